This design comes from an exercise in tuning for small area on the open sky130 flow, not from production work.
Where RTL was checked, it was by simulation tests only, not by an equivalence proof against the original.
The runs stand in the order in which they began. Some may have run side by side, so a run need not build on the results above it, and the first need not be the original design.
The series may have gaps, and a smaller design here may also do less where the tests do not look.
Function not checked in runs 1, 3, 4, 12, 14 to 18 and 21: the RTL went through the layout flow alone.
No activity file was given, so power comes from the tool's default toggle rates.

==> design/flow/config.mk <==
export PLATFORM = sky130hd
export DESIGN_NAME = fir16_top
export DESIGN_NICKNAME = fir16_top
export VERILOG_FILES = /design/flow/design.v
export SDC_FILE = /design/flow/constraint.sdc
export NUM_CORES = 4
export LEC_CHECK = 0
export CAP_MARGIN = 20
export CORE_MARGIN = 2
export CORE_UTILIZATION = 40
export SLEW_MARGIN = 20
==> design/flow/run.sh <==
#!/bin/bash
# synth_recipe.tcl (not shown) runs the flow's synth.tcl, then flattens the netlist and writes it again
# the make line also repeats each setting of config.mk as NAME=value (left out here)
make -C /OpenROAD-flow-scripts/flow DESIGN_CONFIG=/design/flow/config.mk WORK_HOME=/design/flow/orfs CLKGATE_MAP_FILE= SYNTH_SCRIPT=/design/flow/synth_recipe.tcl finish
==> design/flow/constraint.sdc <==
create_clock -name core_clock -period 8.0 [get_ports {clk}]
set_input_delay 1.6000 -clock core_clock [delete_from_list [all_inputs] [get_ports {clk}]]
set_output_delay 1.6000 -clock core_clock [all_outputs]
set_load 0.01 [all_outputs]
==> design/flow/design.v <==
module fir16_shift_reg (clk, reset, sample_in, samples_flat);
  input clk;                       
  input reset;                     
  input signed [15:0] sample_in;   
  output [255:0] samples_flat;     
  reg signed [15:0] tap0, tap1, tap2, tap3, tap4, tap5, tap6, tap7;
  reg signed [15:0] tap8, tap9, tap10, tap11, tap12, tap13, tap14, tap15;
  always @(posedge clk or posedge reset) begin
    if (reset) begin
      tap0  <= 0; tap1  <= 0; tap2  <= 0; tap3  <= 0;
      tap4  <= 0; tap5  <= 0; tap6  <= 0; tap7  <= 0;
      tap8  <= 0; tap9  <= 0; tap10 <= 0; tap11 <= 0;
      tap12 <= 0; tap13 <= 0; tap14 <= 0; tap15 <= 0;
    end else begin
      tap15 <= tap14;
      tap14 <= tap13;
      tap13 <= tap12;
      tap12 <= tap11;
      tap11 <= tap10;
      tap10 <= tap9 ;
      tap9  <= tap8 ;
      tap8  <= tap7 ;
      tap7  <= tap6 ;
      tap6  <= tap5 ;
      tap5  <= tap4 ;
      tap4  <= tap3 ;
      tap3  <= tap2 ;
      tap2  <= tap1 ;
      tap1  <= tap0 ;
      tap0  <= sample_in;      
    end
  end
  assign samples_flat[  15:  0] = tap0;
  assign samples_flat[  31: 16] = tap1;
  assign samples_flat[  47: 32] = tap2;
  assign samples_flat[  63: 48] = tap3;
  assign samples_flat[  79: 64] = tap4;
  assign samples_flat[  95: 80] = tap5;
  assign samples_flat[ 111: 96] = tap6;
  assign samples_flat[ 127:112] = tap7;
  assign samples_flat[ 143:128] = tap8;
  assign samples_flat[ 159:144] = tap9;
  assign samples_flat[ 175:160] = tap10;
  assign samples_flat[ 191:176] = tap11;
  assign samples_flat[ 207:192] = tap12;
  assign samples_flat[ 223:208] = tap13;
  assign samples_flat[ 239:224] = tap14;
  assign samples_flat[ 255:240] = tap15;
endmodule
module fir16_coeff_rom (
    coeff0,  coeff1,  coeff2,  coeff3,
    coeff4,  coeff5,  coeff6,  coeff7,
    coeff8,  coeff9,  coeff10, coeff11,
    coeff12, coeff13, coeff14, coeff15
);
    output signed [15:0] coeff0;
    output signed [15:0] coeff1;
    output signed [15:0] coeff2;
    output signed [15:0] coeff3;
    output signed [15:0] coeff4;
    output signed [15:0] coeff5;
    output signed [15:0] coeff6;
    output signed [15:0] coeff7;
    output signed [15:0] coeff8;
    output signed [15:0] coeff9;
    output signed [15:0] coeff10;
    output signed [15:0] coeff11;
    output signed [15:0] coeff12;
    output signed [15:0] coeff13;
    output signed [15:0] coeff14;
    output signed [15:0] coeff15;
    assign coeff0  = -16'sd84;
    assign coeff1  = -16'sd53;
    assign coeff2  =  16'sd120;
    assign coeff3  =  16'sd240;
    assign coeff4  =  16'sd350;
    assign coeff5  =  16'sd420;
    assign coeff6  =  16'sd450;
    assign coeff7  =  16'sd460;
    assign coeff8  =  16'sd460;
    assign coeff9  =  16'sd450;
    assign coeff10 =  16'sd420;
    assign coeff11 =  16'sd350;
    assign coeff12 =  16'sd240;
    assign coeff13 =  16'sd120;
    assign coeff14 = -16'sd53;
    assign coeff15 = -16'sd84;
endmodule
module fir16_mac_core (
    clk, reset,
    samples_flat,
    coeff0, coeff1, coeff2, coeff3, coeff4, coeff5, coeff6, coeff7,
    coeff8, coeff9, coeff10, coeff11, coeff12, coeff13, coeff14, coeff15,
    y_out
);
    input clk;
    input reset;
    input [255:0] samples_flat;
    input signed [15:0] coeff0,  coeff1,  coeff2,  coeff3;
    input signed [15:0] coeff4,  coeff5,  coeff6,  coeff7;
    input signed [15:0] coeff8,  coeff9,  coeff10, coeff11;
    input signed [15:0] coeff12, coeff13, coeff14, coeff15;
    output reg signed [35:0] y_out;
    wire signed [15:0] sample0,  sample1,  sample2,  sample3;
    wire signed [15:0] sample4,  sample5,  sample6,  sample7;
    wire signed [15:0] sample8,  sample9,  sample10, sample11;
    wire signed [15:0] sample12, sample13, sample14, sample15;
    assign sample0  = samples_flat[  15:  0];
    assign sample1  = samples_flat[  31: 16];
    assign sample2  = samples_flat[  47: 32];
    assign sample3  = samples_flat[  63: 48];
    assign sample4  = samples_flat[  79: 64];
    assign sample5  = samples_flat[  95: 80];
    assign sample6  = samples_flat[ 111: 96];
    assign sample7  = samples_flat[ 127:112];
    assign sample8  = samples_flat[ 143:128];
    assign sample9  = samples_flat[ 159:144];
    assign sample10 = samples_flat[ 175:160];
    assign sample11 = samples_flat[ 191:176];
    assign sample12 = samples_flat[ 207:192];
    assign sample13 = samples_flat[ 223:208];
    assign sample14 = samples_flat[ 239:224];
    assign sample15 = samples_flat[ 255:240];
    reg signed [31:0] prod0,  prod1,  prod2,  prod3;
    reg signed [31:0] prod4,  prod5,  prod6,  prod7;
    reg signed [31:0] prod8,  prod9,  prod10, prod11;
    reg signed [31:0] prod12, prod13, prod14, prod15;
    wire signed [35:0] p0_ext,  p1_ext,  p2_ext,  p3_ext;
    wire signed [35:0] p4_ext,  p5_ext,  p6_ext,  p7_ext;
    wire signed [35:0] p8_ext,  p9_ext,  p10_ext, p11_ext;
    wire signed [35:0] p12_ext, p13_ext, p14_ext, p15_ext;
    assign p0_ext  = { {4{prod0[31]}},  prod0 };
    assign p1_ext  = { {4{prod1[31]}},  prod1 };
    assign p2_ext  = { {4{prod2[31]}},  prod2 };
    assign p3_ext  = { {4{prod3[31]}},  prod3 };
    assign p4_ext  = { {4{prod4[31]}},  prod4 };
    assign p5_ext  = { {4{prod5[31]}},  prod5 };
    assign p6_ext  = { {4{prod6[31]}},  prod6 };
    assign p7_ext  = { {4{prod7[31]}},  prod7 };
    assign p8_ext  = { {4{prod8[31]}},  prod8 };
    assign p9_ext  = { {4{prod9[31]}},  prod9 };
    assign p10_ext = { {4{prod10[31]}}, prod10 };
    assign p11_ext = { {4{prod11[31]}}, prod11 };
    assign p12_ext = { {4{prod12[31]}}, prod12 };
    assign p13_ext = { {4{prod13[31]}}, prod13 };
    assign p14_ext = { {4{prod14[31]}}, prod14 };
    assign p15_ext = { {4{prod15[31]}}, prod15 };
    wire signed [35:0] s0, s1, s2, s3, s4, s5, s6, s7;
    wire signed [35:0] t0, t1, t2, t3;
    wire signed [35:0] u0, u1;
    wire signed [35:0] final_sum;
    assign s0 = p0_ext  + p1_ext;
    assign s1 = p2_ext  + p3_ext;
    assign s2 = p4_ext  + p5_ext;
    assign s3 = p6_ext  + p7_ext;
    assign s4 = p8_ext  + p9_ext;
    assign s5 = p10_ext + p11_ext;
    assign s6 = p12_ext + p13_ext;
    assign s7 = p14_ext + p15_ext;
    assign t0 = s0 + s1;
    assign t1 = s2 + s3;
    assign t2 = s4 + s5;
    assign t3 = s6 + s7;
    assign u0 = t0 + t1;
    assign u1 = t2 + t3;
    assign final_sum = u0 + u1;
    always @(posedge clk or posedge reset) begin
        if (reset) begin
            prod0  <= 0;  prod1  <= 0;  prod2  <= 0;  prod3  <= 0;
            prod4  <= 0;  prod5  <= 0;  prod6  <= 0;  prod7  <= 0;
            prod8  <= 0;  prod9  <= 0;  prod10 <= 0;  prod11 <= 0;
            prod12 <= 0;  prod13 <= 0;  prod14 <= 0;  prod15 <= 0;
            y_out <= 0;
        end else begin
            prod0  <= sample0  * coeff0;
            prod1  <= sample1  * coeff1;
            prod2  <= sample2  * coeff2;
            prod3  <= sample3  * coeff3;
            prod4  <= sample4  * coeff4;
            prod5  <= sample5  * coeff5;
            prod6  <= sample6  * coeff6;
            prod7  <= sample7  * coeff7;
            prod8  <= sample8  * coeff8;
            prod9  <= sample9  * coeff9;
            prod10 <= sample10 * coeff10;
            prod11 <= sample11 * coeff11;
            prod12 <= sample12 * coeff12;
            prod13 <= sample13 * coeff13;
            prod14 <= sample14 * coeff14;
            prod15 <= sample15 * coeff15;
            y_out <= final_sum;
        end
    end
endmodule
module fir16_top (clk, reset, sample_in, y_out);
    input clk;
    input reset;
    input  signed [15:0] sample_in;
    output signed [35:0] y_out;
    wire [255:0] samples_flat;
    wire signed [15:0] coeff0,  coeff1,  coeff2,  coeff3;
    wire signed [15:0] coeff4,  coeff5,  coeff6,  coeff7;
    wire signed [15:0] coeff8,  coeff9,  coeff10, coeff11;
    wire signed [15:0] coeff12, coeff13, coeff14, coeff15;
    fir16_shift_reg shift_reg_inst (
        .clk          (clk),
        .reset        (reset),
        .sample_in    (sample_in),
        .samples_flat (samples_flat)
    );
    fir16_coeff_rom coeff_rom_inst (
        .coeff0  (coeff0),
        .coeff1  (coeff1),
        .coeff2  (coeff2),
        .coeff3  (coeff3),
        .coeff4  (coeff4),
        .coeff5  (coeff5),
        .coeff6  (coeff6),
        .coeff7  (coeff7),
        .coeff8  (coeff8),
        .coeff9  (coeff9),
        .coeff10 (coeff10),
        .coeff11 (coeff11),
        .coeff12 (coeff12),
        .coeff13 (coeff13),
        .coeff14 (coeff14),
        .coeff15 (coeff15)
    );
    fir16_mac_core mac_inst (
        .clk          (clk),
        .reset        (reset),
        .samples_flat (samples_flat),
        .coeff0       (coeff0),
        .coeff1       (coeff1),
        .coeff2       (coeff2),
        .coeff3       (coeff3),
        .coeff4       (coeff4),
        .coeff5       (coeff5),
        .coeff6       (coeff6),
        .coeff7       (coeff7),
        .coeff8       (coeff8),
        .coeff9       (coeff9),
        .coeff10      (coeff10),
        .coeff11      (coeff11),
        .coeff12      (coeff12),
        .coeff13      (coeff13),
        .coeff14      (coeff14),
        .coeff15      (coeff15),
        .y_out        (y_out)
    );
endmodule
==> results.txt, run 1 <==
status=complete, no violations; Primary FF master, synth=dfrtp_1; Synth Area in XOR/XNOR=0.0675; DRT antenna net count=0; die width=404 µm; DRC=0; largest net degree at the start of global routing=157; initial antenna violation count=3; synth top area cells=dfrtp_1 25%, fa_1 22%, ha_1 21%; Root Buffer=clkbuf_16; setup TNS=0 ps; Max-slew headroom=0.305; chip height=404 µm; final hold viol count=0; fin util=0.442; Global Route Usage Sum=0.195; vias in the first global route=44,446; Required @ worst endpoint=8610 ps; Num CTS Buffers=78; Post-Synth Simple-Gate Area=0.0629; post-synthesis mux area share=0.00368; Max clock buf depth=3; clock latency (worst-skew pair)=690 ps; Peak Freq=0.136 GHz; via/cell ratio=5.02; share of the synthesized area in the top cell type=0.248; Final Wtd Congestion=0.908; synthesized area=64,000 µm²; I/O pin total=54; unrepaired setup endpoints after global routing=no; critical path class=reg -> reg; Layout Cells excl Fill=8,458; Compound-Gate Fraction of Synth Area=0.106; Vias=42,463; HP Class=reg -> reg; synthesis-to-layout area growth=9.44%; Starting Density=0.403; Rows=146; Seq/Total Area, Yosys=0.248; DIE AREA=163,000 µm²; Port-buffer cells=53; CTS tree=yes; final setup fails=0; drt wl/cell=17.9 µm; setup bufs post-CTS=0; unique cell type count in the Yosys netlist=76; Clock transition at path regs=60 ps; Final nets=8,122; Synth Area in Adders=0.430; Max FO, Critical Path=5; slew at the pin closest to its max-slew limit=1040 ps; Final period util=0.922; clk sinks=635; FF+latch count, synth=635; 1st-pass router iterations=5; Max Clock Skew=31.3 ps; fin. max-slew vios=0; Critical Path End Type=register; Post-synth ARST share=1.00; CTS H-tree depth=3; largest family of logic cells by synthesized area=adder cells; Core Region=159,000 µm²; DR iter-0 viols=2,458; layout cells sized above 1=0.0348; placed instance count=8,315; arrival time worst endpoint=7990 ps; post-layout minimum cycle time=7370 ps; Worst Setup Start Kind=register; post-DP HPWL=127 mm; Post-synth EDFFs=0; Routed WL=152 mm; Synth Area per Inst=10.3 µm²; Yosys warnings=2; gr ovfl total=0; Synth Instances=6,189; Max-Cap Viols=0; first-pass GRT wire length=249 mm; area leader, netlist=dfrtp_1; Mapped Nets=7,988
[stage by stage]
step	cell area (µm²)	setup WS [ps]	hold WS, ps
CTS	70000	593	428
detailed placement	67200	612	410
global placement	67200	588	399
floorplan	64000	-2270	380
global route	70000	123	455
finish	70000	626	432
[cell usage in the layout, fill, tap and decap left out, types with 12 or more instances in the layout]
master,synthesis,routed
a31o_2,16,16
clkdlybuf4s50_1,0,53
o21ai_0,158,158
clkinv_2,0,12
a31oi_1,30,30
xnor2_1,336,336
ha_1,1084,1084
or3_1,28,28
mux2_2,12,12
o211ai_1,24,24
nor2b_1,47,47
o21a_1,62,62
xor2_1,157,157
or2_2,26,26
nor3_1,92,92
inv_1,1379,1378
clkbuf_16,0,80
and2_1,12,12
o21bai_1,44,44
a21o_1,153,153
a211o_1,15,15
and3_1,40,40
a21oi_1,330,330
dfrtp_1,635,635
nand2b_1,50,50
nand2_1,183,183
a211oi_1,36,36
fa_1,697,697
bufinv_16,0,14
nor2_1,229,229
nand3_1,76,76
nand4_1,23,23
[critical path: stages (launching register included)]
cell and delay [ps]:
dfrtp_1 430, ha_1 270, fa_1 410, a21o_1 170
a21oi_1 310, o21ai_1 170, a311o_1 390, and2_1 200
o21ai_0 200, nand2b_1 90, a21oi_1 190, xor2_1 310
fa_1 490, inv_1 130, fa_1 410, fa_1 490
inv_1 50, fa_1 470, inv_1 40, ha_1 340
a21oi_1 220, nand2_1 70, a21oi_1 300, o21a_1 240
a211oi_1 110, o31ai_1 470, nor2b_1 220, xnor2_1 130
[cell usage after synthesis (28+ instances only)]
| library cell | n |
|---|---|
| inv_1 | 1379 |
| fa_1 | 697 |
| nor3_1 | 92 |
| o21ai_0 | 158 |
| xnor2_1 | 336 |
| a31oi_1 | 30 |
| a21oi_1 | 330 |
| nand3_1 | 76 |
| xor2_1 | 157 |
| a21o_1 | 153 |
| nand2_1 | 183 |
| o21a_1 | 62 |
| nor2_1 | 229 |
| nand2b_1 | 50 |
| and3_1 | 40 |
| ha_1 | 1084 |
| o21bai_1 | 44 |
| or3_1 | 28 |
| dfrtp_1 | 635 |
| a211oi_1 | 36 |
| nor2b_1 | 47 |
[metal layers]
layer / global-route usage / vias to the layer above / wire, µm
met1: 0.284 / 21173 / 73200
met4: 0.0462 / 0 / 3310
met2: 0.310 / 686 / 69100
li1: - / 20444 / -
met5: 0 / - / 0
met3: 0.0222 / 160 / 6220
[area by class of cell]
class / count / area (µm²)
fillers: 15022 / 88600
clock inverters: 45 / 649
multi-input cells: 4162 / 42900
inverters: 1379 / 5180
well taps: 2072 / 2590
diodes: 1 / 2.50
repair buffers: 67 / 673
clock buffers: 97 / 2160
flip-flops and latches: 635 / 15900
[registers in the layout, indices dropped and copies added, names as in the netlist, 22 cells and up]
signal	count
mac_inst.prod1	23
mac_inst.prod8	23
mac_inst.prod14	23
mac_inst.y_out	36
mac_inst.prod11	24
mac_inst.prod4	24
mac_inst.prod15	22
mac_inst.prod7	23
[repair_timing]
| item | 4_1_cts | 5_1_grt |
|---|---|---|
| setup endpoints to repair | 0 | 1 |
| resized for setup | 0 | 1 |
| hold buffers | 0 | 0 |
[path summary, 6_finish.rpt]
kind | startpoint | to | slack [ps] | cells after the start
hold reg to reg | shift_reg_inst.tap13[0] | shift_reg_inst.tap14[0] | 430 | 0
setup reg to reg | shift_reg_inst.tap10[1] | mac_inst.y_out[29] | 630 | 27
min in group asynchronous | reset | mac_inst.y_out[1] | 1450 | 2
setup / recovery | shift_reg_inst.tap10[1] | mac_inst.y_out[29] | 630 | 27
hold / removal | shift_reg_inst.tap13[0] | shift_reg_inst.tap14[0] | 430 | 0
max in group asynchronous | reset | mac_inst.prod7[6] | 4780 | 4
[kinds of logic after synthesis]
family,after synthesis
muxes,22
buffers and inverters,1392
xor gates and xnor gates,493
DFF,635
and+or+nand+nor,835
AOI/OAI and AO/OA,1031
adders and majority gates,1781
Power of run 1 is left out: the tool's default activity adds up to more than one toggle a clock period on the data nets, which glitch-free logic cannot reach.
==> run 2, diff against run 1 <==
==> design/flow/design.v (replaced) <==
module fir16_top (clk, reset, sample_in, y_out);
    input clk;
    input reset;
    input  signed [15:0] sample_in;
    output signed [35:0] y_out;
    reg [16*17-1:0] taps;
    reg signed [28:0] y;
    wire signed [15:0] t1 = taps[16*1 +: 16];
    wire signed [15:0] t2 = taps[16*2 +: 16];
    wire signed [15:0] t3 = taps[16*3 +: 16];
    wire signed [15:0] t4 = taps[16*4 +: 16];
    wire signed [15:0] t5 = taps[16*5 +: 16];
    wire signed [15:0] t6 = taps[16*6 +: 16];
    wire signed [15:0] t7 = taps[16*7 +: 16];
    wire signed [15:0] t8 = taps[16*8 +: 16];
    wire signed [15:0] t9 = taps[16*9 +: 16];
    wire signed [15:0] t10 = taps[16*10 +: 16];
    wire signed [15:0] t11 = taps[16*11 +: 16];
    wire signed [15:0] t12 = taps[16*12 +: 16];
    wire signed [15:0] t13 = taps[16*13 +: 16];
    wire signed [15:0] t14 = taps[16*14 +: 16];
    wire signed [15:0] t15 = taps[16*15 +: 16];
    wire signed [15:0] t16 = taps[16*16 +: 16];
    wire signed [16:0] a0 = t1 + t16;
    wire signed [16:0] a1 = t2 + t15;
    wire signed [16:0] a2 = t3 + t14;
    wire signed [16:0] a3 = t4 + t13;
    wire signed [16:0] a4 = t5 + t12;
    wire signed [16:0] a5 = t6 + t11;
    wire signed [16:0] a6 = t7 + t10;
    wire signed [16:0] a7 = t8 + t9;
    wire signed [28:0] sum = -84*a0 - 53*a1 + 120*a2 + 240*a3 + 350*a4
                            + 420*a5 + 450*a6 + 460*a7;
    always @(posedge clk) begin
        if (reset) begin
            taps <= 0;
            y <= 0;
        end else begin
            taps <= {taps[16*16-1:0], sample_in};
            y <= sum;
        end
    end
    assign y_out = {{7{y[28]}}, y};
endmodule
==> results.txt, run 2 <==
drt wl/cell=16.2 µm (was 17.9 µm); DIE AREA=96,500 µm² (was 163,000 µm²); Area after DPL=47,500 µm² (was 67,200 µm²); Num CTS Buffers=41 (was 78); Hold Slack=437 ps (was 432 ps); fin. max-slew vios=0 (unchanged); Port-buffer cells=53 (unchanged); worst setup margin=-2340 ps (was 626 ps); Max-Cap Viols=0 (unchanged); Rows=112 (was 146); Final period util=1.29 (was 0.922); commonest non-fill, non-tap cell in the layout=buf_4 (was inv_1); Global Route Usage Sum=0.217 (was 0.195); DRT antenna net count=0 (unchanged); Post-synth ARST share=0 (was 1.00); HP Class=reg -> reg (unchanged); Final nets=6,216 (was 8,122); CTS Hold Bufs=0 (unchanged); PwrDens=273 nW/µm²; CP max stage cell=fa_1 (unchanged); arrival time worst endpoint=10,770 ps (was 7990 ps); cell mode on critical path=fa_1 (unchanged); die width=311 µm (was 404 µm); DR iter-0 viols=1,114 (was 2,458); most common cell in the netlist=inv_1 (unchanged); Critical Path Max Stage Delay=570 ps (was 490 ps); Pleak=26.7 nW; Synth Area per Inst=9.31 µm² (was 10.3 µm²); chip height=311 µm (was 404 µm); launch point of the worst reg-to-reg path=taps[192] (was shift_reg_inst.tap10[1]); first-pass GRT wire length=167 mm (was 249 mm); synthesized area=37,600 µm² (was 64,000 µm²); most frequent cells after synthesis=888 x inv_1, 616 x ha_1, 454 x fa_1, 301 x dfxtp_1, 294 x nor2b_1 (was 1,379 x inv_1, 1,084 x ha_1, 697 x fa_1, 635 x dfrtp_1, 336 x xnor2_1); Final Wtd Congestion=0.911 (was 0.908); Final Power=0.0137 W; Core Region=93,200 µm² (was 159,000 µm²); Post-synth EDFFs=0 (unchanged); CTS H-tree depth=2 (was 3); CTS tree=yes (unchanged); Primary FF master, synth=dfxtp_1 (was dfrtp_1); Max-slew headroom=0.0601 (was 0.305); vias in the first global route=31,889 (was 44,446); Root Buffer=clkbuf_16 (unchanged); Seq/Total Area, Yosys=0.160 (was 0.248); Clock transition at path regs=60 ps (about the same); fin util=0.538 (was 0.442); share of the synthesized area in the top cell type=0.242 (was 0.248); unique cell type count in the Yosys netlist=97 (was 76); Reg2Reg Setup Slack=-2340 ps (was 630 ps); post-DP HPWL=89.1 mm (was 127 mm); max reg flops=272 (was 36); final setup fails=22 (was 0); Top reg by flops=taps (was mac_inst.y_out); I/O pin total=54 (unchanged); Worst Setup Start Kind=register (unchanged); area leader, netlist=fa_1 (was dfrtp_1); biggest regs=taps (272), y (29) (was mac_inst.y_out (36), mac_inst.prod11 (24), mac_inst.prod4 (24)); Routed WL=104 mm (was 152 mm); clk sinks=301 (was 635); Max Clock Skew=38.9 ps (was 31.3 ps); Max clock buf depth=3 (unchanged); SO Faults=setup timing; final hold viol count=0 (unchanged); 1st-pass router iterations=7 (was 5); critical path class=reg -> reg (unchanged); critical path startpoint=taps[192] (was shift_reg_inst.tap10[1]); Yosys warnings=1 (was 2); Synth Instances=4,041 (was 6,189); layout cells sized above 1=0.272 (was 0.0348); Vias=30,270 (was 42,463); post-layout minimum cycle time=10,340 ps (was 7370 ps); Max FO, Critical Path=4 (was 5); most frequent cells in the layout=1,022 x buf_4, 849 x inv_1, 574 x ha_1, 435 x fa_1, 296 x dfxtp_1 (was 1,378 x inv_1, 1,084 x ha_1, 697 x fa_1, 635 x dfrtp_1, 336 x xnor2_1); Required @ worst endpoint=8430 ps (was 8610 ps); VDD IR-drop max=639 µV; clock latency (worst-skew pair)=600 ps (was 690 ps); via/cell ratio=4.72 (was 5.02); synth top area cells=fa_1 24%, ha_1 20%, dfxtp_1 16% (was dfrtp_1 25%, fa_1 22%, ha_1 21%); slew at the pin closest to its max-slew limit=1410 ps (was 1040 ps); DRC=0 (unchanged); synthesis-to-layout area growth=33.2% (was 9.44%); initial antenna violation count=1 (was 3); Critical Path End Type=register (unchanged); unrepaired setup endpoints after global routing=yes (was no); gr ovfl total=0 (unchanged); Starting Density=0.404 (was 0.403); FF+latch count, synth=301 (was 635); Mapped Nets=5,129 (was 7,988); worst hold start=taps[14] (was shift_reg_inst.tap13[0]); setup TNS=-37,510 ps (was 0 ps); ANT cells=0 (was 1); Peak Freq=0.0967 GHz (was 0.136 GHz); largest net degree at the start of global routing=186 (was 157); post-route cell area=50,100 µm² (was 70,000 µm²); status=failed layout checks (was complete, no violations)
==> run 2: cell types whose count changed after synthesis, moves of 69 or more <==
cell     delta
a21o_1     -91
a21oi_1   -171
dfrtp_1   -635
dfxtp_1   +301
fa_1      -243
ha_1      -468
inv_1     -491
nand2_1    -69
nor2b_1   +247
xnor2_1   -150
==> run 2: per-stage QoR <==
stage | setup slack [ps] | cells
finish | -2340 | 6413
global route | -2630 | 6413
CTS | -2300 | 6397
detailed placement | -2480 | 6308
global placement | -2450 | 6308
floorplan | -1700 | 4041
==> run 2: final timing paths <==
check,endpoint,cells past startpoint
worst max register to register,y[28],40
worst max-delay path,y[28],40
worst min register to register,taps[30],1
worst min-delay path,taps[30],1
==> run 2: layer usage <==
metal	part of all wire	GRT usage
met5	0.00013	0
met4	0.027	0.0580
met3	0.029	0.0202
met2	0.48	0.377
met1	0.46	0.289
==> run 2: critical path: cells and delay by family, from the launching register on <==
family	cells	cell delay (ps)
adders and majority gates	14	5890
and+or+nand+nor	4	820
xor gates and xnor gates	3	500
DFF	1	340
AOI/OAI and AO/OA	11	1890
buffers and inverters	8	690
==> run 2: timing repair <==
item | 4_1_cts | 5_1_grt
endpoints found under the setup margin | 23 | 23
gates resized for setup | 103 | 125
buffers inserted | 15 | 20
pin swaps | 101 | 119
==> run 2: logic make-up (layout without fill, tap and decap cells) <==
logic type / count (synthesis) / count (layout) / synth area share
flip-flops: 301 / 301 / 0.160
AO/OA/AOI/OAI: 582 / 582 / 0.106
AND/OR/NAND/NOR: 834 / 834 / 0.117
XOR/XNOR: 294 / 294 / 0.0698
buffers and inverters: 941 / 2059 / 0.0950
multiplexers: 19 / 19 / 0.00539
adder cells (fa/ha/maj): 1070 / 1070 / 0.447
==> run 2: cell type report <==
class                           instances  area (µm²)
Sequential cell                       301        6030
Clock buffer                           50        1110
Tap cell                             1254        1570
Timing Repair Buffer                 1095        8470
Fill cell                            8500       43100
Inverter                              890        3350
Clock inverter                         24         249
Multi-Input combinational cell       2799       29300
==> run 2: power breakdown <==
part           total, W  internal [W]  switching [W]
clock           0.00188       0.00110       0.000784
combinational    0.0101       0.00535        0.00477
sequential      0.00166       0.00161      0.0000540
==> run 3, diff against run 2 <==
==> design/flow/design.v (replaced) <==
module fir16_top (clk, reset, sample_in, y_out);
    input clk;
    input reset;
    input  signed [15:0] sample_in;
    output signed [35:0] y_out;
    reg [15:0] tap0;
    reg [15:0] tap1;
    reg [15:0] tap2;
    reg [15:0] tap3;
    reg [15:0] tap4;
    reg [15:0] tap5;
    reg [15:0] tap6;
    reg [15:0] tap7;
    reg [15:0] tap8;
    reg [15:0] tap9;
    reg [15:0] tap10;
    reg [15:0] tap11;
    reg [15:0] tap12;
    reg [15:0] tap13;
    reg [15:0] tap14;
    reg [15:0] tap15;
    reg [15:0] tap16;
    always @(posedge clk) begin
        if (reset) begin
            tap0 <= 16'h0000;
            tap1 <= 16'h0000;
            tap2 <= 16'h0000;
            tap3 <= 16'h0000;
            tap4 <= 16'h0000;
            tap5 <= 16'h0000;
            tap6 <= 16'h0000;
            tap7 <= 16'h0000;
            tap8 <= 16'h0000;
            tap9 <= 16'h0000;
            tap10 <= 16'h0000;
            tap11 <= 16'h0000;
            tap12 <= 16'h0000;
            tap13 <= 16'h0000;
            tap14 <= 16'h0000;
            tap15 <= 16'h0000;
            tap16 <= 16'h0000;
        end else begin
            tap0 <= sample_in;
            tap1 <= tap0;
            tap2 <= tap1;
            tap3 <= tap2;
            tap4 <= tap3;
            tap5 <= tap4;
            tap6 <= tap5;
            tap7 <= tap6;
            tap8 <= tap7;
            tap9 <= tap8;
            tap10 <= tap9;
            tap11 <= tap10;
            tap12 <= tap11;
            tap13 <= tap12;
            tap14 <= tap13;
            tap15 <= tap14;
            tap16 <= tap15;
        end
    end
    wire n1, n2, n3, n4, n5, n6, n7, n8, n9, n10, n11, n12, n13, n14, n15, n16;
    wire n17, n18, n19, n20, n21, n22, n23, n24, n25, n26, n27, n28, n29, n30, n31, n32;
    wire n33, n34, n35, n36, n37, n38, n39, n40, n41, n42, n43, n44, n45, n46, n47, n48;
    wire n49, n50, n51, n52, n53, n54, n55, n56, n57, n58, n59, n60, n61, n62, n63, n64;
    wire n65, n66, n67, n68, n69, n70, n71, n72, n73, n74, n75, n76, n77, n78, n79, n80;
    wire n81, n82, n83, n84, n85, n86, n87, n88, n89, n90, n91, n92, n93, n94, n95, n96;
    wire n97, n98, n99, n100, n101, n102, n103, n104, n105, n106, n107, n108, n109, n110, n111, n112;
    wire n113, n114, n115, n116, n117, n118, n119, n120, n121, n122, n123, n124, n125, n126, n127, n128;
    wire n129, n130, n131, n132, n133, n134, n135, n136, n137, n138, n139, n140, n141, n142, n143, n144;
    wire n145, n146, n147, n148, n149, n150, n151, n152, n153, n154, n155, n156, n157, n158, n159, n160;
    wire n161, n162, n163, n164, n165, n166, n167, n168, n169, n170, n171, n172, n173, n174, n175, n176;
    wire n177, n178, n179, n180, n181, n182, n183, n184, n185, n186, n187, n188, n189, n190, n191, n192;
    wire n193, n194, n195, n196, n197, n198, n199, n200, n201, n202, n203, n204, n205, n206, n207, n208;
    wire n209, n210, n211, n212, n213, n214, n215, n216, n217, n218, n219, n220, n221, n222, n223, n224;
    wire n225, n226, n227, n228, n229, n230, n231, n232, n233, n234, n235, n236, n237, n238, n239, n240;
    wire n241, n242, n243, n244, n245, n246, n247, n248, n249, n250, n251, n252, n253, n254, n255, n256;
    wire n257, n258, n259, n260, n261, n262, n263, n264, n265, n266, n267, n268, n269, n270, n271, n272;
    wire n273, n274, n275, n276, n277, n278, n279, n280, n281, n282, n283, n284, n285, n286, n287, n288;
    wire n289, n290, n291, n292, n293, n294, n295, n296, n297, n298, n299, n300, n301, n302, n303, n304;
    wire n305, n306, n307, n308, n309, n310, n311, n312, n313, n314, n315, n316, n317, n318, n319, n320;
    wire n321, n322, n323, n324, n325, n326, n327, n328, n329, n330, n331, n332, n333, n334, n335, n336;
    wire n337, n338, n339, n340, n341, n342, n343, n344, n345, n346, n347, n348, n349, n350, n351, n352;
    wire n353, n354, n355, n356, n357, n358, n359, n360, n361, n362, n363, n364, n365, n366, n367, n368;
    wire n369, n370, n371, n372, n373, n374, n375, n376, n377, n378, n379, n380, n381, n382, n383, n384;
    wire n385, n386, n387, n388, n389, n390, n391, n392, n393, n394, n395, n396, n397, n398, n399, n400;
    wire n401, n402, n403, n404, n405, n406, n407, n408, n409, n410, n411, n412, n413, n414, n415, n416;
    wire n417, n418, n419, n420, n421, n422, n423, n424, n425, n426, n427, n428, n429, n430, n431, n432;
    wire n433, n434, n435, n436, n437, n438, n439, n440, n441, n442, n443, n444, n445, n446, n447, n448;
    wire n449, n450, n451, n452, n453, n454, n455, n456, n457, n458, n459, n460, n461, n462, n463, n464;
    wire n465, n466, n467, n468, n469, n470, n471, n472, n473, n474, n475, n476, n477, n478, n479, n480;
    wire n481, n482, n483, n484, n485, n486, n487, n488, n489, n490, n491, n492, n493, n494, n495, n496;
    wire n497, n498, n499, n500, n501, n502, n503, n504, n505, n506, n507, n508, n509, n510, n511, n512;
    wire n513, n514, n515, n516, n517, n518, n519, n520, n521, n522, n523, n524, n525, n526, n527, n528;
    wire n529, n530, n531, n532, n533, n534, n535, n536, n537, n538, n539, n540, n541, n542, n543, n544;
    wire n545, n546, n547, n548, n549, n550, n551, n552, n553, n554, n555, n556, n557, n558, n559, n560;
    wire n561, n562, n563, n564, n565, n566, n567, n568, n569, n570, n571, n572, n573, n574, n575, n576;
    wire n577, n578, n579, n580, n581, n582, n583, n584, n585, n586, n587, n588, n589, n590, n591, n592;
    wire n593, n594, n595, n596, n597, n598, n599, n600, n601, n602, n603, n604, n605, n606, n607, n608;
    wire n609, n610, n611, n612, n613, n614, n615, n616, n617, n618, n619, n620, n621, n622, n623, n624;
    wire n625, n626, n627, n628, n629, n630, n631, n632, n633, n634, n635, n636, n637, n638, n639, n640;
    wire n641, n642, n643, n644, n645, n646, n647, n648, n649, n650, n651, n652, n653, n654, n655, n656;
    wire n657, n658, n659, n660, n661, n662, n663, n664, n665, n666, n667, n668, n669, n670, n671, n672;
    wire n673, n674, n675, n676, n677, n678, n679, n680, n681, n682, n683, n684, n685, n686, n687, n688;
    wire n689, n690, n691, n692, n693, n694, n695, n696, n697, n698, n699, n700, n701, n702, n703, n704;
    wire n705, n706, n707, n708, n709, n710, n711, n712, n713, n714, n715, n716, n717, n718, n719, n720;
    wire n721, n722, n723, n724, n725, n726, n727, n728, n729, n730, n731, n732, n733, n734, n735, n736;
    wire n737, n738, n739, n740, n741, n742, n743, n744, n745, n746, n747, n748, n749, n750, n751, n752;
    wire n753, n754, n755, n756, n757, n758, n759, n760, n761, n762, n763, n764, n765, n766, n767, n768;
    wire n769, n770, n771, n772, n773, n774, n775, n776, n777, n778, n779, n780, n781, n782, n783, n784;
    wire n785, n786, n787, n788, n789, n790, n791, n792, n793, n794, n795, n796, n797, n798, n799, n800;
    wire n801, n802, n803, n804, n805, n806, n807, n808, n809, n810, n811, n812, n813, n814, n815, n816;
    wire n817, n818, n819, n820, n821, n822, n823, n824, n825, n826, n827, n828, n829, n830, n831, n832;
    wire n833, n834, n835, n836, n837, n838, n839, n840, n841, n842, n843, n844, n845, n846, n847, n848;
    wire n849, n850, n851, n852, n853, n854, n855, n856, n857, n858, n859, n860, n861, n862, n863, n864;
    wire n865, n866, n867, n868, n869, n870, n871, n872, n873, n874, n875, n876, n877, n878, n879, n880;
    wire n881, n882, n883, n884, n885, n886, n887, n888, n889, n890, n891, n892, n893, n894, n895, n896;
    wire n897, n898, n899, n900, n901, n902, n903, n904, n905, n906, n907, n908, n909, n910, n911, n912;
    wire n913, n914, n915, n916, n917, n918, n919, n920, n921, n922, n923, n924, n925, n926, n927, n928;
    wire n929, n930, n931, n932, n933, n934, n935, n936, n937, n938, n939, n940, n941, n942, n943, n944;
    wire n945, n946, n947, n948, n949, n950, n951, n952, n953, n954, n955, n956, n957, n958, n959, n960;
    wire n961, n962, n963, n964, n965, n966, n967, n968, n969, n970, n971, n972, n973, n974, n975, n976;
    wire n977, n978, n979, n980, n981, n982, n983, n984, n985, n986, n987, n988, n989, n990, n991, n992;
    wire n993, n994, n995, n996, n997, n998, n999, n1000, n1001, n1002, n1003, n1004, n1005, n1006, n1007, n1008;
    wire n1009, n1010, n1011, n1012, n1013, n1014, n1015, n1016, n1017, n1018, n1019, n1020, n1021, n1022, n1023, n1024;
    wire n1025, n1026, n1027, n1028, n1029, n1030, n1031, n1032, n1033, n1034, n1035, n1036, n1037, n1038, n1039, n1040;
    wire n1041, n1042, n1043, n1044, n1045, n1046, n1047, n1048, n1049, n1050, n1051, n1052, n1053, n1054, n1055, n1056;
    wire n1057, n1058, n1059, n1060, n1061, n1062, n1063, n1064, n1065, n1066, n1067, n1068, n1069, n1070, n1071, n1072;
    wire n1073, n1074, n1075, n1076, n1077, n1078, n1079, n1080, n1081, n1082, n1083, n1084, n1085, n1086, n1087, n1088;
    wire n1089, n1090, n1091, n1092, n1093, n1094, n1095, n1096, n1097, n1098, n1099, n1100, n1101, n1102, n1103, n1104;
    wire n1105, n1106, n1107, n1108, n1109, n1110, n1111, n1112, n1113, n1114, n1115, n1116, n1117, n1118, n1119, n1120;
    wire n1121, n1122, n1123, n1124, n1125, n1126, n1127, n1128, n1129, n1130, n1131, n1132, n1133, n1134, n1135, n1136;
    wire n1137, n1138, n1139, n1140, n1141, n1142, n1143, n1144, n1145, n1146, n1147, n1148, n1149, n1150, n1151, n1152;
    wire n1153, n1154, n1155, n1156, n1157, n1158, n1159, n1160, n1161, n1162, n1163, n1164, n1165, n1166, n1167, n1168;
    wire n1169, n1170, n1171, n1172, n1173, n1174, n1175, n1176, n1177, n1178, n1179, n1180, n1181, n1182, n1183, n1184;
    wire n1185, n1186, n1187, n1188, n1189, n1190, n1191, n1192, n1193, n1194, n1195, n1196, n1197, n1198, n1199, n1200;
    wire n1201, n1202, n1203, n1204, n1205, n1206, n1207, n1208, n1209, n1210, n1211, n1212, n1213, n1214, n1215, n1216;
    wire n1217, n1218, n1219, n1220, n1221, n1222, n1223, n1224, n1225, n1226, n1227, n1228, n1229, n1230, n1231, n1232;
    wire n1233, n1234, n1235, n1236, n1237, n1238, n1239, n1240, n1241, n1242, n1243;
    reg r_n33;
    reg r_n259;
    reg r_n269;
    reg r_n281;
    reg r_n299;
    reg r_n321;
    reg r_n351;
    reg r_n389;
    reg r_n433;
    reg r_n481;
    reg r_n535;
    reg r_n591;
    reg r_n651;
    reg r_n652;
    reg r_n713;
    reg r_n771;
    reg r_n772;
    reg r_n833;
    reg r_n834;
    reg r_n891;
    reg r_n949;
    reg r_n950;
    reg r_n1003;
    reg r_n1004;
    reg r_n1049;
    reg r_n1093;
    reg r_n1094;
    reg r_n1127;
    reg r_n1128;
    reg r_n1155;
    reg r_n1156;
    reg r_n1177;
    reg r_n1193;
    reg r_n1194;
    reg r_n1205;
    reg r_n1206;
    reg r_n1209;
    reg r_n1208;
    reg r_n1210;
    reg r_n1211;
    assign n1 = tap1[0] ^ tap16[0];
    assign n2 = tap1[0] & tap16[0];
    assign n3 = tap1[1] ^ tap16[1] ^ n2;
    assign n4 = (tap1[1] & tap16[1]) | (tap1[1] & n2) | (tap16[1] & n2);
    assign n5 = tap1[2] ^ tap16[2] ^ n4;
    assign n6 = (tap1[2] & tap16[2]) | (tap1[2] & n4) | (tap16[2] & n4);
    assign n7 = tap1[3] ^ tap16[3] ^ n6;
    assign n8 = (tap1[3] & tap16[3]) | (tap1[3] & n6) | (tap16[3] & n6);
    assign n9 = tap1[4] ^ tap16[4] ^ n8;
    assign n10 = (tap1[4] & tap16[4]) | (tap1[4] & n8) | (tap16[4] & n8);
    assign n11 = tap1[5] ^ tap16[5] ^ n10;
    assign n12 = (tap1[5] & tap16[5]) | (tap1[5] & n10) | (tap16[5] & n10);
    assign n13 = tap1[6] ^ tap16[6];
    assign n14 = tap1[6] & tap16[6];
    assign n15 = tap1[7] ^ tap16[7] ^ n14;
    assign n16 = (tap1[7] & tap16[7]) | (tap1[7] & n14) | (tap16[7] & n14);
    assign n17 = tap1[8] ^ tap16[8] ^ n16;
    assign n18 = (tap1[8] & tap16[8]) | (tap1[8] & n16) | (tap16[8] & n16);
    assign n19 = tap1[9] ^ tap16[9] ^ n18;
    assign n20 = (tap1[9] & tap16[9]) | (tap1[9] & n18) | (tap16[9] & n18);
    assign n21 = tap1[10] ^ tap16[10] ^ n20;
    assign n22 = (tap1[10] & tap16[10]) | (tap1[10] & n20) | (tap16[10] & n20);
    assign n23 = tap1[11] ^ tap16[11];
    assign n24 = tap1[11] & tap16[11];
    assign n25 = tap1[12] ^ tap16[12] ^ n24;
    assign n26 = (tap1[12] & tap16[12]) | (tap1[12] & n24) | (tap16[12] & n24);
    assign n27 = tap1[13] ^ tap16[13] ^ n26;
    assign n28 = (tap1[13] & tap16[13]) | (tap1[13] & n26) | (tap16[13] & n26);
    assign n29 = tap1[14] ^ tap16[14] ^ n28;
    assign n30 = (tap1[14] & tap16[14]) | (tap1[14] & n28) | (tap16[14] & n28);
    assign n31 = tap1[15] ^ tap16[15] ^ ~n30;
    assign n32 = (tap1[15] & tap16[15]) | (tap1[15] & ~n30) | (tap16[15] & ~n30);
    assign n33 = tap2[0] ^ tap15[0];
    assign n34 = tap2[0] & tap15[0];
    assign n35 = tap2[1] ^ tap15[1] ^ n34;
    assign n36 = (tap2[1] & tap15[1]) | (tap2[1] & n34) | (tap15[1] & n34);
    assign n37 = tap2[2] ^ tap15[2] ^ n36;
    assign n38 = (tap2[2] & tap15[2]) | (tap2[2] & n36) | (tap15[2] & n36);
    assign n39 = tap2[3] ^ tap15[3] ^ n38;
    assign n40 = (tap2[3] & tap15[3]) | (tap2[3] & n38) | (tap15[3] & n38);
    assign n41 = tap2[4] ^ tap15[4] ^ n40;
    assign n42 = (tap2[4] & tap15[4]) | (tap2[4] & n40) | (tap15[4] & n40);
    assign n43 = tap2[5] ^ tap15[5] ^ n42;
    assign n44 = (tap2[5] & tap15[5]) | (tap2[5] & n42) | (tap15[5] & n42);
    assign n45 = tap2[6] ^ tap15[6];
    assign n46 = tap2[6] & tap15[6];
    assign n47 = tap2[7] ^ tap15[7] ^ n46;
    assign n48 = (tap2[7] & tap15[7]) | (tap2[7] & n46) | (tap15[7] & n46);
    assign n49 = tap2[8] ^ tap15[8] ^ n48;
    assign n50 = (tap2[8] & tap15[8]) | (tap2[8] & n48) | (tap15[8] & n48);
    assign n51 = tap2[9] ^ tap15[9] ^ n50;
    assign n52 = (tap2[9] & tap15[9]) | (tap2[9] & n50) | (tap15[9] & n50);
    assign n53 = tap2[10] ^ tap15[10] ^ n52;
    assign n54 = (tap2[10] & tap15[10]) | (tap2[10] & n52) | (tap15[10] & n52);
    assign n55 = tap2[11] ^ tap15[11];
    assign n56 = tap2[11] & tap15[11];
    assign n57 = tap2[12] ^ tap15[12] ^ n56;
    assign n58 = (tap2[12] & tap15[12]) | (tap2[12] & n56) | (tap15[12] & n56);
    assign n59 = tap2[13] ^ tap15[13] ^ n58;
    assign n60 = (tap2[13] & tap15[13]) | (tap2[13] & n58) | (tap15[13] & n58);
    assign n61 = tap2[14] ^ tap15[14] ^ n60;
    assign n62 = (tap2[14] & tap15[14]) | (tap2[14] & n60) | (tap15[14] & n60);
    assign n63 = tap2[15] ^ tap15[15] ^ ~n62;
    assign n64 = (tap2[15] & tap15[15]) | (tap2[15] & ~n62) | (tap15[15] & ~n62);
    assign n65 = tap3[0] ^ tap14[0];
    assign n66 = tap3[0] & tap14[0];
    assign n67 = tap3[1] ^ tap14[1] ^ n66;
    assign n68 = (tap3[1] & tap14[1]) | (tap3[1] & n66) | (tap14[1] & n66);
    assign n69 = tap3[2] ^ tap14[2] ^ n68;
    assign n70 = (tap3[2] & tap14[2]) | (tap3[2] & n68) | (tap14[2] & n68);
    assign n71 = tap3[3] ^ tap14[3] ^ n70;
    assign n72 = (tap3[3] & tap14[3]) | (tap3[3] & n70) | (tap14[3] & n70);
    assign n73 = tap3[4] ^ tap14[4] ^ n72;
    assign n74 = (tap3[4] & tap14[4]) | (tap3[4] & n72) | (tap14[4] & n72);
    assign n75 = tap3[5] ^ tap14[5] ^ n74;
    assign n76 = (tap3[5] & tap14[5]) | (tap3[5] & n74) | (tap14[5] & n74);
    assign n77 = tap3[6] ^ tap14[6];
    assign n78 = tap3[6] & tap14[6];
    assign n79 = tap3[7] ^ tap14[7] ^ n78;
    assign n80 = (tap3[7] & tap14[7]) | (tap3[7] & n78) | (tap14[7] & n78);
    assign n81 = tap3[8] ^ tap14[8] ^ n80;
    assign n82 = (tap3[8] & tap14[8]) | (tap3[8] & n80) | (tap14[8] & n80);
    assign n83 = tap3[9] ^ tap14[9] ^ n82;
    assign n84 = (tap3[9] & tap14[9]) | (tap3[9] & n82) | (tap14[9] & n82);
    assign n85 = tap3[10] ^ tap14[10] ^ n84;
    assign n86 = (tap3[10] & tap14[10]) | (tap3[10] & n84) | (tap14[10] & n84);
    assign n87 = tap3[11] ^ tap14[11];
    assign n88 = tap3[11] & tap14[11];
    assign n89 = tap3[12] ^ tap14[12] ^ n88;
    assign n90 = (tap3[12] & tap14[12]) | (tap3[12] & n88) | (tap14[12] & n88);
    assign n91 = tap3[13] ^ tap14[13] ^ n90;
    assign n92 = (tap3[13] & tap14[13]) | (tap3[13] & n90) | (tap14[13] & n90);
    assign n93 = tap3[14] ^ tap14[14] ^ n92;
    assign n94 = (tap3[14] & tap14[14]) | (tap3[14] & n92) | (tap14[14] & n92);
    assign n95 = tap3[15] ^ tap14[15] ^ ~n94;
    assign n96 = (tap3[15] & tap14[15]) | (tap3[15] & ~n94) | (tap14[15] & ~n94);
    assign n97 = tap4[0] ^ tap13[0];
    assign n98 = tap4[0] & tap13[0];
    assign n99 = tap4[1] ^ tap13[1] ^ n98;
    assign n100 = (tap4[1] & tap13[1]) | (tap4[1] & n98) | (tap13[1] & n98);
    assign n101 = tap4[2] ^ tap13[2] ^ n100;
    assign n102 = (tap4[2] & tap13[2]) | (tap4[2] & n100) | (tap13[2] & n100);
    assign n103 = tap4[3] ^ tap13[3] ^ n102;
    assign n104 = (tap4[3] & tap13[3]) | (tap4[3] & n102) | (tap13[3] & n102);
    assign n105 = tap4[4] ^ tap13[4] ^ n104;
    assign n106 = (tap4[4] & tap13[4]) | (tap4[4] & n104) | (tap13[4] & n104);
    assign n107 = tap4[5] ^ tap13[5] ^ n106;
    assign n108 = (tap4[5] & tap13[5]) | (tap4[5] & n106) | (tap13[5] & n106);
    assign n109 = tap4[6] ^ tap13[6];
    assign n110 = tap4[6] & tap13[6];
    assign n111 = tap4[7] ^ tap13[7] ^ n110;
    assign n112 = (tap4[7] & tap13[7]) | (tap4[7] & n110) | (tap13[7] & n110);
    assign n113 = tap4[8] ^ tap13[8] ^ n112;
    assign n114 = (tap4[8] & tap13[8]) | (tap4[8] & n112) | (tap13[8] & n112);
    assign n115 = tap4[9] ^ tap13[9] ^ n114;
    assign n116 = (tap4[9] & tap13[9]) | (tap4[9] & n114) | (tap13[9] & n114);
    assign n117 = tap4[10] ^ tap13[10] ^ n116;
    assign n118 = (tap4[10] & tap13[10]) | (tap4[10] & n116) | (tap13[10] & n116);
    assign n119 = tap4[11] ^ tap13[11];
    assign n120 = tap4[11] & tap13[11];
    assign n121 = tap4[12] ^ tap13[12] ^ n120;
    assign n122 = (tap4[12] & tap13[12]) | (tap4[12] & n120) | (tap13[12] & n120);
    assign n123 = tap4[13] ^ tap13[13] ^ n122;
    assign n124 = (tap4[13] & tap13[13]) | (tap4[13] & n122) | (tap13[13] & n122);
    assign n125 = tap4[14] ^ tap13[14] ^ n124;
    assign n126 = (tap4[14] & tap13[14]) | (tap4[14] & n124) | (tap13[14] & n124);
    assign n127 = tap4[15] ^ tap13[15] ^ ~n126;
    assign n128 = (tap4[15] & tap13[15]) | (tap4[15] & ~n126) | (tap13[15] & ~n126);
    assign n129 = tap5[0] ^ tap12[0];
    assign n130 = tap5[0] & tap12[0];
    assign n131 = tap5[1] ^ tap12[1] ^ n130;
    assign n132 = (tap5[1] & tap12[1]) | (tap5[1] & n130) | (tap12[1] & n130);
    assign n133 = tap5[2] ^ tap12[2] ^ n132;
    assign n134 = (tap5[2] & tap12[2]) | (tap5[2] & n132) | (tap12[2] & n132);
    assign n135 = tap5[3] ^ tap12[3] ^ n134;
    assign n136 = (tap5[3] & tap12[3]) | (tap5[3] & n134) | (tap12[3] & n134);
    assign n137 = tap5[4] ^ tap12[4] ^ n136;
    assign n138 = (tap5[4] & tap12[4]) | (tap5[4] & n136) | (tap12[4] & n136);
    assign n139 = tap5[5] ^ tap12[5] ^ n138;
    assign n140 = (tap5[5] & tap12[5]) | (tap5[5] & n138) | (tap12[5] & n138);
    assign n141 = tap5[6] ^ tap12[6];
    assign n142 = tap5[6] & tap12[6];
    assign n143 = tap5[7] ^ tap12[7] ^ n142;
    assign n144 = (tap5[7] & tap12[7]) | (tap5[7] & n142) | (tap12[7] & n142);
    assign n145 = tap5[8] ^ tap12[8] ^ n144;
    assign n146 = (tap5[8] & tap12[8]) | (tap5[8] & n144) | (tap12[8] & n144);
    assign n147 = tap5[9] ^ tap12[9] ^ n146;
    assign n148 = (tap5[9] & tap12[9]) | (tap5[9] & n146) | (tap12[9] & n146);
    assign n149 = tap5[10] ^ tap12[10] ^ n148;
    assign n150 = (tap5[10] & tap12[10]) | (tap5[10] & n148) | (tap12[10] & n148);
    assign n151 = tap5[11] ^ tap12[11];
    assign n152 = tap5[11] & tap12[11];
    assign n153 = tap5[12] ^ tap12[12] ^ n152;
    assign n154 = (tap5[12] & tap12[12]) | (tap5[12] & n152) | (tap12[12] & n152);
    assign n155 = tap5[13] ^ tap12[13] ^ n154;
    assign n156 = (tap5[13] & tap12[13]) | (tap5[13] & n154) | (tap12[13] & n154);
    assign n157 = tap5[14] ^ tap12[14] ^ n156;
    assign n158 = (tap5[14] & tap12[14]) | (tap5[14] & n156) | (tap12[14] & n156);
    assign n159 = tap5[15] ^ tap12[15] ^ ~n158;
    assign n160 = (tap5[15] & tap12[15]) | (tap5[15] & ~n158) | (tap12[15] & ~n158);
    assign n161 = tap6[0] ^ tap11[0];
    assign n162 = tap6[0] & tap11[0];
    assign n163 = tap6[1] ^ tap11[1] ^ n162;
    assign n164 = (tap6[1] & tap11[1]) | (tap6[1] & n162) | (tap11[1] & n162);
    assign n165 = tap6[2] ^ tap11[2] ^ n164;
    assign n166 = (tap6[2] & tap11[2]) | (tap6[2] & n164) | (tap11[2] & n164);
    assign n167 = tap6[3] ^ tap11[3] ^ n166;
    assign n168 = (tap6[3] & tap11[3]) | (tap6[3] & n166) | (tap11[3] & n166);
    assign n169 = tap6[4] ^ tap11[4] ^ n168;
    assign n170 = (tap6[4] & tap11[4]) | (tap6[4] & n168) | (tap11[4] & n168);
    assign n171 = tap6[5] ^ tap11[5] ^ n170;
    assign n172 = (tap6[5] & tap11[5]) | (tap6[5] & n170) | (tap11[5] & n170);
    assign n173 = tap6[6] ^ tap11[6];
    assign n174 = tap6[6] & tap11[6];
    assign n175 = tap6[7] ^ tap11[7] ^ n174;
    assign n176 = (tap6[7] & tap11[7]) | (tap6[7] & n174) | (tap11[7] & n174);
    assign n177 = tap6[8] ^ tap11[8] ^ n176;
    assign n178 = (tap6[8] & tap11[8]) | (tap6[8] & n176) | (tap11[8] & n176);
    assign n179 = tap6[9] ^ tap11[9] ^ n178;
    assign n180 = (tap6[9] & tap11[9]) | (tap6[9] & n178) | (tap11[9] & n178);
    assign n181 = tap6[10] ^ tap11[10] ^ n180;
    assign n182 = (tap6[10] & tap11[10]) | (tap6[10] & n180) | (tap11[10] & n180);
    assign n183 = tap6[11] ^ tap11[11];
    assign n184 = tap6[11] & tap11[11];
    assign n185 = tap6[12] ^ tap11[12] ^ n184;
    assign n186 = (tap6[12] & tap11[12]) | (tap6[12] & n184) | (tap11[12] & n184);
    assign n187 = tap6[13] ^ tap11[13] ^ n186;
    assign n188 = (tap6[13] & tap11[13]) | (tap6[13] & n186) | (tap11[13] & n186);
    assign n189 = tap6[14] ^ tap11[14] ^ n188;
    assign n190 = (tap6[14] & tap11[14]) | (tap6[14] & n188) | (tap11[14] & n188);
    assign n191 = tap6[15] ^ tap11[15] ^ ~n190;
    assign n192 = (tap6[15] & tap11[15]) | (tap6[15] & ~n190) | (tap11[15] & ~n190);
    assign n193 = tap7[0] ^ tap10[0];
    assign n194 = tap7[0] & tap10[0];
    assign n195 = tap7[1] ^ tap10[1] ^ n194;
    assign n196 = (tap7[1] & tap10[1]) | (tap7[1] & n194) | (tap10[1] & n194);
    assign n197 = tap7[2] ^ tap10[2] ^ n196;
    assign n198 = (tap7[2] & tap10[2]) | (tap7[2] & n196) | (tap10[2] & n196);
    assign n199 = tap7[3] ^ tap10[3] ^ n198;
    assign n200 = (tap7[3] & tap10[3]) | (tap7[3] & n198) | (tap10[3] & n198);
    assign n201 = tap7[4] ^ tap10[4] ^ n200;
    assign n202 = (tap7[4] & tap10[4]) | (tap7[4] & n200) | (tap10[4] & n200);
    assign n203 = tap7[5] ^ tap10[5] ^ n202;
    assign n204 = (tap7[5] & tap10[5]) | (tap7[5] & n202) | (tap10[5] & n202);
    assign n205 = tap7[6] ^ tap10[6];
    assign n206 = tap7[6] & tap10[6];
    assign n207 = tap7[7] ^ tap10[7] ^ n206;
    assign n208 = (tap7[7] & tap10[7]) | (tap7[7] & n206) | (tap10[7] & n206);
    assign n209 = tap7[8] ^ tap10[8] ^ n208;
    assign n210 = (tap7[8] & tap10[8]) | (tap7[8] & n208) | (tap10[8] & n208);
    assign n211 = tap7[9] ^ tap10[9] ^ n210;
    assign n212 = (tap7[9] & tap10[9]) | (tap7[9] & n210) | (tap10[9] & n210);
    assign n213 = tap7[10] ^ tap10[10] ^ n212;
    assign n214 = (tap7[10] & tap10[10]) | (tap7[10] & n212) | (tap10[10] & n212);
    assign n215 = tap7[11] ^ tap10[11];
    assign n216 = tap7[11] & tap10[11];
    assign n217 = tap7[12] ^ tap10[12] ^ n216;
    assign n218 = (tap7[12] & tap10[12]) | (tap7[12] & n216) | (tap10[12] & n216);
    assign n219 = tap7[13] ^ tap10[13] ^ n218;
    assign n220 = (tap7[13] & tap10[13]) | (tap7[13] & n218) | (tap10[13] & n218);
    assign n221 = tap7[14] ^ tap10[14] ^ n220;
    assign n222 = (tap7[14] & tap10[14]) | (tap7[14] & n220) | (tap10[14] & n220);
    assign n223 = tap7[15] ^ tap10[15] ^ ~n222;
    assign n224 = (tap7[15] & tap10[15]) | (tap7[15] & ~n222) | (tap10[15] & ~n222);
    assign n225 = tap8[0] ^ tap9[0];
    assign n226 = tap8[0] & tap9[0];
    assign n227 = tap8[1] ^ tap9[1] ^ n226;
    assign n228 = (tap8[1] & tap9[1]) | (tap8[1] & n226) | (tap9[1] & n226);
    assign n229 = tap8[2] ^ tap9[2] ^ n228;
    assign n230 = (tap8[2] & tap9[2]) | (tap8[2] & n228) | (tap9[2] & n228);
    assign n231 = tap8[3] ^ tap9[3] ^ n230;
    assign n232 = (tap8[3] & tap9[3]) | (tap8[3] & n230) | (tap9[3] & n230);
    assign n233 = tap8[4] ^ tap9[4] ^ n232;
    assign n234 = (tap8[4] & tap9[4]) | (tap8[4] & n232) | (tap9[4] & n232);
    assign n235 = tap8[5] ^ tap9[5] ^ n234;
    assign n236 = (tap8[5] & tap9[5]) | (tap8[5] & n234) | (tap9[5] & n234);
    assign n237 = tap8[6] ^ tap9[6];
    assign n238 = tap8[6] & tap9[6];
    assign n239 = tap8[7] ^ tap9[7] ^ n238;
    assign n240 = (tap8[7] & tap9[7]) | (tap8[7] & n238) | (tap9[7] & n238);
    assign n241 = tap8[8] ^ tap9[8] ^ n240;
    assign n242 = (tap8[8] & tap9[8]) | (tap8[8] & n240) | (tap9[8] & n240);
    assign n243 = tap8[9] ^ tap9[9] ^ n242;
    assign n244 = (tap8[9] & tap9[9]) | (tap8[9] & n242) | (tap9[9] & n242);
    assign n245 = tap8[10] ^ tap9[10] ^ n244;
    assign n246 = (tap8[10] & tap9[10]) | (tap8[10] & n244) | (tap9[10] & n244);
    assign n247 = tap8[11] ^ tap9[11];
    assign n248 = tap8[11] & tap9[11];
    assign n249 = tap8[12] ^ tap9[12] ^ n248;
    assign n250 = (tap8[12] & tap9[12]) | (tap8[12] & n248) | (tap9[12] & n248);
    assign n251 = tap8[13] ^ tap9[13] ^ n250;
    assign n252 = (tap8[13] & tap9[13]) | (tap8[13] & n250) | (tap9[13] & n250);
    assign n253 = tap8[14] ^ tap9[14] ^ n252;
    assign n254 = (tap8[14] & tap9[14]) | (tap8[14] & n252) | (tap9[14] & n252);
    assign n255 = tap8[15] ^ tap9[15] ^ ~n254;
    assign n256 = (tap8[15] & tap9[15]) | (tap8[15] & ~n254) | (tap9[15] & ~n254);
    assign n257 = ~(~n129 ^ n193);
    assign n258 = ~n129 | n193;
    assign n259 = n33 ^ ~n257 ^ n35;
    assign n260 = (n33 & ~n257) | (n33 & n35) | (~n257 & n35);
    assign n261 = ~(~n1 ^ ~n33);
    assign n262 = ~n1 | ~n33;
    assign n263 = n161 ^ n258 ^ n261;
    assign n264 = (n161 & n258) | (n161 & n261) | (n258 & n261);
    assign n265 = n225 ^ n131 ^ ~n195;
    assign n266 = (n225 & n131) | (n225 & ~n195) | (n131 & ~n195);
    assign n267 = n37 ^ n260 ^ ~n263;
    assign n268 = (n37 & n260) | (n37 & ~n263) | (n260 & ~n263);
    assign n269 = ~n265 ^ ~n267;
    assign n270 = ~n265 & ~n267;
    assign n271 = n65 ^ n3 ^ n35;
    assign n272 = (n65 & n3) | (n65 & n35) | (n3 & n35);
    assign n273 = n262 ^ n163 ^ ~n227;
    assign n274 = (n262 & n163) | (n262 & ~n227) | (n163 & ~n227);
    assign n275 = n264 ^ ~n133 ^ n197;
    assign n276 = (n264 & ~n133) | (n264 & n197) | (~n133 & n197);
    assign n277 = n266 ^ n271 ^ ~n273;
    assign n278 = (n266 & n271) | (n266 & ~n273) | (n271 & ~n273);
    assign n279 = n39 ^ n268 ^ ~n275;
    assign n280 = (n39 & n268) | (n39 & ~n275) | (n268 & ~n275);
    assign n281 = n277 ^ ~n270 ^ n279;
    assign n282 = (n277 & ~n270) | (n277 & n279) | (~n270 & n279);
    assign n283 = ~(~n1 ^ n33);
    assign n284 = ~n1 | n33;
    assign n285 = ~n97 ^ n225 ^ n283;
    assign n286 = (~n97 & n225) | (~n97 & n283) | (n225 & n283);
    assign n287 = n67 ^ n5 ^ n37;
    assign n288 = (n67 & n5) | (n67 & n37) | (n5 & n37);
    assign n289 = n285 ^ n165 ^ n274;
    assign n290 = (n285 & n165) | (n285 & n274) | (n165 & n274);
    assign n291 = n229 ^ n272 ^ n135;
    assign n292 = (n229 & n272) | (n229 & n135) | (n272 & n135);
    assign n293 = n199 ^ n276 ^ n289;
    assign n294 = (n199 & n276) | (n199 & n289) | (n276 & n289);
    assign n295 = n287 ^ n278 ^ n41;
    assign n296 = (n287 & n278) | (n287 & n41) | (n278 & n41);
    assign n297 = n291 ^ n280 ^ ~n293;
    assign n298 = (n291 & n280) | (n291 & ~n293) | (n280 & ~n293);
    assign n299 = n295 ^ n282 ^ n297;
    assign n300 = (n295 & n282) | (n295 & n297) | (n282 & n297);
    assign n301 = ~n129 ^ n161 ^ n284;
    assign n302 = (~n129 & n161) | (~n129 & n284) | (n161 & n284);
    assign n303 = n3 ^ ~n35 ^ n99;
    assign n304 = (n3 & ~n35) | (n3 & n99) | (~n35 & n99);
    assign n305 = n227 ^ n286 ^ n301;
    assign n306 = (n227 & n286) | (n227 & n301) | (n286 & n301);
    assign n307 = n69 ^ n303 ^ n7;
    assign n308 = (n69 & n303) | (n69 & n7) | (n303 & n7);
    assign n309 = n39 ^ n231 ^ n288;
    assign n310 = (n39 & n231) | (n39 & n288) | (n231 & n288);
    assign n311 = n167 ^ n290 ^ n305;
    assign n312 = (n167 & n290) | (n167 & n305) | (n290 & n305);
    assign n313 = n137 ^ n292 ^ n307;
    assign n314 = (n137 & n292) | (n137 & n307) | (n292 & n307);
    assign n315 = n201 ^ n294 ^ n311;
    assign n316 = (n201 & n294) | (n201 & n311) | (n294 & n311);
    assign n317 = n309 ^ n43 ^ n296;
    assign n318 = (n309 & n43) | (n309 & n296) | (n43 & n296);
    assign n319 = n313 ^ n298 ^ ~n315;
    assign n320 = (n313 & n298) | (n313 & ~n315) | (n298 & ~n315);
    assign n321 = n317 ^ n300 ^ n319;
    assign n322 = (n317 & n300) | (n317 & n319) | (n300 & n319);
    assign n323 = n1 ^ n45 ^ n33;
    assign n324 = (n1 & n45) | (n1 & n33) | (n45 & n33);
    assign n325 = n193 ^ n225 ^ n131;
    assign n326 = (n193 & n225) | (n193 & n131) | (n225 & n131);
    assign n327 = n163 ^ n302 ^ n37;
    assign n328 = (n163 & n302) | (n163 & n37) | (n302 & n37);
    assign n329 = n323 ^ n5 ^ n101;
    assign n330 = (n323 & n5) | (n323 & n101) | (n5 & n101);
    assign n331 = ~n229 ^ n304 ^ n325;
    assign n332 = (~n229 & n304) | (~n229 & n325) | (n304 & n325);
    assign n333 = n71 ^ n329 ^ n331;
    assign n334 = (n71 & n329) | (n71 & n331) | (n329 & n331);
    assign n335 = n306 ^ n327 ^ n169;
    assign n336 = (n306 & n327) | (n306 & n169) | (n327 & n169);
    assign n337 = n9 ^ n41 ^ n233;
    assign n338 = (n9 & n41) | (n9 & n233) | (n41 & n233);
    assign n339 = n308 ^ n310 ^ n44;
    assign n340 = (n308 & n310) | (n308 & n44) | (n310 & n44);
    assign n341 = n312 ^ n203 ^ n335;
    assign n342 = (n312 & n203) | (n312 & n335) | (n203 & n335);
    assign n343 = n139 ^ n333 ^ n314;
    assign n344 = (n139 & n333) | (n139 & n314) | (n333 & n314);
    assign n345 = n337 ^ n339 ^ n318;
    assign n346 = (n337 & n339) | (n337 & n318) | (n339 & n318);
    assign n347 = n316 ^ n341 ^ ~n343;
    assign n348 = (n316 & n341) | (n316 & ~n343) | (n341 & ~n343);
    assign n349 = n320 ^ n345 ^ n322;
    assign n350 = (n320 & n345) | (n320 & n322) | (n345 & n322);
    assign n351 = n347 ^ ~n349;
    assign n352 = n347 & ~n349;
    assign n353 = ~(n65 ^ ~n141);
    assign n354 = n65 | ~n141;
    assign n355 = n129 ^ n161 ^ ~n205;
    assign n356 = (n129 & n161) | (n129 & ~n205) | (n161 & ~n205);
    assign n357 = n3 ^ n47 ^ n35;
    assign n358 = (n3 & n47) | (n3 & n35) | (n47 & n35);
    assign n359 = n195 ^ n227 ^ n324;
    assign n360 = (n195 & n227) | (n195 & n324) | (n227 & n324);
    assign n361 = n355 ^ n133 ^ n326;
    assign n362 = (n355 & n133) | (n355 & n326) | (n133 & n326);
    assign n363 = n353 ^ n165 ^ ~n357;
    assign n364 = (n353 & n165) | (n353 & ~n357) | (n165 & ~n357);
    assign n365 = n359 ^ n7 ^ n103;
    assign n366 = (n359 & n7) | (n359 & n103) | (n7 & n103);
    assign n367 = n39 ^ n231 ^ n328;
    assign n368 = (n39 & n231) | (n39 & n328) | (n231 & n328);
    assign n369 = n330 ^ n332 ^ n361;
    assign n370 = (n330 & n332) | (n330 & n361) | (n332 & n361);
    assign n371 = n73 ^ n365 ^ n334;
    assign n372 = (n73 & n365) | (n73 & n334) | (n365 & n334);
    assign n373 = n363 ^ n367 ^ n204;
    assign n374 = (n363 & n367) | (n363 & n204) | (n367 & n204);
    assign n375 = n140 ^ n369 ^ n11;
    assign n376 = (n140 & n369) | (n140 & n11) | (n369 & n11);
    assign n377 = n43 ^ n235 ^ n338;
    assign n378 = (n43 & n235) | (n43 & n338) | (n235 & n338);
    assign n379 = n171 ^ n336 ^ n373;
    assign n380 = (n171 & n336) | (n171 & n373) | (n336 & n373);
    assign n381 = n340 ^ n371 ^ n344;
    assign n382 = (n340 & n371) | (n340 & n344) | (n371 & n344);
    assign n383 = ~n342 ^ n375 ^ n377;
    assign n384 = (~n342 & n375) | (~n342 & n377) | (n375 & n377);
    assign n385 = n346 ^ n381 ^ n383;
    assign n386 = (n346 & n381) | (n346 & n383) | (n381 & n383);
    assign n387 = n379 ^ n348 ^ ~n385;
    assign n388 = (n379 & n348) | (n379 & ~n385) | (n348 & ~n385);
    assign n389 = ~n350 ^ n352 ^ n387;
    assign n390 = (~n350 & n352) | (~n350 & n387) | (n352 & n387);
    assign n391 = n13 ^ n45 ^ n237;
    assign n392 = (n13 & n45) | (n13 & n237) | (n45 & n237);
    assign n393 = n97 ^ n173 ^ n354;
    assign n394 = (n97 & n173) | (n97 & n354) | (n173 & n354);
    assign n395 = n143 ^ n131 ^ n163;
    assign n396 = (n143 & n131) | (n143 & n163) | (n131 & n163);
    assign n397 = n67 ^ n207 ^ ~n356;
    assign n398 = (n67 & n207) | (n67 & ~n356) | (n207 & ~n356);
    assign n399 = n391 ^ n5 ^ n49;
    assign n400 = (n391 & n5) | (n391 & n49) | (n5 & n49);
    assign n401 = n37 ^ n197 ^ n229;
    assign n402 = (n37 & n197) | (n37 & n229) | (n197 & n229);
    assign n403 = n358 ^ n360 ^ n395;
    assign n404 = (n358 & n360) | (n358 & n395) | (n360 & n395);
    assign n405 = n393 ^ n397 ^ n167;
    assign n406 = (n393 & n397) | (n393 & n167) | (n397 & n167);
    assign n407 = n135 ^ n362 ^ n399;
    assign n408 = (n135 & n362) | (n135 & n399) | (n362 & n399);
    assign n409 = n401 ^ n403 ^ n9;
    assign n410 = (n401 & n403) | (n401 & n9) | (n403 & n9);
    assign n411 = n364 ^ n41 ^ n233;
    assign n412 = (n364 & n41) | (n364 & n233) | (n41 & n233);
    assign n413 = n105 ^ n366 ^ n370;
    assign n414 = (n105 & n366) | (n105 & n370) | (n366 & n370);
    assign n415 = n368 ^ n405 ^ n172;
    assign n416 = (n368 & n405) | (n368 & n172) | (n405 & n172);
    assign n417 = n12 ^ n44 ^ n236;
    assign n418 = (n12 & n44) | (n12 & n236) | (n44 & n236);
    assign n419 = n407 ^ n75 ^ n409;
    assign n420 = (n407 & n75) | (n407 & n409) | (n75 & n409);
    assign n421 = n411 ^ n374 ^ n415;
    assign n422 = (n411 & n374) | (n411 & n415) | (n374 & n415);
    assign n423 = n372 ^ n413 ^ n376;
    assign n424 = (n372 & n413) | (n372 & n376) | (n413 & n376);
    assign n425 = n378 ^ n417 ^ n419;
    assign n426 = (n378 & n417) | (n378 & n419) | (n417 & n419);
    assign n427 = n382 ^ n423 ^ n384;
    assign n428 = (n382 & n423) | (n382 & n384) | (n423 & n384);
    assign n429 = n380 ^ n421 ^ ~n425;
    assign n430 = (n380 & n421) | (n380 & ~n425) | (n421 & ~n425);
    assign n431 = n427 ^ n386 ^ ~n429;
    assign n432 = (n427 & n386) | (n427 & ~n429) | (n386 & ~n429);
    assign n433 = n388 ^ ~n431 ^ n390;
    assign n434 = (n388 & ~n431) | (n388 & n390) | (~n431 & n390);
    assign n435 = n129 ^ n161 ^ n193;
    assign n436 = (n129 & n161) | (n129 & n193) | (n161 & n193);
    assign n437 = n77 ^ n15 ^ n47;
    assign n438 = (n77 & n15) | (n77 & n47) | (n15 & n47);
    assign n439 = n225 ^ n99 ^ n175;
    assign n440 = (n225 & n99) | (n225 & n175) | (n99 & n175);
    assign n441 = n239 ^ n392 ^ ~n435;
    assign n442 = (n239 & n392) | (n239 & ~n435) | (n392 & ~n435);
    assign n443 = n394 ^ n69 ^ n209;
    assign n444 = (n394 & n69) | (n394 & n209) | (n69 & n209);
    assign n445 = n145 ^ n133 ^ n165;
    assign n446 = (n145 & n133) | (n145 & n165) | (n133 & n165);
    assign n447 = n396 ^ n437 ^ n441;
    assign n448 = (n396 & n437) | (n396 & n441) | (n437 & n441);
    assign n449 = n7 ^ n51 ^ n39;
    assign n450 = (n7 & n51) | (n7 & n39) | (n51 & n39);
    assign n451 = n199 ^ n231 ^ n400;
    assign n452 = (n199 & n231) | (n199 & n400) | (n231 & n400);
    assign n453 = n398 ^ n439 ^ n443;
    assign n454 = (n398 & n439) | (n398 & n443) | (n439 & n443);
    assign n455 = n402 ^ n404 ^ n445;
    assign n456 = (n402 & n404) | (n402 & n445) | (n404 & n445);
    assign n457 = ~n137 ^ n169 ^ n406;
    assign n458 = (~n137 & n169) | (~n137 & n406) | (n169 & n406);
    assign n459 = n447 ^ n408 ^ n449;
    assign n460 = (n447 & n408) | (n447 & n449) | (n408 & n449);
    assign n461 = n451 ^ n76 ^ n11;
    assign n462 = (n451 & n76) | (n451 & n11) | (n76 & n11);
    assign n463 = n453 ^ n43 ^ n235;
    assign n464 = (n453 & n43) | (n453 & n235) | (n43 & n235);
    assign n465 = n107 ^ n410 ^ n455;
    assign n466 = (n107 & n410) | (n107 & n455) | (n410 & n455);
    assign n467 = n412 ^ n457 ^ n416;
    assign n468 = (n412 & n457) | (n412 & n416) | (n457 & n416);
    assign n469 = n414 ^ n418 ^ n459;
    assign n470 = (n414 & n418) | (n414 & n459) | (n418 & n459);
    assign n471 = n461 ^ n420 ^ n465;
    assign n472 = (n461 & n420) | (n461 & n465) | (n420 & n465);
    assign n473 = n463 ^ n422 ^ n467;
    assign n474 = (n463 & n422) | (n463 & n467) | (n422 & n467);
    assign n475 = n424 ^ n469 ^ n426;
    assign n476 = (n424 & n469) | (n424 & n426) | (n469 & n426);
    assign n477 = n471 ^ n428 ^ n475;
    assign n478 = (n471 & n428) | (n471 & n475) | (n428 & n475);
    assign n479 = n473 ^ n430 ^ ~n432;
    assign n480 = (n473 & n430) | (n473 & ~n432) | (n430 & ~n432);
    assign n481 = ~n477 ^ n479 ^ n434;
    assign n482 = (~n477 & n479) | (~n477 & n434) | (n479 & n434);
    assign n483 = ~(~n13 ^ n45);
    assign n484 = ~n13 | n45;
    assign n485 = ~n109 ^ n237 ^ n483;
    assign n486 = (~n109 & n237) | (~n109 & n483) | (n237 & n483);
    assign n487 = n131 ^ n163 ^ n195;
    assign n488 = (n131 & n163) | (n131 & n195) | (n163 & n195);
    assign n489 = ~n79 ^ n227 ^ n436;
    assign n490 = (~n79 & n227) | (~n79 & n436) | (n227 & n436);
    assign n491 = n485 ^ n101 ^ n177;
    assign n492 = (n485 & n101) | (n485 & n177) | (n101 & n177);
    assign n493 = n17 ^ n49 ^ n241;
    assign n494 = (n17 & n49) | (n17 & n241) | (n49 & n241);
    assign n495 = n440 ^ n487 ^ n489;
    assign n496 = (n440 & n487) | (n440 & n489) | (n487 & n489);
    assign n497 = n438 ^ n442 ^ n147;
    assign n498 = (n438 & n442) | (n438 & n147) | (n442 & n147);
    assign n499 = n71 ^ n211 ^ n444;
    assign n500 = (n71 & n211) | (n71 & n444) | (n211 & n444);
    assign n501 = n135 ^ n167 ^ n446;
    assign n502 = (n135 & n167) | (n135 & n446) | (n167 & n446);
    assign n503 = n493 ^ n448 ^ n9;
    assign n504 = (n493 & n448) | (n493 & n9) | (n448 & n9);
    assign n505 = n53 ^ n41 ^ n201;
    assign n506 = (n53 & n41) | (n53 & n201) | (n41 & n201);
    assign n507 = n233 ^ n450 ^ n452;
    assign n508 = (n233 & n450) | (n233 & n452) | (n450 & n452);
    assign n509 = n491 ^ n495 ^ n454;
    assign n510 = (n491 & n495) | (n491 & n454) | (n495 & n454);
    assign n511 = n497 ^ n501 ^ n456;
    assign n512 = (n497 & n501) | (n497 & n456) | (n501 & n456);
    assign n513 = n499 ^ n44 ^ n236;
    assign n514 = (n499 & n44) | (n499 & n236) | (n44 & n236);
    assign n515 = n12 ^ n108 ^ n139;
    assign n516 = (n12 & n108) | (n12 & n139) | (n108 & n139);
    assign n517 = n503 ^ n505 ^ n507;
    assign n518 = (n503 & n505) | (n503 & n507) | (n505 & n507);
    assign n519 = n171 ^ n458 ^ n509;
    assign n520 = (n171 & n458) | (n171 & n509) | (n458 & n509);
    assign n521 = n460 ^ n462 ^ n511;
    assign n522 = (n460 & n462) | (n460 & n511) | (n462 & n511);
    assign n523 = n464 ^ ~n466 ^ n513;
    assign n524 = (n464 & ~n466) | (n464 & n513) | (~n466 & n513);
    assign n525 = n515 ^ n517 ^ n470;
    assign n526 = (n515 & n517) | (n515 & n470) | (n517 & n470);
    assign n527 = n468 ^ n519 ^ n523;
    assign n528 = (n468 & n519) | (n468 & n523) | (n519 & n523);
    assign n529 = n472 ^ n521 ^ n525;
    assign n530 = (n472 & n521) | (n472 & n525) | (n521 & n525);
    assign n531 = n474 ^ ~n476 ^ n527;
    assign n532 = (n474 & ~n476) | (n474 & n527) | (~n476 & n527);
    assign n533 = n529 ^ n478 ^ ~n531;
    assign n534 = (n529 & n478) | (n529 & ~n531) | (n478 & ~n531);
    assign n535 = n480 ^ ~n533 ^ n482;
    assign n536 = (n480 & ~n533) | (n480 & n482) | (~n533 & n482);
    assign n537 = n55 ^ n141 ^ ~n173;
    assign n538 = (n55 & n141) | (n55 & ~n173) | (n141 & ~n173);
    assign n539 = n484 ^ n47 ^ n239;
    assign n540 = (n484 & n47) | (n484 & n239) | (n47 & n239);
    assign n541 = n15 ^ n111 ^ n537;
    assign n542 = (n15 & n111) | (n15 & n537) | (n111 & n537);
    assign n543 = n486 ^ n133 ^ n165;
    assign n544 = (n486 & n133) | (n486 & n165) | (n133 & n165);
    assign n545 = n197 ^ n229 ^ n488;
    assign n546 = (n197 & n229) | (n197 & n488) | (n229 & n488);
    assign n547 = ~n81 ^ n490 ^ n539;
    assign n548 = (~n81 & n490) | (~n81 & n539) | (n490 & n539);
    assign n549 = n541 ^ n19 ^ n51;
    assign n550 = (n541 & n19) | (n541 & n51) | (n19 & n51);
    assign n551 = n103 ^ n179 ^ n492;
    assign n552 = (n103 & n179) | (n103 & n492) | (n179 & n492);
    assign n553 = n543 ^ n545 ^ n496;
    assign n554 = (n543 & n545) | (n543 & n496) | (n545 & n496);
    assign n555 = n243 ^ n494 ^ n54;
    assign n556 = (n243 & n494) | (n243 & n54) | (n494 & n54);
    assign n557 = n547 ^ n73 ^ n213;
    assign n558 = (n547 & n73) | (n547 & n213) | (n73 & n213);
    assign n559 = n149 ^ n137 ^ n169;
    assign n560 = (n149 & n137) | (n149 & n169) | (n137 & n169);
    assign n561 = n498 ^ n502 ^ n549;
    assign n562 = (n498 & n502) | (n498 & n549) | (n502 & n549);
    assign n563 = n500 ^ n551 ^ n172;
    assign n564 = (n500 & n551) | (n500 & n172) | (n551 & n172);
    assign n565 = n140 ^ n11 ^ n43;
    assign n566 = (n140 & n11) | (n140 & n43) | (n11 & n43);
    assign n567 = n203 ^ n235 ^ n504;
    assign n568 = (n203 & n235) | (n203 & n504) | (n235 & n504);
    assign n569 = n555 ^ n506 ^ n508;
    assign n570 = (n555 & n506) | (n555 & n508) | (n506 & n508);
    assign n571 = n553 ^ n510 ^ n557;
    assign n572 = (n553 & n510) | (n553 & n557) | (n510 & n557);
    assign n573 = n559 ^ n512 ^ n561;
    assign n574 = (n559 & n512) | (n559 & n561) | (n512 & n561);
    assign n575 = n514 ^ ~n516 ^ n563;
    assign n576 = (n514 & ~n516) | (n514 & n563) | (~n516 & n563);
    assign n577 = n565 ^ n567 ^ n518;
    assign n578 = (n565 & n567) | (n565 & n518) | (n567 & n518);
    assign n579 = n569 ^ n522 ^ n573;
    assign n580 = (n569 & n522) | (n569 & n573) | (n522 & n573);
    assign n581 = n520 ^ n571 ^ n524;
    assign n582 = (n520 & n571) | (n520 & n524) | (n571 & n524);
    assign n583 = ~n575 ^ n577 ^ n526;
    assign n584 = (~n575 & n577) | (~n575 & n526) | (n577 & n526);
    assign n585 = n581 ^ n528 ^ ~n579;
    assign n586 = (n581 & n528) | (n581 & ~n579) | (n528 & ~n579);
    assign n587 = n583 ^ n530 ^ ~n532;
    assign n588 = (n583 & n530) | (n583 & ~n532) | (n530 & ~n532);
    assign n589 = ~n585 ^ n534 ^ n587;
    assign n590 = (~n585 & n534) | (~n585 & n587) | (n534 & n587);
    assign n591 = ~n589 ^ n536;
    assign n592 = ~n589 & n536;
    assign n593 = ~(~n13 ^ ~n45);
    assign n594 = ~n13 | ~n45;
    assign n595 = n151 ^ n205 ^ n237;
    assign n596 = (n151 & n205) | (n151 & n237) | (n205 & n237);
    assign n597 = n215 ^ n593 ^ n175;
    assign n598 = (n215 & n593) | (n215 & n175) | (n593 & n175);
    assign n599 = n57 ^ n143 ^ n538;
    assign n600 = (n57 & n143) | (n57 & n538) | (n143 & n538);
    assign n601 = n595 ^ n17 ^ n113;
    assign n602 = (n595 & n17) | (n595 & n113) | (n17 & n113);
    assign n603 = n49 ^ n241 ^ n540;
    assign n604 = (n49 & n241) | (n49 & n540) | (n241 & n540);
    assign n605 = ~n597 ^ n542 ^ n599;
    assign n606 = (~n597 & n542) | (~n597 & n599) | (n542 & n599);
    assign n607 = n135 ^ n167 ^ n199;
    assign n608 = (n135 & n167) | (n135 & n199) | (n167 & n199);
    assign n609 = n231 ^ n544 ^ n546;
    assign n610 = (n231 & n544) | (n231 & n546) | (n544 & n546);
    assign n611 = n83 ^ n601 ^ n150;
    assign n612 = (n83 & n601) | (n83 & n150) | (n601 & n150);
    assign n613 = n548 ^ n603 ^ n214;
    assign n614 = (n548 & n603) | (n548 & n214) | (n603 & n214);
    assign n615 = n605 ^ n21 ^ n53;
    assign n616 = (n605 & n21) | (n605 & n53) | (n21 & n53);
    assign n617 = n105 ^ n181 ^ n552;
    assign n618 = (n105 & n181) | (n105 & n552) | (n181 & n552);
    assign n619 = n607 ^ n554 ^ n609;
    assign n620 = (n607 & n554) | (n607 & n609) | (n554 & n609);
    assign n621 = n245 ^ n550 ^ n12;
    assign n622 = (n245 & n550) | (n245 & n12) | (n550 & n12);
    assign n623 = n44 ^ n204 ^ n236;
    assign n624 = (n44 & n204) | (n44 & n236) | (n204 & n236);
    assign n625 = n556 ^ n139 ^ n171;
    assign n626 = (n556 & n139) | (n556 & n171) | (n139 & n171);
    assign n627 = n75 ^ n613 ^ n558;
    assign n628 = (n75 & n613) | (n75 & n558) | (n613 & n558);
    assign n629 = n611 ^ n560 ^ n562;
    assign n630 = (n611 & n560) | (n611 & n562) | (n560 & n562);
    assign n631 = ~n615 ^ n617 ^ n564;
    assign n632 = (~n615 & n617) | (~n615 & n564) | (n617 & n564);
    assign n633 = n621 ^ n566 ^ n568;
    assign n634 = (n621 & n566) | (n621 & n568) | (n566 & n568);
    assign n635 = n623 ^ n570 ^ n625;
    assign n636 = (n623 & n570) | (n623 & n625) | (n570 & n625);
    assign n637 = n619 ^ n627 ^ n572;
    assign n638 = (n619 & n627) | (n619 & n572) | (n627 & n572);
    assign n639 = n629 ^ n574 ^ ~n631;
    assign n640 = (n629 & n574) | (n629 & ~n631) | (n574 & ~n631);
    assign n641 = n633 ^ n578 ^ n635;
    assign n642 = (n633 & n578) | (n633 & n635) | (n578 & n635);
    assign n643 = n576 ^ n637 ^ n582;
    assign n644 = (n576 & n637) | (n576 & n582) | (n637 & n582);
    assign n645 = n580 ^ n639 ^ n641;
    assign n646 = (n580 & n639) | (n580 & n641) | (n639 & n641);
    assign n647 = ~n584 ^ n643 ^ n586;
    assign n648 = (~n584 & n643) | (~n584 & n586) | (n643 & n586);
    assign n649 = n645 ^ n588 ^ ~n647;
    assign n650 = (n645 & n588) | (n645 & ~n647) | (n588 & ~n647);
    assign n651 = n590 ^ n649 ^ ~n592;
    assign n652 = (n590 & n649) | (n590 & ~n592) | (n649 & ~n592);
    assign n653 = ~(~n23 ^ ~n55);
    assign n654 = ~n23 | ~n55;
    assign n655 = n141 ^ n173 ^ n247;
    assign n656 = (n141 & n173) | (n141 & n247) | (n173 & n247);
    assign n657 = n77 ^ n183 ^ n594;
    assign n658 = (n77 & n183) | (n77 & n594) | (n183 & n594);
    assign n659 = n15 ^ n47 ^ n153;
    assign n660 = (n15 & n47) | (n15 & n153) | (n47 & n153);
    assign n661 = n207 ^ n239 ^ n596;
    assign n662 = (n207 & n239) | (n207 & n596) | (n239 & n596);
    assign n663 = n653 ^ n217 ^ ~n655;
    assign n664 = (n653 & n217) | (n653 & ~n655) | (n217 & ~n655);
    assign n665 = n657 ^ n177 ^ n598;
    assign n666 = (n657 & n177) | (n657 & n598) | (n177 & n598);
    assign n667 = n59 ^ n145 ^ n600;
    assign n668 = (n59 & n145) | (n59 & n600) | (n145 & n600);
    assign n669 = n659 ^ n661 ^ n19;
    assign n670 = (n659 & n661) | (n659 & n19) | (n661 & n19);
    assign n671 = n663 ^ n51 ^ n243;
    assign n672 = (n663 & n51) | (n663 & n243) | (n51 & n243);
    assign n673 = n115 ^ n602 ^ n667;
    assign n674 = (n115 & n602) | (n115 & n667) | (n602 & n667);
    assign n675 = n604 ^ n665 ^ n182;
    assign n676 = (n604 & n665) | (n604 & n182) | (n665 & n182);
    assign n677 = n606 ^ n22 ^ n54;
    assign n678 = (n606 & n22) | (n606 & n54) | (n22 & n54);
    assign n679 = n137 ^ n169 ^ n201;
    assign n680 = (n137 & n169) | (n137 & n201) | (n169 & n201);
    assign n681 = n246 ^ n85 ^ n669;
    assign n682 = (n246 & n85) | (n246 & n669) | (n85 & n669);
    assign n683 = n233 ^ n608 ^ n610;
    assign n684 = (n233 & n608) | (n233 & n610) | (n608 & n610);
    assign n685 = n671 ^ n76 ^ n614;
    assign n686 = (n671 & n76) | (n671 & n614) | (n76 & n614);
    assign n687 = n140 ^ n172 ^ n612;
    assign n688 = (n140 & n172) | (n140 & n612) | (n172 & n612);
    assign n689 = n107 ^ n675 ^ n618;
    assign n690 = (n107 & n675) | (n107 & n618) | (n675 & n618);
    assign n691 = n673 ^ n616 ^ n677;
    assign n692 = (n673 & n616) | (n673 & n677) | (n616 & n677);
    assign n693 = n679 ^ n683 ^ n620;
    assign n694 = (n679 & n683) | (n679 & n620) | (n683 & n620);
    assign n695 = n681 ^ n622 ^ n624;
    assign n696 = (n681 & n622) | (n681 & n624) | (n622 & n624);
    assign n697 = n626 ^ n687 ^ n630;
    assign n698 = (n626 & n687) | (n626 & n630) | (n687 & n630);
    assign n699 = n628 ^ n685 ^ n689;
    assign n700 = (n628 & n685) | (n628 & n689) | (n685 & n689);
    assign n701 = n691 ^ n695 ^ n634;
    assign n702 = (n691 & n695) | (n691 & n634) | (n695 & n634);
    assign n703 = n632 ^ n693 ^ n638;
    assign n704 = (n632 & n693) | (n632 & n638) | (n693 & n638);
    assign n705 = n636 ^ n697 ^ n640;
    assign n706 = (n636 & n697) | (n636 & n640) | (n697 & n640);
    assign n707 = ~n699 ^ n701 ^ n642;
    assign n708 = (~n699 & n701) | (~n699 & n642) | (n701 & n642);
    assign n709 = n703 ^ ~n705 ^ n644;
    assign n710 = (n703 & ~n705) | (n703 & n644) | (~n705 & n644);
    assign n711 = n646 ^ n707 ^ ~n709;
    assign n712 = (n646 & n707) | (n646 & ~n709) | (n707 & ~n709);
    assign n713 = ~n648 ^ n711 ^ n650;
    assign n714 = (~n648 & n711) | (~n648 & n650) | (n711 & n650);
    assign n715 = ~n87 ^ n109 ^ n654;
    assign n716 = (~n87 & n109) | (~n87 & n654) | (n109 & n654);
    assign n717 = n25 ^ n57 ^ n143;
    assign n718 = (n25 & n57) | (n25 & n143) | (n57 & n143);
    assign n719 = n175 ^ n249 ^ n656;
    assign n720 = (n175 & n249) | (n175 & n656) | (n249 & n656);
    assign n721 = n79 ^ n185 ^ n658;
    assign n722 = (n79 & n185) | (n79 & n658) | (n185 & n658);
    assign n723 = n17 ^ n49 ^ n155;
    assign n724 = (n17 & n49) | (n17 & n155) | (n49 & n155);
    assign n725 = n209 ^ n241 ^ n660;
    assign n726 = (n209 & n241) | (n209 & n660) | (n241 & n660);
    assign n727 = n715 ^ n219 ^ n664;
    assign n728 = (n715 & n219) | (n715 & n664) | (n219 & n664);
    assign n729 = n662 ^ n717 ^ n719;
    assign n730 = (n662 & n717) | (n662 & n719) | (n717 & n719);
    assign n731 = n721 ^ n179 ^ n666;
    assign n732 = (n721 & n179) | (n721 & n666) | (n179 & n666);
    assign n733 = n61 ^ n147 ^ n668;
    assign n734 = (n61 & n147) | (n61 & n668) | (n147 & n668);
    assign n735 = n723 ^ n725 ^ n86;
    assign n736 = (n723 & n725) | (n723 & n86) | (n725 & n86);
    assign n737 = n727 ^ n53 ^ n245;
    assign n738 = (n727 & n53) | (n727 & n245) | (n53 & n245);
    assign n739 = n21 ^ n117 ^ n670;
    assign n740 = (n21 & n117) | (n21 & n670) | (n117 & n670);
    assign n741 = n729 ^ n674 ^ n733;
    assign n742 = (n729 & n674) | (n729 & n733) | (n674 & n733);
    assign n743 = n672 ^ n731 ^ n108;
    assign n744 = (n672 & n731) | (n672 & n108) | (n731 & n108);
    assign n745 = n676 ^ n139 ^ n171;
    assign n746 = (n676 & n139) | (n676 & n171) | (n139 & n171);
    assign n747 = n203 ^ n235 ^ n680;
    assign n748 = (n203 & n235) | (n203 & n680) | (n235 & n680);
    assign n749 = n678 ^ n735 ^ n682;
    assign n750 = (n678 & n735) | (n678 & n682) | (n735 & n682);
    assign n751 = n684 ^ n737 ^ n686;
    assign n752 = (n684 & n737) | (n684 & n686) | (n737 & n686);
    assign n753 = n739 ^ n688 ^ n741;
    assign n754 = (n739 & n688) | (n739 & n741) | (n688 & n741);
    assign n755 = n743 ^ n690 ^ n745;
    assign n756 = (n743 & n690) | (n743 & n745) | (n690 & n745);
    assign n757 = n692 ^ n749 ^ n696;
    assign n758 = (n692 & n749) | (n692 & n696) | (n749 & n696);
    assign n759 = n747 ^ n694 ^ n751;
    assign n760 = (n747 & n694) | (n747 & n751) | (n694 & n751);
    assign n761 = n753 ^ n698 ^ ~n700;
    assign n762 = (n753 & n698) | (n753 & ~n700) | (n698 & ~n700);
    assign n763 = n755 ^ n759 ^ n704;
    assign n764 = (n755 & n759) | (n755 & n704) | (n759 & n704);
    assign n765 = n757 ^ n702 ^ n761;
    assign n766 = (n757 & n702) | (n757 & n761) | (n702 & n761);
    assign n767 = n706 ^ n708 ^ n765;
    assign n768 = (n706 & n708) | (n706 & n765) | (n708 & n765);
    assign n769 = n763 ^ n710 ^ ~n767;
    assign n770 = (n763 & n710) | (n763 & ~n767) | (n710 & ~n767);
    assign n771 = n712 ^ ~n769 ^ n714;
    assign n772 = (n712 & ~n769) | (n712 & n714) | (~n769 & n714);
    assign n773 = ~(~n23 ^ n55);
    assign n774 = ~n23 | n55;
    assign n775 = n141 ^ n173 ^ n205;
    assign n776 = (n141 & n173) | (n141 & n205) | (n173 & n205);
    assign n777 = ~n119 ^ n247 ^ n237;
    assign n778 = (~n119 & n247) | (~n119 & n237) | (n247 & n237);
    assign n779 = n773 ^ n111 ^ n775;
    assign n780 = (n773 & n111) | (n773 & n775) | (n111 & n775);
    assign n781 = n89 ^ n27 ^ n59;
    assign n782 = (n89 & n27) | (n89 & n59) | (n27 & n59);
    assign n783 = n777 ^ n716 ^ n81;
    assign n784 = (n777 & n716) | (n777 & n81) | (n716 & n81);
    assign n785 = n145 ^ n177 ^ n251;
    assign n786 = (n145 & n177) | (n145 & n251) | (n177 & n251);
    assign n787 = ~n187 ^ n718 ^ n720;
    assign n788 = (~n187 & n718) | (~n187 & n720) | (n718 & n720);
    assign n789 = n722 ^ n779 ^ n221;
    assign n790 = (n722 & n779) | (n722 & n221) | (n779 & n221);
    assign n791 = n19 ^ n51 ^ n157;
    assign n792 = (n19 & n51) | (n19 & n157) | (n51 & n157);
    assign n793 = n211 ^ n243 ^ n724;
    assign n794 = (n211 & n243) | (n211 & n724) | (n243 & n724);
    assign n795 = n726 ^ n781 ^ n785;
    assign n796 = (n726 & n781) | (n726 & n785) | (n781 & n785);
    assign n797 = n783 ^ n728 ^ n54;
    assign n798 = (n783 & n728) | (n783 & n54) | (n728 & n54);
    assign n799 = n787 ^ n730 ^ n22;
    assign n800 = (n787 & n730) | (n787 & n22) | (n730 & n22);
    assign n801 = n246 ^ n63 ^ n181;
    assign n802 = (n246 & n63) | (n246 & n181) | (n63 & n181);
    assign n803 = n118 ^ n149 ^ n734;
    assign n804 = (n118 & n149) | (n118 & n734) | (n149 & n734);
    assign n805 = n732 ^ n789 ^ n140;
    assign n806 = (n732 & n789) | (n732 & n140) | (n789 & n140);
    assign n807 = n791 ^ n793 ^ n736;
    assign n808 = (n791 & n793) | (n791 & n736) | (n793 & n736);
    assign n809 = n172 ^ n204 ^ n236;
    assign n810 = (n172 & n204) | (n172 & n236) | (n204 & n236);
    assign n811 = n795 ^ n740 ^ n799;
    assign n812 = (n795 & n740) | (n795 & n799) | (n740 & n799);
    assign n813 = n797 ^ n738 ^ n801;
    assign n814 = (n797 & n738) | (n797 & n801) | (n738 & n801);
    assign n815 = n803 ^ n742 ^ n807;
    assign n816 = (n803 & n742) | (n803 & n807) | (n742 & n807);
    assign n817 = n744 ^ n805 ^ n746;
    assign n818 = (n744 & n805) | (n744 & n746) | (n805 & n746);
    assign n819 = n748 ^ n809 ^ ~n750;
    assign n820 = (n748 & n809) | (n748 & ~n750) | (n809 & ~n750);
    assign n821 = ~n811 ^ n813 ^ n752;
    assign n822 = (~n811 & n813) | (~n811 & n752) | (n813 & n752);
    assign n823 = n756 ^ n817 ^ n819;
    assign n824 = (n756 & n817) | (n756 & n819) | (n817 & n819);
    assign n825 = n754 ^ n815 ^ n758;
    assign n826 = (n754 & n815) | (n754 & n758) | (n815 & n758);
    assign n827 = n760 ^ n821 ^ n823;
    assign n828 = (n760 & n821) | (n760 & n823) | (n821 & n823);
    assign n829 = n762 ^ n825 ^ n766;
    assign n830 = (n762 & n825) | (n762 & n766) | (n825 & n766);
    assign n831 = n764 ^ n827 ^ ~n768;
    assign n832 = (n764 & n827) | (n764 & ~n768) | (n827 & ~n768);
    assign n833 = ~n829 ^ n770 ^ n831;
    assign n834 = (~n829 & n770) | (~n829 & n831) | (n770 & n831);
    assign n835 = ~(~n151 ^ n183);
    assign n836 = ~n151 | n183;
    assign n837 = n774 ^ n835 ^ n57;
    assign n838 = (n774 & n835) | (n774 & n57) | (n835 & n57);
    assign n839 = n143 ^ n175 ^ n207;
    assign n840 = (n143 & n175) | (n143 & n207) | (n175 & n207);
    assign n841 = n249 ^ n239 ^ n776;
    assign n842 = (n249 & n239) | (n249 & n776) | (n239 & n776);
    assign n843 = n25 ^ n121 ^ ~n778;
    assign n844 = (n25 & n121) | (n25 & ~n778) | (n121 & ~n778);
    assign n845 = n113 ^ n837 ^ n780;
    assign n846 = (n113 & n837) | (n113 & n780) | (n837 & n780);
    assign n847 = ~n91 ^ n839 ^ n841;
    assign n848 = (~n91 & n839) | (~n91 & n841) | (n839 & n841);
    assign n849 = n843 ^ n29 ^ n61;
    assign n850 = (n843 & n29) | (n843 & n61) | (n29 & n61);
    assign n851 = n83 ^ n189 ^ n784;
    assign n852 = (n83 & n189) | (n83 & n784) | (n189 & n784);
    assign n853 = n147 ^ n179 ^ n253;
    assign n854 = (n147 & n179) | (n147 & n253) | (n179 & n253);
    assign n855 = n782 ^ n786 ^ n788;
    assign n856 = (n782 & n786) | (n782 & n788) | (n786 & n788);
    assign n857 = n64 ^ n182 ^ n845;
    assign n858 = (n64 & n182) | (n64 & n845) | (n182 & n845);
    assign n859 = n150 ^ n21 ^ n53;
    assign n860 = (n150 & n21) | (n150 & n53) | (n21 & n53);
    assign n861 = n223 ^ n213 ^ n245;
    assign n862 = (n223 & n213) | (n223 & n245) | (n213 & n245);
    assign n863 = n159 ^ n790 ^ n847;
    assign n864 = (n159 & n790) | (n159 & n847) | (n790 & n847);
    assign n865 = n792 ^ n794 ^ n849;
    assign n866 = (n792 & n794) | (n792 & n849) | (n794 & n849);
    assign n867 = n853 ^ n796 ^ n855;
    assign n868 = (n853 & n796) | (n853 & n855) | (n796 & n855);
    assign n869 = n851 ^ n798 ^ n802;
    assign n870 = (n851 & n798) | (n851 & n802) | (n798 & n802);
    assign n871 = n800 ^ n804 ^ n859;
    assign n872 = (n800 & n804) | (n800 & n859) | (n804 & n859);
    assign n873 = n857 ^ n863 ^ n806;
    assign n874 = (n857 & n863) | (n857 & n806) | (n863 & n806);
    assign n875 = n861 ^ n808 ^ n865;
    assign n876 = (n861 & n808) | (n861 & n865) | (n808 & n865);
    assign n877 = n810 ^ n869 ^ n814;
    assign n878 = (n810 & n869) | (n810 & n814) | (n869 & n814);
    assign n879 = n867 ^ n812 ^ n871;
    assign n880 = (n867 & n812) | (n867 & n871) | (n812 & n871);
    assign n881 = n873 ^ n818 ^ n820;
    assign n882 = (n873 & n818) | (n873 & n820) | (n818 & n820);
    assign n883 = n816 ^ n875 ^ n879;
    assign n884 = (n816 & n875) | (n816 & n879) | (n875 & n879);
    assign n885 = n822 ^ n877 ^ n881;
    assign n886 = (n822 & n877) | (n822 & n881) | (n877 & n881);
    assign n887 = ~n824 ^ n826 ^ n883;
    assign n888 = (~n824 & n826) | (~n824 & n883) | (n826 & n883);
    assign n889 = n885 ^ n828 ^ ~n887;
    assign n890 = (n885 & n828) | (n885 & ~n887) | (n828 & ~n887);
    assign n891 = ~n830 ^ n889 ^ n832;
    assign n892 = (~n830 & n889) | (~n830 & n832) | (n889 & n832);
    assign n893 = ~(~n23 ^ ~n55);
    assign n894 = ~n23 | ~n55;
    assign n895 = n215 ^ n247 ^ ~n836;
    assign n896 = (n215 & n247) | (n215 & ~n836) | (n247 & ~n836);
    assign n897 = n893 ^ ~n153 ^ n185;
    assign n898 = (n893 & ~n153) | (n893 & n185) | (~n153 & n185);
    assign n899 = n895 ^ n27 ^ n123;
    assign n900 = (n895 & n27) | (n895 & n123) | (n27 & n123);
    assign n901 = n59 ^ n145 ^ n177;
    assign n902 = (n59 & n145) | (n59 & n177) | (n145 & n177);
    assign n903 = n209 ^ n251 ^ n241;
    assign n904 = (n209 & n251) | (n209 & n241) | (n251 & n241);
    assign n905 = n838 ^ n840 ^ n842;
    assign n906 = (n838 & n840) | (n838 & n842) | (n840 & n842);
    assign n907 = n844 ^ ~n897 ^ n93;
    assign n908 = (n844 & ~n897) | (n844 & n93) | (~n897 & n93);
    assign n909 = n115 ^ n846 ^ n901;
    assign n910 = (n115 & n846) | (n115 & n901) | (n846 & n901);
    assign n911 = n903 ^ n905 ^ n848;
    assign n912 = (n903 & n905) | (n903 & n848) | (n905 & n848);
    assign n913 = n899 ^ n22 ^ n54;
    assign n914 = (n899 & n22) | (n899 & n54) | (n22 & n54);
    assign n915 = n224 ^ n214 ^ n246;
    assign n916 = (n224 & n214) | (n224 & n246) | (n214 & n246);
    assign n917 = n160 ^ n31 ^ n63;
    assign n918 = (n160 & n31) | (n160 & n63) | (n31 & n63);
    assign n919 = n149 ^ n191 ^ n181;
    assign n920 = (n149 & n191) | (n149 & n181) | (n191 & n181);
    assign n921 = n85 ^ n255 ^ n852;
    assign n922 = (n85 & n255) | (n85 & n852) | (n255 & n852);
    assign n923 = n850 ^ n854 ^ n907;
    assign n924 = (n850 & n854) | (n850 & n907) | (n854 & n907);
    assign n925 = n856 ^ n860 ^ n862;
    assign n926 = (n856 & n860) | (n856 & n862) | (n860 & n862);
    assign n927 = n858 ^ n909 ^ n864;
    assign n928 = (n858 & n909) | (n858 & n864) | (n909 & n864);
    assign n929 = n913 ^ n915 ^ n866;
    assign n930 = (n913 & n915) | (n913 & n866) | (n915 & n866);
    assign n931 = n911 ^ n917 ^ n921;
    assign n932 = (n911 & n917) | (n911 & n921) | (n917 & n921);
    assign n933 = n919 ^ n923 ^ n868;
    assign n934 = (n919 & n923) | (n919 & n868) | (n923 & n868);
    assign n935 = n870 ^ n927 ^ n874;
    assign n936 = (n870 & n927) | (n870 & n874) | (n927 & n874);
    assign n937 = n872 ^ n925 ^ n929;
    assign n938 = (n872 & n925) | (n872 & n929) | (n925 & n929);
    assign n939 = n876 ^ ~n931 ^ n933;
    assign n940 = (n876 & ~n931) | (n876 & n933) | (~n931 & n933);
    assign n941 = n878 ^ ~n880 ^ n935;
    assign n942 = (n878 & ~n880) | (n878 & n935) | (~n880 & n935);
    assign n943 = n937 ^ ~n882 ^ n939;
    assign n944 = (n937 & ~n882) | (n937 & n939) | (~n882 & n939);
    assign n945 = ~n884 ^ n941 ^ n886;
    assign n946 = (~n884 & n941) | (~n884 & n886) | (n941 & n886);
    assign n947 = n943 ^ n888 ^ ~n945;
    assign n948 = (n943 & n888) | (n943 & ~n945) | (n888 & ~n945);
    assign n949 = n890 ^ ~n947 ^ n892;
    assign n950 = (n890 & ~n947) | (n890 & n892) | (~n947 & n892);
    assign n951 = ~(n87 ^ ~n151);
    assign n952 = n87 | ~n151;
    assign n953 = ~n183 ^ n894 ^ n951;
    assign n954 = (~n183 & n894) | (~n183 & n951) | (n894 & n951);
    assign n955 = n25 ^ n57 ^ n217;
    assign n956 = (n25 & n57) | (n25 & n217) | (n57 & n217);
    assign n957 = n249 ^ n896 ^ n155;
    assign n958 = (n249 & n896) | (n249 & n155) | (n896 & n155);
    assign n959 = n187 ^ n953 ^ n898;
    assign n960 = (n187 & n953) | (n187 & n898) | (n953 & n898);
    assign n961 = n955 ^ n29 ^ n125;
    assign n962 = (n955 & n29) | (n955 & n125) | (n29 & n125);
    assign n963 = n61 ^ n147 ^ n179;
    assign n964 = (n61 & n147) | (n61 & n179) | (n147 & n179);
    assign n965 = n211 ^ n253 ^ n243;
    assign n966 = (n211 & n253) | (n211 & n243) | (n253 & n243);
    assign n967 = n902 ^ n904 ^ n906;
    assign n968 = (n902 & n904) | (n902 & n906) | (n904 & n906);
    assign n969 = n900 ^ n957 ^ n150;
    assign n970 = (n900 & n957) | (n900 & n150) | (n957 & n150);
    assign n971 = n959 ^ n32 ^ n64;
    assign n972 = (n959 & n32) | (n959 & n64) | (n32 & n64);
    assign n973 = n86 ^ n256 ^ n95;
    assign n974 = (n86 & n256) | (n86 & n95) | (n256 & n95);
    assign n975 = n192 ^ n182 ^ n908;
    assign n976 = (n192 & n182) | (n192 & n908) | (n182 & n908);
    assign n977 = n117 ^ n963 ^ n965;
    assign n978 = (n117 & n963) | (n117 & n965) | (n963 & n965);
    assign n979 = n910 ^ n967 ^ n912;
    assign n980 = (n910 & n967) | (n910 & n912) | (n967 & n912);
    assign n981 = n961 ^ n914 ^ n916;
    assign n982 = (n961 & n914) | (n961 & n916) | (n914 & n916);
    assign n983 = n918 ^ n922 ^ n971;
    assign n984 = (n918 & n922) | (n918 & n971) | (n922 & n971);
    assign n985 = n969 ^ n920 ^ n975;
    assign n986 = (n969 & n920) | (n969 & n975) | (n920 & n975);
    assign n987 = n973 ^ n977 ^ n928;
    assign n988 = (n973 & n977) | (n973 & n928) | (n977 & n928);
    assign n989 = n924 ^ n926 ^ n981;
    assign n990 = (n924 & n926) | (n924 & n981) | (n926 & n981);
    assign n991 = n979 ^ n932 ^ n983;
    assign n992 = (n979 & n932) | (n979 & n983) | (n932 & n983);
    assign n993 = n930 ^ n985 ^ n934;
    assign n994 = (n930 & n985) | (n930 & n934) | (n985 & n934);
    assign n995 = n987 ^ n936 ^ n991;
    assign n996 = (n987 & n936) | (n987 & n991) | (n936 & n991);
    assign n997 = n989 ^ n938 ^ n940;
    assign n998 = (n989 & n938) | (n989 & n940) | (n938 & n940);
    assign n999 = n993 ^ n997 ^ n944;
    assign n1000 = (n993 & n997) | (n993 & n944) | (n997 & n944);
    assign n1001 = n942 ^ n995 ^ n946;
    assign n1002 = (n942 & n995) | (n942 & n946) | (n995 & n946);
    assign n1003 = n999 ^ n948 ^ ~n1001;
    assign n1004 = (n999 & n948) | (n999 & ~n1001) | (n948 & ~n1001);
    assign n1005 = ~(n119 ^ n952);
    assign n1006 = n119 | n952;
    assign n1007 = ~n89 ^ n153 ^ n185;
    assign n1008 = (~n89 & n153) | (~n89 & n185) | (n153 & n185);
    assign n1009 = n27 ^ n59 ^ n219;
    assign n1010 = (n27 & n59) | (n27 & n219) | (n59 & n219);
    assign n1011 = n1005 ^ n954 ^ ~n251;
    assign n1012 = (n1005 & n954) | (n1005 & ~n251) | (n954 & ~n251);
    assign n1013 = n956 ^ n1007 ^ n157;
    assign n1014 = (n956 & n1007) | (n956 & n157) | (n1007 & n157);
    assign n1015 = n189 ^ n960 ^ n1011;
    assign n1016 = (n189 & n960) | (n189 & n1011) | (n960 & n1011);
    assign n1017 = n958 ^ n1009 ^ n63;
    assign n1018 = (n958 & n1009) | (n958 & n63) | (n1009 & n63);
    assign n1019 = n96 ^ n118 ^ n31;
    assign n1020 = (n96 & n118) | (n96 & n31) | (n118 & n31);
    assign n1021 = n127 ^ n149 ^ n181;
    assign n1022 = (n127 & n149) | (n127 & n181) | (n149 & n181);
    assign n1023 = n213 ^ n245 ^ n964;
    assign n1024 = (n213 & n245) | (n213 & n964) | (n245 & n964);
    assign n1025 = n255 ^ n962 ^ n1013;
    assign n1026 = (n255 & n962) | (n255 & n1013) | (n962 & n1013);
    assign n1027 = n966 ^ n968 ^ n1015;
    assign n1028 = (n966 & n968) | (n966 & n1015) | (n968 & n1015);
    assign n1029 = n970 ^ n976 ^ n1017;
    assign n1030 = (n970 & n976) | (n970 & n1017) | (n976 & n1017);
    assign n1031 = n972 ^ n974 ^ n1019;
    assign n1032 = (n972 & n974) | (n972 & n1019) | (n974 & n1019);
    assign n1033 = n1021 ^ n1023 ^ n978;
    assign n1034 = (n1021 & n1023) | (n1021 & n978) | (n1023 & n978);
    assign n1035 = n1025 ^ n982 ^ n986;
    assign n1036 = (n1025 & n982) | (n1025 & n986) | (n982 & n986);
    assign n1037 = n980 ^ n1027 ^ n984;
    assign n1038 = (n980 & n1027) | (n980 & n984) | (n1027 & n984);
    assign n1039 = n1031 ^ n1033 ^ n988;
    assign n1040 = (n1031 & n1033) | (n1031 & n988) | (n1033 & n988);
    assign n1041 = n1029 ^ n990 ^ n1035;
    assign n1042 = (n1029 & n990) | (n1029 & n1035) | (n990 & n1035);
    assign n1043 = n1037 ^ n992 ^ ~n994;
    assign n1044 = (n1037 & n992) | (n1037 & ~n994) | (n992 & ~n994);
    assign n1045 = n1039 ^ n996 ^ n1043;
    assign n1046 = (n1039 & n996) | (n1039 & n1043) | (n996 & n1043);
    assign n1047 = n1041 ^ n998 ^ n1000;
    assign n1048 = (n1041 & n998) | (n1041 & n1000) | (n998 & n1000);
    assign n1049 = n1045 ^ n1002 ^ ~n1047;
    assign n1050 = (n1045 & n1002) | (n1045 & ~n1047) | (n1002 & ~n1047);
    assign n1051 = n151 ^ n183 ^ n215;
    assign n1052 = (n151 & n183) | (n151 & n215) | (n183 & n215);
    assign n1053 = n247 ^ n121 ^ n1006;
    assign n1054 = (n247 & n121) | (n247 & n1006) | (n121 & n1006);
    assign n1055 = n155 ^ n187 ^ n1008;
    assign n1056 = (n155 & n187) | (n155 & n1008) | (n187 & n1008);
    assign n1057 = n1051 ^ n91 ^ n1053;
    assign n1058 = (n1051 & n91) | (n1051 & n1053) | (n91 & n1053);
    assign n1059 = n29 ^ n61 ^ n221;
    assign n1060 = (n29 & n61) | (n29 & n221) | (n61 & n221);
    assign n1061 = n253 ^ n1010 ^ n1055;
    assign n1062 = (n253 & n1010) | (n253 & n1055) | (n1010 & n1055);
    assign n1063 = n1012 ^ n32 ^ n128;
    assign n1064 = (n1012 & n32) | (n1012 & n128) | (n32 & n128);
    assign n1065 = n150 ^ n182 ^ n214;
    assign n1066 = (n150 & n182) | (n150 & n214) | (n182 & n214);
    assign n1067 = n64 ^ n256 ^ n191;
    assign n1068 = (n64 & n256) | (n64 & n191) | (n256 & n191);
    assign n1069 = n246 ^ n1057 ^ n159;
    assign n1070 = (n246 & n1057) | (n246 & n159) | (n1057 & n159);
    assign n1071 = n1014 ^ n1059 ^ n1061;
    assign n1072 = (n1014 & n1059) | (n1014 & n1061) | (n1059 & n1061);
    assign n1073 = n1016 ^ n1020 ^ n1022;
    assign n1074 = (n1016 & n1020) | (n1016 & n1022) | (n1020 & n1022);
    assign n1075 = n1024 ^ n1063 ^ n1065;
    assign n1076 = (n1024 & n1063) | (n1024 & n1065) | (n1063 & n1065);
    assign n1077 = n1018 ^ n1067 ^ n1026;
    assign n1078 = (n1018 & n1067) | (n1018 & n1026) | (n1067 & n1026);
    assign n1079 = n1069 ^ n1028 ^ n1032;
    assign n1080 = (n1069 & n1028) | (n1069 & n1032) | (n1028 & n1032);
    assign n1081 = n1073 ^ n1034 ^ n1075;
    assign n1082 = (n1073 & n1034) | (n1073 & n1075) | (n1034 & n1075);
    assign n1083 = n1071 ^ n1030 ^ n1077;
    assign n1084 = (n1071 & n1030) | (n1071 & n1077) | (n1030 & n1077);
    assign n1085 = ~n1036 ^ n1038 ^ n1079;
    assign n1086 = (~n1036 & n1038) | (~n1036 & n1079) | (n1038 & n1079);
    assign n1087 = ~n1083 ^ n1040 ^ n1081;
    assign n1088 = (~n1083 & n1040) | (~n1083 & n1081) | (n1040 & n1081);
    assign n1089 = ~n1042 ^ n1085 ^ n1044;
    assign n1090 = (~n1042 & n1085) | (~n1042 & n1044) | (n1085 & n1044);
    assign n1091 = n1087 ^ n1046 ^ n1089;
    assign n1092 = (n1087 & n1046) | (n1087 & n1089) | (n1046 & n1089);
    assign n1093 = ~n1048 ^ n1091 ^ n1050;
    assign n1094 = (~n1048 & n1091) | (~n1048 & n1050) | (n1091 & n1050);
    assign n1095 = n153 ^ n185 ^ n217;
    assign n1096 = (n153 & n185) | (n153 & n217) | (n185 & n217);
    assign n1097 = n249 ^ n1052 ^ n123;
    assign n1098 = (n249 & n1052) | (n249 & n123) | (n1052 & n123);
    assign n1099 = n1054 ^ n1095 ^ n93;
    assign n1100 = (n1054 & n1095) | (n1054 & n93) | (n1095 & n93);
    assign n1101 = n157 ^ n189 ^ n1056;
    assign n1102 = (n157 & n189) | (n157 & n1056) | (n189 & n1056);
    assign n1103 = n1097 ^ n1058 ^ n160;
    assign n1104 = (n1097 & n1058) | (n1097 & n160) | (n1058 & n160);
    assign n1105 = n31 ^ n63 ^ n223;
    assign n1106 = (n31 & n63) | (n31 & n223) | (n63 & n223);
    assign n1107 = n192 ^ n1060 ^ n1062;
    assign n1108 = (n192 & n1060) | (n192 & n1062) | (n1060 & n1062);
    assign n1109 = n255 ^ n1099 ^ n1064;
    assign n1110 = (n255 & n1099) | (n255 & n1064) | (n1099 & n1064);
    assign n1111 = n1066 ^ n1070 ^ n1103;
    assign n1112 = (n1066 & n1070) | (n1066 & n1103) | (n1070 & n1103);
    assign n1113 = n1101 ^ n1068 ^ n1072;
    assign n1114 = (n1101 & n1068) | (n1101 & n1072) | (n1068 & n1072);
    assign n1115 = n1105 ^ n1074 ^ n1109;
    assign n1116 = (n1105 & n1074) | (n1105 & n1109) | (n1074 & n1109);
    assign n1117 = n1107 ^ ~n1076 ^ n1078;
    assign n1118 = (n1107 & ~n1076) | (n1107 & n1078) | (~n1076 & n1078);
    assign n1119 = n1111 ^ ~n1113 ^ n1080;
    assign n1120 = (n1111 & ~n1113) | (n1111 & n1080) | (~n1113 & n1080);
    assign n1121 = n1115 ^ ~n1084 ^ n1082;
    assign n1122 = (n1115 & ~n1084) | (n1115 & n1082) | (~n1084 & n1082);
    assign n1123 = ~n1117 ^ n1086 ^ n1119;
    assign n1124 = (~n1117 & n1086) | (~n1117 & n1119) | (n1086 & n1119);
    assign n1125 = n1121 ^ n1088 ^ n1090;
    assign n1126 = (n1121 & n1088) | (n1121 & n1090) | (n1088 & n1090);
    assign n1127 = n1123 ^ n1125 ^ n1092;
    assign n1128 = (n1123 & n1125) | (n1123 & n1092) | (n1125 & n1092);
    assign n1129 = ~(n155 ^ n187);
    assign n1130 = n155 | n187;
    assign n1131 = n219 ^ n251 ^ n1096;
    assign n1132 = (n219 & n251) | (n219 & n1096) | (n251 & n1096);
    assign n1133 = n1129 ^ n125 ^ n1098;
    assign n1134 = (n1129 & n125) | (n1129 & n1098) | (n125 & n1098);
    assign n1135 = n1131 ^ n32 ^ n64;
    assign n1136 = (n1131 & n32) | (n1131 & n64) | (n32 & n64);
    assign n1137 = n224 ^ n256 ^ n159;
    assign n1138 = (n224 & n256) | (n224 & n159) | (n256 & n159);
    assign n1139 = ~n95 ^ n191 ^ n1100;
    assign n1140 = (~n95 & n191) | (~n95 & n1100) | (n191 & n1100);
    assign n1141 = n1133 ^ n1104 ^ n1106;
    assign n1142 = (n1133 & n1104) | (n1133 & n1106) | (n1104 & n1106);
    assign n1143 = n1135 ^ n1137 ^ n1139;
    assign n1144 = (n1135 & n1137) | (n1135 & n1139) | (n1137 & n1139);
    assign n1145 = n1102 ^ n1108 ^ ~n1110;
    assign n1146 = (n1102 & n1108) | (n1102 & ~n1110) | (n1108 & ~n1110);
    assign n1147 = n1112 ^ n1141 ^ n1143;
    assign n1148 = (n1112 & n1141) | (n1112 & n1143) | (n1141 & n1143);
    assign n1149 = n1114 ^ n1145 ^ n1118;
    assign n1150 = (n1114 & n1145) | (n1114 & n1118) | (n1145 & n1118);
    assign n1151 = n1116 ^ n1147 ^ n1120;
    assign n1152 = (n1116 & n1147) | (n1116 & n1120) | (n1147 & n1120);
    assign n1153 = n1122 ^ n1151 ^ n1124;
    assign n1154 = (n1122 & n1151) | (n1122 & n1124) | (n1151 & n1124);
    assign n1155 = ~n1149 ^ n1126 ^ n1153;
    assign n1156 = (~n1149 & n1126) | (~n1149 & n1153) | (n1126 & n1153);
    assign n1157 = ~(n1130 ^ n157);
    assign n1158 = n1130 | n157;
    assign n1159 = n189 ^ n221 ^ n253;
    assign n1160 = (n189 & n221) | (n189 & n253) | (n221 & n253);
    assign n1161 = n1132 ^ n160 ^ n192;
    assign n1162 = (n1132 & n160) | (n1132 & n192) | (n160 & n192);
    assign n1163 = n96 ^ ~n1157 ^ n127;
    assign n1164 = (n96 & ~n1157) | (n96 & n127) | (~n1157 & n127);
    assign n1165 = n1134 ^ n1159 ^ n1136;
    assign n1166 = (n1134 & n1159) | (n1134 & n1136) | (n1159 & n1136);
    assign n1167 = n1138 ^ n1140 ^ n1161;
    assign n1168 = (n1138 & n1140) | (n1138 & n1161) | (n1140 & n1161);
    assign n1169 = n1142 ^ n1165 ^ n1144;
    assign n1170 = (n1142 & n1165) | (n1142 & n1144) | (n1165 & n1144);
    assign n1171 = n1163 ^ ~n1167 ^ n1146;
    assign n1172 = (n1163 & ~n1167) | (n1163 & n1146) | (~n1167 & n1146);
    assign n1173 = n1148 ^ n1169 ^ ~n1171;
    assign n1174 = (n1148 & n1169) | (n1148 & ~n1171) | (n1169 & ~n1171);
    assign n1175 = ~n1150 ^ n1152 ^ n1173;
    assign n1176 = (~n1150 & n1152) | (~n1150 & n1173) | (n1152 & n1173);
    assign n1177 = n1154 ^ n1175;
    assign n1178 = n1154 & n1175;
    assign n1179 = ~(~n128 ^ n1158);
    assign n1180 = ~n128 | n1158;
    assign n1181 = n159 ^ n191 ^ n223;
    assign n1182 = (n159 & n191) | (n159 & n223) | (n191 & n223);
    assign n1183 = ~n255 ^ n1160 ^ n1179;
    assign n1184 = (~n255 & n1160) | (~n255 & n1179) | (n1160 & n1179);
    assign n1185 = n1162 ^ n1183 ^ n1166;
    assign n1186 = (n1162 & n1183) | (n1162 & n1166) | (n1183 & n1166);
    assign n1187 = n1164 ^ n1181 ^ ~n1168;
    assign n1188 = (n1164 & n1181) | (n1164 & ~n1168) | (n1181 & ~n1168);
    assign n1189 = n1185 ^ n1170 ^ ~n1187;
    assign n1190 = (n1185 & n1170) | (n1185 & ~n1187) | (n1170 & ~n1187);
    assign n1191 = ~n1172 ^ n1189 ^ n1174;
    assign n1192 = (~n1172 & n1189) | (~n1172 & n1174) | (n1189 & n1174);
    assign n1193 = n1176 ^ n1191 ^ n1178;
    assign n1194 = (n1176 & n1191) | (n1176 & n1178) | (n1191 & n1178);
    assign n1195 = ~(~n160 ^ ~n192);
    assign n1196 = ~n160 | ~n192;
    assign n1197 = n224 ^ n256 ^ ~n1195;
    assign n1198 = (n224 & n256) | (n224 & ~n1195) | (n256 & ~n1195);
    assign n1199 = n1180 ^ ~n1182 ^ n1184;
    assign n1200 = (n1180 & ~n1182) | (n1180 & n1184) | (~n1182 & n1184);
    assign n1201 = ~n1197 ^ n1199 ^ n1186;
    assign n1202 = (~n1197 & n1199) | (~n1197 & n1186) | (n1199 & n1186);
    assign n1203 = ~n1188 ^ n1201 ^ n1190;
    assign n1204 = (~n1188 & n1201) | (~n1188 & n1190) | (n1201 & n1190);
    assign n1205 = n1203 ^ n1192;
    assign n1206 = n1203 & n1192;
    assign n1207 = n1196 ^ ~n1198 ^ n1200;
    assign n1208 = (n1196 & ~n1198) | (n1196 & n1200) | (~n1198 & n1200);
    assign n1209 = n1207 ^ n1202 ^ n1204;
    assign n1210 = (n1207 & n1202) | (n1207 & n1204) | (n1202 & n1204);
    assign n1211 = 1'b1;
    assign n1212 = ~r_n652 ^ ~r_n713;
    assign n1213 = ~r_n652 & ~r_n713;
    assign n1214 = ~r_n771 ^ n1213;
    assign n1215 = ~r_n771 & n1213;
    assign n1216 = ~r_n772 ^ r_n833 ^ n1215;
    assign n1217 = (~r_n772 & r_n833) | (~r_n772 & n1215) | (r_n833 & n1215);
    assign n1218 = r_n834 ^ r_n891 ^ n1217;
    assign n1219 = (r_n834 & r_n891) | (r_n834 & n1217) | (r_n891 & n1217);
    assign n1220 = r_n949 ^ n1219;
    assign n1221 = r_n949 & n1219;
    assign n1222 = r_n950 ^ ~r_n1003 ^ n1221;
    assign n1223 = (r_n950 & ~r_n1003) | (r_n950 & n1221) | (~r_n1003 & n1221);
    assign n1224 = ~r_n1004 ^ r_n1049 ^ n1223;
    assign n1225 = (~r_n1004 & r_n1049) | (~r_n1004 & n1223) | (r_n1049 & n1223);
    assign n1226 = r_n1093 ^ n1225;
    assign n1227 = r_n1093 & n1225;
    assign n1228 = r_n1094 ^ r_n1127 ^ n1227;
    assign n1229 = (r_n1094 & r_n1127) | (r_n1094 & n1227) | (r_n1127 & n1227);
    assign n1230 = r_n1128 ^ r_n1155 ^ n1229;
    assign n1231 = (r_n1128 & r_n1155) | (r_n1128 & n1229) | (r_n1155 & n1229);
    assign n1232 = r_n1156 ^ r_n1177 ^ n1231;
    assign n1233 = (r_n1156 & r_n1177) | (r_n1156 & n1231) | (r_n1177 & n1231);
    assign n1234 = r_n1193 ^ n1233;
    assign n1235 = r_n1193 & n1233;
    assign n1236 = r_n1194 ^ r_n1205 ^ n1235;
    assign n1237 = (r_n1194 & r_n1205) | (r_n1194 & n1235) | (r_n1205 & n1235);
    assign n1238 = r_n1206 ^ r_n1209 ^ n1237;
    assign n1239 = (r_n1206 & r_n1209) | (r_n1206 & n1237) | (r_n1209 & n1237);
    assign n1240 = r_n1208 ^ r_n1210 ^ n1239;
    assign n1241 = (r_n1208 & r_n1210) | (r_n1208 & n1239) | (r_n1210 & n1239);
    assign n1242 = r_n1211 ^ n1241;
    assign n1243 = r_n1211 & n1241;
    wire [28:0] y = {n1242, n1240, n1238, n1236, n1234, n1232, n1230, n1228, n1226, n1224, n1222, n1220, n1218, n1216, n1214, n1212, ~r_n651, r_n591, r_n535, r_n481, r_n433, r_n389, r_n351, ~r_n321, ~r_n299, ~r_n281, r_n269, ~r_n259, r_n33};
    always @(posedge clk) begin
        if (reset) begin
            r_n33 <= 1'b0;
            r_n259 <= 1'b1;
            r_n269 <= 1'b0;
            r_n281 <= 1'b1;
            r_n299 <= 1'b1;
            r_n321 <= 1'b1;
            r_n351 <= 1'b0;
            r_n389 <= 1'b0;
            r_n433 <= 1'b0;
            r_n481 <= 1'b0;
            r_n535 <= 1'b0;
            r_n591 <= 1'b0;
            r_n651 <= 1'b1;
            r_n652 <= 1'b1;
            r_n713 <= 1'b1;
            r_n771 <= 1'b1;
            r_n772 <= 1'b1;
            r_n833 <= 1'b0;
            r_n834 <= 1'b0;
            r_n891 <= 1'b0;
            r_n949 <= 1'b0;
            r_n950 <= 1'b0;
            r_n1003 <= 1'b1;
            r_n1004 <= 1'b1;
            r_n1049 <= 1'b0;
            r_n1093 <= 1'b0;
            r_n1094 <= 1'b0;
            r_n1127 <= 1'b0;
            r_n1128 <= 1'b0;
            r_n1155 <= 1'b0;
            r_n1156 <= 1'b0;
            r_n1177 <= 1'b0;
            r_n1193 <= 1'b0;
            r_n1194 <= 1'b0;
            r_n1205 <= 1'b0;
            r_n1206 <= 1'b0;
            r_n1209 <= 1'b0;
            r_n1208 <= 1'b0;
            r_n1210 <= 1'b0;
            r_n1211 <= 1'b0;
        end else begin
            r_n33 <= n33;
            r_n259 <= n259;
            r_n269 <= n269;
            r_n281 <= n281;
            r_n299 <= n299;
            r_n321 <= n321;
            r_n351 <= n351;
            r_n389 <= n389;
            r_n433 <= n433;
            r_n481 <= n481;
            r_n535 <= n535;
            r_n591 <= n591;
            r_n651 <= n651;
            r_n652 <= n652;
            r_n713 <= n713;
            r_n771 <= n771;
            r_n772 <= n772;
            r_n833 <= n833;
            r_n834 <= n834;
            r_n891 <= n891;
            r_n949 <= n949;
            r_n950 <= n950;
            r_n1003 <= n1003;
            r_n1004 <= n1004;
            r_n1049 <= n1049;
            r_n1093 <= n1093;
            r_n1094 <= n1094;
            r_n1127 <= n1127;
            r_n1128 <= n1128;
            r_n1155 <= n1155;
            r_n1156 <= n1156;
            r_n1177 <= n1177;
            r_n1193 <= n1193;
            r_n1194 <= n1194;
            r_n1205 <= n1205;
            r_n1206 <= n1206;
            r_n1209 <= n1209;
            r_n1208 <= n1208;
            r_n1210 <= n1210;
            r_n1211 <= n1211;
        end
    end
    assign y_out = {{7{y[28]}}, y};
endmodule
==> results.txt, run 3 <==
slew at the pin closest to its max-slew limit=976 ps (was 1410 ps); commonest non-fill, non-tap cell in the layout=inv_1 (was buf_4); synthesized area=23,200 µm² (was 37,600 µm²); Required @ worst endpoint=6400 ps (was 8430 ps); Max clock buf depth=3 (unchanged); Peak Freq=0.132 GHz (was 0.0967 GHz); Num CTS Buffers=37 (was 41); Worst Setup Start Kind=register (unchanged); gr ovfl total=0 (unchanged); final setup fails=0 (was 22); synthesis-to-layout area growth=10.1% (was 33.2%); initial antenna violation count=0 (was 1); cell family with most CP delay=adder cells (unchanged); CTS tree=yes (unchanged); DIE AREA=59,900 µm² (was 96,500 µm²); chip height=245 µm (was 311 µm); 1st-pass router iterations=4 (was 7); Root Buffer=clkbuf_16 (unchanged); share of the synthesized area in the top cell type=0.490 (was 0.242); CTS Hold Bufs=0 (unchanged); clk sinks=312 (was 301); HP Class=reg -> reg (unchanged); Final nets=2,750 (was 6,216); Port-buffer cells=53 (unchanged); die width=245 µm (was 311 µm); Post-synth EDFFs=0 (unchanged); Max-Cap Viols=0 (unchanged); CTS H-tree depth=2 (unchanged); most frequent cells after synthesis=766 x inv_1, 568 x fa_1, 312 x dfxtp_1, 153 x nor2b_1, 148 x nor2_1 (was 888 x inv_1, 616 x ha_1, 454 x fa_1, 301 x dfxtp_1, 294 x nor2b_1); Clock transition at path regs=60 ps (about the same); P_int=0.00332 W (was 0.00806 W); Critical Path End Type=primary output (was register); Final Power=0.00470 W (was 0.0137 W); critical path, cell by cell=inv_1 > ha_1 > ha_1 > inv_1 > fa_1 > inv_1 > fa_1 > ha_1 > inv_1 > fa_1 > fa_1 > inv_1 > ha_1 > fa_1 > fa_1 > fa_1 > ha_1 > fa_1 > fa_1 > inv_1 > fa_2 > inv_1 > clkdlybuf4s50_1; Core Region=57,500 µm² (was 93,200 µm²); Crit path buffers/inverters=8 (unchanged); Critical Path Max Stage Delay=530 ps (was 570 ps); CP max stage cell=clkdlybuf4s50_1 (was fa_1); most common cell in the netlist=inv_1 (unchanged); DRC=0 (unchanged); setup TNS=0 ps (was -37,510 ps); synth top area cells=fa_1 49%, dfxtp_1 27%, inv_1 12% (was fa_1 24%, ha_1 20%, dfxtp_1 16%); arrival time worst endpoint=5950 ps (was 10,770 ps); PwrDens=184 nW/µm² (was 273 nW/µm²); via/cell ratio=4.23 (was 4.72); share of total power in the clock network=0.361 (was 0.138); first-pass GRT wire length=82.1 mm (was 167 mm); unrepaired setup endpoints after global routing=no (was yes); FF+latch count, synth=312 (was 301); placed instance count=2,837 (was 6,308); ANT cells=0 (unchanged); cell mode on critical path=fa_1 (unchanged); Routed WL=50.5 mm (was 104 mm); Max FO, Critical Path=1 (was 4); Final Wtd Congestion=0.889 (was 0.911); sw frac=0.293 (was 0.410); Reg power frac=0.356 (was 0.122); P_sw=0.00138 W (was 0.00560 W); status=complete, no violations (was failed layout checks); I/O pin total=54 (unchanged); clock latency (worst-skew pair)=560 ps (was 600 ps); Starting Density=0.404 (about the same); post-DP HPWL=43.9 mm (was 89.1 mm); final hold viol count=0 (unchanged); Pleak=11.6 nW (was 26.7 nW); Synth Instances=2,082 (was 4,041); fin. max-slew vios=0 (unchanged); vias in the first global route=14,774 (was 31,889); layout cells sized above 1=0.0323 (was 0.272); critical path class=reg -> out (was reg -> reg); DRT antenna net count=0 (unchanged); drt wl/cell=17.4 µm (was 16.2 µm); Vias=12,274 (was 30,270); Max-slew headroom=0.349 (was 0.0601); Primary FF master, synth=dfxtp_1 (unchanged); Comb pwr share=0.283 (was 0.741); Final period util=0.944 (was 1.29); Rows=88 (was 112); DR iter-0 viols=445 (was 1,114); Layout Cells excl Fill=2,903 (was 6,413); largest net degree at the start of global routing=120 (was 186); area leader, netlist=fa_1 (unchanged); Post-synth ARST share=0 (unchanged); Global Route Usage Sum=0.186 (was 0.217); post-layout minimum cycle time=7550 ps (was 10,340 ps); Mapped Nets=2,721 (was 5,129); VDD IR-drop max=175 µV (was 639 µV); Seq/Total Area, Yosys=0.269 (was 0.160); unique cell type count in the Yosys netlist=16 (was 97); Yosys warnings=1 (unchanged); Max Clock Skew=34.0 ps (was 38.9 ps); most frequent cells in the layout=766 x inv_1, 567 x fa_1, 312 x dfxtp_1, 153 x nor2b_1, 148 x nor2_1 (was 1,022 x buf_4, 849 x inv_1, 574 x ha_1, 435 x fa_1, 296 x dfxtp_1); Synth Area per Inst=11.1 µm² (was 9.31 µm²)
-- run 3: final timing paths --
check / start / endpoint / slack [ps] / depth (start not counted)
min: tap0[7] / tap1[7] / 440 / 1
max: r_n652 / y_out[27] / 450 / 23
max reg2reg: tap2[0] / r_n651 / 580 / 28
min reg2reg: tap0[7] / tap1[7] / 440 / 1
-- run 3: routing by layer --
metal | wire (µm) | GRT usage | share of wire
met3 | 1970 | 0.0320 | 0.039
met4 | 1930 | 0.0678 | 0.038
met1 | 19400 | 0.215 | 0.38
met2 | 27200 | 0.344 | 0.54
met5 | 0 | 0 | 0
-- run 3: cell families after synthesis --
| kind of cell | share of synthesized area |
|---|---|
| XOR/XNOR | 0.00151 |
| buffers and inverters | 0.142 |
| flip-flops | 0.269 |
| AO/OA/AOI/OAI | 0.000324 |
| AND/OR/NAND/NOR | 0.0677 |
| adder cells (fa/ha/maj) | 0.519 |
-- run 3: stage by stage --
step / util / hold slack (ps) / setup slack, ps / cell area, µm²
5_1_grt: 0.445 / 451 / 68.7 / 25600
3_5_place_dp: 0.423 / 428 / 570 / 24300
4_1_cts: 0.444 / 443 / 92.2 / 25500
3_3_place_gp: 0.423 / 422 / 616 / 24300
6_report: 0.445 / 439 / 448 / 25600
2_1_floorplan: - / 414 / 954 / 23200
-- run 3: repair_timing --
item,4_1_cts,5_1_grt
buffers inserted,0,0
setup endpoints to repair,8,8
pin swaps,0,0
cloned,0,0
gates resized for setup,1,9
-- run 3: worst reg2reg max path: cells and delay by family (launching register included) --
family	cells	cell delay (ps)
AND/OR/NAND/NOR	1	280
adder cells (fa/ha/maj)	16	6010
flip-flops	1	320
buffers and inverters	11	710
-- run 3: cell type report --
cell class	count	area, µm²
fill	5510	31900
multi-input combinational	939	13700
sequential	312	6250
inverter	766	2880
clock buffer	55	1110
tap	765	957
timing repair buffer	55	571
clock inverter	11	130
-- run 3: power by group through the flow --
stage          clock, W  combinational, W  sequential [W]
2_1_floorplan         0           0.00102         0.00170
3_3_place_gp          0           0.00136         0.00171
3_5_place_dp          0           0.00136         0.00171
4_1_cts         0.00175           0.00139         0.00167
5_1_grt         0.00181           0.00157         0.00168
6_report        0.00170           0.00133         0.00167
## Run 4: large edit since run 3, in outline
design/flow/design.v: 1510 -> 1456 lines; modules unchanged: 0
  fir16_top: edited, 1510 -> 1456 lines, shown in part
==> module fir16_top, changes in run 4, first 70 of 2169 lines <==
@@ -135,6 +135,3 @@
     wire n1169, n1170, n1171, n1172, n1173, n1174, n1175, n1176, n1177, n1178, n1179, n1180, n1181, n1182, n1183, n1184;
-    wire n1185, n1186, n1187, n1188, n1189, n1190, n1191, n1192, n1193, n1194, n1195, n1196, n1197, n1198, n1199, n1200;
-    wire n1201, n1202, n1203, n1204, n1205, n1206, n1207, n1208, n1209, n1210, n1211, n1212, n1213, n1214, n1215, n1216;
-    wire n1217, n1218, n1219, n1220, n1221, n1222, n1223, n1224, n1225, n1226, n1227, n1228, n1229, n1230, n1231, n1232;
-    wire n1233, n1234, n1235, n1236, n1237, n1238, n1239, n1240, n1241, n1242, n1243;
+    wire n1185, n1186, n1187, n1188, n1189, n1190, n1191, n1192, n1193, n1194, n1195;
     reg r_n33;
@@ -146,35 +143,34 @@
     reg r_n351;
-    reg r_n389;
-    reg r_n433;
-    reg r_n481;
-    reg r_n535;
-    reg r_n591;
-    reg r_n651;
-    reg r_n652;
-    reg r_n713;
-    reg r_n771;
-    reg r_n772;
-    reg r_n833;
-    reg r_n834;
-    reg r_n891;
-    reg r_n949;
-    reg r_n950;
-    reg r_n1003;
-    reg r_n1004;
-    reg r_n1049;
-    reg r_n1093;
-    reg r_n1094;
-    reg r_n1127;
-    reg r_n1128;
-    reg r_n1155;
-    reg r_n1156;
-    reg r_n1177;
-    reg r_n1193;
-    reg r_n1194;
-    reg r_n1205;
-    reg r_n1206;
-    reg r_n1209;
-    reg r_n1208;
-    reg r_n1210;
-    reg r_n1211;
+    reg r_n387;
+    reg r_n429;
+    reg r_n479;
+    reg r_n533;
+    reg r_n587;
+    reg r_n643;
+    reg r_n699;
+    reg r_n757;
+    reg r_n758;
+    reg r_n815;
+    reg r_n816;
+    reg r_n869;
+    reg r_n870;
+    reg r_n923;
+    reg r_n924;
+    reg r_n971;
+    reg r_n1013;
+    reg r_n1014;
+    reg r_n1051;
+    reg r_n1052;
+    reg r_n1083;
+    reg r_n1084;
+    reg r_n1111;
+    reg r_n1133;
+    reg r_n1134;
+    reg r_n1149;
+    reg r_n1161;
==> results.txt, run 4 <==
layout cells sized above 1=0.0669 (was 0.0323); synthesized area=22,900 µm² (was 23,200 µm²); DRT antenna net count=0 (unchanged); Post-synth ARST share=0 (unchanged); unique cell type count in the Yosys netlist=12 (was 16); Reg power frac=0.342 (was 0.356); dpl ws=-94.2 ps (was 570 ps); DR iter-0 viols=502 (was 445); share of the synthesized area in the top cell type=0.482 (was 0.490); most common cell in the netlist=inv_1 (unchanged); Pleak=11.2 nW (was 11.6 nW); Synth Instances=2,025 (was 2,082); Max-Cap Viols=0 (unchanged); P_int=0.00339 W (was 0.00332 W); Layout Cells excl Fill=2,877 (was 2,903); Routed WL=49.2 mm (was 50.5 mm); most frequent cells in the layout=743 x inv_1, 522 x fa_1, 309 x dfxtp_1, 292 x nor2b_1, 52 x clkdlybuf4s50_1 (was 766 x inv_1, 567 x fa_1, 312 x dfxtp_1, 153 x nor2b_1, 148 x nor2_1); placed instance count=2,806 (was 2,837); post-DP HPWL=42.2 mm (was 43.9 mm); synth top area cells=fa_1 48%, dfxtp_1 27%, inv_1 12% (was fa_1 49%, dfxtp_1 27%, inv_1 12%); fin. max-slew vios=0 (unchanged); Final nets=2,707 (was 2,750); critical path, cell by cell=ha_1 > inv_1 > fa_1 > fa_2 > buf_4 > fa_1 > fa_2 > fa_1 > fa_2 > fa_1 > fa_1 > fa_1 > fa_1 > inv_1 > fa_1 > fa_2 > fa_2 > fa_1 > inv_1 > fa_1 > inv_1 > ha_1 > nor2b_1 (was inv_1 > ha_1 > ha_1 > inv_1 > fa_1 > inv_1 > fa_1 > ha_1 > inv_1 > fa_1 > fa_1 > inv_1 > ha_1 > fa_1 > fa_1 > fa_1 > ha_1 > fa_1 > fa_1 > inv_1 > fa_2 > inv_1 > clkdlybuf4s50_1); Root Buffer=clkbuf_16 (unchanged); share of total power in the clock network=0.358 (was 0.361); worst setup margin=242 ps (was 448 ps); Mapped Nets=2,640 (was 2,721); Final Wtd Congestion=0.925 (was 0.889); Port-buffer cells=53 (unchanged); clk sinks=311 (was 312); drt wl/cell=17.1 µm (was 17.4 µm); Max-slew headroom=0.429 (was 0.349); commonest non-fill, non-tap cell in the layout=inv_1 (unchanged); DRC=0 (unchanged); Core Region=56,600 µm² (was 57,500 µm²); gr ovfl total=0 (unchanged); initial antenna violation count=0 (unchanged); Critical Path Max Stage Delay=580 ps (was 530 ps); Synth Area per Inst=11.3 µm² (was 11.1 µm²); FF+latch count, synth=311 (was 312); synthesis-to-layout area growth=11.9% (was 10.1%); die width=244 µm (was 245 µm); slew at the pin closest to its max-slew limit=856 ps (was 976 ps); Final period util=0.970 (was 0.944); via/cell ratio=4.20 (was 4.23); Global Route Usage Sum=0.177 (was 0.186); critical path class=reg -> reg (was reg -> out); Comb pwr share=0.300 (was 0.283); post-layout minimum cycle time=7760 ps (was 7550 ps); VDD IR-drop max=147 µV (was 175 µV); Peak Freq=0.129 GHz (was 0.132 GHz); Vias=12,081 (was 12,274); Max Clock Skew=13.6 ps (was 34.0 ps); Max FO, Critical Path=3 (was 1); most frequent cells after synthesis=745 x inv_1, 552 x fa_1, 311 x dfxtp_1, 292 x nor2b_1, 45 x ha_1 (was 766 x inv_1, 568 x fa_1, 312 x dfxtp_1, 153 x nor2b_1, 148 x nor2_1); Starting Density=0.405 (was 0.404); Critical Path End Type=register (was primary output); final setup fails=0 (unchanged); clock latency (worst-skew pair)=570 ps (was 560 ps); Rows=87 (was 88); cell mode on critical path=fa_1 (unchanged); Required @ worst endpoint=8410 ps (was 6400 ps); Clock transition at path regs=60 ps (about the same); Primary FF master, synth=dfxtp_1 (unchanged); I/O pin total=54 (unchanged); HP Class=reg -> reg (unchanged); Worst Setup Start Kind=register (unchanged); ANT cells=0 (unchanged); chip height=244 µm (was 245 µm); CTS tree=yes (unchanged); Crit path buffers/inverters=5 (was 8); CP max stage cell=fa_2 (was clkdlybuf4s50_1); Post-synth EDFFs=0 (unchanged); Seq/Total Area, Yosys=0.271 (was 0.269); area leader, netlist=fa_1 (unchanged); vias in the first global route=14,087 (was 14,774); Yosys warnings=1 (unchanged); 1st-pass router iterations=5 (was 4); largest net degree at the start of global routing=170 (was 120); Max clock buf depth=3 (unchanged); status=complete, no violations (unchanged); final hold viol count=0 (unchanged); first-pass GRT wire length=79.2 mm (was 82.1 mm); arrival time worst endpoint=8170 ps (was 5950 ps); P_sw=0.00148 W (was 0.00138 W); cell family with most CP delay=adder cells (unchanged); Num CTS Buffers=37 (unchanged); PwrDens=189 nW/µm² (was 184 nW/µm²); DIE AREA=59,300 µm² (was 59,900 µm²); sw frac=0.304 (was 0.293); CTS H-tree depth=2 (unchanged)
-- run 4: changes by cell type in the layout (fill, tap and decap cells not counted), sizes merged, moves of 9 or more --
cell,before,now
nor2b,153,292
nand2b,0,9
clkinv,3,12
buf,3,37
fa,568,552
inv,768,746
nor2,148,2
-- run 4: final timing paths --
path | start | to | slack (ps) | cells past startpoint
setup / recovery | tap2[0] | r_n757 | 240 | 23
hold / removal | tap0[14] | tap1[14] | 430 | 1
setup reg to reg | tap2[0] | r_n757 | 240 | 23
hold reg to reg | tap0[14] | tap1[14] | 430 | 1
-- run 4: cells by family (layout without fill, tap and decap cells) --
logic type | after synthesis | count (layout) | share of synthesized area
simple gates | 310 | 310 | 0.0843
buf+inv | 806 | 902 | 0.138
xor+xnor | 1 | 1 | 0.000382
fa+ha+maj | 597 | 597 | 0.506
flops | 311 | 311 | 0.271
-- run 4: per-layer routing --
metal,vias up,global-route usage,part of all wire,wire [µm]
li1,5500,-,-,-
met5,-,0,0,0
met2,238,0.281,0.45,22300
met1,6273,0.253,0.48,23400
met3,70,0.0322,0.048,2360
met4,0,0.0434,0.021,1050
-- run 4: layout make-up --
type                    count  area [µm²]
well taps                 756         946
fillers                  5346       30900
clock inverters            21         249
multi-input cells         908       13600
inverters                 745        2800
repair buffers             89         818
flip-flops and latches    311        6230
clock buffers              47        1010
-- run 4: power by group through the flow --
stage	registers, W	clock network (W)	logic (W)
floorplan	0.00169	0	0.00107
global placement	0.00170	0	0.00149
detailed placement	0.00170	0	0.00152
CTS	0.00167	0.00180	0.00152
global route	0.00167	0.00186	0.00175
finish	0.00166	0.00174	0.00146
-- run 4: through the flow --
step | hold WS, ps | util | setup TNS (ps) | area [µm²] | total power [W]
2_1_floorplan | 414 | - | 0 | 22900 | 0.00276
3_3_place_gp | 423 | 0.430 | 0 | 24300 | 0.00319
3_5_place_dp | 424 | 0.430 | -94.2 | 24300 | 0.00322
4_1_cts | 436 | 0.452 | 0 | 25600 | 0.00499
5_1_grt | 453 | 0.454 | -6.05 | 25700 | 0.00529
6_report | 429 | 0.454 | 0 | 25700 | 0.00487
-- run 4: timing repair --
action,4_1_cts,5_1_grt
endpoints found under the setup margin,1,3
buffers inserted,0,3
pin swaps,0,13
resized for setup,4,31
hold buffers,0,0
-- run 4: worst register-to-register path, delay by kind of cell, from the launching register on --
kind / cells / cell delay [ps]
flip-flops: 1 / 330
buffers and inverters: 5 / 400
adder cells (fa/ha/maj): 17 / 6750
AND/OR/NAND/NOR: 1 / 130
==> run 5: too many edits to list; what changed since run 4 <==
design/flow/design.v: 1456 -> 917 lines; modules unchanged: 0
  fir16_top: edited, 1456 -> 905 lines, shown in part
  fir16_fa: new, 6 lines
  fir16_ha: new, 6 lines
==> module fir16_top, changes in run 5, first 51 of 2041 lines <==
@@ -135,3 +135,6 @@
     wire n1169, n1170, n1171, n1172, n1173, n1174, n1175, n1176, n1177, n1178, n1179, n1180, n1181, n1182, n1183, n1184;
-    wire n1185, n1186, n1187, n1188, n1189, n1190, n1191, n1192, n1193, n1194, n1195;
+    wire n1185, n1186, n1187, n1188, n1189, n1190, n1191, n1192, n1193, n1194, n1195, n1196, n1197, n1198, n1199, n1200;
+    wire n1201, n1202, n1203, n1204, n1205, n1206, n1207, n1208, n1209, n1210, n1211, n1212, n1213, n1214, n1215, n1216;
+    wire n1217, n1218, n1219, n1220, n1221, n1222, n1223, n1224, n1225, n1226, n1227, n1228, n1229, n1230, n1231, n1232;
+    wire n1233, n1234, n1235, n1236, n1237, n1238, n1239, n1240, n1241, n1242, n1243;
     reg r_n33;
@@ -143,1230 +146,674 @@
     reg r_n351;
-    reg r_n387;
-    reg r_n429;
-    reg r_n479;
-    reg r_n533;
-    reg r_n587;
-    reg r_n643;
-    reg r_n699;
-    reg r_n757;
-    reg r_n758;
-    reg r_n815;
-    reg r_n816;
-    reg r_n869;
-    reg r_n870;
-    reg r_n923;
-    reg r_n924;
-    reg r_n971;
-    reg r_n1013;
-    reg r_n1014;
-    reg r_n1051;
-    reg r_n1052;
-    reg r_n1083;
-    reg r_n1084;
-    reg r_n1111;
-    reg r_n1133;
-    reg r_n1134;
-    reg r_n1149;
-    reg r_n1161;
-    reg r_n1162;
-    reg r_n1165;
-    reg r_n1164;
-    reg r_n1166;
-    reg r_n1167;
-    assign n1 = tap1[0] ^ tap16[0];
-    assign n2 = tap1[0] & tap16[0];
-    assign n3 = tap1[1] ^ tap16[1] ^ n2;
-    assign n4 = (tap1[1] & tap16[1]) | (tap1[1] & n2) | (tap16[1] & n2);
-    assign n5 = tap1[2] ^ tap16[2] ^ n4;
-    assign n6 = (tap1[2] & tap16[2]) | (tap1[2] & n4) | (tap16[2] & n4);
-    assign n7 = tap1[3] ^ tap16[3] ^ n6;
-    assign n8 = (tap1[3] & tap16[3]) | (tap1[3] & n6) | (tap16[3] & n6);
-    assign n9 = tap1[4] ^ tap16[4] ^ n8;
==> module fir16_fa as of run 5 <==
module fir16_fa (a, b, c, s, co);
    input a, b, c;
    output s, co;
    assign s = a ^ b ^ c;
    assign co = (a & b) | (a & c) | (b & c);
endmodule
==> module fir16_ha as of run 5 <==
module fir16_ha (a, b, s, co);
    input a, b;
    output s, co;
    assign s = a ^ b;
    assign co = a & b;
endmodule
--- a/design/flow/config.mk
+++ b/design/flow/config.mk
@@ -11 +11,3 @@
 export SLEW_MARGIN = 20
+export SYNTH_HIERARCHICAL = 1
+export SYNTH_MINIMUM_KEEP_SIZE = 0
==> results.txt, run 5 <==
Vias=10,015 (was 12,081); Final Power=0.00458 W (was 0.00487 W); dpl ws=113 ps (was -94.2 ps); Hold Slack=437 ps (was 429 ps); Post-synth EDFFs=0 (unchanged); most common cell in the netlist=fa_1 (was inv_1); Max-Cap Viols=0 (unchanged); Primary FF master, synth=dfxtp_1 (unchanged); unrepaired setup endpoints after global routing=no; clock latency (worst-skew pair)=550 ps (was 570 ps); post-DP HPWL=39.2 mm (was 42.2 mm); Max FO, Critical Path=1 (was 3); VDD IR-drop max=175 µV (was 147 µV); synth top area cells=fa_1 54%, dfxtp_1 29%, nor2b_1 8.9% (was fa_1 48%, dfxtp_1 27%, inv_1 12%); Final period util=0.965 (was 0.970); I/O pin total=54 (unchanged); Rows=84 (was 87); chip height=234 µm (was 244 µm); Synth Area per Inst=14.5 µm² (was 11.3 µm²); Core Region=52,400 µm² (was 56,600 µm²); slew at the pin closest to its max-slew limit=988 ps (was 856 ps); area leader, netlist=fa_1 (unchanged); DIE AREA=54,900 µm² (was 59,300 µm²); Fillers=4,685 (was 5,346); cell mode on critical path=fa_1 (unchanged); commonest non-fill, non-tap cell in the layout=fa_1 (was inv_1); Root Buffer=clkbuf_16 (unchanged); worst setup margin=279 ps (was 242 ps); vias in the first global route=12,189 (was 14,087); initial antenna violation count=0 (unchanged); clk sinks=312 (was 311); Port-buffer cells=53 (unchanged); share of the synthesized area in the top cell type=0.538 (was 0.482); Max-slew headroom=0.341 (was 0.429); largest net degree at the start of global routing=169 (was 170); Worst Setup Start Kind=register (unchanged); Mapped Nets=2,099 (was 2,640); fin. max-slew vios=0 (unchanged); 1st-pass router iterations=4 (was 5); layout cells sized above 1=0.0562 (was 0.0669); via/cell ratio=4.55 (was 4.20); Routed WL=45.8 mm (was 49.2 mm); Peak Freq=0.130 GHz (was 0.129 GHz); Starting Density=0.404 (was 0.405); Max Clock Skew=17.8 ps (was 13.6 ps); final hold viol count=0 (unchanged); status=complete, no violations (unchanged); first-pass GRT wire length=71.3 mm (was 79.2 mm); drt wl/cell=20.8 µm (was 17.1 µm); gr ovfl total=0 (unchanged); cell family with most CP delay=adder cells (unchanged); Final Wtd Congestion=0.901 (was 0.925); Num CTS Buffers=36 (was 37); Post-synth ARST share=0 (unchanged); ANT cells=0 (unchanged); PwrDens=196 nW/µm² (was 189 nW/µm²); Crit path buffers/inverters=2 (was 5); post-layout minimum cycle time=7720 ps (was 7760 ps); setup TNS=0 ps (unchanged); Max clock buf depth=3 (unchanged); critical path, cell by cell=inv_1 > ha_1 > ha_1 > fa_1 > fa_1 > ha_1 > fa_2 > fa_1 > ha_2 > fa_2 > fa_1 > fa_1 > ha_1 > fa_1 > fa_1 > fa_2 > dlygate4sd2_1 (was ha_1 > inv_1 > fa_1 > fa_2 > buf_4 > fa_1 > fa_2 > fa_1 > fa_2 > fa_1 > fa_1 > fa_1 > fa_1 > inv_1 > fa_1 > fa_2 > fa_2 > fa_1 > inv_1 > fa_1 > inv_1 > ha_1 > nor2b_1); Synth Instances=1,461 (was 2,025); Pleak=10.7 nW (was 11.2 nW); Seq/Total Area, Yosys=0.295 (was 0.271); Required @ worst endpoint=6400 ps (was 8410 ps); Yosys warnings=7 (was 1); synthesized area=21,200 µm² (was 22,900 µm²); most frequent cells in the layout=567 x fa_1, 312 x dfxtp_1, 300 x nor2b_1, 153 x inv_1, 48 x ha_1 (was 743 x inv_1, 522 x fa_1, 309 x dfxtp_1, 292 x nor2b_1, 52 x clkdlybuf4s50_1); unique cell type count in the Yosys netlist=9 (was 12); FF+latch count, synth=312 (was 311); arrival time worst endpoint=6120 ps (was 8170 ps); CTS tree=yes (unchanged); CTS Hold Bufs=0 (unchanged); synthesis-to-layout area growth=10.3% (was 11.9%); DRC=0 (unchanged); Final nets=2,128 (was 2,707); most frequent cells after synthesis=570 x fa_1, 312 x dfxtp_1, 300 x nor2b_1, 153 x inv_1, 50 x ha_1 (was 745 x inv_1, 552 x fa_1, 311 x dfxtp_1, 292 x nor2b_1, 45 x ha_1); critical path class=reg -> out (was reg -> reg); register area=6250 µm² (was 6230 µm²); CTS H-tree depth=2 (unchanged); CP max stage cell=fa_2 (unchanged); Critical Path Max Stage Delay=550 ps (was 580 ps); area of the multi-input gates=14,000 µm² (was 13,600 µm²); DR iter-0 viols=408 (was 502); Critical Path End Type=primary output (was register); Global Route Usage Sum=0.182 (was 0.177); Clock transition at path regs=70 ps (was 60 ps); final setup fails=0 (unchanged); HP Class=reg -> reg (unchanged); die width=234 µm (was 244 µm); DRT antenna net count=0 (unchanged)
-- run 5: cell count changes in the layout (fill, tap and decap cells not counted), moves of 4 or more --
cell | previous run | this run
buf_4 | 35 | 3
ha_1 | 44 | 48
clkbuf_2 | 0 | 8
nand2b_1 | 9 | 0
clkdlybuf4s50_1 | 52 | 43
inv_1 | 743 | 153
clkinv_4 | 2 | 7
or2_2 | 7 | 11
fa_2 | 30 | 3
nor2b_1 | 292 | 300
clkinv_2 | 8 | 2
fa_1 | 522 | 567
-- run 5: final timing paths --
kind	startpoint	to	slack, ps	cells past startpoint
worst max-delay path	r_n652	y_out[27]	280	17
worst min-delay path	tap0[12]	tap1[12]	440	1
worst max register to register	tap1[0]	r_n651	560	19
worst min register to register	tap0[12]	tap1[12]	440	1
-- run 5: metal layers --
layer,vias to the layer above,global-route usage,share of wire
li1,4335,-,-
met5,-,0,0
met4,0,0.0732,0.039
met3,83,0.0299,0.034
met1,5418,0.217,0.39
met2,179,0.326,0.54
-- run 5: per-module statistics from Yosys (local to each module, per instance) --
module     copies in the design  cells inside  flops+latches  cell area, µm²
fir16_fa                    570             1              0            20.0
fir16_top                     1           856            312            9350
fir16_ha                     35             1              0            12.5
-- run 5: through the flow --
stage / instances / instance area [µm²] / utilization
finish: 2201 / 23400 / 0.446
global route: 2201 / 23400 / 0.446
CTS: 2201 / 23400 / 0.446
detailed placement: 2140 / 22200 / 0.424
global placement: 2140 / 22200 / 0.424
floorplan: 1461 / 21200 / -
-- run 5: layout make-up --
cell class	instances	share of cell area
clock inverters	13	0.00567
well taps	688	0.0368
inverters	153	0.0246
multi-input cells	931	0.599
clock buffers	48	0.0448
repair buffers	56	0.0221
flip-flops and latches	312	0.267
-- run 5: kinds of logic (layout without fill, tap and decap cells) --
kind of cell  after synthesis  count (layout)  synth area share
simple gates              311             311            0.0918
buf+inv                   218             270            0.0459
fa+ha+maj                 620             620             0.568
flops                     312             312             0.295
-- run 5: worst register-to-register path, stage by stage (launching register included) --
cell and delay [ps]:
dfxtp_1 310, ha_1 200, fa_1 410, fa_1 450, fa_1 690, fa_1 490
fa_1 400, fa_1 390, fa_1 460, fa_1 510, inv_1 50, fa_1 450
fa_1 390, fa_1 400, fa_1 390, fa_1 400, ha_1 200, inv_1 60
fa_1 400, or2_2 270
-- run 5: power by group --
part	internal, W	leakage (nW)	switching (W)
Sequential	0.00164	2.53	0.0000350
Clock	0.000959	0.574	0.000684
Combinational	0.000651	7.61	0.000609
Total	0.00325	10.7	0.00133
-- run 5: what timing repair did --
action                     in CTS  in global routing
pin swaps                       0                  0
setup buffers                   0                  0
gates cloned                    0                  0
setup endpoints to repair       9                  9
gates resized for setup        15                 16
==> run 6, diff against run 5 <==
--- a/design/flow/config.mk
+++ b/design/flow/config.mk
@@ -10,2 +10,3 @@
 export CORE_UTILIZATION = 40
+export CTS_BUF_LIST = sky130_fd_sc_hd__clkbuf_4
 export SLEW_MARGIN = 20
==> results.txt, run 6 <==
final hold viol count=0 (unchanged); DRC=0 (unchanged); CTS Hold Bufs=0 (unchanged); gr busiest metal=met2 (unchanged); clk sinks=312 (unchanged); fin. max-slew vios=0 (unchanged); Yosys warnings=7 (unchanged); Max clock buf depth=3 (unchanged); critical path startpoint=r_n652 (unchanged); Num CTS Buffers=85 (was 36); drt wl/cell=20.1 µm (was 20.8 µm); critical path, cell by cell=inv_1 > ha_1 > ha_1 > fa_2 > fa_2 > ha_2 > fa_2 > fa_2 > ha_2 > fa_2 > fa_2 > fa_2 > ha_2 > fa_2 > fa_2 > fa_2 > ha_4 > clkdlybuf4s15_2 (was inv_1 > ha_1 > ha_1 > fa_1 > fa_1 > ha_1 > fa_2 > fa_1 > ha_2 > fa_2 > fa_1 > fa_1 > ha_1 > fa_1 > fa_1 > fa_2 > dlygate4sd2_1); CTS tree=yes (unchanged); final setup fails=0 (unchanged); DR iter-0 viols=397 (was 408); Max Clock Skew=46.8 ps (was 17.8 ps); Root Buffer=clkbuf_4 (was clkbuf_16); Primary FF master, synth=dfxtp_1 (unchanged); area leader, netlist=fa_1 (unchanged); status=complete, no violations (unchanged); most common cell in the netlist=fa_1 (unchanged); Critical Path Max Stage Delay=380 ps (was 550 ps); Seq/Total Area, Yosys=0.295 (unchanged); Synth Instances=1,461 (unchanged); Final Power=0.00434 W (was 0.00458 W); chip height=234 µm (unchanged); first-pass GRT wire length=71.9 mm (was 71.3 mm); setup bufs post-CTS=0 (unchanged); DRT antenna net count=0 (unchanged); DIE AREA=54,900 µm² (unchanged); met1 usage=0.213 (was 0.217); commonest non-fill, non-tap cell in the layout=fa_1 (unchanged); Post-synth ARST share=0 (unchanged); Required @ worst endpoint=6400 ps (about the same); Starting Density=0.404 (unchanged); Max-slew headroom=0.335 (was 0.341); HP Class=reg -> reg (unchanged); Critical Path End Type=primary output (unchanged); post-route cell area=23,300 µm² (was 23,400 µm²); 1st-pass router iterations=6 (was 4); vias in the first global route=12,523 (was 12,189); synthesis-to-layout area growth=9.87% (was 10.3%); arrival time worst endpoint=6110 ps (was 6120 ps); Clock transition at path regs=60 ps (was 70 ps); clock latency (worst-skew pair)=810 ps (was 550 ps); PwrDens=186 nW/µm² (was 196 nW/µm²); M2 GR Usage=0.327 (was 0.326); Global Route Usage Sum=0.184 (was 0.182); synthesized area=21,200 µm² (unchanged); cell mode on critical path=fa_2 (was fa_1); launch point of the worst reg-to-reg path=tap8[0] (was tap1[0]); Worst Setup Start Kind=register (unchanged); FF+latch count, synth=312 (unchanged); Peak Freq=0.130 GHz (about the same); Vias=10,296 (was 10,015); VDD IR-drop max=128 µV (was 175 µV); via/cell ratio=4.51 (was 4.55); largest net degree at the start of global routing=169 (unchanged); Reg2Reg Setup Slack=580 ps (was 560 ps); Core Region=52,400 µm² (unchanged); Final Wtd Congestion=0.901 (unchanged); CP max stage cell=fa_2 (unchanged); most frequent cells in the layout=560 x fa_1, 312 x dfxtp_1, 300 x nor2b_1, 153 x inv_1, 120 x clkbuf_4 (was 567 x fa_1, 312 x dfxtp_1, 300 x nor2b_1, 153 x inv_1, 48 x ha_1); Max FO, Critical Path=8 (was 1); post-layout minimum cycle time=7710 ps (was 7720 ps); Rows=84 (unchanged); Max-Cap Viols=0 (unchanged); slew at the pin closest to its max-slew limit=997 ps (was 988 ps); Final period util=0.964 (was 0.965); Post-synth EDFFs=0 (unchanged); Final nets=2,177 (was 2,128); Area after DPL=22,200 µm² (unchanged); crit path to=y_out[35] (was y_out[27]); most frequent cells after synthesis=570 x fa_1, 312 x dfxtp_1, 300 x nor2b_1, 153 x inv_1, 50 x ha_1 (unchanged); die width=234 µm (unchanged); Mapped Nets=2,099 (unchanged); unique cell type count in the Yosys netlist=9 (unchanged); initial antenna violation count=2 (was 0); synth top area cells=fa_1 54%, dfxtp_1 29%, nor2b_1 8.9% (unchanged); layout cells sized above 1=0.105 (was 0.0562); RR Endpoint=r_n651 (unchanged); Routed WL=46.0 mm (was 45.8 mm); gr ovfl total=0 (unchanged); post-DP HPWL=39.2 mm (unchanged); Port-buffer cells=53 (unchanged); share of the synthesized area in the top cell type=0.538 (unchanged); I/O pin total=54 (unchanged); critical path class=reg -> out (unchanged); CTS H-tree depth=3 (was 2); Synth Area per Inst=14.5 µm² (unchanged); Pleak=10.7 nW (about the same); Register-to-Register Path Depth=19 (unchanged); met3 Use GR=0.0451 (was 0.0299)
run 6: cell counts after synthesis:
No cell type changed its count.
run 6: Yosys stat by module (local to each module, per instance):
module / flops+latches / cells / times used / cell area [µm²]
fir16_ha: 0 / 1 / 35 / 12.5
fir16_fa: 0 / 1 / 570 / 20.0
fir16_top: 312 / 856 / 1 / 9350
run 6: how the worst min path moves through the flow:
| stage | startpoint | to | slack (ps) | cells after the start |
|---|---|---|---|---|
| global placement | tap0[14] | tap1[14] | 430 | 1 |
| detailed placement | tap0[7] | tap1[7] | 430 | 1 |
| floorplan | tap0[0] | tap1[0] | 410 | 1 |
| finish | tap0[13] | tap1[13] | 420 | 1 |
| global route | tap0[11] | tap1[11] | 440 | 1 |
| CTS | tap0[13] | tap1[13] | 430 | 1 |
run 6: final cells by class:
type                            count  area (µm²)
Timing Repair Buffer               56         554
Sequential cell                   312        6250
Antenna cell                        3        7.51
Inverter                          153         574
Tap cell                          688         861
Clock buffer                      120         901
Clock inverter                     22         121
Fill cell                        4728       29200
Multi-Input combinational cell    931       14000
run 6: repair_timing:
action                                  CTS  global route
endpoints found under the setup margin   10             9
gates resized for setup                  37             5
pin swaps                                 3             2
run 6: logic make-up after synthesis:
logic type    synth area share
fa+ha+maj                0.568
buf+inv                 0.0459
flops                    0.295
simple gates            0.0918
run 6: power by group:
| group | switching [W] | internal (W) | leakage [nW] | total (W) |
|---|---|---|---|---|
| clock network | 0.000673 | 0.000719 | 0.618 | 0.00139 |
| logic | 0.000608 | 0.000656 | 7.60 | 0.00126 |
| registers | 0.0000365 | 0.00164 | 2.53 | 0.00168 |
| total | 0.00132 | 0.00302 | 10.7 | 0.00434 |
run 6: routing by layer:
| metal | wire (µm) | part of all wire |
|---|---|---|
| met1 | 17200 | 0.37 |
| met2 | 25100 | 0.54 |
| met3 | 2220 | 0.048 |
| met4 | 1600 | 0.035 |
| met5 | 0 | 0 |
run 6: worst max-delay path, delay by kind of cell, from the launching register on:
kind	cells	cell delay (ps)
buffers and inverters	2	270
adder cells (fa/ha/maj)	16	4750
flip-flops	1	310
run 6: through the flow:
| stage | util | cells | setup WS [ps] | hold slack, ps | TNS (ps) |
|---|---|---|---|---|---|
| final | 0.444 | 2285 | 290 | 420 | 0 |
| after global placement | 0.424 | 2140 | 179 | 426 | 0 |
| after floorplan | - | 1461 | 912 | 414 | 0 |
| after CTS | 0.444 | 2282 | 10.7 | 428 | 0 |
| after detailed placement | 0.424 | 2140 | 113 | 427 | 0 |
| after global routing | 0.444 | 2285 | -23.2 | 445 | -122 |
==> run 7, diff against run 6 <==
--- a/design/flow/config.mk
+++ b/design/flow/config.mk
@@ -10,3 +10,3 @@
 export CORE_UTILIZATION = 40
-export CTS_BUF_LIST = sky130_fd_sc_hd__clkbuf_4
+export CTS_BUF_LIST = sky130_fd_sc_hd__clkbuf_8
 export SLEW_MARGIN = 20
==> results.txt, run 7 <==
largest net degree at the start of global routing=169 (unchanged); Core Region=52,400 µm² (unchanged); Num CTS Buffers=52 (was 85); setup bufs post-CTS=0 (unchanged); Critical Path End Type=primary output (unchanged); Port-buffer cells=53 (unchanged); Crit path buffers/inverters=2 (unchanged); final setup fails=0 (unchanged); VDD IR-drop max=142 µV (was 128 µV); Routed WL=45.9 mm (was 46.0 mm); post-route cell area=23,500 µm² (was 23,300 µm²); Worst Setup Start Kind=register (unchanged); cell mode on critical path=fa_2 (unchanged); final hold viol count=0 (unchanged); via/cell ratio=4.52 (was 4.51); most frequent cells after synthesis=570 x fa_1, 312 x dfxtp_1, 300 x nor2b_1, 153 x inv_1, 50 x ha_1 (unchanged); slew at the pin closest to its max-slew limit=992 ps (was 997 ps); Yosys warnings=7 (unchanged); Critical Path Max Stage Delay=390 ps (was 380 ps); CTS tree=yes (unchanged); CP max stage cell=fa_1 (was fa_2); Synth Area per Inst=14.5 µm² (unchanged); Final Wtd Congestion=0.901 (unchanged); fin. max-slew vios=0 (unchanged); DR iter-0 viols=368 (was 397); chip height=234 µm (unchanged); unrepaired setup endpoints after global routing=no; arrival time worst endpoint=6110 ps (about the same); synthesis-to-layout area growth=10.7% (was 9.87%); Mapped Nets=2,099 (unchanged); Synth Instances=1,461 (unchanged); Rows=84 (unchanged); commonest non-fill, non-tap cell in the layout=fa_1 (unchanged); status=complete, no violations (unchanged); HP Class=reg -> reg (unchanged); share of the synthesized area in the top cell type=0.538 (unchanged); Max FO, Critical Path=8 (unchanged); drt wl/cell=20.5 µm (was 20.1 µm); Fillers=4,673 (was 4,728); DIE AREA=54,900 µm² (unchanged); Peak Freq=0.130 GHz (about the same); post-DP HPWL=39.2 mm (unchanged); layout cells sized above 1=0.0762 (was 0.105); cell family with most CP delay=adder cells (unchanged); post-layout minimum cycle time=7710 ps (about the same); first-pass GRT wire length=71.3 mm (was 71.9 mm); Area after DPL=22,200 µm² (unchanged); unique cell type count in the Yosys netlist=9 (unchanged); Root Buffer=clkbuf_8 (was clkbuf_4); Seq/Total Area, Yosys=0.295 (unchanged); clock latency (worst-skew pair)=640 ps (was 810 ps); critical path class=reg -> out (unchanged); clk sinks=312 (unchanged); Final nets=2,144 (was 2,177); critical path, cell by cell=inv_1 > ha_1 > ha_1 > fa_2 > fa_1 > ha_2 > fa_2 > fa_1 > ha_2 > fa_2 > fa_1 > fa_1 > ha_1 > fa_2 > fa_2 > fa_2 > ha_4 > clkdlybuf4s15_2 (was inv_1 > ha_1 > ha_1 > fa_2 > fa_2 > ha_2 > fa_2 > fa_2 > ha_2 > fa_2 > fa_2 > fa_2 > ha_2 > fa_2 > fa_2 > fa_2 > ha_4 > clkdlybuf4s15_2); FF+latch count, synth=312 (unchanged); Required @ worst endpoint=6400 ps (about the same); Pleak=10.8 nW (was 10.7 nW); Post-synth ARST share=0 (unchanged); Vias=10,116 (was 10,296); gr ovfl total=0 (unchanged); most common cell in the netlist=fa_1 (unchanged); initial antenna violation count=1 (was 2); die width=234 µm (unchanged); Final period util=0.964 (about the same); Global Route Usage Sum=0.181 (was 0.184); 1st-pass router iterations=4 (was 6); most frequent cells in the layout=564 x fa_1, 312 x dfxtp_1, 300 x nor2b_1, 164 x inv_1, 69 x clkbuf_8 (was 560 x fa_1, 312 x dfxtp_1, 300 x nor2b_1, 153 x inv_1, 120 x clkbuf_4); Max-slew headroom=0.338 (was 0.335); I/O pin total=54 (unchanged); synthesized area=21,200 µm² (unchanged); CTS H-tree depth=2 (was 3); Max clock buf depth=3 (unchanged); synth top area cells=fa_1 54%, dfxtp_1 29%, nor2b_1 8.9% (unchanged); Clock transition at path regs=60 ps (about the same); Max Clock Skew=24.1 ps (was 46.8 ps); Post-synth EDFFs=0 (unchanged); DRC=0 (unchanged); Starting Density=0.404 (unchanged); Max-Cap Viols=0 (unchanged); setup TNS=0 ps (unchanged); Primary FF master, synth=dfxtp_1 (unchanged); vias in the first global route=12,243 (was 12,523); area leader, netlist=fa_1 (unchanged); PwrDens=194 nW/µm² (was 186 nW/µm²); DRT antenna net count=0 (unchanged)
## run 7: cell type report
cell class,instances,area (µm²),share of cell area
Multi-Input combinational cell,931,14000,0.597
Sequential cell,312,6250,0.266
Clock buffer,69,950,0.0405
Tap cell,688,861,0.0367
Inverter,153,574,0.0245
Timing Repair Buffer,56,567,0.0241
Clock inverter,28,262,0.0111
Antenna cell,1,2.50,0.000107
## run 7: worst register-to-register path, stage by stage, from the launching register on
cell and delay [ps]:
dfxtp_1 320, ha_1 210, fa_1 410, fa_1 430
fa_1 690, fa_1 490, fa_1 410, fa_1 390
fa_1 460, fa_1 510, inv_1 50, fa_1 450
fa_1 390, fa_1 400, fa_1 390, fa_1 400
ha_1 200, inv_1 60, fa_1 400, or2_2 270
## run 7: logic make-up after synthesis
family | synth area share
simple gates | 0.0918
buf+inv | 0.0459
fa+ha+maj | 0.568
flops | 0.295
## run 7: layer usage
| metal | up-vias | GRT usage | routed length (µm) |
|---|---|---|---|
| met5 | - | 0 | 0 |
| met4 | 0 | 0.0686 | 1520 |
| met1 | 5456 | 0.215 | 17500 |
| li1 | 4366 | - | - |
| met2 | 211 | 0.328 | 25000 |
| met3 | 83 | 0.0323 | 1820 |
## run 7: Yosys stat by module (local to each module, per instance)
module | cells inside | times used | area [µm²] | flops+latches
fir16_top | 856 | 1 | 9350 | 312
fir16_fa | 1 | 570 | 20.0 | 0
fir16_ha | 1 | 35 | 12.5 | 0
## run 7: what timing repair did
action                     in CTS  in global routing
gates resized for setup        32                  3
pin swaps                       0                  1
gates cloned                    0                  0
hold buffers                    0                  0
setup endpoints to repair       9                  9
## run 7: path summary, 6_finish.rpt
kind	start	endpoint	slack, ps	cells past startpoint
worst max-delay path	r_n652	y_out[35]	290	18
worst min-delay path	tap0[9]	tap1[9]	440	1
worst max register to register	tap1[0]	r_n651	570	19
worst min register to register	tap0[9]	tap1[9]	440	1
## run 7: metrics by stage
stage / utilization / hold WS, ps / cells / power (W) / setup slack [ps]
4_1_cts: 0.447 / 442 / 2237 / 0.00467 / 53.6
6_report: 0.448 / 436 / 2238 / 0.00456 / 288
3_5_place_dp: 0.424 / 427 / 2140 / 0.00301 / 113
2_1_floorplan: - / 414 / 1461 / 0.00266 / 912
3_3_place_gp: 0.424 / 426 / 2140 / 0.00302 / 179
5_1_grt: 0.448 / 454 / 2238 / 0.00491 / 16.7
## run 7: power breakdown
group / leakage (nW) / switching (W) / internal, W
sequential: 2.53 / 0.0000354 / 0.00164
combinational: 7.61 / 0.000612 / 0.000657
clock: 0.669 / 0.000680 / 0.000936
total: 10.8 / 0.00133 / 0.00323
==> run 8, diff against run 7 <==
--- a/design/flow/config.mk
+++ b/design/flow/config.mk
@@ -10,3 +10,5 @@
 export CORE_UTILIZATION = 40
-export CTS_BUF_LIST = sky130_fd_sc_hd__clkbuf_8
+export CTS_BUF_LIST = sky130_fd_sc_hd__clkbuf_4 sky130_fd_sc_hd__clkbuf_8
+export CTS_CLUSTER_DIAMETER = 60
+export CTS_CLUSTER_SIZE = 12
 export SLEW_MARGIN = 20
==> results.txt, run 8 <==
Layout Cells excl Fill=2,197 (was 2,238); setup bufs post-CTS=0 (unchanged); Pleak=10.5 nW (was 10.8 nW); Post-synth ARST share=0 (unchanged); CTS H-tree depth=2 (unchanged); final hold viol count=0 (unchanged); Final period util=0.964 (about the same); Hold Slack=424 ps (was 436 ps); Vias=9,982 (was 10,116); Global Route Usage Sum=0.179 (was 0.181); Primary FF master, synth=dfxtp_1 (unchanged); VDD IR-drop max=127 µV (was 142 µV); critical path startpoint=r_n652 (unchanged); clk sinks=312 (unchanged); Routed WL=45.4 mm (was 45.9 mm); placed instance count=2,140 (unchanged); RR Endpoint=r_n651 (unchanged); FF+latch count, synth=312 (unchanged); synthesis-to-layout area growth=8.27% (was 10.7%); share of the synthesized area in the top cell type=0.538 (unchanged); largest net degree at the start of global routing=169 (unchanged); 1st-pass router iterations=4 (unchanged); Required @ worst endpoint=6400 ps (about the same); Core Region=52,400 µm² (unchanged); Yosys warnings=7 (unchanged); CTS Hold Bufs=0 (unchanged); Fillers=4,728 (was 4,673); Register-to-Register Path Depth=19 (unchanged); Reg2Reg Setup Slack=580 ps (was 570 ps); area leader, netlist=fa_1 (unchanged); Area after DPL=22,200 µm² (unchanged); PwrDens=179 nW/µm² (was 194 nW/µm²); chip height=234 µm (unchanged); unrepaired setup endpoints after global routing=no (unchanged); Critical Path End Type=primary output (unchanged); most common cell in the netlist=fa_1 (unchanged); Num CTS Buffers=37 (was 52); drt wl/cell=20.7 µm (was 20.5 µm); Final Wtd Congestion=0.901 (unchanged); worst hold endpoint=tap1[15] (was tap1[9]); post-route cell area=23,000 µm² (was 23,500 µm²); layout cells sized above 1=0.0570 (was 0.0762); synthesized area=21,200 µm² (unchanged); first-pass GRT wire length=70.6 mm (was 71.3 mm); CTS tree=yes (unchanged); synth top area cells=fa_1 54%, dfxtp_1 29%, nor2b_1 8.9% (unchanged); most frequent cells in the layout=565 x fa_1, 312 x dfxtp_1, 300 x nor2b_1, 153 x inv_1, 48 x ha_1 (was 564 x fa_1, 312 x dfxtp_1, 300 x nor2b_1, 164 x inv_1, 69 x clkbuf_8); Peak Freq=0.130 GHz (about the same); Max Clock Skew=32.5 ps (was 24.1 ps); Worst Setup Start Kind=register (unchanged); hold-critical path depth=1 (unchanged); status=complete, no violations (unchanged); Synth Instances=1,461 (unchanged); critical path, cell by cell=inv_1 > ha_1 > ha_1 > fa_2 > fa_1 > ha_2 > fa_2 > fa_1 > ha_1 > fa_2 > fa_1 > fa_1 > ha_1 > fa_1 > fa_2 > fa_2 > ha_4 > clkdlybuf4s15_2 (was inv_1 > ha_1 > ha_1 > fa_2 > fa_1 > ha_2 > fa_2 > fa_1 > ha_2 > fa_2 > fa_1 > fa_1 > ha_1 > fa_2 > fa_2 > fa_2 > ha_4 > clkdlybuf4s15_2); Final nets=2,129 (was 2,144); gr ovfl total=0 (unchanged); Mapped Nets=2,099 (unchanged); Root Buffer=clkbuf_8 (unchanged); DR iter-0 viols=416 (was 368); Rows=84 (unchanged); launch point of the worst reg-to-reg path=tap1[0] (unchanged); post-layout minimum cycle time=7710 ps (about the same); fin. max-slew vios=0 (unchanged); DRC=0 (unchanged); Max-Cap Viols=0 (unchanged); Clock transition at path regs=80 ps (was 60 ps); I/O pin total=54 (unchanged); CP max stage cell=fa_1 (unchanged); Synth Area per Inst=14.5 µm² (unchanged); via/cell ratio=4.54 (was 4.52); Max FO, Critical Path=8 (unchanged); initial antenna violation count=1 (unchanged); HP Class=reg -> reg (unchanged); vias in the first global route=12,077 (was 12,243); CTS resizes=16 (was 32); Starting Density=0.404 (unchanged); DIE AREA=54,900 µm² (unchanged); critical path class=reg -> out (unchanged); post-DP HPWL=39.2 mm (unchanged); arrival time worst endpoint=6110 ps (about the same); unique cell type count in the Yosys netlist=9 (unchanged); fin util=0.438 (was 0.448); Post-synth EDFFs=0 (unchanged); slew at the pin closest to its max-slew limit=998 ps (was 992 ps); DRT antenna net count=0 (unchanged); final setup fails=0 (unchanged); commonest non-fill, non-tap cell in the layout=fa_1 (unchanged); Max-slew headroom=0.335 (was 0.338); die width=234 µm (unchanged); Port-buffer cells=53 (unchanged); most frequent cells after synthesis=570 x fa_1, 312 x dfxtp_1, 300 x nor2b_1, 153 x inv_1, 50 x ha_1 (unchanged); Critical Path Max Stage Delay=390 ps (about the same); Seq/Total Area, Yosys=0.295 (unchanged); worst hold start=tap0[15] (was tap0[9]); Max clock buf depth=3 (unchanged); clock latency (worst-skew pair)=580 ps (was 640 ps)
-- run 8: worst max-delay path: cells and delay by family, from the launching register on --
family | cells | cell delay [ps]
adders and majority gates | 16 | 4980
buffers and inverters | 2 | 260
DFF | 1 | 310
-- run 8: how the worst max path moves through the flow --
stage	to	slack [ps]	depth (start not counted)
6_report	y_out[30]	290	18
5_1_grt	y_out[30]	10	18
4_1_cts	y_out[35]	-10	18
3_5_place_dp	y_out[35]	110	18
3_3_place_gp	y_out[35]	180	18
2_1_floorplan	y_out[28]	910	18
-- run 8: power breakdown --
group	internal [W]	leakage (nW)	switching [W]
sequential	0.00164	2.53	0.0000350
combinational	0.000652	7.61	0.000610
clock	0.000569	0.383	0.000598
total	0.00286	10.5	0.00124
-- run 8: per-layer routing --
layer	share of wire	vias to the layer above	GRT usage	routed length (µm)
met5	0	-	0	0
met4	0.031	0	0.0585	1430
met3	0.036	72	0.0294	1650
met2	0.55	173	0.327	24900
met1	0.38	5421	0.215	17400
li1	-	4316	-	-
-- run 8: area by class of cell --
class / count / area [µm²] / area share
diodes: 1 / 2.50 / 0.000109
flip-flops and latches: 312 / 6250 / 0.272
well taps: 688 / 861 / 0.0375
clock buffers: 45 / 601 / 0.0262
clock inverters: 11 / 138 / 0.00600
inverters: 153 / 574 / 0.0250
multi-input cells: 931 / 14000 / 0.610
repair buffers: 56 / 523 / 0.0228
-- run 8: logic make-up (layout without fill, tap and decap cells) --
kind of cell,Yosys count,in the layout,share of synthesized area
adders and majority gates,620,620,0.568
other,0,1,0
buffers and inverters,218,265,0.0459
and+or+nand+nor,311,311,0.0918
DFF,312,312,0.295
-- run 8: per-stage QoR --
stage	setup slack, ps	TNS (ps)	total power [W]
2_1_floorplan	912	0	0.00266
3_3_place_gp	179	0	0.00302
3_5_place_dp	113	0	0.00301
4_1_cts	-12.0	-51.2	0.00421
5_1_grt	13.1	0	0.00444
6_report	286	0	0.00410
-- run 8: per-module statistics from Yosys, one instance, submodules excluded --
| module | times used | flip-flops and latches | cells inside |
|---|---|---|---|
| fir16_fa | 570 | 0 | 1 |
| fir16_ha | 35 | 0 | 1 |
| fir16_top | 1 | 312 | 856 |
==> run 9, diff against run 8 <==
--- a/design/flow/config.mk
+++ b/design/flow/config.mk
@@ -10,5 +10,5 @@
 export CORE_UTILIZATION = 40
-export CTS_BUF_LIST = sky130_fd_sc_hd__clkbuf_4 sky130_fd_sc_hd__clkbuf_8
+export CTS_BUF_LIST = sky130_fd_sc_hd__clkbuf_8 sky130_fd_sc_hd__clkbuf_16
 export CTS_CLUSTER_DIAMETER = 60
-export CTS_CLUSTER_SIZE = 12
+export CTS_CLUSTER_SIZE = 18
 export SLEW_MARGIN = 20
==> results.txt, run 9 <==
setup TNS=0 ps (unchanged); Area after DPL=22,200 µm² (unchanged); Worst Setup Start Kind=register (unchanged); Fillers=4,671 (was 4,728); PwrDens=191 nW/µm² (was 179 nW/µm²); launch point of the worst reg-to-reg path=tap1[0] (unchanged); Final nets=2,121 (was 2,129); chip height=234 µm (unchanged); commonest non-fill, non-tap cell in the layout=fa_1 (unchanged); DRT antenna net count=0 (unchanged); Seq/Total Area, Yosys=0.295 (unchanged); gr ovfl total=0 (unchanged); setup bufs post-CTS=0 (unchanged); Max FO, Critical Path=8 (unchanged); critical path, cell by cell=inv_1 > ha_1 > ha_1 > fa_2 > fa_1 > ha_1 > fa_2 > fa_1 > ha_1 > fa_2 > fa_2 > fa_1 > ha_1 > fa_1 > fa_2 > fa_2 > ha_4 > clkdlybuf4s15_2 (was inv_1 > ha_1 > ha_1 > fa_2 > fa_1 > ha_2 > fa_2 > fa_1 > ha_1 > fa_2 > fa_1 > fa_1 > ha_1 > fa_1 > fa_2 > fa_2 > ha_4 > clkdlybuf4s15_2); most frequent cells after synthesis=570 x fa_1, 312 x dfxtp_1, 300 x nor2b_1, 153 x inv_1, 50 x ha_1 (unchanged); CTS tree=yes (unchanged); final setup fails=0 (unchanged); die width=234 µm (unchanged); Mapped Nets=2,099 (unchanged); Critical Path Max Stage Delay=390 ps (about the same); critical path startpoint=r_n652 (unchanged); cell family with most CP delay=adder cells (unchanged); CTS resizes=17 (was 16); placed instance count=2,140 (unchanged); Crit path buffers/inverters=2 (unchanged); post-DP HPWL=39.2 mm (unchanged); fin. max-slew vios=0 (unchanged); Core Region=52,400 µm² (unchanged); largest net degree at the start of global routing=169 (unchanged); clock latency (worst-skew pair)=600 ps (was 580 ps); vias in the first global route=12,027 (was 12,077); Primary FF master, synth=dfxtp_1 (unchanged); Synth Instances=1,461 (unchanged); ANT cells=0 (was 1); DIE AREA=54,900 µm² (unchanged); Root Buffer=clkbuf_16 (was clkbuf_8); unique cell type count in the Yosys netlist=9 (unchanged); CP max stage cell=fa_1 (unchanged); synthesized area=21,200 µm² (unchanged); most frequent cells in the layout=564 x fa_1, 312 x dfxtp_1, 300 x nor2b_1, 156 x inv_1, 49 x ha_1 (was 565 x fa_1, 312 x dfxtp_1, 300 x nor2b_1, 153 x inv_1, 48 x ha_1); Global Route Usage Sum=0.178 (was 0.179); Required @ worst endpoint=6400 ps (about the same); Final Wtd Congestion=0.901 (unchanged); highest metal used=met4 (unchanged); Synth Area per Inst=14.5 µm² (unchanged); synth top area cells=fa_1 54%, dfxtp_1 29%, nor2b_1 8.9% (unchanged); slew at the pin closest to its max-slew limit=994 ps (was 998 ps); Final period util=0.966 (was 0.964); FF+latch count, synth=312 (unchanged); Max clock buf depth=3 (unchanged); M1 WL=17.4 mm (about the same); critical path class=reg -> out (unchanged); DR iter-0 viols=459 (was 416); drt wl/cell=20.7 µm (about the same); Max-slew headroom=0.337 (was 0.335); final hold viol count=0 (unchanged); RR Endpoint=r_n651 (unchanged); Reg2Reg Setup Slack=570 ps (was 580 ps); via/cell ratio=4.58 (was 4.54); first-pass GRT wire length=70.6 mm (about the same); Rows=84 (unchanged); Max-Cap Viols=0 (unchanged); layout cells sized above 1=0.0519 (was 0.0570); Starting Density=0.404 (unchanged); CTS Hold Bufs=0 (unchanged); register area=6250 µm² (unchanged); Post-synth EDFFs=0 (unchanged); status=complete, no violations (unchanged); VDD IR-drop max=151 µV (was 127 µV); post-layout minimum cycle time=7730 ps (was 7710 ps); unrepaired setup endpoints after global routing=no (unchanged); Pleak=10.6 nW (was 10.5 nW); Peak Freq=0.129 GHz (was 0.130 GHz); Clock transition at path regs=70 ps (was 80 ps); Levels on crit path=18 (unchanged); Num CTS Buffers=29 (was 37); CTS H-tree depth=1 (was 2); met3 wire len=1.60 mm (was 1.65 mm); most common cell in the netlist=fa_1 (unchanged); arrival time worst endpoint=6130 ps (was 6110 ps); clk sinks=312 (unchanged); share of the synthesized area in the top cell type=0.538 (unchanged); Layout Cells excl Fill=2,191 (was 2,197); Port-buffer cells=53 (unchanged); cell mode on critical path=fa_2; met2 WL post-DR=24.6 mm (was 24.9 mm); HP Class=reg -> reg (unchanged); I/O pin total=54 (unchanged); 1st-pass router iterations=5 (was 4); crit path to=y_out[30] (unchanged); Post-synth ARST share=0 (unchanged); DRC=0 (unchanged); area of the multi-input gates=14,000 µm² (unchanged); Routed WL=45.4 mm (about the same); Vias=10,031 (was 9,982); area leader, netlist=fa_1 (unchanged); synthesis-to-layout area growth=9.67% (was 8.27%); Register-to-Register Path Depth=19 (unchanged); initial antenna violation count=0 (was 1); Yosys warnings=7 (unchanged); post-route cell area=23,200 µm² (was 23,000 µm²); Max Clock Skew=26.2 ps (was 32.5 ps); Critical Path End Type=primary output (unchanged); Hold Slack=425 ps (was 424 ps)
-- run 9: cell counts after synthesis --
No cell type changed its count.
-- run 9: per-module statistics from Yosys, one instance, submodules excluded --
module	cell area, µm²	times used	cells	flip-flops and latches
fir16_fa	20.0	570	1	0
fir16_ha	12.5	35	1	0
fir16_top	9350	1	856	312
-- run 9: how the worst min path moves through the flow --
stage                         from  endpoint  cells past startpoint
after detailed placement   tap0[7]   tap1[7]                      1
after global placement    tap0[14]  tap1[14]                      1
final                      tap0[7]   tap1[7]                      1
after CTS                  tap0[7]   tap1[7]                      1
after global routing       tap0[7]   tap1[7]                      1
after floorplan            tap0[0]   tap1[0]                      1
-- run 9: routing by layer --
layer / vias to the layer above / track usage
li1: 4310 / -
met1: 5451 / 0.215
met2: 182 / 0.323
met3: 88 / 0.0277
met4: 0 / 0.0633
met5: - / 0
-- run 9: cells by family (layout without fill, tap and decap cells) --
family                   Yosys count  after routing  synth area share
adder cells (fa/ha/maj)          620            620             0.568
buffers and inverters            218            260            0.0459
flip-flops                       312            312             0.295
AND/OR/NAND/NOR                  311            311            0.0918
-- run 9: layout make-up --
type / count / share of cell area
clock buffers: 30 / 0.0318
clock inverters: 21 / 0.0128
inverters: 153 / 0.0247
multi-input cells: 931 / 0.603
flip-flops and latches: 312 / 0.269
well taps: 688 / 0.0370
repair buffers: 56 / 0.0225
-- run 9: power breakdown --
part           internal, W  leakage (nW)  switching [W]  total (W)
clock             0.000802         0.499       0.000695    0.00150
combinational     0.000652          7.61       0.000609    0.00126
sequential         0.00164          2.53      0.0000351    0.00167
total              0.00309          10.6        0.00134    0.00443
-- run 9: stage by stage --
step | setup WS (ps) | power, W | utilization
detailed placement | 113 | 0.00301 | 0.424
finish | 275 | 0.00443 | 0.443
global placement | 179 | 0.00302 | 0.424
floorplan | 912 | 0.00266 | -
global route | 1.31 | 0.00476 | 0.443
CTS | 21.0 | 0.00453 | 0.444
-- run 9: worst reg2reg max path: stages (launching register included) --
cell and delay, ps:
dfxtp_1 320, ha_1 210, fa_1 410, fa_1 440
fa_1 680, fa_1 490, fa_1 400, fa_1 390
fa_1 460, fa_1 510, inv_1 50, fa_1 450
fa_1 390, fa_1 400, fa_1 390, fa_1 400
ha_1 200, inv_1 60, fa_1 400, or2_2 270
==> run 10, diff against run 9 <==
--- a/design/flow/config.mk
+++ b/design/flow/config.mk
@@ -10,5 +10,5 @@
 export CORE_UTILIZATION = 40
-export CTS_BUF_LIST = sky130_fd_sc_hd__clkbuf_8 sky130_fd_sc_hd__clkbuf_16
-export CTS_CLUSTER_DIAMETER = 60
-export CTS_CLUSTER_SIZE = 18
+export CTS_BUF_LIST = sky130_fd_sc_hd__clkbuf_8
+export CTS_CLUSTER_DIAMETER = 50
+export CTS_CLUSTER_SIZE = 20
 export SLEW_MARGIN = 20
==> results.txt, run 10 <==
status=complete, no violations (unchanged); Reg2Reg Setup Slack=580 ps (was 570 ps); CP max stage cell=fa_1 (unchanged); Hold Slack=433 ps (was 425 ps); launch point of the worst reg-to-reg path=tap1[0] (unchanged); RR Endpoint=r_n651 (unchanged); Critical Path Max Stage Delay=390 ps (about the same); Synth Instances=1,461 (unchanged); Global Route Usage Sum=0.179 (was 0.178); DRC=0 (unchanged); clock latency (worst-skew pair)=600 ps (about the same); Rows=84 (unchanged); Max-Cap Viols=0 (unchanged); Clock transition at path regs=110 ps (was 70 ps); Yosys warnings=7 (unchanged); fin util=0.442 (was 0.443); area leader, netlist=fa_1 (unchanged); CTS Hold Bufs=0 (unchanged); Max-slew headroom=0.331 (was 0.337); largest net degree at the start of global routing=169 (unchanged); via/cell ratio=4.52 (was 4.58); Required @ worst endpoint=6400 ps (about the same); Starting Density=0.404 (unchanged); Max FO, Critical Path=8 (unchanged); initial antenna violation count=1 (was 0); Final nets=2,128 (was 2,121); PwrDens=184 nW/µm² (was 191 nW/µm²); Num CTS Buffers=36 (was 29); fin. max-slew vios=0 (unchanged); FF+latch count, synth=312 (unchanged); Post-synth ARST share=0 (unchanged); Port-buffer cells=53 (unchanged); Synth Area per Inst=14.5 µm² (unchanged); Core Region=52,400 µm² (unchanged); Critical Path End Type=primary output (unchanged); final setup fails=0 (unchanged); synthesized area=21,200 µm² (unchanged); slew at the pin closest to its max-slew limit=1000 ps (was 994 ps); gr ovfl total=0 (unchanged); DIE AREA=54,900 µm² (unchanged); worst setup margin=285 ps (was 275 ps); die width=234 µm (unchanged); Mapped Nets=2,099 (unchanged); DR iter-0 viols=431 (was 459); first-pass GRT wire length=70.5 mm (was 70.6 mm); share of the synthesized area in the top cell type=0.538 (unchanged); layout cells sized above 1=0.0633 (was 0.0519); unrepaired setup endpoints after global routing=no (unchanged); worst hold endpoint=tap1[7] (unchanged); cell mode on critical path=fa_2 (unchanged); critical path class=reg -> out (unchanged); Fillers=4,698 (was 4,671); I/O pin total=54 (unchanged); Routed WL=45.3 mm (was 45.4 mm); most frequent cells in the layout=564 x fa_1, 312 x dfxtp_1, 300 x nor2b_1, 153 x inv_1, 48 x ha_1 (was 564 x fa_1, 312 x dfxtp_1, 300 x nor2b_1, 156 x inv_1, 49 x ha_1); CTS tree=yes (unchanged); drt wl/cell=20.5 µm (was 20.7 µm); HP Class=reg -> reg (unchanged); Final Power=0.00427 W (was 0.00443 W); worst hold start=tap0[7] (unchanged); post-layout minimum cycle time=7720 ps (was 7730 ps); clk sinks=312 (unchanged); chip height=234 µm (unchanged); synthesis-to-layout area growth=9.27% (was 9.67%); commonest non-fill, non-tap cell in the layout=fa_1 (unchanged); Worst Setup Start Kind=register (unchanged); post-DP HPWL=39.2 mm (unchanged); synth top area cells=fa_1 54%, dfxtp_1 29%, nor2b_1 8.9% (unchanged); 1st-pass router iterations=4 (was 5); Primary FF master, synth=dfxtp_1 (unchanged); Pleak=10.6 nW (about the same); most frequent cells after synthesis=570 x fa_1, 312 x dfxtp_1, 300 x nor2b_1, 153 x inv_1, 50 x ha_1 (unchanged); dpl ws=113 ps (unchanged); Final Wtd Congestion=0.901 (unchanged); setup TNS=0 ps (unchanged); critical path, cell by cell=inv_1 > ha_1 > ha_1 > fa_2 > fa_1 > ha_2 > fa_2 > fa_1 > ha_1 > fa_2 > fa_1 > fa_1 > ha_1 > fa_2 > fa_2 > fa_2 > ha_4 > clkdlybuf4s15_2 (was inv_1 > ha_1 > ha_1 > fa_2 > fa_1 > ha_1 > fa_2 > fa_1 > ha_1 > fa_2 > fa_2 > fa_1 > ha_1 > fa_1 > fa_2 > fa_2 > ha_4 > clkdlybuf4s15_2); CTS H-tree depth=2 (was 1); Post-synth EDFFs=0 (unchanged); Vias=9,982 (was 10,031); Seq/Total Area, Yosys=0.295 (unchanged); hold-critical path depth=1 (unchanged); unique cell type count in the Yosys netlist=9 (unchanged); Max clock buf depth=3 (unchanged); DRT antenna net count=0 (unchanged); arrival time worst endpoint=6120 ps (was 6130 ps); Register-to-Register Path Depth=19 (unchanged); Max Clock Skew=43.2 ps (was 26.2 ps); Final period util=0.964 (was 0.966); most common cell in the netlist=fa_1 (unchanged); vias in the first global route=12,101 (was 12,027); VDD IR-drop max=165 µV (was 151 µV); Peak Freq=0.130 GHz (was 0.129 GHz); final hold viol count=0 (unchanged); Root Buffer=clkbuf_8 (was clkbuf_16)
## run 10: routing by layer
metal  up-vias  GRT usage  wire [µm]
li1       4323          -          -
met1      5393      0.214      17300
met2       189      0.325      24700
met3        77     0.0298       1700
met4         0     0.0625       1570
met5         -          0          0
## run 10: worst max-delay path, delay by kind of cell (launching register included)
kind                       cells  cell delay, ps
adders and majority gates     16            4910
DFF                            1             330
buffers and inverters          2             270
## run 10: kinds of logic after synthesis
kind of cell	Yosys count	share of synthesized area
simple gates	311	0.0918
fa+ha+maj	620	0.568
buf+inv	218	0.0459
flops	312	0.295
## run 10: what timing repair did
| item | 4_1_cts | 5_1_grt |
|---|---|---|
| endpoints found under the setup margin | 9 | 10 |
| gates resized for setup | 30 | 4 |
| pin swaps | 0 | 1 |
| setup buffers | 0 | 0 |
## run 10: layout make-up
| class | count | area [µm²] | share of cell area |
|---|---|---|---|
| Antenna cell | 1 | 2.50 | 0.000108 |
| Clock buffer | 37 | 509 | 0.0220 |
| Clock inverter | 28 | 393 | 0.0170 |
| Inverter | 153 | 574 | 0.0248 |
| Multi-Input combinational cell | 931 | 14000 | 0.605 |
| Sequential cell | 312 | 6250 | 0.270 |
| Tap cell | 688 | 861 | 0.0372 |
| Timing Repair Buffer | 56 | 567 | 0.0245 |
## run 10: report_power, final
group | leakage [nW] | internal, W | switching [W] | total [W]
sequential | 2.53 | 0.00164 | 0.0000354 | 0.00167
clock | 0.440 | 0.000583 | 0.000748 | 0.00133
combinational | 7.61 | 0.000654 | 0.000607 | 0.00126
## run 10: worst max-delay path by stage
stage / start / to / slack (ps) / depth (start not counted)
after global placement: r_n652 / y_out[35] / 180 / 18
after floorplan: r_n652 / y_out[28] / 910 / 18
after global routing: r_n652 / y_out[32] / 5 / 18
final: r_n652 / y_out[35] / 280 / 18
after detailed placement: r_n652 / y_out[35] / 110 / 18
after CTS: r_n652 / y_out[35] / 2 / 18
## run 10: through the flow
step,cell area (µm²),cells
2_1_floorplan,21200,1461
3_3_place_gp,22200,2140
3_5_place_dp,22200,2140
4_1_cts,23200,2205
5_1_grt,23200,2206
6_report,23200,2206
## run 10: Yosys stat by module, one instance, submodules excluded
module | cells inside | copies in the design
fir16_top | 856 | 1
fir16_fa | 1 | 570
fir16_ha | 1 | 35
==> run 11, diff against run 10 <==
--- a/design/flow/config.mk
+++ b/design/flow/config.mk
@@ -11,4 +11,4 @@
 export CTS_BUF_LIST = sky130_fd_sc_hd__clkbuf_8
-export CTS_CLUSTER_DIAMETER = 50
-export CTS_CLUSTER_SIZE = 20
+export CTS_CLUSTER_DIAMETER = 80
+export CTS_CLUSTER_SIZE = 16
 export SLEW_MARGIN = 20
==> results.txt, run 11 <==
Max-slew headroom=0.347 (was 0.331); synthesized area=21,200 µm² (unchanged); P_sw=0.00121 W (was 0.00139 W); most frequent cells after synthesis=570 x fa_1, 312 x dfxtp_1, 300 x nor2b_1, 153 x inv_1, 50 x ha_1 (unchanged); Worst Setup Start Kind=register (unchanged); P_int=0.00263 W (was 0.00288 W); Required @ worst endpoint=6400 ps (about the same); area leader, netlist=fa_1 (unchanged); synth top area cells=fa_1 54%, dfxtp_1 29%, nor2b_1 8.9% (unchanged); DR iter-0 viols=428 (was 431); clock latency (worst-skew pair)=620 ps (was 600 ps); final hold viol count=0 (unchanged); Critical Path End Type=primary output (unchanged); DRC=0 (unchanged); Crit path buffers/inverters=2 (unchanged); CP max stage cell=fa_1 (unchanged); DIE AREA=54,900 µm² (unchanged); I/O pin total=54 (unchanged); initial antenna violation count=1 (unchanged); Max Clock Skew=18.0 ps (was 43.2 ps); via/cell ratio=4.56 (was 4.52); DRT antenna net count=0 (unchanged); Synth Area per Inst=14.5 µm² (unchanged); cell mode on critical path=fa_2 (unchanged); layout cells sized above 1=0.0457 (was 0.0633); CTS H-tree depth=1 (was 2); Comb pwr share=0.329 (was 0.296); unrepaired setup endpoints after global routing=no (unchanged); share of total power in the clock network=0.235 (was 0.312); Reg power frac=0.436 (was 0.392); final setup fails=0 (unchanged); Root Buffer=clkbuf_8 (unchanged); most frequent cells in the layout=563 x fa_1, 312 x dfxtp_1, 300 x nor2b_1, 153 x inv_1, 48 x ha_1 (was 564 x fa_1, 312 x dfxtp_1, 300 x nor2b_1, 153 x inv_1, 48 x ha_1); Synth Instances=1,461 (unchanged); vias in the first global route=11,969 (was 12,101); unique cell type count in the Yosys netlist=9 (unchanged); 1st-pass router iterations=4 (unchanged); commonest non-fill, non-tap cell in the layout=fa_1 (unchanged); Primary FF master, synth=dfxtp_1 (unchanged); Final period util=0.960 (was 0.964); post-DP HPWL=39.2 mm (unchanged); sw frac=0.314 (was 0.326); Core Region=52,400 µm² (unchanged); Seq/Total Area, Yosys=0.295 (unchanged); status=complete, no violations (unchanged); arrival time worst endpoint=6080 ps (was 6120 ps); gr ovfl total=0 (unchanged); Post-synth EDFFs=0 (unchanged); dpl ws=113 ps (unchanged); first-pass GRT wire length=70.3 mm (was 70.5 mm); Vias=9,937 (was 9,982); fin util=0.433 (was 0.442); Critical Path Max Stage Delay=380 ps (was 390 ps); Final nets=2,118 (was 2,128); fin. max-slew vios=0 (unchanged); slew at the pin closest to its max-slew limit=980 ps (was 1000 ps); Post-synth ARST share=0 (unchanged); Final Power=0.00384 W (was 0.00427 W); Peak Freq=0.130 GHz (about the same); Max FO, Critical Path=8 (unchanged); Area after DPL=22,200 µm² (unchanged); post-layout minimum cycle time=7680 ps (was 7720 ps); PwrDens=169 nW/µm² (was 184 nW/µm²); clk sinks=312 (unchanged); most common cell in the netlist=fa_1 (unchanged); Rows=84 (unchanged); VDD IR-drop max=128 µV (was 165 µV); cell family with most CP delay=adder cells (unchanged); Num CTS Buffers=26 (was 36); CTS tree=yes (unchanged); Final Wtd Congestion=0.901 (unchanged); largest net degree at the start of global routing=169 (unchanged); area of the multi-input gates=14,000 µm² (about the same); drt wl/cell=20.8 µm (was 20.5 µm); Routed WL=45.3 mm (about the same); Max-Cap Viols=0 (unchanged); Starting Density=0.404 (unchanged); post-route cell area=22,700 µm² (was 23,200 µm²); worst setup margin=317 ps (was 285 ps); Fillers=4,735 (was 4,698); HP Class=reg -> reg (unchanged); synthesis-to-layout area growth=7.23% (was 9.27%); Pleak=10.4 nW (was 10.6 nW); Clock transition at path regs=100 ps (was 110 ps); FF+latch count, synth=312 (unchanged); Yosys warnings=7 (unchanged); setup bufs post-CTS=0 (unchanged); setup TNS=0 ps (unchanged); share of the synthesized area in the top cell type=0.538 (unchanged); chip height=234 µm (unchanged); Mapped Nets=2,099 (unchanged); Global Route Usage Sum=0.178 (was 0.179); critical path, cell by cell=inv_1 > ha_1 > ha_1 > fa_2 > fa_1 > ha_2 > fa_2 > fa_1 > ha_1 > fa_2 > fa_2 > fa_1 > ha_1 > fa_2 > fa_2 > fa_2 > ha_4 > clkdlybuf4s15_2 (was inv_1 > ha_1 > ha_1 > fa_2 > fa_1 > ha_2 > fa_2 > fa_1 > ha_1 > fa_2 > fa_1 > fa_1 > ha_1 > fa_2 > fa_2 > fa_2 > ha_4 > clkdlybuf4s15_2); critical path class=reg -> out (unchanged); die width=234 µm (unchanged); Max clock buf depth=3 (unchanged); Port-buffer cells=53 (unchanged); register area=6250 µm² (unchanged)
-- run 11: cells by family after synthesis --
logic type | Yosys count | share of synthesized area
flops | 312 | 0.295
simple gates | 311 | 0.0918
fa+ha+maj | 620 | 0.568
buf+inv | 218 | 0.0459
-- run 11: final timing paths --
kind,start,end,slack [ps],depth (start not counted)
worst min register to register,tap0[7],tap1[7],440,1
worst min-delay path,tap0[7],tap1[7],440,1
worst max register to register,tap1[0],r_n651,560,19
worst max-delay path,r_n652,y_out[35],320,18
-- run 11: stage by stage --
stage / cells / hold slack [ps]
6_report: 2177 / 435
5_1_grt: 2177 / 452
4_1_cts: 2176 / 432
3_5_place_dp: 2140 / 427
3_3_place_gp: 2140 / 426
2_1_floorplan: 1461 / 414
-- run 11: worst register-to-register path, cell delays in order (launching register included) --
cell and delay (ps):
dfxtp_1 330, ha_1 200, fa_1 410, fa_1 440, fa_1 680, fa_1 490
fa_1 410, fa_1 390, fa_1 460, fa_1 510, inv_1 50, fa_1 450
fa_1 390, fa_1 400, fa_1 390, fa_1 400, ha_1 200, inv_1 70
fa_1 410, or2_2 270
-- run 11: modules after synthesis, one instance, submodules excluded --
| module | cells | flip-flops and latches | cell area (µm²) |
|---|---|---|---|
| fir16_fa | 1 | 0 | 20.0 |
| fir16_top | 856 | 312 | 9350 |
| fir16_ha | 1 | 0 | 12.5 |
-- run 11: repair_timing --
item,in CTS,in global routing
pin swaps,0,1
hold buffers,0,0
endpoints found under the setup margin,9,10
gates resized for setup,31,4
-- run 11: metal layers --
| layer | part of all wire | up-vias | GRT usage |
|---|---|---|---|
| li1 | - | 4283 | - |
| met1 | 0.38 | 5400 | 0.215 |
| met2 | 0.55 | 180 | 0.325 |
| met3 | 0.038 | 74 | 0.0265 |
| met4 | 0.036 | 0 | 0.0568 |
| met5 | 0 | - | 0 |
-- run 11: power groups by stage --
stage          Sequential [W]  Combinational, W  Clock [W]
2_1_floorplan         0.00170          0.000956          0
3_3_place_gp          0.00171           0.00131          0
3_5_place_dp          0.00171           0.00130          0
4_1_cts               0.00168           0.00131   0.000943
5_1_grt               0.00169           0.00148   0.000994
6_report              0.00167           0.00126   0.000903
-- run 11: area by class of cell --
type | instances | area share
sequential | 312 | 0.275
clock inverter | 7 | 0.00303
timing repair buffer | 56 | 0.0249
tap | 688 | 0.0379
inverter | 153 | 0.0253
clock buffer | 29 | 0.0176
antenna | 1 | 0.000110
multi-input combinational | 931 | 0.616
==> run 12: too many edits to list; what changed since run 11 <==
design/flow/design.v: 917 -> 833 lines; modules unchanged: 2
  fir16_top: edited, 905 -> 821 lines, shown in part
==> module fir16_top as of run 12, first 63 of 821 lines <==
module fir16_top (clk, reset, sample_in, y_out);
    input clk;
    input reset;
    input  signed [15:0] sample_in;
    output signed [35:0] y_out;
    reg [15:0] tap0;
    reg [15:0] tap1;
    reg [15:0] tap2;
    reg [15:0] tap3;
    reg [15:0] tap4;
    reg [15:0] tap5;
    reg [15:0] tap6;
    reg [15:0] tap7;
    reg [15:0] tap8;
    reg [15:0] tap9;
    reg [15:0] tap10;
    reg [15:0] tap11;
    reg [15:0] tap12;
    reg [15:0] tap13;
    reg [15:0] tap14;
    reg [15:0] tap15;
    reg [15:0] tap16;
    always @(posedge clk) begin
        if (reset) begin
            tap0 <= 16'h0000;
            tap1 <= 16'h0000;
            tap2 <= 16'h0000;
            tap3 <= 16'h0000;
            tap4 <= 16'h0000;
            tap5 <= 16'h0000;
            tap6 <= 16'h0000;
            tap7 <= 16'h0000;
            tap8 <= 16'h0000;
            tap9 <= 16'h0000;
            tap10 <= 16'h0000;
            tap11 <= 16'h0000;
            tap12 <= 16'h0000;
            tap13 <= 16'h0000;
            tap14 <= 16'h0000;
            tap15 <= 16'h0000;
            tap16 <= 16'h0000;
        end else begin
            tap0 <= sample_in;
            tap1 <= tap0;
            tap2 <= tap1;
            tap3 <= tap2;
            tap4 <= tap3;
            tap5 <= tap4;
            tap6 <= tap5;
            tap7 <= tap6;
            tap8 <= tap7;
            tap9 <= tap8;
            tap10 <= tap9;
            tap11 <= tap10;
            tap12 <= tap11;
            tap13 <= tap12;
            tap14 <= tap13;
            tap15 <= tap14;
            tap16 <= tap15;
        end
    end
    wire n1, n2, n3, n4, n5, n6, n7, n8, n9, n10, n11, n12, n13, n14, n15, n16;
    wire n17, n18, n19, n20, n21, n22, n23, n24, n25, n26, n27, n28, n29, n30, n31, n32;
--- a/design/flow/config.mk
+++ b/design/flow/config.mk
@@ -7,2 +7,3 @@
 export LEC_CHECK = 0
+export ABC_AREA = 1
 export CAP_MARGIN = 20
@@ -10,5 +11,5 @@
 export CORE_UTILIZATION = 40
-export CTS_BUF_LIST = sky130_fd_sc_hd__clkbuf_8
-export CTS_CLUSTER_DIAMETER = 80
-export CTS_CLUSTER_SIZE = 16
+export CTS_BUF_LIST = sky130_fd_sc_hd__clkbuf_4 sky130_fd_sc_hd__clkbuf_8
+export CTS_CLUSTER_DIAMETER = 60
+export CTS_CLUSTER_SIZE = 12
 export SLEW_MARGIN = 20
==> results.txt, run 12 <==
Global Route Usage Sum=0.162 (was 0.178); first-pass GRT wire length=63.7 mm (was 70.3 mm); arrival time worst endpoint=6020 ps (was 6080 ps); CP max stage cell=clkdlybuf4s50_1 (was fa_1); Comb pwr share=0.293 (was 0.329); share of the synthesized area in the top cell type=0.491 (was 0.538); DR iter-0 viols=461 (was 428); CTS tree=yes (unchanged); share of total power in the clock network=0.293 (was 0.235); Synth Area per Inst=12.0 µm² (was 14.5 µm²); Synth Instances=1,677 (was 1,461); critical path startpoint=r_n690 (was r_n652); Required @ worst endpoint=6400 ps (about the same); commonest non-fill, non-tap cell in the layout=fa_1 (unchanged); slew at the pin closest to its max-slew limit=1000 ps (was 980 ps); P_sw=0.00125 W (was 0.00121 W); most frequent cells in the layout=490 x fa_1, 447 x inv_1, 313 x dfxtp_1, 290 x nor2_1, 49 x ha_1 (was 563 x fa_1, 312 x dfxtp_1, 300 x nor2b_1, 153 x inv_1, 48 x ha_1); Root Buffer=clkbuf_8 (unchanged); 1st-pass router iterations=5 (was 4); chip height=228 µm (was 234 µm); Mapped Nets=2,237 (was 2,099); I/O pin total=54 (unchanged); Levels on crit path=20 (was 18); Vias=10,083 (was 9,937); CTS H-tree depth=2 (was 1); Num CTS Buffers=37 (was 26); final hold viol count=0 (unchanged); vias in the first global route=11,714 (was 11,969); Port-buffer cells=53 (unchanged); layout cells sized above 1=0.0348 (was 0.0457); cell family with most CP delay=adder cells (unchanged); synth top area cells=fa_1 49%, dfxtp_1 31%, inv_1 8.4% (was fa_1 54%, dfxtp_1 29%, nor2b_1 8.9%); Max Clock Skew=45.2 ps (was 18.0 ps); DIE AREA=52,000 µm² (was 54,900 µm²); HP Class=reg -> reg (unchanged); ANT cells=0 (was 1); status=complete, no violations (unchanged); Final Power=0.00406 W (was 0.00384 W); cell mode on critical path=fa_1 (was fa_2); most frequent cells after synthesis=493 x fa_1, 447 x inv_1, 313 x dfxtp_1, 290 x nor2_1, 49 x ha_1 (was 570 x fa_1, 312 x dfxtp_1, 300 x nor2b_1, 153 x inv_1, 50 x ha_1); setup TNS=0 ps (unchanged); DRT antenna net count=0 (unchanged); worst hold start=tap5[8] (was tap0[7]); Clock transition at path regs=80 ps (was 100 ps); synthesis-to-layout area growth=8.25% (was 7.23%); Post-synth EDFFs=0 (unchanged); PwrDens=187 nW/µm² (was 169 nW/µm²); Register-to-Register Path Depth=17 (was 19); Worst Setup Start Kind=register (unchanged); critical path class=reg -> out (unchanged); Core Region=49,900 µm² (was 52,400 µm²); unique cell type count in the Yosys netlist=10 (was 9); final setup fails=0 (unchanged); clock latency (worst-skew pair)=600 ps (was 620 ps); Reg power frac=0.413 (was 0.436); hold-critical path depth=2 (was 1); Final nets=2,271 (was 2,118); Final Wtd Congestion=0.880 (was 0.901); post-layout minimum cycle time=7620 ps (was 7680 ps); Primary FF master, synth=dfxtp_1 (unchanged); fin. max-slew vios=0 (unchanged); Seq/Total Area, Yosys=0.312 (was 0.295); Critical Path Max Stage Delay=520 ps (was 380 ps); via/cell ratio=4.20 (was 4.56); Fillers=4,735 (unchanged); Max-Cap Viols=0 (unchanged); Max-slew headroom=0.333 (was 0.347); P_int=0.00281 W (was 0.00263 W); Max FO, Critical Path=1 (was 8); Routed WL=39.7 mm (was 45.3 mm); gr ovfl total=0 (unchanged); DRC=0 (unchanged); clk sinks=313 (was 312); setup bufs post-CTS=0 (unchanged); Post-synth ARST share=0 (unchanged); FF+latch count, synth=313 (was 312); most common cell in the netlist=fa_1 (unchanged); sw frac=0.307 (was 0.314); Max clock buf depth=3 (unchanged); VDD IR-drop max=118 µV (was 128 µV); Rows=82 (was 84); unrepaired setup endpoints after global routing=no (unchanged); Crit path buffers/inverters=6 (was 2); Critical Path End Type=primary output (unchanged); initial antenna violation count=0 (was 1); drt wl/cell=16.5 µm (was 20.8 µm); synthesized area=20,100 µm² (was 21,200 µm²); Yosys warnings=7 (unchanged); Final period util=0.953 (was 0.960); Peak Freq=0.131 GHz (was 0.130 GHz); launch point of the worst reg-to-reg path=tap2[0] (was tap1[0]); Pleak=10.1 nW (was 10.4 nW); Reg2Reg Setup Slack=540 ps (was 560 ps); area leader, netlist=fa_1 (unchanged); largest net degree at the start of global routing=203 (was 169); critical path, cell by cell=inv_1 > ha_1 > fa_1 > fa_2 > fa_2 > fa_1 > fa_1 > ha_1 > fa_2 > fa_1 > ha_1 > fa_1 > inv_1 > fa_1 > inv_1 > ha_1 > inv_1 > fa_1 > inv_1 > clkdlybuf4s50_1 (was inv_1 > ha_1 > ha_1 > fa_2 > fa_1 > ha_2 > fa_2 > fa_1 > ha_1 > fa_2 > fa_2 > fa_1 > ha_1 > fa_2 > fa_2 > fa_2 > ha_4 > clkdlybuf4s15_2); post-DP HPWL=34.2 mm (was 39.2 mm); CTS Hold Bufs=0 (unchanged); Starting Density=0.403 (was 0.404); die width=228 µm (was 234 µm)
[run 12: area by class of cell]
cell class	instances	area, µm²	share of cell area
well taps	672	841	0.0387
clock buffers	40	538	0.0247
inverters	448	1680	0.0773
clock inverters	14	201	0.00926
repair buffers	54	548	0.0252
flip-flops and latches	313	6270	0.288
multi-input cells	857	11700	0.537
[run 12: logic make-up after synthesis]
| logic type | Yosys count | synth area share |
|---|---|---|
| fa+ha+maj | 542 | 0.522 |
| buf+inv | 507 | 0.107 |
| simple gates | 315 | 0.0589 |
| flops | 313 | 0.312 |
[run 12: routing by layer]
layer,GRT usage,vias to the layer above,wire [µm]
met3,0.0299,58,1480
li1,-,4678,-
met4,0.0415,0,899
met5,0,-,0
met1,0.225,5225,18400
met2,0.264,122,18900
[run 12: through the flow]
stage                     hold WS [ps]  worst slack [ps]  std cells   util  instance area, µm²
after floorplan                    388               956       1677      -               20100
after global placement             389               538       2344  0.421               21000
after detailed placement           394               490       2344  0.421               21000
after CTS                          383              52.1       2398  0.436               21700
after global routing               401              35.9       2398  0.436               21700
final                              395               377       2398  0.436               21700
[run 12: worst min-delay path: cells and delay by family, from the launching register on]
family | cells | cell delay, ps
flip-flops | 1 | 320
buffers and inverters | 1 | 50
AND/OR/NAND/NOR | 1 | 30
[run 12: final timing paths]
kind | endpoint
worst max register to register | r_n729
worst min register to register | tap6[8]
worst max-delay path | y_out[26]
worst min-delay path | tap6[8]
[run 12: per-module statistics from Yosys (local to each module, per instance)]
| module | times used | flip-flops and latches |
|---|---|---|
| fir16_top | 1 | 313 |
| fir16_fa | 493 | 0 |
| fir16_ha | 33 | 0 |
[run 12: repair_timing]
item                       CTS  global route
gates cloned                 0             0
gates resized for setup     11             1
pin swaps                    0             0
setup endpoints to repair    9             1
[run 12: power groups by stage]
| stage | registers (W) | clock network [W] | logic, W |
|---|---|---|---|
| finish | 0.00168 | 0.00119 | 0.00119 |
| global placement | 0.00171 | 0 | 0.00122 |
| floorplan | 0.00171 | 0 | 0.000921 |
| CTS | 0.00168 | 0.00126 | 0.00124 |
| global route | 0.00169 | 0.00132 | 0.00142 |
| detailed placement | 0.00172 | 0 | 0.00124 |
==> run 13, diff against run 12 <==
--- a/design/flow/design.v
+++ b/design/flow/design.v
@@ -23,19 +23,21 @@
     always @(posedge clk) begin
+        tap1 <= tap0;
+        tap3 <= tap2;
+        tap5 <= tap4;
+        tap7 <= tap6;
+        tap9 <= tap8;
+        tap11 <= tap10;
+        tap13 <= tap12;
+        tap15 <= tap14;
+    end
+    always @(posedge clk) begin
         if (reset) begin
             tap0 <= 16'h0000;
-            tap1 <= 16'h0000;
             tap2 <= 16'h0000;
-            tap3 <= 16'h0000;
             tap4 <= 16'h0000;
-            tap5 <= 16'h0000;
             tap6 <= 16'h0000;
-            tap7 <= 16'h0000;
             tap8 <= 16'h0000;
-            tap9 <= 16'h0000;
             tap10 <= 16'h0000;
-            tap11 <= 16'h0000;
             tap12 <= 16'h0000;
-            tap13 <= 16'h0000;
             tap14 <= 16'h0000;
-            tap15 <= 16'h0000;
             tap16 <= 16'h0000;
@@ -43,17 +45,9 @@
             tap0 <= sample_in;
-            tap1 <= tap0;
             tap2 <= tap1;
-            tap3 <= tap2;
             tap4 <= tap3;
-            tap5 <= tap4;
             tap6 <= tap5;
-            tap7 <= tap6;
             tap8 <= tap7;
-            tap9 <= tap8;
             tap10 <= tap9;
-            tap11 <= tap10;
             tap12 <= tap11;
-            tap13 <= tap12;
             tap14 <= tap13;
-            tap15 <= tap14;
             tap16 <= tap15;
--- a/design/flow/config.mk
+++ b/design/flow/config.mk
@@ -7,3 +7,2 @@
 export LEC_CHECK = 0
-export ABC_AREA = 1
 export CAP_MARGIN = 20
@@ -11,5 +10,5 @@
 export CORE_UTILIZATION = 40
-export CTS_BUF_LIST = sky130_fd_sc_hd__clkbuf_4 sky130_fd_sc_hd__clkbuf_8
-export CTS_CLUSTER_DIAMETER = 60
-export CTS_CLUSTER_SIZE = 12
+export CTS_BUF_LIST = sky130_fd_sc_hd__clkbuf_8
+export CTS_CLUSTER_DIAMETER = 80
+export CTS_CLUSTER_SIZE = 16
 export SLEW_MARGIN = 20
==> results.txt, run 13 <==
Max clock buf depth=3 (unchanged); DR iter-0 viols=299 (was 461); arrival time worst endpoint=6080 ps (was 6020 ps); Max Clock Skew=68.1 ps (was 45.2 ps); Max-Cap Viols=0 (unchanged); area leader, netlist=fa_1 (unchanged); Yosys warnings=7 (unchanged); status=complete, no violations (unchanged); Starting Density=0.405 (was 0.403); vias in the first global route=10,157 (was 11,714); first-pass GRT wire length=56.3 mm (was 63.7 mm); fin util=0.436 (about the same); Vias=8,459 (was 10,083); drt wl/cell=18.5 µm (was 16.5 µm); I/O pin total=54 (unchanged); ANT cells=0 (unchanged); area of the multi-input gates=11,600 µm² (was 11,700 µm²); M2 GR Usage=0.258 (was 0.264); Core Region=46,500 µm² (was 49,900 µm²); Critical Path End Type=primary output (unchanged); Final nets=1,855 (was 2,271); Max FO, Critical Path=1 (unchanged); Worst Setup Start Kind=register (unchanged); gr ovfl total=0 (unchanged); post-layout minimum cycle time=7680 ps (was 7620 ps); synthesis-to-layout area growth=7.75% (was 8.25%); CTS Hold Bufs=0 (unchanged); Routed WL=35.2 mm (was 39.7 mm); Reg2Reg Setup Slack=500 ps (was 540 ps); most common cell in the netlist=fa_1 (unchanged); die width=221 µm (was 228 µm); via/cell ratio=4.43 (was 4.20); DIE AREA=48,800 µm² (was 52,000 µm²); FF+latch count, synth=313 (unchanged); clk sinks=313 (unchanged); synthesized area=18,800 µm² (was 20,100 µm²); post-DP HPWL=30.8 mm (was 34.2 mm); Seq/Total Area, Yosys=0.333 (was 0.312); Hold Slack=305 ps (was 395 ps); Clock transition at path regs=100 ps (was 80 ps); largest net degree at the start of global routing=114 (was 203); initial antenna violation count=0 (unchanged); Peak Freq=0.130 GHz (was 0.131 GHz); Post-synth ARST share=0 (unchanged); Num CTS Buffers=25 (was 37); CTS tree=yes (unchanged); Mapped Nets=1,818 (was 2,237); Fillers=4,300 (was 4,735); HP Class=reg -> reg (unchanged); share of the synthesized area in the top cell type=0.525 (was 0.491); DRC=0 (unchanged); Final Power=0.00550 W (was 0.00406 W); met1 usage=0.208 (was 0.225); final hold viol count=0 (unchanged); register area=6270 µm² (unchanged); Root Buffer=clkbuf_8 (unchanged); PwrDens=272 nW/µm² (was 187 nW/µm²); slew at the pin closest to its max-slew limit=897 ps (was 1000 ps); commonest non-fill, non-tap cell in the layout=fa_1 (unchanged); Max-slew headroom=0.402 (was 0.333); Synth Area per Inst=14.9 µm² (was 12.0 µm²); Final Wtd Congestion=0.871 (was 0.880); Final period util=0.960 (was 0.953); most frequent cells after synthesis=493 x fa_1, 313 x dfxtp_1, 173 x inv_1, 142 x nor2b_1, 49 x ha_1 (was 493 x fa_1, 447 x inv_1, 313 x dfxtp_1, 290 x nor2_1, 49 x ha_1); Layout Cells excl Fill=1,909 (was 2,398); Required @ worst endpoint=6400 ps (about the same); layout cells sized above 1=0.0307 (was 0.0348); setup TNS=0 ps (unchanged); placed instance count=1,874 (was 2,344); unrepaired setup endpoints after global routing=no (unchanged); synth top area cells=fa_1 52%, dfxtp_1 33%, nor2b_1 4.7% (was fa_1 49%, dfxtp_1 31%, inv_1 8.4%); Rows=79 (was 82); 1st-pass router iterations=4 (was 5); critical path class=reg -> out (unchanged); Pleak=9.33 nW (was 10.1 nW); met3 Use GR=0.0226 (was 0.0299); Synth Instances=1,258 (was 1,677); unique cell type count in the Yosys netlist=12 (was 10); DRT antenna net count=0 (unchanged); VDD IR-drop max=225 µV (was 118 µV); Global Route Usage Sum=0.153 (was 0.162); clock latency (worst-skew pair)=630 ps (was 600 ps); chip height=221 µm (was 228 µm); final setup fails=0 (unchanged); Port-buffer cells=53 (unchanged); fin. max-slew vios=0 (unchanged); gr busiest metal=met2 (unchanged); CTS H-tree depth=1 (was 2); Post-synth EDFFs=0 (unchanged); Primary FF master, synth=dfxtp_1 (unchanged); most frequent cells in the layout=492 x fa_1, 313 x dfxtp_1, 175 x inv_1, 142 x nor2b_1, 49 x ha_1 (was 490 x fa_1, 447 x inv_1, 313 x dfxtp_1, 290 x nor2_1, 49 x ha_1)
## run 13: cell types whose count changed after synthesis, moves of 12 or more
cell      delta
buf_2       +13
nor2b_1    +142
inv_1      -274
nand2b_1    +22
nor2_1     -272
buf_4       -17
buf_6       -12
nand2_1     -25
## run 13: layout make-up
| type | count | share of cell area |
|---|---|---|
| multi-input cells | 727 | 0.574 |
| clock inverters | 7 | 0.00327 |
| clock buffers | 27 | 0.0183 |
| repair buffers | 55 | 0.0260 |
| flip-flops and latches | 313 | 0.309 |
| well taps | 607 | 0.0375 |
| inverters | 173 | 0.0321 |
## run 13: timing repair
action,CTS,global route
resized for setup,12,7
setup buffers,0,1
pin swaps,1,0
setup endpoints to repair,9,9
## run 13: cells by family (layout without fill, tap and decap cells)
group / after synthesis / in the layout / synth area share
DFF: 313 / 313 / 0.333
adders and majority gates: 542 / 542 / 0.557
xor gates and xnor gates: 1 / 1 / 0.000466
buffers and inverters: 218 / 262 / 0.0498
and+or+nand+nor: 184 / 184 / 0.0590
## run 13: worst max-delay path: stages, from the launching register on
cell           delay, ps
dfxtp_1              320
inv_1                 40
ha_1                 200
fa_1                 380
fa_1                 390
fa_1                 390
fa_1                 390
fa_1                 380
ha_1                 200
fa_1                 380
fa_1                 370
ha_1                 220
fa_1                 370
inv_1                 80
fa_1                 160
inv_1                 40
ha_1                 180
inv_1                 60
fa_1                 170
fa_2                 430
inv_1                 60
dlygate4sd2_1        260
## run 13: power by group
group          switching, W  total [W]  internal [W]
clock              0.000523   0.000839      0.000316
sequential        0.0000435    0.00174       0.00169
combinational       0.00151    0.00293       0.00142
## run 13: final timing paths
check                           startpoint   endpoint  depth (start not counted)
worst max-delay path                r_n690  y_out[27]                         21
worst min-delay path               tap4[8]    tap5[8]                          0
worst max register to register    tap11[0]     r_n729                         18
worst min register to register     tap4[8]    tap5[8]                          0
## run 13: per-module statistics from Yosys, one instance, submodules excluded
| module | cells | area, µm² |
|---|---|---|
| fir16_fa | 1 | 20.0 |
| fir16_top | 732 | 8520 |
| fir16_ha | 1 | 12.5 |
## run 13: metal layers
metal  share of wire  wire [µm]  vias to the layer above
met5               0          0                        -
met4           0.024        840                        0
met3           0.031       1080                       46
met2            0.51      18100                      114
met1            0.43      15200                     4599
li1                -          -                     3700
## run 13: through the flow
step	worst slack, ps	instance area [µm²]
after detailed placement	367	19800
after global routing	16.6	20300
after CTS	82.4	20300
final	316	20300
after floorplan	956	18800
after global placement	505	19800
## Run 14: large edit since run 13, in outline
design/flow/design.v: 827 -> 859 lines; modules unchanged: 2
  fir16_top: edited, 815 -> 847 lines, shown in part
==> module fir16_top, changes in run 14, first 69 of 1250 lines <==
@@ -122,44 +122,47 @@
     wire n1057, n1058, n1059, n1060, n1061, n1062, n1063, n1064, n1065, n1066, n1067, n1068, n1069, n1070, n1071, n1072;
-    wire n1073, n1074, n1075, n1076, n1077, n1078, n1079, n1080, n1081, n1082, n1083, n1084, n1085, n1086, n1087;
+    wire n1073, n1074, n1075, n1076, n1077, n1078, n1079, n1080, n1081, n1082, n1083, n1084, n1085, n1086, n1087, n1088;
+    wire n1089, n1090, n1091, n1092, n1093, n1094, n1095, n1096, n1097, n1098, n1099, n1100, n1101, n1102, n1103, n1104;
+    wire n1105, n1106, n1107, n1108, n1109, n1110, n1111, n1112, n1113, n1114, n1115, n1116, n1117, n1118, n1119, n1120;
+    wire n1121, n1122, n1123, n1124, n1125, n1126, n1127, n1128, n1129, n1130, n1131, n1132, n1133;
     reg r_n33;
-    reg r_n397;
-    reg r_n405;
-    reg r_n415;
-    reg r_n429;
-    reg r_n447;
-    reg r_n471;
-    reg r_n499;
-    reg r_n529;
-    reg r_n565;
-    reg r_n605;
-    reg r_n645;
-    reg r_n689;
-    reg r_n690;
-    reg r_n729;
-    reg r_n730;
-    reg r_n769;
-    reg r_n770;
-    reg r_n811;
-    reg r_n812;
-    reg r_n851;
-    reg r_n889;
-    reg r_n891;
-    reg r_n892;
-    reg r_n927;
-    reg r_n957;
-    reg r_n958;
-    reg r_n983;
-    reg r_n984;
-    reg r_n1003;
-    reg r_n1019;
-    reg r_n1020;
-    reg r_n1031;
-    reg r_n1032;
-    reg r_n1041;
-    reg r_n1049;
-    reg r_n1050;
-    reg r_n1053;
-    reg r_n1052;
-    reg r_n1054;
-    reg r_n1055;
+    reg r_n403;
+    reg r_n411;
+    reg r_n423;
+    reg r_n437;
+    reg r_n455;
+    reg r_n479;
+    reg r_n511;
+    reg r_n545;
+    reg r_n583;
+    reg r_n623;
+    reg r_n665;
+    reg r_n711;
+    reg r_n712;
+    reg r_n755;
+    reg r_n801;
+    reg r_n802;
+    reg r_n843;
+    reg r_n844;
+    reg r_n885;
+    reg r_n886;
+    reg r_n923;
==> results.txt, run 14 <==
post-DP HPWL=33.2 mm (was 30.8 mm); first-pass GRT wire length=59.9 mm (was 56.3 mm); VDD IR-drop max=233 µV (was 225 µV); most frequent cells after synthesis=492 x fa_1, 313 x dfxtp_1, 179 x inv_1, 142 x nor2b_1, 73 x ha_1 (was 493 x fa_1, 313 x dfxtp_1, 173 x inv_1, 142 x nor2b_1, 49 x ha_1); Root Buffer=clkbuf_8 (unchanged); I/O pin total=54 (unchanged); Core Region=47,400 µm² (was 46,500 µm²); Routed WL=37.3 mm (was 35.2 mm); Max Clock Skew=25.4 ps (was 68.1 ps); unique cell type count in the Yosys netlist=12 (unchanged); Starting Density=0.402 (was 0.405); P_sw=0.00193 W (was 0.00208 W); Final Wtd Congestion=0.908 (was 0.871); Max-slew headroom=0.321 (was 0.402); Max FO, Critical Path=1 (unchanged); Vias=8,691 (was 8,459); clock latency (worst-skew pair)=600 ps (was 630 ps); vias in the first global route=10,611 (was 10,157); synthesis-to-layout area growth=7.83% (was 7.75%); commonest non-fill, non-tap cell in the layout=fa_1 (unchanged); status=complete, no violations (unchanged); Global Route Usage Sum=0.162 (was 0.153); critical path, cell by cell=inv_1 > ha_1 > ha_1 > fa_1 > fa_2 > fa_1 > ha_1 > fa_1 > fa_2 > fa_2 > fa_1 > fa_2 > fa_1 > ha_1 > inv_1 > fa_2 > inv_1 > clkdlybuf4s50_1 (was inv_1 > ha_1 > fa_1 > fa_1 > fa_1 > fa_1 > fa_1 > ha_1 > fa_1 > fa_1 > ha_1 > fa_1 > inv_1 > fa_1 > inv_1 > ha_1 > inv_1 > fa_1 > fa_2 > inv_1 > dlygate4sd2_1); Worst Setup Start Kind=register (unchanged); sw frac=0.369 (was 0.378); DRT antenna net count=0 (unchanged); most common cell in the netlist=fa_1 (unchanged); Max clock buf depth=3 (unchanged); chip height=222 µm (was 221 µm); DR iter-0 viols=344 (was 299); arrival time worst endpoint=6090 ps (was 6080 ps); post-layout minimum cycle time=7690 ps (was 7680 ps); clk sinks=313 (unchanged); HP Class=reg -> reg (unchanged); share of total power in the clock network=0.157 (was 0.152); FF+latch count, synth=313 (unchanged); CP max stage cell=clkdlybuf4s50_1 (was fa_2); CTS Hold Bufs=0 (unchanged); synth top area cells=fa_1 52%, dfxtp_1 33%, ha_1 4.8% (was fa_1 52%, dfxtp_1 33%, nor2b_1 4.7%); final hold viol count=0 (unchanged); area leader, netlist=fa_1 (unchanged); most frequent cells in the layout=486 x fa_1, 313 x dfxtp_1, 180 x inv_1, 142 x nor2b_1, 73 x ha_1 (was 492 x fa_1, 313 x dfxtp_1, 175 x inv_1, 142 x nor2b_1, 49 x ha_1); DRC=0 (unchanged); Comb pwr share=0.511 (was 0.532); die width=222 µm (was 221 µm); Clock transition at path regs=100 ps (about the same); area of the multi-input gates=11,900 µm² (was 11,600 µm²); Reg power frac=0.332 (was 0.316); initial antenna violation count=0 (unchanged); via/cell ratio=4.47 (was 4.43); share of the synthesized area in the top cell type=0.516 (was 0.525); Rows=80 (was 79); setup TNS=0 ps (unchanged); Critical Path Max Stage Delay=530 ps (was 430 ps); Post-synth ARST share=0 (unchanged); drt wl/cell=19.2 µm (was 18.5 µm); final setup fails=0 (unchanged); 1st-pass router iterations=4 (unchanged); unrepaired setup endpoints after global routing=no (unchanged); Required @ worst endpoint=6400 ps (about the same); Yosys warnings=7 (unchanged); PwrDens=254 nW/µm² (was 272 nW/µm²); Post-synth EDFFs=0 (unchanged); ANT cells=0 (unchanged); Seq/Total Area, Yosys=0.328 (was 0.333); Fillers=4,394 (was 4,300); DIE AREA=49,500 µm² (was 48,800 µm²); Critical Path End Type=primary output (unchanged); post-route cell area=20,600 µm² (was 20,300 µm²); critical path class=reg -> out (unchanged); P_int=0.00330 W (was 0.00343 W); fin. max-slew vios=0 (unchanged); Synth Instances=1,285 (was 1,258); Synth Area per Inst=14.9 µm² (about the same); layout cells sized above 1=0.0331 (was 0.0307); synthesized area=19,100 µm² (was 18,800 µm²); Mapped Nets=1,868 (was 1,818); Num CTS Buffers=25 (unchanged); Pleak=9.65 nW (was 9.33 nW); Final period util=0.962 (was 0.960); slew at the pin closest to its max-slew limit=1020 ps (was 897 ps); Max-Cap Viols=0 (unchanged); Primary FF master, synth=dfxtp_1 (unchanged); register area=6270 µm² (unchanged); CTS H-tree depth=1 (unchanged); CTS tree=yes (unchanged); gr ovfl total=0 (unchanged); Port-buffer cells=53 (unchanged); Final nets=1,908 (was 1,855); Area after DPL=20,100 µm² (was 19,800 µm²); Peak Freq=0.130 GHz (about the same); largest net degree at the start of global routing=96 (was 114)
run 14: cells by family after synthesis:
logic type / after synthesis / synth area share
adder cells (fa/ha/maj): 565 / 0.564
flip-flops: 313 / 0.328
buffers and inverters: 222 / 0.0494
AND/OR/NAND/NOR: 184 / 0.0578
XOR/XNOR: 1 / 0.000459
run 14: critical path, delay by kind of cell (launching register included):
kind	cells	cell delay, ps
DFF	1	320
adders and majority gates	14	4490
buffers and inverters	4	700
run 14: final timing paths:
check / from / cells after the start / end / slack [ps]
hold / removal: tap0[12] / 0 / tap1[12] / 330
hold reg to reg: tap0[12] / 0 / tap1[12] / 330
setup reg to reg: tap2[0] / 23 / r_n711 / 730
setup / recovery: r_n712 / 18 / y_out[26] / 310
run 14: per-stage QoR:
stage | hold WS, ps | util | total power [W] | setup slack [ps] | instances
final | 333 | 0.434 | 0.00524 | 307 | 1945
after global routing | 347 | 0.434 | 0.00591 | 28.2 | 1945
after CTS | 336 | 0.434 | 0.00542 | 58.1 | 1945
after detailed placement | 312 | 0.424 | 0.00458 | 235 | 1911
after global placement | 311 | 0.424 | 0.00454 | 375 | 1911
after floorplan | 310 | - | 0.00392 | 1020 | 1285
run 14: final cells by class:
| type | instances | share of cell area |
|---|---|---|
| clock inverters | 6 | 0.00316 |
| well taps | 615 | 0.0374 |
| repair buffers | 56 | 0.0261 |
| flip-flops and latches | 313 | 0.305 |
| inverters | 179 | 0.0327 |
| multi-input cells | 750 | 0.579 |
| clock buffers | 26 | 0.0174 |
run 14: Yosys stat by module (local to each module, per instance):
module	cells inside	flops+latches	copies in the design	cell area, µm²
fir16_fa	1	0	492	20.0
fir16_ha	1	0	51	12.5
fir16_top	742	313	1	8600
run 14: layer usage:
layer	wire length, µm	GRT usage	vias up
li1	-	-	3803
met1	14200	0.195	4731
met2	21100	0.310	115
met3	1180	0.0192	42
met4	811	0.0364	0
met5	0	0	-
run 14: power by group through the flow:
stage	registers [W]	logic [W]	clock network, W
2_1_floorplan	0.00177	0.00216	0
6_report	0.00174	0.00268	0.000821
3_5_place_dp	0.00177	0.00280	0
4_1_cts	0.00174	0.00282	0.000866
3_3_place_gp	0.00177	0.00277	0
5_1_grt	0.00175	0.00324	0.000924
run 14: timing repair:
item | CTS | global route
resized for setup | 16 | 4
setup buffers | 2 | 0
pin swaps | 2 | 1
endpoints found under the hold margin | 0 | 0
setup endpoints to repair | 9 | 10
--- run 15: outline of the changes from run 14 ---
design/flow/design.v: 859 -> 807 lines; modules unchanged: 2
  fir16_top: edited, 847 -> 795 lines, shown in part
==> module fir16_top, changes in run 15, first 58 of 1078 lines <==
@@ -120,8 +120,3 @@
     wire n1025, n1026, n1027, n1028, n1029, n1030, n1031, n1032, n1033, n1034, n1035, n1036, n1037, n1038, n1039, n1040;
-    wire n1041, n1042, n1043, n1044, n1045, n1046, n1047, n1048, n1049, n1050, n1051, n1052, n1053, n1054, n1055, n1056;
-    wire n1057, n1058, n1059, n1060, n1061, n1062, n1063, n1064, n1065, n1066, n1067, n1068, n1069, n1070, n1071, n1072;
-    wire n1073, n1074, n1075, n1076, n1077, n1078, n1079, n1080, n1081, n1082, n1083, n1084, n1085, n1086, n1087, n1088;
-    wire n1089, n1090, n1091, n1092, n1093, n1094, n1095, n1096, n1097, n1098, n1099, n1100, n1101, n1102, n1103, n1104;
-    wire n1105, n1106, n1107, n1108, n1109, n1110, n1111, n1112, n1113, n1114, n1115, n1116, n1117, n1118, n1119, n1120;
-    wire n1121, n1122, n1123, n1124, n1125, n1126, n1127, n1128, n1129, n1130, n1131, n1132, n1133;
+    wire n1041, n1042, n1043, n1044, n1045, n1046, n1047, n1048, n1049, n1050, n1051, n1052, n1053;
     reg r_n33;
@@ -132,37 +127,35 @@
     reg r_n455;
-    reg r_n479;
-    reg r_n511;
-    reg r_n545;
-    reg r_n583;
-    reg r_n623;
-    reg r_n665;
-    reg r_n711;
-    reg r_n712;
-    reg r_n755;
-    reg r_n801;
-    reg r_n802;
-    reg r_n843;
-    reg r_n844;
-    reg r_n885;
-    reg r_n886;
-    reg r_n923;
-    reg r_n959;
-    reg r_n960;
-    reg r_n993;
-    reg r_n994;
+    reg r_n475;
+    reg r_n499;
+    reg r_n527;
+    reg r_n559;
+    reg r_n595;
+    reg r_n631;
+    reg r_n669;
+    reg r_n709;
+    reg r_n710;
+    reg r_n749;
+    reg r_n750;
+    reg r_n787;
+    reg r_n788;
+    reg r_n823;
+    reg r_n824;
+    reg r_n859;
+    reg r_n891;
+    reg r_n921;
+    reg r_n922;
+    reg r_n945;
+    reg r_n946;
+    reg r_n967;
+    reg r_n985;
+    reg r_n986;
+    reg r_n999;
+    reg r_n1000;
==> results.txt, run 15 <==
P_sw=0.00213 W (was 0.00193 W); Max clock buf depth=3 (unchanged); final hold viol count=0 (unchanged); fin. max-slew vios=0 (unchanged); dpl ws=163 ps (was 235 ps); DRT antenna net count=0 (unchanged); most common cell in the netlist=fa_1 (unchanged); Critical Path End Type=register (was primary output); status=complete, no violations (unchanged); Max FO, Critical Path=3 (was 1); slew at the pin closest to its max-slew limit=878 ps (was 1020 ps); share of total power in the clock network=0.170 (was 0.157); worst setup margin=230 ps (was 307 ps); gr ovfl total=0 (unchanged); post-DP HPWL=30.7 mm (was 33.2 mm); cell mode on critical path=fa_1; unique cell type count in the Yosys netlist=11 (was 12); HP Class=reg -> reg (unchanged); largest net degree at the start of global routing=103 (was 96); Final Power=0.00558 W (was 0.00524 W); unrepaired setup endpoints after global routing=no (unchanged); Yosys warnings=7 (unchanged); Final Wtd Congestion=0.927 (was 0.908); final setup fails=0 (unchanged); CP max stage cell=fa_1 (was clkdlybuf4s50_1); Worst Setup Start Kind=register (unchanged); critical path class=reg -> reg (was reg -> out); chip height=218 µm (was 222 µm); Seq/Total Area, Yosys=0.339 (was 0.328); Max-slew headroom=0.415 (was 0.321); Critical Path Max Stage Delay=760 ps (was 530 ps); Post-synth EDFFs=0 (unchanged); CTS H-tree depth=1 (unchanged); area leader, netlist=fa_1 (unchanged); P_int=0.00345 W (was 0.00330 W); sw frac=0.381 (was 0.369); first-pass GRT wire length=57.1 mm (was 59.9 mm); VDD IR-drop max=314 µV (was 233 µV); Final period util=0.971 (was 0.962); die width=218 µm (was 222 µm); Synth Instances=1,236 (was 1,285); via/cell ratio=4.42 (was 4.47); post-layout minimum cycle time=7770 ps (was 7690 ps); Clock transition at path regs=100 ps (about the same); PwrDens=279 nW/µm² (was 254 nW/µm²); Pleak=9.23 nW (was 9.65 nW); DR iter-0 viols=404 (was 344); Vias=8,389 (was 8,691); Max Clock Skew=29.6 ps (was 25.4 ps); Port-buffer cells=53 (unchanged); 1st-pass router iterations=4 (unchanged); Reg power frac=0.309 (was 0.332); DIE AREA=47,600 µm² (was 49,500 µm²); drt wl/cell=18.9 µm (was 19.2 µm); commonest non-fill, non-tap cell in the layout=fa_1 (unchanged); Final nets=1,831 (was 1,908); clock latency (worst-skew pair)=630 ps (was 600 ps); Post-synth ARST share=0 (unchanged); Global Route Usage Sum=0.161 (was 0.162); initial antenna violation count=0 (unchanged); DRC=0 (unchanged); Required @ worst endpoint=8560 ps (was 6400 ps); most frequent cells in the layout=457 x fa_1, 311 x dfxtp_1, 176 x inv_1, 144 x nor2b_1, 57 x ha_1 (was 486 x fa_1, 313 x dfxtp_1, 180 x inv_1, 142 x nor2b_1, 73 x ha_1); Mapped Nets=1,779 (was 1,868); Synth Area per Inst=14.8 µm² (was 14.9 µm²); arrival time worst endpoint=8330 ps (was 6090 ps); critical path, cell by cell=ha_1 > fa_1 > fa_1 > fa_1 > fa_1 > fa_1 > fa_1 > fa_1 > fa_1 > fa_1 > fa_1 > fa_1 > fa_1 > fa_1 > inv_1 > fa_1 > inv_1 > fa_1 > nand2b_1 (was inv_1 > ha_1 > ha_1 > fa_1 > fa_2 > fa_1 > ha_1 > fa_1 > fa_2 > fa_2 > fa_1 > fa_2 > fa_1 > ha_1 > inv_1 > fa_2 > inv_1 > clkdlybuf4s50_1); clk sinks=311 (was 313); Routed WL=35.9 mm (was 37.3 mm); Num CTS Buffers=28 (was 25); Root Buffer=clkbuf_8 (unchanged); layout cells sized above 1=0.0470 (was 0.0331); synthesized area=18,300 µm² (was 19,100 µm²); vias in the first global route=9,975 (was 10,611); share of the synthesized area in the top cell type=0.511 (was 0.516); Rows=78 (was 80); I/O pin total=54 (unchanged); Core Region=45,300 µm² (was 47,400 µm²); Max-Cap Viols=0 (unchanged); Peak Freq=0.129 GHz (was 0.130 GHz); CTS tree=yes (unchanged); Comb pwr share=0.521 (was 0.511); FF+latch count, synth=311 (was 313); Starting Density=0.405 (was 0.402); synthesis-to-layout area growth=9.01% (was 7.83%); most frequent cells after synthesis=468 x fa_1, 311 x dfxtp_1, 176 x inv_1, 144 x nor2b_1, 57 x ha_1 (was 492 x fa_1, 313 x dfxtp_1, 179 x inv_1, 142 x nor2b_1, 73 x ha_1); fin util=0.442 (was 0.434); Primary FF master, synth=dfxtp_1 (unchanged); synth top area cells=fa_1 51%, dfxtp_1 34%, nor2b_1 4.9% (was fa_1 52%, dfxtp_1 33%, ha_1 4.8%); setup TNS=0 ps (unchanged)
run 15: logic make-up after synthesis:
| logic type | count (synthesis) | share of synthesized area |
|---|---|---|
| XOR/XNOR | 1 | 0.000478 |
| flip-flops | 311 | 0.339 |
| buffers and inverters | 217 | 0.0500 |
| AND/OR/NAND/NOR | 182 | 0.0603 |
| adder cells (fa/ha/maj) | 525 | 0.550 |
run 15: layout make-up:
class / instances / area (µm²)
Fill cell: 4113 / 25300
Multi-Input combinational cell: 708 / 11200
Sequential cell: 311 / 6230
Tap cell: 600 / 751
Inverter: 176 / 661
Timing Repair Buffer: 63 / 607
Clock buffer: 30 / 413
Clock inverter: 9 / 109
Antenna cell: 1 / 2.50
run 15: modules after synthesis (local to each module, per instance):
module     cells inside  cell area [µm²]  copies in the design
fir16_ha              1             12.5                    36
fir16_top           732             8520                     1
fir16_fa              1             20.0                   468
run 15: critical path, delay by kind of cell, from the launching register on:
family	cells	cell delay, ps
adder cells (fa/ha/maj)	16	7180
buffers and inverters	2	130
flip-flops	1	320
AND/OR/NAND/NOR	1	70
run 15: final timing paths:
path / end / cells past startpoint / slack, ps / start
min reg2reg: tap1[10] / 0 / 330 / tap0[10]
min: tap1[10] / 0 / 330 / tap0[10]
max: r_n921 / 19 / 230 / tap6[8]
max reg2reg: r_n921 / 19 / 230 / tap6[8]
run 15: power by group through the flow:
stage,Combinational [W],Clock (W),Sequential (W)
global route,0.00353,0.00105,0.00174
CTS,0.00303,0.000991,0.00173
finish,0.00291,0.000949,0.00173
floorplan,0.00231,0,0.00175
global placement,0.00299,0,0.00176
detailed placement,0.00302,0,0.00176
run 15: timing repair:
item                       CTS  global route
buffers inserted             0             1
hold buffers                 0             0
setup endpoints to repair    0             2
gates resized for setup      0            11
run 15: metrics by stage:
| stage | cells | area, µm² | hold WS [ps] |
|---|---|---|---|
| finish | 1898 | 20000 | 335 |
| global route | 1897 | 20000 | 341 |
| CTS | 1896 | 20000 | 335 |
| detailed placement | 1857 | 19400 | 312 |
| global placement | 1857 | 19400 | 312 |
| floorplan | 1236 | 18300 | 310 |
run 15: routing by layer:
metal	vias up	track usage	share of wire
met5	-	0	0
met4	0	0.0293	0.012
met3	27	0.0335	0.054
met2	161	0.258	0.48
met1	4522	0.230	0.46
li1	3679	-	-
==> run 16, diff against run 15 <==
--- a/design/flow/config.mk
+++ b/design/flow/config.mk
@@ -9,3 +9,3 @@
 export CORE_MARGIN = 2
-export CORE_UTILIZATION = 40
+export CORE_UTILIZATION = 55
 export CTS_BUF_LIST = sky130_fd_sc_hd__clkbuf_8
==> results.txt, run 16 <==
via/cell ratio=4.78 (was 4.42); Pleak=9.17 nW (was 9.23 nW); most common cell in the netlist=fa_1 (unchanged); post-route cell area=19,700 µm² (was 20,000 µm²); drt wl/cell=20.4 µm (was 18.9 µm); Post-synth EDFFs=0 (unchanged); cell family with most CP delay=adder cells (unchanged); Synth Area in XOR/XNOR=0.000478 (unchanged); VDD IR-drop max=274 µV (was 314 µV); met3 Use GR=0.0431 (was 0.0335); Worst Setup Start Kind=register (unchanged); first-pass GRT wire length=55.7 mm (was 57.1 mm); 1st-pass router iterations=6 (was 4); post-layout minimum cycle time=7810 ps (was 7770 ps); Peak Freq=0.128 GHz (was 0.129 GHz); PwrDens=279 nW/µm² (about the same); post-DP HPWL=30.6 mm (was 30.7 mm); fin util=0.601 (was 0.442); clock latency (worst-skew pair)=590 ps (was 630 ps); CTS tree=yes (unchanged); DR iter-0 viols=469 (was 404); Required @ worst endpoint=8540 ps (was 8560 ps); initial antenna violation count=0 (unchanged); DIE AREA=34,800 µm² (was 47,600 µm²); gr busiest metal=met1 (was met2); Routed WL=35.4 mm (was 35.9 mm); Max Clock Skew=15.3 ps (was 29.6 ps); Max FO, Critical Path=2 (was 3); largest family of logic cells by synthesized area=adder cells (unchanged); chip height=187 µm (was 218 µm); DRT antenna net count=0 (unchanged); Root Buffer=clkbuf_8 (unchanged); Mapped Nets=1,779 (unchanged); commonest non-fill, non-tap cell in the layout=fa_1 (unchanged); unique cell type count in the Yosys netlist=11 (unchanged); Final nets=1,828 (was 1,831); die width=187 µm (was 218 µm); cell mode on critical path=fa_1 (unchanged); CTS Hold Bufs=0 (unchanged); Num CTS Buffers=24 (was 28); Compound-Gate Fraction of Synth Area=0 (unchanged); CP max stage cell=fa_1 (unchanged); Starting Density=0.561 (was 0.405); Global Route Usage Sum=0.215 (was 0.161); Rows=66 (was 78); area leader, netlist=fa_1 (unchanged); setup TNS=0 ps (unchanged); critical path class=reg -> reg (unchanged); Synth Area in Adders=0.550 (unchanged); final hold viol count=0 (unchanged); Synth Area per Inst=14.8 µm² (unchanged); synthesized area=18,300 µm² (unchanged); Synth Instances=1,236 (unchanged); Core Region=32,700 µm² (was 45,300 µm²); status=complete, no violations (unchanged); Max clock buf depth=3 (unchanged); FF+latch count, synth=311 (unchanged); Layout Cells excl Fill=1,731 (was 1,898); Critical Path End Type=register (unchanged); Max-Cap Viols=0 (unchanged); HP Class=reg -> reg (unchanged); layout cells sized above 1=0.0396 (was 0.0470); most frequent cells in the layout=459 x fa_1, 311 x dfxtp_1, 176 x inv_1, 144 x nor2b_1, 57 x ha_1 (was 457 x fa_1, 311 x dfxtp_1, 176 x inv_1, 144 x nor2b_1, 57 x ha_1); Port-buffer cells=53 (unchanged); Area after DPL=19,200 µm² (was 19,400 µm²); Primary FF master, synth=dfxtp_1 (unchanged); placed instance count=1,699 (was 1,857); post-synthesis mux area share=0 (unchanged); slew at the pin closest to its max-slew limit=871 ps (was 878 ps); Post-synth ARST share=0 (unchanged); vias in the first global route=9,595 (was 9,975); final setup fails=0 (unchanged); Clock transition at path regs=90 ps (was 100 ps); Post-Synth Simple-Gate Area=0.0603 (unchanged); share of the synthesized area in the top cell type=0.511 (unchanged); Vias=8,269 (was 8,389); Critical Path Max Stage Delay=520 ps (was 760 ps); clk sinks=311 (unchanged); synthesis-to-layout area growth=7.22% (was 9.01%); critical path, cell by cell=ha_1 > fa_1 > fa_2 > fa_1 > fa_1 > fa_1 > fa_1 > fa_1 > fa_1 > fa_1 > fa_2 > fa_1 > fa_1 > fa_1 > fa_1 > fa_1 > fa_1 > inv_1 > fa_1 > nand2b_1 (was ha_1 > fa_1 > fa_1 > fa_1 > fa_1 > fa_1 > fa_1 > fa_1 > fa_1 > fa_1 > fa_1 > fa_1 > fa_1 > fa_1 > inv_1 > fa_1 > inv_1 > fa_1 > nand2b_1); Seq/Total Area, Yosys=0.339 (unchanged); unrepaired setup endpoints after global routing=no (unchanged); largest net degree at the start of global routing=120 (was 103); Final period util=0.976 (was 0.971); M2 GR Usage=0.292 (was 0.258); DRC=0 (unchanged); arrival time worst endpoint=8350 ps (was 8330 ps); most frequent cells after synthesis=468 x fa_1, 311 x dfxtp_1, 176 x inv_1, 144 x nor2b_1, 57 x ha_1 (unchanged); met1 usage=0.365 (was 0.230); Final Wtd Congestion=0.900 (was 0.927); Max-slew headroom=0.419 (was 0.415); Crit path buffers/inverters=1 (was 2); fin. max-slew vios=0 (unchanged); CTS H-tree depth=1 (unchanged); synth top area cells=fa_1 51%, dfxtp_1 34%, nor2b_1 4.9% (unchanged); Yosys warnings=7 (unchanged); gr ovfl total=0 (unchanged); I/O pin total=54 (unchanged); ANT cells=0 (was 1)
-- run 16: Yosys stat by module (local to each module, per instance) --
module     area [µm²]  flops+latches  cells inside
fir16_ha         12.5              0             1
fir16_fa         20.0              0             1
fir16_top        8520            311           732
-- run 16: layer usage --
layer | routed length, µm | part of all wire
met1 | 19000 | 0.54
met2 | 13900 | 0.39
met3 | 2130 | 0.060
met4 | 396 | 0.011
met5 | 0 | 0
-- run 16: repair_timing --
item / CTS / global route
gates resized for setup: 0 / 9
setup buffers: 0 / 2
endpoints found under the setup margin: 0 / 2
-- run 16: worst paths after layout --
kind	endpoint	depth (start not counted)	slack, ps	startpoint
max	r_n921	20	190	tap2[0]
min	tap1[13]	0	330	tap0[13]
max reg2reg	r_n921	20	190	tap2[0]
min reg2reg	tap1[13]	0	330	tap0[13]
-- run 16: layout make-up --
type	count	area, µm²
clock buffers	25	344
multi-input cells	708	11200
flip-flops and latches	311	6230
clock inverters	5	47.5
inverters	176	661
well taps	442	553
repair buffers	64	614
fillers	2616	13000
-- run 16: power breakdown --
part           total [W]  internal (W)  switching [W]  leakage [nW]
sequential       0.00172       0.00168      0.0000406          2.53
combinational    0.00298       0.00144        0.00154          6.43
clock           0.000787      0.000290       0.000497         0.203
-- run 16: cell families after synthesis --
kind of cell,after synthesis
adders and majority gates,525
DFF,311
buffers and inverters,217
and+or+nand+nor,182
xor gates and xnor gates,1
-- run 16: per-stage QoR --
stage	worst slack, ps	hold slack, ps	total power (W)
2_1_floorplan	510	310	0.00406
3_3_place_gp	79.3	310	0.00481
3_5_place_dp	106	312	0.00480
4_1_cts	42.7	333	0.00561
5_1_grt	7.68	336	0.00611
6_report	188	330	0.00549
==> run 17, diff against run 16 <==
--- a/design/flow/config.mk
+++ b/design/flow/config.mk
@@ -9,3 +9,3 @@
 export CORE_MARGIN = 2
-export CORE_UTILIZATION = 55
+export CORE_UTILIZATION = 70
 export CTS_BUF_LIST = sky130_fd_sc_hd__clkbuf_8
==> results.txt, run 17 <==
Critical Path End Type=register (unchanged); Post-synth ARST share=0 (unchanged); final setup fails=0 (unchanged); cell mode on critical path=fa_1 (unchanged); post-DP HPWL=29.6 mm (was 30.6 mm); Mapped Nets=1,779 (unchanged); critical path, cell by cell=ha_1 > fa_1 > fa_1 > fa_1 > fa_1 > fa_1 > fa_1 > fa_1 > fa_1 > fa_1 > inv_1 > fa_1 > fa_1 > fa_1 > fa_1 > fa_1 > fa_1 > inv_1 > fa_1 > nand2b_1 (was ha_1 > fa_1 > fa_2 > fa_1 > fa_1 > fa_1 > fa_1 > fa_1 > fa_1 > fa_1 > fa_2 > fa_1 > fa_1 > fa_1 > fa_1 > fa_1 > fa_1 > inv_1 > fa_1 > nand2b_1); CTS Hold Bufs=0 (unchanged); initial antenna violation count=0 (unchanged); critical path class=reg -> reg (unchanged); setup TNS=0 ps (unchanged); synthesized area=18,300 µm² (unchanged); most frequent cells in the layout=462 x fa_1, 311 x dfxtp_1, 176 x inv_1, 144 x nor2b_1, 57 x ha_1 (was 459 x fa_1, 311 x dfxtp_1, 176 x inv_1, 144 x nor2b_1, 57 x ha_1); Post-synth EDFFs=0 (unchanged); gr ovfl total=0 (unchanged); Core Region=25,900 µm² (was 32,700 µm²); DIE AREA=27,500 µm² (was 34,800 µm²); Max clock buf depth=3 (unchanged); PwrDens=282 nW/µm² (was 279 nW/µm²); most frequent cells after synthesis=468 x fa_1, 311 x dfxtp_1, 176 x inv_1, 144 x nor2b_1, 57 x ha_1 (unchanged); vias in the first global route=9,855 (was 9,595); die width=166 µm (was 187 µm); register area=6230 µm² (unchanged); clock latency (worst-skew pair)=580 ps (was 590 ps); worst hold start=tap0[8] (was tap0[13]); arrival time worst endpoint=8310 ps (was 8350 ps); launch point of the worst reg-to-reg path=tap5[0] (was tap2[0]); DR iter-0 viols=427 (was 469); first-pass GRT wire length=54.7 mm (was 55.7 mm); Max Clock Skew=25.2 ps (was 15.3 ps); Root Buffer=clkbuf_8 (unchanged); most common cell in the netlist=fa_1 (unchanged); RR Endpoint=r_n921 (unchanged); Required @ worst endpoint=8520 ps (was 8540 ps); Max FO, Critical Path=3 (was 2); CP max stage cell=fa_1 (unchanged); unrepaired setup endpoints after global routing=no (unchanged); chip height=166 µm (was 187 µm); 1st-pass router iterations=4 (was 6); Primary FF master, synth=dfxtp_1 (unchanged); commonest non-fill, non-tap cell in the layout=fa_1 (unchanged); slew at the pin closest to its max-slew limit=829 ps (was 871 ps); Final Wtd Congestion=0.924 (was 0.900); hold-critical path depth=0 (unchanged); synth top area cells=fa_1 51%, dfxtp_1 34%, nor2b_1 4.9% (unchanged); Fillers=1,649 (was 2,616); Port-buffer cells=53 (unchanged); Max-slew headroom=0.448 (was 0.419); FF+latch count, synth=311 (unchanged); Clock transition at path regs=90 ps (about the same); CTS tree=yes (unchanged); worst hold endpoint=tap1[8] (was tap1[13]); Worst Setup Start Kind=register (unchanged); final hold viol count=0 (unchanged); DRT antenna net count=0 (unchanged); Synth Instances=1,236 (unchanged); CTS H-tree depth=1 (unchanged); Seq/Total Area, Yosys=0.339 (unchanged); Peak Freq=0.128 GHz (about the same); synthesis-to-layout area growth=6.30% (was 7.22%); Pleak=9.15 nW (was 9.17 nW); largest net degree at the start of global routing=102 (was 120); Area after DPL=19,100 µm² (was 19,200 µm²); area leader, netlist=fa_1 (unchanged); fin. max-slew vios=0 (unchanged); Vias=8,440 (was 8,269); Num CTS Buffers=25 (was 24); Yosys warnings=7 (unchanged); clk sinks=311 (unchanged); Register-to-Register Path Depth=20 (unchanged); post-route cell area=19,500 µm² (was 19,700 µm²); I/O pin total=54 (unchanged); via/cell ratio=5.20 (was 4.78); status=complete, no violations (unchanged); VDD IR-drop max=549 µV (was 274 µV); ANT cells=0 (unchanged); Synth Area per Inst=14.8 µm² (unchanged); share of the synthesized area in the top cell type=0.511 (unchanged); Max-Cap Viols=0 (unchanged); Routed WL=34.0 mm (was 35.4 mm); area of the multi-input gates=11,200 µm² (about the same); HP Class=reg -> reg (unchanged); Final nets=1,823 (was 1,828); Global Route Usage Sum=0.268 (was 0.215); Starting Density=0.708 (was 0.561); Final period util=0.974 (was 0.976); Reg2Reg Setup Slack=210 ps (was 190 ps); layout cells sized above 1=0.0357 (was 0.0396); post-layout minimum cycle time=7790 ps (was 7810 ps); Critical Path Max Stage Delay=580 ps (was 520 ps); drt wl/cell=21.0 µm (was 20.4 µm); Rows=59 (was 66); unique cell type count in the Yosys netlist=11 (unchanged); DRC=0 (unchanged)
run 17: cell type report:
cell class / instances / area share
Inverter: 176 / 0.0339
Timing Repair Buffer: 58 / 0.0292
Tap cell: 335 / 0.0215
Multi-Input combinational cell: 708 / 0.575
Clock buffer: 25 / 0.0176
Clock inverter: 9 / 0.00334
Sequential cell: 311 / 0.319
run 17: power breakdown:
| group | internal (W) | switching [W] | total, W | leakage, nW |
|---|---|---|---|---|
| sequential | 0.00168 | 0.0000427 | 0.00173 | 2.53 |
| combinational | 0.00142 | 0.00154 | 0.00296 | 6.41 |
| clock | 0.000296 | 0.000516 | 0.000812 | 0.203 |
| total | 0.00340 | 0.00210 | 0.00550 | 9.15 |
run 17: timing repair:
item / CTS / global route
setup endpoints to repair: 0 / 3
setup buffers: 0 / 0
gates resized for setup: 0 / 6
run 17: layer usage:
metal,GRT usage,part of all wire,vias up
met5,0,0,-
met3,0.0353,0.044,45
li1,-,-,3659
met4,0.0537,0.018,0
met2,0.464,0.53,186
met1,0.375,0.41,4550
run 17: worst max-delay path: cells and delay by family (launching register included):
kind / cells / cell delay [ps]
and+or+nand+nor: 1 / 70
buffers and inverters: 2 / 140
DFF: 1 / 320
adders and majority gates: 17 / 7220
run 17: cell families (layout without fill, tap and decap cells):
kind of cell,Yosys count,count (layout),share of synthesized area
adder cells (fa/ha/maj),525,525,0.550
flip-flops,311,311,0.339
buffers and inverters,217,268,0.0500
AND/OR/NAND/NOR,182,182,0.0603
XOR/XNOR,1,1,0.000478
run 17: worst max path at each step:
stage                     startpoint      to
after floorplan              tap2[0]  r_n921
after global placement       tap5[0]  r_n921
after detailed placement     tap2[0]  r_n921
after CTS                    tap2[0]  r_n921
after global routing        tap10[0]  r_n709
final                        tap5[0]  r_n921
run 17: modules after synthesis, one instance, submodules excluded:
| module | flip-flops and latches | copies in the design |
|---|---|---|
| fir16_top | 311 | 1 |
| fir16_fa | 0 | 468 |
| fir16_ha | 0 | 36 |
run 17: per-stage QoR:
stage          setup slack [ps]  hold WS (ps)  power, W  cells   util
2_1_floorplan               510           310   0.00406   1236      -
3_3_place_gp                223           311   0.00474   1588  0.736
3_5_place_dp                110           312   0.00482   1588  0.736
4_1_cts                    64.7           333   0.00563   1622  0.752
5_1_grt                    23.8           340   0.00615   1622  0.752
6_report                    208           329   0.00550   1622  0.752
==> run 18, diff against run 17 <==
==> design/flow/flow/run.sh (new file) <==
#!/bin/bash
# Standard layout; only the port buffers are the smallest buffer cell.
set -euo pipefail
bash standard.sh 'BUFFER_PORTS_ARGS=-buffer_cell sky130_fd_sc_hd__buf_1' finish > standard_flow.log 2>&1
==> design/flow/standard.sh (new file) <==
#!/bin/bash
# synth_recipe.tcl (not shown) runs the flow's synth.tcl, then flattens the netlist and writes it again
# the make line also repeats each setting of config.mk as NAME=value (left out here)
make -C /OpenROAD-flow-scripts/flow DESIGN_CONFIG=/design/flow/config.mk WORK_HOME=/design/flow/orfs CLKGATE_MAP_FILE= SYNTH_SCRIPT=/design/flow/synth_recipe.tcl "${@:-finish}"
--- a/design/flow/config.mk
+++ b/design/flow/config.mk
@@ -9,3 +9,3 @@
 export CORE_MARGIN = 2
-export CORE_UTILIZATION = 70
+export CORE_UTILIZATION = 40
 export CTS_BUF_LIST = sky130_fd_sc_hd__clkbuf_8
removed: design/flow/run.sh
==> results.txt, run 18 <==
chip height=218 µm (was 166 µm); area of the multi-input gates=11,200 µm² (about the same); Starting Density=0.405 (was 0.708); Hold Slack=333 ps (was 329 ps); Fillers=4,125 (was 1,649); DR iter-0 viols=439 (was 427); final hold viol count=0 (unchanged); synthesis-to-layout area growth=7.12% (was 6.30%); Mapped Nets=1,779 (unchanged); final setup fails=0 (unchanged); Synth Area per Inst=14.8 µm² (unchanged); first-pass GRT wire length=56.0 mm (was 54.7 mm); largest net degree at the start of global routing=103 (was 102); P_int=0.00333 W (was 0.00340 W); Peak Freq=0.129 GHz (was 0.128 GHz); critical path, cell by cell=ha_1 > fa_1 > fa_1 > fa_1 > fa_1 > fa_1 > fa_1 > fa_1 > fa_1 > fa_1 > fa_1 > fa_1 > fa_1 > fa_1 > inv_1 > fa_1 > inv_1 > fa_1 > nand2b_1 (was ha_1 > fa_1 > fa_1 > fa_1 > fa_1 > fa_1 > fa_1 > fa_1 > fa_1 > fa_1 > inv_1 > fa_1 > fa_1 > fa_1 > fa_1 > fa_1 > fa_1 > inv_1 > fa_1 > nand2b_1); unique cell type count in the Yosys netlist=11 (unchanged); Rows=78 (was 59); status=complete, no violations (unchanged); area leader, netlist=fa_1 (unchanged); clk sinks=311 (unchanged); P_sw=0.00212 W (was 0.00210 W); DRC=0 (unchanged); VDD IR-drop max=298 µV (was 549 µV); unrepaired setup endpoints after global routing=no (unchanged); Critical Path End Type=register (unchanged); DRT antenna net count=0 (unchanged); Max-slew headroom=0.386 (was 0.448); DIE AREA=47,600 µm² (was 27,500 µm²); Max-Cap Viols=0 (unchanged); Pleak=9.08 nW (was 9.15 nW); post-DP HPWL=30.4 mm (was 29.6 mm); Final Wtd Congestion=0.948 (was 0.924); Max Clock Skew=45.2 ps (was 25.2 ps); met1 usage=0.227 (was 0.375); post-layout minimum cycle time=7760 ps (was 7790 ps); I/O pin total=54 (unchanged); via/cell ratio=4.38 (was 5.20); share of the synthesized area in the top cell type=0.511 (unchanged); Reg power frac=0.317 (was 0.314); commonest non-fill, non-tap cell in the layout=fa_1 (unchanged); share of total power in the clock network=0.169 (was 0.148); Port-buffer cells=53 (unchanged); M2 GR Usage=0.251 (was 0.464); Num CTS Buffers=28 (was 25); layout cells sized above 1=0.0455 (was 0.0357); Max FO, Critical Path=3 (unchanged); PwrDens=277 nW/µm² (was 282 nW/µm²); CTS tree=yes (unchanged); Core Region=45,300 µm² (was 25,900 µm²); slew at the pin closest to its max-slew limit=921 ps (was 829 ps); most common cell in the netlist=fa_1 (unchanged); Clock transition at path regs=100 ps (was 90 ps); CTS H-tree depth=1 (unchanged); CTS Hold Bufs=0 (unchanged); Worst Setup Start Kind=register (unchanged); clock latency (worst-skew pair)=640 ps (was 580 ps); Max clock buf depth=3 (unchanged); cell family with most CP delay=adder cells (unchanged); setup TNS=0 ps (unchanged); most frequent cells in the layout=459 x fa_1, 311 x dfxtp_1, 177 x inv_1, 144 x nor2b_1, 57 x ha_1 (was 462 x fa_1, 311 x dfxtp_1, 176 x inv_1, 144 x nor2b_1, 57 x ha_1); Global Route Usage Sum=0.158 (was 0.268); Post-synth EDFFs=0 (unchanged); Final nets=1,830 (was 1,823); Primary FF master, synth=dfxtp_1 (unchanged); initial antenna violation count=0 (unchanged); HP Class=reg -> reg (unchanged); gr busiest metal=met2 (unchanged); Final period util=0.970 (was 0.974); Critical Path Max Stage Delay=730 ps (was 580 ps); critical path class=reg -> reg (unchanged); most frequent cells after synthesis=468 x fa_1, 311 x dfxtp_1, 176 x inv_1, 144 x nor2b_1, 57 x ha_1 (unchanged); 1st-pass router iterations=4 (unchanged); met3 Use GR=0.0266 (was 0.0353); register area=6230 µm² (unchanged); drt wl/cell=18.6 µm (was 21.0 µm); die width=218 µm (was 166 µm); gr ovfl total=0 (unchanged); sw frac=0.389 (was 0.381); Seq/Total Area, Yosys=0.339 (unchanged); CP max stage cell=fa_1 (unchanged); Post-synth ARST share=0 (unchanged); Yosys warnings=7 (unchanged); FF+latch count, synth=311 (unchanged); synthesized area=18,300 µm² (unchanged); Comb pwr share=0.514 (was 0.538); Required @ worst endpoint=8570 ps (was 8520 ps); Synth Instances=1,236 (unchanged); synth top area cells=fa_1 51%, dfxtp_1 34%, nor2b_1 4.9% (unchanged); cell mode on critical path=fa_1 (unchanged); arrival time worst endpoint=8330 ps (was 8310 ps); Routed WL=35.4 mm (was 34.0 mm); vias in the first global route=9,966 (was 9,855); fin. max-slew vios=0 (unchanged); Root Buffer=clkbuf_8 (unchanged); Crit path buffers/inverters=2 (unchanged); Vias=8,310 (was 8,440)
## run 18: per-module statistics from Yosys (local to each module, per instance)
module,cells,times used,flops+latches
fir16_top,732,1,311
fir16_fa,1,468,0
fir16_ha,1,36,0
## run 18: final cells by class
type,instances,area share
tap,600,0.0382
clock buffer,28,0.0196
multi-input combinational,708,0.571
antenna,1,0.000127
sequential,311,0.317
clock inverter,13,0.00650
timing repair buffer,62,0.0139
inverter,176,0.0336
## run 18: path summary, 6_finish.rpt
path | startpoint | endpoint | slack [ps] | depth (start not counted)
hold reg to reg | tap0[9] | tap1[9] | 330 | 0
hold / removal | tap0[9] | tap1[9] | 330 | 0
setup / recovery | tap8[8] | r_n921 | 240 | 19
setup reg to reg | tap8[8] | r_n921 | 240 | 19
## run 18: through the flow
step | worst slack, ps | total power (W) | utilization | area [µm²] | std cells
floorplan | 510 | 0.00406 | - | 18300 | 1236
CTS | 90.7 | 0.00561 | 0.433 | 19600 | 1898
global placement | 224 | 0.00461 | 0.422 | 19100 | 1857
detailed placement | 122 | 0.00466 | 0.422 | 19100 | 1857
finish | 240 | 0.00545 | 0.434 | 19600 | 1899
global route | 7.92 | 0.00617 | 0.434 | 19600 | 1898
## run 18: cells by family (layout without fill, tap and decap cells)
family,Yosys count,in the layout,share of synthesized area
DFF,311,311,0.339
and+or+nand+nor,182,182,0.0603
adders and majority gates,525,525,0.550
xor gates and xnor gates,1,1,0.000478
buffers and inverters,217,279,0.0500
other,0,1,0
## run 18: timing repair
| item | CTS | global route |
|---|---|---|
| gates resized for setup | 0 | 9 |
| buffers inserted | 0 | 0 |
| endpoints found under the setup margin | 0 | 2 |
## run 18: power by group through the flow
stage          clock (W)  combinational (W)  sequential (W)
6_report        0.000921            0.00280         0.00173
5_1_grt          0.00103            0.00340         0.00174
4_1_cts         0.000965            0.00291         0.00173
3_5_place_dp           0            0.00289         0.00177
3_3_place_gp           0            0.00285         0.00176
2_1_floorplan          0            0.00231         0.00175
## run 18: per-layer routing
layer  up-vias  wire length, µm
met4         0              800
met3        44             1450
met5         -                0
met2       130            16500
met1      4453            16600
li1       3683                -
==> run 19, diff against run 18 <==
--- a/design/flow/design.v
+++ b/design/flow/design.v
@@ -374,6 +374,6 @@
     assign n414 = ~n65 | n225;
-    fir16_fa un415 (.a(n413), .b(~n35), .c(n406), .s(n415), .co(n416));
-    fir16_fa un417 (.a(n197), .b(n408), .c(n369), .s(n417), .co(n418));
-    fir16_fa un419 (.a(n133), .b(~n415), .c(n410), .s(n419), .co(n420));
-    fir16_fa un421 (.a(n417), .b(~n259), .c(n412), .s(n421), .co(n422));
+    fir16_fa un415 (.a(n413), .b(n406), .c(n197), .s(n415), .co(n416));
+    fir16_fa un417 (.a(n408), .b(n369), .c(n415), .s(n417), .co(n418));
+    fir16_fa un419 (.a(n35), .b(n133), .c(n410), .s(n419), .co(n420));
+    fir16_fa un421 (.a(~n259), .b(n417), .c(n412), .s(n421), .co(n422));
     fir16_ha un423 (.a(~n419), .b(n421), .s(n423), .co(n424));
@@ -381,28 +381,28 @@
     assign n426 = ~n33 | n414;
-    fir16_fa un427 (.a(n227), .b(n425), .c(~n295), .s(n427), .co(n428));
-    fir16_fa un429 (.a(n416), .b(n199), .c(n427), .s(n429), .co(n430));
-    fir16_fa un431 (.a(n257), .b(n135), .c(~n371), .s(n431), .co(n432));
-    fir16_fa un433 (.a(n418), .b(n429), .c(~n431), .s(n433), .co(n434));
-    fir16_fa un435 (.a(n420), .b(n261), .c(~n422), .s(n435), .co(n436));
-    fir16_fa un437 (.a(n433), .b(n424), .c(~n435), .s(n437), .co(n438));
+    fir16_fa un427 (.a(n227), .b(n425), .c(n199), .s(n427), .co(n428));
+    fir16_fa un429 (.a(n295), .b(n257), .c(n135), .s(n429), .co(n430));
+    fir16_fa un431 (.a(n416), .b(n371), .c(n418), .s(n431), .co(n432));
+    fir16_fa un433 (.a(n429), .b(n420), .c(n261), .s(n433), .co(n434));
+    fir16_fa un435 (.a(n427), .b(n431), .c(n422), .s(n435), .co(n436));
+    fir16_fa un437 (.a(~n433), .b(n424), .c(n435), .s(n437), .co(n438));
     assign n439 = ~(~n129 ^ ~n33);
     assign n440 = ~n129 | ~n33;
-    fir16_fa un441 (.a(n161), .b(~n439), .c(n35), .s(n441), .co(n442));
-    fir16_fa un443 (.a(n426), .b(n229), .c(~n441), .s(n443), .co(n444));
-    fir16_fa un445 (.a(n428), .b(~n297), .c(n443), .s(n445), .co(n446));
-    fir16_fa un447 (.a(n201), .b(n430), .c(n373), .s(n447), .co(n448));
-    fir16_fa un449 (.a(n137), .b(n259), .c(n432), .s(n449), .co(n450));
-    fir16_fa un451 (.a(n445), .b(n434), .c(n447), .s(n451), .co(n452));
-    fir16_fa un453 (.a(n449), .b(n263), .c(n436), .s(n453), .co(n454));
-    fir16_fa un455 (.a(n451), .b(n438), .c(~n453), .s(n455), .co(n456));
+    fir16_fa un441 (.a(n439), .b(n426), .c(n229), .s(n441), .co(n442));
+    fir16_fa un443 (.a(n161), .b(n35), .c(n297), .s(n443), .co(n444));
+    fir16_fa un445 (.a(n441), .b(n201), .c(n428), .s(n445), .co(n446));
+    fir16_fa un447 (.a(n137), .b(n430), .c(n259), .s(n447), .co(n448));
+    fir16_fa un449 (.a(n373), .b(n432), .c(n445), .s(n449), .co(n450));
+    fir16_fa un451 (.a(n443), .b(n447), .c(n263), .s(n451), .co(n452));
+    fir16_fa un453 (.a(~n434), .b(n449), .c(n436), .s(n453), .co(n454));
+    fir16_fa un455 (.a(~n451), .b(n438), .c(n453), .s(n455), .co(n456));
     fir16_fa un457 (.a(n367), .b(n35), .c(n163), .s(n457), .co(n458));
-    fir16_fa un459 (.a(~n440), .b(n331), .c(n442), .s(n459), .co(n460));
-    fir16_fa un461 (.a(n457), .b(n257), .c(~n231), .s(n461), .co(n462));
-    fir16_fa un463 (.a(n459), .b(n461), .c(n299), .s(n463), .co(n464));
-    fir16_fa un465 (.a(n444), .b(n446), .c(n203), .s(n465), .co(n466));
-    fir16_fa un467 (.a(n139), .b(n261), .c(n450), .s(n467), .co(n468));
-    fir16_fa un469 (.a(n375), .b(n448), .c(~n463), .s(n469), .co(n470));
-    fir16_fa un471 (.a(n465), .b(n452), .c(n469), .s(n471), .co(n472));
-    fir16_fa un473 (.a(n467), .b(n265), .c(n454), .s(n473), .co(n474));
-    fir16_fa un475 (.a(n471), .b(~n473), .c(n456), .s(n475), .co(n476));
+    fir16_fa un459 (.a(n331), .b(n457), .c(n257), .s(n459), .co(n460));
+    fir16_fa un461 (.a(n440), .b(n231), .c(n442), .s(n461), .co(n462));
+    fir16_fa un463 (.a(n459), .b(n444), .c(n299), .s(n463), .co(n464));
+    fir16_fa un465 (.a(n461), .b(n203), .c(n446), .s(n465), .co(n466));
+    fir16_fa un467 (.a(n139), .b(n448), .c(n261), .s(n467), .co(n468));
+    fir16_fa un469 (.a(n375), .b(n450), .c(n465), .s(n469), .co(n470));
+    fir16_fa un471 (.a(n463), .b(n467), .c(n265), .s(n471), .co(n472));
+    fir16_fa un473 (.a(~n452), .b(n454), .c(n469), .s(n473), .co(n474));
+    fir16_fa un475 (.a(~n471), .b(n456), .c(n473), .s(n475), .co(n476));
     assign n477 = ~(n65 ^ n129);
@@ -410,12 +410,12 @@
     fir16_fa un479 (.a(n37), .b(n165), .c(n458), .s(n479), .co(n480));
-    fir16_fa un481 (.a(n369), .b(n460), .c(n333), .s(n481), .co(n482));
-    fir16_fa un483 (.a(n479), .b(n462), .c(n259), .s(n483), .co(n484));
-    fir16_fa un485 (.a(n477), .b(n233), .c(~n481), .s(n485), .co(n486));
-    fir16_fa un487 (.a(n301), .b(n464), .c(n483), .s(n487), .co(n488));
-    fir16_fa un489 (.a(n485), .b(n205), .c(n466), .s(n489), .co(n490));
-    fir16_fa un491 (.a(n141), .b(n263), .c(n468), .s(n491), .co(n492));
-    fir16_fa un493 (.a(n377), .b(n470), .c(~n487), .s(n493), .co(n494));
-    fir16_fa un495 (.a(n489), .b(n472), .c(n493), .s(n495), .co(n496));
-    fir16_fa un497 (.a(n491), .b(n267), .c(n474), .s(n497), .co(n498));
-    fir16_fa un499 (.a(n495), .b(~n497), .c(n476), .s(n499), .co(n500));
+    fir16_fa un481 (.a(n369), .b(n333), .c(n479), .s(n481), .co(n482));
+    fir16_fa un483 (.a(n477), .b(n233), .c(n462), .s(n483), .co(n484));
+    fir16_fa un485 (.a(n460), .b(n259), .c(n481), .s(n485), .co(n486));
+    fir16_fa un487 (.a(n301), .b(n464), .c(n141), .s(n487), .co(n488));
+    fir16_fa un489 (.a(n483), .b(n205), .c(n466), .s(n489), .co(n490));
+    fir16_fa un491 (.a(n485), .b(n263), .c(n468), .s(n491), .co(n492));
+    fir16_fa un493 (.a(n377), .b(n489), .c(n470), .s(n493), .co(n494));
+    fir16_fa un495 (.a(n487), .b(n491), .c(n267), .s(n495), .co(n496));
+    fir16_fa un497 (.a(~n472), .b(n493), .c(n474), .s(n497), .co(n498));
+    fir16_fa un499 (.a(~n495), .b(n497), .c(n476), .s(n499), .co(n500));
     assign n501 = ~(n129 ^ n478);
@@ -424,200 +424,198 @@
     fir16_fa un505 (.a(n39), .b(n167), .c(n480), .s(n505), .co(n506));
-    fir16_fa un507 (.a(n371), .b(n482), .c(n335), .s(n507), .co(n508));
-    fir16_fa un509 (.a(n503), .b(~n505), .c(n235), .s(n509), .co(n510));
-    fir16_fa un511 (.a(n484), .b(n261), .c(n507), .s(n511), .co(n512));
-    fir16_fa un513 (.a(n303), .b(n48), .c(n488), .s(n513), .co(n514));
-    fir16_fa un515 (.a(n486), .b(n509), .c(n207), .s(n515), .co(n516));
-    fir16_fa un517 (.a(n143), .b(n511), .c(n265), .s(n517), .co(n518));
-    fir16_fa un519 (.a(n490), .b(n379), .c(n494), .s(n519), .co(n520));
-    fir16_fa un521 (.a(n492), .b(n513), .c(~n515), .s(n521), .co(n522));
-    fir16_fa un523 (.a(n517), .b(n269), .c(n521), .s(n523), .co(n524));
-    fir16_fa un525 (.a(n519), .b(n496), .c(~n498), .s(n525), .co(n526));
+    fir16_fa un507 (.a(n371), .b(n335), .c(n482), .s(n507), .co(n508));
+    fir16_fa un509 (.a(n503), .b(n235), .c(n484), .s(n509), .co(n510));
+    fir16_fa un511 (.a(n505), .b(n261), .c(n486), .s(n511), .co(n512));
+    fir16_fa un513 (.a(n507), .b(n303), .c(n48), .s(n513), .co(n514));
+    fir16_fa un515 (.a(n143), .b(n488), .c(n511), .s(n515), .co(n516));
+    fir16_fa un517 (.a(n509), .b(n207), .c(n490), .s(n517), .co(n518));
+    fir16_fa un519 (.a(n265), .b(n492), .c(n513), .s(n519), .co(n520));
+    fir16_fa un521 (.a(n379), .b(n517), .c(n494), .s(n521), .co(n522));
+    fir16_fa un523 (.a(n515), .b(n519), .c(n269), .s(n523), .co(n524));
+    fir16_fa un525 (.a(~n496), .b(n521), .c(n498), .s(n525), .co(n526));
     fir16_fa un527 (.a(~n523), .b(n525), .c(n500), .s(n527), .co(n528));
-    fir16_fa un529 (.a(~n145), .b(n209), .c(n367), .s(n529), .co(n530));
-    fir16_fa un531 (.a(n502), .b(n331), .c(n133), .s(n531), .co(n532));
-    fir16_fa un533 (.a(n529), .b(n504), .c(n297), .s(n533), .co(n534));
-    fir16_fa un535 (.a(n41), .b(n169), .c(n506), .s(n535), .co(n536));
-    fir16_fa un537 (.a(n531), .b(~n373), .c(n533), .s(n537), .co(n538));
-    fir16_fa un539 (.a(n337), .b(n508), .c(n535), .s(n539), .co(n540));
-    fir16_fa un541 (.a(n237), .b(n510), .c(n537), .s(n541), .co(n542));
+    fir16_fa un529 (.a(n209), .b(n367), .c(n502), .s(n529), .co(n530));
+    fir16_fa un531 (.a(n331), .b(n133), .c(n529), .s(n531), .co(n532));
+    fir16_fa un533 (.a(n504), .b(n297), .c(n531), .s(n533), .co(n534));
+    fir16_fa un535 (.a(n145), .b(n41), .c(n169), .s(n535), .co(n536));
+    fir16_fa un537 (.a(n506), .b(n373), .c(n337), .s(n537), .co(n538));
+    fir16_fa un539 (.a(~n533), .b(n535), .c(n508), .s(n539), .co(n540));
+    fir16_fa un541 (.a(n237), .b(n510), .c(n208), .s(n541), .co(n542));
     fir16_fa un543 (.a(n263), .b(n144), .c(n512), .s(n543), .co(n544));
-    fir16_fa un545 (.a(n539), .b(n305), .c(n514), .s(n545), .co(n546));
-    fir16_fa un547 (.a(n208), .b(n541), .c(n516), .s(n547), .co(n548));
-    fir16_fa un549 (.a(n543), .b(n267), .c(n518), .s(n549), .co(n550));
-    fir16_fa un551 (.a(n381), .b(n520), .c(n547), .s(n551), .co(n552));
-    fir16_fa un553 (.a(n545), .b(n522), .c(n549), .s(n553), .co(n554));
-    fir16_fa un555 (.a(n271), .b(~n551), .c(n524), .s(n555), .co(n556));
-    fir16_fa un557 (.a(~n526), .b(n553), .c(n555), .s(n557), .co(n558));
-    fir16_ha un559 (.a(n528), .b(~n557), .s(n559), .co(n560));
-    fir16_fa un561 (.a(~n147), .b(n211), .c(n530), .s(n561), .co(n562));
-    fir16_fa un563 (.a(n369), .b(n135), .c(n561), .s(n563), .co(n564));
-    fir16_fa un565 (.a(~n273), .b(n532), .c(n333), .s(n565), .co(n566));
-    fir16_fa un567 (.a(n534), .b(n299), .c(n563), .s(n567), .co(n568));
-    fir16_fa un569 (.a(n43), .b(n171), .c(n536), .s(n569), .co(n570));
-    fir16_fa un571 (.a(n565), .b(n538), .c(n567), .s(n571), .co(n572));
-    fir16_fa un573 (.a(n375), .b(n339), .c(n569), .s(n573), .co(n574));
+    fir16_fa un545 (.a(n537), .b(n539), .c(n305), .s(n545), .co(n546));
+    fir16_fa un547 (.a(n514), .b(n516), .c(n543), .s(n547), .co(n548));
+    fir16_fa un549 (.a(n541), .b(n518), .c(n381), .s(n549), .co(n550));
+    fir16_fa un551 (.a(n267), .b(n545), .c(n520), .s(n551), .co(n552));
+    fir16_fa un553 (.a(~n547), .b(n522), .c(n549), .s(n553), .co(n554));
+    fir16_fa un555 (.a(n551), .b(n271), .c(n524), .s(n555), .co(n556));
+    fir16_fa un557 (.a(n526), .b(n553), .c(~n555), .s(n557), .co(n558));
+    fir16_ha un559 (.a(n528), .b(n557), .s(n559), .co(n560));
+    fir16_fa un561 (.a(n211), .b(n530), .c(n369), .s(n561), .co(n562));
+    fir16_fa un563 (.a(n135), .b(n333), .c(n532), .s(n563), .co(n564));
+    fir16_fa un565 (.a(n561), .b(n299), .c(n534), .s(n565), .co(n566));
+    fir16_fa un567 (.a(n147), .b(n273), .c(n43), .s(n567), .co(n568));
+    fir16_fa un569 (.a(n171), .b(n536), .c(n375), .s(n569), .co(n570));
+    fir16_fa un571 (.a(n567), .b(n339), .c(n538), .s(n571), .co(n572));
+    fir16_fa un573 (.a(n563), .b(n565), .c(n176), .s(n573), .co(n574));
     fir16_fa un575 (.a(n540), .b(n16), .c(n48), .s(n575), .co(n576));
-    fir16_fa un577 (.a(n176), .b(n240), .c(n239), .s(n577), .co(n578));
-    fir16_fa un579 (.a(n542), .b(n571), .c(~n265), .s(n579), .co(n580));
-    fir16_fa un581 (.a(n544), .b(n573), .c(n575), .s(n581), .co(n582));
-    fir16_fa un583 (.a(n577), .b(n579), .c(n548), .s(n583), .co(n584));
-    fir16_fa un585 (.a(n307), .b(n546), .c(n269), .s(n585), .co(n586));
-    fir16_fa un587 (.a(~n383), .b(n581), .c(n550), .s(n587), .co(n588));
-    fir16_fa un589 (.a(~n272), .b(n552), .c(n583), .s(n589), .co(n590));
-    fir16_fa un591 (.a(n585), .b(n554), .c(n587), .s(n591), .co(n592));
-    fir16_fa un593 (.a(n556), .b(~n589), .c(n591), .s(n593), .co(n594));
-    fir16_fa un595 (.a(n558), .b(n593), .c(~n560), .s(n595), .co(n596));
+    fir16_fa un577 (.a(n240), .b(~n569), .c(n239), .s(n577), .co(n578));
+    fir16_fa un579 (.a(n265), .b(n544), .c(n571), .s(n579), .co(n580));
+    fir16_fa un581 (.a(n542), .b(n573), .c(n577), .s(n581), .co(n582));
+    fir16_fa un583 (.a(n575), .b(n307), .c(n546), .s(n583), .co(n584));
+    fir16_fa un585 (.a(n548), .b(n579), .c(n269), .s(n585), .co(n586));
+    fir16_fa un587 (.a(n383), .b(n550), .c(n581), .s(n587), .co(n588));
+    fir16_fa un589 (.a(n583), .b(n552), .c(n272), .s(n589), .co(n590));
+    fir16_fa un591 (.a(n554), .b(~n585), .c(n587), .s(n591), .co(n592));
+    fir16_fa un593 (.a(n589), .b(n556), .c(~n591), .s(n593), .co(n594));
+    fir16_fa un595 (.a(n558), .b(~n593), .c(n560), .s(n595), .co(n596));
     assign n597 = ~(n241 ^ ~n149);
     assign n598 = n241 | ~n149;
-    fir16_fa un599 (.a(n213), .b(n562), .c(n597), .s(n599), .co(n600));
-    fir16_fa un601 (.a(n371), .b(n137), .c(n564), .s(n601), .co(n602));
-    fir16_fa un603 (.a(n599), .b(n566), .c(n335), .s(n603), .co(n604));
-    fir16_fa un605 (.a(n301), .b(n601), .c(n568), .s(n605), .co(n606));
-    fir16_fa un607 (.a(n275), .b(n45), .c(n173), .s(n607), .co(n608));
-    fir16_fa un609 (.a(n570), .b(n377), .c(n80), .s(n609), .co(n610));
-    fir16_fa un611 (.a(n603), .b(n240), .c(n572), .s(n611), .co(n612));
-    fir16_fa un613 (.a(n341), .b(n607), .c(n574), .s(n613), .co(n614));
-    fir16_fa un615 (.a(n605), .b(n578), .c(n611), .s(n615), .co(n616));
-    fir16_fa un617 (.a(n576), .b(n609), .c(n267), .s(n617), .co(n618));
-    fir16_fa un619 (.a(n613), .b(n582), .c(n309), .s(n619), .co(n620));
-    fir16_fa un621 (.a(n580), .b(n615), .c(n584), .s(n621), .co(n622));
+    fir16_fa un599 (.a(n213), .b(n597), .c(n371), .s(n599), .co(n600));
+    fir16_fa un601 (.a(n562), .b(n137), .c(n335), .s(n601), .co(n602));
+    fir16_fa un603 (.a(n564), .b(n599), .c(n301), .s(n603), .co(n604));
+    fir16_fa un605 (.a(n275), .b(n45), .c(n173), .s(n605), .co(n606));
+    fir16_fa un607 (.a(n601), .b(n566), .c(~n568), .s(n607), .co(n608));
+    fir16_fa un609 (.a(n377), .b(n570), .c(n80), .s(n609), .co(n610));
+    fir16_fa un611 (.a(n240), .b(n603), .c(n607), .s(n611), .co(n612));
+    fir16_fa un613 (.a(n341), .b(n605), .c(n572), .s(n613), .co(n614));
+    fir16_fa un615 (.a(n574), .b(~n576), .c(n578), .s(n615), .co(n616));
+    fir16_fa un617 (.a(n609), .b(n267), .c(n613), .s(n617), .co(n618));
+    fir16_fa un619 (.a(n611), .b(n582), .c(n615), .s(n619), .co(n620));
+    fir16_fa un621 (.a(n580), .b(n309), .c(n584), .s(n621), .co(n622));
     fir16_fa un623 (.a(n617), .b(n271), .c(n586), .s(n623), .co(n624));
-    fir16_fa un625 (.a(~n385), .b(n588), .c(n619), .s(n625), .co(n626));
-    fir16_fa un627 (.a(n623), .b(n592), .c(n625), .s(n627), .co(n628));
-    fir16_fa un629 (.a(n621), .b(n590), .c(~n594), .s(n629), .co(n630));
-    fir16_fa un631 (.a(n627), .b(~n629), .c(n596), .s(n631), .co(n632));
+    fir16_fa un625 (.a(n385), .b(n588), .c(n619), .s(n625), .co(n626));
+    fir16_fa un627 (.a(n621), .b(n590), .c(n623), .s(n627), .co(n628));
+    fir16_fa un629 (.a(n592), .b(n625), .c(~n627), .s(n629), .co(n630));
+    fir16_fa un631 (.a(~n594), .b(n629), .c(n596), .s(n631), .co(n632));
     fir16_fa un633 (.a(n243), .b(n598), .c(n387), .s(n633), .co(n634));
-    fir16_fa un635 (.a(n273), .b(n151), .c(~n215), .s(n635), .co(n636));
-    fir16_fa un637 (.a(n600), .b(n633), .c(n373), .s(n637), .co(n638));
-    fir16_fa un639 (.a(n139), .b(n602), .c(n337), .s(n639), .co(n640));
-    fir16_fa un641 (.a(n635), .b(n277), .c(~n604), .s(n641), .co(n642));
-    fir16_fa un643 (.a(n637), .b(n303), .c(n606), .s(n643), .co(n644));
-    fir16_fa un645 (.a(n16), .b(n48), .c(n112), .s(n645), .co(n646));
-    fir16_fa un647 (.a(n47), .b(n175), .c(n641), .s(n647), .co(n648));
-    fir16_fa un649 (.a(n608), .b(n379), .c(n610), .s(n649), .co(n650));
-    fir16_fa un651 (.a(n639), .b(n612), .c(n643), .s(n651), .co(n652));
-    fir16_fa un653 (.a(n645), .b(n343), .c(n647), .s(n653), .co(n654));
-    fir16_fa un655 (.a(n614), .b(n649), .c(n269), .s(n655), .co(n656));
-    fir16_fa un657 (.a(n616), .b(~n618), .c(n651), .s(n657), .co(n658));
-    fir16_fa un659 (.a(n653), .b(n272), .c(n311), .s(n659), .co(n660));
-    fir16_fa un661 (.a(n386), .b(n657), .c(n622), .s(n661), .co(n662));
-    fir16_fa un663 (.a(n620), .b(n655), .c(n624), .s(n663), .co(n664));
+    fir16_fa un635 (.a(n215), .b(n633), .c(n373), .s(n635), .co(n636));
+    fir16_fa un637 (.a(n273), .b(n151), .c(n277), .s(n637), .co(n638));
+    fir16_fa un639 (.a(n600), .b(n139), .c(n337), .s(n639), .co(n640));
+    fir16_fa un641 (.a(n602), .b(n635), .c(n303), .s(n641), .co(n642));
+    fir16_fa un643 (.a(n16), .b(n48), .c(n112), .s(n643), .co(n644));
+    fir16_fa un645 (.a(n637), .b(n47), .c(n175), .s(n645), .co(n646));
+    fir16_fa un647 (.a(n604), .b(n639), .c(n608), .s(n647), .co(n648));
+    fir16_fa un649 (.a(n606), .b(n379), .c(n610), .s(n649), .co(n650));
+    fir16_fa un651 (.a(n641), .b(n647), .c(n612), .s(n651), .co(n652));
+    fir16_fa un653 (.a(n643), .b(n343), .c(n645), .s(n653), .co(n654));
+    fir16_fa un655 (.a(n614), .b(n649), .c(~n616), .s(n655), .co(n656));
+    fir16_fa un657 (.a(n269), .b(n653), .c(n618), .s(n657), .co(n658));
+    fir16_fa un659 (.a(n651), .b(n386), .c(n620), .s(n659), .co(n660));
+    fir16_fa un661 (.a(n272), .b(n311), .c(n655), .s(n661), .co(n662));
+    fir16_fa un663 (.a(n622), .b(n657), .c(n624), .s(n663), .co(n664));
     fir16_fa un665 (.a(n659), .b(n626), .c(~n661), .s(n665), .co(n666));
-    fir16_fa un667 (.a(n663), .b(n628), .c(n665), .s(n667), .co(n668));
-    fir16_fa un669 (.a(~n630), .b(n667), .c(n632), .s(n669), .co(n670));
+    fir16_fa un667 (.a(n628), .b(n663), .c(~n665), .s(n667), .co(n668));
+    fir16_fa un669 (.a(n630), .b(~n667), .c(n632), .s(n669), .co(n670));
     assign n671 = ~(~n49 ^ ~n177);
     assign n672 = ~n49 | ~n177;
-    fir16_fa un673 (.a(n671), .b(n245), .c(~n313), .s(n673), .co(n674));
-    fir16_fa un675 (.a(n634), .b(n217), .c(n673), .s(n675), .co(n676));
-    fir16_fa un677 (.a(n153), .b(n636), .c(n275), .s(n677), .co(n678));
-    fir16_fa un679 (.a(n389), .b(n375), .c(n638), .s(n679), .co(n680));
-    fir16_fa un681 (.a(n675), .b(~n677), .c(n141), .s(n681), .co(n682));
-    fir16_fa un683 (.a(n279), .b(n642), .c(n144), .s(n683), .co(n684));
-    fir16_fa un685 (.a(n339), .b(n640), .c(n679), .s(n685), .co(n686));
-    fir16_fa un687 (.a(n48), .b(n176), .c(~n681), .s(n687), .co(n688));
-    fir16_fa un689 (.a(n646), .b(n648), .c(n683), .s(n689), .co(n690));
-    fir16_fa un691 (.a(n305), .b(n644), .c(n685), .s(n691), .co(n692));
-    fir16_fa un693 (.a(n381), .b(n687), .c(n650), .s(n693), .co(n694));
-    fir16_fa un695 (.a(n345), .b(n654), .c(n689), .s(n695), .co(n696));
-    fir16_fa un697 (.a(n693), .b(n312), .c(n271), .s(n697), .co(n698));
-    fir16_fa un699 (.a(n652), .b(n691), .c(n658), .s(n699), .co(n700));
-    fir16_fa un701 (.a(n656), .b(n695), .c(n660), .s(n701), .co(n702));
-    fir16_fa un703 (.a(~n697), .b(n699), .c(n662), .s(n703), .co(n704));
-    fir16_fa un705 (.a(n664), .b(n701), .c(n666), .s(n705), .co(n706));
+    fir16_fa un673 (.a(n671), .b(n245), .c(n634), .s(n673), .co(n674));
+    fir16_fa un675 (.a(n313), .b(n153), .c(n275), .s(n675), .co(n676));
+    fir16_fa un677 (.a(n217), .b(n389), .c(n673), .s(n677), .co(n678));
+    fir16_fa un679 (.a(n375), .b(n636), .c(~n675), .s(n679), .co(n680));
+    fir16_fa un681 (.a(n141), .b(n339), .c(n640), .s(n681), .co(n682));
+    fir16_fa un683 (.a(n279), .b(n638), .c(n144), .s(n683), .co(n684));
+    fir16_fa un685 (.a(~n677), .b(n48), .c(n176), .s(n685), .co(n686));
+    fir16_fa un687 (.a(n679), .b(n305), .c(n642), .s(n687), .co(n688));
+    fir16_fa un689 (.a(n644), .b(n683), .c(n646), .s(n689), .co(n690));
+    fir16_fa un691 (.a(n681), .b(n648), .c(~n685), .s(n691), .co(n692));
+    fir16_fa un693 (.a(n381), .b(n650), .c(~n687), .s(n693), .co(n694));
+    fir16_fa un695 (.a(n345), .b(n689), .c(n654), .s(n695), .co(n696));
+    fir16_fa un697 (.a(n656), .b(n312), .c(n693), .s(n697), .co(n698));
+    fir16_fa un699 (.a(n652), .b(n691), .c(~n271), .s(n699), .co(n700));
+    fir16_fa un701 (.a(n695), .b(n658), .c(n662), .s(n701), .co(n702));
+    fir16_fa un703 (.a(n660), .b(~n697), .c(n699), .s(n703), .co(n704));
+    fir16_fa un705 (.a(n664), .b(n701), .c(~n666), .s(n705), .co(n706));
     fir16_fa un707 (.a(~n703), .b(n668), .c(n705), .s(n707), .co(n708));
-    assign n709 = n707 ^ n670;
-    assign n710 = ~(n707 | n670);
+    fir16_ha un709 (.a(~n707), .b(n670), .s(n709), .co(n710));
     assign n711 = ~(n672 ^ ~n51);
     assign n712 = n672 | ~n51;
-    fir16_fa un713 (.a(n179), .b(~n711), .c(n273), .s(n713), .co(n714));
-    fir16_fa un715 (.a(n247), .b(n674), .c(~n713), .s(n715), .co(n716));
-    fir16_fa un717 (.a(n315), .b(n155), .c(n678), .s(n717), .co(n718));
-    fir16_fa un719 (.a(n219), .b(n676), .c(n715), .s(n719), .co(n720));
-    fir16_fa un721 (.a(n391), .b(n377), .c(n680), .s(n721), .co(n722));
-    fir16_fa un723 (.a(n277), .b(n717), .c(n16), .s(n723), .co(n724));
-    fir16_fa un725 (.a(n208), .b(n176), .c(n240), .s(n725), .co(n726));
-    fir16_fa un727 (.a(n719), .b(n143), .c(n682), .s(n727), .co(n728));
-    fir16_fa un729 (.a(n341), .b(n686), .c(n721), .s(n729), .co(n730));
-    fir16_fa un731 (.a(n281), .b(n684), .c(n723), .s(n731), .co(n732));
-    fir16_fa un733 (.a(n725), .b(n688), .c(~n307), .s(n733), .co(n734));
-    fir16_fa un735 (.a(n690), .b(n731), .c(n383), .s(n735), .co(n736));
-    fir16_fa un737 (.a(n727), .b(n692), .c(n729), .s(n737), .co(n738));
-    fir16_fa un739 (.a(n694), .b(n733), .c(n272), .s(n739), .co(n740));
-    fir16_fa un741 (.a(n347), .b(n696), .c(n735), .s(n741), .co(n742));
-    fir16_fa un743 (.a(~n737), .b(n698), .c(n739), .s(n743), .co(n744));
-    fir16_fa un745 (.a(~n700), .b(n741), .c(n702), .s(n745), .co(n746));
-    fir16_fa un747 (.a(n743), .b(~n704), .c(n745), .s(n747), .co(n748));
-    fir16_fa un749 (.a(n706), .b(n747), .c(n708), .s(n749), .co(n750));
-    fir16_fa un751 (.a(n145), .b(n712), .c(~n53), .s(n751), .co(n752));
-    fir16_fa un753 (.a(n181), .b(n349), .c(~n751), .s(n753), .co(n754));
-    fir16_fa un755 (.a(n714), .b(n275), .c(n753), .s(n755), .co(n756));
-    fir16_fa un757 (.a(n249), .b(n716), .c(~n317), .s(n757), .co(n758));
-    fir16_fa un759 (.a(n755), .b(n157), .c(n718), .s(n759), .co(n760));
-    fir16_fa un761 (.a(n221), .b(n720), .c(n393), .s(n761), .co(n762));
-    fir16_fa un763 (.a(n80), .b(n144), .c(n757), .s(n763), .co(n764));
-    fir16_fa un765 (.a(n279), .b(n759), .c(n724), .s(n765), .co(n766));
-    fir16_fa un767 (.a(n379), .b(n722), .c(n761), .s(n767), .co(n768));
-    fir16_fa un769 (.a(n728), .b(n763), .c(n343), .s(n769), .co(n770));
-    fir16_fa un771 (.a(n726), .b(n283), .c(n765), .s(n771), .co(n772));
-    fir16_fa un773 (.a(n730), .b(n767), .c(n309), .s(n773), .co(n774));
-    fir16_fa un775 (.a(n732), .b(n734), .c(~n769), .s(n775), .co(n776));
-    fir16_fa un777 (.a(n348), .b(n771), .c(n385), .s(n777), .co(n778));
-    fir16_fa un779 (.a(n738), .b(~n736), .c(n773), .s(n779), .co(n780));
-    fir16_fa un781 (.a(n775), .b(n740), .c(n777), .s(n781), .co(n782));
-    fir16_fa un783 (.a(n742), .b(~n779), .c(n744), .s(n783), .co(n784));
-    fir16_fa un785 (.a(n781), .b(n746), .c(n783), .s(n785), .co(n786));
-    assign n787 = n748 ^ n785;
-    assign n788 = ~(n748 | n785);
+    fir16_fa un713 (.a(n179), .b(n273), .c(n315), .s(n713), .co(n714));
+    fir16_fa un715 (.a(n711), .b(n247), .c(n674), .s(n715), .co(n716));
+    fir16_fa un717 (.a(n155), .b(n676), .c(n277), .s(n717), .co(n718));
+    fir16_fa un719 (.a(n219), .b(n391), .c(~n713), .s(n719), .co(n720));
+    fir16_fa un721 (.a(n678), .b(n715), .c(n377), .s(n721), .co(n722));
+    fir16_fa un723 (.a(n16), .b(n208), .c(n176), .s(n723), .co(n724));
+    fir16_fa un725 (.a(n680), .b(n143), .c(n719), .s(n725), .co(n726));
+    fir16_fa un727 (.a(n240), .b(n717), .c(n281), .s(n727), .co(n728));
+    fir16_fa un729 (.a(n341), .b(n682), .c(n721), .s(n729), .co(n730));
+    fir16_fa un731 (.a(n684), .b(n686), .c(n723), .s(n731), .co(n732));
+    fir16_fa un733 (.a(n307), .b(n725), .c(n688), .s(n733), .co(n734));
+    fir16_fa un735 (.a(n727), .b(n690), .c(n383), .s(n735), .co(n736));
+    fir16_fa un737 (.a(n729), .b(n692), .c(~n731), .s(n737), .co(n738));
+    fir16_fa un739 (.a(n694), .b(n272), .c(n347), .s(n739), .co(n740));
+    fir16_fa un741 (.a(~n733), .b(n696), .c(n735), .s(n741), .co(n742));
+    fir16_fa un743 (.a(n737), .b(~n698), .c(n700), .s(n743), .co(n744));
+    fir16_fa un745 (.a(n739), .b(n741), .c(n702), .s(n745), .co(n746));
+    fir16_fa un747 (.a(n704), .b(n743), .c(~n745), .s(n747), .co(n748));
+    fir16_fa un749 (.a(n706), .b(~n747), .c(n708), .s(n749), .co(n750));
+    fir16_fa un751 (.a(n53), .b(n181), .c(n349), .s(n751), .co(n752));
+    fir16_fa un753 (.a(n145), .b(n712), .c(n249), .s(n753), .co(n754));
+    fir16_fa un755 (.a(n751), .b(n275), .c(n714), .s(n755), .co(n756));
+    fir16_fa un757 (.a(n753), .b(n716), .c(n221), .s(n757), .co(n758));
+    fir16_fa un759 (.a(n317), .b(n157), .c(n279), .s(n759), .co(n760));
+    fir16_fa un761 (.a(n393), .b(n720), .c(n80), .s(n761), .co(n762));
+    fir16_fa un763 (.a(n718), .b(n755), .c(~n144), .s(n763), .co(n764));
+    fir16_fa un765 (.a(n757), .b(n379), .c(n722), .s(n765), .co(n766));
+    fir16_fa un767 (.a(n759), .b(n724), .c(n763), .s(n767), .co(n768));
+    fir16_fa un769 (.a(n726), .b(n761), .c(n343), .s(n769), .co(n770));
+    fir16_fa un771 (.a(n283), .b(n728), .c(n732), .s(n771), .co(n772));
+    fir16_fa un773 (.a(n730), .b(n765), .c(n309), .s(n773), .co(n774));
+    fir16_fa un775 (.a(~n767), .b(n734), .c(n769), .s(n775), .co(n776));
+    fir16_fa un777 (.a(n348), .b(n385), .c(n736), .s(n777), .co(n778));
+    fir16_fa un779 (.a(n738), .b(~n771), .c(n773), .s(n779), .co(n780));
+    fir16_fa un781 (.a(n740), .b(n742), .c(n777), .s(n781), .co(n782));
+    fir16_fa un783 (.a(n775), .b(n779), .c(n744), .s(n783), .co(n784));
+    fir16_fa un785 (.a(n781), .b(n746), .c(~n783), .s(n785), .co(n786));
+    fir16_ha un787 (.a(n748), .b(~n785), .s(n787), .co(n788));
     fir16_fa un789 (.a(n387), .b(n55), .c(n183), .s(n789), .co(n790));
-    fir16_fa un791 (.a(n351), .b(n754), .c(n789), .s(n791), .co(n792));
-    fir16_fa un793 (.a(n147), .b(n752), .c(n251), .s(n793), .co(n794));
-    fir16_fa un795 (.a(n277), .b(n756), .c(n791), .s(n795), .co(n796));
-    fir16_fa un797 (.a(n793), .b(n758), .c(n112), .s(n797), .co(n798));
-    fir16_fa un799 (.a(n319), .b(n223), .c(n795), .s(n799), .co(n800));
-    fir16_fa un801 (.a(n144), .b(n159), .c(n395), .s(n801), .co(n802));
-    fir16_fa un803 (.a(n762), .b(n764), .c(n797), .s(n803), .co(n804));
-    fir16_fa un805 (.a(n760), .b(n281), .c(n799), .s(n805), .co(n806));
-    fir16_fa un807 (.a(n381), .b(n801), .c(n768), .s(n807), .co(n808));
+    fir16_fa un791 (.a(n752), .b(n351), .c(n789), .s(n791), .co(n792));
+    fir16_fa un793 (.a(n147), .b(n251), .c(n754), .s(n793), .co(n794));
+    fir16_fa un795 (.a(n277), .b(n791), .c(n756), .s(n795), .co(n796));
+    fir16_fa un797 (.a(n793), .b(n112), .c(n144), .s(n797), .co(n798));
+    fir16_fa un799 (.a(n319), .b(~n159), .c(n223), .s(n799), .co(n800));
+    fir16_fa un801 (.a(n281), .b(n760), .c(n795), .s(n801), .co(n802));
+    fir16_fa un803 (.a(n758), .b(n395), .c(n762), .s(n803), .co(n804));
+    fir16_fa un805 (.a(n797), .b(n381), .c(n766), .s(n805), .co(n806));
+    fir16_fa un807 (.a(n764), .b(n799), .c(n801), .s(n807), .co(n808));
     fir16_fa un809 (.a(n803), .b(n345), .c(n770), .s(n809), .co(n810));
-    fir16_fa un811 (.a(n766), .b(n287), .c(n805), .s(n811), .co(n812));
-    fir16_fa un813 (.a(n807), .b(n311), .c(n774), .s(n813), .co(n814));
-    fir16_fa un815 (.a(n772), .b(n386), .c(n776), .s(n815), .co(n816));
+    fir16_fa un811 (.a(n287), .b(n768), .c(n386), .s(n811), .co(n812));
+    fir16_fa un813 (.a(n805), .b(n311), .c(n774), .s(n813), .co(n814));
+    fir16_fa un815 (.a(n772), .b(n807), .c(~n776), .s(n815), .co(n816));
     fir16_fa un817 (.a(n809), .b(n780), .c(n813), .s(n817), .co(n818));
     fir16_fa un819 (.a(n811), .b(n778), .c(n815), .s(n819), .co(n820));
-    fir16_fa un821 (.a(n782), .b(n819), .c(n784), .s(n821), .co(n822));
-    fir16_fa un823 (.a(~n817), .b(n786), .c(n821), .s(n823), .co(n824));
+    fir16_fa un821 (.a(n782), .b(~n817), .c(n819), .s(n821), .co(n822));
+    fir16_fa un823 (.a(~n784), .b(n821), .c(n786), .s(n823), .co(n824));
     fir16_fa un825 (.a(n57), .b(n185), .c(n790), .s(n825), .co(n826));
-    fir16_fa un827 (.a(n149), .b(n313), .c(~n389), .s(n827), .co(n828));
-    fir16_fa un829 (.a(n353), .b(n792), .c(n825), .s(n829), .co(n830));
-    fir16_fa un831 (.a(n827), .b(n253), .c(n794), .s(n831), .co(n832));
-    fir16_fa un833 (.a(n208), .b(n176), .c(n240), .s(n833), .co(n834));
-    fir16_fa un835 (.a(n279), .b(n224), .c(n796), .s(n835), .co(n836));
-    fir16_fa un837 (.a(n160), .b(n831), .c(n798), .s(n837), .co(n838));
-    fir16_fa un839 (.a(n829), .b(n321), .c(n800), .s(n839), .co(n840));
-    fir16_fa un841 (.a(n835), .b(n283), .c(n397), .s(n841), .co(n842));
-    fir16_fa un843 (.a(n833), .b(n802), .c(n837), .s(n843), .co(n844));
-    fir16_fa un845 (.a(n839), .b(n806), .c(n291), .s(n845), .co(n846));
-    fir16_fa un847 (.a(n804), .b(n383), .c(n808), .s(n847), .co(n848));
-    fir16_fa un849 (.a(n312), .b(n843), .c(n347), .s(n849), .co(n850));
-    fir16_fa un851 (.a(n841), .b(n812), .c(n845), .s(n851), .co(n852));
-    fir16_fa un853 (.a(n810), .b(n847), .c(n814), .s(n853), .co(n854));
-    fir16_fa un855 (.a(n816), .b(~n849), .c(n851), .s(n855), .co(n856));
-    fir16_fa un857 (.a(n853), .b(n818), .c(~n820), .s(n857), .co(n858));
-    fir16_fa un859 (.a(n855), .b(~n857), .c(n822), .s(n859), .co(n860));
+    fir16_fa un827 (.a(n389), .b(n353), .c(n792), .s(n827), .co(n828));
+    fir16_fa un829 (.a(n149), .b(n313), .c(n253), .s(n829), .co(n830));
+    fir16_fa un831 (.a(n794), .b(n208), .c(n176), .s(n831), .co(n832));
+    fir16_fa un833 (.a(n825), .b(n279), .c(n224), .s(n833), .co(n834));
+    fir16_fa un835 (.a(n240), .b(n160), .c(n829), .s(n835), .co(n836));
+    fir16_fa un837 (.a(n827), .b(n796), .c(n321), .s(n837), .co(n838));
+    fir16_fa un839 (.a(n833), .b(n800), .c(n283), .s(n839), .co(n840));
+    fir16_fa un841 (.a(n798), .b(n831), .c(n835), .s(n841), .co(n842));
+    fir16_fa un843 (.a(n397), .b(n802), .c(n837), .s(n843), .co(n844));
+    fir16_fa un845 (.a(n804), .b(n383), .c(n806), .s(n845), .co(n846));
+    fir16_fa un847 (.a(n291), .b(n839), .c(n808), .s(n847), .co(n848));
+    fir16_fa un849 (.a(n841), .b(n312), .c(n347), .s(n849), .co(n850));
+    fir16_fa un851 (.a(n843), .b(n812), .c(n847), .s(n851), .co(n852));
+    fir16_fa un853 (.a(n810), .b(n845), .c(n814), .s(n853), .co(n854));
+    fir16_fa un855 (.a(n849), .b(n853), .c(n818), .s(n855), .co(n856));
+    fir16_fa un857 (.a(n816), .b(n851), .c(n820), .s(n857), .co(n858));
+    fir16_fa un859 (.a(n822), .b(~n855), .c(n857), .s(n859), .co(n860));
     fir16_fa un861 (.a(n349), .b(n151), .c(n315), .s(n861), .co(n862));
     fir16_fa un863 (.a(n59), .b(n187), .c(n826), .s(n863), .co(n864));
-    fir16_fa un865 (.a(~n391), .b(n828), .c(n861), .s(n865), .co(n866));
-    fir16_fa un867 (.a(n355), .b(n863), .c(n830), .s(n867), .co(n868));
-    fir16_fa un869 (.a(~n255), .b(n865), .c(n832), .s(n869), .co(n870));
-    fir16_fa un871 (.a(n281), .b(n836), .c(n867), .s(n871), .co(n872));
-    fir16_fa un873 (.a(n834), .b(n869), .c(n838), .s(n873), .co(n874));
-    fir16_fa un875 (.a(n323), .b(n287), .c(n840), .s(n875), .co(n876));
-    fir16_fa un877 (.a(n871), .b(n399), .c(n842), .s(n877), .co(n878));
-    fir16_fa un879 (.a(n844), .b(n873), .c(n348), .s(n879), .co(n880));
-    fir16_fa un881 (.a(n875), .b(n846), .c(n293), .s(n881), .co(n882));
-    fir16_fa un883 (.a(n385), .b(~n877), .c(n848), .s(n883), .co(n884));
-    fir16_fa un885 (.a(n850), .b(n879), .c(~n852), .s(n885), .co(n886));
-    fir16_fa un887 (.a(~n881), .b(n883), .c(n854), .s(n887), .co(n888));
-    fir16_fa un889 (.a(n885), .b(n887), .c(n858), .s(n889), .co(n890));
-    fir16_fa un891 (.a(n856), .b(~n889), .c(n860), .s(n891), .co(n892));
+    fir16_fa un865 (.a(n391), .b(n355), .c(n863), .s(n865), .co(n866));
+    fir16_fa un867 (.a(~n861), .b(n828), .c(n255), .s(n867), .co(n868));
+    fir16_fa un869 (.a(n281), .b(n834), .c(n865), .s(n869), .co(n870));
+    fir16_fa un871 (.a(n830), .b(n832), .c(n836), .s(n871), .co(n872));
+    fir16_fa un873 (.a(n867), .b(n323), .c(n838), .s(n873), .co(n874));
+    fir16_fa un875 (.a(n287), .b(n869), .c(n399), .s(n875), .co(n876));
+    fir16_fa un877 (.a(~n840), .b(n842), .c(n871), .s(n877), .co(n878));
+    fir16_fa un879 (.a(n844), .b(n873), .c(~n348), .s(n879), .co(n880));
+    fir16_fa un881 (.a(n875), .b(n293), .c(n848), .s(n881), .co(n882));
+    fir16_fa un883 (.a(n385), .b(n846), .c(n877), .s(n883), .co(n884));
+    fir16_fa un885 (.a(n879), .b(n852), .c(n881), .s(n885), .co(n886));
+    fir16_fa un887 (.a(n850), .b(n883), .c(n854), .s(n887), .co(n888));
+    fir16_fa un889 (.a(~n885), .b(n887), .c(n856), .s(n889), .co(n890));
+    fir16_fa un891 (.a(n858), .b(~n889), .c(n860), .s(n891), .co(n892));
     fir16_fa un893 (.a(n387), .b(n153), .c(n351), .s(n893), .co(n894));
@@ -625,14 +623,14 @@
     fir16_fa un897 (.a(n61), .b(n189), .c(n864), .s(n897), .co(n898));
-    fir16_fa un899 (.a(n393), .b(~n866), .c(n256), .s(n899), .co(n900));
-    fir16_fa un901 (.a(n357), .b(n897), .c(n868), .s(n901), .co(n902));
-    fir16_fa un903 (.a(n895), .b(~n899), .c(n870), .s(n903), .co(n904));
-    fir16_fa un905 (.a(n283), .b(n901), .c(n872), .s(n905), .co(n906));
-    fir16_fa un907 (.a(n327), .b(n400), .c(n291), .s(n907), .co(n908));
-    fir16_fa un909 (.a(n903), .b(n874), .c(n386), .s(n909), .co(n910));
-    fir16_fa un911 (.a(n876), .b(n905), .c(n294), .s(n911), .co(n912));
-    fir16_fa un913 (.a(n878), .b(n907), .c(~n880), .s(n913), .co(n914));
-    fir16_fa un915 (.a(~n909), .b(n882), .c(n911), .s(n915), .co(n916));
-    fir16_fa un917 (.a(n884), .b(~n913), .c(n886), .s(n917), .co(n918));
-    fir16_fa un919 (.a(~n915), .b(n888), .c(n917), .s(n919), .co(n920));
-    fir16_fa un921 (.a(n890), .b(n919), .c(~n892), .s(n921), .co(n922));
+    fir16_fa un899 (.a(n393), .b(n256), .c(~n895), .s(n899), .co(n900));
+    fir16_fa un901 (.a(n357), .b(n897), .c(n866), .s(n901), .co(n902));
+    fir16_fa un903 (.a(n868), .b(n899), .c(n283), .s(n903), .co(n904));
+    fir16_fa un905 (.a(n901), .b(n870), .c(n327), .s(n905), .co(n906));
+    fir16_fa un907 (.a(n400), .b(n874), .c(n291), .s(n907), .co(n908));
+    fir16_fa un909 (.a(n903), .b(n876), .c(n905), .s(n909), .co(n910));
+    fir16_fa un911 (.a(n872), .b(n386), .c(n878), .s(n911), .co(n912));
+    fir16_fa un913 (.a(n294), .b(n907), .c(n880), .s(n913), .co(n914));
+    fir16_fa un915 (.a(n909), .b(n882), .c(~n911), .s(n915), .co(n916));
+    fir16_fa un917 (.a(n913), .b(n886), .c(n915), .s(n917), .co(n918));
+    fir16_fa un919 (.a(n884), .b(n888), .c(n890), .s(n919), .co(n920));
+    fir16_fa un921 (.a(n917), .b(~n919), .c(n892), .s(n921), .co(n922));
     fir16_fa un923 (.a(n389), .b(n155), .c(n894), .s(n923), .co(n924));
@@ -643,8 +641,8 @@
     fir16_fa un933 (.a(n902), .b(n287), .c(n929), .s(n933), .co(n934));
-    fir16_fa un935 (.a(n906), .b(n329), .c(n933), .s(n935), .co(n936));
-    fir16_fa un937 (.a(n904), .b(n931), .c(~n908), .s(n937), .co(n938));
-    fir16_fa un939 (.a(n293), .b(n912), .c(n935), .s(n939), .co(n940));
-    fir16_fa un941 (.a(n910), .b(n937), .c(~n914), .s(n941), .co(n942));
-    fir16_fa un943 (.a(n916), .b(n939), .c(~n941), .s(n943), .co(n944));
-    fir16_fa un945 (.a(n918), .b(~n943), .c(n920), .s(n945), .co(n946));
+    fir16_fa un935 (.a(n904), .b(n906), .c(n329), .s(n935), .co(n936));
+    fir16_fa un937 (.a(n933), .b(n908), .c(n293), .s(n937), .co(n938));
+    fir16_fa un939 (.a(~n931), .b(n910), .c(n935), .s(n939), .co(n940));
+    fir16_fa un941 (.a(~n912), .b(n914), .c(n937), .s(n941), .co(n942));
+    fir16_fa un943 (.a(n939), .b(n916), .c(n941), .s(n943), .co(n944));
+    fir16_fa un945 (.a(n918), .b(n943), .c(~n920), .s(n945), .co(n946));
     assign n947 = ~(n391 ^ n157);
@@ -658,5 +656,5 @@
     fir16_fa un961 (.a(n934), .b(n294), .c(n957), .s(n961), .co(n962));
-    fir16_fa un963 (.a(~n936), .b(n959), .c(n938), .s(n963), .co(n964));
-    fir16_fa un965 (.a(n961), .b(n940), .c(~n963), .s(n965), .co(n966));
-    fir16_fa un967 (.a(~n942), .b(n965), .c(n944), .s(n967), .co(n968));
+    fir16_fa un963 (.a(n936), .b(~n959), .c(n938), .s(n963), .co(n964));
+    fir16_fa un965 (.a(n961), .b(n940), .c(n963), .s(n965), .co(n966));
+    fir16_fa un967 (.a(n942), .b(n965), .c(n944), .s(n967), .co(n968));
     assign n969 = ~(n393 ^ n948);
@@ -666,7 +664,7 @@
     fir16_fa un975 (.a(n971), .b(n954), .c(n399), .s(n975), .co(n976));
-    fir16_fa un977 (.a(n956), .b(n973), .c(~n365), .s(n977), .co(n978));
+    fir16_fa un977 (.a(n973), .b(n956), .c(~n365), .s(n977), .co(n978));
     fir16_fa un979 (.a(~n975), .b(n293), .c(n958), .s(n979), .co(n980));
     fir16_fa un981 (.a(n960), .b(n977), .c(~n962), .s(n981), .co(n982));
-    fir16_fa un983 (.a(~n979), .b(n964), .c(n981), .s(n983), .co(n984));
-    fir16_fa un985 (.a(n966), .b(~n983), .c(n968), .s(n985), .co(n986));
+    fir16_fa un983 (.a(n979), .b(n964), .c(~n981), .s(n983), .co(n984));
+    fir16_fa un985 (.a(n966), .b(n983), .c(n968), .s(n985), .co(n986));
     fir16_fa un987 (.a(~n160), .b(n970), .c(n395), .s(n987), .co(n988));
@@ -677,3 +675,3 @@
     fir16_fa un997 (.a(n993), .b(~n980), .c(n995), .s(n997), .co(n998));
-    fir16_fa un999 (.a(n982), .b(n997), .c(n984), .s(n999), .co(n1000));
+    fir16_fa un999 (.a(n982), .b(n997), .c(~n984), .s(n999), .co(n1000));
     assign n1001 = ~(~n397 ^ n988);
@@ -697,6 +695,6 @@
     fir16_ha un1032 (.a(r_n891), .b(n1031), .s(n1032), .co(n1033));
-    fir16_ha un1034 (.a(~r_n921), .b(n1033), .s(n1034), .co(n1035));
-    fir16_fa un1036 (.a(r_n922), .b(r_n945), .c(~n1035), .s(n1036), .co(n1037));
-    fir16_fa un1038 (.a(r_n946), .b(~r_n967), .c(n1037), .s(n1038), .co(n1039));
-    fir16_ha un1040 (.a(r_n985), .b(~n1039), .s(n1040), .co(n1041));
+    fir16_ha un1034 (.a(r_n921), .b(n1033), .s(n1034), .co(n1035));
+    fir16_fa un1036 (.a(r_n922), .b(r_n945), .c(n1035), .s(n1036), .co(n1037));
+    fir16_fa un1038 (.a(r_n946), .b(r_n967), .c(n1037), .s(n1038), .co(n1039));
+    fir16_ha un1040 (.a(r_n985), .b(n1039), .s(n1040), .co(n1041));
     fir16_fa un1042 (.a(r_n986), .b(~r_n999), .c(n1041), .s(n1042), .co(n1043));
@@ -709,3 +707,3 @@
     assign n1053 = ~(r_n1023 | n1051);
-    wire [28:0] y = {n1052, ~n1050, ~n1048, n1046, ~n1044, n1042, n1040, ~n1038, ~n1036, n1034, n1032, n1030, n1028, n1026, n1024, ~r_n709, r_n669, r_n631, r_n595, ~r_n559, ~r_n527, ~r_n499, ~r_n475, ~r_n455, ~r_n437, ~r_n423, ~r_n411, r_n403, ~r_n33};
+    wire [28:0] y = {n1052, ~n1050, ~n1048, n1046, ~n1044, n1042, n1040, n1038, n1036, n1034, n1032, n1030, n1028, n1026, n1024, ~r_n709, ~r_n669, ~r_n631, ~r_n595, ~r_n559, ~r_n527, ~r_n499, ~r_n475, ~r_n455, ~r_n437, ~r_n423, ~r_n411, r_n403, ~r_n33};
     always @(posedge clk) begin
@@ -722,5 +720,5 @@
             r_n559 <= 1'b1;
-            r_n595 <= 1'b0;
-            r_n631 <= 1'b0;
-            r_n669 <= 1'b0;
+            r_n595 <= 1'b1;
+            r_n631 <= 1'b1;
+            r_n669 <= 1'b1;
             r_n709 <= 1'b1;
@@ -735,6 +733,6 @@
             r_n891 <= 1'b0;
-            r_n921 <= 1'b1;
-            r_n922 <= 1'b1;
-            r_n945 <= 1'b1;
-            r_n946 <= 1'b1;
+            r_n921 <= 1'b0;
+            r_n922 <= 1'b0;
+            r_n945 <= 1'b0;
+            r_n946 <= 1'b0;
             r_n967 <= 1'b0;
--- a/design/flow/config.mk
+++ b/design/flow/config.mk
@@ -9,3 +9,3 @@
 export CORE_MARGIN = 2
-export CORE_UTILIZATION = 40
+export CORE_UTILIZATION = 70
 export CTS_BUF_LIST = sky130_fd_sc_hd__clkbuf_8
==> results.txt, run 19 <==
status=complete, no violations (unchanged); Primary FF master, synth=dfxtp_1 (unchanged); clock latency (worst-skew pair)=570 ps (was 640 ps); DR iter-0 viols=411 (was 439); hold-critical path depth=0 (unchanged); I/O pin total=54 (unchanged); Root Buffer=clkbuf_8 (unchanged); CTS H-tree depth=1 (unchanged); setup TNS=0 ps (unchanged); drt wl/cell=21.7 µm (was 18.6 µm); gr ovfl total=0 (unchanged); fin util=0.740 (was 0.434); Final period util=0.977 (was 0.970); RR Endpoint=r_n921 (unchanged); largest net degree at the start of global routing=85 (was 103); Max-Cap Viols=0 (unchanged); Post-synth EDFFs=0 (unchanged); slew at the pin closest to its max-slew limit=857 ps (was 921 ps); post-layout minimum cycle time=7820 ps (was 7760 ps); Max Clock Skew=16.6 ps (was 45.2 ps); Fillers=1,711 (was 4,125); HP Class=reg -> reg (unchanged); Routed WL=34.8 mm (was 35.4 mm); worst setup margin=181 ps (was 240 ps); share of the synthesized area in the top cell type=0.514 (was 0.511); CTS Hold Bufs=0 (unchanged); worst hold endpoint=tap1[7] (was tap1[9]); fin. max-slew vios=0 (unchanged); DRT antenna net count=0 (unchanged); ANT cells=0 (was 1); Clock transition at path regs=100 ps (about the same); Max clock buf depth=3 (unchanged); most frequent cells in the layout=454 x fa_1, 311 x dfxtp_1, 154 x inv_1, 144 x nor2b_1, 57 x ha_1 (was 459 x fa_1, 311 x dfxtp_1, 177 x inv_1, 144 x nor2b_1, 57 x ha_1); arrival time worst endpoint=8250 ps (was 8330 ps); VDD IR-drop max=339 µV (was 298 µV); die width=165 µm (was 218 µm); Required @ worst endpoint=8430 ps (was 8570 ps); Num CTS Buffers=23 (was 28); most common cell in the netlist=fa_1 (unchanged); launch point of the worst reg-to-reg path=tap3[0] (was tap8[8]); via/cell ratio=5.24 (was 4.38); 1st-pass router iterations=4 (unchanged); Port-buffer cells=53 (unchanged); initial antenna violation count=0 (unchanged); Final Wtd Congestion=0.935 (was 0.948); area leader, netlist=fa_1 (unchanged); unique cell type count in the Yosys netlist=11 (unchanged); Synth Instances=1,211 (was 1,236); worst hold start=tap0[7] (was tap0[9]); Yosys warnings=7 (unchanged); Synth Area per Inst=15.1 µm² (was 14.8 µm²); Peak Freq=0.128 GHz (was 0.129 GHz); synthesized area=18,200 µm² (was 18,300 µm²); unrepaired setup endpoints after global routing=yes (was no); Mapped Nets=1,754 (was 1,779); synthesis-to-layout area growth=4.84% (was 7.12%); layout cells sized above 1=0.0457 (was 0.0455); Seq/Total Area, Yosys=0.341 (was 0.339); Max FO, Critical Path=2 (was 3); DIE AREA=27,400 µm² (was 47,600 µm²); post-DP HPWL=30.4 mm (about the same); register area=6230 µm² (unchanged); Rows=59 (was 78); Pleak=9.02 nW (was 9.08 nW); Vias=8,398 (was 8,310); chip height=165 µm (was 218 µm); clk sinks=311 (unchanged); first-pass GRT wire length=53.9 mm (was 56.0 mm); Register-to-Register Path Depth=19 (unchanged); Reg2Reg Setup Slack=180 ps (was 240 ps); Global Route Usage Sum=0.276 (was 0.158); commonest non-fill, non-tap cell in the layout=fa_1 (unchanged); Worst Setup Start Kind=register (unchanged); Max-slew headroom=0.429 (was 0.386); FF+latch count, synth=311 (unchanged); Final nets=1,810 (was 1,830); critical path class=reg -> reg (unchanged); Critical Path End Type=register (unchanged); final setup fails=0 (unchanged); final hold viol count=0 (unchanged); synth top area cells=fa_1 51%, dfxtp_1 34%, nor2b_1 4.9% (unchanged); Hold Slack=331 ps (was 333 ps); area of the multi-input gates=11,200 µm² (about the same); dpl ws=46.2 ps (was 122 ps); PwrDens=258 nW/µm² (was 277 nW/µm²); Starting Density=0.706 (was 0.405); DRC=0 (unchanged); CTS tree=yes (unchanged); most frequent cells after synthesis=468 x fa_1, 311 x dfxtp_1, 152 x inv_1, 144 x nor2b_1, 57 x ha_1 (was 468 x fa_1, 311 x dfxtp_1, 176 x inv_1, 144 x nor2b_1, 57 x ha_1); vias in the first global route=9,647 (was 9,966); Post-synth ARST share=0 (unchanged); Core Region=25,800 µm² (was 45,300 µm²)
==> run 19: cell count changes in the layout (fill, tap and decap cells not counted), sizes merged <==
cell      previous run  this run
buf                 62        70
clkbuf              28        24
clkinv               4         0
clkinvlp             2         1
diode                1         0
inv                183       155
nand2b              25        24
nor2                13        14
==> run 19: kinds of logic after synthesis <==
family                     Yosys count  share of synthesized area
DFF                                311                      0.341
buffers and inverters              192                     0.0449
and+or+nand+nor                    182                     0.0605
adders and majority gates          525                      0.553
xor gates and xnor gates             1                   0.000480
==> run 19: Yosys stat by module (local to each module, per instance) <==
module,copies in the design,cells inside,flops+latches
fir16_fa,468,1,0
fir16_ha,38,1,0
fir16_top,1,705,311
==> run 19: worst max-delay path, cell delays in order (launching register included) <==
cell and delay [ps]:
dfxtp_1 320, ha_1 200, fa_1 400, fa_1 410, fa_1 470, fa_1 420, fa_1 400, fa_1 410
fa_1 400, fa_1 590, fa_1 510, fa_1 410, inv_1 90, fa_1 430, fa_1 470, fa_1 420
fa_1 450, fa_1 390, fa_1 490, nor2_1 40
==> run 19: worst max path at each step <==
stage,start,endpoint,slack (ps)
4_1_cts,tap5[0],r_n921,40
5_1_grt,tap3[0],r_n921,-40
6_report,tap3[0],r_n921,180
3_5_place_dp,tap5[0],r_n921,50
2_1_floorplan,tap6[0],r_n921,480
3_3_place_gp,tap5[0],r_n921,100
==> run 19: cell type report <==
cell class                      instances  share of cell area
Sequential cell                       311               0.326
Timing Repair Buffer                   71              0.0177
Clock inverter                          4             0.00124
Tap cell                              335              0.0219
Multi-Input combinational cell        708               0.587
Clock buffer                           23              0.0166
Inverter                              152              0.0298
==> run 19: power by group <==
group	switching (W)	leakage, nW	internal, W
clock	0.000469	0.181	0.000263
sequential	0.0000435	2.53	0.00168
combinational	0.00134	6.31	0.00114
==> run 19: timing repair <==
action                                  in CTS  in global routing
gates resized for setup                      0                 14
endpoints found under the setup margin       0                  3
setup buffers                                0                  2
==> run 19: stage by stage <==
step,instance area (µm²),instances,total power [W]
2_1_floorplan,18200,1211,0.00372
3_3_place_gp,18700,1575,0.00421
3_5_place_dp,18700,1575,0.00430
4_1_cts,19100,1602,0.00502
5_1_grt,19100,1604,0.00549
6_report,19100,1604,0.00493
==> run 19: metal layers <==
layer  wire length (µm)  vias to the layer above  part of all wire  track usage
met5                  0                        -                 0            0
met4                429                        0             0.012       0.0423
met3               2950                       32             0.085       0.0817
met2              14500                      246              0.42        0.381
met1              17000                     4494              0.49        0.452
li1                   -                     3626                 -            -
==> run 20, diff against run 19 <==
--- a/design/flow/design.v
+++ b/design/flow/design.v
@@ -32,3 +32,3 @@
     end
-    always @(posedge clk) begin
+    always @(posedge clk or posedge reset) begin
         if (reset) begin
==> results.txt, run 20 <==
Post-synth EDFFs=0 (unchanged); critical path startpoint=tap14[0] (was tap3[0]); Primary FF master, synth=dfxtp_1 (unchanged); ANT cells=0 (unchanged); hold-critical path depth=0 (unchanged); die width=164 µm (was 165 µm); Global Route Usage Sum=0.283 (was 0.276); worst setup margin=209 ps (was 181 ps); worst hold start=tap0[3] (was tap0[7]); Vias=7,791 (was 8,398); Final nets=1,670 (was 1,810); CTS H-tree depth=1 (unchanged); critical path class=reg -> reg (unchanged); vias in the first global route=9,384 (was 9,647); most frequent cells after synthesis=468 x fa_1, 167 x dfxtp_1, 153 x inv_1, 144 x dfrtp_1, 57 x ha_1 (was 468 x fa_1, 311 x dfxtp_1, 152 x inv_1, 144 x nor2b_1, 57 x ha_1); Critical Path Max Stage Delay=640 ps (was 590 ps); Seq/Total Area, Yosys=0.386 (was 0.341); chip height=164 µm (was 165 µm); Clock transition at path regs=100 ps (about the same); post-DP HPWL=30.3 mm (was 30.4 mm); fin. max-slew vios=0 (unchanged); CP max stage cell=fa_2 (was fa_1); via/cell ratio=5.29 (was 5.24); layout cells sized above 1=0.0752 (was 0.0457); Max Clock Skew=35.9 ps (was 16.6 ps); Max clock buf depth=3 (unchanged); final setup fails=0 (unchanged); Final Wtd Congestion=0.907 (was 0.935); I/O pin total=54 (unchanged); synth top area cells=fa_1 52%, dfrtp_1 20%, dfxtp_1 19% (was fa_1 51%, dfxtp_1 34%, nor2b_1 4.9%); Critical Path End Type=register (unchanged); FF+latch count, synth=311 (unchanged); HP Class=reg -> reg (unchanged); DR iter-0 viols=429 (was 411); slew at the pin closest to its max-slew limit=960 ps (was 857 ps); Reg2Reg Setup Slack=210 ps (was 180 ps); DRC=0 (unchanged); Yosys warnings=7 (unchanged); dpl ws=-26.0 ps (was 46.2 ps); Routed WL=34.5 mm (was 34.8 mm); post-layout minimum cycle time=7790 ps (was 7820 ps); status=complete, no violations (unchanged); drt wl/cell=23.4 µm (was 21.7 µm); DRT antenna net count=0 (unchanged); Num CTS Buffers=24 (was 23); largest net degree at the start of global routing=77 (was 85); Peak Freq=0.128 GHz (about the same); Mapped Nets=1,595 (was 1,754); synthesized area=18,000 µm² (was 18,200 µm²); commonest non-fill, non-tap cell in the layout=fa_1 (unchanged); Synth Area per Inst=17.1 µm² (was 15.1 µm²); DIE AREA=27,000 µm² (was 27,400 µm²); gr ovfl total=0 (unchanged); area of the multi-input gates=10,400 µm² (was 11,200 µm²); Final period util=0.974 (was 0.977); synthesis-to-layout area growth=6.15% (was 4.84%); Root Buffer=clkbuf_8 (unchanged); Starting Density=0.715 (was 0.706); worst hold endpoint=tap1[3] (was tap1[7]); CTS Hold Bufs=0 (unchanged); final hold viol count=0 (unchanged); Worst Setup Start Kind=register (unchanged); Rows=58 (was 59); Max FO, Critical Path=2 (unchanged); most frequent cells in the layout=432 x fa_1, 167 x dfxtp_1, 166 x inv_1, 144 x dfrtp_1, 57 x ha_1 (was 454 x fa_1, 311 x dfxtp_1, 154 x inv_1, 144 x nor2b_1, 57 x ha_1); Register-to-Register Path Depth=19 (unchanged); launch point of the worst reg-to-reg path=tap14[0] (was tap3[0]); first-pass GRT wire length=53.7 mm (was 53.9 mm); register area=6950 µm² (was 6230 µm²); cell mode on critical path=fa_1 (unchanged); Max-Cap Viols=0 (unchanged); share of the synthesized area in the top cell type=0.521 (was 0.514); Port-buffer cells=53 (unchanged); Synth Instances=1,052 (was 1,211); clk sinks=311 (unchanged); CTS tree=yes (unchanged); RR Endpoint=r_n921 (unchanged); Post-synth ARST share=0.463 (was 0); Fillers=1,507 (was 1,711); Max-slew headroom=0.360 (was 0.429); most common cell in the netlist=fa_1 (unchanged); clock latency (worst-skew pair)=580 ps (was 570 ps); 1st-pass router iterations=4 (unchanged); area leader, netlist=fa_1 (unchanged); arrival time worst endpoint=8240 ps (was 8250 ps); Required @ worst endpoint=8450 ps (was 8430 ps); critical path, cell by cell=ha_1 > fa_1 > fa_1 > fa_1 > fa_1 > fa_1 > fa_1 > fa_1 > fa_1 > fa_1 > fa_2 > fa_1 > fa_1 > inv_1 > fa_2 > fa_1 > fa_1 > fa_1 > nor2_1 (was ha_1 > fa_1 > fa_1 > fa_1 > fa_1 > fa_1 > fa_1 > fa_1 > fa_1 > fa_1 > fa_1 > inv_1 > fa_1 > fa_1 > fa_1 > fa_1 > fa_1 > fa_1 > nor2_1); Core Region=25,200 µm² (was 25,800 µm²); unique cell type count in the Yosys netlist=11 (unchanged); initial antenna violation count=0 (unchanged)
[run 20: per-layer routing]
layer | routed length (µm) | vias to the layer above | share of wire | global-route usage
li1 | - | 3227 | - | -
met5 | 0 | - | 0 | 0
met1 | 13800 | 4312 | 0.40 | 0.391
met4 | 1170 | 0 | 0.034 | 0.0841
met2 | 18200 | 187 | 0.53 | 0.486
met3 | 1320 | 65 | 0.038 | 0.0346
[run 20: critical path: cells and delay by family, from the launching register on]
kind	cells	cell delay [ps]
fa+ha+maj	17	7160
flops	1	390
buf+inv	1	60
simple gates	1	40
[run 20: how the worst max path moves through the flow]
stage | end | slack (ps)
global route | r_n921 | -3
detailed placement | r_n921 | -30
CTS | r_n921 | 30
finish | r_n921 | 210
global placement | r_n921 | 80
floorplan | r_n921 | 410
[run 20: timing repair]
action / CTS / global route
pin swaps: 0 / 6
buffers inserted: 0 / 7
resized for setup: 4 / 33
endpoints found under the setup margin: 1 / 3
[run 20: cell type report]
type,count,share of cell area
clock buffer,25,0.0180
clock inverter,18,0.00465
inverter,153,0.0303
multi-input combinational,564,0.544
sequential,311,0.364
tap,330,0.0216
timing repair buffer,73,0.0183
[run 20: per-module statistics from Yosys (local to each module, per instance)]
module     copies in the design  cell area [µm²]  flip-flops and latches
fir16_top                     1             8150                     311
fir16_ha                     38             12.5                       0
fir16_fa                    468             20.0                       0
[run 20: through the flow]
stage                     TNS (ps)  area (µm²)  instances  hold slack (ps)   util
after floorplan                  0       18000       1052              324      -
after global placement           0       18500       1424              325  0.736
after detailed placement     -26.0       18500       1424              327  0.736
after CTS                        0       19000       1467              346  0.753
after global routing         -2.89       19100       1474              354  0.759
final                            0       19100       1474              332  0.759
[run 20: kinds of logic (layout without fill, tap and decap cells)]
logic type	count (synthesis)	after routing	synth area share
DFF	311	311	0.386
buffers and inverters	177	269	0.0421
adders and majority gates	525	525	0.560
xor gates and xnor gates	1	1	0.000487
and+or+nand+nor	38	38	0.0113
Power of run 20 is left out: the tool's default activity adds up to more than one toggle a clock period on the data nets, which glitch-free logic cannot reach.
--- run 21: outline of the changes from run 20 ---
design/flow/design.v: 805 -> 855 lines; modules unchanged: 2
  fir16_top: edited, 793 -> 843 lines, shown in part
==> module fir16_top, changes in run 21, first 58 of 1073 lines <==
@@ -120,3 +120,8 @@
     wire n1025, n1026, n1027, n1028, n1029, n1030, n1031, n1032, n1033, n1034, n1035, n1036, n1037, n1038, n1039, n1040;
-    wire n1041, n1042, n1043, n1044, n1045, n1046, n1047, n1048, n1049, n1050, n1051, n1052, n1053;
+    wire n1041, n1042, n1043, n1044, n1045, n1046, n1047, n1048, n1049, n1050, n1051, n1052, n1053, n1054, n1055, n1056;
+    wire n1057, n1058, n1059, n1060, n1061, n1062, n1063, n1064, n1065, n1066, n1067, n1068, n1069, n1070, n1071, n1072;
+    wire n1073, n1074, n1075, n1076, n1077, n1078, n1079, n1080, n1081, n1082, n1083, n1084, n1085, n1086, n1087, n1088;
+    wire n1089, n1090, n1091, n1092, n1093, n1094, n1095, n1096, n1097, n1098, n1099, n1100, n1101, n1102, n1103, n1104;
+    wire n1105, n1106, n1107, n1108, n1109, n1110, n1111, n1112, n1113, n1114, n1115, n1116, n1117, n1118, n1119, n1120;
+    wire n1121, n1122, n1123, n1124, n1125, n1126, n1127, n1128, n1129, n1130, n1131, n1132, n1133;
     reg r_n33;
@@ -127,35 +132,36 @@
     reg r_n455;
-    reg r_n475;
-    reg r_n499;
-    reg r_n527;
-    reg r_n559;
-    reg r_n595;
-    reg r_n631;
-    reg r_n669;
-    reg r_n709;
-    reg r_n710;
+    reg r_n479;
+    reg r_n509;
+    reg r_n543;
+    reg r_n579;
+    reg r_n619;
+    reg r_n661;
+    reg r_n705;
+    reg r_n706;
     reg r_n749;
-    reg r_n750;
-    reg r_n787;
-    reg r_n788;
-    reg r_n823;
-    reg r_n824;
-    reg r_n859;
-    reg r_n891;
-    reg r_n921;
-    reg r_n922;
-    reg r_n945;
-    reg r_n946;
-    reg r_n967;
-    reg r_n985;
-    reg r_n986;
-    reg r_n999;
-    reg r_n1000;
-    reg r_n1009;
+    reg r_n793;
+    reg r_n794;
+    reg r_n835;
+    reg r_n836;
+    reg r_n877;
+    reg r_n917;
+    reg r_n918;
+    reg r_n953;
+    reg r_n989;
+    reg r_n990;
     reg r_n1017;
==> results.txt, run 21 <==
Starting Density=0.717 (was 0.715); Required @ worst endpoint=6400 ps (was 8450 ps); 1st-pass router iterations=5 (was 4); CTS resizes=0 (was 4); Final Wtd Congestion=0.961 (was 0.907); most frequent cells after synthesis=492 x fa_1, 168 x dfxtp_1, 159 x inv_1, 144 x dfrtp_1, 73 x ha_1 (was 468 x fa_1, 167 x dfxtp_1, 153 x inv_1, 144 x dfrtp_1, 57 x ha_1); synthesis-to-layout area growth=4.62% (was 6.15%); Num CTS Buffers=23 (was 24); post-DP HPWL=33.0 mm (was 30.3 mm); Post-synth EDFFs=0 (unchanged); CP max stage cell=fa_1 (was fa_2); arrival time worst endpoint=5970 ps (was 8240 ps); post-route cell area=19,600 µm² (was 19,100 µm²); final setup fails=0 (unchanged); DIE AREA=28,100 µm² (was 27,000 µm²); clk sinks=312 (was 311); final hold viol count=0 (unchanged); Core Region=26,100 µm² (was 25,200 µm²); synth top area cells=fa_1 53%, dfrtp_1 19%, dfxtp_1 18% (was fa_1 52%, dfrtp_1 20%, dfxtp_1 19%); via/cell ratio=5.47 (was 5.29); Mapped Nets=1,685 (was 1,595); Critical Path Max Stage Delay=390 ps (was 640 ps); post-layout minimum cycle time=7570 ps (was 7790 ps); FF+latch count, synth=312 (was 311); CTS tree=yes (unchanged); Final period util=0.946 (was 0.974); I/O pin total=54 (unchanged); Global Route Usage Sum=0.292 (was 0.283); initial antenna violation count=0 (unchanged); DRC=0 (unchanged); status=complete, no violations (unchanged); area leader, netlist=fa_1 (unchanged); cell mode on critical path=fa_1 (unchanged); slew at the pin closest to its max-slew limit=719 ps (was 960 ps); Seq/Total Area, Yosys=0.372 (was 0.386); Peak Freq=0.132 GHz (was 0.128 GHz); DR iter-0 viols=625 (was 429); Critical Path End Type=primary output (was register); Fillers=1,589 (was 1,507); Max clock buf depth=3 (unchanged); Max FO, Critical Path=8 (was 2); synthesized area=18,700 µm² (was 18,000 µm²); Rows=59 (was 58); Area after DPL=19,200 µm² (was 18,500 µm²); drt wl/cell=25.0 µm (was 23.4 µm); critical path class=reg -> out (was reg -> reg); layout cells sized above 1=0.0247 (was 0.0752); Max Clock Skew=22.5 ps (was 35.9 ps); setup TNS=0 ps (unchanged); HP Class=reg -> reg (unchanged); chip height=168 µm (was 164 µm); Primary FF master, synth=dfxtp_1 (unchanged); fin. max-slew vios=0 (unchanged); Worst Setup Start Kind=register (unchanged); Yosys warnings=7 (unchanged); CTS H-tree depth=1 (unchanged); gr ovfl total=0 (unchanged); most common cell in the netlist=fa_1 (unchanged); die width=168 µm (was 164 µm); commonest non-fill, non-tap cell in the layout=fa_1 (unchanged); Synth Instances=1,102 (was 1,052); Routed WL=37.7 mm (was 34.5 mm); most frequent cells in the layout=492 x fa_1, 174 x inv_1, 168 x dfxtp_1, 144 x dfrtp_1, 73 x ha_1 (was 432 x fa_1, 167 x dfxtp_1, 166 x inv_1, 144 x dfrtp_1, 57 x ha_1); register area=6970 µm² (was 6950 µm²); Post-synth ARST share=0.462 (was 0.463); Port-buffer cells=53 (unchanged); share of the synthesized area in the top cell type=0.526 (was 0.521); Vias=8,251 (was 7,791); largest net degree at the start of global routing=81 (was 77); Root Buffer=clkbuf_8 (unchanged); ANT cells=0 (unchanged); Max-slew headroom=0.520 (was 0.360); DRT antenna net count=0 (unchanged); Final nets=1,739 (was 1,670); setup bufs post-CTS=0 (unchanged); area of the multi-input gates=11,000 µm² (was 10,400 µm²); unique cell type count in the Yosys netlist=10 (was 11); clock latency (worst-skew pair)=590 ps (was 580 ps); Max-Cap Viols=0 (unchanged); CTS Hold Bufs=0 (unchanged); first-pass GRT wire length=58.1 mm (was 53.7 mm); Clock transition at path regs=90 ps (was 100 ps); unrepaired setup endpoints after global routing=no; vias in the first global route=9,769 (was 9,384); Synth Area per Inst=17.0 µm² (was 17.1 µm²); critical path, cell by cell=inv_1 > ha_1 > ha_1 > fa_1 > fa_1 > ha_1 > fa_1 > ha_1 > fa_1 > fa_1 > ha_1 > fa_1 > fa_1 > fa_1 > inv_1 > fa_1 > fa_1 > xor2_1 > buf_1 (was ha_1 > fa_1 > fa_1 > fa_1 > fa_1 > fa_1 > fa_1 > fa_1 > fa_1 > fa_1 > fa_2 > fa_1 > fa_1 > inv_1 > fa_2 > fa_1 > fa_1 > fa_1 > nor2_1)
run 21: layout make-up:
class                           instances  share of cell area
Clock buffer                           24              0.0169
Sequential cell                       312               0.356
Clock inverter                         18             0.00396
Tap cell                              335              0.0214
Multi-Input combinational cell        605               0.560
Inverter                              159              0.0307
Timing Repair Buffer                   55              0.0111
run 21: logic make-up after synthesis:
kind of cell	synth area share
fa+ha+maj	0.575
simple gates	0.0110
buf+inv	0.0418
xor+xnor	0.000468
flops	0.372
run 21: final timing paths:
path                          start   endpoint  slack (ps)  depth (start not counted)
hold reg to reg            tap0[15]   tap1[15]         350                          0
setup / recovery             r_n706  y_out[31]         430                         19
setup reg to reg            tap2[5]     r_n989         430                         18
max in group asynchronous     reset   tap12[0]        5480                          4
min in group asynchronous     reset   tap12[2]        1320                          3
hold / removal             tap0[15]   tap1[15]         350                          0
run 21: Yosys stat by module (local to each module, per instance):
module,cells inside,area [µm²],times used
fir16_ha,1,12.5,52
fir16_fa,1,20.0,492
fir16_top,558,8230,1
run 21: worst max-delay path, delay by kind of cell (launching register included):
kind | cells | cell delay [ps]
buffers and inverters | 3 | 320
xor gates and xnor gates | 1 | 380
DFF | 1 | 320
adders and majority gates | 15 | 4370
run 21: per-stage QoR:
stage,setup WS [ps],utilization,hold slack (ps),instances
after floorplan,902,-,324,1102
after global placement,575,0.734,324,1466
after detailed placement,495,0.734,327,1466
after CTS,338,0.750,348,1508
after global routing,111,0.750,355,1508
final,428,0.750,345,1508
run 21: routing by layer:
metal | GRT usage | vias up | wire length [µm]
met1 | 0.463 | 4559 | 17100
met5 | 0 | - | 0
met2 | 0.417 | 319 | 16400
li1 | - | 3335 | -
met4 | 0.0529 | 0 | 553
met3 | 0.0948 | 38 | 3600
Power of run 21 is left out for the same reason.
==> run 22, diff against run 21 <==
==> design/flow/design.v: back to that of run 20 <==
--- a/design/flow/config.mk
+++ b/design/flow/config.mk
@@ -11,4 +11,4 @@
 export CTS_BUF_LIST = sky130_fd_sc_hd__clkbuf_8
-export CTS_CLUSTER_DIAMETER = 80
-export CTS_CLUSTER_SIZE = 16
+export CTS_CLUSTER_DIAMETER = 70
+export CTS_CLUSTER_SIZE = 18
 export SLEW_MARGIN = 20
==> results.txt, run 22 <==
critical path class=reg -> reg (was reg -> out); fin. max-slew vios=0 (unchanged); Max FO, Critical Path=2 (was 8); share of the synthesized area in the top cell type=0.521 (was 0.526); arrival time worst endpoint=8230 ps (was 5970 ps); Max clock buf depth=3 (unchanged); Post-synth ARST share=0.463 (was 0.462); worst setup margin=187 ps (was 428 ps); Root Buffer=clkbuf_8 (unchanged); slew at the pin closest to its max-slew limit=957 ps (was 719 ps); Area after DPL=18,500 µm² (was 19,200 µm²); critical path, cell by cell=ha_1 > fa_1 > fa_1 > fa_1 > fa_1 > fa_1 > fa_1 > fa_1 > fa_1 > fa_1 > fa_2 > fa_1 > fa_1 > inv_1 > fa_2 > fa_1 > fa_1 > fa_1 > nor2_1 (was inv_1 > ha_1 > ha_1 > fa_1 > fa_1 > ha_1 > fa_1 > ha_1 > fa_1 > fa_1 > ha_1 > fa_1 > fa_1 > fa_1 > inv_1 > fa_1 > fa_1 > xor2_1 > buf_1); Core Region=25,200 µm² (was 26,100 µm²); first-pass GRT wire length=53.4 mm (was 58.1 mm); CTS tree=yes (unchanged); met3 Use GR=0.0323 (was 0.0948); I/O pin total=54 (unchanged); Num CTS Buffers=23 (unchanged); Starting Density=0.715 (was 0.717); Primary FF master, synth=dfxtp_1 (unchanged); synthesized area=18,000 µm² (was 18,700 µm²); Post-synth EDFFs=0 (unchanged); CP max stage cell=fa_2 (was fa_1); Routed WL=34.2 mm (was 37.7 mm); dpl ws=-26.0 ps (was 495 ps); Rows=58 (was 59); final setup fails=0 (unchanged); Final nets=1,669 (was 1,739); cell mode on critical path=fa_1 (unchanged); vias in the first global route=9,327 (was 9,769); most common cell in the netlist=fa_1 (unchanged); clk sinks=311 (was 312); Critical Path End Type=register (was primary output); HP Class=reg -> reg (unchanged); commonest non-fill, non-tap cell in the layout=fa_1 (unchanged); Port-buffer cells=53 (unchanged); Critical Path Max Stage Delay=630 ps (was 390 ps); post-DP HPWL=30.3 mm (was 33.0 mm); post-layout minimum cycle time=7810 ps (was 7570 ps); clock latency (worst-skew pair)=570 ps (was 590 ps); most frequent cells in the layout=433 x fa_1, 167 x dfxtp_1, 165 x inv_1, 144 x dfrtp_1, 57 x ha_1 (was 492 x fa_1, 174 x inv_1, 168 x dfxtp_1, 144 x dfrtp_1, 73 x ha_1); Required @ worst endpoint=8420 ps (was 6400 ps); Vias=7,793 (was 8,251); layout cells sized above 1=0.0736 (was 0.0247); CTS H-tree depth=1 (unchanged); cell family with most CP delay=adder cells (unchanged); ANT cells=0 (unchanged); synth top area cells=fa_1 52%, dfrtp_1 20%, dfxtp_1 19% (was fa_1 53%, dfrtp_1 19%, dfxtp_1 18%); Mapped Nets=1,595 (was 1,685); Clock transition at path regs=110 ps (was 90 ps); FF+latch count, synth=311 (was 312); DRT antenna net count=0 (unchanged); drt wl/cell=23.3 µm (was 25.0 µm); final hold viol count=0 (unchanged); Worst Setup Start Kind=register (unchanged); Yosys warnings=7 (unchanged); Synth Instances=1,052 (was 1,102); Max-Cap Viols=0 (unchanged); area leader, netlist=fa_1 (unchanged); largest net degree at the start of global routing=77 (was 81); Final Wtd Congestion=0.907 (was 0.961); Reg2Reg Setup Slack=190 ps (was 430 ps); DR iter-0 viols=448 (was 625); Max-slew headroom=0.362 (was 0.520); Crit path buffers/inverters=1 (was 3); die width=164 µm (was 168 µm); status=complete, no violations (unchanged); synthesis-to-layout area growth=6.06% (was 4.62%); M2 GR Usage=0.479 (was 0.417); met1 usage=0.390 (was 0.463); gr ovfl total=0 (unchanged); Peak Freq=0.128 GHz (was 0.132 GHz); CTS Hold Bufs=0 (unchanged); Final period util=0.977 (was 0.946); post-route cell area=19,100 µm² (was 19,600 µm²); unique cell type count in the Yosys netlist=11 (was 10); gr busiest metal=met2 (was met1); initial antenna violation count=0 (unchanged); via/cell ratio=5.29 (was 5.47); 1st-pass router iterations=4 (was 5); Seq/Total Area, Yosys=0.386 (was 0.372); Global Route Usage Sum=0.281 (was 0.292); most frequent cells after synthesis=468 x fa_1, 167 x dfxtp_1, 153 x inv_1, 144 x dfrtp_1, 57 x ha_1 (was 492 x fa_1, 168 x dfxtp_1, 159 x inv_1, 144 x dfrtp_1, 73 x ha_1); DIE AREA=27,000 µm² (was 28,100 µm²); chip height=164 µm (was 168 µm); DRC=0 (unchanged); Max Clock Skew=30.4 ps (was 22.5 ps); Synth Area per Inst=17.1 µm² (was 17.0 µm²)
run 22: changes by cell type in the layout (fill, tap and decap cells not counted), moves of 2 or more:
| cell | before | now |
|---|---|---|
| buf_4 | 1 | 20 |
| fa_1 | 492 | 433 |
| inv_12 | 0 | 2 |
| inv_6 | 1 | 3 |
| ha_1 | 73 | 57 |
| fa_2 | 0 | 35 |
| inv_1 | 174 | 165 |
run 22: cell families after synthesis:
family,share of synthesized area
xor gates and xnor gates,0.000487
adders and majority gates,0.560
buffers and inverters,0.0421
DFF,0.386
and+or+nand+nor,0.0113
run 22: area by class of cell:
class                      count  area, µm²
multi-input combinational    564      10400
sequential                   311       6950
fill                        1508       6090
inverter                     153        579
tap                          330        413
timing repair buffer          73        349
clock buffer                  23        317
clock inverter                18        103
run 22: metrics by stage:
| stage | instances | TNS (ps) | hold WS (ps) | utilization |
|---|---|---|---|---|
| 2_1_floorplan | 1052 | 0 | 324 | - |
| 3_3_place_gp | 1424 | 0 | 325 | 0.736 |
| 3_5_place_dp | 1424 | -26.0 | 327 | 0.736 |
| 4_1_cts | 1465 | 0 | 346 | 0.753 |
| 5_1_grt | 1472 | -19.4 | 359 | 0.758 |
| 6_report | 1472 | 0 | 339 | 0.758 |
run 22: path summary, 6_finish.rpt:
| path | from | to | cells after the start |
|---|---|---|---|
| worst max-delay path | tap14[0] | r_n921 | 19 |
| min in group asynchronous | reset | tap14[1] | 3 |
| worst max register to register | tap14[0] | r_n921 | 19 |
| worst min-delay path | tap0[3] | tap1[3] | 0 |
| worst min register to register | tap0[3] | tap1[3] | 0 |
| max in group asynchronous | reset | tap2[15] | 4 |
run 22: routing by layer:
metal	vias up	share of wire
met1	4308	0.40
met2	203	0.53
li1	3218	-
met5	-	0
met3	64	0.039
met4	0	0.035
run 22: per-module statistics from Yosys, one instance, submodules excluded:
module / cells / cell area (µm²) / flip-flops and latches
fir16_top: 546 / 8150 / 311
fir16_ha: 1 / 12.5 / 0
fir16_fa: 1 / 20.0 / 0
run 22: worst reg2reg max path, stage by stage, from the launching register on:
cell and delay (ps):
dfrtp_1 390, ha_1 190, fa_1 390, fa_1 490, fa_1 440, fa_1 400, fa_1 390, fa_1 390
fa_1 380, fa_1 400, fa_1 420, fa_2 630, fa_1 460, fa_1 500, inv_1 60, fa_2 360
fa_1 440, fa_1 390, fa_1 490, nor2_1 40
run 22: repair_timing:
item                       in CTS  in global routing
pin swaps                       0                  6
setup endpoints to repair       1                  3
setup buffers                   0                  7
gates resized for setup         4                 32
Power of run 22 is left out for the same reason.
==> run 23, diff against run 22 <==
--- a/design/flow/design.v
+++ b/design/flow/design.v
@@ -134,28 +134,26 @@
     reg r_n669;
-    reg r_n709;
-    reg r_n710;
-    reg r_n749;
-    reg r_n750;
-    reg r_n787;
-    reg r_n788;
-    reg r_n823;
-    reg r_n824;
-    reg r_n859;
-    reg r_n891;
-    reg r_n921;
-    reg r_n922;
-    reg r_n945;
-    reg r_n946;
-    reg r_n967;
-    reg r_n985;
-    reg r_n986;
-    reg r_n999;
-    reg r_n1000;
-    reg r_n1009;
-    reg r_n1017;
+    reg r_n670;
+    reg r_n707;
+    reg r_n747;
+    reg r_n785;
+    reg r_n786;
+    reg r_n821;
+    reg r_n822;
+    reg r_n857;
+    reg r_n889;
+    reg r_n919;
+    reg r_n920;
+    reg r_n943;
+    reg r_n944;
+    reg r_n965;
+    reg r_n983;
+    reg r_n984;
+    reg r_n997;
+    reg r_n1007;
+    reg r_n1015;
+    reg r_n1016;
+    reg r_n1019;
     reg r_n1018;
-    reg r_n1021;
     reg r_n1020;
-    reg r_n1022;
-    reg r_n1023;
+    reg r_n1021;
     fir16_ha un1 (.a(tap1[0]), .b(tap16[0]), .s(n1), .co(n2));
@@ -527,183 +525,182 @@
     fir16_fa un707 (.a(~n703), .b(n668), .c(n705), .s(n707), .co(n708));
-    fir16_ha un709 (.a(~n707), .b(n670), .s(n709), .co(n710));
-    assign n711 = ~(n672 ^ ~n51);
-    assign n712 = n672 | ~n51;
-    fir16_fa un713 (.a(n179), .b(n273), .c(n315), .s(n713), .co(n714));
-    fir16_fa un715 (.a(n711), .b(n247), .c(n674), .s(n715), .co(n716));
-    fir16_fa un717 (.a(n155), .b(n676), .c(n277), .s(n717), .co(n718));
-    fir16_fa un719 (.a(n219), .b(n391), .c(~n713), .s(n719), .co(n720));
-    fir16_fa un721 (.a(n678), .b(n715), .c(n377), .s(n721), .co(n722));
-    fir16_fa un723 (.a(n16), .b(n208), .c(n176), .s(n723), .co(n724));
-    fir16_fa un725 (.a(n680), .b(n143), .c(n719), .s(n725), .co(n726));
-    fir16_fa un727 (.a(n240), .b(n717), .c(n281), .s(n727), .co(n728));
-    fir16_fa un729 (.a(n341), .b(n682), .c(n721), .s(n729), .co(n730));
-    fir16_fa un731 (.a(n684), .b(n686), .c(n723), .s(n731), .co(n732));
-    fir16_fa un733 (.a(n307), .b(n725), .c(n688), .s(n733), .co(n734));
-    fir16_fa un735 (.a(n727), .b(n690), .c(n383), .s(n735), .co(n736));
-    fir16_fa un737 (.a(n729), .b(n692), .c(~n731), .s(n737), .co(n738));
-    fir16_fa un739 (.a(n694), .b(n272), .c(n347), .s(n739), .co(n740));
-    fir16_fa un741 (.a(~n733), .b(n696), .c(n735), .s(n741), .co(n742));
-    fir16_fa un743 (.a(n737), .b(~n698), .c(n700), .s(n743), .co(n744));
-    fir16_fa un745 (.a(n739), .b(n741), .c(n702), .s(n745), .co(n746));
-    fir16_fa un747 (.a(n704), .b(n743), .c(~n745), .s(n747), .co(n748));
-    fir16_fa un749 (.a(n706), .b(~n747), .c(n708), .s(n749), .co(n750));
-    fir16_fa un751 (.a(n53), .b(n181), .c(n349), .s(n751), .co(n752));
-    fir16_fa un753 (.a(n145), .b(n712), .c(n249), .s(n753), .co(n754));
-    fir16_fa un755 (.a(n751), .b(n275), .c(n714), .s(n755), .co(n756));
-    fir16_fa un757 (.a(n753), .b(n716), .c(n221), .s(n757), .co(n758));
-    fir16_fa un759 (.a(n317), .b(n157), .c(n279), .s(n759), .co(n760));
-    fir16_fa un761 (.a(n393), .b(n720), .c(n80), .s(n761), .co(n762));
-    fir16_fa un763 (.a(n718), .b(n755), .c(~n144), .s(n763), .co(n764));
-    fir16_fa un765 (.a(n757), .b(n379), .c(n722), .s(n765), .co(n766));
-    fir16_fa un767 (.a(n759), .b(n724), .c(n763), .s(n767), .co(n768));
-    fir16_fa un769 (.a(n726), .b(n761), .c(n343), .s(n769), .co(n770));
-    fir16_fa un771 (.a(n283), .b(n728), .c(n732), .s(n771), .co(n772));
-    fir16_fa un773 (.a(n730), .b(n765), .c(n309), .s(n773), .co(n774));
-    fir16_fa un775 (.a(~n767), .b(n734), .c(n769), .s(n775), .co(n776));
-    fir16_fa un777 (.a(n348), .b(n385), .c(n736), .s(n777), .co(n778));
-    fir16_fa un779 (.a(n738), .b(~n771), .c(n773), .s(n779), .co(n780));
-    fir16_fa un781 (.a(n740), .b(n742), .c(n777), .s(n781), .co(n782));
-    fir16_fa un783 (.a(n775), .b(n779), .c(n744), .s(n783), .co(n784));
-    fir16_fa un785 (.a(n781), .b(n746), .c(~n783), .s(n785), .co(n786));
-    fir16_ha un787 (.a(n748), .b(~n785), .s(n787), .co(n788));
-    fir16_fa un789 (.a(n387), .b(n55), .c(n183), .s(n789), .co(n790));
-    fir16_fa un791 (.a(n752), .b(n351), .c(n789), .s(n791), .co(n792));
-    fir16_fa un793 (.a(n147), .b(n251), .c(n754), .s(n793), .co(n794));
-    fir16_fa un795 (.a(n277), .b(n791), .c(n756), .s(n795), .co(n796));
-    fir16_fa un797 (.a(n793), .b(n112), .c(n144), .s(n797), .co(n798));
-    fir16_fa un799 (.a(n319), .b(~n159), .c(n223), .s(n799), .co(n800));
-    fir16_fa un801 (.a(n281), .b(n760), .c(n795), .s(n801), .co(n802));
-    fir16_fa un803 (.a(n758), .b(n395), .c(n762), .s(n803), .co(n804));
-    fir16_fa un805 (.a(n797), .b(n381), .c(n766), .s(n805), .co(n806));
-    fir16_fa un807 (.a(n764), .b(n799), .c(n801), .s(n807), .co(n808));
-    fir16_fa un809 (.a(n803), .b(n345), .c(n770), .s(n809), .co(n810));
-    fir16_fa un811 (.a(n287), .b(n768), .c(n386), .s(n811), .co(n812));
-    fir16_fa un813 (.a(n805), .b(n311), .c(n774), .s(n813), .co(n814));
-    fir16_fa un815 (.a(n772), .b(n807), .c(~n776), .s(n815), .co(n816));
-    fir16_fa un817 (.a(n809), .b(n780), .c(n813), .s(n817), .co(n818));
-    fir16_fa un819 (.a(n811), .b(n778), .c(n815), .s(n819), .co(n820));
-    fir16_fa un821 (.a(n782), .b(~n817), .c(n819), .s(n821), .co(n822));
-    fir16_fa un823 (.a(~n784), .b(n821), .c(n786), .s(n823), .co(n824));
-    fir16_fa un825 (.a(n57), .b(n185), .c(n790), .s(n825), .co(n826));
-    fir16_fa un827 (.a(n389), .b(n353), .c(n792), .s(n827), .co(n828));
-    fir16_fa un829 (.a(n149), .b(n313), .c(n253), .s(n829), .co(n830));
-    fir16_fa un831 (.a(n794), .b(n208), .c(n176), .s(n831), .co(n832));
-    fir16_fa un833 (.a(n825), .b(n279), .c(n224), .s(n833), .co(n834));
-    fir16_fa un835 (.a(n240), .b(n160), .c(n829), .s(n835), .co(n836));
-    fir16_fa un837 (.a(n827), .b(n796), .c(n321), .s(n837), .co(n838));
-    fir16_fa un839 (.a(n833), .b(n800), .c(n283), .s(n839), .co(n840));
-    fir16_fa un841 (.a(n798), .b(n831), .c(n835), .s(n841), .co(n842));
-    fir16_fa un843 (.a(n397), .b(n802), .c(n837), .s(n843), .co(n844));
-    fir16_fa un845 (.a(n804), .b(n383), .c(n806), .s(n845), .co(n846));
-    fir16_fa un847 (.a(n291), .b(n839), .c(n808), .s(n847), .co(n848));
-    fir16_fa un849 (.a(n841), .b(n312), .c(n347), .s(n849), .co(n850));
-    fir16_fa un851 (.a(n843), .b(n812), .c(n847), .s(n851), .co(n852));
-    fir16_fa un853 (.a(n810), .b(n845), .c(n814), .s(n853), .co(n854));
-    fir16_fa un855 (.a(n849), .b(n853), .c(n818), .s(n855), .co(n856));
-    fir16_fa un857 (.a(n816), .b(n851), .c(n820), .s(n857), .co(n858));
-    fir16_fa un859 (.a(n822), .b(~n855), .c(n857), .s(n859), .co(n860));
-    fir16_fa un861 (.a(n349), .b(n151), .c(n315), .s(n861), .co(n862));
-    fir16_fa un863 (.a(n59), .b(n187), .c(n826), .s(n863), .co(n864));
-    fir16_fa un865 (.a(n391), .b(n355), .c(n863), .s(n865), .co(n866));
-    fir16_fa un867 (.a(~n861), .b(n828), .c(n255), .s(n867), .co(n868));
-    fir16_fa un869 (.a(n281), .b(n834), .c(n865), .s(n869), .co(n870));
-    fir16_fa un871 (.a(n830), .b(n832), .c(n836), .s(n871), .co(n872));
-    fir16_fa un873 (.a(n867), .b(n323), .c(n838), .s(n873), .co(n874));
-    fir16_fa un875 (.a(n287), .b(n869), .c(n399), .s(n875), .co(n876));
-    fir16_fa un877 (.a(~n840), .b(n842), .c(n871), .s(n877), .co(n878));
-    fir16_fa un879 (.a(n844), .b(n873), .c(~n348), .s(n879), .co(n880));
-    fir16_fa un881 (.a(n875), .b(n293), .c(n848), .s(n881), .co(n882));
-    fir16_fa un883 (.a(n385), .b(n846), .c(n877), .s(n883), .co(n884));
-    fir16_fa un885 (.a(n879), .b(n852), .c(n881), .s(n885), .co(n886));
-    fir16_fa un887 (.a(n850), .b(n883), .c(n854), .s(n887), .co(n888));
-    fir16_fa un889 (.a(~n885), .b(n887), .c(n856), .s(n889), .co(n890));
-    fir16_fa un891 (.a(n858), .b(~n889), .c(n860), .s(n891), .co(n892));
-    fir16_fa un893 (.a(n387), .b(n153), .c(n351), .s(n893), .co(n894));
-    fir16_fa un895 (.a(n862), .b(n317), .c(n893), .s(n895), .co(n896));
-    fir16_fa un897 (.a(n61), .b(n189), .c(n864), .s(n897), .co(n898));
-    fir16_fa un899 (.a(n393), .b(n256), .c(~n895), .s(n899), .co(n900));
-    fir16_fa un901 (.a(n357), .b(n897), .c(n866), .s(n901), .co(n902));
-    fir16_fa un903 (.a(n868), .b(n899), .c(n283), .s(n903), .co(n904));
-    fir16_fa un905 (.a(n901), .b(n870), .c(n327), .s(n905), .co(n906));
-    fir16_fa un907 (.a(n400), .b(n874), .c(n291), .s(n907), .co(n908));
-    fir16_fa un909 (.a(n903), .b(n876), .c(n905), .s(n909), .co(n910));
-    fir16_fa un911 (.a(n872), .b(n386), .c(n878), .s(n911), .co(n912));
-    fir16_fa un913 (.a(n294), .b(n907), .c(n880), .s(n913), .co(n914));
-    fir16_fa un915 (.a(n909), .b(n882), .c(~n911), .s(n915), .co(n916));
-    fir16_fa un917 (.a(n913), .b(n886), .c(n915), .s(n917), .co(n918));
-    fir16_fa un919 (.a(n884), .b(n888), .c(n890), .s(n919), .co(n920));
-    fir16_fa un921 (.a(n917), .b(~n919), .c(n892), .s(n921), .co(n922));
-    fir16_fa un923 (.a(n389), .b(n155), .c(n894), .s(n923), .co(n924));
-    fir16_fa un925 (.a(n353), .b(n319), .c(n923), .s(n925), .co(n926));
-    fir16_fa un927 (.a(n896), .b(n63), .c(n191), .s(n927), .co(n928));
-    fir16_fa un929 (.a(n898), .b(n395), .c(n900), .s(n929), .co(n930));
-    fir16_fa un931 (.a(n925), .b(~n359), .c(n927), .s(n931), .co(n932));
-    fir16_fa un933 (.a(n902), .b(n287), .c(n929), .s(n933), .co(n934));
-    fir16_fa un935 (.a(n904), .b(n906), .c(n329), .s(n935), .co(n936));
-    fir16_fa un937 (.a(n933), .b(n908), .c(n293), .s(n937), .co(n938));
-    fir16_fa un939 (.a(~n931), .b(n910), .c(n935), .s(n939), .co(n940));
-    fir16_fa un941 (.a(~n912), .b(n914), .c(n937), .s(n941), .co(n942));
-    fir16_fa un943 (.a(n939), .b(n916), .c(n941), .s(n943), .co(n944));
-    fir16_fa un945 (.a(n918), .b(n943), .c(~n920), .s(n945), .co(n946));
-    assign n947 = ~(n391 ^ n157);
-    assign n948 = n391 | n157;
-    fir16_fa un949 (.a(n924), .b(n355), .c(n64), .s(n949), .co(n950));
-    fir16_fa un951 (.a(n192), .b(n947), .c(n321), .s(n951), .co(n952));
-    fir16_fa un953 (.a(n926), .b(n949), .c(n928), .s(n953), .co(n954));
-    fir16_fa un955 (.a(n397), .b(n951), .c(~n930), .s(n955), .co(n956));
-    fir16_fa un957 (.a(n363), .b(n291), .c(n330), .s(n957), .co(n958));
-    fir16_fa un959 (.a(n953), .b(n932), .c(n955), .s(n959), .co(n960));
-    fir16_fa un961 (.a(n934), .b(n294), .c(n957), .s(n961), .co(n962));
-    fir16_fa un963 (.a(n936), .b(~n959), .c(n938), .s(n963), .co(n964));
-    fir16_fa un965 (.a(n961), .b(n940), .c(n963), .s(n965), .co(n966));
-    fir16_fa un967 (.a(n942), .b(n965), .c(n944), .s(n967), .co(n968));
-    assign n969 = ~(n393 ^ n948);
-    assign n970 = n393 | n948;
-    fir16_fa un971 (.a(n969), .b(n357), .c(n950), .s(n971), .co(n972));
-    fir16_fa un973 (.a(~n159), .b(n323), .c(n952), .s(n973), .co(n974));
-    fir16_fa un975 (.a(n971), .b(n954), .c(n399), .s(n975), .co(n976));
-    fir16_fa un977 (.a(n973), .b(n956), .c(~n365), .s(n977), .co(n978));
-    fir16_fa un979 (.a(~n975), .b(n293), .c(n958), .s(n979), .co(n980));
-    fir16_fa un981 (.a(n960), .b(n977), .c(~n962), .s(n981), .co(n982));
-    fir16_fa un983 (.a(n979), .b(n964), .c(~n981), .s(n983), .co(n984));
-    fir16_fa un985 (.a(n966), .b(n983), .c(n968), .s(n985), .co(n986));
-    fir16_fa un987 (.a(~n160), .b(n970), .c(n395), .s(n987), .co(n988));
-    fir16_fa un989 (.a(n359), .b(n972), .c(n987), .s(n989), .co(n990));
-    fir16_fa un991 (.a(n327), .b(n400), .c(n974), .s(n991), .co(n992));
-    fir16_fa un993 (.a(~n366), .b(n989), .c(n976), .s(n993), .co(n994));
-    fir16_fa un995 (.a(~n294), .b(n991), .c(n978), .s(n995), .co(n996));
-    fir16_fa un997 (.a(n993), .b(~n980), .c(n995), .s(n997), .co(n998));
-    fir16_fa un999 (.a(n982), .b(n997), .c(~n984), .s(n999), .co(n1000));
-    assign n1001 = ~(~n397 ^ n988);
-    assign n1002 = ~n397 | n988;
-    fir16_fa un1003 (.a(n363), .b(n1001), .c(n990), .s(n1003), .co(n1004));
-    fir16_fa un1005 (.a(n329), .b(n992), .c(n1003), .s(n1005), .co(n1006));
-    fir16_fa un1007 (.a(n994), .b(n996), .c(n1005), .s(n1007), .co(n1008));
-    fir16_ha un1009 (.a(n998), .b(n1007), .s(n1009), .co(n1010));
-    assign n1011 = ~(n1002 ^ ~n399);
-    assign n1012 = n1002 | ~n399;
-    fir16_fa un1013 (.a(n330), .b(n365), .c(n1011), .s(n1013), .co(n1014));
-    fir16_fa un1015 (.a(n1004), .b(n1013), .c(n1006), .s(n1015), .co(n1016));
-    fir16_fa un1017 (.a(n1008), .b(n1015), .c(n1010), .s(n1017), .co(n1018));
-    fir16_fa un1019 (.a(~n400), .b(n366), .c(n1012), .s(n1019), .co(n1020));
-    fir16_fa un1021 (.a(n1014), .b(n1019), .c(n1016), .s(n1021), .co(n1022));
-    assign n1023 = 1'b1;
-    fir16_ha un1024 (.a(~r_n710), .b(r_n749), .s(n1024), .co(n1025));
-    fir16_fa un1026 (.a(r_n750), .b(~r_n787), .c(n1025), .s(n1026), .co(n1027));
-    fir16_fa un1028 (.a(~r_n788), .b(r_n823), .c(n1027), .s(n1028), .co(n1029));
-    fir16_fa un1030 (.a(r_n824), .b(r_n859), .c(n1029), .s(n1030), .co(n1031));
-    fir16_ha un1032 (.a(r_n891), .b(n1031), .s(n1032), .co(n1033));
-    fir16_ha un1034 (.a(r_n921), .b(n1033), .s(n1034), .co(n1035));
-    fir16_fa un1036 (.a(r_n922), .b(r_n945), .c(n1035), .s(n1036), .co(n1037));
-    fir16_fa un1038 (.a(r_n946), .b(r_n967), .c(n1037), .s(n1038), .co(n1039));
-    fir16_ha un1040 (.a(r_n985), .b(n1039), .s(n1040), .co(n1041));
-    fir16_fa un1042 (.a(r_n986), .b(~r_n999), .c(n1041), .s(n1042), .co(n1043));
-    fir16_fa un1044 (.a(r_n1000), .b(r_n1009), .c(~n1043), .s(n1044), .co(n1045));
-    assign n1046 = r_n1017 ^ n1045;
-    assign n1047 = ~(r_n1017 | n1045);
-    fir16_fa un1048 (.a(r_n1018), .b(r_n1021), .c(~n1047), .s(n1048), .co(n1049));
-    fir16_fa un1050 (.a(r_n1020), .b(r_n1022), .c(n1049), .s(n1050), .co(n1051));
-    assign n1052 = r_n1023 ^ n1051;
-    assign n1053 = ~(r_n1023 | n1051);
-    wire [28:0] y = {n1052, ~n1050, ~n1048, n1046, ~n1044, n1042, n1040, n1038, n1036, n1034, n1032, n1030, n1028, n1026, n1024, ~r_n709, ~r_n669, ~r_n631, ~r_n595, ~r_n559, ~r_n527, ~r_n499, ~r_n475, ~r_n455, ~r_n437, ~r_n423, ~r_n411, r_n403, ~r_n33};
+    assign n709 = ~(n672 ^ ~n51);
+    assign n710 = n672 | ~n51;
+    fir16_fa un711 (.a(n179), .b(n273), .c(n315), .s(n711), .co(n712));
+    fir16_fa un713 (.a(n709), .b(n247), .c(n674), .s(n713), .co(n714));
+    fir16_fa un715 (.a(n155), .b(n676), .c(n277), .s(n715), .co(n716));
+    fir16_fa un717 (.a(n219), .b(n391), .c(~n711), .s(n717), .co(n718));
+    fir16_fa un719 (.a(n678), .b(n713), .c(n377), .s(n719), .co(n720));
+    fir16_fa un721 (.a(n16), .b(n208), .c(n176), .s(n721), .co(n722));
+    fir16_fa un723 (.a(n680), .b(n143), .c(n717), .s(n723), .co(n724));
+    fir16_fa un725 (.a(n240), .b(n715), .c(n281), .s(n725), .co(n726));
+    fir16_fa un727 (.a(n341), .b(n682), .c(n719), .s(n727), .co(n728));
+    fir16_fa un729 (.a(n684), .b(n686), .c(n721), .s(n729), .co(n730));
+    fir16_fa un731 (.a(n307), .b(n723), .c(n688), .s(n731), .co(n732));
+    fir16_fa un733 (.a(n725), .b(n690), .c(n383), .s(n733), .co(n734));
+    fir16_fa un735 (.a(n727), .b(n692), .c(~n729), .s(n735), .co(n736));
+    fir16_fa un737 (.a(n694), .b(n272), .c(n347), .s(n737), .co(n738));
+    fir16_fa un739 (.a(~n731), .b(n696), .c(n733), .s(n739), .co(n740));
+    fir16_fa un741 (.a(n735), .b(~n698), .c(n700), .s(n741), .co(n742));
+    fir16_fa un743 (.a(n737), .b(n739), .c(n702), .s(n743), .co(n744));
+    fir16_fa un745 (.a(n704), .b(n741), .c(~n743), .s(n745), .co(n746));
+    fir16_fa un747 (.a(n706), .b(~n745), .c(n708), .s(n747), .co(n748));
+    fir16_fa un749 (.a(n53), .b(n181), .c(n349), .s(n749), .co(n750));
+    fir16_fa un751 (.a(n145), .b(n710), .c(n249), .s(n751), .co(n752));
+    fir16_fa un753 (.a(n749), .b(n275), .c(n712), .s(n753), .co(n754));
+    fir16_fa un755 (.a(n751), .b(n714), .c(n221), .s(n755), .co(n756));
+    fir16_fa un757 (.a(n317), .b(n157), .c(n279), .s(n757), .co(n758));
+    fir16_fa un759 (.a(n393), .b(n718), .c(n80), .s(n759), .co(n760));
+    fir16_fa un761 (.a(n716), .b(n753), .c(~n144), .s(n761), .co(n762));
+    fir16_fa un763 (.a(n755), .b(n379), .c(n720), .s(n763), .co(n764));
+    fir16_fa un765 (.a(n757), .b(n722), .c(n761), .s(n765), .co(n766));
+    fir16_fa un767 (.a(n724), .b(n759), .c(n343), .s(n767), .co(n768));
+    fir16_fa un769 (.a(n283), .b(n726), .c(n730), .s(n769), .co(n770));
+    fir16_fa un771 (.a(n728), .b(n763), .c(n309), .s(n771), .co(n772));
+    fir16_fa un773 (.a(~n765), .b(n732), .c(n767), .s(n773), .co(n774));
+    fir16_fa un775 (.a(n348), .b(n385), .c(n734), .s(n775), .co(n776));
+    fir16_fa un777 (.a(n736), .b(~n769), .c(n771), .s(n777), .co(n778));
+    fir16_fa un779 (.a(n738), .b(n740), .c(n775), .s(n779), .co(n780));
+    fir16_fa un781 (.a(n773), .b(n777), .c(n742), .s(n781), .co(n782));
+    fir16_fa un783 (.a(n779), .b(n744), .c(~n781), .s(n783), .co(n784));
+    fir16_fa un785 (.a(~n746), .b(n783), .c(n748), .s(n785), .co(n786));
+    fir16_fa un787 (.a(n387), .b(n55), .c(n183), .s(n787), .co(n788));
+    fir16_fa un789 (.a(n750), .b(n351), .c(n787), .s(n789), .co(n790));
+    fir16_fa un791 (.a(n147), .b(n251), .c(n752), .s(n791), .co(n792));
+    fir16_fa un793 (.a(n277), .b(n789), .c(n754), .s(n793), .co(n794));
+    fir16_fa un795 (.a(n791), .b(n112), .c(n144), .s(n795), .co(n796));
+    fir16_fa un797 (.a(n319), .b(~n159), .c(n223), .s(n797), .co(n798));
+    fir16_fa un799 (.a(n281), .b(n758), .c(n793), .s(n799), .co(n800));
+    fir16_fa un801 (.a(n756), .b(n395), .c(n760), .s(n801), .co(n802));
+    fir16_fa un803 (.a(n795), .b(n381), .c(n764), .s(n803), .co(n804));
+    fir16_fa un805 (.a(n762), .b(n797), .c(n799), .s(n805), .co(n806));
+    fir16_fa un807 (.a(n801), .b(n345), .c(n768), .s(n807), .co(n808));
+    fir16_fa un809 (.a(n287), .b(n766), .c(n386), .s(n809), .co(n810));
+    fir16_fa un811 (.a(n803), .b(n311), .c(n772), .s(n811), .co(n812));
+    fir16_fa un813 (.a(n770), .b(n805), .c(~n774), .s(n813), .co(n814));
+    fir16_fa un815 (.a(n807), .b(n778), .c(n811), .s(n815), .co(n816));
+    fir16_fa un817 (.a(n809), .b(n776), .c(n813), .s(n817), .co(n818));
+    fir16_fa un819 (.a(n780), .b(~n815), .c(n817), .s(n819), .co(n820));
+    fir16_fa un821 (.a(~n782), .b(n819), .c(n784), .s(n821), .co(n822));
+    fir16_fa un823 (.a(n57), .b(n185), .c(n788), .s(n823), .co(n824));
+    fir16_fa un825 (.a(n389), .b(n353), .c(n790), .s(n825), .co(n826));
+    fir16_fa un827 (.a(n149), .b(n313), .c(n253), .s(n827), .co(n828));
+    fir16_fa un829 (.a(n792), .b(n208), .c(n176), .s(n829), .co(n830));
+    fir16_fa un831 (.a(n823), .b(n279), .c(n224), .s(n831), .co(n832));
+    fir16_fa un833 (.a(n240), .b(n160), .c(n827), .s(n833), .co(n834));
+    fir16_fa un835 (.a(n825), .b(n794), .c(n321), .s(n835), .co(n836));
+    fir16_fa un837 (.a(n831), .b(n798), .c(n283), .s(n837), .co(n838));
+    fir16_fa un839 (.a(n796), .b(n829), .c(n833), .s(n839), .co(n840));
+    fir16_fa un841 (.a(n397), .b(n800), .c(n835), .s(n841), .co(n842));
+    fir16_fa un843 (.a(n802), .b(n383), .c(n804), .s(n843), .co(n844));
+    fir16_fa un845 (.a(n291), .b(n837), .c(n806), .s(n845), .co(n846));
+    fir16_fa un847 (.a(n839), .b(n312), .c(n347), .s(n847), .co(n848));
+    fir16_fa un849 (.a(n841), .b(n810), .c(n845), .s(n849), .co(n850));
+    fir16_fa un851 (.a(n808), .b(n843), .c(n812), .s(n851), .co(n852));
+    fir16_fa un853 (.a(n847), .b(n851), .c(n816), .s(n853), .co(n854));
+    fir16_fa un855 (.a(n814), .b(n849), .c(n818), .s(n855), .co(n856));
+    fir16_fa un857 (.a(n820), .b(~n853), .c(n855), .s(n857), .co(n858));
+    fir16_fa un859 (.a(n349), .b(n151), .c(n315), .s(n859), .co(n860));
+    fir16_fa un861 (.a(n59), .b(n187), .c(n824), .s(n861), .co(n862));
+    fir16_fa un863 (.a(n391), .b(n355), .c(n861), .s(n863), .co(n864));
+    fir16_fa un865 (.a(~n859), .b(n826), .c(n255), .s(n865), .co(n866));
+    fir16_fa un867 (.a(n281), .b(n832), .c(n863), .s(n867), .co(n868));
+    fir16_fa un869 (.a(n828), .b(n830), .c(n834), .s(n869), .co(n870));
+    fir16_fa un871 (.a(n865), .b(n323), .c(n836), .s(n871), .co(n872));
+    fir16_fa un873 (.a(n287), .b(n867), .c(n399), .s(n873), .co(n874));
+    fir16_fa un875 (.a(~n838), .b(n840), .c(n869), .s(n875), .co(n876));
+    fir16_fa un877 (.a(n842), .b(n871), .c(~n348), .s(n877), .co(n878));
+    fir16_fa un879 (.a(n873), .b(n293), .c(n846), .s(n879), .co(n880));
+    fir16_fa un881 (.a(n385), .b(n844), .c(n875), .s(n881), .co(n882));
+    fir16_fa un883 (.a(n877), .b(n850), .c(n879), .s(n883), .co(n884));
+    fir16_fa un885 (.a(n848), .b(n881), .c(n852), .s(n885), .co(n886));
+    fir16_fa un887 (.a(~n883), .b(n885), .c(n854), .s(n887), .co(n888));
+    fir16_fa un889 (.a(n856), .b(~n887), .c(n858), .s(n889), .co(n890));
+    fir16_fa un891 (.a(n387), .b(n153), .c(n351), .s(n891), .co(n892));
+    fir16_fa un893 (.a(n860), .b(n317), .c(n891), .s(n893), .co(n894));
+    fir16_fa un895 (.a(n61), .b(n189), .c(n862), .s(n895), .co(n896));
+    fir16_fa un897 (.a(n393), .b(n256), .c(~n893), .s(n897), .co(n898));
+    fir16_fa un899 (.a(n357), .b(n895), .c(n864), .s(n899), .co(n900));
+    fir16_fa un901 (.a(n866), .b(n897), .c(n283), .s(n901), .co(n902));
+    fir16_fa un903 (.a(n899), .b(n868), .c(n327), .s(n903), .co(n904));
+    fir16_fa un905 (.a(n400), .b(n872), .c(n291), .s(n905), .co(n906));
+    fir16_fa un907 (.a(n901), .b(n874), .c(n903), .s(n907), .co(n908));
+    fir16_fa un909 (.a(n870), .b(n386), .c(n876), .s(n909), .co(n910));
+    fir16_fa un911 (.a(n294), .b(n905), .c(n878), .s(n911), .co(n912));
+    fir16_fa un913 (.a(n907), .b(n880), .c(~n909), .s(n913), .co(n914));
+    fir16_fa un915 (.a(n911), .b(n884), .c(n913), .s(n915), .co(n916));
+    fir16_fa un917 (.a(n882), .b(n886), .c(n888), .s(n917), .co(n918));
+    fir16_fa un919 (.a(n915), .b(~n917), .c(n890), .s(n919), .co(n920));
+    fir16_fa un921 (.a(n389), .b(n155), .c(n892), .s(n921), .co(n922));
+    fir16_fa un923 (.a(n353), .b(n319), .c(n921), .s(n923), .co(n924));
+    fir16_fa un925 (.a(n894), .b(n63), .c(n191), .s(n925), .co(n926));
+    fir16_fa un927 (.a(n896), .b(n395), .c(n898), .s(n927), .co(n928));
+    fir16_fa un929 (.a(n923), .b(~n359), .c(n925), .s(n929), .co(n930));
+    fir16_fa un931 (.a(n900), .b(n287), .c(n927), .s(n931), .co(n932));
+    fir16_fa un933 (.a(n902), .b(n904), .c(n329), .s(n933), .co(n934));
+    fir16_fa un935 (.a(n931), .b(n906), .c(n293), .s(n935), .co(n936));
+    fir16_fa un937 (.a(~n929), .b(n908), .c(n933), .s(n937), .co(n938));
+    fir16_fa un939 (.a(~n910), .b(n912), .c(n935), .s(n939), .co(n940));
+    fir16_fa un941 (.a(n937), .b(n914), .c(n939), .s(n941), .co(n942));
+    fir16_fa un943 (.a(n916), .b(n941), .c(~n918), .s(n943), .co(n944));
+    assign n945 = ~(n391 ^ n157);
+    assign n946 = n391 | n157;
+    fir16_fa un947 (.a(n922), .b(n355), .c(n64), .s(n947), .co(n948));
+    fir16_fa un949 (.a(n192), .b(n945), .c(n321), .s(n949), .co(n950));
+    fir16_fa un951 (.a(n924), .b(n947), .c(n926), .s(n951), .co(n952));
+    fir16_fa un953 (.a(n397), .b(n949), .c(~n928), .s(n953), .co(n954));
+    fir16_fa un955 (.a(n363), .b(n291), .c(n330), .s(n955), .co(n956));
+    fir16_fa un957 (.a(n951), .b(n930), .c(n953), .s(n957), .co(n958));
+    fir16_fa un959 (.a(n932), .b(n294), .c(n955), .s(n959), .co(n960));
+    fir16_fa un961 (.a(n934), .b(~n957), .c(n936), .s(n961), .co(n962));
+    fir16_fa un963 (.a(n959), .b(n938), .c(n961), .s(n963), .co(n964));
+    fir16_fa un965 (.a(n940), .b(n963), .c(n942), .s(n965), .co(n966));
+    assign n967 = ~(n393 ^ n946);
+    assign n968 = n393 | n946;
+    fir16_fa un969 (.a(n967), .b(n357), .c(n948), .s(n969), .co(n970));
+    fir16_fa un971 (.a(~n159), .b(n323), .c(n950), .s(n971), .co(n972));
+    fir16_fa un973 (.a(n969), .b(n952), .c(n399), .s(n973), .co(n974));
+    fir16_fa un975 (.a(n971), .b(n954), .c(~n365), .s(n975), .co(n976));
+    fir16_fa un977 (.a(~n973), .b(n293), .c(n956), .s(n977), .co(n978));
+    fir16_fa un979 (.a(n958), .b(n975), .c(~n960), .s(n979), .co(n980));
+    fir16_fa un981 (.a(n977), .b(n962), .c(~n979), .s(n981), .co(n982));
+    fir16_fa un983 (.a(n964), .b(n981), .c(n966), .s(n983), .co(n984));
+    fir16_fa un985 (.a(~n160), .b(n968), .c(n395), .s(n985), .co(n986));
+    fir16_fa un987 (.a(n359), .b(n970), .c(n985), .s(n987), .co(n988));
+    fir16_fa un989 (.a(n327), .b(n400), .c(n972), .s(n989), .co(n990));
+    fir16_fa un991 (.a(~n366), .b(n987), .c(n974), .s(n991), .co(n992));
+    fir16_fa un993 (.a(~n294), .b(n989), .c(n976), .s(n993), .co(n994));
+    fir16_fa un995 (.a(n991), .b(~n978), .c(n993), .s(n995), .co(n996));
+    fir16_fa un997 (.a(n980), .b(n995), .c(~n982), .s(n997), .co(n998));
+    assign n999 = ~(~n397 ^ n986);
+    assign n1000 = ~n397 | n986;
+    fir16_fa un1001 (.a(n363), .b(n999), .c(n988), .s(n1001), .co(n1002));
+    fir16_fa un1003 (.a(n329), .b(n990), .c(n1001), .s(n1003), .co(n1004));
+    fir16_fa un1005 (.a(n992), .b(n994), .c(n1003), .s(n1005), .co(n1006));
+    fir16_fa un1007 (.a(n996), .b(n1005), .c(n998), .s(n1007), .co(n1008));
+    assign n1009 = ~(n1000 ^ ~n399);
+    assign n1010 = n1000 | ~n399;
+    fir16_fa un1011 (.a(n330), .b(n365), .c(n1009), .s(n1011), .co(n1012));
+    fir16_fa un1013 (.a(n1002), .b(n1011), .c(n1004), .s(n1013), .co(n1014));
+    fir16_fa un1015 (.a(n1006), .b(n1013), .c(n1008), .s(n1015), .co(n1016));
+    fir16_fa un1017 (.a(~n400), .b(n366), .c(n1010), .s(n1017), .co(n1018));
+    fir16_fa un1019 (.a(n1012), .b(n1017), .c(n1014), .s(n1019), .co(n1020));
+    assign n1021 = 1'b1;
+    fir16_ha un1022 (.a(~r_n670), .b(r_n707), .s(n1022), .co(n1023));
+    fir16_ha un1024 (.a(r_n747), .b(n1023), .s(n1024), .co(n1025));
+    fir16_ha un1026 (.a(r_n785), .b(n1025), .s(n1026), .co(n1027));
+    fir16_fa un1028 (.a(r_n786), .b(r_n821), .c(n1027), .s(n1028), .co(n1029));
+    fir16_fa un1030 (.a(r_n822), .b(r_n857), .c(n1029), .s(n1030), .co(n1031));
+    fir16_ha un1032 (.a(r_n889), .b(n1031), .s(n1032), .co(n1033));
+    fir16_ha un1034 (.a(r_n919), .b(n1033), .s(n1034), .co(n1035));
+    fir16_fa un1036 (.a(r_n920), .b(r_n943), .c(n1035), .s(n1036), .co(n1037));
+    fir16_fa un1038 (.a(r_n944), .b(r_n965), .c(n1037), .s(n1038), .co(n1039));
+    fir16_ha un1040 (.a(r_n983), .b(n1039), .s(n1040), .co(n1041));
+    fir16_fa un1042 (.a(r_n984), .b(~r_n997), .c(n1041), .s(n1042), .co(n1043));
+    fir16_ha un1044 (.a(~r_n1007), .b(n1043), .s(n1044), .co(n1045));
+    fir16_ha un1046 (.a(~r_n1015), .b(n1045), .s(n1046), .co(n1047));
+    fir16_fa un1048 (.a(r_n1016), .b(r_n1019), .c(~n1047), .s(n1048), .co(n1049));
+    fir16_fa un1050 (.a(r_n1018), .b(r_n1020), .c(n1049), .s(n1050), .co(n1051));
+    assign n1052 = r_n1021 ^ n1051;
+    assign n1053 = ~(r_n1021 | n1051);
+    wire [28:0] y = {n1052, ~n1050, ~n1048, n1046, n1044, n1042, n1040, n1038, n1036, n1034, n1032, n1030, n1028, n1026, n1024, n1022, ~r_n669, ~r_n631, ~r_n595, ~r_n559, ~r_n527, ~r_n499, ~r_n475, ~r_n455, ~r_n437, ~r_n423, ~r_n411, r_n403, ~r_n33};
     always @(posedge clk) begin
@@ -723,28 +720,26 @@
             r_n669 <= 1'b1;
-            r_n709 <= 1'b1;
-            r_n710 <= 1'b1;
-            r_n749 <= 1'b0;
-            r_n750 <= 1'b0;
-            r_n787 <= 1'b1;
-            r_n788 <= 1'b1;
-            r_n823 <= 1'b0;
-            r_n824 <= 1'b0;
-            r_n859 <= 1'b0;
-            r_n891 <= 1'b0;
-            r_n921 <= 1'b0;
-            r_n922 <= 1'b0;
-            r_n945 <= 1'b0;
-            r_n946 <= 1'b0;
-            r_n967 <= 1'b0;
-            r_n985 <= 1'b0;
-            r_n986 <= 1'b0;
-            r_n999 <= 1'b1;
-            r_n1000 <= 1'b1;
-            r_n1009 <= 1'b1;
-            r_n1017 <= 1'b1;
+            r_n670 <= 1'b1;
+            r_n707 <= 1'b0;
+            r_n747 <= 1'b0;
+            r_n785 <= 1'b0;
+            r_n786 <= 1'b0;
+            r_n821 <= 1'b0;
+            r_n822 <= 1'b0;
+            r_n857 <= 1'b0;
+            r_n889 <= 1'b0;
+            r_n919 <= 1'b0;
+            r_n920 <= 1'b0;
+            r_n943 <= 1'b0;
+            r_n944 <= 1'b0;
+            r_n965 <= 1'b0;
+            r_n983 <= 1'b0;
+            r_n984 <= 1'b0;
+            r_n997 <= 1'b1;
+            r_n1007 <= 1'b1;
+            r_n1015 <= 1'b1;
+            r_n1016 <= 1'b1;
+            r_n1019 <= 1'b1;
             r_n1018 <= 1'b1;
-            r_n1021 <= 1'b1;
             r_n1020 <= 1'b1;
-            r_n1022 <= 1'b1;
-            r_n1023 <= 1'b1;
+            r_n1021 <= 1'b1;
         end else begin
@@ -763,28 +758,26 @@
             r_n669 <= ~n669;
-            r_n709 <= ~n709;
-            r_n710 <= ~n710;
-            r_n749 <= ~n749;
-            r_n750 <= ~n750;
-            r_n787 <= ~n787;
-            r_n788 <= ~n788;
-            r_n823 <= ~n823;
-            r_n824 <= ~n824;
-            r_n859 <= ~n859;
-            r_n891 <= ~n891;
-            r_n921 <= ~n921;
-            r_n922 <= ~n922;
-            r_n945 <= ~n945;
-            r_n946 <= ~n946;
-            r_n967 <= ~n967;
-            r_n985 <= ~n985;
-            r_n986 <= ~n986;
-            r_n999 <= ~n999;
-            r_n1000 <= ~n1000;
-            r_n1009 <= ~n1009;
-            r_n1017 <= ~n1017;
+            r_n670 <= ~n670;
+            r_n707 <= ~n707;
+            r_n747 <= ~n747;
+            r_n785 <= ~n785;
+            r_n786 <= ~n786;
+            r_n821 <= ~n821;
+            r_n822 <= ~n822;
+            r_n857 <= ~n857;
+            r_n889 <= ~n889;
+            r_n919 <= ~n919;
+            r_n920 <= ~n920;
+            r_n943 <= ~n943;
+            r_n944 <= ~n944;
+            r_n965 <= ~n965;
+            r_n983 <= ~n983;
+            r_n984 <= ~n984;
+            r_n997 <= ~n997;
+            r_n1007 <= ~n1007;
+            r_n1015 <= ~n1015;
+            r_n1016 <= ~n1016;
+            r_n1019 <= ~n1019;
             r_n1018 <= ~n1018;
-            r_n1021 <= ~n1021;
             r_n1020 <= ~n1020;
-            r_n1022 <= ~n1022;
-            r_n1023 <= ~n1023;
+            r_n1021 <= ~n1021;
         end
==> results.txt, run 23 <==
largest net degree at the start of global routing=77 (unchanged); most frequent cells in the layout=423 x fa_1, 165 x dfxtp_1, 158 x inv_1, 144 x dfrtp_1, 57 x ha_1 (was 433 x fa_1, 167 x dfxtp_1, 165 x inv_1, 144 x dfrtp_1, 57 x ha_1); DRT antenna net count=0 (unchanged); Critical Path End Type=register (unchanged); synthesis-to-layout area growth=6.23% (was 6.06%); first-pass GRT wire length=53.8 mm (was 53.4 mm); Starting Density=0.714 (was 0.715); vias in the first global route=9,527 (was 9,327); gr ovfl total=0 (unchanged); hold-critical path depth=0 (unchanged); layout cells sized above 1=0.0995 (was 0.0736); status=complete, no violations (unchanged); post-layout minimum cycle time=7810 ps (about the same); critical path startpoint=tap14[0] (unchanged); Max-Cap Viols=0 (unchanged); Final period util=0.977 (about the same); Rows=58 (unchanged); Post-synth ARST share=0.466 (was 0.463); CTS Hold Bufs=0 (unchanged); final setup fails=0 (unchanged); Primary FF master, synth=dfxtp_1 (unchanged); initial antenna violation count=0 (unchanged); Final nets=1,664 (was 1,669); slew at the pin closest to its max-slew limit=870 ps (was 957 ps); Global Route Usage Sum=0.282 (was 0.281); CTS H-tree depth=1 (unchanged); Port-buffer cells=53 (unchanged); Routed WL=33.9 mm (was 34.2 mm); Num CTS Buffers=21 (was 23); commonest non-fill, non-tap cell in the layout=fa_1 (unchanged); Max-slew headroom=0.420 (was 0.362); RR Endpoint=r_n785 (was r_n921); Max Clock Skew=21.3 ps (was 30.4 ps); Max clock buf depth=3 (unchanged); 1st-pass router iterations=4 (unchanged); placed instance count=1,422 (was 1,424); Max FO, Critical Path=2 (unchanged); critical path class=reg -> reg (unchanged); post-DP HPWL=30.2 mm (was 30.3 mm); ANT cells=0 (unchanged); Core Region=25,300 µm² (was 25,200 µm²); final hold viol count=0 (unchanged); Synth Instances=1,044 (was 1,052); DR iter-0 viols=396 (was 448); drt wl/cell=23.1 µm (was 23.3 µm); Peak Freq=0.128 GHz (about the same); share of the synthesized area in the top cell type=0.519 (was 0.521); most frequent cells after synthesis=468 x fa_1, 165 x dfxtp_1, 147 x inv_1, 144 x dfrtp_1, 57 x ha_1 (was 468 x fa_1, 167 x dfxtp_1, 153 x inv_1, 144 x dfrtp_1, 57 x ha_1); unique cell type count in the Yosys netlist=11 (unchanged); Vias=7,695 (was 7,793); HP Class=reg -> reg (unchanged); I/O pin total=54 (unchanged); Layout Cells excl Fill=1,466 (was 1,472); Post-synth EDFFs=0 (unchanged); Root Buffer=clkbuf_8 (unchanged); most common cell in the netlist=fa_1 (unchanged); dpl ws=-129 ps (was -26.0 ps); synthesized area=18,000 µm² (about the same); fin util=0.759 (was 0.758); Worst Setup Start Kind=register (unchanged); arrival time worst endpoint=8230 ps (about the same); Final Wtd Congestion=0.934 (was 0.907); clk sinks=309 (was 311); area leader, netlist=fa_1 (unchanged); Seq/Total Area, Yosys=0.383 (was 0.386); crit path to=r_n785 (was r_n921); DIE AREA=27,100 µm² (was 27,000 µm²); via/cell ratio=5.25 (was 5.29); FF+latch count, synth=309 (was 311); Required @ worst endpoint=8420 ps (about the same); clock latency (worst-skew pair)=570 ps (about the same); CTS tree=yes (unchanged); Reg2Reg Setup Slack=190 ps (about the same); launch point of the worst reg-to-reg path=tap14[0] (unchanged); Yosys warnings=7 (unchanged); fin. max-slew vios=0 (unchanged); DRC=0 (unchanged); Synth Area per Inst=17.3 µm² (was 17.1 µm²); worst setup margin=188 ps (was 187 ps); Register-to-Register Path Depth=20 (was 19); Mapped Nets=1,587 (was 1,595); synth top area cells=fa_1 52%, dfrtp_1 20%, dfxtp_1 18% (was fa_1 52%, dfrtp_1 20%, dfxtp_1 19%); die width=165 µm (was 164 µm); Clock transition at path regs=110 ps (about the same); chip height=165 µm (was 164 µm)
==> run 23: cells by family after synthesis <==
| logic type | after synthesis | share of synthesized area |
|---|---|---|
| xor gates and xnor gates | 1 | 0.000486 |
| adders and majority gates | 525 | 0.559 |
| buffers and inverters | 173 | 0.0422 |
| DFF | 309 | 0.383 |
| and+or+nand+nor | 36 | 0.0157 |
==> run 23: metal layers <==
| metal | track usage | vias up | part of all wire |
|---|---|---|---|
| met2 | 0.475 | 178 | 0.52 |
| met1 | 0.391 | 4248 | 0.40 |
| met4 | 0.0917 | 0 | 0.037 |
| li1 | - | 3206 | - |
| met3 | 0.0387 | 63 | 0.040 |
| met5 | 0 | - | 0 |
==> run 23: area by class of cell <==
class                   instances  area, µm²
multi-input cells             562      10500
well taps                     330        413
flip-flops and latches        309       6910
clock buffers                  21        289
clock inverters                17        100
inverters                     147        557
fillers                      1542       6090
repair buffers                 80        415
==> run 23: timing repair <==
item | CTS | global route
setup buffers | 1 | 5
setup endpoints to repair | 4 | 5
resized for setup | 17 | 29
pin swaps | 4 | 7
==> run 23: worst max-delay path, stage by stage, from the launching register on <==
cell and delay (ps):
dfrtp_1 390, ha_1 190, fa_1 400, fa_2 370
fa_1 380, fa_1 400, fa_1 400, fa_1 390
fa_1 530, fa_1 440, fa_1 520, fa_1 450
fa_1 410, fa_1 400, fa_1 490, inv_1 50
fa_1 480, inv_1 50, fa_1 400, fa_1 490
nor2_1 40
==> run 23: how the worst min path moves through the flow <==
stage / start / endpoint / slack (ps)
after floorplan: tap0[0] / tap1[0] / 320
after global placement: tap0[0] / tap1[0] / 320
after detailed placement: tap0[4] / tap1[4] / 330
after CTS: tap0[4] / tap1[4] / 350
after global routing: tap0[4] / tap1[4] / 350
final: tap0[1] / tap1[1] / 350
==> run 23: metrics by stage <==
stage	area (µm²)	TNS, ps	hold slack (ps)
after floorplan	18000	0	324
after global placement	18600	-148	324
after global routing	19200	-27.8	353
after detailed placement	18600	-295	329
final	19200	0	350
after CTS	19000	0	350
==> run 23: modules after synthesis (local to each module, per instance) <==
module	flip-flops and latches	cells
fir16_fa	0	1
fir16_ha	0	1
fir16_top	309	537
Power of run 23 is left out for the same reason.
==> run 24, diff against run 23 <==
--- a/design/flow/design.v
+++ b/design/flow/design.v
@@ -24,9 +24,12 @@
         tap1 <= tap0;
-        tap3 <= tap2;
+        tap2 <= tap1;
+        tap4 <= tap3;
         tap5 <= tap4;
         tap7 <= tap6;
-        tap9 <= tap8;
+        tap8 <= tap7;
+        tap10 <= tap9;
         tap11 <= tap10;
         tap13 <= tap12;
-        tap15 <= tap14;
+        tap14 <= tap13;
+        tap16 <= tap15;
     end
@@ -35,20 +38,14 @@
             tap0 <= 16'h0000;
-            tap2 <= 16'h0000;
-            tap4 <= 16'h0000;
+            tap3 <= 16'h0000;
             tap6 <= 16'h0000;
-            tap8 <= 16'h0000;
-            tap10 <= 16'h0000;
+            tap9 <= 16'h0000;
             tap12 <= 16'h0000;
-            tap14 <= 16'h0000;
-            tap16 <= 16'h0000;
+            tap15 <= 16'h0000;
         end else begin
             tap0 <= sample_in;
-            tap2 <= tap1;
-            tap4 <= tap3;
+            tap3 <= tap2;
             tap6 <= tap5;
-            tap8 <= tap7;
-            tap10 <= tap9;
+            tap9 <= tap8;
             tap12 <= tap11;
-            tap14 <= tap13;
-            tap16 <= tap15;
+            tap15 <= tap14;
         end
@@ -704,17 +701,17 @@
     assign n1053 = ~(r_n1021 | n1051);
-    wire [28:0] y = {n1052, ~n1050, ~n1048, n1046, n1044, n1042, n1040, n1038, n1036, n1034, n1032, n1030, n1028, n1026, n1024, n1022, ~r_n669, ~r_n631, ~r_n595, ~r_n559, ~r_n527, ~r_n499, ~r_n475, ~r_n455, ~r_n437, ~r_n423, ~r_n411, r_n403, ~r_n33};
+    wire [28:0] y = {n1052, ~n1050, ~n1048, n1046, n1044, n1042, n1040, n1038, n1036, n1034, n1032, n1030, n1028, n1026, n1024, n1022, ~r_n669, r_n631, r_n595, r_n559, r_n527, r_n499, r_n475, r_n455, r_n437, r_n423, r_n411, r_n403, r_n33};
     always @(posedge clk) begin
         if (reset) begin
-            r_n33 <= 1'b1;
+            r_n33 <= 1'b0;
             r_n403 <= 1'b0;
-            r_n411 <= 1'b1;
-            r_n423 <= 1'b1;
-            r_n437 <= 1'b1;
-            r_n455 <= 1'b1;
-            r_n475 <= 1'b1;
-            r_n499 <= 1'b1;
-            r_n527 <= 1'b1;
-            r_n559 <= 1'b1;
-            r_n595 <= 1'b1;
-            r_n631 <= 1'b1;
+            r_n411 <= 1'b0;
+            r_n423 <= 1'b0;
+            r_n437 <= 1'b0;
+            r_n455 <= 1'b0;
+            r_n475 <= 1'b0;
+            r_n499 <= 1'b0;
+            r_n527 <= 1'b0;
+            r_n559 <= 1'b0;
+            r_n595 <= 1'b0;
+            r_n631 <= 1'b0;
             r_n669 <= 1'b1;
@@ -745,14 +742,14 @@
         end else begin
-            r_n33 <= ~n33;
+            r_n33 <= n33;
             r_n403 <= ~n403;
-            r_n411 <= ~n411;
-            r_n423 <= ~n423;
-            r_n437 <= ~n437;
-            r_n455 <= ~n455;
-            r_n475 <= ~n475;
-            r_n499 <= ~n499;
-            r_n527 <= ~n527;
-            r_n559 <= ~n559;
-            r_n595 <= ~n595;
-            r_n631 <= ~n631;
+            r_n411 <= n411;
+            r_n423 <= n423;
+            r_n437 <= n437;
+            r_n455 <= n455;
+            r_n475 <= n475;
+            r_n499 <= n499;
+            r_n527 <= n527;
+            r_n559 <= n559;
+            r_n595 <= n595;
+            r_n631 <= n631;
             r_n669 <= ~n669;
--- a/design/flow/config.mk
+++ b/design/flow/config.mk
@@ -11,4 +11,4 @@
 export CTS_BUF_LIST = sky130_fd_sc_hd__clkbuf_8
-export CTS_CLUSTER_DIAMETER = 70
-export CTS_CLUSTER_SIZE = 18
+export CTS_CLUSTER_DIAMETER = 80
+export CTS_CLUSTER_SIZE = 16
 export SLEW_MARGIN = 20
==> results.txt, run 24 <==
worst hold endpoint=tap1[2] (was tap1[1]); largest net degree at the start of global routing=50 (was 77); setup TNS=0 ps (unchanged); fin util=0.749 (was 0.759); chip height=164 µm (was 165 µm); Yosys warnings=7 (unchanged); Critical Path End Type=register (unchanged); commonest non-fill, non-tap cell in the layout=fa_1 (unchanged); Required @ worst endpoint=8410 ps (was 8420 ps); most common cell in the netlist=fa_1 (unchanged); Post-synth ARST share=0.311 (was 0.466); hold-critical path depth=0 (unchanged); slew at the pin closest to its max-slew limit=787 ps (was 870 ps); DRC=0 (unchanged); synth top area cells=fa_1 53%, dfxtp_1 24%, dfrtp_1 13% (was fa_1 52%, dfrtp_1 20%, dfxtp_1 18%); via/cell ratio=5.16 (was 5.25); Port-buffer cells=53 (unchanged); drt wl/cell=22.7 µm (was 23.1 µm); Peak Freq=0.128 GHz (about the same); I/O pin total=54 (unchanged); Core Region=25,100 µm² (was 25,300 µm²); Reg2Reg Setup Slack=200 ps (was 190 ps); final setup fails=0 (unchanged); clk sinks=309 (unchanged); Synth Area per Inst=17.1 µm² (was 17.3 µm²); unrepaired setup endpoints after global routing=yes; die width=164 µm (was 165 µm); HP Class=reg -> reg (unchanged); area leader, netlist=fa_1 (unchanged); CTS tree=yes (unchanged); Primary FF master, synth=dfxtp_1 (unchanged); Synth Instances=1,044 (unchanged); first-pass GRT wire length=52.0 mm (was 53.8 mm); Final Wtd Congestion=0.885 (was 0.934); Hold Slack=342 ps (was 350 ps); Vias=7,521 (was 7,695); DR iter-0 viols=332 (was 396); launch point of the worst reg-to-reg path=tap6[0] (was tap14[0]); Final nets=1,655 (was 1,664); Routed WL=33.1 mm (was 33.9 mm); RR Endpoint=r_n785 (unchanged); initial antenna violation count=0 (unchanged); Starting Density=0.710 (was 0.714); CTS H-tree depth=1 (unchanged); 1st-pass router iterations=4 (unchanged); Num CTS Buffers=23 (was 21); layout cells sized above 1=0.0807 (was 0.0995); Max-slew headroom=0.475 (was 0.420); synthesized area=17,800 µm² (was 18,000 µm²); worst hold start=tap0[2] (was tap0[1]); gr ovfl total=0 (unchanged); synthesis-to-layout area growth=5.45% (was 6.23%); Register-to-Register Path Depth=19 (was 20); final hold viol count=0 (unchanged); area of the multi-input gates=10,400 µm² (was 10,500 µm²); Fillers=1,581 (was 1,542); Post-synth EDFFs=0 (unchanged); ANT cells=0 (unchanged); most frequent cells in the layout=443 x fa_1, 213 x dfxtp_1, 150 x inv_1, 96 x dfrtp_1, 57 x ha_1 (was 423 x fa_1, 165 x dfxtp_1, 158 x inv_1, 144 x dfrtp_1, 57 x ha_1); arrival time worst endpoint=8210 ps (was 8230 ps); Final period util=0.975 (was 0.977); Global Route Usage Sum=0.275 (was 0.282); unique cell type count in the Yosys netlist=14 (was 11); Max Clock Skew=14.2 ps (was 21.3 ps); register area=6670 µm² (was 6910 µm²); vias in the first global route=9,340 (was 9,527); Max-Cap Viols=0 (unchanged); Max clock buf depth=3 (unchanged); CTS Hold Bufs=0 (unchanged); DRT antenna net count=0 (unchanged); Root Buffer=clkbuf_8 (unchanged); Mapped Nets=1,587 (unchanged); FF+latch count, synth=309 (unchanged); Worst Setup Start Kind=register (unchanged); fin. max-slew vios=0 (unchanged); post-layout minimum cycle time=7800 ps (was 7810 ps); critical path class=reg -> reg (unchanged); share of the synthesized area in the top cell type=0.526 (was 0.519); Max FO, Critical Path=3 (was 2); Seq/Total Area, Yosys=0.374 (was 0.383); Rows=58 (unchanged); status=complete, no violations (unchanged); DIE AREA=26,800 µm² (was 27,100 µm²); most frequent cells after synthesis=468 x fa_1, 213 x dfxtp_1, 136 x inv_1, 96 x dfrtp_1, 57 x ha_1 (was 468 x fa_1, 165 x dfxtp_1, 147 x inv_1, 144 x dfrtp_1, 57 x ha_1); clock latency (worst-skew pair)=560 ps (was 570 ps); Clock transition at path regs=100 ps (was 110 ps); post-DP HPWL=29.4 mm (was 30.2 mm)
run 24: cell types whose count changed after synthesis, sizes merged:
cell	delta
nor2b	+9
and2b	+2
inv	-11
dfxtp	+48
dfrtp	-48
buf	+11
nand2b	-11
run 24: per-layer routing:
layer	share of wire	global-route usage
met3	0.036	0.0389
met1	0.36	0.341
met2	0.56	0.498
met4	0.043	0.101
met5	0	0
run 24: how the worst max path moves through the flow:
stage                   from  slack, ps      to  cells after the start
detailed placement  tap12[0]         -4  r_n919                     19
global route         tap6[0]         -7  r_n785                     19
floorplan            tap6[0]        410  r_n919                     20
CTS                  tap6[0]         40  r_n919                     20
finish               tap6[0]        200  r_n785                     19
global placement     tap6[0]        130  r_n919                     18
run 24: modules after synthesis, one instance, submodules excluded:
module,times used,cells inside
fir16_top,1,537
fir16_ha,39,1
fir16_fa,468,1
run 24: kinds of logic after synthesis:
group	share of synthesized area
buf+inv	0.0453
fa+ha+maj	0.566
simple gates	0.0147
flops	0.374
xor+xnor	0.000491
run 24: metrics by stage:
step / setup WS (ps) / cell area [µm²] / cells
4_1_cts: 39.3 / 18700 / 1449
3_5_place_dp: -3.75 / 18300 / 1409
6_report: 198 / 18800 / 1457
3_3_place_gp: 133 / 18300 / 1409
5_1_grt: -6.82 / 18800 / 1457
2_1_floorplan: 412 / 17800 / 1044
run 24: layout make-up:
class                      instances  area share
clock buffer                      23      0.0168
clock inverter                    17     0.00379
inverter                         136      0.0273
multi-input combinational        562       0.554
sequential                       309       0.355
tap                              330      0.0220
timing repair buffer              80      0.0214
run 24: what timing repair did:
item | in CTS | in global routing
pin swaps | 0 | 5
endpoints found under the setup margin | 1 | 3
setup buffers | 0 | 8
gates resized for setup | 3 | 22
hold endpoints to repair | 0 | 0
gates cloned | 0 | 0
run 24: critical path: stages (launching register included):
cell     delay (ps)
dfrtp_1         390
ha_1            220
fa_2            460
fa_1            420
fa_1            380
fa_1            390
fa_1            400
fa_1            470
fa_2            420
fa_2            410
fa_2            530
fa_1            470
fa_1            420
fa_1            520
inv_1            50
fa_1            380
fa_1            410
fa_1            380
fa_1            490
nor2_1           50
Power of run 24 is left out for the same reason.
==> run 25, diff against run 24 <==
--- a/design/flow/config.mk
+++ b/design/flow/config.mk
@@ -9,3 +9,3 @@
 export CORE_MARGIN = 2
-export CORE_UTILIZATION = 70
+export CORE_UTILIZATION = 60
 export CTS_BUF_LIST = sky130_fd_sc_hd__clkbuf_8
==> results.txt, run 25 <==
Yosys warnings=7 (unchanged); Max FO, Critical Path=3 (unchanged); synthesized area=17,800 µm² (unchanged); clk sinks=309 (unchanged); final hold viol count=0 (unchanged); Root Buffer=clkbuf_8 (unchanged); HP Class=reg -> reg (unchanged); I/O pin total=54 (unchanged); Hold Slack=348 ps (was 342 ps); most common cell in the netlist=fa_1 (unchanged); DR iter-0 viols=189 (was 332); Global Route Usage Sum=0.240 (was 0.275); vias in the first global route=9,205 (was 9,340); Rows=63 (was 58); ANT cells=0 (unchanged); Post-synth ARST share=0.311 (unchanged); critical path class=reg -> reg (unchanged); FF+latch count, synth=309 (unchanged); synth top area cells=fa_1 53%, dfxtp_1 24%, dfrtp_1 13% (unchanged); fin. max-slew vios=0 (unchanged); Worst Setup Start Kind=register (unchanged); first-pass GRT wire length=53.2 mm (was 52.0 mm); hold-critical path depth=0 (unchanged); Layout Cells excl Fill=1,517 (was 1,457); fin util=0.641 (was 0.749); Routed WL=33.7 mm (was 33.1 mm); Post-synth EDFFs=0 (unchanged); Starting Density=0.605 (was 0.710); Primary FF master, synth=dfxtp_1 (unchanged); Core Region=29,500 µm² (was 25,100 µm²); Max-slew headroom=0.467 (was 0.475); Reg2Reg Setup Slack=190 ps (was 200 ps); Max-Cap Viols=0 (unchanged); CTS tree=yes (unchanged); gr ovfl total=0 (unchanged); post-DP HPWL=30.4 mm (was 29.4 mm); worst hold start=tap0[10] (was tap0[2]); die width=176 µm (was 164 µm); share of the synthesized area in the top cell type=0.526 (unchanged); Synth Instances=1,044 (unchanged); Required @ worst endpoint=8420 ps (was 8410 ps); slew at the pin closest to its max-slew limit=799 ps (was 787 ps); chip height=176 µm (was 164 µm); Num CTS Buffers=24 (was 23); Max clock buf depth=3 (unchanged); area leader, netlist=fa_1 (unchanged); Seq/Total Area, Yosys=0.374 (unchanged); launch point of the worst reg-to-reg path=tap6[0] (unchanged); 1st-pass router iterations=4 (unchanged); CTS H-tree depth=1 (unchanged); setup TNS=0 ps (unchanged); Synth Area per Inst=17.1 µm² (unchanged); Critical Path End Type=register (unchanged); status=complete, no violations (unchanged); Final nets=1,653 (was 1,655); synthesis-to-layout area growth=5.99% (was 5.45%); Vias=7,490 (was 7,521); final setup fails=0 (unchanged); critical path startpoint=tap6[0] (unchanged); Max Clock Skew=29.7 ps (was 14.2 ps); Register-to-Register Path Depth=18 (was 19); drt wl/cell=22.2 µm (was 22.7 µm); post-layout minimum cycle time=7810 ps (was 7800 ps); clock latency (worst-skew pair)=580 ps (was 560 ps); layout cells sized above 1=0.0816 (was 0.0807); Port-buffer cells=53 (unchanged); Final period util=0.976 (was 0.975); initial antenna violation count=0 (unchanged); Clock transition at path regs=100 ps (about the same); unique cell type count in the Yosys netlist=14 (unchanged); DRC=0 (unchanged); unrepaired setup endpoints after global routing=no (was yes); arrival time worst endpoint=8230 ps (was 8210 ps); Final Wtd Congestion=0.866 (was 0.885); DIE AREA=31,100 µm² (was 26,800 µm²); most frequent cells after synthesis=468 x fa_1, 213 x dfxtp_1, 136 x inv_1, 96 x dfrtp_1, 57 x ha_1 (unchanged); placed instance count=1,472 (was 1,409); largest net degree at the start of global routing=53 (was 50); Mapped Nets=1,587 (unchanged); via/cell ratio=4.94 (was 5.16); Peak Freq=0.128 GHz (about the same); most frequent cells in the layout=444 x fa_1, 213 x dfxtp_1, 148 x inv_1, 96 x dfrtp_1, 57 x ha_1 (was 443 x fa_1, 213 x dfxtp_1, 150 x inv_1, 96 x dfrtp_1, 57 x ha_1); DRT antenna net count=0 (unchanged); commonest non-fill, non-tap cell in the layout=fa_1 (unchanged)
-- run 25: cell counts after synthesis --
Identical to the previous run, type by type.
-- run 25: final timing paths --
kind,end
max in group asynchronous,tap9[15]
hold / removal,tap1[10]
setup reg to reg,r_n919
min in group asynchronous,tap9[0]
hold reg to reg,tap1[10]
setup / recovery,r_n919
-- run 25: worst max-delay path, cell delays in order (launching register included) --
cell     delay, ps
dfrtp_1        390
ha_1           200
fa_1           400
fa_1           520
fa_1           450
fa_1           390
fa_1           390
fa_1           410
fa_1           410
fa_2           380
fa_2           640
fa_1           460
fa_1           400
fa_1           430
fa_1           460
fa_1           440
fa_1           390
fa_1           490
nor2_1          40
-- run 25: through the flow --
stage               worst slack (ps)  area (µm²)
floorplan                        412       17800
global placement                75.7       18400
detailed placement              12.5       18400
CTS                             2.61       18800
global route                    3.33       18900
finish                           189       18900
-- run 25: area by class of cell --
type | count | area (µm²)
clock buffer | 25 | 344
clock inverter | 18 | 88.8
fill | 2220 | 10600
inverter | 136 | 513
multi-input combinational | 562 | 10400
sequential | 309 | 6670
tap | 390 | 488
timing repair buffer | 77 | 380
-- run 25: layer usage --
layer | routed length, µm | GRT usage
met3 | 1210 | 0.0332
met4 | 1010 | 0.0634
met2 | 19300 | 0.445
met5 | 0 | 0
met1 | 12200 | 0.297
-- run 25: what timing repair did --
action / 4_1_cts / 5_1_grt
hold buffers: 0 / 0
resized for setup: 0 / 24
setup buffers: 0 / 2
setup endpoints to repair: 0 / 7
hold endpoints to repair: 0 / 0
-- run 25: Yosys stat by module (local to each module, per instance) --
module	copies in the design	flip-flops and latches	area (µm²)	cells inside
fir16_top	1	309	7970	537
fir16_fa	468	0	20.0	1
fir16_ha	39	0	12.5	1
-- run 25: kinds of logic after synthesis --
group	Yosys count	synth area share
flip-flops	309	0.374
AND/OR/NAND/NOR	36	0.0147
adder cells (fa/ha/maj)	525	0.566
XOR/XNOR	1	0.000491
buffers and inverters	173	0.0453
Power of run 25 is left out for the same reason.
==> run 26, diff against run 25 <==
--- a/design/flow/config.mk
+++ b/design/flow/config.mk
@@ -9,6 +9,6 @@
 export CORE_MARGIN = 2
-export CORE_UTILIZATION = 60
-export CTS_BUF_LIST = sky130_fd_sc_hd__clkbuf_8
-export CTS_CLUSTER_DIAMETER = 80
-export CTS_CLUSTER_SIZE = 16
+export CORE_UTILIZATION = 70
+export CTS_BUF_LIST = sky130_fd_sc_hd__clkbuf_4
+export CTS_CLUSTER_DIAMETER = 60
+export CTS_CLUSTER_SIZE = 10
 export SLEW_MARGIN = 20
==> results.txt, run 26 <==
Yosys warnings=7 (unchanged); cell family with most CP delay=adder cells (unchanged); Reg2Reg Setup Slack=200 ps (was 190 ps); Synth Instances=1,044 (unchanged); Core Region=25,100 µm² (was 29,500 µm²); worst hold endpoint=tap1[2] (was tap1[10]); Max FO, Critical Path=2 (was 3); CTS Hold Bufs=0 (unchanged); hold-critical path depth=0 (unchanged); unique cell type count in the Yosys netlist=14 (unchanged); Area after DPL=18,300 µm² (was 18,400 µm²); clk sinks=309 (unchanged); Worst Setup Start Kind=register (unchanged); most frequent cells after synthesis=468 x fa_1, 213 x dfxtp_1, 136 x inv_1, 96 x dfrtp_1, 57 x ha_1 (unchanged); commonest non-fill, non-tap cell in the layout=fa_1 (unchanged); Starting Density=0.710 (was 0.605); critical path startpoint=tap3[0] (was tap6[0]); final setup fails=0 (unchanged); die width=164 µm (was 176 µm); cell mode on critical path=fa_1 (unchanged); post-route cell area=19,000 µm² (was 18,900 µm²); most frequent cells in the layout=442 x fa_1, 213 x dfxtp_1, 135 x inv_1, 96 x dfrtp_1, 61 x clkbuf_4 (was 444 x fa_1, 213 x dfxtp_1, 148 x inv_1, 96 x dfrtp_1, 57 x ha_1); Required @ worst endpoint=8520 ps (was 8420 ps); post-DP HPWL=29.4 mm (was 30.4 mm); arrival time worst endpoint=8330 ps (was 8230 ps); first-pass GRT wire length=53.2 mm (about the same); drt wl/cell=22.7 µm (was 22.2 µm); CP max stage cell=fa_1 (was fa_2); Num CTS Buffers=38 (was 24); M2 GR Usage=0.499 (was 0.445); Mapped Nets=1,587 (unchanged); Critical Path End Type=register (unchanged); Primary FF master, synth=dfxtp_1 (unchanged); Rows=58 (was 63); synth top area cells=fa_1 53%, dfxtp_1 24%, dfrtp_1 13% (unchanged); Root Buffer=clkbuf_4 (was clkbuf_8); Seq/Total Area, Yosys=0.374 (unchanged); Routed WL=33.8 mm (was 33.7 mm); met1 usage=0.347 (was 0.297); synthesis-to-layout area growth=6.65% (was 5.99%); FF+latch count, synth=309 (unchanged); setup TNS=0 ps (unchanged); initial antenna violation count=1 (was 0); fin. max-slew vios=0 (unchanged); gr ovfl total=0 (unchanged); Crit path buffers/inverters=1 (was 0); DIE AREA=26,800 µm² (was 31,100 µm²); largest net degree at the start of global routing=50 (was 53); RR Endpoint=r_n919 (unchanged); worst setup margin=198 ps (was 189 ps); post-layout minimum cycle time=7800 ps (was 7810 ps); Max Clock Skew=22.1 ps (was 29.7 ps); gr busiest metal=met2 (unchanged); clock latency (worst-skew pair)=670 ps (was 580 ps); Post-synth ARST share=0.311 (unchanged); DR iter-0 viols=332 (was 189); CTS tree=yes (unchanged); unrepaired setup endpoints after global routing=yes (was no); Post-synth EDFFs=0 (unchanged); CTS H-tree depth=2 (was 1); slew at the pin closest to its max-slew limit=794 ps (was 799 ps); share of the synthesized area in the top cell type=0.526 (unchanged); Peak Freq=0.128 GHz (about the same); vias in the first global route=9,559 (was 9,205); Synth Area per Inst=17.1 µm² (unchanged); Max clock buf depth=3 (unchanged); worst hold start=tap0[2] (was tap0[10]); most common cell in the netlist=fa_1 (unchanged); Register-to-Register Path Depth=19 (was 18); Max-Cap Viols=0 (unchanged); DRC=0 (unchanged); dpl ws=-3.75 ps (was 12.5 ps); area leader, netlist=fa_1 (unchanged); fin util=0.757 (was 0.641); Final nets=1,666 (was 1,653); Final Wtd Congestion=0.885 (was 0.866); Global Route Usage Sum=0.283 (was 0.240); Fillers=1,538 (was 2,220); final hold viol count=0 (unchanged); HP Class=reg -> reg (unchanged); met3 Use GR=0.0480 (was 0.0332); I/O pin total=54 (unchanged); Vias=7,716 (was 7,490); status=complete, no violations (unchanged); Critical Path Max Stage Delay=580 ps (was 640 ps); launch point of the worst reg-to-reg path=tap3[0] (was tap6[0]); 1st-pass router iterations=4 (unchanged); Port-buffer cells=53 (unchanged); Max-slew headroom=0.470 (was 0.467); layout cells sized above 1=0.113 (was 0.0816); synthesized area=17,800 µm² (unchanged); Final period util=0.975 (was 0.976); DRT antenna net count=0 (unchanged); Clock transition at path regs=110 ps (was 100 ps); critical path class=reg -> reg (unchanged); critical path, cell by cell=ha_1 > fa_1 > fa_1 > fa_1 > fa_1 > fa_1 > fa_1 > fa_1 > fa_1 > fa_1 > fa_1 > inv_1 > fa_1 > fa_1 > fa_2 > fa_1 > fa_1 > fa_1 > nor2_1 (was ha_1 > fa_1 > fa_1 > fa_1 > fa_1 > fa_1 > fa_1 > fa_1 > fa_2 > fa_2 > fa_1 > fa_1 > fa_1 > fa_1 > fa_1 > fa_1 > fa_1 > nor2_1); chip height=164 µm (was 176 µm); via/cell ratio=5.20 (was 4.94)
-- run 26: per-stage QoR --
step | std cells | hold slack [ps]
5_1_grt | 1485 | 355
3_5_place_dp | 1409 | 327
6_report | 1485 | 350
3_3_place_gp | 1409 | 324
2_1_floorplan | 1044 | 324
4_1_cts | 1477 | 352
-- run 26: worst max path at each step --
stage,to,cells after the start
3_5_place_dp,r_n919,19
2_1_floorplan,r_n919,20
6_report,r_n919,19
4_1_cts,r_n919,19
5_1_grt,r_n919,19
3_3_place_gp,r_n919,18
-- run 26: routing by layer --
| layer | up-vias | wire length, µm |
|---|---|---|
| li1 | 3233 | - |
| met1 | 4203 | 11900 |
| met2 | 180 | 18500 |
| met3 | 100 | 1490 |
| met4 | 0 | 1890 |
| met5 | - | 0 |
-- run 26: cells by family (layout without fill, tap and decap cells) --
logic type	Yosys count	in the layout	synth area share
xor gates and xnor gates	1	1	0.000491
adders and majority gates	525	525	0.566
buffers and inverters	173	279	0.0453
DFF	309	309	0.374
other	0	5	0
and+or+nand+nor	36	36	0.0147
-- run 26: timing repair --
action | CTS | global route
buffers inserted | 1 | 3
endpoints found under the setup margin | 1 | 4
gates resized for setup | 2 | 24
pin swaps | 1 | 3
-- run 26: worst register-to-register path, stage by stage (launching register included) --
cell and delay (ps):
dfrtp_1 410, ha_1 230, fa_1 390, fa_1 390
fa_1 390, fa_1 390, fa_1 470, fa_1 420
fa_1 580, fa_1 450, fa_1 410, fa_1 410
inv_1 80, fa_1 460, fa_1 490, fa_2 360
fa_1 430, fa_1 390, fa_1 490, nor2_1 40
-- run 26: cell type report --
type / count / area, µm² / area share
tap: 330 / 413 / 0.0217
sequential: 309 / 6670 / 0.351
inverter: 136 / 513 / 0.0270
multi-input combinational: 562 / 10400 / 0.548
clock inverter: 6 / 159 / 0.00836
timing repair buffer: 76 / 373 / 0.0196
antenna: 5 / 12.5 / 0.000658
clock buffer: 61 / 458 / 0.0241
-- run 26: modules after synthesis, one instance, submodules excluded --
module | cell area [µm²] | cells inside
fir16_ha | 12.5 | 1
fir16_fa | 20.0 | 1
fir16_top | 7970 | 537
Power of run 26 is left out for the same reason.
==> run 27, diff against run 26 <==
--- a/design/flow/config.mk
+++ b/design/flow/config.mk
@@ -10,5 +10,5 @@
 export CORE_UTILIZATION = 70
-export CTS_BUF_LIST = sky130_fd_sc_hd__clkbuf_4
-export CTS_CLUSTER_DIAMETER = 60
-export CTS_CLUSTER_SIZE = 10
+export CTS_BUF_LIST = sky130_fd_sc_hd__clkbuf_2 sky130_fd_sc_hd__clkbuf_4 sky130_fd_sc_hd__clkbuf_8
+export CTS_CLUSTER_DIAMETER = 80
+export CTS_CLUSTER_SIZE = 16
 export SLEW_MARGIN = 20
==> results.txt, run 27 <==
status=complete, no violations (unchanged); synth top area cells=fa_1 53%, dfxtp_1 24%, dfrtp_1 13% (unchanged); CTS tree=yes (unchanged); Max FO, Critical Path=3 (was 2); critical path class=reg -> reg (unchanged); Final period util=0.975 (about the same); Synth Area in Adders=0.566 (unchanged); commonest non-fill, non-tap cell in the layout=fa_1 (unchanged); FF+latch count, synth=309 (unchanged); Layout Cells excl Fill=1,457 (was 1,485); synthesis-to-layout area growth=5.77% (was 6.65%); post-synthesis mux area share=0 (unchanged); Port-buffer cells=53 (unchanged); Seq/Total Area, Yosys=0.374 (unchanged); Final nets=1,655 (was 1,666); Post-synth EDFFs=0 (unchanged); Synth Area in XOR/XNOR=0.000491 (unchanged); chip height=164 µm (unchanged); fin util=0.751 (was 0.757); Max-slew headroom=0.473 (was 0.470); register area=6670 µm² (unchanged); initial antenna violation count=0 (was 1); clock latency (worst-skew pair)=560 ps (was 670 ps); DIE AREA=26,800 µm² (unchanged); synthesized area=17,800 µm² (unchanged); share of the synthesized area in the top cell type=0.526 (unchanged); Core Region=25,100 µm² (unchanged); unrepaired setup endpoints after global routing=yes (unchanged); unique cell type count in the Yosys netlist=14 (unchanged); die width=164 µm (unchanged); Global Route Usage Sum=0.275 (was 0.283); launch point of the worst reg-to-reg path=tap6[0] (was tap3[0]); Max Clock Skew=14.6 ps (was 22.1 ps); post-DP HPWL=29.4 mm (unchanged); most common cell in the netlist=fa_1 (unchanged); via/cell ratio=5.18 (was 5.20); I/O pin total=54 (unchanged); layout cells sized above 1=0.0941 (was 0.113); DRC=0 (unchanged); final setup fails=0 (unchanged); HP Class=reg -> reg (unchanged); Required @ worst endpoint=8410 ps (was 8520 ps); first-pass GRT wire length=52.0 mm (was 53.2 mm); Max-Cap Viols=0 (unchanged); most frequent cells in the layout=443 x fa_1, 213 x dfxtp_1, 135 x inv_1, 96 x dfrtp_1, 57 x ha_1 (was 442 x fa_1, 213 x dfxtp_1, 135 x inv_1, 96 x dfrtp_1, 61 x clkbuf_4); clk sinks=309 (unchanged); CTS H-tree depth=1 (was 2); Vias=7,554 (was 7,716); final hold viol count=0 (unchanged); ANT cells=0 (was 5); 1st-pass router iterations=4 (unchanged); Yosys warnings=7 (unchanged); Num CTS Buffers=23 (was 38); arrival time worst endpoint=8210 ps (was 8330 ps); area of the multi-input gates=10,400 µm² (about the same); gr ovfl total=0 (unchanged); Worst Setup Start Kind=register (unchanged); largest family of logic cells by synthesized area=adder cells (unchanged); Starting Density=0.710 (unchanged); vias in the first global route=9,320 (was 9,559); area leader, netlist=fa_1 (unchanged); Peak Freq=0.128 GHz (about the same); Clock transition at path regs=100 ps (was 110 ps); Root Buffer=clkbuf_8 (was clkbuf_4); Fillers=1,564 (was 1,538); Compound-Gate Fraction of Synth Area=0 (unchanged); Primary FF master, synth=dfxtp_1 (unchanged); critical path startpoint=tap6[0] (was tap3[0]); Routed WL=33.1 mm (was 33.8 mm); drt wl/cell=22.7 µm (about the same); Max clock buf depth=3 (unchanged); worst hold start=tap0[12] (was tap0[2]); Final Wtd Congestion=0.885 (unchanged); largest net degree at the start of global routing=50 (unchanged); post-layout minimum cycle time=7800 ps (about the same); placed instance count=1,409 (unchanged); Post-Synth Simple-Gate Area=0.0147 (unchanged); Mapped Nets=1,587 (unchanged); slew at the pin closest to its max-slew limit=790 ps (was 794 ps); Critical Path End Type=register (unchanged); DRT antenna net count=0 (unchanged); Rows=58 (unchanged); fin. max-slew vios=0 (unchanged); Synth Instances=1,044 (unchanged); setup TNS=0 ps (unchanged); DR iter-0 viols=378 (was 332); most frequent cells after synthesis=468 x fa_1, 213 x dfxtp_1, 136 x inv_1, 96 x dfrtp_1, 57 x ha_1 (unchanged); Post-synth ARST share=0.311 (unchanged); Synth Area per Inst=17.1 µm² (unchanged)
[run 27: cell counts after synthesis]
No cell type changed its count.
[run 27: logic make-up (layout without fill, tap and decap cells)]
logic type / after synthesis / in the layout
simple gates: 36 / 36
xor+xnor: 1 / 1
fa+ha+maj: 525 / 525
buf+inv: 173 / 256
flops: 309 / 309
[run 27: area by class of cell]
cell class / instances / area share
multi-input combinational: 562 / 0.552
sequential: 309 / 0.354
inverter: 136 / 0.0272
clock buffer: 38 / 0.0228
tap: 330 / 0.0219
timing repair buffer: 80 / 0.0214
clock inverter: 2 / 0.000796
[run 27: critical path, cell delays in order (launching register included)]
cell	delay (ps)
dfrtp_1	390
ha_1	220
fa_2	460
fa_1	420
fa_1	380
fa_1	390
fa_1	400
fa_1	470
fa_2	420
fa_2	410
fa_2	530
fa_1	470
fa_1	420
fa_1	520
inv_1	50
fa_1	380
fa_1	410
fa_1	380
fa_1	490
nor2_1	50
[run 27: timing repair]
item	CTS	global route
endpoints found under the setup margin	1	3
resized for setup	2	23
pin swaps	0	5
buffers inserted	0	8
hold buffers	0	0
gates cloned	0	0
[run 27: path summary, 6_finish.rpt]
kind	to	slack [ps]	cells after the start
max	r_n785	200	19
min	tap1[12]	340	0
max reg2reg	r_n785	200	19
min reg2reg	tap1[12]	340	0
max in group asynchronous	tap0[9]	5210	3
min in group asynchronous	tap9[0]	1670	2
[run 27: per-layer routing]
layer | up-vias | share of wire | global-route usage
met5 | - | 0 | 0
met4 | 0 | 0.043 | 0.101
li1 | 3187 | - | -
met3 | 67 | 0.036 | 0.0389
met1 | 4163 | 0.36 | 0.342
met2 | 137 | 0.56 | 0.496
[run 27: per-module statistics from Yosys, one instance, submodules excluded]
| module | area (µm²) | cells inside | flops+latches |
|---|---|---|---|
| fir16_fa | 20.0 | 1 | 0 |
| fir16_ha | 12.5 | 1 | 0 |
| fir16_top | 7970 | 537 | 309 |
[run 27: stage by stage]
step / hold WS (ps) / cell area (µm²) / worst slack (ps)
detailed placement: 327 / 18300 / -3.75
global route: 346 / 18900 / -7.12
global placement: 324 / 18300 / 133
CTS: 346 / 18700 / 18.8
finish: 344 / 18900 / 200
floorplan: 324 / 17800 / 412
Power of run 27 is left out for the same reason.
==> run 28, diff against run 27 <==
--- a/design/flow/config.mk
+++ b/design/flow/config.mk
@@ -7,2 +7,3 @@
 export LEC_CHECK = 0
+export ABC_AREA = 1
 export CAP_MARGIN = 20
@@ -10,4 +11,4 @@
 export CORE_UTILIZATION = 70
-export CTS_BUF_LIST = sky130_fd_sc_hd__clkbuf_2 sky130_fd_sc_hd__clkbuf_4 sky130_fd_sc_hd__clkbuf_8
-export CTS_CLUSTER_DIAMETER = 80
+export CTS_BUF_LIST = sky130_fd_sc_hd__clkbuf_8
+export CTS_CLUSTER_DIAMETER = 60
 export CTS_CLUSTER_SIZE = 16
==> results.txt, run 28 <==
critical path class=reg -> reg (unchanged); unrepaired setup endpoints after global routing=yes (unchanged); HP Class=reg -> reg (unchanged); CTS tree=yes (unchanged); unique cell type count in the Yosys netlist=10 (was 14); Starting Density=0.708 (was 0.710); Required @ worst endpoint=8500 ps (was 8410 ps); status=complete, no violations (unchanged); layout cells sized above 1=0.0607 (was 0.0941); ANT cells=0 (unchanged); Area after DPL=18,200 µm² (was 18,300 µm²); initial antenna violation count=0 (unchanged); DIE AREA=26,600 µm² (was 26,800 µm²); final setup fails=0 (unchanged); launch point of the worst reg-to-reg path=tap12[0] (was tap6[0]); Routed WL=32.8 mm (was 33.1 mm); Post-synth EDFFs=0 (unchanged); post-DP HPWL=29.1 mm (was 29.4 mm); CP max stage cell=fa_1 (was fa_2); I/O pin total=54 (unchanged); Final period util=0.974 (was 0.975); Max clock buf depth=3 (unchanged); fin util=0.748 (was 0.751); post-layout minimum cycle time=7790 ps (was 7800 ps); vias in the first global route=9,404 (was 9,320); clk sinks=309 (unchanged); most frequent cells after synthesis=468 x fa_1, 213 x dfxtp_1, 148 x inv_1, 96 x dfrtp_1, 57 x ha_1 (was 468 x fa_1, 213 x dfxtp_1, 136 x inv_1, 96 x dfrtp_1, 57 x ha_1); Final nets=1,663 (was 1,655); worst hold start=tap0[10] (was tap0[12]); Seq/Total Area, Yosys=0.376 (was 0.374); Worst Setup Start Kind=register (unchanged); Primary FF master, synth=dfxtp_1 (unchanged); RR Endpoint=r_n919 (was r_n785); Final Wtd Congestion=0.937 (was 0.885); Core Region=25,000 µm² (was 25,100 µm²); Critical Path End Type=register (unchanged); Critical Path Max Stage Delay=580 ps (was 530 ps); critical path, cell by cell=ha_1 > fa_1 > fa_2 > fa_1 > fa_1 > fa_1 > fa_1 > fa_1 > fa_1 > fa_1 > fa_1 > inv_1 > fa_1 > fa_1 > fa_1 > fa_1 > fa_1 > fa_1 > nor2_1 (was ha_1 > fa_2 > fa_1 > fa_1 > fa_1 > fa_1 > fa_1 > fa_2 > fa_2 > fa_2 > fa_1 > fa_1 > fa_1 > inv_1 > fa_1 > fa_1 > fa_1 > fa_1 > nor2_1); Peak Freq=0.128 GHz (about the same); Max Clock Skew=24.3 ps (was 14.6 ps); placed instance count=1,420 (was 1,409); first-pass GRT wire length=53.0 mm (was 52.0 mm); Synth Area per Inst=16.8 µm² (was 17.1 µm²); via/cell ratio=5.21 (was 5.18); clock latency (worst-skew pair)=600 ps (was 560 ps); area leader, netlist=fa_1 (unchanged); Yosys warnings=7 (unchanged); hold-critical path depth=0 (unchanged); Vias=7,648 (was 7,554); slew at the pin closest to its max-slew limit=465 ps (was 790 ps); synthesis-to-layout area growth=5.60% (was 5.77%); Global Route Usage Sum=0.280 (was 0.275); fin. max-slew vios=0 (unchanged); Layout Cells excl Fill=1,467 (was 1,457); DR iter-0 viols=327 (was 378); DRT antenna net count=0 (unchanged); register area=6670 µm² (unchanged); drt wl/cell=22.3 µm (was 22.7 µm); Post-synth ARST share=0.311 (unchanged); CTS Hold Bufs=0 (unchanged); Clock transition at path regs=100 ps (about the same); Max-Cap Viols=0 (unchanged); worst hold endpoint=tap1[10] (was tap1[12]); 1st-pass router iterations=4 (unchanged); Num CTS Buffers=25 (was 23); Max FO, Critical Path=3 (unchanged); Synth Instances=1,058 (was 1,044); Reg2Reg Setup Slack=210 ps (was 200 ps); Mapped Nets=1,601 (was 1,587); arrival time worst endpoint=8290 ps (was 8210 ps); largest net degree at the start of global routing=72 (was 50); post-route cell area=18,700 µm² (was 18,900 µm²); Fillers=1,548 (was 1,564); synth top area cells=fa_1 53%, dfxtp_1 24%, dfrtp_1 14% (was fa_1 53%, dfxtp_1 24%, dfrtp_1 13%); most common cell in the netlist=fa_1 (unchanged); Max-slew headroom=0.690 (was 0.473); die width=163 µm (was 164 µm); DRC=0 (unchanged); Rows=58 (unchanged); gr ovfl total=0 (unchanged); share of the synthesized area in the top cell type=0.528 (was 0.526); CTS H-tree depth=1 (unchanged); synthesized area=17,700 µm² (was 17,800 µm²); FF+latch count, synth=309 (unchanged); chip height=163 µm (was 164 µm); area of the multi-input gates=10,300 µm² (was 10,400 µm²); Port-buffer cells=53 (unchanged); Register-to-Register Path Depth=19 (unchanged); most frequent cells in the layout=450 x fa_1, 213 x dfxtp_1, 161 x inv_1, 96 x dfrtp_1, 56 x ha_1 (was 443 x fa_1, 213 x dfxtp_1, 135 x inv_1, 96 x dfrtp_1, 57 x ha_1); Root Buffer=clkbuf_8 (unchanged); final hold viol count=0 (unchanged); cell mode on critical path=fa_1 (unchanged); commonest non-fill, non-tap cell in the layout=fa_1 (unchanged)
## run 28: worst max-delay path: cells and delay by family (launching register included)
family	cells	cell delay [ps]
fa+ha+maj	17	7150
flops	1	410
buf+inv	1	70
simple gates	1	40
## run 28: kinds of logic after synthesis
logic type               synth area share
adder cells (fa/ha/maj)             0.568
buffers and inverters              0.0474
flip-flops                          0.376
AND/OR/NAND/NOR                   0.00825
## run 28: worst max path at each step
stage | startpoint | end | slack (ps) | cells past startpoint
after floorplan | tap6[0] | r_n919 | 410 | 20
final | tap12[0] | r_n919 | 210 | 19
after CTS | tap6[0] | r_n919 | 90 | 20
after global routing | tap12[0] | r_n919 | -20 | 19
after global placement | tap6[0] | r_n919 | 160 | 18
after detailed placement | tap12[0] | r_n919 | 60 | 19
## run 28: per-stage QoR
stage          hold slack [ps]  worst slack (ps)  TNS (ps)
5_1_grt                    359             -24.1     -24.1
6_report                   348               209         0
3_5_place_dp               327              60.7         0
3_3_place_gp               325               157         0
4_1_cts                    350              87.8         0
2_1_floorplan              324               412         0
## run 28: timing repair
action / CTS / global route
gates resized for setup: 0 / 19
endpoints found under the setup margin: 0 / 4
buffers inserted: 0 / 2
## run 28: metal layers
metal / track usage / wire length [µm] / vias up
met5: 0 / 0 / -
met4: 0.104 / 1660 / 0
met3: 0.0353 / 1230 / 78
met2: 0.506 / 18400 / 168
met1: 0.349 / 11500 / 4205
li1: - / - / 3197
## run 28: cell type report
cell class / count / area share
multi-input combinational: 564 / 0.549
sequential: 309 / 0.356
inverter: 149 / 0.0300
tap: 330 / 0.0220
timing repair buffer: 71 / 0.0189
clock buffer: 25 / 0.0184
clock inverter: 19 / 0.00608
## run 28: modules after synthesis, one instance, submodules excluded
| module | flops+latches | area (µm²) | times used |
|---|---|---|---|
| fir16_fa | 0 | 20.0 | 468 |
| fir16_ha | 0 | 12.5 | 39 |
| fir16_top | 309 | 7880 | 1 |
Power of run 28 is left out for the same reason.
==> run 29, diff against run 28 <==
--- a/design/flow/config.mk
+++ b/design/flow/config.mk
@@ -12,4 +12,4 @@
 export CTS_BUF_LIST = sky130_fd_sc_hd__clkbuf_8
-export CTS_CLUSTER_DIAMETER = 60
-export CTS_CLUSTER_SIZE = 16
+export CTS_CLUSTER_DIAMETER = 80
+export CTS_CLUSTER_SIZE = 14
 export SLEW_MARGIN = 20
==> results.txt, run 29 <==
register area=6670 µm² (unchanged); first-pass GRT wire length=52.9 mm (was 53.0 mm); initial antenna violation count=0 (unchanged); FF+latch count, synth=309 (unchanged); clock latency (worst-skew pair)=580 ps (was 600 ps); status=complete, no violations (unchanged); worst hold endpoint=tap1[10] (unchanged); Compound-Gate Fraction of Synth Area=0 (unchanged); 1st-pass router iterations=4 (unchanged); Max Clock Skew=32.9 ps (was 24.3 ps); Yosys warnings=7 (unchanged); unrepaired setup endpoints after global routing=yes (unchanged); Post-synth ARST share=0.311 (unchanged); post-layout minimum cycle time=7790 ps (about the same); Max clock buf depth=3 (unchanged); most frequent cells in the layout=450 x fa_1, 213 x dfxtp_1, 167 x inv_1, 96 x dfrtp_1, 56 x ha_1 (was 450 x fa_1, 213 x dfxtp_1, 161 x inv_1, 96 x dfrtp_1, 56 x ha_1); Synth Area in XOR/XNOR=0 (unchanged); DRC=0 (unchanged); arrival time worst endpoint=8250 ps (was 8290 ps); Post-Synth Simple-Gate Area=0.00825 (unchanged); Seq/Total Area, Yosys=0.376 (unchanged); critical path, cell by cell=ha_1 > fa_1 > fa_1 > fa_1 > fa_1 > fa_1 > fa_1 > fa_1 > fa_1 > fa_1 > inv_1 > fa_1 > fa_1 > fa_1 > fa_1 > fa_1 > fa_1 > nor2_1 (was ha_1 > fa_1 > fa_2 > fa_1 > fa_1 > fa_1 > fa_1 > fa_1 > fa_1 > fa_1 > fa_1 > inv_1 > fa_1 > fa_1 > fa_1 > fa_1 > fa_1 > fa_1 > nor2_1); Synth Area per Inst=16.8 µm² (unchanged); launch point of the worst reg-to-reg path=tap6[8] (was tap12[0]); post-route cell area=18,700 µm² (about the same); synthesis-to-layout area growth=5.61% (was 5.60%); largest family of logic cells by synthesized area=adder cells (unchanged); clk sinks=309 (unchanged); Layout Cells excl Fill=1,471 (was 1,467); Max FO, Critical Path=3 (unchanged); ANT cells=0 (unchanged); synthesized area=17,700 µm² (unchanged); Synth Area in Adders=0.568 (unchanged); DR iter-0 viols=363 (was 327); commonest non-fill, non-tap cell in the layout=fa_1 (unchanged); DIE AREA=26,600 µm² (unchanged); synth top area cells=fa_1 53%, dfxtp_1 24%, dfrtp_1 14% (unchanged); chip height=163 µm (unchanged); gr ovfl total=0 (unchanged); Max-slew headroom=0.691 (was 0.690); hold-critical path depth=0 (unchanged); layout cells sized above 1=0.0587 (was 0.0607); DRT antenna net count=0 (unchanged); area of the multi-input gates=10,300 µm² (unchanged); Num CTS Buffers=26 (was 25); critical path class=reg -> reg (unchanged); CTS H-tree depth=1 (unchanged); drt wl/cell=22.2 µm (was 22.3 µm); via/cell ratio=5.18 (was 5.21); Post-synth EDFFs=0 (unchanged); most common cell in the netlist=fa_1 (unchanged); Vias=7,622 (was 7,648); Area after DPL=18,200 µm² (unchanged); CTS Hold Bufs=0 (unchanged); final setup fails=0 (unchanged); I/O pin total=54 (unchanged); Max-Cap Viols=0 (unchanged); RR Endpoint=r_n919 (unchanged); Routed WL=32.6 mm (was 32.8 mm); Global Route Usage Sum=0.278 (was 0.280); Critical Path End Type=register (unchanged); post-synthesis mux area share=0 (unchanged); Critical Path Max Stage Delay=740 ps (was 580 ps); post-DP HPWL=29.1 mm (unchanged); CTS tree=yes (unchanged); Primary FF master, synth=dfxtp_1 (unchanged); Register-to-Register Path Depth=18 (was 19); Peak Freq=0.128 GHz (about the same); Final period util=0.974 (about the same); Mapped Nets=1,601 (unchanged); Required @ worst endpoint=8460 ps (was 8500 ps); vias in the first global route=9,369 (was 9,404); largest net degree at the start of global routing=72 (unchanged); Final Wtd Congestion=0.937 (unchanged); Clock transition at path regs=90 ps (was 100 ps); share of the synthesized area in the top cell type=0.528 (unchanged); fin. max-slew vios=0 (unchanged); CP max stage cell=fa_1 (unchanged); Fillers=1,539 (was 1,548); Root Buffer=clkbuf_8 (unchanged); Rows=58 (unchanged); worst hold start=tap0[10] (unchanged); placed instance count=1,420 (unchanged); Core Region=25,000 µm² (unchanged); HP Class=reg -> reg (unchanged); Final nets=1,664 (was 1,663); worst setup margin=210 ps (was 209 ps); Reg2Reg Setup Slack=210 ps (about the same); most frequent cells after synthesis=468 x fa_1, 213 x dfxtp_1, 148 x inv_1, 96 x dfrtp_1, 57 x ha_1 (unchanged); slew at the pin closest to its max-slew limit=463 ps (was 465 ps); cell mode on critical path=fa_1 (unchanged); final hold viol count=0 (unchanged); Synth Instances=1,058 (unchanged); die width=163 µm (unchanged); Port-buffer cells=53 (unchanged); unique cell type count in the Yosys netlist=10 (unchanged); Starting Density=0.708 (unchanged); area leader, netlist=fa_1 (unchanged); dpl ws=60.7 ps (unchanged); Worst Setup Start Kind=register (unchanged)
==> run 29: cell counts after synthesis <==
Identical to the previous run, type by type.
==> run 29: metrics by stage <==
stage	utilization	hold WS, ps	setup TNS (ps)
2_1_floorplan	-	324	0
5_1_grt	0.748	356	-4.20
3_5_place_dp	0.726	327	0
4_1_cts	0.745	348	0
6_report	0.748	344	0
3_3_place_gp	0.726	325	0
==> run 29: worst max path at each step <==
| stage | start | endpoint | cells past startpoint |
|---|---|---|---|
| floorplan | tap6[0] | r_n919 | 20 |
| detailed placement | tap12[0] | r_n919 | 19 |
| global placement | tap6[0] | r_n919 | 18 |
| finish | tap6[8] | r_n919 | 18 |
| CTS | tap1[0] | r_n919 | 20 |
| global route | tap1[0] | r_n919 | 20 |
==> run 29: area by class of cell <==
cell class	count	area share
clock buffer	27	0.0198
clock inverter	21	0.00468
inverter	149	0.0300
multi-input combinational	564	0.549
sequential	309	0.356
tap	330	0.0220
timing repair buffer	71	0.0189
==> run 29: critical path, delay by kind of cell (launching register included) <==
family                     cells  cell delay, ps
adders and majority gates     16            7170
DFF                            1             400
buffers and inverters          1              70
and+or+nand+nor                1              40
==> run 29: routing by layer <==
metal  vias to the layer above  track usage  wire [µm]
li1                       3204            -          -
met1                      4180        0.350      11500
met2                       172        0.507      18500
met3                        66       0.0302       1130
met4                         0       0.0990       1520
met5                         -            0          0
==> run 29: repair_timing <==
action                                  4_1_cts  5_1_grt
endpoints found under the setup margin        0        4
gates resized for setup                       0       19
buffers inserted                              0        2
==> run 29: cells by family after synthesis <==
kind of cell	after synthesis
fa+ha+maj	525
buf+inv	185
flops	309
simple gates	39
==> run 29: modules after synthesis (local to each module, per instance) <==
module	cells	copies in the design	flops+latches
fir16_ha	1	39	0
fir16_fa	1	468	0
fir16_top	551	1	309
Power of run 29 is left out for the same reason.
==> run 30, diff against run 29 <==
--- a/design/flow/config.mk
+++ b/design/flow/config.mk
@@ -13,3 +13,3 @@
 export CTS_CLUSTER_DIAMETER = 80
-export CTS_CLUSTER_SIZE = 14
+export CTS_CLUSTER_SIZE = 16
 export SLEW_MARGIN = 20
==> results.txt, run 30 <==
status=complete, no violations (unchanged); launch point of the worst reg-to-reg path=tap6[8] (unchanged); area leader, netlist=fa_1 (unchanged); via/cell ratio=5.16 (was 5.18); post-route cell area=18,600 µm² (was 18,700 µm²); 1st-pass router iterations=4 (unchanged); clock latency (worst-skew pair)=570 ps (was 580 ps); gr ovfl total=0 (unchanged); Synth Instances=1,058 (unchanged); hold-critical path depth=0 (unchanged); clk sinks=309 (unchanged); Seq/Total Area, Yosys=0.376 (unchanged); Core Region=25,000 µm² (unchanged); fin. max-slew vios=0 (unchanged); critical path, cell by cell=ha_1 > fa_1 > fa_1 > fa_1 > fa_1 > fa_1 > fa_1 > inv_1 > fa_1 > fa_1 > fa_2 > fa_1 > fa_1 > fa_1 > inv_1 > fa_1 > fa_1 > inv_1 > fa_1 > nor2_1 (was ha_1 > fa_1 > fa_1 > fa_1 > fa_1 > fa_1 > fa_1 > fa_1 > fa_1 > fa_1 > inv_1 > fa_1 > fa_1 > fa_1 > fa_1 > fa_1 > fa_1 > nor2_1); die width=163 µm (unchanged); Peak Freq=0.129 GHz (was 0.128 GHz); Vias=7,559 (was 7,622); Reg2Reg Setup Slack=220 ps (was 210 ps); synthesis-to-layout area growth=5.07% (was 5.61%); slew at the pin closest to its max-slew limit=741 ps (was 463 ps); Port-buffer cells=53 (unchanged); Crit path buffers/inverters=3 (was 1); first-pass GRT wire length=52.6 mm (was 52.9 mm); Critical Path Max Stage Delay=630 ps (was 740 ps); worst hold endpoint=tap1[14] (was tap1[10]); setup TNS=0 ps (unchanged); Root Buffer=clkbuf_8 (unchanged); met2 WL post-DR=18.6 mm (was 18.5 mm); Register-to-Register Path Depth=20 (was 18); cell family with most CP delay=adder cells (unchanged); drt wl/cell=22.1 µm (was 22.2 µm); dpl ws=60.7 ps (unchanged); Levels on crit path=20 (was 18); Starting Density=0.708 (unchanged); I/O pin total=54 (unchanged); synth top area cells=fa_1 53%, dfxtp_1 24%, dfrtp_1 14% (unchanged); Critical Path End Type=register (unchanged); most frequent cells after synthesis=468 x fa_1, 213 x dfxtp_1, 148 x inv_1, 96 x dfrtp_1, 57 x ha_1 (unchanged); CTS tree=yes (unchanged); Post-synth EDFFs=0 (unchanged); critical path class=reg -> reg (unchanged); most common cell in the netlist=fa_1 (unchanged); highest metal used=met4 (unchanged); share of the synthesized area in the top cell type=0.528 (unchanged); worst setup margin=224 ps (was 210 ps); Area after DPL=18,200 µm² (unchanged); Max-Cap Viols=0 (unchanged); most frequent cells in the layout=454 x fa_1, 213 x dfxtp_1, 164 x inv_1, 96 x dfrtp_1, 56 x ha_1 (was 450 x fa_1, 213 x dfxtp_1, 167 x inv_1, 96 x dfrtp_1, 56 x ha_1); post-layout minimum cycle time=7780 ps (was 7790 ps); Post-synth ARST share=0.311 (unchanged); vias in the first global route=9,321 (was 9,369); met3 wire len=923 µm (was 1.13 mm); Clock transition at path regs=110 ps (was 90 ps); CTS H-tree depth=1 (unchanged); Final nets=1,660 (was 1,664); final hold viol count=0 (unchanged); Final Wtd Congestion=0.937 (unchanged); DRC=0 (unchanged); arrival time worst endpoint=8230 ps (was 8250 ps); Max-slew headroom=0.506 (was 0.691); Mapped Nets=1,601 (unchanged); worst hold start=tap0[14] (was tap0[10]); commonest non-fill, non-tap cell in the layout=fa_1 (unchanged); Worst Setup Start Kind=register (unchanged); Max FO, Critical Path=3 (unchanged); Global Route Usage Sum=0.278 (about the same); HP Class=reg -> reg (unchanged); unique cell type count in the Yosys netlist=10 (unchanged); layout cells sized above 1=0.0520 (was 0.0587); Final period util=0.972 (was 0.974); Required @ worst endpoint=8460 ps (about the same); initial antenna violation count=0 (unchanged); DR iter-0 viols=324 (was 363); Max clock buf depth=3 (unchanged); unrepaired setup endpoints after global routing=yes (unchanged); DRT antenna net count=0 (unchanged); DIE AREA=26,600 µm² (unchanged); Primary FF master, synth=dfxtp_1 (unchanged); M1 WL=11.6 mm (was 11.5 mm); CP max stage cell=fa_2 (was fa_1); Rows=58 (unchanged); fin util=0.744 (was 0.748); largest net degree at the start of global routing=72 (unchanged); Synth Area per Inst=16.8 µm² (unchanged); Num CTS Buffers=23 (was 26); Routed WL=32.4 mm (was 32.6 mm); synthesized area=17,700 µm² (unchanged); ANT cells=0 (unchanged); RR Endpoint=r_n919 (unchanged); cell mode on critical path=fa_1 (unchanged); FF+latch count, synth=309 (unchanged); chip height=163 µm (unchanged); final setup fails=0 (unchanged); post-DP HPWL=29.1 mm (unchanged); Max Clock Skew=30.2 ps (was 32.9 ps); Yosys warnings=7 (unchanged)
==> run 30: cell counts after synthesis <==
Identical to the previous run, type by type.
==> run 30: worst max path at each step <==
stage | startpoint | to | slack [ps]
floorplan | tap6[0] | r_n919 | 410
global placement | tap6[0] | r_n919 | 160
detailed placement | tap12[0] | r_n919 | 60
CTS | tap6[0] | r_n919 | 90
global route | tap15[0] | r_n919 | -20
finish | tap6[8] | r_n919 | 220
==> run 30: metal layers <==
layer | global-route usage | vias to the layer above
li1 | - | 3192
met1 | 0.354 | 4165
met2 | 0.512 | 147
met3 | 0.0264 | 55
met4 | 0.0853 | 0
met5 | 0 | -
==> run 30: timing repair <==
action,in CTS,in global routing
endpoints found under the setup margin,0,5
gates resized for setup,0,15
hold buffers,0,0
buffers inserted,0,2
==> run 30: stage by stage <==
stage | cells | hold WS, ps
global route | 1464 | 347
global placement | 1420 | 325
floorplan | 1058 | 324
CTS | 1462 | 342
finish | 1464 | 332
detailed placement | 1420 | 327
==> run 30: area by class of cell <==
class,count,area (µm²)
multi-input cells,564,10300
flip-flops and latches,309,6670
fillers,1556,6400
inverters,149,562
well taps,330,413
repair buffers,70,330
clock buffers,23,317
clock inverters,19,81.3
==> run 30: kinds of logic (layout without fill, tap and decap cells) <==
logic type / after synthesis / after routing / synth area share
adders and majority gates: 525 / 525 / 0.568
buffers and inverters: 185 / 261 / 0.0474
DFF: 309 / 309 / 0.376
and+or+nand+nor: 39 / 39 / 0.00825
==> run 30: per-module statistics from Yosys (local to each module, per instance) <==
module	cell area [µm²]	copies in the design
fir16_ha	12.5	39
fir16_top	7880	1
fir16_fa	20.0	468
Power of run 30 is left out for the same reason.

[static timing again, ports no longer ideal]
The results above use ideal ports. As a check the final layouts listed here were re-extracted and re-timed, cells and wires unchanged.
Step 1: set_driving_cell puts a clkbuf_16 on clk and a buf_2 on each other input, an assumption about the parent block.
Step 2 adds t to the input delays and takes it off the output delays; t is the mean of the earliest and latest rising clock arrival at the registers after step 1. Input paths then give back, and output paths get back, about the clock's delay inside the block.
a / b / c = ideal / step 1 / step 2; a / b = the first two.
run | t (ns) | slack for setup (ns) | hold slack, ns
run 1 | 0.752 | 0.626 / 0.626 / 0.626 | 0.432 / 0.432 / 0.432
run 2 | 0.643 | -2.339 / -2.339 / -2.339 | 0.437 / 0.437 / 0.437
run 3 | 0.593 | 0.448 / 0.394 / 0.585 | 0.439 / 0.439 / 0.439
run 4 | 0.618 | 0.242 / 0.242 / 0.242 | 0.429 / 0.429 / 0.429
run 5 | 0.601 | 0.279 / 0.223 / 0.563 | 0.437 / 0.437 / 0.437
run 6 | 0.836 | 0.290 / 0.239 / 0.584 | 0.420 / 0.420 / 0.420
run 7 | 0.682 | 0.288 / 0.236 / 0.569 | 0.436 / 0.436 / 0.436
run 8 | 0.615 | 0.286 / 0.235 / 0.579 | 0.424 / 0.424 / 0.424
run 9 | 0.645 | 0.275 / 0.218 / 0.571 | 0.425 / 0.425 / 0.425
run 10 | 0.633 | 0.285 / 0.232 / 0.584 | 0.433 / 0.433 / 0.433
run 11 | 0.667 | 0.317 / 0.264 / 0.564 | 0.435 / 0.435 / 0.435
run 12 | 0.627 | 0.377 / 0.329 / 0.544 | 0.395 / 0.395 / 0.395
run 13 | 0.650 | 0.316 / 0.265 / 0.504 | 0.305 / 0.305 / 0.305
run 14 | 0.640 | 0.307 / 0.256 / 0.732 | 0.333 / 0.333 / 0.333
run 15 | 0.671 | 0.230 / 0.230 / 0.230 | 0.335 / 0.335 / 0.335
run 16 | 0.635 | 0.188 / 0.188 / 0.188 | 0.330 / 0.330 / 0.330
run 17 | 0.615 | 0.208 / 0.208 / 0.208 | 0.329 / 0.329 / 0.329
run 18 | 0.668 | 0.240 / 0.240 / 0.240 | 0.333 / 0.333 / 0.333
run 19 | 0.601 | 0.181 / 0.181 / 0.181 | 0.331 / 0.331 / 0.331
run 20 | 0.607 | 0.209 / 0.209 / 0.209 | 0.332 / 0.332 / 0.332
run 21 | 0.623 | 0.428 / 0.382 / 0.434 | 0.345 / 0.345 / 0.345
run 22 | 0.595 | 0.187 / 0.187 / 0.187 | 0.339 / 0.339 / 0.339
run 23 | 0.598 | 0.188 / 0.188 / 0.188 | 0.350 / 0.350 / 0.350
run 24 | 0.595 | 0.198 / 0.198 / 0.198 | 0.342 / 0.342 / 0.342
run 25 | 0.612 | 0.189 / 0.189 / 0.189 | 0.348 / 0.348 / 0.348
run 26 | 0.706 | 0.198 / 0.198 / 0.198 | 0.350 / 0.350 / 0.350
run 27 | 0.596 | 0.200 / 0.201 / 0.201 | 0.344 / 0.344 / 0.344
run 28 | 0.639 | 0.209 / 0.209 / 0.209 | 0.348 / 0.348 / 0.348
run 29 | 0.617 | 0.210 / 0.210 / 0.210 | 0.344 / 0.344 / 0.344
run 30 | 0.605 | 0.224 / 0.224 / 0.224 | 0.332 / 0.332 / 0.332
